This is an optimization exercise on Yosys and OpenROAD, whose aim is small area, a short achievable clock period and few clock cycles per item, not a production implementation. In this exercise RTL edits were held to simulation tests only and were not proved equivalent to the original. Order is by start time. A run may have started before the one above it ended, and the first run may already hold edits. Not every run is shown, and edits may drop behaviour that the tests do not exercise.

File: flow/run.sh
#!/bin/bash
# synth_recipe.tcl (not shown) runs the flow's synth.tcl, then flattens the netlist and writes it again
# the make line also repeats each setting of config.mk as NAME=value (left out here)
make -C /OpenROAD-flow-scripts/flow DESIGN_CONFIG=/design/flow/config.mk WORK_HOME=/design/flow/orfs CLKGATE_MAP_FILE= SYNTH_SCRIPT=/design/flow/synth_recipe.tcl finish
File: flow/design.v
module fa (input logic a, input logic b, input logic c, output logic s, output logic co);
   assign s  = a ^ b ^ c;
   assign co = (a & b) | (a & c) | (b & c);
endmodule
module psel (input logic one_n, input logic pa_n, input logic two_n, input logic pb_n, output logic m);
   assign m = ~((one_n | pa_n) & (two_n | pb_n));
endmodule
module pnor (input logic a_n, input logic b_n, output logic m);
   assign m = ~(a_n | b_n);
endmodule
module xr (input logic a, input logic b, output logic y);
   assign y = a ^ b;
endmodule
module conv_s1 (
   input  logic [199:0] win_n,  
   input  logic [99:0]  one_n,  
   input  logic [99:0]  two_n,  
   input  logic [99:0]  neg,    
   output logic [41:0]  mid     
);
wire [7:0] pn0 = win_n[0 +: 8];
wire [7:0] pn1 = win_n[8 +: 8];
wire [7:0] pn2 = win_n[16 +: 8];
wire [7:0] pn3 = win_n[24 +: 8];
wire [7:0] pn4 = win_n[32 +: 8];
wire [7:0] pn5 = win_n[40 +: 8];
wire [7:0] pn6 = win_n[48 +: 8];
wire [7:0] pn7 = win_n[56 +: 8];
wire [7:0] pn8 = win_n[64 +: 8];
wire [7:0] pn9 = win_n[72 +: 8];
wire [7:0] pn10 = win_n[80 +: 8];
wire [7:0] pn11 = win_n[88 +: 8];
wire [7:0] pn12 = win_n[96 +: 8];
wire [7:0] pn13 = win_n[104 +: 8];
wire [7:0] pn14 = win_n[112 +: 8];
wire [7:0] pn15 = win_n[120 +: 8];
wire [7:0] pn16 = win_n[128 +: 8];
wire [7:0] pn17 = win_n[136 +: 8];
wire [7:0] pn18 = win_n[144 +: 8];
wire [7:0] pn19 = win_n[152 +: 8];
wire [7:0] pn20 = win_n[160 +: 8];
wire [7:0] pn21 = win_n[168 +: 8];
wire [7:0] pn22 = win_n[176 +: 8];
wire [7:0] pn23 = win_n[184 +: 8];
wire [7:0] pn24 = win_n[192 +: 8];
wire m0_0_0, x0_0_0, m0_0_1, x0_0_1, m0_0_2, x0_0_2, m0_0_3, x0_0_3, m0_0_4, x0_0_4, m0_0_5, x0_0_5, m0_0_6, x0_0_6, m0_0_7, x0_0_7;
wire m0_0_8, x0_0_8, m0_1_0, x0_1_0, m0_1_1, x0_1_1, m0_1_2, x0_1_2, m0_1_3, x0_1_3, m0_1_4, x0_1_4, m0_1_5, x0_1_5, m0_1_6, x0_1_6;
wire m0_1_7, x0_1_7, m0_1_8, x0_1_8, m0_2_0, x0_2_0, m0_2_1, x0_2_1, m0_2_2, x0_2_2, m0_2_3, x0_2_3, m0_2_4, x0_2_4, m0_2_5, x0_2_5;
wire m0_2_6, x0_2_6, m0_2_7, x0_2_7, m0_2_8, x0_2_8, m0_3_0, x0_3_0, m0_3_1, x0_3_1, m0_3_2, x0_3_2, m0_3_3, x0_3_3, m0_3_4, x0_3_4;
wire m0_3_5, x0_3_5, m0_3_6, x0_3_6, m0_3_7, x0_3_7, m0_3_8, x0_3_8, m1_0_0, x1_0_0, m1_0_1, x1_0_1, m1_0_2, x1_0_2, m1_0_3, x1_0_3;
wire m1_0_4, x1_0_4, m1_0_5, x1_0_5, m1_0_6, x1_0_6, m1_0_7, x1_0_7, m1_0_8, x1_0_8, m1_1_0, x1_1_0, m1_1_1, x1_1_1, m1_1_2, x1_1_2;
wire m1_1_3, x1_1_3, m1_1_4, x1_1_4, m1_1_5, x1_1_5, m1_1_6, x1_1_6, m1_1_7, x1_1_7, m1_1_8, x1_1_8, m1_2_0, x1_2_0, m1_2_1, x1_2_1;
wire m1_2_2, x1_2_2, m1_2_3, x1_2_3, m1_2_4, x1_2_4, m1_2_5, x1_2_5, m1_2_6, x1_2_6, m1_2_7, x1_2_7, m1_2_8, x1_2_8, m1_3_0, x1_3_0;
wire m1_3_1, x1_3_1, m1_3_2, x1_3_2, m1_3_3, x1_3_3, m1_3_4, x1_3_4, m1_3_5, x1_3_5, m1_3_6, x1_3_6, m1_3_7, x1_3_7, m1_3_8, x1_3_8;
wire m2_0_0, x2_0_0, m2_0_1, x2_0_1, m2_0_2, x2_0_2, m2_0_3, x2_0_3, m2_0_4, x2_0_4, m2_0_5, x2_0_5, m2_0_6, x2_0_6, m2_0_7, x2_0_7;
wire m2_0_8, x2_0_8, m2_1_0, x2_1_0, m2_1_1, x2_1_1, m2_1_2, x2_1_2, m2_1_3, x2_1_3, m2_1_4, x2_1_4, m2_1_5, x2_1_5, m2_1_6, x2_1_6;
wire m2_1_7, x2_1_7, m2_1_8, x2_1_8, m2_2_0, x2_2_0, m2_2_1, x2_2_1, m2_2_2, x2_2_2, m2_2_3, x2_2_3, m2_2_4, x2_2_4, m2_2_5, x2_2_5;
wire m2_2_6, x2_2_6, m2_2_7, x2_2_7, m2_2_8, x2_2_8, m2_3_0, x2_3_0, m2_3_1, x2_3_1, m2_3_2, x2_3_2, m2_3_3, x2_3_3, m2_3_4, x2_3_4;
wire m2_3_5, x2_3_5, m2_3_6, x2_3_6, m2_3_7, x2_3_7, m2_3_8, x2_3_8, m3_0_0, x3_0_0, m3_0_1, x3_0_1, m3_0_2, x3_0_2, m3_0_3, x3_0_3;
wire m3_0_4, x3_0_4, m3_0_5, x3_0_5, m3_0_6, x3_0_6, m3_0_7, x3_0_7, m3_0_8, x3_0_8, m3_1_0, x3_1_0, m3_1_1, x3_1_1, m3_1_2, x3_1_2;
wire m3_1_3, x3_1_3, m3_1_4, x3_1_4, m3_1_5, x3_1_5, m3_1_6, x3_1_6, m3_1_7, x3_1_7, m3_1_8, x3_1_8, m3_2_0, x3_2_0, m3_2_1, x3_2_1;
wire m3_2_2, x3_2_2, m3_2_3, x3_2_3, m3_2_4, x3_2_4, m3_2_5, x3_2_5, m3_2_6, x3_2_6, m3_2_7, x3_2_7, m3_2_8, x3_2_8, m3_3_0, x3_3_0;
wire m3_3_1, x3_3_1, m3_3_2, x3_3_2, m3_3_3, x3_3_3, m3_3_4, x3_3_4, m3_3_5, x3_3_5, m3_3_6, x3_3_6, m3_3_7, x3_3_7, m3_3_8, x3_3_8;
wire m4_0_0, x4_0_0, m4_0_1, x4_0_1, m4_0_2, x4_0_2, m4_0_3, x4_0_3, m4_0_4, x4_0_4, m4_0_5, x4_0_5, m4_0_6, x4_0_6, m4_0_7, x4_0_7;
wire m4_0_8, x4_0_8, m4_1_0, x4_1_0, m4_1_1, x4_1_1, m4_1_2, x4_1_2, m4_1_3, x4_1_3, m4_1_4, x4_1_4, m4_1_5, x4_1_5, m4_1_6, x4_1_6;
wire m4_1_7, x4_1_7, m4_1_8, x4_1_8, m4_2_0, x4_2_0, m4_2_1, x4_2_1, m4_2_2, x4_2_2, m4_2_3, x4_2_3, m4_2_4, x4_2_4, m4_2_5, x4_2_5;
wire m4_2_6, x4_2_6, m4_2_7, x4_2_7, m4_2_8, x4_2_8, m4_3_0, x4_3_0, m4_3_1, x4_3_1, m4_3_2, x4_3_2, m4_3_3, x4_3_3, m4_3_4, x4_3_4;
wire m4_3_5, x4_3_5, m4_3_6, x4_3_6, m4_3_7, x4_3_7, m4_3_8, x4_3_8, m5_0_0, x5_0_0, m5_0_1, x5_0_1, m5_0_2, x5_0_2, m5_0_3, x5_0_3;
wire m5_0_4, x5_0_4, m5_0_5, x5_0_5, m5_0_6, x5_0_6, m5_0_7, x5_0_7, m5_0_8, x5_0_8, m5_1_0, x5_1_0, m5_1_1, x5_1_1, m5_1_2, x5_1_2;
wire m5_1_3, x5_1_3, m5_1_4, x5_1_4, m5_1_5, x5_1_5, m5_1_6, x5_1_6, m5_1_7, x5_1_7, m5_1_8, x5_1_8, m5_2_0, x5_2_0, m5_2_1, x5_2_1;
wire m5_2_2, x5_2_2, m5_2_3, x5_2_3, m5_2_4, x5_2_4, m5_2_5, x5_2_5, m5_2_6, x5_2_6, m5_2_7, x5_2_7, m5_2_8, x5_2_8, m5_3_0, x5_3_0;
wire m5_3_1, x5_3_1, m5_3_2, x5_3_2, m5_3_3, x5_3_3, m5_3_4, x5_3_4, m5_3_5, x5_3_5, m5_3_6, x5_3_6, m5_3_7, x5_3_7, m5_3_8, x5_3_8;
wire m6_0_0, x6_0_0, m6_0_1, x6_0_1, m6_0_2, x6_0_2, m6_0_3, x6_0_3, m6_0_4, x6_0_4, m6_0_5, x6_0_5, m6_0_6, x6_0_6, m6_0_7, x6_0_7;
wire m6_0_8, x6_0_8, m6_1_0, x6_1_0, m6_1_1, x6_1_1, m6_1_2, x6_1_2, m6_1_3, x6_1_3, m6_1_4, x6_1_4, m6_1_5, x6_1_5, m6_1_6, x6_1_6;
wire m6_1_7, x6_1_7, m6_1_8, x6_1_8, m6_2_0, x6_2_0, m6_2_1, x6_2_1, m6_2_2, x6_2_2, m6_2_3, x6_2_3, m6_2_4, x6_2_4, m6_2_5, x6_2_5;
wire m6_2_6, x6_2_6, m6_2_7, x6_2_7, m6_2_8, x6_2_8, m6_3_0, x6_3_0, m6_3_1, x6_3_1, m6_3_2, x6_3_2, m6_3_3, x6_3_3, m6_3_4, x6_3_4;
wire m6_3_5, x6_3_5, m6_3_6, x6_3_6, m6_3_7, x6_3_7, m6_3_8, x6_3_8, m7_0_0, x7_0_0, m7_0_1, x7_0_1, m7_0_2, x7_0_2, m7_0_3, x7_0_3;
wire m7_0_4, x7_0_4, m7_0_5, x7_0_5, m7_0_6, x7_0_6, m7_0_7, x7_0_7, m7_0_8, x7_0_8, m7_1_0, x7_1_0, m7_1_1, x7_1_1, m7_1_2, x7_1_2;
wire m7_1_3, x7_1_3, m7_1_4, x7_1_4, m7_1_5, x7_1_5, m7_1_6, x7_1_6, m7_1_7, x7_1_7, m7_1_8, x7_1_8, m7_2_0, x7_2_0, m7_2_1, x7_2_1;
wire m7_2_2, x7_2_2, m7_2_3, x7_2_3, m7_2_4, x7_2_4, m7_2_5, x7_2_5, m7_2_6, x7_2_6, m7_2_7, x7_2_7, m7_2_8, x7_2_8, m7_3_0, x7_3_0;
wire m7_3_1, x7_3_1, m7_3_2, x7_3_2, m7_3_3, x7_3_3, m7_3_4, x7_3_4, m7_3_5, x7_3_5, m7_3_6, x7_3_6, m7_3_7, x7_3_7, m7_3_8, x7_3_8;
wire m8_0_0, x8_0_0, m8_0_1, x8_0_1, m8_0_2, x8_0_2, m8_0_3, x8_0_3, m8_0_4, x8_0_4, m8_0_5, x8_0_5, m8_0_6, x8_0_6, m8_0_7, x8_0_7;
wire m8_0_8, x8_0_8, m8_1_0, x8_1_0, m8_1_1, x8_1_1, m8_1_2, x8_1_2, m8_1_3, x8_1_3, m8_1_4, x8_1_4, m8_1_5, x8_1_5, m8_1_6, x8_1_6;
wire m8_1_7, x8_1_7, m8_1_8, x8_1_8, m8_2_0, x8_2_0, m8_2_1, x8_2_1, m8_2_2, x8_2_2, m8_2_3, x8_2_3, m8_2_4, x8_2_4, m8_2_5, x8_2_5;
wire m8_2_6, x8_2_6, m8_2_7, x8_2_7, m8_2_8, x8_2_8, m8_3_0, x8_3_0, m8_3_1, x8_3_1, m8_3_2, x8_3_2, m8_3_3, x8_3_3, m8_3_4, x8_3_4;
wire m8_3_5, x8_3_5, m8_3_6, x8_3_6, m8_3_7, x8_3_7, m8_3_8, x8_3_8, m9_0_0, x9_0_0, m9_0_1, x9_0_1, m9_0_2, x9_0_2, m9_0_3, x9_0_3;
wire m9_0_4, x9_0_4, m9_0_5, x9_0_5, m9_0_6, x9_0_6, m9_0_7, x9_0_7, m9_0_8, x9_0_8, m9_1_0, x9_1_0, m9_1_1, x9_1_1, m9_1_2, x9_1_2;
wire m9_1_3, x9_1_3, m9_1_4, x9_1_4, m9_1_5, x9_1_5, m9_1_6, x9_1_6, m9_1_7, x9_1_7, m9_1_8, x9_1_8, m9_2_0, x9_2_0, m9_2_1, x9_2_1;
wire m9_2_2, x9_2_2, m9_2_3, x9_2_3, m9_2_4, x9_2_4, m9_2_5, x9_2_5, m9_2_6, x9_2_6, m9_2_7, x9_2_7, m9_2_8, x9_2_8, m9_3_0, x9_3_0;
wire m9_3_1, x9_3_1, m9_3_2, x9_3_2, m9_3_3, x9_3_3, m9_3_4, x9_3_4, m9_3_5, x9_3_5, m9_3_6, x9_3_6, m9_3_7, x9_3_7, m9_3_8, x9_3_8;
wire m10_0_0, x10_0_0, m10_0_1, x10_0_1, m10_0_2, x10_0_2, m10_0_3, x10_0_3, m10_0_4, x10_0_4, m10_0_5, x10_0_5, m10_0_6, x10_0_6, m10_0_7, x10_0_7;
wire m10_0_8, x10_0_8, m10_1_0, x10_1_0, m10_1_1, x10_1_1, m10_1_2, x10_1_2, m10_1_3, x10_1_3, m10_1_4, x10_1_4, m10_1_5, x10_1_5, m10_1_6, x10_1_6;
wire m10_1_7, x10_1_7, m10_1_8, x10_1_8, m10_2_0, x10_2_0, m10_2_1, x10_2_1, m10_2_2, x10_2_2, m10_2_3, x10_2_3, m10_2_4, x10_2_4, m10_2_5, x10_2_5;
wire m10_2_6, x10_2_6, m10_2_7, x10_2_7, m10_2_8, x10_2_8, m10_3_0, x10_3_0, m10_3_1, x10_3_1, m10_3_2, x10_3_2, m10_3_3, x10_3_3, m10_3_4, x10_3_4;
wire m10_3_5, x10_3_5, m10_3_6, x10_3_6, m10_3_7, x10_3_7, m10_3_8, x10_3_8, m11_0_0, x11_0_0, m11_0_1, x11_0_1, m11_0_2, x11_0_2, m11_0_3, x11_0_3;
wire m11_0_4, x11_0_4, m11_0_5, x11_0_5, m11_0_6, x11_0_6, m11_0_7, x11_0_7, m11_0_8, x11_0_8, m11_1_0, x11_1_0, m11_1_1, x11_1_1, m11_1_2, x11_1_2;
wire m11_1_3, x11_1_3, m11_1_4, x11_1_4, m11_1_5, x11_1_5, m11_1_6, x11_1_6, m11_1_7, x11_1_7, m11_1_8, x11_1_8, m11_2_0, x11_2_0, m11_2_1, x11_2_1;
wire m11_2_2, x11_2_2, m11_2_3, x11_2_3, m11_2_4, x11_2_4, m11_2_5, x11_2_5, m11_2_6, x11_2_6, m11_2_7, x11_2_7, m11_2_8, x11_2_8, m11_3_0, x11_3_0;
wire m11_3_1, x11_3_1, m11_3_2, x11_3_2, m11_3_3, x11_3_3, m11_3_4, x11_3_4, m11_3_5, x11_3_5, m11_3_6, x11_3_6, m11_3_7, x11_3_7, m11_3_8, x11_3_8;
wire m12_0_0, x12_0_0, m12_0_1, x12_0_1, m12_0_2, x12_0_2, m12_0_3, x12_0_3, m12_0_4, x12_0_4, m12_0_5, x12_0_5, m12_0_6, x12_0_6, m12_0_7, x12_0_7;
wire m12_0_8, x12_0_8, m12_1_0, x12_1_0, m12_1_1, x12_1_1, m12_1_2, x12_1_2, m12_1_3, x12_1_3, m12_1_4, x12_1_4, m12_1_5, x12_1_5, m12_1_6, x12_1_6;
wire m12_1_7, x12_1_7, m12_1_8, x12_1_8, m12_2_0, x12_2_0, m12_2_1, x12_2_1, m12_2_2, x12_2_2, m12_2_3, x12_2_3, m12_2_4, x12_2_4, m12_2_5, x12_2_5;
wire m12_2_6, x12_2_6, m12_2_7, x12_2_7, m12_2_8, x12_2_8, m12_3_0, x12_3_0, m12_3_1, x12_3_1, m12_3_2, x12_3_2, m12_3_3, x12_3_3, m12_3_4, x12_3_4;
wire m12_3_5, x12_3_5, m12_3_6, x12_3_6, m12_3_7, x12_3_7, m12_3_8, x12_3_8, m13_0_0, x13_0_0, m13_0_1, x13_0_1, m13_0_2, x13_0_2, m13_0_3, x13_0_3;
wire m13_0_4, x13_0_4, m13_0_5, x13_0_5, m13_0_6, x13_0_6, m13_0_7, x13_0_7, m13_0_8, x13_0_8, m13_1_0, x13_1_0, m13_1_1, x13_1_1, m13_1_2, x13_1_2;
wire m13_1_3, x13_1_3, m13_1_4, x13_1_4, m13_1_5, x13_1_5, m13_1_6, x13_1_6, m13_1_7, x13_1_7, m13_1_8, x13_1_8, m13_2_0, x13_2_0, m13_2_1, x13_2_1;
wire m13_2_2, x13_2_2, m13_2_3, x13_2_3, m13_2_4, x13_2_4, m13_2_5, x13_2_5, m13_2_6, x13_2_6, m13_2_7, x13_2_7, m13_2_8, x13_2_8, m13_3_0, x13_3_0;
wire m13_3_1, x13_3_1, m13_3_2, x13_3_2, m13_3_3, x13_3_3, m13_3_4, x13_3_4, m13_3_5, x13_3_5, m13_3_6, x13_3_6, m13_3_7, x13_3_7, m13_3_8, x13_3_8;
wire m14_0_0, x14_0_0, m14_0_1, x14_0_1, m14_0_2, x14_0_2, m14_0_3, x14_0_3, m14_0_4, x14_0_4, m14_0_5, x14_0_5, m14_0_6, x14_0_6, m14_0_7, x14_0_7;
wire m14_0_8, x14_0_8, m14_1_0, x14_1_0, m14_1_1, x14_1_1, m14_1_2, x14_1_2, m14_1_3, x14_1_3, m14_1_4, x14_1_4, m14_1_5, x14_1_5, m14_1_6, x14_1_6;
wire m14_1_7, x14_1_7, m14_1_8, x14_1_8, m14_2_0, x14_2_0, m14_2_1, x14_2_1, m14_2_2, x14_2_2, m14_2_3, x14_2_3, m14_2_4, x14_2_4, m14_2_5, x14_2_5;
wire m14_2_6, x14_2_6, m14_2_7, x14_2_7, m14_2_8, x14_2_8, m14_3_0, x14_3_0, m14_3_1, x14_3_1, m14_3_2, x14_3_2, m14_3_3, x14_3_3, m14_3_4, x14_3_4;
wire m14_3_5, x14_3_5, m14_3_6, x14_3_6, m14_3_7, x14_3_7, m14_3_8, x14_3_8, m15_0_0, x15_0_0, m15_0_1, x15_0_1, m15_0_2, x15_0_2, m15_0_3, x15_0_3;
wire m15_0_4, x15_0_4, m15_0_5, x15_0_5, m15_0_6, x15_0_6, m15_0_7, x15_0_7, m15_0_8, x15_0_8, m15_1_0, x15_1_0, m15_1_1, x15_1_1, m15_1_2, x15_1_2;
wire m15_1_3, x15_1_3, m15_1_4, x15_1_4, m15_1_5, x15_1_5, m15_1_6, x15_1_6, m15_1_7, x15_1_7, m15_1_8, x15_1_8, m15_2_0, x15_2_0, m15_2_1, x15_2_1;
wire m15_2_2, x15_2_2, m15_2_3, x15_2_3, m15_2_4, x15_2_4, m15_2_5, x15_2_5, m15_2_6, x15_2_6, m15_2_7, x15_2_7, m15_2_8, x15_2_8, m15_3_0, x15_3_0;
wire m15_3_1, x15_3_1, m15_3_2, x15_3_2, m15_3_3, x15_3_3, m15_3_4, x15_3_4, m15_3_5, x15_3_5, m15_3_6, x15_3_6, m15_3_7, x15_3_7, m15_3_8, x15_3_8;
wire m16_0_0, x16_0_0, m16_0_1, x16_0_1, m16_0_2, x16_0_2, m16_0_3, x16_0_3, m16_0_4, x16_0_4, m16_0_5, x16_0_5, m16_0_6, x16_0_6, m16_0_7, x16_0_7;
wire m16_0_8, x16_0_8, m16_1_0, x16_1_0, m16_1_1, x16_1_1, m16_1_2, x16_1_2, m16_1_3, x16_1_3, m16_1_4, x16_1_4, m16_1_5, x16_1_5, m16_1_6, x16_1_6;
wire m16_1_7, x16_1_7, m16_1_8, x16_1_8, m16_2_0, x16_2_0, m16_2_1, x16_2_1, m16_2_2, x16_2_2, m16_2_3, x16_2_3, m16_2_4, x16_2_4, m16_2_5, x16_2_5;
wire m16_2_6, x16_2_6, m16_2_7, x16_2_7, m16_2_8, x16_2_8, m16_3_0, x16_3_0, m16_3_1, x16_3_1, m16_3_2, x16_3_2, m16_3_3, x16_3_3, m16_3_4, x16_3_4;
wire m16_3_5, x16_3_5, m16_3_6, x16_3_6, m16_3_7, x16_3_7, m16_3_8, x16_3_8, m17_0_0, x17_0_0, m17_0_1, x17_0_1, m17_0_2, x17_0_2, m17_0_3, x17_0_3;
wire m17_0_4, x17_0_4, m17_0_5, x17_0_5, m17_0_6, x17_0_6, m17_0_7, x17_0_7, m17_0_8, x17_0_8, m17_1_0, x17_1_0, m17_1_1, x17_1_1, m17_1_2, x17_1_2;
wire m17_1_3, x17_1_3, m17_1_4, x17_1_4, m17_1_5, x17_1_5, m17_1_6, x17_1_6, m17_1_7, x17_1_7, m17_1_8, x17_1_8, m17_2_0, x17_2_0, m17_2_1, x17_2_1;
wire m17_2_2, x17_2_2, m17_2_3, x17_2_3, m17_2_4, x17_2_4, m17_2_5, x17_2_5, m17_2_6, x17_2_6, m17_2_7, x17_2_7, m17_2_8, x17_2_8, m17_3_0, x17_3_0;
wire m17_3_1, x17_3_1, m17_3_2, x17_3_2, m17_3_3, x17_3_3, m17_3_4, x17_3_4, m17_3_5, x17_3_5, m17_3_6, x17_3_6, m17_3_7, x17_3_7, m17_3_8, x17_3_8;
wire m18_0_0, x18_0_0, m18_0_1, x18_0_1, m18_0_2, x18_0_2, m18_0_3, x18_0_3, m18_0_4, x18_0_4, m18_0_5, x18_0_5, m18_0_6, x18_0_6, m18_0_7, x18_0_7;
wire m18_0_8, x18_0_8, m18_1_0, x18_1_0, m18_1_1, x18_1_1, m18_1_2, x18_1_2, m18_1_3, x18_1_3, m18_1_4, x18_1_4, m18_1_5, x18_1_5, m18_1_6, x18_1_6;
wire m18_1_7, x18_1_7, m18_1_8, x18_1_8, m18_2_0, x18_2_0, m18_2_1, x18_2_1, m18_2_2, x18_2_2, m18_2_3, x18_2_3, m18_2_4, x18_2_4, m18_2_5, x18_2_5;
wire m18_2_6, x18_2_6, m18_2_7, x18_2_7, m18_2_8, x18_2_8, m18_3_0, x18_3_0, m18_3_1, x18_3_1, m18_3_2, x18_3_2, m18_3_3, x18_3_3, m18_3_4, x18_3_4;
wire m18_3_5, x18_3_5, m18_3_6, x18_3_6, m18_3_7, x18_3_7, m18_3_8, x18_3_8, m19_0_0, x19_0_0, m19_0_1, x19_0_1, m19_0_2, x19_0_2, m19_0_3, x19_0_3;
wire m19_0_4, x19_0_4, m19_0_5, x19_0_5, m19_0_6, x19_0_6, m19_0_7, x19_0_7, m19_0_8, x19_0_8, m19_1_0, x19_1_0, m19_1_1, x19_1_1, m19_1_2, x19_1_2;
wire m19_1_3, x19_1_3, m19_1_4, x19_1_4, m19_1_5, x19_1_5, m19_1_6, x19_1_6, m19_1_7, x19_1_7, m19_1_8, x19_1_8, m19_2_0, x19_2_0, m19_2_1, x19_2_1;
wire m19_2_2, x19_2_2, m19_2_3, x19_2_3, m19_2_4, x19_2_4, m19_2_5, x19_2_5, m19_2_6, x19_2_6, m19_2_7, x19_2_7, m19_2_8, x19_2_8, m19_3_0, x19_3_0;
wire m19_3_1, x19_3_1, m19_3_2, x19_3_2, m19_3_3, x19_3_3, m19_3_4, x19_3_4, m19_3_5, x19_3_5, m19_3_6, x19_3_6, m19_3_7, x19_3_7, m19_3_8, x19_3_8;
wire m20_0_0, x20_0_0, m20_0_1, x20_0_1, m20_0_2, x20_0_2, m20_0_3, x20_0_3, m20_0_4, x20_0_4, m20_0_5, x20_0_5, m20_0_6, x20_0_6, m20_0_7, x20_0_7;
wire m20_0_8, x20_0_8, m20_1_0, x20_1_0, m20_1_1, x20_1_1, m20_1_2, x20_1_2, m20_1_3, x20_1_3, m20_1_4, x20_1_4, m20_1_5, x20_1_5, m20_1_6, x20_1_6;
wire m20_1_7, x20_1_7, m20_1_8, x20_1_8, m20_2_0, x20_2_0, m20_2_1, x20_2_1, m20_2_2, x20_2_2, m20_2_3, x20_2_3, m20_2_4, x20_2_4, m20_2_5, x20_2_5;
wire m20_2_6, x20_2_6, m20_2_7, x20_2_7, m20_2_8, x20_2_8, m20_3_0, x20_3_0, m20_3_1, x20_3_1, m20_3_2, x20_3_2, m20_3_3, x20_3_3, m20_3_4, x20_3_4;
wire m20_3_5, x20_3_5, m20_3_6, x20_3_6, m20_3_7, x20_3_7, m20_3_8, x20_3_8, m21_0_0, x21_0_0, m21_0_1, x21_0_1, m21_0_2, x21_0_2, m21_0_3, x21_0_3;
wire m21_0_4, x21_0_4, m21_0_5, x21_0_5, m21_0_6, x21_0_6, m21_0_7, x21_0_7, m21_0_8, x21_0_8, m21_1_0, x21_1_0, m21_1_1, x21_1_1, m21_1_2, x21_1_2;
wire m21_1_3, x21_1_3, m21_1_4, x21_1_4, m21_1_5, x21_1_5, m21_1_6, x21_1_6, m21_1_7, x21_1_7, m21_1_8, x21_1_8, m21_2_0, x21_2_0, m21_2_1, x21_2_1;
wire m21_2_2, x21_2_2, m21_2_3, x21_2_3, m21_2_4, x21_2_4, m21_2_5, x21_2_5, m21_2_6, x21_2_6, m21_2_7, x21_2_7, m21_2_8, x21_2_8, m21_3_0, x21_3_0;
wire m21_3_1, x21_3_1, m21_3_2, x21_3_2, m21_3_3, x21_3_3, m21_3_4, x21_3_4, m21_3_5, x21_3_5, m21_3_6, x21_3_6, m21_3_7, x21_3_7, m21_3_8, x21_3_8;
wire m22_0_0, x22_0_0, m22_0_1, x22_0_1, m22_0_2, x22_0_2, m22_0_3, x22_0_3, m22_0_4, x22_0_4, m22_0_5, x22_0_5, m22_0_6, x22_0_6, m22_0_7, x22_0_7;
wire m22_0_8, x22_0_8, m22_1_0, x22_1_0, m22_1_1, x22_1_1, m22_1_2, x22_1_2, m22_1_3, x22_1_3, m22_1_4, x22_1_4, m22_1_5, x22_1_5, m22_1_6, x22_1_6;
wire m22_1_7, x22_1_7, m22_1_8, x22_1_8, m22_2_0, x22_2_0, m22_2_1, x22_2_1, m22_2_2, x22_2_2, m22_2_3, x22_2_3, m22_2_4, x22_2_4, m22_2_5, x22_2_5;
wire m22_2_6, x22_2_6, m22_2_7, x22_2_7, m22_2_8, x22_2_8, m22_3_0, x22_3_0, m22_3_1, x22_3_1, m22_3_2, x22_3_2, m22_3_3, x22_3_3, m22_3_4, x22_3_4;
wire m22_3_5, x22_3_5, m22_3_6, x22_3_6, m22_3_7, x22_3_7, m22_3_8, x22_3_8, m23_0_0, x23_0_0, m23_0_1, x23_0_1, m23_0_2, x23_0_2, m23_0_3, x23_0_3;
wire m23_0_4, x23_0_4, m23_0_5, x23_0_5, m23_0_6, x23_0_6, m23_0_7, x23_0_7, m23_0_8, x23_0_8, m23_1_0, x23_1_0, m23_1_1, x23_1_1, m23_1_2, x23_1_2;
wire m23_1_3, x23_1_3, m23_1_4, x23_1_4, m23_1_5, x23_1_5, m23_1_6, x23_1_6, m23_1_7, x23_1_7, m23_1_8, x23_1_8, m23_2_0, x23_2_0, m23_2_1, x23_2_1;
wire m23_2_2, x23_2_2, m23_2_3, x23_2_3, m23_2_4, x23_2_4, m23_2_5, x23_2_5, m23_2_6, x23_2_6, m23_2_7, x23_2_7, m23_2_8, x23_2_8, m23_3_0, x23_3_0;
wire m23_3_1, x23_3_1, m23_3_2, x23_3_2, m23_3_3, x23_3_3, m23_3_4, x23_3_4, m23_3_5, x23_3_5, m23_3_6, x23_3_6, m23_3_7, x23_3_7, m23_3_8, x23_3_8;
wire m24_0_0, x24_0_0, m24_0_1, x24_0_1, m24_0_2, x24_0_2, m24_0_3, x24_0_3, m24_0_4, x24_0_4, m24_0_5, x24_0_5, m24_0_6, x24_0_6, m24_0_7, x24_0_7;
wire m24_0_8, x24_0_8, m24_1_0, x24_1_0, m24_1_1, x24_1_1, m24_1_2, x24_1_2, m24_1_3, x24_1_3, m24_1_4, x24_1_4, m24_1_5, x24_1_5, m24_1_6, x24_1_6;
wire m24_1_7, x24_1_7, m24_1_8, x24_1_8, m24_2_0, x24_2_0, m24_2_1, x24_2_1, m24_2_2, x24_2_2, m24_2_3, x24_2_3, m24_2_4, x24_2_4, m24_2_5, x24_2_5;
wire m24_2_6, x24_2_6, m24_2_7, x24_2_7, m24_2_8, x24_2_8, m24_3_0, x24_3_0, m24_3_1, x24_3_1, m24_3_2, x24_3_2, m24_3_3, x24_3_3, m24_3_4, x24_3_4;
wire m24_3_5, x24_3_5, m24_3_6, x24_3_6, m24_3_7, x24_3_7, m24_3_8, x24_3_8;
wire as0, ac0, as1, ac1, as2, ac2, as3, ac3, as4, ac4, as5, ac5, as6, ac6, as7, ac7;
wire as8, ac8, as9, ac9, as10, ac10, as11, ac11, as12, ac12, as13, ac13, as14, ac14, as15, ac15;
wire as16, ac16, as17, ac17, as18, ac18, as19, ac19, as20, ac20, as21, ac21, as22, ac22, as23, ac23;
wire as24, ac24, as25, ac25, as26, ac26, as27, ac27, as28, ac28, as29, ac29, as30, ac30, as31, ac31;
wire as32, ac32, as33, ac33, as34, ac34, as35, ac35, as36, ac36, as37, ac37, as38, ac38, as39, ac39;
wire as40, ac40, as41, ac41, as42, ac42, as43, ac43, as44, ac44, as45, ac45, as46, ac46, as47, ac47;
wire as48, ac48, as49, ac49, as50, ac50, as51, ac51, as52, ac52, as53, ac53, as54, ac54, as55, ac55;
wire as56, ac56, as57, ac57, as58, ac58, as59, ac59, as60, ac60, as61, ac61, as62, ac62, as63, ac63;
wire as64, ac64, as65, ac65, as66, ac66, as67, ac67, as68, ac68, as69, ac69, as70, ac70, as71, ac71;
wire as72, ac72, as73, ac73, as74, ac74, as75, ac75, as76, ac76, as77, ac77, as78, ac78, as79, ac79;
wire as80, ac80, as81, ac81, as82, ac82, as83, ac83, as84, ac84, as85, ac85, as86, ac86, as87, ac87;
wire as88, ac88, as89, ac89, as90, ac90, as91, ac91, as92, ac92, as93, ac93, as94, ac94, as95, ac95;
wire as96, ac96, as97, ac97, as98, ac98, as99, ac99, as100, ac100, as101, ac101, as102, ac102, as103, ac103;
wire as104, ac104, as105, ac105, as106, ac106, as107, ac107, as108, ac108, as109, ac109, as110, ac110, as111, ac111;
wire as112, ac112, as113, ac113, as114, ac114, as115, ac115, as116, ac116, as117, ac117, as118, ac118, as119, ac119;
wire as120, ac120, as121, ac121, as122, ac122, as123, ac123, as124, ac124, as125, ac125, as126, ac126, as127, ac127;
wire as128, ac128, as129, ac129, as130, ac130, as131, ac131, as132, ac132, as133, ac133, as134, ac134, as135, ac135;
wire as136, ac136, as137, ac137, as138, ac138, as139, ac139, as140, ac140, as141, ac141, as142, ac142, as143, ac143;
wire as144, ac144, as145, ac145, as146, ac146, as147, ac147, as148, ac148, as149, ac149, as150, ac150, as151, ac151;
wire as152, ac152, as153, ac153, as154, ac154, as155, ac155, as156, ac156, as157, ac157, as158, ac158, as159, ac159;
wire as160, ac160, as161, ac161, as162, ac162, as163, ac163, as164, ac164, as165, ac165, as166, ac166, as167, ac167;
wire as168, ac168, as169, ac169, as170, ac170, as171, ac171, as172, ac172, as173, ac173, as174, ac174, as175, ac175;
wire as176, ac176, as177, ac177, as178, ac178, as179, ac179, as180, ac180, as181, ac181, as182, ac182, as183, ac183;
wire as184, ac184, as185, ac185, as186, ac186, as187, ac187, as188, ac188, as189, ac189, as190, ac190, as191, ac191;
wire as192, ac192, as193, ac193, as194, ac194, as195, ac195, as196, ac196, as197, ac197, as198, ac198, as199, ac199;
wire as200, ac200, as201, ac201, as202, ac202, as203, ac203, as204, ac204, as205, ac205, as206, ac206, as207, ac207;
wire as208, ac208, as209, ac209, as210, ac210, as211, ac211, as212, ac212, as213, ac213, as214, ac214, as215, ac215;
wire as216, ac216, as217, ac217, as218, ac218, as219, ac219, as220, ac220, as221, ac221, as222, ac222, as223, ac223;
wire as224, ac224, as225, ac225, as226, ac226, as227, ac227, as228, ac228, as229, ac229, as230, ac230, as231, ac231;
wire as232, ac232, as233, ac233, as234, ac234, as235, ac235, as236, ac236, as237, ac237, as238, ac238, as239, ac239;
wire as240, ac240, as241, ac241, as242, ac242, as243, ac243, as244, ac244, as245, ac245, as246, ac246, as247, ac247;
wire as248, ac248, as249, ac249, as250, ac250, as251, ac251, as252, ac252, as253, ac253, as254, ac254, as255, ac255;
wire as256, ac256, as257, ac257, as258, ac258, as259, ac259, as260, ac260, as261, ac261, as262, ac262, as263, ac263;
wire as264, ac264, as265, ac265, as266, ac266, as267, ac267, as268, ac268, as269, ac269, as270, ac270, as271, ac271;
wire as272, ac272, as273, ac273, as274, ac274, as275, ac275, as276, ac276, as277, ac277, as278, ac278, as279, ac279;
wire as280, ac280, as281, ac281, as282, ac282, as283, ac283, as284, ac284, as285, ac285, as286, ac286, as287, ac287;
wire as288, ac288, as289, ac289, as290, ac290, as291, ac291, as292, ac292, as293, ac293, as294, ac294, as295, ac295;
wire as296, ac296, as297, ac297, as298, ac298, as299, ac299, as300, ac300, as301, ac301, as302, ac302, as303, ac303;
wire as304, ac304, as305, ac305, as306, ac306, as307, ac307, as308, ac308, as309, ac309, as310, ac310, as311, ac311;
wire as312, ac312, as313, ac313, as314, ac314, as315, ac315, as316, ac316, as317, ac317, as318, ac318, as319, ac319;
wire as320, ac320, as321, ac321, as322, ac322, as323, ac323, as324, ac324, as325, ac325, as326, ac326, as327, ac327;
wire as328, ac328, as329, ac329, as330, ac330, as331, ac331, as332, ac332, as333, ac333, as334, ac334, as335, ac335;
wire as336, ac336, as337, ac337, as338, ac338, as339, ac339, as340, ac340, as341, ac341, as342, ac342, as343, ac343;
wire as344, ac344, as345, ac345, as346, ac346, as347, ac347, as348, ac348, as349, ac349, as350, ac350, as351, ac351;
wire as352, ac352, as353, ac353, as354, ac354, as355, ac355, as356, ac356, as357, ac357, as358, ac358, as359, ac359;
wire as360, ac360, as361, ac361, as362, ac362, as363, ac363, as364, ac364, as365, ac365, as366, ac366, as367, ac367;
wire as368, ac368, as369, ac369, as370, ac370, as371, ac371, as372, ac372, as373, ac373, as374, ac374, as375, ac375;
wire as376, ac376, as377, ac377, as378, ac378, as379, ac379, as380, ac380, as381, ac381, as382, ac382, as383, ac383;
wire as384, ac384, as385, ac385, as386, ac386, as387, ac387, as388, ac388, as389, ac389, as390, ac390, as391, ac391;
wire as392, ac392, as393, ac393, as394, ac394, as395, ac395, as396, ac396, as397, ac397, as398, ac398, as399, ac399;
wire as400, ac400, as401, ac401, as402, ac402, as403, ac403, as404, ac404, as405, ac405, as406, ac406, as407, ac407;
wire as408, ac408, as409, ac409, as410, ac410, as411, ac411, as412, ac412, as413, ac413, as414, ac414, as415, ac415;
wire as416, ac416, as417, ac417, as418, ac418, as419, ac419, as420, ac420, as421, ac421, as422, ac422, as423, ac423;
wire as424, ac424, as425, ac425, as426, ac426, as427, ac427, as428, ac428, as429, ac429, as430, ac430, as431, ac431;
wire as432, ac432, as433, ac433, as434, ac434, as435, ac435, as436, ac436, as437, ac437, as438, ac438, as439, ac439;
wire as440, ac440, as441, ac441, as442, ac442, as443, ac443, as444, ac444, as445, ac445, as446, ac446, as447, ac447;
wire as448, ac448, as449, ac449, as450, ac450, as451, ac451, as452, ac452, as453, ac453, as454, ac454, as455, ac455;
wire as456, ac456, as457, ac457, as458, ac458, as459, ac459, as460, ac460, as461, ac461, as462, ac462, as463, ac463;
wire as464, ac464, as465, ac465, as466, ac466, as467, ac467, as468, ac468, as469, ac469, as470, ac470, as471, ac471;
wire as472, ac472, as473, ac473, as474, ac474, as475, ac475, as476, ac476, as477, ac477, as478, ac478, as479, ac479;
wire as480, ac480, as481, ac481, as482, ac482, as483, ac483, as484, ac484, as485, ac485, as486, ac486, as487, ac487;
wire as488, ac488, as489, ac489, as490, ac490, as491, ac491, as492, ac492, as493, ac493, as494, ac494, as495, ac495;
wire as496, ac496, as497, ac497, as498, ac498, as499, ac499, as500, ac500, as501, ac501, as502, ac502, as503, ac503;
wire as504, ac504, as505, ac505, as506, ac506, as507, ac507, as508, ac508, as509, ac509, as510, ac510, as511, ac511;
wire as512, ac512, as513, ac513, as514, ac514, as515, ac515, as516, ac516, as517, ac517, as518, ac518, as519, ac519;
wire as520, ac520, as521, ac521, as522, ac522, as523, ac523, as524, ac524, as525, ac525, as526, ac526, as527, ac527;
wire as528, ac528, as529, ac529, as530, ac530, as531, ac531, as532, ac532, as533, ac533, as534, ac534, as535, ac535;
wire as536, ac536, as537, ac537, as538, ac538, as539, ac539, as540, ac540, as541, ac541, as542, ac542, as543, ac543;
wire as544, ac544, as545, ac545, as546, ac546, as547, ac547, as548, ac548, as549, ac549, as550, ac550, as551, ac551;
wire as552, ac552, as553, ac553, as554, ac554, as555, ac555, as556, ac556, as557, ac557, as558, ac558, as559, ac559;
wire as560, ac560, as561, ac561, as562, ac562, as563, ac563, as564, ac564, as565, ac565, as566, ac566, as567, ac567;
wire as568, ac568, as569, ac569, as570, ac570, as571, ac571, as572, ac572, as573, ac573, as574, ac574, as575, ac575;
wire as576, ac576, as577, ac577, as578, ac578, as579, ac579, as580, ac580, as581, ac581, as582, ac582, as583, ac583;
wire as584, ac584, as585, ac585, as586, ac586, as587, ac587, as588, ac588, as589, ac589, as590, ac590, as591, ac591;
wire as592, ac592, as593, ac593, as594, ac594, as595, ac595, as596, ac596, as597, ac597, as598, ac598, as599, ac599;
wire as600, ac600, as601, ac601, as602, ac602, as603, ac603, as604, ac604, as605, ac605, as606, ac606, as607, ac607;
wire as608, ac608, as609, ac609, as610, ac610, as611, ac611, as612, ac612, as613, ac613, as614, ac614, as615, ac615;
wire as616, ac616, as617, ac617, as618, ac618, as619, ac619, as620, ac620, as621, ac621, as622, ac622, as623, ac623;
wire as624, ac624, as625, ac625, as626, ac626, as627, ac627, as628, ac628, as629, ac629, as630, ac630, as631, ac631;
wire as632, ac632, as633, ac633, as634, ac634, as635, ac635, as636, ac636, as637, ac637, as638, ac638, as639, ac639;
wire as640, ac640, as641, ac641, as642, ac642, as643, ac643, as644, ac644, as645, ac645, as646, ac646, as647, ac647;
wire as648, ac648, as649, ac649, as650, ac650, as651, ac651, as652, ac652, as653, ac653, as654, ac654, as655, ac655;
wire as656, ac656, as657, ac657, as658, ac658, as659, ac659, as660, ac660, as661, ac661, as662, ac662, as663, ac663;
wire as664, ac664, as665, ac665, as666, ac666, as667, ac667, as668, ac668, as669, ac669, as670, ac670, as671, ac671;
wire as672, ac672, as673, ac673, as674, ac674, as675, ac675, as676, ac676, as677, ac677, as678, ac678, as679, ac679;
wire as680, ac680, as681, ac681, as682, ac682, as683, ac683, as684, ac684, as685, ac685, as686, ac686, as687, ac687;
wire as688, ac688, as689, ac689, as690, ac690, as691, ac691, as692, ac692, as693, ac693, as694, ac694, as695, ac695;
wire as696, ac696, as697, ac697, as698, ac698, as699, ac699, as700, ac700, as701, ac701, as702, ac702, as703, ac703;
wire as704, ac704, as705, ac705, as706, ac706, as707, ac707, as708, ac708, as709, ac709, as710, ac710, as711, ac711;
wire as712, ac712, as713, ac713, as714, ac714, as715, ac715, as716, ac716, as717, ac717, as718, ac718, as719, ac719;
wire as720, ac720, as721, ac721, as722, ac722, as723, ac723, as724, ac724, as725, ac725, as726, ac726, as727, ac727;
wire as728, ac728, as729, ac729, as730, ac730, as731, ac731, as732, ac732, as733, ac733, as734, ac734, as735, ac735;
wire as736, ac736, as737, ac737, as738, ac738, as739, ac739, as740, ac740, as741, ac741, as742, ac742, as743, ac743;
wire as744, ac744, as745, ac745, as746, ac746, as747, ac747, as748, ac748, as749, ac749, as750, ac750, as751, ac751;
wire as752, ac752, as753, ac753, as754, ac754, as755, ac755, as756, ac756, as757, ac757, as758, ac758, as759, ac759;
wire as760, ac760, as761, ac761, as762, ac762, as763, ac763, as764, ac764, as765, ac765, as766, ac766, as767, ac767;
wire as768, ac768, as769, ac769, as770, ac770, as771, ac771, as772, ac772, as773, ac773, as774, ac774, as775, ac775;
wire as776, ac776, as777, ac777, as778, ac778, as779, ac779, as780, ac780, as781, ac781, as782, ac782, as783, ac783;
wire as784, ac784, as785, ac785, as786, ac786, as787, ac787, as788, ac788, as789, ac789, as790, ac790, as791, ac791;
wire as792, ac792, as793, ac793, as794, ac794, as795, ac795, as796, ac796, as797, ac797, as798, ac798, as799, ac799;
wire as800, ac800, as801, ac801, as802, ac802, as803, ac803, as804, ac804, as805, ac805, as806, ac806, as807, ac807;
wire as808, ac808, as809, ac809, as810, ac810, as811, ac811, as812, ac812, as813, ac813, as814, ac814, as815, ac815;
wire as816, ac816, as817, ac817, as818, ac818, as819, ac819, as820, ac820, as821, ac821, as822, ac822, as823, ac823;
wire as824, ac824, as825, ac825, as826, ac826, as827, ac827, as828, ac828, as829, ac829, as830, ac830, as831, ac831;
wire as832, ac832, as833, ac833, as834, ac834, as835, ac835, as836, ac836, as837, ac837, as838, ac838, as839, ac839;
wire as840, ac840, as841, ac841, as842, ac842, as843, ac843, as844, ac844, as845, ac845, as846, ac846, as847, ac847;
wire as848, ac848, as849, ac849, as850, ac850, as851, ac851, as852, ac852, as853, ac853, as854, ac854, as855, ac855;
wire as856, ac856, as857, ac857;
pnor u_m0_0_0 (.a_n(one_n[0]), .b_n(pn0[0]), .m(m0_0_0));
xr u_x0_0_0 (.a(m0_0_0), .b(neg[0]), .y(x0_0_0));
psel u_m0_0_1 (.one_n(one_n[0]), .pa_n(pn0[1]), .two_n(two_n[0]), .pb_n(pn0[0]), .m(m0_0_1));
xr u_x0_0_1 (.a(m0_0_1), .b(neg[0]), .y(x0_0_1));
psel u_m0_0_2 (.one_n(one_n[0]), .pa_n(pn0[2]), .two_n(two_n[0]), .pb_n(pn0[1]), .m(m0_0_2));
xr u_x0_0_2 (.a(m0_0_2), .b(neg[0]), .y(x0_0_2));
psel u_m0_0_3 (.one_n(one_n[0]), .pa_n(pn0[3]), .two_n(two_n[0]), .pb_n(pn0[2]), .m(m0_0_3));
xr u_x0_0_3 (.a(m0_0_3), .b(neg[0]), .y(x0_0_3));
psel u_m0_0_4 (.one_n(one_n[0]), .pa_n(pn0[4]), .two_n(two_n[0]), .pb_n(pn0[3]), .m(m0_0_4));
xr u_x0_0_4 (.a(m0_0_4), .b(neg[0]), .y(x0_0_4));
psel u_m0_0_5 (.one_n(one_n[0]), .pa_n(pn0[5]), .two_n(two_n[0]), .pb_n(pn0[4]), .m(m0_0_5));
xr u_x0_0_5 (.a(m0_0_5), .b(neg[0]), .y(x0_0_5));
psel u_m0_0_6 (.one_n(one_n[0]), .pa_n(pn0[6]), .two_n(two_n[0]), .pb_n(pn0[5]), .m(m0_0_6));
xr u_x0_0_6 (.a(m0_0_6), .b(neg[0]), .y(x0_0_6));
psel u_m0_0_7 (.one_n(one_n[0]), .pa_n(pn0[7]), .two_n(two_n[0]), .pb_n(pn0[6]), .m(m0_0_7));
xr u_x0_0_7 (.a(m0_0_7), .b(neg[0]), .y(x0_0_7));
pnor u_m0_0_8 (.a_n(two_n[0]), .b_n(pn0[7]), .m(m0_0_8));
xr u_x0_0_8 (.a(m0_0_8), .b(neg[0]), .y(x0_0_8));
pnor u_m0_1_0 (.a_n(one_n[1]), .b_n(pn0[0]), .m(m0_1_0));
xr u_x0_1_0 (.a(m0_1_0), .b(neg[1]), .y(x0_1_0));
psel u_m0_1_1 (.one_n(one_n[1]), .pa_n(pn0[1]), .two_n(two_n[1]), .pb_n(pn0[0]), .m(m0_1_1));
xr u_x0_1_1 (.a(m0_1_1), .b(neg[1]), .y(x0_1_1));
psel u_m0_1_2 (.one_n(one_n[1]), .pa_n(pn0[2]), .two_n(two_n[1]), .pb_n(pn0[1]), .m(m0_1_2));
xr u_x0_1_2 (.a(m0_1_2), .b(neg[1]), .y(x0_1_2));
psel u_m0_1_3 (.one_n(one_n[1]), .pa_n(pn0[3]), .two_n(two_n[1]), .pb_n(pn0[2]), .m(m0_1_3));
xr u_x0_1_3 (.a(m0_1_3), .b(neg[1]), .y(x0_1_3));
psel u_m0_1_4 (.one_n(one_n[1]), .pa_n(pn0[4]), .two_n(two_n[1]), .pb_n(pn0[3]), .m(m0_1_4));
xr u_x0_1_4 (.a(m0_1_4), .b(neg[1]), .y(x0_1_4));
psel u_m0_1_5 (.one_n(one_n[1]), .pa_n(pn0[5]), .two_n(two_n[1]), .pb_n(pn0[4]), .m(m0_1_5));
xr u_x0_1_5 (.a(m0_1_5), .b(neg[1]), .y(x0_1_5));
psel u_m0_1_6 (.one_n(one_n[1]), .pa_n(pn0[6]), .two_n(two_n[1]), .pb_n(pn0[5]), .m(m0_1_6));
xr u_x0_1_6 (.a(m0_1_6), .b(neg[1]), .y(x0_1_6));
psel u_m0_1_7 (.one_n(one_n[1]), .pa_n(pn0[7]), .two_n(two_n[1]), .pb_n(pn0[6]), .m(m0_1_7));
xr u_x0_1_7 (.a(m0_1_7), .b(neg[1]), .y(x0_1_7));
pnor u_m0_1_8 (.a_n(two_n[1]), .b_n(pn0[7]), .m(m0_1_8));
xr u_x0_1_8 (.a(m0_1_8), .b(neg[1]), .y(x0_1_8));
pnor u_m0_2_0 (.a_n(one_n[2]), .b_n(pn0[0]), .m(m0_2_0));
xr u_x0_2_0 (.a(m0_2_0), .b(neg[2]), .y(x0_2_0));
psel u_m0_2_1 (.one_n(one_n[2]), .pa_n(pn0[1]), .two_n(two_n[2]), .pb_n(pn0[0]), .m(m0_2_1));
xr u_x0_2_1 (.a(m0_2_1), .b(neg[2]), .y(x0_2_1));
psel u_m0_2_2 (.one_n(one_n[2]), .pa_n(pn0[2]), .two_n(two_n[2]), .pb_n(pn0[1]), .m(m0_2_2));
xr u_x0_2_2 (.a(m0_2_2), .b(neg[2]), .y(x0_2_2));
psel u_m0_2_3 (.one_n(one_n[2]), .pa_n(pn0[3]), .two_n(two_n[2]), .pb_n(pn0[2]), .m(m0_2_3));
xr u_x0_2_3 (.a(m0_2_3), .b(neg[2]), .y(x0_2_3));
psel u_m0_2_4 (.one_n(one_n[2]), .pa_n(pn0[4]), .two_n(two_n[2]), .pb_n(pn0[3]), .m(m0_2_4));
xr u_x0_2_4 (.a(m0_2_4), .b(neg[2]), .y(x0_2_4));
psel u_m0_2_5 (.one_n(one_n[2]), .pa_n(pn0[5]), .two_n(two_n[2]), .pb_n(pn0[4]), .m(m0_2_5));
xr u_x0_2_5 (.a(m0_2_5), .b(neg[2]), .y(x0_2_5));
psel u_m0_2_6 (.one_n(one_n[2]), .pa_n(pn0[6]), .two_n(two_n[2]), .pb_n(pn0[5]), .m(m0_2_6));
xr u_x0_2_6 (.a(m0_2_6), .b(neg[2]), .y(x0_2_6));
psel u_m0_2_7 (.one_n(one_n[2]), .pa_n(pn0[7]), .two_n(two_n[2]), .pb_n(pn0[6]), .m(m0_2_7));
xr u_x0_2_7 (.a(m0_2_7), .b(neg[2]), .y(x0_2_7));
pnor u_m0_2_8 (.a_n(two_n[2]), .b_n(pn0[7]), .m(m0_2_8));
xr u_x0_2_8 (.a(m0_2_8), .b(neg[2]), .y(x0_2_8));
pnor u_m0_3_0 (.a_n(one_n[3]), .b_n(pn0[0]), .m(m0_3_0));
xr u_x0_3_0 (.a(m0_3_0), .b(neg[3]), .y(x0_3_0));
psel u_m0_3_1 (.one_n(one_n[3]), .pa_n(pn0[1]), .two_n(two_n[3]), .pb_n(pn0[0]), .m(m0_3_1));
xr u_x0_3_1 (.a(m0_3_1), .b(neg[3]), .y(x0_3_1));
psel u_m0_3_2 (.one_n(one_n[3]), .pa_n(pn0[2]), .two_n(two_n[3]), .pb_n(pn0[1]), .m(m0_3_2));
xr u_x0_3_2 (.a(m0_3_2), .b(neg[3]), .y(x0_3_2));
psel u_m0_3_3 (.one_n(one_n[3]), .pa_n(pn0[3]), .two_n(two_n[3]), .pb_n(pn0[2]), .m(m0_3_3));
xr u_x0_3_3 (.a(m0_3_3), .b(neg[3]), .y(x0_3_3));
psel u_m0_3_4 (.one_n(one_n[3]), .pa_n(pn0[4]), .two_n(two_n[3]), .pb_n(pn0[3]), .m(m0_3_4));
xr u_x0_3_4 (.a(m0_3_4), .b(neg[3]), .y(x0_3_4));
psel u_m0_3_5 (.one_n(one_n[3]), .pa_n(pn0[5]), .two_n(two_n[3]), .pb_n(pn0[4]), .m(m0_3_5));
xr u_x0_3_5 (.a(m0_3_5), .b(neg[3]), .y(x0_3_5));
psel u_m0_3_6 (.one_n(one_n[3]), .pa_n(pn0[6]), .two_n(two_n[3]), .pb_n(pn0[5]), .m(m0_3_6));
xr u_x0_3_6 (.a(m0_3_6), .b(neg[3]), .y(x0_3_6));
psel u_m0_3_7 (.one_n(one_n[3]), .pa_n(pn0[7]), .two_n(two_n[3]), .pb_n(pn0[6]), .m(m0_3_7));
xr u_x0_3_7 (.a(m0_3_7), .b(neg[3]), .y(x0_3_7));
pnor u_m0_3_8 (.a_n(two_n[3]), .b_n(pn0[7]), .m(m0_3_8));
xr u_x0_3_8 (.a(m0_3_8), .b(neg[3]), .y(x0_3_8));
pnor u_m1_0_0 (.a_n(one_n[4]), .b_n(pn1[0]), .m(m1_0_0));
xr u_x1_0_0 (.a(m1_0_0), .b(neg[4]), .y(x1_0_0));
psel u_m1_0_1 (.one_n(one_n[4]), .pa_n(pn1[1]), .two_n(two_n[4]), .pb_n(pn1[0]), .m(m1_0_1));
xr u_x1_0_1 (.a(m1_0_1), .b(neg[4]), .y(x1_0_1));
psel u_m1_0_2 (.one_n(one_n[4]), .pa_n(pn1[2]), .two_n(two_n[4]), .pb_n(pn1[1]), .m(m1_0_2));
xr u_x1_0_2 (.a(m1_0_2), .b(neg[4]), .y(x1_0_2));
psel u_m1_0_3 (.one_n(one_n[4]), .pa_n(pn1[3]), .two_n(two_n[4]), .pb_n(pn1[2]), .m(m1_0_3));
xr u_x1_0_3 (.a(m1_0_3), .b(neg[4]), .y(x1_0_3));
psel u_m1_0_4 (.one_n(one_n[4]), .pa_n(pn1[4]), .two_n(two_n[4]), .pb_n(pn1[3]), .m(m1_0_4));
xr u_x1_0_4 (.a(m1_0_4), .b(neg[4]), .y(x1_0_4));
psel u_m1_0_5 (.one_n(one_n[4]), .pa_n(pn1[5]), .two_n(two_n[4]), .pb_n(pn1[4]), .m(m1_0_5));
xr u_x1_0_5 (.a(m1_0_5), .b(neg[4]), .y(x1_0_5));
psel u_m1_0_6 (.one_n(one_n[4]), .pa_n(pn1[6]), .two_n(two_n[4]), .pb_n(pn1[5]), .m(m1_0_6));
xr u_x1_0_6 (.a(m1_0_6), .b(neg[4]), .y(x1_0_6));
psel u_m1_0_7 (.one_n(one_n[4]), .pa_n(pn1[7]), .two_n(two_n[4]), .pb_n(pn1[6]), .m(m1_0_7));
xr u_x1_0_7 (.a(m1_0_7), .b(neg[4]), .y(x1_0_7));
pnor u_m1_0_8 (.a_n(two_n[4]), .b_n(pn1[7]), .m(m1_0_8));
xr u_x1_0_8 (.a(m1_0_8), .b(neg[4]), .y(x1_0_8));
pnor u_m1_1_0 (.a_n(one_n[5]), .b_n(pn1[0]), .m(m1_1_0));
xr u_x1_1_0 (.a(m1_1_0), .b(neg[5]), .y(x1_1_0));
psel u_m1_1_1 (.one_n(one_n[5]), .pa_n(pn1[1]), .two_n(two_n[5]), .pb_n(pn1[0]), .m(m1_1_1));
xr u_x1_1_1 (.a(m1_1_1), .b(neg[5]), .y(x1_1_1));
psel u_m1_1_2 (.one_n(one_n[5]), .pa_n(pn1[2]), .two_n(two_n[5]), .pb_n(pn1[1]), .m(m1_1_2));
xr u_x1_1_2 (.a(m1_1_2), .b(neg[5]), .y(x1_1_2));
psel u_m1_1_3 (.one_n(one_n[5]), .pa_n(pn1[3]), .two_n(two_n[5]), .pb_n(pn1[2]), .m(m1_1_3));
xr u_x1_1_3 (.a(m1_1_3), .b(neg[5]), .y(x1_1_3));
psel u_m1_1_4 (.one_n(one_n[5]), .pa_n(pn1[4]), .two_n(two_n[5]), .pb_n(pn1[3]), .m(m1_1_4));
xr u_x1_1_4 (.a(m1_1_4), .b(neg[5]), .y(x1_1_4));
psel u_m1_1_5 (.one_n(one_n[5]), .pa_n(pn1[5]), .two_n(two_n[5]), .pb_n(pn1[4]), .m(m1_1_5));
xr u_x1_1_5 (.a(m1_1_5), .b(neg[5]), .y(x1_1_5));
psel u_m1_1_6 (.one_n(one_n[5]), .pa_n(pn1[6]), .two_n(two_n[5]), .pb_n(pn1[5]), .m(m1_1_6));
xr u_x1_1_6 (.a(m1_1_6), .b(neg[5]), .y(x1_1_6));
psel u_m1_1_7 (.one_n(one_n[5]), .pa_n(pn1[7]), .two_n(two_n[5]), .pb_n(pn1[6]), .m(m1_1_7));
xr u_x1_1_7 (.a(m1_1_7), .b(neg[5]), .y(x1_1_7));
pnor u_m1_1_8 (.a_n(two_n[5]), .b_n(pn1[7]), .m(m1_1_8));
xr u_x1_1_8 (.a(m1_1_8), .b(neg[5]), .y(x1_1_8));
pnor u_m1_2_0 (.a_n(one_n[6]), .b_n(pn1[0]), .m(m1_2_0));
xr u_x1_2_0 (.a(m1_2_0), .b(neg[6]), .y(x1_2_0));
psel u_m1_2_1 (.one_n(one_n[6]), .pa_n(pn1[1]), .two_n(two_n[6]), .pb_n(pn1[0]), .m(m1_2_1));
xr u_x1_2_1 (.a(m1_2_1), .b(neg[6]), .y(x1_2_1));
psel u_m1_2_2 (.one_n(one_n[6]), .pa_n(pn1[2]), .two_n(two_n[6]), .pb_n(pn1[1]), .m(m1_2_2));
xr u_x1_2_2 (.a(m1_2_2), .b(neg[6]), .y(x1_2_2));
psel u_m1_2_3 (.one_n(one_n[6]), .pa_n(pn1[3]), .two_n(two_n[6]), .pb_n(pn1[2]), .m(m1_2_3));
xr u_x1_2_3 (.a(m1_2_3), .b(neg[6]), .y(x1_2_3));
psel u_m1_2_4 (.one_n(one_n[6]), .pa_n(pn1[4]), .two_n(two_n[6]), .pb_n(pn1[3]), .m(m1_2_4));
xr u_x1_2_4 (.a(m1_2_4), .b(neg[6]), .y(x1_2_4));
psel u_m1_2_5 (.one_n(one_n[6]), .pa_n(pn1[5]), .two_n(two_n[6]), .pb_n(pn1[4]), .m(m1_2_5));
xr u_x1_2_5 (.a(m1_2_5), .b(neg[6]), .y(x1_2_5));
psel u_m1_2_6 (.one_n(one_n[6]), .pa_n(pn1[6]), .two_n(two_n[6]), .pb_n(pn1[5]), .m(m1_2_6));
xr u_x1_2_6 (.a(m1_2_6), .b(neg[6]), .y(x1_2_6));
psel u_m1_2_7 (.one_n(one_n[6]), .pa_n(pn1[7]), .two_n(two_n[6]), .pb_n(pn1[6]), .m(m1_2_7));
xr u_x1_2_7 (.a(m1_2_7), .b(neg[6]), .y(x1_2_7));
pnor u_m1_2_8 (.a_n(two_n[6]), .b_n(pn1[7]), .m(m1_2_8));
xr u_x1_2_8 (.a(m1_2_8), .b(neg[6]), .y(x1_2_8));
pnor u_m1_3_0 (.a_n(one_n[7]), .b_n(pn1[0]), .m(m1_3_0));
xr u_x1_3_0 (.a(m1_3_0), .b(neg[7]), .y(x1_3_0));
psel u_m1_3_1 (.one_n(one_n[7]), .pa_n(pn1[1]), .two_n(two_n[7]), .pb_n(pn1[0]), .m(m1_3_1));
xr u_x1_3_1 (.a(m1_3_1), .b(neg[7]), .y(x1_3_1));
psel u_m1_3_2 (.one_n(one_n[7]), .pa_n(pn1[2]), .two_n(two_n[7]), .pb_n(pn1[1]), .m(m1_3_2));
xr u_x1_3_2 (.a(m1_3_2), .b(neg[7]), .y(x1_3_2));
psel u_m1_3_3 (.one_n(one_n[7]), .pa_n(pn1[3]), .two_n(two_n[7]), .pb_n(pn1[2]), .m(m1_3_3));
xr u_x1_3_3 (.a(m1_3_3), .b(neg[7]), .y(x1_3_3));
psel u_m1_3_4 (.one_n(one_n[7]), .pa_n(pn1[4]), .two_n(two_n[7]), .pb_n(pn1[3]), .m(m1_3_4));
xr u_x1_3_4 (.a(m1_3_4), .b(neg[7]), .y(x1_3_4));
psel u_m1_3_5 (.one_n(one_n[7]), .pa_n(pn1[5]), .two_n(two_n[7]), .pb_n(pn1[4]), .m(m1_3_5));
xr u_x1_3_5 (.a(m1_3_5), .b(neg[7]), .y(x1_3_5));
psel u_m1_3_6 (.one_n(one_n[7]), .pa_n(pn1[6]), .two_n(two_n[7]), .pb_n(pn1[5]), .m(m1_3_6));
xr u_x1_3_6 (.a(m1_3_6), .b(neg[7]), .y(x1_3_6));
psel u_m1_3_7 (.one_n(one_n[7]), .pa_n(pn1[7]), .two_n(two_n[7]), .pb_n(pn1[6]), .m(m1_3_7));
xr u_x1_3_7 (.a(m1_3_7), .b(neg[7]), .y(x1_3_7));
pnor u_m1_3_8 (.a_n(two_n[7]), .b_n(pn1[7]), .m(m1_3_8));
xr u_x1_3_8 (.a(m1_3_8), .b(neg[7]), .y(x1_3_8));
pnor u_m2_0_0 (.a_n(one_n[8]), .b_n(pn2[0]), .m(m2_0_0));
xr u_x2_0_0 (.a(m2_0_0), .b(neg[8]), .y(x2_0_0));
psel u_m2_0_1 (.one_n(one_n[8]), .pa_n(pn2[1]), .two_n(two_n[8]), .pb_n(pn2[0]), .m(m2_0_1));
xr u_x2_0_1 (.a(m2_0_1), .b(neg[8]), .y(x2_0_1));
psel u_m2_0_2 (.one_n(one_n[8]), .pa_n(pn2[2]), .two_n(two_n[8]), .pb_n(pn2[1]), .m(m2_0_2));
xr u_x2_0_2 (.a(m2_0_2), .b(neg[8]), .y(x2_0_2));
psel u_m2_0_3 (.one_n(one_n[8]), .pa_n(pn2[3]), .two_n(two_n[8]), .pb_n(pn2[2]), .m(m2_0_3));
xr u_x2_0_3 (.a(m2_0_3), .b(neg[8]), .y(x2_0_3));
psel u_m2_0_4 (.one_n(one_n[8]), .pa_n(pn2[4]), .two_n(two_n[8]), .pb_n(pn2[3]), .m(m2_0_4));
xr u_x2_0_4 (.a(m2_0_4), .b(neg[8]), .y(x2_0_4));
psel u_m2_0_5 (.one_n(one_n[8]), .pa_n(pn2[5]), .two_n(two_n[8]), .pb_n(pn2[4]), .m(m2_0_5));
xr u_x2_0_5 (.a(m2_0_5), .b(neg[8]), .y(x2_0_5));
psel u_m2_0_6 (.one_n(one_n[8]), .pa_n(pn2[6]), .two_n(two_n[8]), .pb_n(pn2[5]), .m(m2_0_6));
xr u_x2_0_6 (.a(m2_0_6), .b(neg[8]), .y(x2_0_6));
psel u_m2_0_7 (.one_n(one_n[8]), .pa_n(pn2[7]), .two_n(two_n[8]), .pb_n(pn2[6]), .m(m2_0_7));
xr u_x2_0_7 (.a(m2_0_7), .b(neg[8]), .y(x2_0_7));
pnor u_m2_0_8 (.a_n(two_n[8]), .b_n(pn2[7]), .m(m2_0_8));
xr u_x2_0_8 (.a(m2_0_8), .b(neg[8]), .y(x2_0_8));
pnor u_m2_1_0 (.a_n(one_n[9]), .b_n(pn2[0]), .m(m2_1_0));
xr u_x2_1_0 (.a(m2_1_0), .b(neg[9]), .y(x2_1_0));
psel u_m2_1_1 (.one_n(one_n[9]), .pa_n(pn2[1]), .two_n(two_n[9]), .pb_n(pn2[0]), .m(m2_1_1));
xr u_x2_1_1 (.a(m2_1_1), .b(neg[9]), .y(x2_1_1));
psel u_m2_1_2 (.one_n(one_n[9]), .pa_n(pn2[2]), .two_n(two_n[9]), .pb_n(pn2[1]), .m(m2_1_2));
xr u_x2_1_2 (.a(m2_1_2), .b(neg[9]), .y(x2_1_2));
psel u_m2_1_3 (.one_n(one_n[9]), .pa_n(pn2[3]), .two_n(two_n[9]), .pb_n(pn2[2]), .m(m2_1_3));
xr u_x2_1_3 (.a(m2_1_3), .b(neg[9]), .y(x2_1_3));
psel u_m2_1_4 (.one_n(one_n[9]), .pa_n(pn2[4]), .two_n(two_n[9]), .pb_n(pn2[3]), .m(m2_1_4));
xr u_x2_1_4 (.a(m2_1_4), .b(neg[9]), .y(x2_1_4));
psel u_m2_1_5 (.one_n(one_n[9]), .pa_n(pn2[5]), .two_n(two_n[9]), .pb_n(pn2[4]), .m(m2_1_5));
xr u_x2_1_5 (.a(m2_1_5), .b(neg[9]), .y(x2_1_5));
psel u_m2_1_6 (.one_n(one_n[9]), .pa_n(pn2[6]), .two_n(two_n[9]), .pb_n(pn2[5]), .m(m2_1_6));
xr u_x2_1_6 (.a(m2_1_6), .b(neg[9]), .y(x2_1_6));
psel u_m2_1_7 (.one_n(one_n[9]), .pa_n(pn2[7]), .two_n(two_n[9]), .pb_n(pn2[6]), .m(m2_1_7));
xr u_x2_1_7 (.a(m2_1_7), .b(neg[9]), .y(x2_1_7));
pnor u_m2_1_8 (.a_n(two_n[9]), .b_n(pn2[7]), .m(m2_1_8));
xr u_x2_1_8 (.a(m2_1_8), .b(neg[9]), .y(x2_1_8));
pnor u_m2_2_0 (.a_n(one_n[10]), .b_n(pn2[0]), .m(m2_2_0));
xr u_x2_2_0 (.a(m2_2_0), .b(neg[10]), .y(x2_2_0));
psel u_m2_2_1 (.one_n(one_n[10]), .pa_n(pn2[1]), .two_n(two_n[10]), .pb_n(pn2[0]), .m(m2_2_1));
xr u_x2_2_1 (.a(m2_2_1), .b(neg[10]), .y(x2_2_1));
psel u_m2_2_2 (.one_n(one_n[10]), .pa_n(pn2[2]), .two_n(two_n[10]), .pb_n(pn2[1]), .m(m2_2_2));
xr u_x2_2_2 (.a(m2_2_2), .b(neg[10]), .y(x2_2_2));
psel u_m2_2_3 (.one_n(one_n[10]), .pa_n(pn2[3]), .two_n(two_n[10]), .pb_n(pn2[2]), .m(m2_2_3));
xr u_x2_2_3 (.a(m2_2_3), .b(neg[10]), .y(x2_2_3));
psel u_m2_2_4 (.one_n(one_n[10]), .pa_n(pn2[4]), .two_n(two_n[10]), .pb_n(pn2[3]), .m(m2_2_4));
xr u_x2_2_4 (.a(m2_2_4), .b(neg[10]), .y(x2_2_4));
psel u_m2_2_5 (.one_n(one_n[10]), .pa_n(pn2[5]), .two_n(two_n[10]), .pb_n(pn2[4]), .m(m2_2_5));
xr u_x2_2_5 (.a(m2_2_5), .b(neg[10]), .y(x2_2_5));
psel u_m2_2_6 (.one_n(one_n[10]), .pa_n(pn2[6]), .two_n(two_n[10]), .pb_n(pn2[5]), .m(m2_2_6));
xr u_x2_2_6 (.a(m2_2_6), .b(neg[10]), .y(x2_2_6));
psel u_m2_2_7 (.one_n(one_n[10]), .pa_n(pn2[7]), .two_n(two_n[10]), .pb_n(pn2[6]), .m(m2_2_7));
xr u_x2_2_7 (.a(m2_2_7), .b(neg[10]), .y(x2_2_7));
pnor u_m2_2_8 (.a_n(two_n[10]), .b_n(pn2[7]), .m(m2_2_8));
xr u_x2_2_8 (.a(m2_2_8), .b(neg[10]), .y(x2_2_8));
pnor u_m2_3_0 (.a_n(one_n[11]), .b_n(pn2[0]), .m(m2_3_0));
xr u_x2_3_0 (.a(m2_3_0), .b(neg[11]), .y(x2_3_0));
psel u_m2_3_1 (.one_n(one_n[11]), .pa_n(pn2[1]), .two_n(two_n[11]), .pb_n(pn2[0]), .m(m2_3_1));
xr u_x2_3_1 (.a(m2_3_1), .b(neg[11]), .y(x2_3_1));
psel u_m2_3_2 (.one_n(one_n[11]), .pa_n(pn2[2]), .two_n(two_n[11]), .pb_n(pn2[1]), .m(m2_3_2));
xr u_x2_3_2 (.a(m2_3_2), .b(neg[11]), .y(x2_3_2));
psel u_m2_3_3 (.one_n(one_n[11]), .pa_n(pn2[3]), .two_n(two_n[11]), .pb_n(pn2[2]), .m(m2_3_3));
xr u_x2_3_3 (.a(m2_3_3), .b(neg[11]), .y(x2_3_3));
psel u_m2_3_4 (.one_n(one_n[11]), .pa_n(pn2[4]), .two_n(two_n[11]), .pb_n(pn2[3]), .m(m2_3_4));
xr u_x2_3_4 (.a(m2_3_4), .b(neg[11]), .y(x2_3_4));
psel u_m2_3_5 (.one_n(one_n[11]), .pa_n(pn2[5]), .two_n(two_n[11]), .pb_n(pn2[4]), .m(m2_3_5));
xr u_x2_3_5 (.a(m2_3_5), .b(neg[11]), .y(x2_3_5));
psel u_m2_3_6 (.one_n(one_n[11]), .pa_n(pn2[6]), .two_n(two_n[11]), .pb_n(pn2[5]), .m(m2_3_6));
xr u_x2_3_6 (.a(m2_3_6), .b(neg[11]), .y(x2_3_6));
psel u_m2_3_7 (.one_n(one_n[11]), .pa_n(pn2[7]), .two_n(two_n[11]), .pb_n(pn2[6]), .m(m2_3_7));
xr u_x2_3_7 (.a(m2_3_7), .b(neg[11]), .y(x2_3_7));
pnor u_m2_3_8 (.a_n(two_n[11]), .b_n(pn2[7]), .m(m2_3_8));
xr u_x2_3_8 (.a(m2_3_8), .b(neg[11]), .y(x2_3_8));
pnor u_m3_0_0 (.a_n(one_n[12]), .b_n(pn3[0]), .m(m3_0_0));
xr u_x3_0_0 (.a(m3_0_0), .b(neg[12]), .y(x3_0_0));
psel u_m3_0_1 (.one_n(one_n[12]), .pa_n(pn3[1]), .two_n(two_n[12]), .pb_n(pn3[0]), .m(m3_0_1));
xr u_x3_0_1 (.a(m3_0_1), .b(neg[12]), .y(x3_0_1));
psel u_m3_0_2 (.one_n(one_n[12]), .pa_n(pn3[2]), .two_n(two_n[12]), .pb_n(pn3[1]), .m(m3_0_2));
xr u_x3_0_2 (.a(m3_0_2), .b(neg[12]), .y(x3_0_2));
psel u_m3_0_3 (.one_n(one_n[12]), .pa_n(pn3[3]), .two_n(two_n[12]), .pb_n(pn3[2]), .m(m3_0_3));
xr u_x3_0_3 (.a(m3_0_3), .b(neg[12]), .y(x3_0_3));
psel u_m3_0_4 (.one_n(one_n[12]), .pa_n(pn3[4]), .two_n(two_n[12]), .pb_n(pn3[3]), .m(m3_0_4));
xr u_x3_0_4 (.a(m3_0_4), .b(neg[12]), .y(x3_0_4));
psel u_m3_0_5 (.one_n(one_n[12]), .pa_n(pn3[5]), .two_n(two_n[12]), .pb_n(pn3[4]), .m(m3_0_5));
xr u_x3_0_5 (.a(m3_0_5), .b(neg[12]), .y(x3_0_5));
psel u_m3_0_6 (.one_n(one_n[12]), .pa_n(pn3[6]), .two_n(two_n[12]), .pb_n(pn3[5]), .m(m3_0_6));
xr u_x3_0_6 (.a(m3_0_6), .b(neg[12]), .y(x3_0_6));
psel u_m3_0_7 (.one_n(one_n[12]), .pa_n(pn3[7]), .two_n(two_n[12]), .pb_n(pn3[6]), .m(m3_0_7));
xr u_x3_0_7 (.a(m3_0_7), .b(neg[12]), .y(x3_0_7));
pnor u_m3_0_8 (.a_n(two_n[12]), .b_n(pn3[7]), .m(m3_0_8));
xr u_x3_0_8 (.a(m3_0_8), .b(neg[12]), .y(x3_0_8));
pnor u_m3_1_0 (.a_n(one_n[13]), .b_n(pn3[0]), .m(m3_1_0));
xr u_x3_1_0 (.a(m3_1_0), .b(neg[13]), .y(x3_1_0));
psel u_m3_1_1 (.one_n(one_n[13]), .pa_n(pn3[1]), .two_n(two_n[13]), .pb_n(pn3[0]), .m(m3_1_1));
xr u_x3_1_1 (.a(m3_1_1), .b(neg[13]), .y(x3_1_1));
psel u_m3_1_2 (.one_n(one_n[13]), .pa_n(pn3[2]), .two_n(two_n[13]), .pb_n(pn3[1]), .m(m3_1_2));
xr u_x3_1_2 (.a(m3_1_2), .b(neg[13]), .y(x3_1_2));
psel u_m3_1_3 (.one_n(one_n[13]), .pa_n(pn3[3]), .two_n(two_n[13]), .pb_n(pn3[2]), .m(m3_1_3));
xr u_x3_1_3 (.a(m3_1_3), .b(neg[13]), .y(x3_1_3));
psel u_m3_1_4 (.one_n(one_n[13]), .pa_n(pn3[4]), .two_n(two_n[13]), .pb_n(pn3[3]), .m(m3_1_4));
xr u_x3_1_4 (.a(m3_1_4), .b(neg[13]), .y(x3_1_4));
psel u_m3_1_5 (.one_n(one_n[13]), .pa_n(pn3[5]), .two_n(two_n[13]), .pb_n(pn3[4]), .m(m3_1_5));
xr u_x3_1_5 (.a(m3_1_5), .b(neg[13]), .y(x3_1_5));
psel u_m3_1_6 (.one_n(one_n[13]), .pa_n(pn3[6]), .two_n(two_n[13]), .pb_n(pn3[5]), .m(m3_1_6));
xr u_x3_1_6 (.a(m3_1_6), .b(neg[13]), .y(x3_1_6));
psel u_m3_1_7 (.one_n(one_n[13]), .pa_n(pn3[7]), .two_n(two_n[13]), .pb_n(pn3[6]), .m(m3_1_7));
xr u_x3_1_7 (.a(m3_1_7), .b(neg[13]), .y(x3_1_7));
pnor u_m3_1_8 (.a_n(two_n[13]), .b_n(pn3[7]), .m(m3_1_8));
xr u_x3_1_8 (.a(m3_1_8), .b(neg[13]), .y(x3_1_8));
pnor u_m3_2_0 (.a_n(one_n[14]), .b_n(pn3[0]), .m(m3_2_0));
xr u_x3_2_0 (.a(m3_2_0), .b(neg[14]), .y(x3_2_0));
psel u_m3_2_1 (.one_n(one_n[14]), .pa_n(pn3[1]), .two_n(two_n[14]), .pb_n(pn3[0]), .m(m3_2_1));
xr u_x3_2_1 (.a(m3_2_1), .b(neg[14]), .y(x3_2_1));
psel u_m3_2_2 (.one_n(one_n[14]), .pa_n(pn3[2]), .two_n(two_n[14]), .pb_n(pn3[1]), .m(m3_2_2));
xr u_x3_2_2 (.a(m3_2_2), .b(neg[14]), .y(x3_2_2));
psel u_m3_2_3 (.one_n(one_n[14]), .pa_n(pn3[3]), .two_n(two_n[14]), .pb_n(pn3[2]), .m(m3_2_3));
xr u_x3_2_3 (.a(m3_2_3), .b(neg[14]), .y(x3_2_3));
psel u_m3_2_4 (.one_n(one_n[14]), .pa_n(pn3[4]), .two_n(two_n[14]), .pb_n(pn3[3]), .m(m3_2_4));
xr u_x3_2_4 (.a(m3_2_4), .b(neg[14]), .y(x3_2_4));
psel u_m3_2_5 (.one_n(one_n[14]), .pa_n(pn3[5]), .two_n(two_n[14]), .pb_n(pn3[4]), .m(m3_2_5));
xr u_x3_2_5 (.a(m3_2_5), .b(neg[14]), .y(x3_2_5));
psel u_m3_2_6 (.one_n(one_n[14]), .pa_n(pn3[6]), .two_n(two_n[14]), .pb_n(pn3[5]), .m(m3_2_6));
xr u_x3_2_6 (.a(m3_2_6), .b(neg[14]), .y(x3_2_6));
psel u_m3_2_7 (.one_n(one_n[14]), .pa_n(pn3[7]), .two_n(two_n[14]), .pb_n(pn3[6]), .m(m3_2_7));
xr u_x3_2_7 (.a(m3_2_7), .b(neg[14]), .y(x3_2_7));
pnor u_m3_2_8 (.a_n(two_n[14]), .b_n(pn3[7]), .m(m3_2_8));
xr u_x3_2_8 (.a(m3_2_8), .b(neg[14]), .y(x3_2_8));
pnor u_m3_3_0 (.a_n(one_n[15]), .b_n(pn3[0]), .m(m3_3_0));
xr u_x3_3_0 (.a(m3_3_0), .b(neg[15]), .y(x3_3_0));
psel u_m3_3_1 (.one_n(one_n[15]), .pa_n(pn3[1]), .two_n(two_n[15]), .pb_n(pn3[0]), .m(m3_3_1));
xr u_x3_3_1 (.a(m3_3_1), .b(neg[15]), .y(x3_3_1));
psel u_m3_3_2 (.one_n(one_n[15]), .pa_n(pn3[2]), .two_n(two_n[15]), .pb_n(pn3[1]), .m(m3_3_2));
xr u_x3_3_2 (.a(m3_3_2), .b(neg[15]), .y(x3_3_2));
psel u_m3_3_3 (.one_n(one_n[15]), .pa_n(pn3[3]), .two_n(two_n[15]), .pb_n(pn3[2]), .m(m3_3_3));
xr u_x3_3_3 (.a(m3_3_3), .b(neg[15]), .y(x3_3_3));
psel u_m3_3_4 (.one_n(one_n[15]), .pa_n(pn3[4]), .two_n(two_n[15]), .pb_n(pn3[3]), .m(m3_3_4));
xr u_x3_3_4 (.a(m3_3_4), .b(neg[15]), .y(x3_3_4));
psel u_m3_3_5 (.one_n(one_n[15]), .pa_n(pn3[5]), .two_n(two_n[15]), .pb_n(pn3[4]), .m(m3_3_5));
xr u_x3_3_5 (.a(m3_3_5), .b(neg[15]), .y(x3_3_5));
psel u_m3_3_6 (.one_n(one_n[15]), .pa_n(pn3[6]), .two_n(two_n[15]), .pb_n(pn3[5]), .m(m3_3_6));
xr u_x3_3_6 (.a(m3_3_6), .b(neg[15]), .y(x3_3_6));
psel u_m3_3_7 (.one_n(one_n[15]), .pa_n(pn3[7]), .two_n(two_n[15]), .pb_n(pn3[6]), .m(m3_3_7));
xr u_x3_3_7 (.a(m3_3_7), .b(neg[15]), .y(x3_3_7));
pnor u_m3_3_8 (.a_n(two_n[15]), .b_n(pn3[7]), .m(m3_3_8));
xr u_x3_3_8 (.a(m3_3_8), .b(neg[15]), .y(x3_3_8));
pnor u_m4_0_0 (.a_n(one_n[16]), .b_n(pn4[0]), .m(m4_0_0));
xr u_x4_0_0 (.a(m4_0_0), .b(neg[16]), .y(x4_0_0));
psel u_m4_0_1 (.one_n(one_n[16]), .pa_n(pn4[1]), .two_n(two_n[16]), .pb_n(pn4[0]), .m(m4_0_1));
xr u_x4_0_1 (.a(m4_0_1), .b(neg[16]), .y(x4_0_1));
psel u_m4_0_2 (.one_n(one_n[16]), .pa_n(pn4[2]), .two_n(two_n[16]), .pb_n(pn4[1]), .m(m4_0_2));
xr u_x4_0_2 (.a(m4_0_2), .b(neg[16]), .y(x4_0_2));
psel u_m4_0_3 (.one_n(one_n[16]), .pa_n(pn4[3]), .two_n(two_n[16]), .pb_n(pn4[2]), .m(m4_0_3));
xr u_x4_0_3 (.a(m4_0_3), .b(neg[16]), .y(x4_0_3));
psel u_m4_0_4 (.one_n(one_n[16]), .pa_n(pn4[4]), .two_n(two_n[16]), .pb_n(pn4[3]), .m(m4_0_4));
xr u_x4_0_4 (.a(m4_0_4), .b(neg[16]), .y(x4_0_4));
psel u_m4_0_5 (.one_n(one_n[16]), .pa_n(pn4[5]), .two_n(two_n[16]), .pb_n(pn4[4]), .m(m4_0_5));
xr u_x4_0_5 (.a(m4_0_5), .b(neg[16]), .y(x4_0_5));
psel u_m4_0_6 (.one_n(one_n[16]), .pa_n(pn4[6]), .two_n(two_n[16]), .pb_n(pn4[5]), .m(m4_0_6));
xr u_x4_0_6 (.a(m4_0_6), .b(neg[16]), .y(x4_0_6));
psel u_m4_0_7 (.one_n(one_n[16]), .pa_n(pn4[7]), .two_n(two_n[16]), .pb_n(pn4[6]), .m(m4_0_7));
xr u_x4_0_7 (.a(m4_0_7), .b(neg[16]), .y(x4_0_7));
pnor u_m4_0_8 (.a_n(two_n[16]), .b_n(pn4[7]), .m(m4_0_8));
xr u_x4_0_8 (.a(m4_0_8), .b(neg[16]), .y(x4_0_8));
pnor u_m4_1_0 (.a_n(one_n[17]), .b_n(pn4[0]), .m(m4_1_0));
xr u_x4_1_0 (.a(m4_1_0), .b(neg[17]), .y(x4_1_0));
psel u_m4_1_1 (.one_n(one_n[17]), .pa_n(pn4[1]), .two_n(two_n[17]), .pb_n(pn4[0]), .m(m4_1_1));
xr u_x4_1_1 (.a(m4_1_1), .b(neg[17]), .y(x4_1_1));
psel u_m4_1_2 (.one_n(one_n[17]), .pa_n(pn4[2]), .two_n(two_n[17]), .pb_n(pn4[1]), .m(m4_1_2));
xr u_x4_1_2 (.a(m4_1_2), .b(neg[17]), .y(x4_1_2));
psel u_m4_1_3 (.one_n(one_n[17]), .pa_n(pn4[3]), .two_n(two_n[17]), .pb_n(pn4[2]), .m(m4_1_3));
xr u_x4_1_3 (.a(m4_1_3), .b(neg[17]), .y(x4_1_3));
psel u_m4_1_4 (.one_n(one_n[17]), .pa_n(pn4[4]), .two_n(two_n[17]), .pb_n(pn4[3]), .m(m4_1_4));
xr u_x4_1_4 (.a(m4_1_4), .b(neg[17]), .y(x4_1_4));
psel u_m4_1_5 (.one_n(one_n[17]), .pa_n(pn4[5]), .two_n(two_n[17]), .pb_n(pn4[4]), .m(m4_1_5));
xr u_x4_1_5 (.a(m4_1_5), .b(neg[17]), .y(x4_1_5));
psel u_m4_1_6 (.one_n(one_n[17]), .pa_n(pn4[6]), .two_n(two_n[17]), .pb_n(pn4[5]), .m(m4_1_6));
xr u_x4_1_6 (.a(m4_1_6), .b(neg[17]), .y(x4_1_6));
psel u_m4_1_7 (.one_n(one_n[17]), .pa_n(pn4[7]), .two_n(two_n[17]), .pb_n(pn4[6]), .m(m4_1_7));
xr u_x4_1_7 (.a(m4_1_7), .b(neg[17]), .y(x4_1_7));
pnor u_m4_1_8 (.a_n(two_n[17]), .b_n(pn4[7]), .m(m4_1_8));
xr u_x4_1_8 (.a(m4_1_8), .b(neg[17]), .y(x4_1_8));
pnor u_m4_2_0 (.a_n(one_n[18]), .b_n(pn4[0]), .m(m4_2_0));
xr u_x4_2_0 (.a(m4_2_0), .b(neg[18]), .y(x4_2_0));
psel u_m4_2_1 (.one_n(one_n[18]), .pa_n(pn4[1]), .two_n(two_n[18]), .pb_n(pn4[0]), .m(m4_2_1));
xr u_x4_2_1 (.a(m4_2_1), .b(neg[18]), .y(x4_2_1));
psel u_m4_2_2 (.one_n(one_n[18]), .pa_n(pn4[2]), .two_n(two_n[18]), .pb_n(pn4[1]), .m(m4_2_2));
xr u_x4_2_2 (.a(m4_2_2), .b(neg[18]), .y(x4_2_2));
psel u_m4_2_3 (.one_n(one_n[18]), .pa_n(pn4[3]), .two_n(two_n[18]), .pb_n(pn4[2]), .m(m4_2_3));
xr u_x4_2_3 (.a(m4_2_3), .b(neg[18]), .y(x4_2_3));
psel u_m4_2_4 (.one_n(one_n[18]), .pa_n(pn4[4]), .two_n(two_n[18]), .pb_n(pn4[3]), .m(m4_2_4));
xr u_x4_2_4 (.a(m4_2_4), .b(neg[18]), .y(x4_2_4));
psel u_m4_2_5 (.one_n(one_n[18]), .pa_n(pn4[5]), .two_n(two_n[18]), .pb_n(pn4[4]), .m(m4_2_5));
xr u_x4_2_5 (.a(m4_2_5), .b(neg[18]), .y(x4_2_5));
psel u_m4_2_6 (.one_n(one_n[18]), .pa_n(pn4[6]), .two_n(two_n[18]), .pb_n(pn4[5]), .m(m4_2_6));
xr u_x4_2_6 (.a(m4_2_6), .b(neg[18]), .y(x4_2_6));
psel u_m4_2_7 (.one_n(one_n[18]), .pa_n(pn4[7]), .two_n(two_n[18]), .pb_n(pn4[6]), .m(m4_2_7));
xr u_x4_2_7 (.a(m4_2_7), .b(neg[18]), .y(x4_2_7));
pnor u_m4_2_8 (.a_n(two_n[18]), .b_n(pn4[7]), .m(m4_2_8));
xr u_x4_2_8 (.a(m4_2_8), .b(neg[18]), .y(x4_2_8));
pnor u_m4_3_0 (.a_n(one_n[19]), .b_n(pn4[0]), .m(m4_3_0));
xr u_x4_3_0 (.a(m4_3_0), .b(neg[19]), .y(x4_3_0));
psel u_m4_3_1 (.one_n(one_n[19]), .pa_n(pn4[1]), .two_n(two_n[19]), .pb_n(pn4[0]), .m(m4_3_1));
xr u_x4_3_1 (.a(m4_3_1), .b(neg[19]), .y(x4_3_1));
psel u_m4_3_2 (.one_n(one_n[19]), .pa_n(pn4[2]), .two_n(two_n[19]), .pb_n(pn4[1]), .m(m4_3_2));
xr u_x4_3_2 (.a(m4_3_2), .b(neg[19]), .y(x4_3_2));
psel u_m4_3_3 (.one_n(one_n[19]), .pa_n(pn4[3]), .two_n(two_n[19]), .pb_n(pn4[2]), .m(m4_3_3));
xr u_x4_3_3 (.a(m4_3_3), .b(neg[19]), .y(x4_3_3));
psel u_m4_3_4 (.one_n(one_n[19]), .pa_n(pn4[4]), .two_n(two_n[19]), .pb_n(pn4[3]), .m(m4_3_4));
xr u_x4_3_4 (.a(m4_3_4), .b(neg[19]), .y(x4_3_4));
psel u_m4_3_5 (.one_n(one_n[19]), .pa_n(pn4[5]), .two_n(two_n[19]), .pb_n(pn4[4]), .m(m4_3_5));
xr u_x4_3_5 (.a(m4_3_5), .b(neg[19]), .y(x4_3_5));
psel u_m4_3_6 (.one_n(one_n[19]), .pa_n(pn4[6]), .two_n(two_n[19]), .pb_n(pn4[5]), .m(m4_3_6));
xr u_x4_3_6 (.a(m4_3_6), .b(neg[19]), .y(x4_3_6));
psel u_m4_3_7 (.one_n(one_n[19]), .pa_n(pn4[7]), .two_n(two_n[19]), .pb_n(pn4[6]), .m(m4_3_7));
xr u_x4_3_7 (.a(m4_3_7), .b(neg[19]), .y(x4_3_7));
pnor u_m4_3_8 (.a_n(two_n[19]), .b_n(pn4[7]), .m(m4_3_8));
xr u_x4_3_8 (.a(m4_3_8), .b(neg[19]), .y(x4_3_8));
pnor u_m5_0_0 (.a_n(one_n[20]), .b_n(pn5[0]), .m(m5_0_0));
xr u_x5_0_0 (.a(m5_0_0), .b(neg[20]), .y(x5_0_0));
psel u_m5_0_1 (.one_n(one_n[20]), .pa_n(pn5[1]), .two_n(two_n[20]), .pb_n(pn5[0]), .m(m5_0_1));
xr u_x5_0_1 (.a(m5_0_1), .b(neg[20]), .y(x5_0_1));
psel u_m5_0_2 (.one_n(one_n[20]), .pa_n(pn5[2]), .two_n(two_n[20]), .pb_n(pn5[1]), .m(m5_0_2));
xr u_x5_0_2 (.a(m5_0_2), .b(neg[20]), .y(x5_0_2));
psel u_m5_0_3 (.one_n(one_n[20]), .pa_n(pn5[3]), .two_n(two_n[20]), .pb_n(pn5[2]), .m(m5_0_3));
xr u_x5_0_3 (.a(m5_0_3), .b(neg[20]), .y(x5_0_3));
psel u_m5_0_4 (.one_n(one_n[20]), .pa_n(pn5[4]), .two_n(two_n[20]), .pb_n(pn5[3]), .m(m5_0_4));
xr u_x5_0_4 (.a(m5_0_4), .b(neg[20]), .y(x5_0_4));
psel u_m5_0_5 (.one_n(one_n[20]), .pa_n(pn5[5]), .two_n(two_n[20]), .pb_n(pn5[4]), .m(m5_0_5));
xr u_x5_0_5 (.a(m5_0_5), .b(neg[20]), .y(x5_0_5));
psel u_m5_0_6 (.one_n(one_n[20]), .pa_n(pn5[6]), .two_n(two_n[20]), .pb_n(pn5[5]), .m(m5_0_6));
xr u_x5_0_6 (.a(m5_0_6), .b(neg[20]), .y(x5_0_6));
psel u_m5_0_7 (.one_n(one_n[20]), .pa_n(pn5[7]), .two_n(two_n[20]), .pb_n(pn5[6]), .m(m5_0_7));
xr u_x5_0_7 (.a(m5_0_7), .b(neg[20]), .y(x5_0_7));
pnor u_m5_0_8 (.a_n(two_n[20]), .b_n(pn5[7]), .m(m5_0_8));
xr u_x5_0_8 (.a(m5_0_8), .b(neg[20]), .y(x5_0_8));
pnor u_m5_1_0 (.a_n(one_n[21]), .b_n(pn5[0]), .m(m5_1_0));
xr u_x5_1_0 (.a(m5_1_0), .b(neg[21]), .y(x5_1_0));
psel u_m5_1_1 (.one_n(one_n[21]), .pa_n(pn5[1]), .two_n(two_n[21]), .pb_n(pn5[0]), .m(m5_1_1));
xr u_x5_1_1 (.a(m5_1_1), .b(neg[21]), .y(x5_1_1));
psel u_m5_1_2 (.one_n(one_n[21]), .pa_n(pn5[2]), .two_n(two_n[21]), .pb_n(pn5[1]), .m(m5_1_2));
xr u_x5_1_2 (.a(m5_1_2), .b(neg[21]), .y(x5_1_2));
psel u_m5_1_3 (.one_n(one_n[21]), .pa_n(pn5[3]), .two_n(two_n[21]), .pb_n(pn5[2]), .m(m5_1_3));
xr u_x5_1_3 (.a(m5_1_3), .b(neg[21]), .y(x5_1_3));
psel u_m5_1_4 (.one_n(one_n[21]), .pa_n(pn5[4]), .two_n(two_n[21]), .pb_n(pn5[3]), .m(m5_1_4));
xr u_x5_1_4 (.a(m5_1_4), .b(neg[21]), .y(x5_1_4));
psel u_m5_1_5 (.one_n(one_n[21]), .pa_n(pn5[5]), .two_n(two_n[21]), .pb_n(pn5[4]), .m(m5_1_5));
xr u_x5_1_5 (.a(m5_1_5), .b(neg[21]), .y(x5_1_5));
psel u_m5_1_6 (.one_n(one_n[21]), .pa_n(pn5[6]), .two_n(two_n[21]), .pb_n(pn5[5]), .m(m5_1_6));
xr u_x5_1_6 (.a(m5_1_6), .b(neg[21]), .y(x5_1_6));
psel u_m5_1_7 (.one_n(one_n[21]), .pa_n(pn5[7]), .two_n(two_n[21]), .pb_n(pn5[6]), .m(m5_1_7));
xr u_x5_1_7 (.a(m5_1_7), .b(neg[21]), .y(x5_1_7));
pnor u_m5_1_8 (.a_n(two_n[21]), .b_n(pn5[7]), .m(m5_1_8));
xr u_x5_1_8 (.a(m5_1_8), .b(neg[21]), .y(x5_1_8));
pnor u_m5_2_0 (.a_n(one_n[22]), .b_n(pn5[0]), .m(m5_2_0));
xr u_x5_2_0 (.a(m5_2_0), .b(neg[22]), .y(x5_2_0));
psel u_m5_2_1 (.one_n(one_n[22]), .pa_n(pn5[1]), .two_n(two_n[22]), .pb_n(pn5[0]), .m(m5_2_1));
xr u_x5_2_1 (.a(m5_2_1), .b(neg[22]), .y(x5_2_1));
psel u_m5_2_2 (.one_n(one_n[22]), .pa_n(pn5[2]), .two_n(two_n[22]), .pb_n(pn5[1]), .m(m5_2_2));
xr u_x5_2_2 (.a(m5_2_2), .b(neg[22]), .y(x5_2_2));
psel u_m5_2_3 (.one_n(one_n[22]), .pa_n(pn5[3]), .two_n(two_n[22]), .pb_n(pn5[2]), .m(m5_2_3));
xr u_x5_2_3 (.a(m5_2_3), .b(neg[22]), .y(x5_2_3));
psel u_m5_2_4 (.one_n(one_n[22]), .pa_n(pn5[4]), .two_n(two_n[22]), .pb_n(pn5[3]), .m(m5_2_4));
xr u_x5_2_4 (.a(m5_2_4), .b(neg[22]), .y(x5_2_4));
psel u_m5_2_5 (.one_n(one_n[22]), .pa_n(pn5[5]), .two_n(two_n[22]), .pb_n(pn5[4]), .m(m5_2_5));
xr u_x5_2_5 (.a(m5_2_5), .b(neg[22]), .y(x5_2_5));
psel u_m5_2_6 (.one_n(one_n[22]), .pa_n(pn5[6]), .two_n(two_n[22]), .pb_n(pn5[5]), .m(m5_2_6));
xr u_x5_2_6 (.a(m5_2_6), .b(neg[22]), .y(x5_2_6));
psel u_m5_2_7 (.one_n(one_n[22]), .pa_n(pn5[7]), .two_n(two_n[22]), .pb_n(pn5[6]), .m(m5_2_7));
xr u_x5_2_7 (.a(m5_2_7), .b(neg[22]), .y(x5_2_7));
pnor u_m5_2_8 (.a_n(two_n[22]), .b_n(pn5[7]), .m(m5_2_8));
xr u_x5_2_8 (.a(m5_2_8), .b(neg[22]), .y(x5_2_8));
pnor u_m5_3_0 (.a_n(one_n[23]), .b_n(pn5[0]), .m(m5_3_0));
xr u_x5_3_0 (.a(m5_3_0), .b(neg[23]), .y(x5_3_0));
psel u_m5_3_1 (.one_n(one_n[23]), .pa_n(pn5[1]), .two_n(two_n[23]), .pb_n(pn5[0]), .m(m5_3_1));
xr u_x5_3_1 (.a(m5_3_1), .b(neg[23]), .y(x5_3_1));
psel u_m5_3_2 (.one_n(one_n[23]), .pa_n(pn5[2]), .two_n(two_n[23]), .pb_n(pn5[1]), .m(m5_3_2));
xr u_x5_3_2 (.a(m5_3_2), .b(neg[23]), .y(x5_3_2));
psel u_m5_3_3 (.one_n(one_n[23]), .pa_n(pn5[3]), .two_n(two_n[23]), .pb_n(pn5[2]), .m(m5_3_3));
xr u_x5_3_3 (.a(m5_3_3), .b(neg[23]), .y(x5_3_3));
psel u_m5_3_4 (.one_n(one_n[23]), .pa_n(pn5[4]), .two_n(two_n[23]), .pb_n(pn5[3]), .m(m5_3_4));
xr u_x5_3_4 (.a(m5_3_4), .b(neg[23]), .y(x5_3_4));
psel u_m5_3_5 (.one_n(one_n[23]), .pa_n(pn5[5]), .two_n(two_n[23]), .pb_n(pn5[4]), .m(m5_3_5));
xr u_x5_3_5 (.a(m5_3_5), .b(neg[23]), .y(x5_3_5));
psel u_m5_3_6 (.one_n(one_n[23]), .pa_n(pn5[6]), .two_n(two_n[23]), .pb_n(pn5[5]), .m(m5_3_6));
xr u_x5_3_6 (.a(m5_3_6), .b(neg[23]), .y(x5_3_6));
psel u_m5_3_7 (.one_n(one_n[23]), .pa_n(pn5[7]), .two_n(two_n[23]), .pb_n(pn5[6]), .m(m5_3_7));
xr u_x5_3_7 (.a(m5_3_7), .b(neg[23]), .y(x5_3_7));
pnor u_m5_3_8 (.a_n(two_n[23]), .b_n(pn5[7]), .m(m5_3_8));
xr u_x5_3_8 (.a(m5_3_8), .b(neg[23]), .y(x5_3_8));
pnor u_m6_0_0 (.a_n(one_n[24]), .b_n(pn6[0]), .m(m6_0_0));
xr u_x6_0_0 (.a(m6_0_0), .b(neg[24]), .y(x6_0_0));
psel u_m6_0_1 (.one_n(one_n[24]), .pa_n(pn6[1]), .two_n(two_n[24]), .pb_n(pn6[0]), .m(m6_0_1));
xr u_x6_0_1 (.a(m6_0_1), .b(neg[24]), .y(x6_0_1));
psel u_m6_0_2 (.one_n(one_n[24]), .pa_n(pn6[2]), .two_n(two_n[24]), .pb_n(pn6[1]), .m(m6_0_2));
xr u_x6_0_2 (.a(m6_0_2), .b(neg[24]), .y(x6_0_2));
psel u_m6_0_3 (.one_n(one_n[24]), .pa_n(pn6[3]), .two_n(two_n[24]), .pb_n(pn6[2]), .m(m6_0_3));
xr u_x6_0_3 (.a(m6_0_3), .b(neg[24]), .y(x6_0_3));
psel u_m6_0_4 (.one_n(one_n[24]), .pa_n(pn6[4]), .two_n(two_n[24]), .pb_n(pn6[3]), .m(m6_0_4));
xr u_x6_0_4 (.a(m6_0_4), .b(neg[24]), .y(x6_0_4));
psel u_m6_0_5 (.one_n(one_n[24]), .pa_n(pn6[5]), .two_n(two_n[24]), .pb_n(pn6[4]), .m(m6_0_5));
xr u_x6_0_5 (.a(m6_0_5), .b(neg[24]), .y(x6_0_5));
psel u_m6_0_6 (.one_n(one_n[24]), .pa_n(pn6[6]), .two_n(two_n[24]), .pb_n(pn6[5]), .m(m6_0_6));
xr u_x6_0_6 (.a(m6_0_6), .b(neg[24]), .y(x6_0_6));
psel u_m6_0_7 (.one_n(one_n[24]), .pa_n(pn6[7]), .two_n(two_n[24]), .pb_n(pn6[6]), .m(m6_0_7));
xr u_x6_0_7 (.a(m6_0_7), .b(neg[24]), .y(x6_0_7));
pnor u_m6_0_8 (.a_n(two_n[24]), .b_n(pn6[7]), .m(m6_0_8));
xr u_x6_0_8 (.a(m6_0_8), .b(neg[24]), .y(x6_0_8));
pnor u_m6_1_0 (.a_n(one_n[25]), .b_n(pn6[0]), .m(m6_1_0));
xr u_x6_1_0 (.a(m6_1_0), .b(neg[25]), .y(x6_1_0));
psel u_m6_1_1 (.one_n(one_n[25]), .pa_n(pn6[1]), .two_n(two_n[25]), .pb_n(pn6[0]), .m(m6_1_1));
xr u_x6_1_1 (.a(m6_1_1), .b(neg[25]), .y(x6_1_1));
psel u_m6_1_2 (.one_n(one_n[25]), .pa_n(pn6[2]), .two_n(two_n[25]), .pb_n(pn6[1]), .m(m6_1_2));
xr u_x6_1_2 (.a(m6_1_2), .b(neg[25]), .y(x6_1_2));
psel u_m6_1_3 (.one_n(one_n[25]), .pa_n(pn6[3]), .two_n(two_n[25]), .pb_n(pn6[2]), .m(m6_1_3));
xr u_x6_1_3 (.a(m6_1_3), .b(neg[25]), .y(x6_1_3));
psel u_m6_1_4 (.one_n(one_n[25]), .pa_n(pn6[4]), .two_n(two_n[25]), .pb_n(pn6[3]), .m(m6_1_4));
xr u_x6_1_4 (.a(m6_1_4), .b(neg[25]), .y(x6_1_4));
psel u_m6_1_5 (.one_n(one_n[25]), .pa_n(pn6[5]), .two_n(two_n[25]), .pb_n(pn6[4]), .m(m6_1_5));
xr u_x6_1_5 (.a(m6_1_5), .b(neg[25]), .y(x6_1_5));
psel u_m6_1_6 (.one_n(one_n[25]), .pa_n(pn6[6]), .two_n(two_n[25]), .pb_n(pn6[5]), .m(m6_1_6));
xr u_x6_1_6 (.a(m6_1_6), .b(neg[25]), .y(x6_1_6));
psel u_m6_1_7 (.one_n(one_n[25]), .pa_n(pn6[7]), .two_n(two_n[25]), .pb_n(pn6[6]), .m(m6_1_7));
xr u_x6_1_7 (.a(m6_1_7), .b(neg[25]), .y(x6_1_7));
pnor u_m6_1_8 (.a_n(two_n[25]), .b_n(pn6[7]), .m(m6_1_8));
xr u_x6_1_8 (.a(m6_1_8), .b(neg[25]), .y(x6_1_8));
pnor u_m6_2_0 (.a_n(one_n[26]), .b_n(pn6[0]), .m(m6_2_0));
xr u_x6_2_0 (.a(m6_2_0), .b(neg[26]), .y(x6_2_0));
psel u_m6_2_1 (.one_n(one_n[26]), .pa_n(pn6[1]), .two_n(two_n[26]), .pb_n(pn6[0]), .m(m6_2_1));
xr u_x6_2_1 (.a(m6_2_1), .b(neg[26]), .y(x6_2_1));
psel u_m6_2_2 (.one_n(one_n[26]), .pa_n(pn6[2]), .two_n(two_n[26]), .pb_n(pn6[1]), .m(m6_2_2));
xr u_x6_2_2 (.a(m6_2_2), .b(neg[26]), .y(x6_2_2));
psel u_m6_2_3 (.one_n(one_n[26]), .pa_n(pn6[3]), .two_n(two_n[26]), .pb_n(pn6[2]), .m(m6_2_3));
xr u_x6_2_3 (.a(m6_2_3), .b(neg[26]), .y(x6_2_3));
psel u_m6_2_4 (.one_n(one_n[26]), .pa_n(pn6[4]), .two_n(two_n[26]), .pb_n(pn6[3]), .m(m6_2_4));
xr u_x6_2_4 (.a(m6_2_4), .b(neg[26]), .y(x6_2_4));
psel u_m6_2_5 (.one_n(one_n[26]), .pa_n(pn6[5]), .two_n(two_n[26]), .pb_n(pn6[4]), .m(m6_2_5));
xr u_x6_2_5 (.a(m6_2_5), .b(neg[26]), .y(x6_2_5));
psel u_m6_2_6 (.one_n(one_n[26]), .pa_n(pn6[6]), .two_n(two_n[26]), .pb_n(pn6[5]), .m(m6_2_6));
xr u_x6_2_6 (.a(m6_2_6), .b(neg[26]), .y(x6_2_6));
psel u_m6_2_7 (.one_n(one_n[26]), .pa_n(pn6[7]), .two_n(two_n[26]), .pb_n(pn6[6]), .m(m6_2_7));
xr u_x6_2_7 (.a(m6_2_7), .b(neg[26]), .y(x6_2_7));
pnor u_m6_2_8 (.a_n(two_n[26]), .b_n(pn6[7]), .m(m6_2_8));
xr u_x6_2_8 (.a(m6_2_8), .b(neg[26]), .y(x6_2_8));
pnor u_m6_3_0 (.a_n(one_n[27]), .b_n(pn6[0]), .m(m6_3_0));
xr u_x6_3_0 (.a(m6_3_0), .b(neg[27]), .y(x6_3_0));
psel u_m6_3_1 (.one_n(one_n[27]), .pa_n(pn6[1]), .two_n(two_n[27]), .pb_n(pn6[0]), .m(m6_3_1));
xr u_x6_3_1 (.a(m6_3_1), .b(neg[27]), .y(x6_3_1));
psel u_m6_3_2 (.one_n(one_n[27]), .pa_n(pn6[2]), .two_n(two_n[27]), .pb_n(pn6[1]), .m(m6_3_2));
xr u_x6_3_2 (.a(m6_3_2), .b(neg[27]), .y(x6_3_2));
psel u_m6_3_3 (.one_n(one_n[27]), .pa_n(pn6[3]), .two_n(two_n[27]), .pb_n(pn6[2]), .m(m6_3_3));
xr u_x6_3_3 (.a(m6_3_3), .b(neg[27]), .y(x6_3_3));
psel u_m6_3_4 (.one_n(one_n[27]), .pa_n(pn6[4]), .two_n(two_n[27]), .pb_n(pn6[3]), .m(m6_3_4));
xr u_x6_3_4 (.a(m6_3_4), .b(neg[27]), .y(x6_3_4));
psel u_m6_3_5 (.one_n(one_n[27]), .pa_n(pn6[5]), .two_n(two_n[27]), .pb_n(pn6[4]), .m(m6_3_5));
xr u_x6_3_5 (.a(m6_3_5), .b(neg[27]), .y(x6_3_5));
psel u_m6_3_6 (.one_n(one_n[27]), .pa_n(pn6[6]), .two_n(two_n[27]), .pb_n(pn6[5]), .m(m6_3_6));
xr u_x6_3_6 (.a(m6_3_6), .b(neg[27]), .y(x6_3_6));
psel u_m6_3_7 (.one_n(one_n[27]), .pa_n(pn6[7]), .two_n(two_n[27]), .pb_n(pn6[6]), .m(m6_3_7));
xr u_x6_3_7 (.a(m6_3_7), .b(neg[27]), .y(x6_3_7));
pnor u_m6_3_8 (.a_n(two_n[27]), .b_n(pn6[7]), .m(m6_3_8));
xr u_x6_3_8 (.a(m6_3_8), .b(neg[27]), .y(x6_3_8));
pnor u_m7_0_0 (.a_n(one_n[28]), .b_n(pn7[0]), .m(m7_0_0));
xr u_x7_0_0 (.a(m7_0_0), .b(neg[28]), .y(x7_0_0));
psel u_m7_0_1 (.one_n(one_n[28]), .pa_n(pn7[1]), .two_n(two_n[28]), .pb_n(pn7[0]), .m(m7_0_1));
xr u_x7_0_1 (.a(m7_0_1), .b(neg[28]), .y(x7_0_1));
psel u_m7_0_2 (.one_n(one_n[28]), .pa_n(pn7[2]), .two_n(two_n[28]), .pb_n(pn7[1]), .m(m7_0_2));
xr u_x7_0_2 (.a(m7_0_2), .b(neg[28]), .y(x7_0_2));
psel u_m7_0_3 (.one_n(one_n[28]), .pa_n(pn7[3]), .two_n(two_n[28]), .pb_n(pn7[2]), .m(m7_0_3));
xr u_x7_0_3 (.a(m7_0_3), .b(neg[28]), .y(x7_0_3));
psel u_m7_0_4 (.one_n(one_n[28]), .pa_n(pn7[4]), .two_n(two_n[28]), .pb_n(pn7[3]), .m(m7_0_4));
xr u_x7_0_4 (.a(m7_0_4), .b(neg[28]), .y(x7_0_4));
psel u_m7_0_5 (.one_n(one_n[28]), .pa_n(pn7[5]), .two_n(two_n[28]), .pb_n(pn7[4]), .m(m7_0_5));
xr u_x7_0_5 (.a(m7_0_5), .b(neg[28]), .y(x7_0_5));
psel u_m7_0_6 (.one_n(one_n[28]), .pa_n(pn7[6]), .two_n(two_n[28]), .pb_n(pn7[5]), .m(m7_0_6));
xr u_x7_0_6 (.a(m7_0_6), .b(neg[28]), .y(x7_0_6));
psel u_m7_0_7 (.one_n(one_n[28]), .pa_n(pn7[7]), .two_n(two_n[28]), .pb_n(pn7[6]), .m(m7_0_7));
xr u_x7_0_7 (.a(m7_0_7), .b(neg[28]), .y(x7_0_7));
pnor u_m7_0_8 (.a_n(two_n[28]), .b_n(pn7[7]), .m(m7_0_8));
xr u_x7_0_8 (.a(m7_0_8), .b(neg[28]), .y(x7_0_8));
pnor u_m7_1_0 (.a_n(one_n[29]), .b_n(pn7[0]), .m(m7_1_0));
xr u_x7_1_0 (.a(m7_1_0), .b(neg[29]), .y(x7_1_0));
psel u_m7_1_1 (.one_n(one_n[29]), .pa_n(pn7[1]), .two_n(two_n[29]), .pb_n(pn7[0]), .m(m7_1_1));
xr u_x7_1_1 (.a(m7_1_1), .b(neg[29]), .y(x7_1_1));
psel u_m7_1_2 (.one_n(one_n[29]), .pa_n(pn7[2]), .two_n(two_n[29]), .pb_n(pn7[1]), .m(m7_1_2));
xr u_x7_1_2 (.a(m7_1_2), .b(neg[29]), .y(x7_1_2));
psel u_m7_1_3 (.one_n(one_n[29]), .pa_n(pn7[3]), .two_n(two_n[29]), .pb_n(pn7[2]), .m(m7_1_3));
xr u_x7_1_3 (.a(m7_1_3), .b(neg[29]), .y(x7_1_3));
psel u_m7_1_4 (.one_n(one_n[29]), .pa_n(pn7[4]), .two_n(two_n[29]), .pb_n(pn7[3]), .m(m7_1_4));
xr u_x7_1_4 (.a(m7_1_4), .b(neg[29]), .y(x7_1_4));
psel u_m7_1_5 (.one_n(one_n[29]), .pa_n(pn7[5]), .two_n(two_n[29]), .pb_n(pn7[4]), .m(m7_1_5));
xr u_x7_1_5 (.a(m7_1_5), .b(neg[29]), .y(x7_1_5));
psel u_m7_1_6 (.one_n(one_n[29]), .pa_n(pn7[6]), .two_n(two_n[29]), .pb_n(pn7[5]), .m(m7_1_6));
xr u_x7_1_6 (.a(m7_1_6), .b(neg[29]), .y(x7_1_6));
psel u_m7_1_7 (.one_n(one_n[29]), .pa_n(pn7[7]), .two_n(two_n[29]), .pb_n(pn7[6]), .m(m7_1_7));
xr u_x7_1_7 (.a(m7_1_7), .b(neg[29]), .y(x7_1_7));
pnor u_m7_1_8 (.a_n(two_n[29]), .b_n(pn7[7]), .m(m7_1_8));
xr u_x7_1_8 (.a(m7_1_8), .b(neg[29]), .y(x7_1_8));
pnor u_m7_2_0 (.a_n(one_n[30]), .b_n(pn7[0]), .m(m7_2_0));
xr u_x7_2_0 (.a(m7_2_0), .b(neg[30]), .y(x7_2_0));
psel u_m7_2_1 (.one_n(one_n[30]), .pa_n(pn7[1]), .two_n(two_n[30]), .pb_n(pn7[0]), .m(m7_2_1));
xr u_x7_2_1 (.a(m7_2_1), .b(neg[30]), .y(x7_2_1));
psel u_m7_2_2 (.one_n(one_n[30]), .pa_n(pn7[2]), .two_n(two_n[30]), .pb_n(pn7[1]), .m(m7_2_2));
xr u_x7_2_2 (.a(m7_2_2), .b(neg[30]), .y(x7_2_2));
psel u_m7_2_3 (.one_n(one_n[30]), .pa_n(pn7[3]), .two_n(two_n[30]), .pb_n(pn7[2]), .m(m7_2_3));
xr u_x7_2_3 (.a(m7_2_3), .b(neg[30]), .y(x7_2_3));
psel u_m7_2_4 (.one_n(one_n[30]), .pa_n(pn7[4]), .two_n(two_n[30]), .pb_n(pn7[3]), .m(m7_2_4));
xr u_x7_2_4 (.a(m7_2_4), .b(neg[30]), .y(x7_2_4));
psel u_m7_2_5 (.one_n(one_n[30]), .pa_n(pn7[5]), .two_n(two_n[30]), .pb_n(pn7[4]), .m(m7_2_5));
xr u_x7_2_5 (.a(m7_2_5), .b(neg[30]), .y(x7_2_5));
psel u_m7_2_6 (.one_n(one_n[30]), .pa_n(pn7[6]), .two_n(two_n[30]), .pb_n(pn7[5]), .m(m7_2_6));
xr u_x7_2_6 (.a(m7_2_6), .b(neg[30]), .y(x7_2_6));
psel u_m7_2_7 (.one_n(one_n[30]), .pa_n(pn7[7]), .two_n(two_n[30]), .pb_n(pn7[6]), .m(m7_2_7));
xr u_x7_2_7 (.a(m7_2_7), .b(neg[30]), .y(x7_2_7));
pnor u_m7_2_8 (.a_n(two_n[30]), .b_n(pn7[7]), .m(m7_2_8));
xr u_x7_2_8 (.a(m7_2_8), .b(neg[30]), .y(x7_2_8));
pnor u_m7_3_0 (.a_n(one_n[31]), .b_n(pn7[0]), .m(m7_3_0));
xr u_x7_3_0 (.a(m7_3_0), .b(neg[31]), .y(x7_3_0));
psel u_m7_3_1 (.one_n(one_n[31]), .pa_n(pn7[1]), .two_n(two_n[31]), .pb_n(pn7[0]), .m(m7_3_1));
xr u_x7_3_1 (.a(m7_3_1), .b(neg[31]), .y(x7_3_1));
psel u_m7_3_2 (.one_n(one_n[31]), .pa_n(pn7[2]), .two_n(two_n[31]), .pb_n(pn7[1]), .m(m7_3_2));
xr u_x7_3_2 (.a(m7_3_2), .b(neg[31]), .y(x7_3_2));
psel u_m7_3_3 (.one_n(one_n[31]), .pa_n(pn7[3]), .two_n(two_n[31]), .pb_n(pn7[2]), .m(m7_3_3));
xr u_x7_3_3 (.a(m7_3_3), .b(neg[31]), .y(x7_3_3));
psel u_m7_3_4 (.one_n(one_n[31]), .pa_n(pn7[4]), .two_n(two_n[31]), .pb_n(pn7[3]), .m(m7_3_4));
xr u_x7_3_4 (.a(m7_3_4), .b(neg[31]), .y(x7_3_4));
psel u_m7_3_5 (.one_n(one_n[31]), .pa_n(pn7[5]), .two_n(two_n[31]), .pb_n(pn7[4]), .m(m7_3_5));
xr u_x7_3_5 (.a(m7_3_5), .b(neg[31]), .y(x7_3_5));
psel u_m7_3_6 (.one_n(one_n[31]), .pa_n(pn7[6]), .two_n(two_n[31]), .pb_n(pn7[5]), .m(m7_3_6));
xr u_x7_3_6 (.a(m7_3_6), .b(neg[31]), .y(x7_3_6));
psel u_m7_3_7 (.one_n(one_n[31]), .pa_n(pn7[7]), .two_n(two_n[31]), .pb_n(pn7[6]), .m(m7_3_7));
xr u_x7_3_7 (.a(m7_3_7), .b(neg[31]), .y(x7_3_7));
pnor u_m7_3_8 (.a_n(two_n[31]), .b_n(pn7[7]), .m(m7_3_8));
xr u_x7_3_8 (.a(m7_3_8), .b(neg[31]), .y(x7_3_8));
pnor u_m8_0_0 (.a_n(one_n[32]), .b_n(pn8[0]), .m(m8_0_0));
xr u_x8_0_0 (.a(m8_0_0), .b(neg[32]), .y(x8_0_0));
psel u_m8_0_1 (.one_n(one_n[32]), .pa_n(pn8[1]), .two_n(two_n[32]), .pb_n(pn8[0]), .m(m8_0_1));
xr u_x8_0_1 (.a(m8_0_1), .b(neg[32]), .y(x8_0_1));
psel u_m8_0_2 (.one_n(one_n[32]), .pa_n(pn8[2]), .two_n(two_n[32]), .pb_n(pn8[1]), .m(m8_0_2));
xr u_x8_0_2 (.a(m8_0_2), .b(neg[32]), .y(x8_0_2));
psel u_m8_0_3 (.one_n(one_n[32]), .pa_n(pn8[3]), .two_n(two_n[32]), .pb_n(pn8[2]), .m(m8_0_3));
xr u_x8_0_3 (.a(m8_0_3), .b(neg[32]), .y(x8_0_3));
psel u_m8_0_4 (.one_n(one_n[32]), .pa_n(pn8[4]), .two_n(two_n[32]), .pb_n(pn8[3]), .m(m8_0_4));
xr u_x8_0_4 (.a(m8_0_4), .b(neg[32]), .y(x8_0_4));
psel u_m8_0_5 (.one_n(one_n[32]), .pa_n(pn8[5]), .two_n(two_n[32]), .pb_n(pn8[4]), .m(m8_0_5));
xr u_x8_0_5 (.a(m8_0_5), .b(neg[32]), .y(x8_0_5));
psel u_m8_0_6 (.one_n(one_n[32]), .pa_n(pn8[6]), .two_n(two_n[32]), .pb_n(pn8[5]), .m(m8_0_6));
xr u_x8_0_6 (.a(m8_0_6), .b(neg[32]), .y(x8_0_6));
psel u_m8_0_7 (.one_n(one_n[32]), .pa_n(pn8[7]), .two_n(two_n[32]), .pb_n(pn8[6]), .m(m8_0_7));
xr u_x8_0_7 (.a(m8_0_7), .b(neg[32]), .y(x8_0_7));
pnor u_m8_0_8 (.a_n(two_n[32]), .b_n(pn8[7]), .m(m8_0_8));
xr u_x8_0_8 (.a(m8_0_8), .b(neg[32]), .y(x8_0_8));
pnor u_m8_1_0 (.a_n(one_n[33]), .b_n(pn8[0]), .m(m8_1_0));
xr u_x8_1_0 (.a(m8_1_0), .b(neg[33]), .y(x8_1_0));
psel u_m8_1_1 (.one_n(one_n[33]), .pa_n(pn8[1]), .two_n(two_n[33]), .pb_n(pn8[0]), .m(m8_1_1));
xr u_x8_1_1 (.a(m8_1_1), .b(neg[33]), .y(x8_1_1));
psel u_m8_1_2 (.one_n(one_n[33]), .pa_n(pn8[2]), .two_n(two_n[33]), .pb_n(pn8[1]), .m(m8_1_2));
xr u_x8_1_2 (.a(m8_1_2), .b(neg[33]), .y(x8_1_2));
psel u_m8_1_3 (.one_n(one_n[33]), .pa_n(pn8[3]), .two_n(two_n[33]), .pb_n(pn8[2]), .m(m8_1_3));
xr u_x8_1_3 (.a(m8_1_3), .b(neg[33]), .y(x8_1_3));
psel u_m8_1_4 (.one_n(one_n[33]), .pa_n(pn8[4]), .two_n(two_n[33]), .pb_n(pn8[3]), .m(m8_1_4));
xr u_x8_1_4 (.a(m8_1_4), .b(neg[33]), .y(x8_1_4));
psel u_m8_1_5 (.one_n(one_n[33]), .pa_n(pn8[5]), .two_n(two_n[33]), .pb_n(pn8[4]), .m(m8_1_5));
xr u_x8_1_5 (.a(m8_1_5), .b(neg[33]), .y(x8_1_5));
psel u_m8_1_6 (.one_n(one_n[33]), .pa_n(pn8[6]), .two_n(two_n[33]), .pb_n(pn8[5]), .m(m8_1_6));
xr u_x8_1_6 (.a(m8_1_6), .b(neg[33]), .y(x8_1_6));
psel u_m8_1_7 (.one_n(one_n[33]), .pa_n(pn8[7]), .two_n(two_n[33]), .pb_n(pn8[6]), .m(m8_1_7));
xr u_x8_1_7 (.a(m8_1_7), .b(neg[33]), .y(x8_1_7));
pnor u_m8_1_8 (.a_n(two_n[33]), .b_n(pn8[7]), .m(m8_1_8));
xr u_x8_1_8 (.a(m8_1_8), .b(neg[33]), .y(x8_1_8));
pnor u_m8_2_0 (.a_n(one_n[34]), .b_n(pn8[0]), .m(m8_2_0));
xr u_x8_2_0 (.a(m8_2_0), .b(neg[34]), .y(x8_2_0));
psel u_m8_2_1 (.one_n(one_n[34]), .pa_n(pn8[1]), .two_n(two_n[34]), .pb_n(pn8[0]), .m(m8_2_1));
xr u_x8_2_1 (.a(m8_2_1), .b(neg[34]), .y(x8_2_1));
psel u_m8_2_2 (.one_n(one_n[34]), .pa_n(pn8[2]), .two_n(two_n[34]), .pb_n(pn8[1]), .m(m8_2_2));
xr u_x8_2_2 (.a(m8_2_2), .b(neg[34]), .y(x8_2_2));
psel u_m8_2_3 (.one_n(one_n[34]), .pa_n(pn8[3]), .two_n(two_n[34]), .pb_n(pn8[2]), .m(m8_2_3));
xr u_x8_2_3 (.a(m8_2_3), .b(neg[34]), .y(x8_2_3));
psel u_m8_2_4 (.one_n(one_n[34]), .pa_n(pn8[4]), .two_n(two_n[34]), .pb_n(pn8[3]), .m(m8_2_4));
xr u_x8_2_4 (.a(m8_2_4), .b(neg[34]), .y(x8_2_4));
psel u_m8_2_5 (.one_n(one_n[34]), .pa_n(pn8[5]), .two_n(two_n[34]), .pb_n(pn8[4]), .m(m8_2_5));
xr u_x8_2_5 (.a(m8_2_5), .b(neg[34]), .y(x8_2_5));
psel u_m8_2_6 (.one_n(one_n[34]), .pa_n(pn8[6]), .two_n(two_n[34]), .pb_n(pn8[5]), .m(m8_2_6));
xr u_x8_2_6 (.a(m8_2_6), .b(neg[34]), .y(x8_2_6));
psel u_m8_2_7 (.one_n(one_n[34]), .pa_n(pn8[7]), .two_n(two_n[34]), .pb_n(pn8[6]), .m(m8_2_7));
xr u_x8_2_7 (.a(m8_2_7), .b(neg[34]), .y(x8_2_7));
pnor u_m8_2_8 (.a_n(two_n[34]), .b_n(pn8[7]), .m(m8_2_8));
xr u_x8_2_8 (.a(m8_2_8), .b(neg[34]), .y(x8_2_8));
pnor u_m8_3_0 (.a_n(one_n[35]), .b_n(pn8[0]), .m(m8_3_0));
xr u_x8_3_0 (.a(m8_3_0), .b(neg[35]), .y(x8_3_0));
psel u_m8_3_1 (.one_n(one_n[35]), .pa_n(pn8[1]), .two_n(two_n[35]), .pb_n(pn8[0]), .m(m8_3_1));
xr u_x8_3_1 (.a(m8_3_1), .b(neg[35]), .y(x8_3_1));
psel u_m8_3_2 (.one_n(one_n[35]), .pa_n(pn8[2]), .two_n(two_n[35]), .pb_n(pn8[1]), .m(m8_3_2));
xr u_x8_3_2 (.a(m8_3_2), .b(neg[35]), .y(x8_3_2));
psel u_m8_3_3 (.one_n(one_n[35]), .pa_n(pn8[3]), .two_n(two_n[35]), .pb_n(pn8[2]), .m(m8_3_3));
xr u_x8_3_3 (.a(m8_3_3), .b(neg[35]), .y(x8_3_3));
psel u_m8_3_4 (.one_n(one_n[35]), .pa_n(pn8[4]), .two_n(two_n[35]), .pb_n(pn8[3]), .m(m8_3_4));
xr u_x8_3_4 (.a(m8_3_4), .b(neg[35]), .y(x8_3_4));
psel u_m8_3_5 (.one_n(one_n[35]), .pa_n(pn8[5]), .two_n(two_n[35]), .pb_n(pn8[4]), .m(m8_3_5));
xr u_x8_3_5 (.a(m8_3_5), .b(neg[35]), .y(x8_3_5));
psel u_m8_3_6 (.one_n(one_n[35]), .pa_n(pn8[6]), .two_n(two_n[35]), .pb_n(pn8[5]), .m(m8_3_6));
xr u_x8_3_6 (.a(m8_3_6), .b(neg[35]), .y(x8_3_6));
psel u_m8_3_7 (.one_n(one_n[35]), .pa_n(pn8[7]), .two_n(two_n[35]), .pb_n(pn8[6]), .m(m8_3_7));
xr u_x8_3_7 (.a(m8_3_7), .b(neg[35]), .y(x8_3_7));
pnor u_m8_3_8 (.a_n(two_n[35]), .b_n(pn8[7]), .m(m8_3_8));
xr u_x8_3_8 (.a(m8_3_8), .b(neg[35]), .y(x8_3_8));
pnor u_m9_0_0 (.a_n(one_n[36]), .b_n(pn9[0]), .m(m9_0_0));
xr u_x9_0_0 (.a(m9_0_0), .b(neg[36]), .y(x9_0_0));
psel u_m9_0_1 (.one_n(one_n[36]), .pa_n(pn9[1]), .two_n(two_n[36]), .pb_n(pn9[0]), .m(m9_0_1));
xr u_x9_0_1 (.a(m9_0_1), .b(neg[36]), .y(x9_0_1));
psel u_m9_0_2 (.one_n(one_n[36]), .pa_n(pn9[2]), .two_n(two_n[36]), .pb_n(pn9[1]), .m(m9_0_2));
xr u_x9_0_2 (.a(m9_0_2), .b(neg[36]), .y(x9_0_2));
psel u_m9_0_3 (.one_n(one_n[36]), .pa_n(pn9[3]), .two_n(two_n[36]), .pb_n(pn9[2]), .m(m9_0_3));
xr u_x9_0_3 (.a(m9_0_3), .b(neg[36]), .y(x9_0_3));
psel u_m9_0_4 (.one_n(one_n[36]), .pa_n(pn9[4]), .two_n(two_n[36]), .pb_n(pn9[3]), .m(m9_0_4));
xr u_x9_0_4 (.a(m9_0_4), .b(neg[36]), .y(x9_0_4));
psel u_m9_0_5 (.one_n(one_n[36]), .pa_n(pn9[5]), .two_n(two_n[36]), .pb_n(pn9[4]), .m(m9_0_5));
xr u_x9_0_5 (.a(m9_0_5), .b(neg[36]), .y(x9_0_5));
psel u_m9_0_6 (.one_n(one_n[36]), .pa_n(pn9[6]), .two_n(two_n[36]), .pb_n(pn9[5]), .m(m9_0_6));
xr u_x9_0_6 (.a(m9_0_6), .b(neg[36]), .y(x9_0_6));
psel u_m9_0_7 (.one_n(one_n[36]), .pa_n(pn9[7]), .two_n(two_n[36]), .pb_n(pn9[6]), .m(m9_0_7));
xr u_x9_0_7 (.a(m9_0_7), .b(neg[36]), .y(x9_0_7));
pnor u_m9_0_8 (.a_n(two_n[36]), .b_n(pn9[7]), .m(m9_0_8));
xr u_x9_0_8 (.a(m9_0_8), .b(neg[36]), .y(x9_0_8));
pnor u_m9_1_0 (.a_n(one_n[37]), .b_n(pn9[0]), .m(m9_1_0));
xr u_x9_1_0 (.a(m9_1_0), .b(neg[37]), .y(x9_1_0));
psel u_m9_1_1 (.one_n(one_n[37]), .pa_n(pn9[1]), .two_n(two_n[37]), .pb_n(pn9[0]), .m(m9_1_1));
xr u_x9_1_1 (.a(m9_1_1), .b(neg[37]), .y(x9_1_1));
psel u_m9_1_2 (.one_n(one_n[37]), .pa_n(pn9[2]), .two_n(two_n[37]), .pb_n(pn9[1]), .m(m9_1_2));
xr u_x9_1_2 (.a(m9_1_2), .b(neg[37]), .y(x9_1_2));
psel u_m9_1_3 (.one_n(one_n[37]), .pa_n(pn9[3]), .two_n(two_n[37]), .pb_n(pn9[2]), .m(m9_1_3));
xr u_x9_1_3 (.a(m9_1_3), .b(neg[37]), .y(x9_1_3));
psel u_m9_1_4 (.one_n(one_n[37]), .pa_n(pn9[4]), .two_n(two_n[37]), .pb_n(pn9[3]), .m(m9_1_4));
xr u_x9_1_4 (.a(m9_1_4), .b(neg[37]), .y(x9_1_4));
psel u_m9_1_5 (.one_n(one_n[37]), .pa_n(pn9[5]), .two_n(two_n[37]), .pb_n(pn9[4]), .m(m9_1_5));
xr u_x9_1_5 (.a(m9_1_5), .b(neg[37]), .y(x9_1_5));
psel u_m9_1_6 (.one_n(one_n[37]), .pa_n(pn9[6]), .two_n(two_n[37]), .pb_n(pn9[5]), .m(m9_1_6));
xr u_x9_1_6 (.a(m9_1_6), .b(neg[37]), .y(x9_1_6));
psel u_m9_1_7 (.one_n(one_n[37]), .pa_n(pn9[7]), .two_n(two_n[37]), .pb_n(pn9[6]), .m(m9_1_7));
xr u_x9_1_7 (.a(m9_1_7), .b(neg[37]), .y(x9_1_7));
pnor u_m9_1_8 (.a_n(two_n[37]), .b_n(pn9[7]), .m(m9_1_8));
xr u_x9_1_8 (.a(m9_1_8), .b(neg[37]), .y(x9_1_8));
pnor u_m9_2_0 (.a_n(one_n[38]), .b_n(pn9[0]), .m(m9_2_0));
xr u_x9_2_0 (.a(m9_2_0), .b(neg[38]), .y(x9_2_0));
psel u_m9_2_1 (.one_n(one_n[38]), .pa_n(pn9[1]), .two_n(two_n[38]), .pb_n(pn9[0]), .m(m9_2_1));
xr u_x9_2_1 (.a(m9_2_1), .b(neg[38]), .y(x9_2_1));
psel u_m9_2_2 (.one_n(one_n[38]), .pa_n(pn9[2]), .two_n(two_n[38]), .pb_n(pn9[1]), .m(m9_2_2));
xr u_x9_2_2 (.a(m9_2_2), .b(neg[38]), .y(x9_2_2));
psel u_m9_2_3 (.one_n(one_n[38]), .pa_n(pn9[3]), .two_n(two_n[38]), .pb_n(pn9[2]), .m(m9_2_3));
xr u_x9_2_3 (.a(m9_2_3), .b(neg[38]), .y(x9_2_3));
psel u_m9_2_4 (.one_n(one_n[38]), .pa_n(pn9[4]), .two_n(two_n[38]), .pb_n(pn9[3]), .m(m9_2_4));
xr u_x9_2_4 (.a(m9_2_4), .b(neg[38]), .y(x9_2_4));
psel u_m9_2_5 (.one_n(one_n[38]), .pa_n(pn9[5]), .two_n(two_n[38]), .pb_n(pn9[4]), .m(m9_2_5));
xr u_x9_2_5 (.a(m9_2_5), .b(neg[38]), .y(x9_2_5));
psel u_m9_2_6 (.one_n(one_n[38]), .pa_n(pn9[6]), .two_n(two_n[38]), .pb_n(pn9[5]), .m(m9_2_6));
xr u_x9_2_6 (.a(m9_2_6), .b(neg[38]), .y(x9_2_6));
psel u_m9_2_7 (.one_n(one_n[38]), .pa_n(pn9[7]), .two_n(two_n[38]), .pb_n(pn9[6]), .m(m9_2_7));
xr u_x9_2_7 (.a(m9_2_7), .b(neg[38]), .y(x9_2_7));
pnor u_m9_2_8 (.a_n(two_n[38]), .b_n(pn9[7]), .m(m9_2_8));
xr u_x9_2_8 (.a(m9_2_8), .b(neg[38]), .y(x9_2_8));
pnor u_m9_3_0 (.a_n(one_n[39]), .b_n(pn9[0]), .m(m9_3_0));
xr u_x9_3_0 (.a(m9_3_0), .b(neg[39]), .y(x9_3_0));
psel u_m9_3_1 (.one_n(one_n[39]), .pa_n(pn9[1]), .two_n(two_n[39]), .pb_n(pn9[0]), .m(m9_3_1));
xr u_x9_3_1 (.a(m9_3_1), .b(neg[39]), .y(x9_3_1));
psel u_m9_3_2 (.one_n(one_n[39]), .pa_n(pn9[2]), .two_n(two_n[39]), .pb_n(pn9[1]), .m(m9_3_2));
xr u_x9_3_2 (.a(m9_3_2), .b(neg[39]), .y(x9_3_2));
psel u_m9_3_3 (.one_n(one_n[39]), .pa_n(pn9[3]), .two_n(two_n[39]), .pb_n(pn9[2]), .m(m9_3_3));
xr u_x9_3_3 (.a(m9_3_3), .b(neg[39]), .y(x9_3_3));
psel u_m9_3_4 (.one_n(one_n[39]), .pa_n(pn9[4]), .two_n(two_n[39]), .pb_n(pn9[3]), .m(m9_3_4));
xr u_x9_3_4 (.a(m9_3_4), .b(neg[39]), .y(x9_3_4));
psel u_m9_3_5 (.one_n(one_n[39]), .pa_n(pn9[5]), .two_n(two_n[39]), .pb_n(pn9[4]), .m(m9_3_5));
xr u_x9_3_5 (.a(m9_3_5), .b(neg[39]), .y(x9_3_5));
psel u_m9_3_6 (.one_n(one_n[39]), .pa_n(pn9[6]), .two_n(two_n[39]), .pb_n(pn9[5]), .m(m9_3_6));
xr u_x9_3_6 (.a(m9_3_6), .b(neg[39]), .y(x9_3_6));
psel u_m9_3_7 (.one_n(one_n[39]), .pa_n(pn9[7]), .two_n(two_n[39]), .pb_n(pn9[6]), .m(m9_3_7));
xr u_x9_3_7 (.a(m9_3_7), .b(neg[39]), .y(x9_3_7));
pnor u_m9_3_8 (.a_n(two_n[39]), .b_n(pn9[7]), .m(m9_3_8));
xr u_x9_3_8 (.a(m9_3_8), .b(neg[39]), .y(x9_3_8));
pnor u_m10_0_0 (.a_n(one_n[40]), .b_n(pn10[0]), .m(m10_0_0));
xr u_x10_0_0 (.a(m10_0_0), .b(neg[40]), .y(x10_0_0));
psel u_m10_0_1 (.one_n(one_n[40]), .pa_n(pn10[1]), .two_n(two_n[40]), .pb_n(pn10[0]), .m(m10_0_1));
xr u_x10_0_1 (.a(m10_0_1), .b(neg[40]), .y(x10_0_1));
psel u_m10_0_2 (.one_n(one_n[40]), .pa_n(pn10[2]), .two_n(two_n[40]), .pb_n(pn10[1]), .m(m10_0_2));
xr u_x10_0_2 (.a(m10_0_2), .b(neg[40]), .y(x10_0_2));
psel u_m10_0_3 (.one_n(one_n[40]), .pa_n(pn10[3]), .two_n(two_n[40]), .pb_n(pn10[2]), .m(m10_0_3));
xr u_x10_0_3 (.a(m10_0_3), .b(neg[40]), .y(x10_0_3));
psel u_m10_0_4 (.one_n(one_n[40]), .pa_n(pn10[4]), .two_n(two_n[40]), .pb_n(pn10[3]), .m(m10_0_4));
xr u_x10_0_4 (.a(m10_0_4), .b(neg[40]), .y(x10_0_4));
psel u_m10_0_5 (.one_n(one_n[40]), .pa_n(pn10[5]), .two_n(two_n[40]), .pb_n(pn10[4]), .m(m10_0_5));
xr u_x10_0_5 (.a(m10_0_5), .b(neg[40]), .y(x10_0_5));
psel u_m10_0_6 (.one_n(one_n[40]), .pa_n(pn10[6]), .two_n(two_n[40]), .pb_n(pn10[5]), .m(m10_0_6));
xr u_x10_0_6 (.a(m10_0_6), .b(neg[40]), .y(x10_0_6));
psel u_m10_0_7 (.one_n(one_n[40]), .pa_n(pn10[7]), .two_n(two_n[40]), .pb_n(pn10[6]), .m(m10_0_7));
xr u_x10_0_7 (.a(m10_0_7), .b(neg[40]), .y(x10_0_7));
pnor u_m10_0_8 (.a_n(two_n[40]), .b_n(pn10[7]), .m(m10_0_8));
xr u_x10_0_8 (.a(m10_0_8), .b(neg[40]), .y(x10_0_8));
pnor u_m10_1_0 (.a_n(one_n[41]), .b_n(pn10[0]), .m(m10_1_0));
xr u_x10_1_0 (.a(m10_1_0), .b(neg[41]), .y(x10_1_0));
psel u_m10_1_1 (.one_n(one_n[41]), .pa_n(pn10[1]), .two_n(two_n[41]), .pb_n(pn10[0]), .m(m10_1_1));
xr u_x10_1_1 (.a(m10_1_1), .b(neg[41]), .y(x10_1_1));
psel u_m10_1_2 (.one_n(one_n[41]), .pa_n(pn10[2]), .two_n(two_n[41]), .pb_n(pn10[1]), .m(m10_1_2));
xr u_x10_1_2 (.a(m10_1_2), .b(neg[41]), .y(x10_1_2));
psel u_m10_1_3 (.one_n(one_n[41]), .pa_n(pn10[3]), .two_n(two_n[41]), .pb_n(pn10[2]), .m(m10_1_3));
xr u_x10_1_3 (.a(m10_1_3), .b(neg[41]), .y(x10_1_3));
psel u_m10_1_4 (.one_n(one_n[41]), .pa_n(pn10[4]), .two_n(two_n[41]), .pb_n(pn10[3]), .m(m10_1_4));
xr u_x10_1_4 (.a(m10_1_4), .b(neg[41]), .y(x10_1_4));
psel u_m10_1_5 (.one_n(one_n[41]), .pa_n(pn10[5]), .two_n(two_n[41]), .pb_n(pn10[4]), .m(m10_1_5));
xr u_x10_1_5 (.a(m10_1_5), .b(neg[41]), .y(x10_1_5));
psel u_m10_1_6 (.one_n(one_n[41]), .pa_n(pn10[6]), .two_n(two_n[41]), .pb_n(pn10[5]), .m(m10_1_6));
xr u_x10_1_6 (.a(m10_1_6), .b(neg[41]), .y(x10_1_6));
psel u_m10_1_7 (.one_n(one_n[41]), .pa_n(pn10[7]), .two_n(two_n[41]), .pb_n(pn10[6]), .m(m10_1_7));
xr u_x10_1_7 (.a(m10_1_7), .b(neg[41]), .y(x10_1_7));
pnor u_m10_1_8 (.a_n(two_n[41]), .b_n(pn10[7]), .m(m10_1_8));
xr u_x10_1_8 (.a(m10_1_8), .b(neg[41]), .y(x10_1_8));
pnor u_m10_2_0 (.a_n(one_n[42]), .b_n(pn10[0]), .m(m10_2_0));
xr u_x10_2_0 (.a(m10_2_0), .b(neg[42]), .y(x10_2_0));
psel u_m10_2_1 (.one_n(one_n[42]), .pa_n(pn10[1]), .two_n(two_n[42]), .pb_n(pn10[0]), .m(m10_2_1));
xr u_x10_2_1 (.a(m10_2_1), .b(neg[42]), .y(x10_2_1));
psel u_m10_2_2 (.one_n(one_n[42]), .pa_n(pn10[2]), .two_n(two_n[42]), .pb_n(pn10[1]), .m(m10_2_2));
xr u_x10_2_2 (.a(m10_2_2), .b(neg[42]), .y(x10_2_2));
psel u_m10_2_3 (.one_n(one_n[42]), .pa_n(pn10[3]), .two_n(two_n[42]), .pb_n(pn10[2]), .m(m10_2_3));
xr u_x10_2_3 (.a(m10_2_3), .b(neg[42]), .y(x10_2_3));
psel u_m10_2_4 (.one_n(one_n[42]), .pa_n(pn10[4]), .two_n(two_n[42]), .pb_n(pn10[3]), .m(m10_2_4));
xr u_x10_2_4 (.a(m10_2_4), .b(neg[42]), .y(x10_2_4));
psel u_m10_2_5 (.one_n(one_n[42]), .pa_n(pn10[5]), .two_n(two_n[42]), .pb_n(pn10[4]), .m(m10_2_5));
xr u_x10_2_5 (.a(m10_2_5), .b(neg[42]), .y(x10_2_5));
psel u_m10_2_6 (.one_n(one_n[42]), .pa_n(pn10[6]), .two_n(two_n[42]), .pb_n(pn10[5]), .m(m10_2_6));
xr u_x10_2_6 (.a(m10_2_6), .b(neg[42]), .y(x10_2_6));
psel u_m10_2_7 (.one_n(one_n[42]), .pa_n(pn10[7]), .two_n(two_n[42]), .pb_n(pn10[6]), .m(m10_2_7));
xr u_x10_2_7 (.a(m10_2_7), .b(neg[42]), .y(x10_2_7));
pnor u_m10_2_8 (.a_n(two_n[42]), .b_n(pn10[7]), .m(m10_2_8));
xr u_x10_2_8 (.a(m10_2_8), .b(neg[42]), .y(x10_2_8));
pnor u_m10_3_0 (.a_n(one_n[43]), .b_n(pn10[0]), .m(m10_3_0));
xr u_x10_3_0 (.a(m10_3_0), .b(neg[43]), .y(x10_3_0));
psel u_m10_3_1 (.one_n(one_n[43]), .pa_n(pn10[1]), .two_n(two_n[43]), .pb_n(pn10[0]), .m(m10_3_1));
xr u_x10_3_1 (.a(m10_3_1), .b(neg[43]), .y(x10_3_1));
psel u_m10_3_2 (.one_n(one_n[43]), .pa_n(pn10[2]), .two_n(two_n[43]), .pb_n(pn10[1]), .m(m10_3_2));
xr u_x10_3_2 (.a(m10_3_2), .b(neg[43]), .y(x10_3_2));
psel u_m10_3_3 (.one_n(one_n[43]), .pa_n(pn10[3]), .two_n(two_n[43]), .pb_n(pn10[2]), .m(m10_3_3));
xr u_x10_3_3 (.a(m10_3_3), .b(neg[43]), .y(x10_3_3));
psel u_m10_3_4 (.one_n(one_n[43]), .pa_n(pn10[4]), .two_n(two_n[43]), .pb_n(pn10[3]), .m(m10_3_4));
xr u_x10_3_4 (.a(m10_3_4), .b(neg[43]), .y(x10_3_4));
psel u_m10_3_5 (.one_n(one_n[43]), .pa_n(pn10[5]), .two_n(two_n[43]), .pb_n(pn10[4]), .m(m10_3_5));
xr u_x10_3_5 (.a(m10_3_5), .b(neg[43]), .y(x10_3_5));
psel u_m10_3_6 (.one_n(one_n[43]), .pa_n(pn10[6]), .two_n(two_n[43]), .pb_n(pn10[5]), .m(m10_3_6));
xr u_x10_3_6 (.a(m10_3_6), .b(neg[43]), .y(x10_3_6));
psel u_m10_3_7 (.one_n(one_n[43]), .pa_n(pn10[7]), .two_n(two_n[43]), .pb_n(pn10[6]), .m(m10_3_7));
xr u_x10_3_7 (.a(m10_3_7), .b(neg[43]), .y(x10_3_7));
pnor u_m10_3_8 (.a_n(two_n[43]), .b_n(pn10[7]), .m(m10_3_8));
xr u_x10_3_8 (.a(m10_3_8), .b(neg[43]), .y(x10_3_8));
pnor u_m11_0_0 (.a_n(one_n[44]), .b_n(pn11[0]), .m(m11_0_0));
xr u_x11_0_0 (.a(m11_0_0), .b(neg[44]), .y(x11_0_0));
psel u_m11_0_1 (.one_n(one_n[44]), .pa_n(pn11[1]), .two_n(two_n[44]), .pb_n(pn11[0]), .m(m11_0_1));
xr u_x11_0_1 (.a(m11_0_1), .b(neg[44]), .y(x11_0_1));
psel u_m11_0_2 (.one_n(one_n[44]), .pa_n(pn11[2]), .two_n(two_n[44]), .pb_n(pn11[1]), .m(m11_0_2));
xr u_x11_0_2 (.a(m11_0_2), .b(neg[44]), .y(x11_0_2));
psel u_m11_0_3 (.one_n(one_n[44]), .pa_n(pn11[3]), .two_n(two_n[44]), .pb_n(pn11[2]), .m(m11_0_3));
xr u_x11_0_3 (.a(m11_0_3), .b(neg[44]), .y(x11_0_3));
psel u_m11_0_4 (.one_n(one_n[44]), .pa_n(pn11[4]), .two_n(two_n[44]), .pb_n(pn11[3]), .m(m11_0_4));
xr u_x11_0_4 (.a(m11_0_4), .b(neg[44]), .y(x11_0_4));
psel u_m11_0_5 (.one_n(one_n[44]), .pa_n(pn11[5]), .two_n(two_n[44]), .pb_n(pn11[4]), .m(m11_0_5));
xr u_x11_0_5 (.a(m11_0_5), .b(neg[44]), .y(x11_0_5));
psel u_m11_0_6 (.one_n(one_n[44]), .pa_n(pn11[6]), .two_n(two_n[44]), .pb_n(pn11[5]), .m(m11_0_6));
xr u_x11_0_6 (.a(m11_0_6), .b(neg[44]), .y(x11_0_6));
psel u_m11_0_7 (.one_n(one_n[44]), .pa_n(pn11[7]), .two_n(two_n[44]), .pb_n(pn11[6]), .m(m11_0_7));
xr u_x11_0_7 (.a(m11_0_7), .b(neg[44]), .y(x11_0_7));
pnor u_m11_0_8 (.a_n(two_n[44]), .b_n(pn11[7]), .m(m11_0_8));
xr u_x11_0_8 (.a(m11_0_8), .b(neg[44]), .y(x11_0_8));
pnor u_m11_1_0 (.a_n(one_n[45]), .b_n(pn11[0]), .m(m11_1_0));
xr u_x11_1_0 (.a(m11_1_0), .b(neg[45]), .y(x11_1_0));
psel u_m11_1_1 (.one_n(one_n[45]), .pa_n(pn11[1]), .two_n(two_n[45]), .pb_n(pn11[0]), .m(m11_1_1));
xr u_x11_1_1 (.a(m11_1_1), .b(neg[45]), .y(x11_1_1));
psel u_m11_1_2 (.one_n(one_n[45]), .pa_n(pn11[2]), .two_n(two_n[45]), .pb_n(pn11[1]), .m(m11_1_2));
xr u_x11_1_2 (.a(m11_1_2), .b(neg[45]), .y(x11_1_2));
psel u_m11_1_3 (.one_n(one_n[45]), .pa_n(pn11[3]), .two_n(two_n[45]), .pb_n(pn11[2]), .m(m11_1_3));
xr u_x11_1_3 (.a(m11_1_3), .b(neg[45]), .y(x11_1_3));
psel u_m11_1_4 (.one_n(one_n[45]), .pa_n(pn11[4]), .two_n(two_n[45]), .pb_n(pn11[3]), .m(m11_1_4));
xr u_x11_1_4 (.a(m11_1_4), .b(neg[45]), .y(x11_1_4));
psel u_m11_1_5 (.one_n(one_n[45]), .pa_n(pn11[5]), .two_n(two_n[45]), .pb_n(pn11[4]), .m(m11_1_5));
xr u_x11_1_5 (.a(m11_1_5), .b(neg[45]), .y(x11_1_5));
psel u_m11_1_6 (.one_n(one_n[45]), .pa_n(pn11[6]), .two_n(two_n[45]), .pb_n(pn11[5]), .m(m11_1_6));
xr u_x11_1_6 (.a(m11_1_6), .b(neg[45]), .y(x11_1_6));
psel u_m11_1_7 (.one_n(one_n[45]), .pa_n(pn11[7]), .two_n(two_n[45]), .pb_n(pn11[6]), .m(m11_1_7));
xr u_x11_1_7 (.a(m11_1_7), .b(neg[45]), .y(x11_1_7));
pnor u_m11_1_8 (.a_n(two_n[45]), .b_n(pn11[7]), .m(m11_1_8));
xr u_x11_1_8 (.a(m11_1_8), .b(neg[45]), .y(x11_1_8));
pnor u_m11_2_0 (.a_n(one_n[46]), .b_n(pn11[0]), .m(m11_2_0));
xr u_x11_2_0 (.a(m11_2_0), .b(neg[46]), .y(x11_2_0));
psel u_m11_2_1 (.one_n(one_n[46]), .pa_n(pn11[1]), .two_n(two_n[46]), .pb_n(pn11[0]), .m(m11_2_1));
xr u_x11_2_1 (.a(m11_2_1), .b(neg[46]), .y(x11_2_1));
psel u_m11_2_2 (.one_n(one_n[46]), .pa_n(pn11[2]), .two_n(two_n[46]), .pb_n(pn11[1]), .m(m11_2_2));
xr u_x11_2_2 (.a(m11_2_2), .b(neg[46]), .y(x11_2_2));
psel u_m11_2_3 (.one_n(one_n[46]), .pa_n(pn11[3]), .two_n(two_n[46]), .pb_n(pn11[2]), .m(m11_2_3));
xr u_x11_2_3 (.a(m11_2_3), .b(neg[46]), .y(x11_2_3));
psel u_m11_2_4 (.one_n(one_n[46]), .pa_n(pn11[4]), .two_n(two_n[46]), .pb_n(pn11[3]), .m(m11_2_4));
xr u_x11_2_4 (.a(m11_2_4), .b(neg[46]), .y(x11_2_4));
psel u_m11_2_5 (.one_n(one_n[46]), .pa_n(pn11[5]), .two_n(two_n[46]), .pb_n(pn11[4]), .m(m11_2_5));
xr u_x11_2_5 (.a(m11_2_5), .b(neg[46]), .y(x11_2_5));
psel u_m11_2_6 (.one_n(one_n[46]), .pa_n(pn11[6]), .two_n(two_n[46]), .pb_n(pn11[5]), .m(m11_2_6));
xr u_x11_2_6 (.a(m11_2_6), .b(neg[46]), .y(x11_2_6));
psel u_m11_2_7 (.one_n(one_n[46]), .pa_n(pn11[7]), .two_n(two_n[46]), .pb_n(pn11[6]), .m(m11_2_7));
xr u_x11_2_7 (.a(m11_2_7), .b(neg[46]), .y(x11_2_7));
pnor u_m11_2_8 (.a_n(two_n[46]), .b_n(pn11[7]), .m(m11_2_8));
xr u_x11_2_8 (.a(m11_2_8), .b(neg[46]), .y(x11_2_8));
pnor u_m11_3_0 (.a_n(one_n[47]), .b_n(pn11[0]), .m(m11_3_0));
xr u_x11_3_0 (.a(m11_3_0), .b(neg[47]), .y(x11_3_0));
psel u_m11_3_1 (.one_n(one_n[47]), .pa_n(pn11[1]), .two_n(two_n[47]), .pb_n(pn11[0]), .m(m11_3_1));
xr u_x11_3_1 (.a(m11_3_1), .b(neg[47]), .y(x11_3_1));
psel u_m11_3_2 (.one_n(one_n[47]), .pa_n(pn11[2]), .two_n(two_n[47]), .pb_n(pn11[1]), .m(m11_3_2));
xr u_x11_3_2 (.a(m11_3_2), .b(neg[47]), .y(x11_3_2));
psel u_m11_3_3 (.one_n(one_n[47]), .pa_n(pn11[3]), .two_n(two_n[47]), .pb_n(pn11[2]), .m(m11_3_3));
xr u_x11_3_3 (.a(m11_3_3), .b(neg[47]), .y(x11_3_3));
psel u_m11_3_4 (.one_n(one_n[47]), .pa_n(pn11[4]), .two_n(two_n[47]), .pb_n(pn11[3]), .m(m11_3_4));
xr u_x11_3_4 (.a(m11_3_4), .b(neg[47]), .y(x11_3_4));
psel u_m11_3_5 (.one_n(one_n[47]), .pa_n(pn11[5]), .two_n(two_n[47]), .pb_n(pn11[4]), .m(m11_3_5));
xr u_x11_3_5 (.a(m11_3_5), .b(neg[47]), .y(x11_3_5));
psel u_m11_3_6 (.one_n(one_n[47]), .pa_n(pn11[6]), .two_n(two_n[47]), .pb_n(pn11[5]), .m(m11_3_6));
xr u_x11_3_6 (.a(m11_3_6), .b(neg[47]), .y(x11_3_6));
psel u_m11_3_7 (.one_n(one_n[47]), .pa_n(pn11[7]), .two_n(two_n[47]), .pb_n(pn11[6]), .m(m11_3_7));
xr u_x11_3_7 (.a(m11_3_7), .b(neg[47]), .y(x11_3_7));
pnor u_m11_3_8 (.a_n(two_n[47]), .b_n(pn11[7]), .m(m11_3_8));
xr u_x11_3_8 (.a(m11_3_8), .b(neg[47]), .y(x11_3_8));
pnor u_m12_0_0 (.a_n(one_n[48]), .b_n(pn12[0]), .m(m12_0_0));
xr u_x12_0_0 (.a(m12_0_0), .b(neg[48]), .y(x12_0_0));
psel u_m12_0_1 (.one_n(one_n[48]), .pa_n(pn12[1]), .two_n(two_n[48]), .pb_n(pn12[0]), .m(m12_0_1));
xr u_x12_0_1 (.a(m12_0_1), .b(neg[48]), .y(x12_0_1));
psel u_m12_0_2 (.one_n(one_n[48]), .pa_n(pn12[2]), .two_n(two_n[48]), .pb_n(pn12[1]), .m(m12_0_2));
xr u_x12_0_2 (.a(m12_0_2), .b(neg[48]), .y(x12_0_2));
psel u_m12_0_3 (.one_n(one_n[48]), .pa_n(pn12[3]), .two_n(two_n[48]), .pb_n(pn12[2]), .m(m12_0_3));
xr u_x12_0_3 (.a(m12_0_3), .b(neg[48]), .y(x12_0_3));
psel u_m12_0_4 (.one_n(one_n[48]), .pa_n(pn12[4]), .two_n(two_n[48]), .pb_n(pn12[3]), .m(m12_0_4));
xr u_x12_0_4 (.a(m12_0_4), .b(neg[48]), .y(x12_0_4));
psel u_m12_0_5 (.one_n(one_n[48]), .pa_n(pn12[5]), .two_n(two_n[48]), .pb_n(pn12[4]), .m(m12_0_5));
xr u_x12_0_5 (.a(m12_0_5), .b(neg[48]), .y(x12_0_5));
psel u_m12_0_6 (.one_n(one_n[48]), .pa_n(pn12[6]), .two_n(two_n[48]), .pb_n(pn12[5]), .m(m12_0_6));
xr u_x12_0_6 (.a(m12_0_6), .b(neg[48]), .y(x12_0_6));
psel u_m12_0_7 (.one_n(one_n[48]), .pa_n(pn12[7]), .two_n(two_n[48]), .pb_n(pn12[6]), .m(m12_0_7));
xr u_x12_0_7 (.a(m12_0_7), .b(neg[48]), .y(x12_0_7));
pnor u_m12_0_8 (.a_n(two_n[48]), .b_n(pn12[7]), .m(m12_0_8));
xr u_x12_0_8 (.a(m12_0_8), .b(neg[48]), .y(x12_0_8));
pnor u_m12_1_0 (.a_n(one_n[49]), .b_n(pn12[0]), .m(m12_1_0));
xr u_x12_1_0 (.a(m12_1_0), .b(neg[49]), .y(x12_1_0));
psel u_m12_1_1 (.one_n(one_n[49]), .pa_n(pn12[1]), .two_n(two_n[49]), .pb_n(pn12[0]), .m(m12_1_1));
xr u_x12_1_1 (.a(m12_1_1), .b(neg[49]), .y(x12_1_1));
psel u_m12_1_2 (.one_n(one_n[49]), .pa_n(pn12[2]), .two_n(two_n[49]), .pb_n(pn12[1]), .m(m12_1_2));
xr u_x12_1_2 (.a(m12_1_2), .b(neg[49]), .y(x12_1_2));
psel u_m12_1_3 (.one_n(one_n[49]), .pa_n(pn12[3]), .two_n(two_n[49]), .pb_n(pn12[2]), .m(m12_1_3));
xr u_x12_1_3 (.a(m12_1_3), .b(neg[49]), .y(x12_1_3));
psel u_m12_1_4 (.one_n(one_n[49]), .pa_n(pn12[4]), .two_n(two_n[49]), .pb_n(pn12[3]), .m(m12_1_4));
xr u_x12_1_4 (.a(m12_1_4), .b(neg[49]), .y(x12_1_4));
psel u_m12_1_5 (.one_n(one_n[49]), .pa_n(pn12[5]), .two_n(two_n[49]), .pb_n(pn12[4]), .m(m12_1_5));
xr u_x12_1_5 (.a(m12_1_5), .b(neg[49]), .y(x12_1_5));
psel u_m12_1_6 (.one_n(one_n[49]), .pa_n(pn12[6]), .two_n(two_n[49]), .pb_n(pn12[5]), .m(m12_1_6));
xr u_x12_1_6 (.a(m12_1_6), .b(neg[49]), .y(x12_1_6));
psel u_m12_1_7 (.one_n(one_n[49]), .pa_n(pn12[7]), .two_n(two_n[49]), .pb_n(pn12[6]), .m(m12_1_7));
xr u_x12_1_7 (.a(m12_1_7), .b(neg[49]), .y(x12_1_7));
pnor u_m12_1_8 (.a_n(two_n[49]), .b_n(pn12[7]), .m(m12_1_8));
xr u_x12_1_8 (.a(m12_1_8), .b(neg[49]), .y(x12_1_8));
pnor u_m12_2_0 (.a_n(one_n[50]), .b_n(pn12[0]), .m(m12_2_0));
xr u_x12_2_0 (.a(m12_2_0), .b(neg[50]), .y(x12_2_0));
psel u_m12_2_1 (.one_n(one_n[50]), .pa_n(pn12[1]), .two_n(two_n[50]), .pb_n(pn12[0]), .m(m12_2_1));
xr u_x12_2_1 (.a(m12_2_1), .b(neg[50]), .y(x12_2_1));
psel u_m12_2_2 (.one_n(one_n[50]), .pa_n(pn12[2]), .two_n(two_n[50]), .pb_n(pn12[1]), .m(m12_2_2));
xr u_x12_2_2 (.a(m12_2_2), .b(neg[50]), .y(x12_2_2));
psel u_m12_2_3 (.one_n(one_n[50]), .pa_n(pn12[3]), .two_n(two_n[50]), .pb_n(pn12[2]), .m(m12_2_3));
xr u_x12_2_3 (.a(m12_2_3), .b(neg[50]), .y(x12_2_3));
psel u_m12_2_4 (.one_n(one_n[50]), .pa_n(pn12[4]), .two_n(two_n[50]), .pb_n(pn12[3]), .m(m12_2_4));
xr u_x12_2_4 (.a(m12_2_4), .b(neg[50]), .y(x12_2_4));
psel u_m12_2_5 (.one_n(one_n[50]), .pa_n(pn12[5]), .two_n(two_n[50]), .pb_n(pn12[4]), .m(m12_2_5));
xr u_x12_2_5 (.a(m12_2_5), .b(neg[50]), .y(x12_2_5));
psel u_m12_2_6 (.one_n(one_n[50]), .pa_n(pn12[6]), .two_n(two_n[50]), .pb_n(pn12[5]), .m(m12_2_6));
xr u_x12_2_6 (.a(m12_2_6), .b(neg[50]), .y(x12_2_6));
psel u_m12_2_7 (.one_n(one_n[50]), .pa_n(pn12[7]), .two_n(two_n[50]), .pb_n(pn12[6]), .m(m12_2_7));
xr u_x12_2_7 (.a(m12_2_7), .b(neg[50]), .y(x12_2_7));
pnor u_m12_2_8 (.a_n(two_n[50]), .b_n(pn12[7]), .m(m12_2_8));
xr u_x12_2_8 (.a(m12_2_8), .b(neg[50]), .y(x12_2_8));
pnor u_m12_3_0 (.a_n(one_n[51]), .b_n(pn12[0]), .m(m12_3_0));
xr u_x12_3_0 (.a(m12_3_0), .b(neg[51]), .y(x12_3_0));
psel u_m12_3_1 (.one_n(one_n[51]), .pa_n(pn12[1]), .two_n(two_n[51]), .pb_n(pn12[0]), .m(m12_3_1));
xr u_x12_3_1 (.a(m12_3_1), .b(neg[51]), .y(x12_3_1));
psel u_m12_3_2 (.one_n(one_n[51]), .pa_n(pn12[2]), .two_n(two_n[51]), .pb_n(pn12[1]), .m(m12_3_2));
xr u_x12_3_2 (.a(m12_3_2), .b(neg[51]), .y(x12_3_2));
psel u_m12_3_3 (.one_n(one_n[51]), .pa_n(pn12[3]), .two_n(two_n[51]), .pb_n(pn12[2]), .m(m12_3_3));
xr u_x12_3_3 (.a(m12_3_3), .b(neg[51]), .y(x12_3_3));
psel u_m12_3_4 (.one_n(one_n[51]), .pa_n(pn12[4]), .two_n(two_n[51]), .pb_n(pn12[3]), .m(m12_3_4));
xr u_x12_3_4 (.a(m12_3_4), .b(neg[51]), .y(x12_3_4));
psel u_m12_3_5 (.one_n(one_n[51]), .pa_n(pn12[5]), .two_n(two_n[51]), .pb_n(pn12[4]), .m(m12_3_5));
xr u_x12_3_5 (.a(m12_3_5), .b(neg[51]), .y(x12_3_5));
psel u_m12_3_6 (.one_n(one_n[51]), .pa_n(pn12[6]), .two_n(two_n[51]), .pb_n(pn12[5]), .m(m12_3_6));
xr u_x12_3_6 (.a(m12_3_6), .b(neg[51]), .y(x12_3_6));
psel u_m12_3_7 (.one_n(one_n[51]), .pa_n(pn12[7]), .two_n(two_n[51]), .pb_n(pn12[6]), .m(m12_3_7));
xr u_x12_3_7 (.a(m12_3_7), .b(neg[51]), .y(x12_3_7));
pnor u_m12_3_8 (.a_n(two_n[51]), .b_n(pn12[7]), .m(m12_3_8));
xr u_x12_3_8 (.a(m12_3_8), .b(neg[51]), .y(x12_3_8));
pnor u_m13_0_0 (.a_n(one_n[52]), .b_n(pn13[0]), .m(m13_0_0));
xr u_x13_0_0 (.a(m13_0_0), .b(neg[52]), .y(x13_0_0));
psel u_m13_0_1 (.one_n(one_n[52]), .pa_n(pn13[1]), .two_n(two_n[52]), .pb_n(pn13[0]), .m(m13_0_1));
xr u_x13_0_1 (.a(m13_0_1), .b(neg[52]), .y(x13_0_1));
psel u_m13_0_2 (.one_n(one_n[52]), .pa_n(pn13[2]), .two_n(two_n[52]), .pb_n(pn13[1]), .m(m13_0_2));
xr u_x13_0_2 (.a(m13_0_2), .b(neg[52]), .y(x13_0_2));
psel u_m13_0_3 (.one_n(one_n[52]), .pa_n(pn13[3]), .two_n(two_n[52]), .pb_n(pn13[2]), .m(m13_0_3));
xr u_x13_0_3 (.a(m13_0_3), .b(neg[52]), .y(x13_0_3));
psel u_m13_0_4 (.one_n(one_n[52]), .pa_n(pn13[4]), .two_n(two_n[52]), .pb_n(pn13[3]), .m(m13_0_4));
xr u_x13_0_4 (.a(m13_0_4), .b(neg[52]), .y(x13_0_4));
psel u_m13_0_5 (.one_n(one_n[52]), .pa_n(pn13[5]), .two_n(two_n[52]), .pb_n(pn13[4]), .m(m13_0_5));
xr u_x13_0_5 (.a(m13_0_5), .b(neg[52]), .y(x13_0_5));
psel u_m13_0_6 (.one_n(one_n[52]), .pa_n(pn13[6]), .two_n(two_n[52]), .pb_n(pn13[5]), .m(m13_0_6));
xr u_x13_0_6 (.a(m13_0_6), .b(neg[52]), .y(x13_0_6));
psel u_m13_0_7 (.one_n(one_n[52]), .pa_n(pn13[7]), .two_n(two_n[52]), .pb_n(pn13[6]), .m(m13_0_7));
xr u_x13_0_7 (.a(m13_0_7), .b(neg[52]), .y(x13_0_7));
pnor u_m13_0_8 (.a_n(two_n[52]), .b_n(pn13[7]), .m(m13_0_8));
xr u_x13_0_8 (.a(m13_0_8), .b(neg[52]), .y(x13_0_8));
pnor u_m13_1_0 (.a_n(one_n[53]), .b_n(pn13[0]), .m(m13_1_0));
xr u_x13_1_0 (.a(m13_1_0), .b(neg[53]), .y(x13_1_0));
psel u_m13_1_1 (.one_n(one_n[53]), .pa_n(pn13[1]), .two_n(two_n[53]), .pb_n(pn13[0]), .m(m13_1_1));
xr u_x13_1_1 (.a(m13_1_1), .b(neg[53]), .y(x13_1_1));
psel u_m13_1_2 (.one_n(one_n[53]), .pa_n(pn13[2]), .two_n(two_n[53]), .pb_n(pn13[1]), .m(m13_1_2));
xr u_x13_1_2 (.a(m13_1_2), .b(neg[53]), .y(x13_1_2));
psel u_m13_1_3 (.one_n(one_n[53]), .pa_n(pn13[3]), .two_n(two_n[53]), .pb_n(pn13[2]), .m(m13_1_3));
xr u_x13_1_3 (.a(m13_1_3), .b(neg[53]), .y(x13_1_3));
psel u_m13_1_4 (.one_n(one_n[53]), .pa_n(pn13[4]), .two_n(two_n[53]), .pb_n(pn13[3]), .m(m13_1_4));
xr u_x13_1_4 (.a(m13_1_4), .b(neg[53]), .y(x13_1_4));
psel u_m13_1_5 (.one_n(one_n[53]), .pa_n(pn13[5]), .two_n(two_n[53]), .pb_n(pn13[4]), .m(m13_1_5));
xr u_x13_1_5 (.a(m13_1_5), .b(neg[53]), .y(x13_1_5));
psel u_m13_1_6 (.one_n(one_n[53]), .pa_n(pn13[6]), .two_n(two_n[53]), .pb_n(pn13[5]), .m(m13_1_6));
xr u_x13_1_6 (.a(m13_1_6), .b(neg[53]), .y(x13_1_6));
psel u_m13_1_7 (.one_n(one_n[53]), .pa_n(pn13[7]), .two_n(two_n[53]), .pb_n(pn13[6]), .m(m13_1_7));
xr u_x13_1_7 (.a(m13_1_7), .b(neg[53]), .y(x13_1_7));
pnor u_m13_1_8 (.a_n(two_n[53]), .b_n(pn13[7]), .m(m13_1_8));
xr u_x13_1_8 (.a(m13_1_8), .b(neg[53]), .y(x13_1_8));
pnor u_m13_2_0 (.a_n(one_n[54]), .b_n(pn13[0]), .m(m13_2_0));
xr u_x13_2_0 (.a(m13_2_0), .b(neg[54]), .y(x13_2_0));
psel u_m13_2_1 (.one_n(one_n[54]), .pa_n(pn13[1]), .two_n(two_n[54]), .pb_n(pn13[0]), .m(m13_2_1));
xr u_x13_2_1 (.a(m13_2_1), .b(neg[54]), .y(x13_2_1));
psel u_m13_2_2 (.one_n(one_n[54]), .pa_n(pn13[2]), .two_n(two_n[54]), .pb_n(pn13[1]), .m(m13_2_2));
xr u_x13_2_2 (.a(m13_2_2), .b(neg[54]), .y(x13_2_2));
psel u_m13_2_3 (.one_n(one_n[54]), .pa_n(pn13[3]), .two_n(two_n[54]), .pb_n(pn13[2]), .m(m13_2_3));
xr u_x13_2_3 (.a(m13_2_3), .b(neg[54]), .y(x13_2_3));
psel u_m13_2_4 (.one_n(one_n[54]), .pa_n(pn13[4]), .two_n(two_n[54]), .pb_n(pn13[3]), .m(m13_2_4));
xr u_x13_2_4 (.a(m13_2_4), .b(neg[54]), .y(x13_2_4));
psel u_m13_2_5 (.one_n(one_n[54]), .pa_n(pn13[5]), .two_n(two_n[54]), .pb_n(pn13[4]), .m(m13_2_5));
xr u_x13_2_5 (.a(m13_2_5), .b(neg[54]), .y(x13_2_5));
psel u_m13_2_6 (.one_n(one_n[54]), .pa_n(pn13[6]), .two_n(two_n[54]), .pb_n(pn13[5]), .m(m13_2_6));
xr u_x13_2_6 (.a(m13_2_6), .b(neg[54]), .y(x13_2_6));
psel u_m13_2_7 (.one_n(one_n[54]), .pa_n(pn13[7]), .two_n(two_n[54]), .pb_n(pn13[6]), .m(m13_2_7));
xr u_x13_2_7 (.a(m13_2_7), .b(neg[54]), .y(x13_2_7));
pnor u_m13_2_8 (.a_n(two_n[54]), .b_n(pn13[7]), .m(m13_2_8));
xr u_x13_2_8 (.a(m13_2_8), .b(neg[54]), .y(x13_2_8));
pnor u_m13_3_0 (.a_n(one_n[55]), .b_n(pn13[0]), .m(m13_3_0));
xr u_x13_3_0 (.a(m13_3_0), .b(neg[55]), .y(x13_3_0));
psel u_m13_3_1 (.one_n(one_n[55]), .pa_n(pn13[1]), .two_n(two_n[55]), .pb_n(pn13[0]), .m(m13_3_1));
xr u_x13_3_1 (.a(m13_3_1), .b(neg[55]), .y(x13_3_1));
psel u_m13_3_2 (.one_n(one_n[55]), .pa_n(pn13[2]), .two_n(two_n[55]), .pb_n(pn13[1]), .m(m13_3_2));
xr u_x13_3_2 (.a(m13_3_2), .b(neg[55]), .y(x13_3_2));
psel u_m13_3_3 (.one_n(one_n[55]), .pa_n(pn13[3]), .two_n(two_n[55]), .pb_n(pn13[2]), .m(m13_3_3));
xr u_x13_3_3 (.a(m13_3_3), .b(neg[55]), .y(x13_3_3));
psel u_m13_3_4 (.one_n(one_n[55]), .pa_n(pn13[4]), .two_n(two_n[55]), .pb_n(pn13[3]), .m(m13_3_4));
xr u_x13_3_4 (.a(m13_3_4), .b(neg[55]), .y(x13_3_4));
psel u_m13_3_5 (.one_n(one_n[55]), .pa_n(pn13[5]), .two_n(two_n[55]), .pb_n(pn13[4]), .m(m13_3_5));
xr u_x13_3_5 (.a(m13_3_5), .b(neg[55]), .y(x13_3_5));
psel u_m13_3_6 (.one_n(one_n[55]), .pa_n(pn13[6]), .two_n(two_n[55]), .pb_n(pn13[5]), .m(m13_3_6));
xr u_x13_3_6 (.a(m13_3_6), .b(neg[55]), .y(x13_3_6));
psel u_m13_3_7 (.one_n(one_n[55]), .pa_n(pn13[7]), .two_n(two_n[55]), .pb_n(pn13[6]), .m(m13_3_7));
xr u_x13_3_7 (.a(m13_3_7), .b(neg[55]), .y(x13_3_7));
pnor u_m13_3_8 (.a_n(two_n[55]), .b_n(pn13[7]), .m(m13_3_8));
xr u_x13_3_8 (.a(m13_3_8), .b(neg[55]), .y(x13_3_8));
pnor u_m14_0_0 (.a_n(one_n[56]), .b_n(pn14[0]), .m(m14_0_0));
xr u_x14_0_0 (.a(m14_0_0), .b(neg[56]), .y(x14_0_0));
psel u_m14_0_1 (.one_n(one_n[56]), .pa_n(pn14[1]), .two_n(two_n[56]), .pb_n(pn14[0]), .m(m14_0_1));
xr u_x14_0_1 (.a(m14_0_1), .b(neg[56]), .y(x14_0_1));
psel u_m14_0_2 (.one_n(one_n[56]), .pa_n(pn14[2]), .two_n(two_n[56]), .pb_n(pn14[1]), .m(m14_0_2));
xr u_x14_0_2 (.a(m14_0_2), .b(neg[56]), .y(x14_0_2));
psel u_m14_0_3 (.one_n(one_n[56]), .pa_n(pn14[3]), .two_n(two_n[56]), .pb_n(pn14[2]), .m(m14_0_3));
xr u_x14_0_3 (.a(m14_0_3), .b(neg[56]), .y(x14_0_3));
psel u_m14_0_4 (.one_n(one_n[56]), .pa_n(pn14[4]), .two_n(two_n[56]), .pb_n(pn14[3]), .m(m14_0_4));
xr u_x14_0_4 (.a(m14_0_4), .b(neg[56]), .y(x14_0_4));
psel u_m14_0_5 (.one_n(one_n[56]), .pa_n(pn14[5]), .two_n(two_n[56]), .pb_n(pn14[4]), .m(m14_0_5));
xr u_x14_0_5 (.a(m14_0_5), .b(neg[56]), .y(x14_0_5));
psel u_m14_0_6 (.one_n(one_n[56]), .pa_n(pn14[6]), .two_n(two_n[56]), .pb_n(pn14[5]), .m(m14_0_6));
xr u_x14_0_6 (.a(m14_0_6), .b(neg[56]), .y(x14_0_6));
psel u_m14_0_7 (.one_n(one_n[56]), .pa_n(pn14[7]), .two_n(two_n[56]), .pb_n(pn14[6]), .m(m14_0_7));
xr u_x14_0_7 (.a(m14_0_7), .b(neg[56]), .y(x14_0_7));
pnor u_m14_0_8 (.a_n(two_n[56]), .b_n(pn14[7]), .m(m14_0_8));
xr u_x14_0_8 (.a(m14_0_8), .b(neg[56]), .y(x14_0_8));
pnor u_m14_1_0 (.a_n(one_n[57]), .b_n(pn14[0]), .m(m14_1_0));
xr u_x14_1_0 (.a(m14_1_0), .b(neg[57]), .y(x14_1_0));
psel u_m14_1_1 (.one_n(one_n[57]), .pa_n(pn14[1]), .two_n(two_n[57]), .pb_n(pn14[0]), .m(m14_1_1));
xr u_x14_1_1 (.a(m14_1_1), .b(neg[57]), .y(x14_1_1));
psel u_m14_1_2 (.one_n(one_n[57]), .pa_n(pn14[2]), .two_n(two_n[57]), .pb_n(pn14[1]), .m(m14_1_2));
xr u_x14_1_2 (.a(m14_1_2), .b(neg[57]), .y(x14_1_2));
psel u_m14_1_3 (.one_n(one_n[57]), .pa_n(pn14[3]), .two_n(two_n[57]), .pb_n(pn14[2]), .m(m14_1_3));
xr u_x14_1_3 (.a(m14_1_3), .b(neg[57]), .y(x14_1_3));
psel u_m14_1_4 (.one_n(one_n[57]), .pa_n(pn14[4]), .two_n(two_n[57]), .pb_n(pn14[3]), .m(m14_1_4));
xr u_x14_1_4 (.a(m14_1_4), .b(neg[57]), .y(x14_1_4));
psel u_m14_1_5 (.one_n(one_n[57]), .pa_n(pn14[5]), .two_n(two_n[57]), .pb_n(pn14[4]), .m(m14_1_5));
xr u_x14_1_5 (.a(m14_1_5), .b(neg[57]), .y(x14_1_5));
psel u_m14_1_6 (.one_n(one_n[57]), .pa_n(pn14[6]), .two_n(two_n[57]), .pb_n(pn14[5]), .m(m14_1_6));
xr u_x14_1_6 (.a(m14_1_6), .b(neg[57]), .y(x14_1_6));
psel u_m14_1_7 (.one_n(one_n[57]), .pa_n(pn14[7]), .two_n(two_n[57]), .pb_n(pn14[6]), .m(m14_1_7));
xr u_x14_1_7 (.a(m14_1_7), .b(neg[57]), .y(x14_1_7));
pnor u_m14_1_8 (.a_n(two_n[57]), .b_n(pn14[7]), .m(m14_1_8));
xr u_x14_1_8 (.a(m14_1_8), .b(neg[57]), .y(x14_1_8));
pnor u_m14_2_0 (.a_n(one_n[58]), .b_n(pn14[0]), .m(m14_2_0));
xr u_x14_2_0 (.a(m14_2_0), .b(neg[58]), .y(x14_2_0));
psel u_m14_2_1 (.one_n(one_n[58]), .pa_n(pn14[1]), .two_n(two_n[58]), .pb_n(pn14[0]), .m(m14_2_1));
xr u_x14_2_1 (.a(m14_2_1), .b(neg[58]), .y(x14_2_1));
psel u_m14_2_2 (.one_n(one_n[58]), .pa_n(pn14[2]), .two_n(two_n[58]), .pb_n(pn14[1]), .m(m14_2_2));
xr u_x14_2_2 (.a(m14_2_2), .b(neg[58]), .y(x14_2_2));
psel u_m14_2_3 (.one_n(one_n[58]), .pa_n(pn14[3]), .two_n(two_n[58]), .pb_n(pn14[2]), .m(m14_2_3));
xr u_x14_2_3 (.a(m14_2_3), .b(neg[58]), .y(x14_2_3));
psel u_m14_2_4 (.one_n(one_n[58]), .pa_n(pn14[4]), .two_n(two_n[58]), .pb_n(pn14[3]), .m(m14_2_4));
xr u_x14_2_4 (.a(m14_2_4), .b(neg[58]), .y(x14_2_4));
psel u_m14_2_5 (.one_n(one_n[58]), .pa_n(pn14[5]), .two_n(two_n[58]), .pb_n(pn14[4]), .m(m14_2_5));
xr u_x14_2_5 (.a(m14_2_5), .b(neg[58]), .y(x14_2_5));
psel u_m14_2_6 (.one_n(one_n[58]), .pa_n(pn14[6]), .two_n(two_n[58]), .pb_n(pn14[5]), .m(m14_2_6));
xr u_x14_2_6 (.a(m14_2_6), .b(neg[58]), .y(x14_2_6));
psel u_m14_2_7 (.one_n(one_n[58]), .pa_n(pn14[7]), .two_n(two_n[58]), .pb_n(pn14[6]), .m(m14_2_7));
xr u_x14_2_7 (.a(m14_2_7), .b(neg[58]), .y(x14_2_7));
pnor u_m14_2_8 (.a_n(two_n[58]), .b_n(pn14[7]), .m(m14_2_8));
xr u_x14_2_8 (.a(m14_2_8), .b(neg[58]), .y(x14_2_8));
pnor u_m14_3_0 (.a_n(one_n[59]), .b_n(pn14[0]), .m(m14_3_0));
xr u_x14_3_0 (.a(m14_3_0), .b(neg[59]), .y(x14_3_0));
psel u_m14_3_1 (.one_n(one_n[59]), .pa_n(pn14[1]), .two_n(two_n[59]), .pb_n(pn14[0]), .m(m14_3_1));
xr u_x14_3_1 (.a(m14_3_1), .b(neg[59]), .y(x14_3_1));
psel u_m14_3_2 (.one_n(one_n[59]), .pa_n(pn14[2]), .two_n(two_n[59]), .pb_n(pn14[1]), .m(m14_3_2));
xr u_x14_3_2 (.a(m14_3_2), .b(neg[59]), .y(x14_3_2));
psel u_m14_3_3 (.one_n(one_n[59]), .pa_n(pn14[3]), .two_n(two_n[59]), .pb_n(pn14[2]), .m(m14_3_3));
xr u_x14_3_3 (.a(m14_3_3), .b(neg[59]), .y(x14_3_3));
psel u_m14_3_4 (.one_n(one_n[59]), .pa_n(pn14[4]), .two_n(two_n[59]), .pb_n(pn14[3]), .m(m14_3_4));
xr u_x14_3_4 (.a(m14_3_4), .b(neg[59]), .y(x14_3_4));
psel u_m14_3_5 (.one_n(one_n[59]), .pa_n(pn14[5]), .two_n(two_n[59]), .pb_n(pn14[4]), .m(m14_3_5));
xr u_x14_3_5 (.a(m14_3_5), .b(neg[59]), .y(x14_3_5));
psel u_m14_3_6 (.one_n(one_n[59]), .pa_n(pn14[6]), .two_n(two_n[59]), .pb_n(pn14[5]), .m(m14_3_6));
xr u_x14_3_6 (.a(m14_3_6), .b(neg[59]), .y(x14_3_6));
psel u_m14_3_7 (.one_n(one_n[59]), .pa_n(pn14[7]), .two_n(two_n[59]), .pb_n(pn14[6]), .m(m14_3_7));
xr u_x14_3_7 (.a(m14_3_7), .b(neg[59]), .y(x14_3_7));
pnor u_m14_3_8 (.a_n(two_n[59]), .b_n(pn14[7]), .m(m14_3_8));
xr u_x14_3_8 (.a(m14_3_8), .b(neg[59]), .y(x14_3_8));
pnor u_m15_0_0 (.a_n(one_n[60]), .b_n(pn15[0]), .m(m15_0_0));
xr u_x15_0_0 (.a(m15_0_0), .b(neg[60]), .y(x15_0_0));
psel u_m15_0_1 (.one_n(one_n[60]), .pa_n(pn15[1]), .two_n(two_n[60]), .pb_n(pn15[0]), .m(m15_0_1));
xr u_x15_0_1 (.a(m15_0_1), .b(neg[60]), .y(x15_0_1));
psel u_m15_0_2 (.one_n(one_n[60]), .pa_n(pn15[2]), .two_n(two_n[60]), .pb_n(pn15[1]), .m(m15_0_2));
xr u_x15_0_2 (.a(m15_0_2), .b(neg[60]), .y(x15_0_2));
psel u_m15_0_3 (.one_n(one_n[60]), .pa_n(pn15[3]), .two_n(two_n[60]), .pb_n(pn15[2]), .m(m15_0_3));
xr u_x15_0_3 (.a(m15_0_3), .b(neg[60]), .y(x15_0_3));
psel u_m15_0_4 (.one_n(one_n[60]), .pa_n(pn15[4]), .two_n(two_n[60]), .pb_n(pn15[3]), .m(m15_0_4));
xr u_x15_0_4 (.a(m15_0_4), .b(neg[60]), .y(x15_0_4));
psel u_m15_0_5 (.one_n(one_n[60]), .pa_n(pn15[5]), .two_n(two_n[60]), .pb_n(pn15[4]), .m(m15_0_5));
xr u_x15_0_5 (.a(m15_0_5), .b(neg[60]), .y(x15_0_5));
psel u_m15_0_6 (.one_n(one_n[60]), .pa_n(pn15[6]), .two_n(two_n[60]), .pb_n(pn15[5]), .m(m15_0_6));
xr u_x15_0_6 (.a(m15_0_6), .b(neg[60]), .y(x15_0_6));
psel u_m15_0_7 (.one_n(one_n[60]), .pa_n(pn15[7]), .two_n(two_n[60]), .pb_n(pn15[6]), .m(m15_0_7));
xr u_x15_0_7 (.a(m15_0_7), .b(neg[60]), .y(x15_0_7));
pnor u_m15_0_8 (.a_n(two_n[60]), .b_n(pn15[7]), .m(m15_0_8));
xr u_x15_0_8 (.a(m15_0_8), .b(neg[60]), .y(x15_0_8));
pnor u_m15_1_0 (.a_n(one_n[61]), .b_n(pn15[0]), .m(m15_1_0));
xr u_x15_1_0 (.a(m15_1_0), .b(neg[61]), .y(x15_1_0));
psel u_m15_1_1 (.one_n(one_n[61]), .pa_n(pn15[1]), .two_n(two_n[61]), .pb_n(pn15[0]), .m(m15_1_1));
xr u_x15_1_1 (.a(m15_1_1), .b(neg[61]), .y(x15_1_1));
psel u_m15_1_2 (.one_n(one_n[61]), .pa_n(pn15[2]), .two_n(two_n[61]), .pb_n(pn15[1]), .m(m15_1_2));
xr u_x15_1_2 (.a(m15_1_2), .b(neg[61]), .y(x15_1_2));
psel u_m15_1_3 (.one_n(one_n[61]), .pa_n(pn15[3]), .two_n(two_n[61]), .pb_n(pn15[2]), .m(m15_1_3));
xr u_x15_1_3 (.a(m15_1_3), .b(neg[61]), .y(x15_1_3));
psel u_m15_1_4 (.one_n(one_n[61]), .pa_n(pn15[4]), .two_n(two_n[61]), .pb_n(pn15[3]), .m(m15_1_4));
xr u_x15_1_4 (.a(m15_1_4), .b(neg[61]), .y(x15_1_4));
psel u_m15_1_5 (.one_n(one_n[61]), .pa_n(pn15[5]), .two_n(two_n[61]), .pb_n(pn15[4]), .m(m15_1_5));
xr u_x15_1_5 (.a(m15_1_5), .b(neg[61]), .y(x15_1_5));
psel u_m15_1_6 (.one_n(one_n[61]), .pa_n(pn15[6]), .two_n(two_n[61]), .pb_n(pn15[5]), .m(m15_1_6));
xr u_x15_1_6 (.a(m15_1_6), .b(neg[61]), .y(x15_1_6));
psel u_m15_1_7 (.one_n(one_n[61]), .pa_n(pn15[7]), .two_n(two_n[61]), .pb_n(pn15[6]), .m(m15_1_7));
xr u_x15_1_7 (.a(m15_1_7), .b(neg[61]), .y(x15_1_7));
pnor u_m15_1_8 (.a_n(two_n[61]), .b_n(pn15[7]), .m(m15_1_8));
xr u_x15_1_8 (.a(m15_1_8), .b(neg[61]), .y(x15_1_8));
pnor u_m15_2_0 (.a_n(one_n[62]), .b_n(pn15[0]), .m(m15_2_0));
xr u_x15_2_0 (.a(m15_2_0), .b(neg[62]), .y(x15_2_0));
psel u_m15_2_1 (.one_n(one_n[62]), .pa_n(pn15[1]), .two_n(two_n[62]), .pb_n(pn15[0]), .m(m15_2_1));
xr u_x15_2_1 (.a(m15_2_1), .b(neg[62]), .y(x15_2_1));
psel u_m15_2_2 (.one_n(one_n[62]), .pa_n(pn15[2]), .two_n(two_n[62]), .pb_n(pn15[1]), .m(m15_2_2));
xr u_x15_2_2 (.a(m15_2_2), .b(neg[62]), .y(x15_2_2));
psel u_m15_2_3 (.one_n(one_n[62]), .pa_n(pn15[3]), .two_n(two_n[62]), .pb_n(pn15[2]), .m(m15_2_3));
xr u_x15_2_3 (.a(m15_2_3), .b(neg[62]), .y(x15_2_3));
psel u_m15_2_4 (.one_n(one_n[62]), .pa_n(pn15[4]), .two_n(two_n[62]), .pb_n(pn15[3]), .m(m15_2_4));
xr u_x15_2_4 (.a(m15_2_4), .b(neg[62]), .y(x15_2_4));
psel u_m15_2_5 (.one_n(one_n[62]), .pa_n(pn15[5]), .two_n(two_n[62]), .pb_n(pn15[4]), .m(m15_2_5));
xr u_x15_2_5 (.a(m15_2_5), .b(neg[62]), .y(x15_2_5));
psel u_m15_2_6 (.one_n(one_n[62]), .pa_n(pn15[6]), .two_n(two_n[62]), .pb_n(pn15[5]), .m(m15_2_6));
xr u_x15_2_6 (.a(m15_2_6), .b(neg[62]), .y(x15_2_6));
psel u_m15_2_7 (.one_n(one_n[62]), .pa_n(pn15[7]), .two_n(two_n[62]), .pb_n(pn15[6]), .m(m15_2_7));
xr u_x15_2_7 (.a(m15_2_7), .b(neg[62]), .y(x15_2_7));
pnor u_m15_2_8 (.a_n(two_n[62]), .b_n(pn15[7]), .m(m15_2_8));
xr u_x15_2_8 (.a(m15_2_8), .b(neg[62]), .y(x15_2_8));
pnor u_m15_3_0 (.a_n(one_n[63]), .b_n(pn15[0]), .m(m15_3_0));
xr u_x15_3_0 (.a(m15_3_0), .b(neg[63]), .y(x15_3_0));
psel u_m15_3_1 (.one_n(one_n[63]), .pa_n(pn15[1]), .two_n(two_n[63]), .pb_n(pn15[0]), .m(m15_3_1));
xr u_x15_3_1 (.a(m15_3_1), .b(neg[63]), .y(x15_3_1));
psel u_m15_3_2 (.one_n(one_n[63]), .pa_n(pn15[2]), .two_n(two_n[63]), .pb_n(pn15[1]), .m(m15_3_2));
xr u_x15_3_2 (.a(m15_3_2), .b(neg[63]), .y(x15_3_2));
psel u_m15_3_3 (.one_n(one_n[63]), .pa_n(pn15[3]), .two_n(two_n[63]), .pb_n(pn15[2]), .m(m15_3_3));
xr u_x15_3_3 (.a(m15_3_3), .b(neg[63]), .y(x15_3_3));
psel u_m15_3_4 (.one_n(one_n[63]), .pa_n(pn15[4]), .two_n(two_n[63]), .pb_n(pn15[3]), .m(m15_3_4));
xr u_x15_3_4 (.a(m15_3_4), .b(neg[63]), .y(x15_3_4));
psel u_m15_3_5 (.one_n(one_n[63]), .pa_n(pn15[5]), .two_n(two_n[63]), .pb_n(pn15[4]), .m(m15_3_5));
xr u_x15_3_5 (.a(m15_3_5), .b(neg[63]), .y(x15_3_5));
psel u_m15_3_6 (.one_n(one_n[63]), .pa_n(pn15[6]), .two_n(two_n[63]), .pb_n(pn15[5]), .m(m15_3_6));
xr u_x15_3_6 (.a(m15_3_6), .b(neg[63]), .y(x15_3_6));
psel u_m15_3_7 (.one_n(one_n[63]), .pa_n(pn15[7]), .two_n(two_n[63]), .pb_n(pn15[6]), .m(m15_3_7));
xr u_x15_3_7 (.a(m15_3_7), .b(neg[63]), .y(x15_3_7));
pnor u_m15_3_8 (.a_n(two_n[63]), .b_n(pn15[7]), .m(m15_3_8));
xr u_x15_3_8 (.a(m15_3_8), .b(neg[63]), .y(x15_3_8));
pnor u_m16_0_0 (.a_n(one_n[64]), .b_n(pn16[0]), .m(m16_0_0));
xr u_x16_0_0 (.a(m16_0_0), .b(neg[64]), .y(x16_0_0));
psel u_m16_0_1 (.one_n(one_n[64]), .pa_n(pn16[1]), .two_n(two_n[64]), .pb_n(pn16[0]), .m(m16_0_1));
xr u_x16_0_1 (.a(m16_0_1), .b(neg[64]), .y(x16_0_1));
psel u_m16_0_2 (.one_n(one_n[64]), .pa_n(pn16[2]), .two_n(two_n[64]), .pb_n(pn16[1]), .m(m16_0_2));
xr u_x16_0_2 (.a(m16_0_2), .b(neg[64]), .y(x16_0_2));
psel u_m16_0_3 (.one_n(one_n[64]), .pa_n(pn16[3]), .two_n(two_n[64]), .pb_n(pn16[2]), .m(m16_0_3));
xr u_x16_0_3 (.a(m16_0_3), .b(neg[64]), .y(x16_0_3));
psel u_m16_0_4 (.one_n(one_n[64]), .pa_n(pn16[4]), .two_n(two_n[64]), .pb_n(pn16[3]), .m(m16_0_4));
xr u_x16_0_4 (.a(m16_0_4), .b(neg[64]), .y(x16_0_4));
psel u_m16_0_5 (.one_n(one_n[64]), .pa_n(pn16[5]), .two_n(two_n[64]), .pb_n(pn16[4]), .m(m16_0_5));
xr u_x16_0_5 (.a(m16_0_5), .b(neg[64]), .y(x16_0_5));
psel u_m16_0_6 (.one_n(one_n[64]), .pa_n(pn16[6]), .two_n(two_n[64]), .pb_n(pn16[5]), .m(m16_0_6));
xr u_x16_0_6 (.a(m16_0_6), .b(neg[64]), .y(x16_0_6));
psel u_m16_0_7 (.one_n(one_n[64]), .pa_n(pn16[7]), .two_n(two_n[64]), .pb_n(pn16[6]), .m(m16_0_7));
xr u_x16_0_7 (.a(m16_0_7), .b(neg[64]), .y(x16_0_7));
pnor u_m16_0_8 (.a_n(two_n[64]), .b_n(pn16[7]), .m(m16_0_8));
xr u_x16_0_8 (.a(m16_0_8), .b(neg[64]), .y(x16_0_8));
pnor u_m16_1_0 (.a_n(one_n[65]), .b_n(pn16[0]), .m(m16_1_0));
xr u_x16_1_0 (.a(m16_1_0), .b(neg[65]), .y(x16_1_0));
psel u_m16_1_1 (.one_n(one_n[65]), .pa_n(pn16[1]), .two_n(two_n[65]), .pb_n(pn16[0]), .m(m16_1_1));
xr u_x16_1_1 (.a(m16_1_1), .b(neg[65]), .y(x16_1_1));
psel u_m16_1_2 (.one_n(one_n[65]), .pa_n(pn16[2]), .two_n(two_n[65]), .pb_n(pn16[1]), .m(m16_1_2));
xr u_x16_1_2 (.a(m16_1_2), .b(neg[65]), .y(x16_1_2));
psel u_m16_1_3 (.one_n(one_n[65]), .pa_n(pn16[3]), .two_n(two_n[65]), .pb_n(pn16[2]), .m(m16_1_3));
xr u_x16_1_3 (.a(m16_1_3), .b(neg[65]), .y(x16_1_3));
psel u_m16_1_4 (.one_n(one_n[65]), .pa_n(pn16[4]), .two_n(two_n[65]), .pb_n(pn16[3]), .m(m16_1_4));
xr u_x16_1_4 (.a(m16_1_4), .b(neg[65]), .y(x16_1_4));
psel u_m16_1_5 (.one_n(one_n[65]), .pa_n(pn16[5]), .two_n(two_n[65]), .pb_n(pn16[4]), .m(m16_1_5));
xr u_x16_1_5 (.a(m16_1_5), .b(neg[65]), .y(x16_1_5));
psel u_m16_1_6 (.one_n(one_n[65]), .pa_n(pn16[6]), .two_n(two_n[65]), .pb_n(pn16[5]), .m(m16_1_6));
xr u_x16_1_6 (.a(m16_1_6), .b(neg[65]), .y(x16_1_6));
psel u_m16_1_7 (.one_n(one_n[65]), .pa_n(pn16[7]), .two_n(two_n[65]), .pb_n(pn16[6]), .m(m16_1_7));
xr u_x16_1_7 (.a(m16_1_7), .b(neg[65]), .y(x16_1_7));
pnor u_m16_1_8 (.a_n(two_n[65]), .b_n(pn16[7]), .m(m16_1_8));
xr u_x16_1_8 (.a(m16_1_8), .b(neg[65]), .y(x16_1_8));
pnor u_m16_2_0 (.a_n(one_n[66]), .b_n(pn16[0]), .m(m16_2_0));
xr u_x16_2_0 (.a(m16_2_0), .b(neg[66]), .y(x16_2_0));
psel u_m16_2_1 (.one_n(one_n[66]), .pa_n(pn16[1]), .two_n(two_n[66]), .pb_n(pn16[0]), .m(m16_2_1));
xr u_x16_2_1 (.a(m16_2_1), .b(neg[66]), .y(x16_2_1));
psel u_m16_2_2 (.one_n(one_n[66]), .pa_n(pn16[2]), .two_n(two_n[66]), .pb_n(pn16[1]), .m(m16_2_2));
xr u_x16_2_2 (.a(m16_2_2), .b(neg[66]), .y(x16_2_2));
psel u_m16_2_3 (.one_n(one_n[66]), .pa_n(pn16[3]), .two_n(two_n[66]), .pb_n(pn16[2]), .m(m16_2_3));
xr u_x16_2_3 (.a(m16_2_3), .b(neg[66]), .y(x16_2_3));
psel u_m16_2_4 (.one_n(one_n[66]), .pa_n(pn16[4]), .two_n(two_n[66]), .pb_n(pn16[3]), .m(m16_2_4));
xr u_x16_2_4 (.a(m16_2_4), .b(neg[66]), .y(x16_2_4));
psel u_m16_2_5 (.one_n(one_n[66]), .pa_n(pn16[5]), .two_n(two_n[66]), .pb_n(pn16[4]), .m(m16_2_5));
xr u_x16_2_5 (.a(m16_2_5), .b(neg[66]), .y(x16_2_5));
psel u_m16_2_6 (.one_n(one_n[66]), .pa_n(pn16[6]), .two_n(two_n[66]), .pb_n(pn16[5]), .m(m16_2_6));
xr u_x16_2_6 (.a(m16_2_6), .b(neg[66]), .y(x16_2_6));
psel u_m16_2_7 (.one_n(one_n[66]), .pa_n(pn16[7]), .two_n(two_n[66]), .pb_n(pn16[6]), .m(m16_2_7));
xr u_x16_2_7 (.a(m16_2_7), .b(neg[66]), .y(x16_2_7));
pnor u_m16_2_8 (.a_n(two_n[66]), .b_n(pn16[7]), .m(m16_2_8));
xr u_x16_2_8 (.a(m16_2_8), .b(neg[66]), .y(x16_2_8));
pnor u_m16_3_0 (.a_n(one_n[67]), .b_n(pn16[0]), .m(m16_3_0));
xr u_x16_3_0 (.a(m16_3_0), .b(neg[67]), .y(x16_3_0));
psel u_m16_3_1 (.one_n(one_n[67]), .pa_n(pn16[1]), .two_n(two_n[67]), .pb_n(pn16[0]), .m(m16_3_1));
xr u_x16_3_1 (.a(m16_3_1), .b(neg[67]), .y(x16_3_1));
psel u_m16_3_2 (.one_n(one_n[67]), .pa_n(pn16[2]), .two_n(two_n[67]), .pb_n(pn16[1]), .m(m16_3_2));
xr u_x16_3_2 (.a(m16_3_2), .b(neg[67]), .y(x16_3_2));
psel u_m16_3_3 (.one_n(one_n[67]), .pa_n(pn16[3]), .two_n(two_n[67]), .pb_n(pn16[2]), .m(m16_3_3));
xr u_x16_3_3 (.a(m16_3_3), .b(neg[67]), .y(x16_3_3));
psel u_m16_3_4 (.one_n(one_n[67]), .pa_n(pn16[4]), .two_n(two_n[67]), .pb_n(pn16[3]), .m(m16_3_4));
xr u_x16_3_4 (.a(m16_3_4), .b(neg[67]), .y(x16_3_4));
psel u_m16_3_5 (.one_n(one_n[67]), .pa_n(pn16[5]), .two_n(two_n[67]), .pb_n(pn16[4]), .m(m16_3_5));
xr u_x16_3_5 (.a(m16_3_5), .b(neg[67]), .y(x16_3_5));
psel u_m16_3_6 (.one_n(one_n[67]), .pa_n(pn16[6]), .two_n(two_n[67]), .pb_n(pn16[5]), .m(m16_3_6));
xr u_x16_3_6 (.a(m16_3_6), .b(neg[67]), .y(x16_3_6));
psel u_m16_3_7 (.one_n(one_n[67]), .pa_n(pn16[7]), .two_n(two_n[67]), .pb_n(pn16[6]), .m(m16_3_7));
xr u_x16_3_7 (.a(m16_3_7), .b(neg[67]), .y(x16_3_7));
pnor u_m16_3_8 (.a_n(two_n[67]), .b_n(pn16[7]), .m(m16_3_8));
xr u_x16_3_8 (.a(m16_3_8), .b(neg[67]), .y(x16_3_8));
pnor u_m17_0_0 (.a_n(one_n[68]), .b_n(pn17[0]), .m(m17_0_0));
xr u_x17_0_0 (.a(m17_0_0), .b(neg[68]), .y(x17_0_0));
psel u_m17_0_1 (.one_n(one_n[68]), .pa_n(pn17[1]), .two_n(two_n[68]), .pb_n(pn17[0]), .m(m17_0_1));
xr u_x17_0_1 (.a(m17_0_1), .b(neg[68]), .y(x17_0_1));
psel u_m17_0_2 (.one_n(one_n[68]), .pa_n(pn17[2]), .two_n(two_n[68]), .pb_n(pn17[1]), .m(m17_0_2));
xr u_x17_0_2 (.a(m17_0_2), .b(neg[68]), .y(x17_0_2));
psel u_m17_0_3 (.one_n(one_n[68]), .pa_n(pn17[3]), .two_n(two_n[68]), .pb_n(pn17[2]), .m(m17_0_3));
xr u_x17_0_3 (.a(m17_0_3), .b(neg[68]), .y(x17_0_3));
psel u_m17_0_4 (.one_n(one_n[68]), .pa_n(pn17[4]), .two_n(two_n[68]), .pb_n(pn17[3]), .m(m17_0_4));
xr u_x17_0_4 (.a(m17_0_4), .b(neg[68]), .y(x17_0_4));
psel u_m17_0_5 (.one_n(one_n[68]), .pa_n(pn17[5]), .two_n(two_n[68]), .pb_n(pn17[4]), .m(m17_0_5));
xr u_x17_0_5 (.a(m17_0_5), .b(neg[68]), .y(x17_0_5));
psel u_m17_0_6 (.one_n(one_n[68]), .pa_n(pn17[6]), .two_n(two_n[68]), .pb_n(pn17[5]), .m(m17_0_6));
xr u_x17_0_6 (.a(m17_0_6), .b(neg[68]), .y(x17_0_6));
psel u_m17_0_7 (.one_n(one_n[68]), .pa_n(pn17[7]), .two_n(two_n[68]), .pb_n(pn17[6]), .m(m17_0_7));
xr u_x17_0_7 (.a(m17_0_7), .b(neg[68]), .y(x17_0_7));
pnor u_m17_0_8 (.a_n(two_n[68]), .b_n(pn17[7]), .m(m17_0_8));
xr u_x17_0_8 (.a(m17_0_8), .b(neg[68]), .y(x17_0_8));
pnor u_m17_1_0 (.a_n(one_n[69]), .b_n(pn17[0]), .m(m17_1_0));
xr u_x17_1_0 (.a(m17_1_0), .b(neg[69]), .y(x17_1_0));
psel u_m17_1_1 (.one_n(one_n[69]), .pa_n(pn17[1]), .two_n(two_n[69]), .pb_n(pn17[0]), .m(m17_1_1));
xr u_x17_1_1 (.a(m17_1_1), .b(neg[69]), .y(x17_1_1));
psel u_m17_1_2 (.one_n(one_n[69]), .pa_n(pn17[2]), .two_n(two_n[69]), .pb_n(pn17[1]), .m(m17_1_2));
xr u_x17_1_2 (.a(m17_1_2), .b(neg[69]), .y(x17_1_2));
psel u_m17_1_3 (.one_n(one_n[69]), .pa_n(pn17[3]), .two_n(two_n[69]), .pb_n(pn17[2]), .m(m17_1_3));
xr u_x17_1_3 (.a(m17_1_3), .b(neg[69]), .y(x17_1_3));
psel u_m17_1_4 (.one_n(one_n[69]), .pa_n(pn17[4]), .two_n(two_n[69]), .pb_n(pn17[3]), .m(m17_1_4));
xr u_x17_1_4 (.a(m17_1_4), .b(neg[69]), .y(x17_1_4));
psel u_m17_1_5 (.one_n(one_n[69]), .pa_n(pn17[5]), .two_n(two_n[69]), .pb_n(pn17[4]), .m(m17_1_5));
xr u_x17_1_5 (.a(m17_1_5), .b(neg[69]), .y(x17_1_5));
psel u_m17_1_6 (.one_n(one_n[69]), .pa_n(pn17[6]), .two_n(two_n[69]), .pb_n(pn17[5]), .m(m17_1_6));
xr u_x17_1_6 (.a(m17_1_6), .b(neg[69]), .y(x17_1_6));
psel u_m17_1_7 (.one_n(one_n[69]), .pa_n(pn17[7]), .two_n(two_n[69]), .pb_n(pn17[6]), .m(m17_1_7));
xr u_x17_1_7 (.a(m17_1_7), .b(neg[69]), .y(x17_1_7));
pnor u_m17_1_8 (.a_n(two_n[69]), .b_n(pn17[7]), .m(m17_1_8));
xr u_x17_1_8 (.a(m17_1_8), .b(neg[69]), .y(x17_1_8));
pnor u_m17_2_0 (.a_n(one_n[70]), .b_n(pn17[0]), .m(m17_2_0));
xr u_x17_2_0 (.a(m17_2_0), .b(neg[70]), .y(x17_2_0));
psel u_m17_2_1 (.one_n(one_n[70]), .pa_n(pn17[1]), .two_n(two_n[70]), .pb_n(pn17[0]), .m(m17_2_1));
xr u_x17_2_1 (.a(m17_2_1), .b(neg[70]), .y(x17_2_1));
psel u_m17_2_2 (.one_n(one_n[70]), .pa_n(pn17[2]), .two_n(two_n[70]), .pb_n(pn17[1]), .m(m17_2_2));
xr u_x17_2_2 (.a(m17_2_2), .b(neg[70]), .y(x17_2_2));
psel u_m17_2_3 (.one_n(one_n[70]), .pa_n(pn17[3]), .two_n(two_n[70]), .pb_n(pn17[2]), .m(m17_2_3));
xr u_x17_2_3 (.a(m17_2_3), .b(neg[70]), .y(x17_2_3));
psel u_m17_2_4 (.one_n(one_n[70]), .pa_n(pn17[4]), .two_n(two_n[70]), .pb_n(pn17[3]), .m(m17_2_4));
xr u_x17_2_4 (.a(m17_2_4), .b(neg[70]), .y(x17_2_4));
psel u_m17_2_5 (.one_n(one_n[70]), .pa_n(pn17[5]), .two_n(two_n[70]), .pb_n(pn17[4]), .m(m17_2_5));
xr u_x17_2_5 (.a(m17_2_5), .b(neg[70]), .y(x17_2_5));
psel u_m17_2_6 (.one_n(one_n[70]), .pa_n(pn17[6]), .two_n(two_n[70]), .pb_n(pn17[5]), .m(m17_2_6));
xr u_x17_2_6 (.a(m17_2_6), .b(neg[70]), .y(x17_2_6));
psel u_m17_2_7 (.one_n(one_n[70]), .pa_n(pn17[7]), .two_n(two_n[70]), .pb_n(pn17[6]), .m(m17_2_7));
xr u_x17_2_7 (.a(m17_2_7), .b(neg[70]), .y(x17_2_7));
pnor u_m17_2_8 (.a_n(two_n[70]), .b_n(pn17[7]), .m(m17_2_8));
xr u_x17_2_8 (.a(m17_2_8), .b(neg[70]), .y(x17_2_8));
pnor u_m17_3_0 (.a_n(one_n[71]), .b_n(pn17[0]), .m(m17_3_0));
xr u_x17_3_0 (.a(m17_3_0), .b(neg[71]), .y(x17_3_0));
psel u_m17_3_1 (.one_n(one_n[71]), .pa_n(pn17[1]), .two_n(two_n[71]), .pb_n(pn17[0]), .m(m17_3_1));
xr u_x17_3_1 (.a(m17_3_1), .b(neg[71]), .y(x17_3_1));
psel u_m17_3_2 (.one_n(one_n[71]), .pa_n(pn17[2]), .two_n(two_n[71]), .pb_n(pn17[1]), .m(m17_3_2));
xr u_x17_3_2 (.a(m17_3_2), .b(neg[71]), .y(x17_3_2));
psel u_m17_3_3 (.one_n(one_n[71]), .pa_n(pn17[3]), .two_n(two_n[71]), .pb_n(pn17[2]), .m(m17_3_3));
xr u_x17_3_3 (.a(m17_3_3), .b(neg[71]), .y(x17_3_3));
psel u_m17_3_4 (.one_n(one_n[71]), .pa_n(pn17[4]), .two_n(two_n[71]), .pb_n(pn17[3]), .m(m17_3_4));
xr u_x17_3_4 (.a(m17_3_4), .b(neg[71]), .y(x17_3_4));
psel u_m17_3_5 (.one_n(one_n[71]), .pa_n(pn17[5]), .two_n(two_n[71]), .pb_n(pn17[4]), .m(m17_3_5));
xr u_x17_3_5 (.a(m17_3_5), .b(neg[71]), .y(x17_3_5));
psel u_m17_3_6 (.one_n(one_n[71]), .pa_n(pn17[6]), .two_n(two_n[71]), .pb_n(pn17[5]), .m(m17_3_6));
xr u_x17_3_6 (.a(m17_3_6), .b(neg[71]), .y(x17_3_6));
psel u_m17_3_7 (.one_n(one_n[71]), .pa_n(pn17[7]), .two_n(two_n[71]), .pb_n(pn17[6]), .m(m17_3_7));
xr u_x17_3_7 (.a(m17_3_7), .b(neg[71]), .y(x17_3_7));
pnor u_m17_3_8 (.a_n(two_n[71]), .b_n(pn17[7]), .m(m17_3_8));
xr u_x17_3_8 (.a(m17_3_8), .b(neg[71]), .y(x17_3_8));
pnor u_m18_0_0 (.a_n(one_n[72]), .b_n(pn18[0]), .m(m18_0_0));
xr u_x18_0_0 (.a(m18_0_0), .b(neg[72]), .y(x18_0_0));
psel u_m18_0_1 (.one_n(one_n[72]), .pa_n(pn18[1]), .two_n(two_n[72]), .pb_n(pn18[0]), .m(m18_0_1));
xr u_x18_0_1 (.a(m18_0_1), .b(neg[72]), .y(x18_0_1));
psel u_m18_0_2 (.one_n(one_n[72]), .pa_n(pn18[2]), .two_n(two_n[72]), .pb_n(pn18[1]), .m(m18_0_2));
xr u_x18_0_2 (.a(m18_0_2), .b(neg[72]), .y(x18_0_2));
psel u_m18_0_3 (.one_n(one_n[72]), .pa_n(pn18[3]), .two_n(two_n[72]), .pb_n(pn18[2]), .m(m18_0_3));
xr u_x18_0_3 (.a(m18_0_3), .b(neg[72]), .y(x18_0_3));
psel u_m18_0_4 (.one_n(one_n[72]), .pa_n(pn18[4]), .two_n(two_n[72]), .pb_n(pn18[3]), .m(m18_0_4));
xr u_x18_0_4 (.a(m18_0_4), .b(neg[72]), .y(x18_0_4));
psel u_m18_0_5 (.one_n(one_n[72]), .pa_n(pn18[5]), .two_n(two_n[72]), .pb_n(pn18[4]), .m(m18_0_5));
xr u_x18_0_5 (.a(m18_0_5), .b(neg[72]), .y(x18_0_5));
psel u_m18_0_6 (.one_n(one_n[72]), .pa_n(pn18[6]), .two_n(two_n[72]), .pb_n(pn18[5]), .m(m18_0_6));
xr u_x18_0_6 (.a(m18_0_6), .b(neg[72]), .y(x18_0_6));
psel u_m18_0_7 (.one_n(one_n[72]), .pa_n(pn18[7]), .two_n(two_n[72]), .pb_n(pn18[6]), .m(m18_0_7));
xr u_x18_0_7 (.a(m18_0_7), .b(neg[72]), .y(x18_0_7));
pnor u_m18_0_8 (.a_n(two_n[72]), .b_n(pn18[7]), .m(m18_0_8));
xr u_x18_0_8 (.a(m18_0_8), .b(neg[72]), .y(x18_0_8));
pnor u_m18_1_0 (.a_n(one_n[73]), .b_n(pn18[0]), .m(m18_1_0));
xr u_x18_1_0 (.a(m18_1_0), .b(neg[73]), .y(x18_1_0));
psel u_m18_1_1 (.one_n(one_n[73]), .pa_n(pn18[1]), .two_n(two_n[73]), .pb_n(pn18[0]), .m(m18_1_1));
xr u_x18_1_1 (.a(m18_1_1), .b(neg[73]), .y(x18_1_1));
psel u_m18_1_2 (.one_n(one_n[73]), .pa_n(pn18[2]), .two_n(two_n[73]), .pb_n(pn18[1]), .m(m18_1_2));
xr u_x18_1_2 (.a(m18_1_2), .b(neg[73]), .y(x18_1_2));
psel u_m18_1_3 (.one_n(one_n[73]), .pa_n(pn18[3]), .two_n(two_n[73]), .pb_n(pn18[2]), .m(m18_1_3));
xr u_x18_1_3 (.a(m18_1_3), .b(neg[73]), .y(x18_1_3));
psel u_m18_1_4 (.one_n(one_n[73]), .pa_n(pn18[4]), .two_n(two_n[73]), .pb_n(pn18[3]), .m(m18_1_4));
xr u_x18_1_4 (.a(m18_1_4), .b(neg[73]), .y(x18_1_4));
psel u_m18_1_5 (.one_n(one_n[73]), .pa_n(pn18[5]), .two_n(two_n[73]), .pb_n(pn18[4]), .m(m18_1_5));
xr u_x18_1_5 (.a(m18_1_5), .b(neg[73]), .y(x18_1_5));
psel u_m18_1_6 (.one_n(one_n[73]), .pa_n(pn18[6]), .two_n(two_n[73]), .pb_n(pn18[5]), .m(m18_1_6));
xr u_x18_1_6 (.a(m18_1_6), .b(neg[73]), .y(x18_1_6));
psel u_m18_1_7 (.one_n(one_n[73]), .pa_n(pn18[7]), .two_n(two_n[73]), .pb_n(pn18[6]), .m(m18_1_7));
xr u_x18_1_7 (.a(m18_1_7), .b(neg[73]), .y(x18_1_7));
pnor u_m18_1_8 (.a_n(two_n[73]), .b_n(pn18[7]), .m(m18_1_8));
xr u_x18_1_8 (.a(m18_1_8), .b(neg[73]), .y(x18_1_8));
pnor u_m18_2_0 (.a_n(one_n[74]), .b_n(pn18[0]), .m(m18_2_0));
xr u_x18_2_0 (.a(m18_2_0), .b(neg[74]), .y(x18_2_0));
psel u_m18_2_1 (.one_n(one_n[74]), .pa_n(pn18[1]), .two_n(two_n[74]), .pb_n(pn18[0]), .m(m18_2_1));
xr u_x18_2_1 (.a(m18_2_1), .b(neg[74]), .y(x18_2_1));
psel u_m18_2_2 (.one_n(one_n[74]), .pa_n(pn18[2]), .two_n(two_n[74]), .pb_n(pn18[1]), .m(m18_2_2));
xr u_x18_2_2 (.a(m18_2_2), .b(neg[74]), .y(x18_2_2));
psel u_m18_2_3 (.one_n(one_n[74]), .pa_n(pn18[3]), .two_n(two_n[74]), .pb_n(pn18[2]), .m(m18_2_3));
xr u_x18_2_3 (.a(m18_2_3), .b(neg[74]), .y(x18_2_3));
psel u_m18_2_4 (.one_n(one_n[74]), .pa_n(pn18[4]), .two_n(two_n[74]), .pb_n(pn18[3]), .m(m18_2_4));
xr u_x18_2_4 (.a(m18_2_4), .b(neg[74]), .y(x18_2_4));
psel u_m18_2_5 (.one_n(one_n[74]), .pa_n(pn18[5]), .two_n(two_n[74]), .pb_n(pn18[4]), .m(m18_2_5));
xr u_x18_2_5 (.a(m18_2_5), .b(neg[74]), .y(x18_2_5));
psel u_m18_2_6 (.one_n(one_n[74]), .pa_n(pn18[6]), .two_n(two_n[74]), .pb_n(pn18[5]), .m(m18_2_6));
xr u_x18_2_6 (.a(m18_2_6), .b(neg[74]), .y(x18_2_6));
psel u_m18_2_7 (.one_n(one_n[74]), .pa_n(pn18[7]), .two_n(two_n[74]), .pb_n(pn18[6]), .m(m18_2_7));
xr u_x18_2_7 (.a(m18_2_7), .b(neg[74]), .y(x18_2_7));
pnor u_m18_2_8 (.a_n(two_n[74]), .b_n(pn18[7]), .m(m18_2_8));
xr u_x18_2_8 (.a(m18_2_8), .b(neg[74]), .y(x18_2_8));
pnor u_m18_3_0 (.a_n(one_n[75]), .b_n(pn18[0]), .m(m18_3_0));
xr u_x18_3_0 (.a(m18_3_0), .b(neg[75]), .y(x18_3_0));
psel u_m18_3_1 (.one_n(one_n[75]), .pa_n(pn18[1]), .two_n(two_n[75]), .pb_n(pn18[0]), .m(m18_3_1));
xr u_x18_3_1 (.a(m18_3_1), .b(neg[75]), .y(x18_3_1));
psel u_m18_3_2 (.one_n(one_n[75]), .pa_n(pn18[2]), .two_n(two_n[75]), .pb_n(pn18[1]), .m(m18_3_2));
xr u_x18_3_2 (.a(m18_3_2), .b(neg[75]), .y(x18_3_2));
psel u_m18_3_3 (.one_n(one_n[75]), .pa_n(pn18[3]), .two_n(two_n[75]), .pb_n(pn18[2]), .m(m18_3_3));
xr u_x18_3_3 (.a(m18_3_3), .b(neg[75]), .y(x18_3_3));
psel u_m18_3_4 (.one_n(one_n[75]), .pa_n(pn18[4]), .two_n(two_n[75]), .pb_n(pn18[3]), .m(m18_3_4));
xr u_x18_3_4 (.a(m18_3_4), .b(neg[75]), .y(x18_3_4));
psel u_m18_3_5 (.one_n(one_n[75]), .pa_n(pn18[5]), .two_n(two_n[75]), .pb_n(pn18[4]), .m(m18_3_5));
xr u_x18_3_5 (.a(m18_3_5), .b(neg[75]), .y(x18_3_5));
psel u_m18_3_6 (.one_n(one_n[75]), .pa_n(pn18[6]), .two_n(two_n[75]), .pb_n(pn18[5]), .m(m18_3_6));
xr u_x18_3_6 (.a(m18_3_6), .b(neg[75]), .y(x18_3_6));
psel u_m18_3_7 (.one_n(one_n[75]), .pa_n(pn18[7]), .two_n(two_n[75]), .pb_n(pn18[6]), .m(m18_3_7));
xr u_x18_3_7 (.a(m18_3_7), .b(neg[75]), .y(x18_3_7));
pnor u_m18_3_8 (.a_n(two_n[75]), .b_n(pn18[7]), .m(m18_3_8));
xr u_x18_3_8 (.a(m18_3_8), .b(neg[75]), .y(x18_3_8));
pnor u_m19_0_0 (.a_n(one_n[76]), .b_n(pn19[0]), .m(m19_0_0));
xr u_x19_0_0 (.a(m19_0_0), .b(neg[76]), .y(x19_0_0));
psel u_m19_0_1 (.one_n(one_n[76]), .pa_n(pn19[1]), .two_n(two_n[76]), .pb_n(pn19[0]), .m(m19_0_1));
xr u_x19_0_1 (.a(m19_0_1), .b(neg[76]), .y(x19_0_1));
psel u_m19_0_2 (.one_n(one_n[76]), .pa_n(pn19[2]), .two_n(two_n[76]), .pb_n(pn19[1]), .m(m19_0_2));
xr u_x19_0_2 (.a(m19_0_2), .b(neg[76]), .y(x19_0_2));
psel u_m19_0_3 (.one_n(one_n[76]), .pa_n(pn19[3]), .two_n(two_n[76]), .pb_n(pn19[2]), .m(m19_0_3));
xr u_x19_0_3 (.a(m19_0_3), .b(neg[76]), .y(x19_0_3));
psel u_m19_0_4 (.one_n(one_n[76]), .pa_n(pn19[4]), .two_n(two_n[76]), .pb_n(pn19[3]), .m(m19_0_4));
xr u_x19_0_4 (.a(m19_0_4), .b(neg[76]), .y(x19_0_4));
psel u_m19_0_5 (.one_n(one_n[76]), .pa_n(pn19[5]), .two_n(two_n[76]), .pb_n(pn19[4]), .m(m19_0_5));
xr u_x19_0_5 (.a(m19_0_5), .b(neg[76]), .y(x19_0_5));
psel u_m19_0_6 (.one_n(one_n[76]), .pa_n(pn19[6]), .two_n(two_n[76]), .pb_n(pn19[5]), .m(m19_0_6));
xr u_x19_0_6 (.a(m19_0_6), .b(neg[76]), .y(x19_0_6));
psel u_m19_0_7 (.one_n(one_n[76]), .pa_n(pn19[7]), .two_n(two_n[76]), .pb_n(pn19[6]), .m(m19_0_7));
xr u_x19_0_7 (.a(m19_0_7), .b(neg[76]), .y(x19_0_7));
pnor u_m19_0_8 (.a_n(two_n[76]), .b_n(pn19[7]), .m(m19_0_8));
xr u_x19_0_8 (.a(m19_0_8), .b(neg[76]), .y(x19_0_8));
pnor u_m19_1_0 (.a_n(one_n[77]), .b_n(pn19[0]), .m(m19_1_0));
xr u_x19_1_0 (.a(m19_1_0), .b(neg[77]), .y(x19_1_0));
psel u_m19_1_1 (.one_n(one_n[77]), .pa_n(pn19[1]), .two_n(two_n[77]), .pb_n(pn19[0]), .m(m19_1_1));
xr u_x19_1_1 (.a(m19_1_1), .b(neg[77]), .y(x19_1_1));
psel u_m19_1_2 (.one_n(one_n[77]), .pa_n(pn19[2]), .two_n(two_n[77]), .pb_n(pn19[1]), .m(m19_1_2));
xr u_x19_1_2 (.a(m19_1_2), .b(neg[77]), .y(x19_1_2));
psel u_m19_1_3 (.one_n(one_n[77]), .pa_n(pn19[3]), .two_n(two_n[77]), .pb_n(pn19[2]), .m(m19_1_3));
xr u_x19_1_3 (.a(m19_1_3), .b(neg[77]), .y(x19_1_3));
psel u_m19_1_4 (.one_n(one_n[77]), .pa_n(pn19[4]), .two_n(two_n[77]), .pb_n(pn19[3]), .m(m19_1_4));
xr u_x19_1_4 (.a(m19_1_4), .b(neg[77]), .y(x19_1_4));
psel u_m19_1_5 (.one_n(one_n[77]), .pa_n(pn19[5]), .two_n(two_n[77]), .pb_n(pn19[4]), .m(m19_1_5));
xr u_x19_1_5 (.a(m19_1_5), .b(neg[77]), .y(x19_1_5));
psel u_m19_1_6 (.one_n(one_n[77]), .pa_n(pn19[6]), .two_n(two_n[77]), .pb_n(pn19[5]), .m(m19_1_6));
xr u_x19_1_6 (.a(m19_1_6), .b(neg[77]), .y(x19_1_6));
psel u_m19_1_7 (.one_n(one_n[77]), .pa_n(pn19[7]), .two_n(two_n[77]), .pb_n(pn19[6]), .m(m19_1_7));
xr u_x19_1_7 (.a(m19_1_7), .b(neg[77]), .y(x19_1_7));
pnor u_m19_1_8 (.a_n(two_n[77]), .b_n(pn19[7]), .m(m19_1_8));
xr u_x19_1_8 (.a(m19_1_8), .b(neg[77]), .y(x19_1_8));
pnor u_m19_2_0 (.a_n(one_n[78]), .b_n(pn19[0]), .m(m19_2_0));
xr u_x19_2_0 (.a(m19_2_0), .b(neg[78]), .y(x19_2_0));
psel u_m19_2_1 (.one_n(one_n[78]), .pa_n(pn19[1]), .two_n(two_n[78]), .pb_n(pn19[0]), .m(m19_2_1));
xr u_x19_2_1 (.a(m19_2_1), .b(neg[78]), .y(x19_2_1));
psel u_m19_2_2 (.one_n(one_n[78]), .pa_n(pn19[2]), .two_n(two_n[78]), .pb_n(pn19[1]), .m(m19_2_2));
xr u_x19_2_2 (.a(m19_2_2), .b(neg[78]), .y(x19_2_2));
psel u_m19_2_3 (.one_n(one_n[78]), .pa_n(pn19[3]), .two_n(two_n[78]), .pb_n(pn19[2]), .m(m19_2_3));
xr u_x19_2_3 (.a(m19_2_3), .b(neg[78]), .y(x19_2_3));
psel u_m19_2_4 (.one_n(one_n[78]), .pa_n(pn19[4]), .two_n(two_n[78]), .pb_n(pn19[3]), .m(m19_2_4));
xr u_x19_2_4 (.a(m19_2_4), .b(neg[78]), .y(x19_2_4));
psel u_m19_2_5 (.one_n(one_n[78]), .pa_n(pn19[5]), .two_n(two_n[78]), .pb_n(pn19[4]), .m(m19_2_5));
xr u_x19_2_5 (.a(m19_2_5), .b(neg[78]), .y(x19_2_5));
psel u_m19_2_6 (.one_n(one_n[78]), .pa_n(pn19[6]), .two_n(two_n[78]), .pb_n(pn19[5]), .m(m19_2_6));
xr u_x19_2_6 (.a(m19_2_6), .b(neg[78]), .y(x19_2_6));
psel u_m19_2_7 (.one_n(one_n[78]), .pa_n(pn19[7]), .two_n(two_n[78]), .pb_n(pn19[6]), .m(m19_2_7));
xr u_x19_2_7 (.a(m19_2_7), .b(neg[78]), .y(x19_2_7));
pnor u_m19_2_8 (.a_n(two_n[78]), .b_n(pn19[7]), .m(m19_2_8));
xr u_x19_2_8 (.a(m19_2_8), .b(neg[78]), .y(x19_2_8));
pnor u_m19_3_0 (.a_n(one_n[79]), .b_n(pn19[0]), .m(m19_3_0));
xr u_x19_3_0 (.a(m19_3_0), .b(neg[79]), .y(x19_3_0));
psel u_m19_3_1 (.one_n(one_n[79]), .pa_n(pn19[1]), .two_n(two_n[79]), .pb_n(pn19[0]), .m(m19_3_1));
xr u_x19_3_1 (.a(m19_3_1), .b(neg[79]), .y(x19_3_1));
psel u_m19_3_2 (.one_n(one_n[79]), .pa_n(pn19[2]), .two_n(two_n[79]), .pb_n(pn19[1]), .m(m19_3_2));
xr u_x19_3_2 (.a(m19_3_2), .b(neg[79]), .y(x19_3_2));
psel u_m19_3_3 (.one_n(one_n[79]), .pa_n(pn19[3]), .two_n(two_n[79]), .pb_n(pn19[2]), .m(m19_3_3));
xr u_x19_3_3 (.a(m19_3_3), .b(neg[79]), .y(x19_3_3));
psel u_m19_3_4 (.one_n(one_n[79]), .pa_n(pn19[4]), .two_n(two_n[79]), .pb_n(pn19[3]), .m(m19_3_4));
xr u_x19_3_4 (.a(m19_3_4), .b(neg[79]), .y(x19_3_4));
psel u_m19_3_5 (.one_n(one_n[79]), .pa_n(pn19[5]), .two_n(two_n[79]), .pb_n(pn19[4]), .m(m19_3_5));
xr u_x19_3_5 (.a(m19_3_5), .b(neg[79]), .y(x19_3_5));
psel u_m19_3_6 (.one_n(one_n[79]), .pa_n(pn19[6]), .two_n(two_n[79]), .pb_n(pn19[5]), .m(m19_3_6));
xr u_x19_3_6 (.a(m19_3_6), .b(neg[79]), .y(x19_3_6));
psel u_m19_3_7 (.one_n(one_n[79]), .pa_n(pn19[7]), .two_n(two_n[79]), .pb_n(pn19[6]), .m(m19_3_7));
xr u_x19_3_7 (.a(m19_3_7), .b(neg[79]), .y(x19_3_7));
pnor u_m19_3_8 (.a_n(two_n[79]), .b_n(pn19[7]), .m(m19_3_8));
xr u_x19_3_8 (.a(m19_3_8), .b(neg[79]), .y(x19_3_8));
pnor u_m20_0_0 (.a_n(one_n[80]), .b_n(pn20[0]), .m(m20_0_0));
xr u_x20_0_0 (.a(m20_0_0), .b(neg[80]), .y(x20_0_0));
psel u_m20_0_1 (.one_n(one_n[80]), .pa_n(pn20[1]), .two_n(two_n[80]), .pb_n(pn20[0]), .m(m20_0_1));
xr u_x20_0_1 (.a(m20_0_1), .b(neg[80]), .y(x20_0_1));
psel u_m20_0_2 (.one_n(one_n[80]), .pa_n(pn20[2]), .two_n(two_n[80]), .pb_n(pn20[1]), .m(m20_0_2));
xr u_x20_0_2 (.a(m20_0_2), .b(neg[80]), .y(x20_0_2));
psel u_m20_0_3 (.one_n(one_n[80]), .pa_n(pn20[3]), .two_n(two_n[80]), .pb_n(pn20[2]), .m(m20_0_3));
xr u_x20_0_3 (.a(m20_0_3), .b(neg[80]), .y(x20_0_3));
psel u_m20_0_4 (.one_n(one_n[80]), .pa_n(pn20[4]), .two_n(two_n[80]), .pb_n(pn20[3]), .m(m20_0_4));
xr u_x20_0_4 (.a(m20_0_4), .b(neg[80]), .y(x20_0_4));
psel u_m20_0_5 (.one_n(one_n[80]), .pa_n(pn20[5]), .two_n(two_n[80]), .pb_n(pn20[4]), .m(m20_0_5));
xr u_x20_0_5 (.a(m20_0_5), .b(neg[80]), .y(x20_0_5));
psel u_m20_0_6 (.one_n(one_n[80]), .pa_n(pn20[6]), .two_n(two_n[80]), .pb_n(pn20[5]), .m(m20_0_6));
xr u_x20_0_6 (.a(m20_0_6), .b(neg[80]), .y(x20_0_6));
psel u_m20_0_7 (.one_n(one_n[80]), .pa_n(pn20[7]), .two_n(two_n[80]), .pb_n(pn20[6]), .m(m20_0_7));
xr u_x20_0_7 (.a(m20_0_7), .b(neg[80]), .y(x20_0_7));
pnor u_m20_0_8 (.a_n(two_n[80]), .b_n(pn20[7]), .m(m20_0_8));
xr u_x20_0_8 (.a(m20_0_8), .b(neg[80]), .y(x20_0_8));
pnor u_m20_1_0 (.a_n(one_n[81]), .b_n(pn20[0]), .m(m20_1_0));
xr u_x20_1_0 (.a(m20_1_0), .b(neg[81]), .y(x20_1_0));
psel u_m20_1_1 (.one_n(one_n[81]), .pa_n(pn20[1]), .two_n(two_n[81]), .pb_n(pn20[0]), .m(m20_1_1));
xr u_x20_1_1 (.a(m20_1_1), .b(neg[81]), .y(x20_1_1));
psel u_m20_1_2 (.one_n(one_n[81]), .pa_n(pn20[2]), .two_n(two_n[81]), .pb_n(pn20[1]), .m(m20_1_2));
xr u_x20_1_2 (.a(m20_1_2), .b(neg[81]), .y(x20_1_2));
psel u_m20_1_3 (.one_n(one_n[81]), .pa_n(pn20[3]), .two_n(two_n[81]), .pb_n(pn20[2]), .m(m20_1_3));
xr u_x20_1_3 (.a(m20_1_3), .b(neg[81]), .y(x20_1_3));
psel u_m20_1_4 (.one_n(one_n[81]), .pa_n(pn20[4]), .two_n(two_n[81]), .pb_n(pn20[3]), .m(m20_1_4));
xr u_x20_1_4 (.a(m20_1_4), .b(neg[81]), .y(x20_1_4));
psel u_m20_1_5 (.one_n(one_n[81]), .pa_n(pn20[5]), .two_n(two_n[81]), .pb_n(pn20[4]), .m(m20_1_5));
xr u_x20_1_5 (.a(m20_1_5), .b(neg[81]), .y(x20_1_5));
psel u_m20_1_6 (.one_n(one_n[81]), .pa_n(pn20[6]), .two_n(two_n[81]), .pb_n(pn20[5]), .m(m20_1_6));
xr u_x20_1_6 (.a(m20_1_6), .b(neg[81]), .y(x20_1_6));
psel u_m20_1_7 (.one_n(one_n[81]), .pa_n(pn20[7]), .two_n(two_n[81]), .pb_n(pn20[6]), .m(m20_1_7));
xr u_x20_1_7 (.a(m20_1_7), .b(neg[81]), .y(x20_1_7));
pnor u_m20_1_8 (.a_n(two_n[81]), .b_n(pn20[7]), .m(m20_1_8));
xr u_x20_1_8 (.a(m20_1_8), .b(neg[81]), .y(x20_1_8));
pnor u_m20_2_0 (.a_n(one_n[82]), .b_n(pn20[0]), .m(m20_2_0));
xr u_x20_2_0 (.a(m20_2_0), .b(neg[82]), .y(x20_2_0));
psel u_m20_2_1 (.one_n(one_n[82]), .pa_n(pn20[1]), .two_n(two_n[82]), .pb_n(pn20[0]), .m(m20_2_1));
xr u_x20_2_1 (.a(m20_2_1), .b(neg[82]), .y(x20_2_1));
psel u_m20_2_2 (.one_n(one_n[82]), .pa_n(pn20[2]), .two_n(two_n[82]), .pb_n(pn20[1]), .m(m20_2_2));
xr u_x20_2_2 (.a(m20_2_2), .b(neg[82]), .y(x20_2_2));
psel u_m20_2_3 (.one_n(one_n[82]), .pa_n(pn20[3]), .two_n(two_n[82]), .pb_n(pn20[2]), .m(m20_2_3));
xr u_x20_2_3 (.a(m20_2_3), .b(neg[82]), .y(x20_2_3));
psel u_m20_2_4 (.one_n(one_n[82]), .pa_n(pn20[4]), .two_n(two_n[82]), .pb_n(pn20[3]), .m(m20_2_4));
xr u_x20_2_4 (.a(m20_2_4), .b(neg[82]), .y(x20_2_4));
psel u_m20_2_5 (.one_n(one_n[82]), .pa_n(pn20[5]), .two_n(two_n[82]), .pb_n(pn20[4]), .m(m20_2_5));
xr u_x20_2_5 (.a(m20_2_5), .b(neg[82]), .y(x20_2_5));
psel u_m20_2_6 (.one_n(one_n[82]), .pa_n(pn20[6]), .two_n(two_n[82]), .pb_n(pn20[5]), .m(m20_2_6));
xr u_x20_2_6 (.a(m20_2_6), .b(neg[82]), .y(x20_2_6));
psel u_m20_2_7 (.one_n(one_n[82]), .pa_n(pn20[7]), .two_n(two_n[82]), .pb_n(pn20[6]), .m(m20_2_7));
xr u_x20_2_7 (.a(m20_2_7), .b(neg[82]), .y(x20_2_7));
pnor u_m20_2_8 (.a_n(two_n[82]), .b_n(pn20[7]), .m(m20_2_8));
xr u_x20_2_8 (.a(m20_2_8), .b(neg[82]), .y(x20_2_8));
pnor u_m20_3_0 (.a_n(one_n[83]), .b_n(pn20[0]), .m(m20_3_0));
xr u_x20_3_0 (.a(m20_3_0), .b(neg[83]), .y(x20_3_0));
psel u_m20_3_1 (.one_n(one_n[83]), .pa_n(pn20[1]), .two_n(two_n[83]), .pb_n(pn20[0]), .m(m20_3_1));
xr u_x20_3_1 (.a(m20_3_1), .b(neg[83]), .y(x20_3_1));
psel u_m20_3_2 (.one_n(one_n[83]), .pa_n(pn20[2]), .two_n(two_n[83]), .pb_n(pn20[1]), .m(m20_3_2));
xr u_x20_3_2 (.a(m20_3_2), .b(neg[83]), .y(x20_3_2));
psel u_m20_3_3 (.one_n(one_n[83]), .pa_n(pn20[3]), .two_n(two_n[83]), .pb_n(pn20[2]), .m(m20_3_3));
xr u_x20_3_3 (.a(m20_3_3), .b(neg[83]), .y(x20_3_3));
psel u_m20_3_4 (.one_n(one_n[83]), .pa_n(pn20[4]), .two_n(two_n[83]), .pb_n(pn20[3]), .m(m20_3_4));
xr u_x20_3_4 (.a(m20_3_4), .b(neg[83]), .y(x20_3_4));
psel u_m20_3_5 (.one_n(one_n[83]), .pa_n(pn20[5]), .two_n(two_n[83]), .pb_n(pn20[4]), .m(m20_3_5));
xr u_x20_3_5 (.a(m20_3_5), .b(neg[83]), .y(x20_3_5));
psel u_m20_3_6 (.one_n(one_n[83]), .pa_n(pn20[6]), .two_n(two_n[83]), .pb_n(pn20[5]), .m(m20_3_6));
xr u_x20_3_6 (.a(m20_3_6), .b(neg[83]), .y(x20_3_6));
psel u_m20_3_7 (.one_n(one_n[83]), .pa_n(pn20[7]), .two_n(two_n[83]), .pb_n(pn20[6]), .m(m20_3_7));
xr u_x20_3_7 (.a(m20_3_7), .b(neg[83]), .y(x20_3_7));
pnor u_m20_3_8 (.a_n(two_n[83]), .b_n(pn20[7]), .m(m20_3_8));
xr u_x20_3_8 (.a(m20_3_8), .b(neg[83]), .y(x20_3_8));
pnor u_m21_0_0 (.a_n(one_n[84]), .b_n(pn21[0]), .m(m21_0_0));
xr u_x21_0_0 (.a(m21_0_0), .b(neg[84]), .y(x21_0_0));
psel u_m21_0_1 (.one_n(one_n[84]), .pa_n(pn21[1]), .two_n(two_n[84]), .pb_n(pn21[0]), .m(m21_0_1));
xr u_x21_0_1 (.a(m21_0_1), .b(neg[84]), .y(x21_0_1));
psel u_m21_0_2 (.one_n(one_n[84]), .pa_n(pn21[2]), .two_n(two_n[84]), .pb_n(pn21[1]), .m(m21_0_2));
xr u_x21_0_2 (.a(m21_0_2), .b(neg[84]), .y(x21_0_2));
psel u_m21_0_3 (.one_n(one_n[84]), .pa_n(pn21[3]), .two_n(two_n[84]), .pb_n(pn21[2]), .m(m21_0_3));
xr u_x21_0_3 (.a(m21_0_3), .b(neg[84]), .y(x21_0_3));
psel u_m21_0_4 (.one_n(one_n[84]), .pa_n(pn21[4]), .two_n(two_n[84]), .pb_n(pn21[3]), .m(m21_0_4));
xr u_x21_0_4 (.a(m21_0_4), .b(neg[84]), .y(x21_0_4));
psel u_m21_0_5 (.one_n(one_n[84]), .pa_n(pn21[5]), .two_n(two_n[84]), .pb_n(pn21[4]), .m(m21_0_5));
xr u_x21_0_5 (.a(m21_0_5), .b(neg[84]), .y(x21_0_5));
psel u_m21_0_6 (.one_n(one_n[84]), .pa_n(pn21[6]), .two_n(two_n[84]), .pb_n(pn21[5]), .m(m21_0_6));
xr u_x21_0_6 (.a(m21_0_6), .b(neg[84]), .y(x21_0_6));
psel u_m21_0_7 (.one_n(one_n[84]), .pa_n(pn21[7]), .two_n(two_n[84]), .pb_n(pn21[6]), .m(m21_0_7));
xr u_x21_0_7 (.a(m21_0_7), .b(neg[84]), .y(x21_0_7));
pnor u_m21_0_8 (.a_n(two_n[84]), .b_n(pn21[7]), .m(m21_0_8));
xr u_x21_0_8 (.a(m21_0_8), .b(neg[84]), .y(x21_0_8));
pnor u_m21_1_0 (.a_n(one_n[85]), .b_n(pn21[0]), .m(m21_1_0));
xr u_x21_1_0 (.a(m21_1_0), .b(neg[85]), .y(x21_1_0));
psel u_m21_1_1 (.one_n(one_n[85]), .pa_n(pn21[1]), .two_n(two_n[85]), .pb_n(pn21[0]), .m(m21_1_1));
xr u_x21_1_1 (.a(m21_1_1), .b(neg[85]), .y(x21_1_1));
psel u_m21_1_2 (.one_n(one_n[85]), .pa_n(pn21[2]), .two_n(two_n[85]), .pb_n(pn21[1]), .m(m21_1_2));
xr u_x21_1_2 (.a(m21_1_2), .b(neg[85]), .y(x21_1_2));
psel u_m21_1_3 (.one_n(one_n[85]), .pa_n(pn21[3]), .two_n(two_n[85]), .pb_n(pn21[2]), .m(m21_1_3));
xr u_x21_1_3 (.a(m21_1_3), .b(neg[85]), .y(x21_1_3));
psel u_m21_1_4 (.one_n(one_n[85]), .pa_n(pn21[4]), .two_n(two_n[85]), .pb_n(pn21[3]), .m(m21_1_4));
xr u_x21_1_4 (.a(m21_1_4), .b(neg[85]), .y(x21_1_4));
psel u_m21_1_5 (.one_n(one_n[85]), .pa_n(pn21[5]), .two_n(two_n[85]), .pb_n(pn21[4]), .m(m21_1_5));
xr u_x21_1_5 (.a(m21_1_5), .b(neg[85]), .y(x21_1_5));
psel u_m21_1_6 (.one_n(one_n[85]), .pa_n(pn21[6]), .two_n(two_n[85]), .pb_n(pn21[5]), .m(m21_1_6));
xr u_x21_1_6 (.a(m21_1_6), .b(neg[85]), .y(x21_1_6));
psel u_m21_1_7 (.one_n(one_n[85]), .pa_n(pn21[7]), .two_n(two_n[85]), .pb_n(pn21[6]), .m(m21_1_7));
xr u_x21_1_7 (.a(m21_1_7), .b(neg[85]), .y(x21_1_7));
pnor u_m21_1_8 (.a_n(two_n[85]), .b_n(pn21[7]), .m(m21_1_8));
xr u_x21_1_8 (.a(m21_1_8), .b(neg[85]), .y(x21_1_8));
pnor u_m21_2_0 (.a_n(one_n[86]), .b_n(pn21[0]), .m(m21_2_0));
xr u_x21_2_0 (.a(m21_2_0), .b(neg[86]), .y(x21_2_0));
psel u_m21_2_1 (.one_n(one_n[86]), .pa_n(pn21[1]), .two_n(two_n[86]), .pb_n(pn21[0]), .m(m21_2_1));
xr u_x21_2_1 (.a(m21_2_1), .b(neg[86]), .y(x21_2_1));
psel u_m21_2_2 (.one_n(one_n[86]), .pa_n(pn21[2]), .two_n(two_n[86]), .pb_n(pn21[1]), .m(m21_2_2));
xr u_x21_2_2 (.a(m21_2_2), .b(neg[86]), .y(x21_2_2));
psel u_m21_2_3 (.one_n(one_n[86]), .pa_n(pn21[3]), .two_n(two_n[86]), .pb_n(pn21[2]), .m(m21_2_3));
xr u_x21_2_3 (.a(m21_2_3), .b(neg[86]), .y(x21_2_3));
psel u_m21_2_4 (.one_n(one_n[86]), .pa_n(pn21[4]), .two_n(two_n[86]), .pb_n(pn21[3]), .m(m21_2_4));
xr u_x21_2_4 (.a(m21_2_4), .b(neg[86]), .y(x21_2_4));
psel u_m21_2_5 (.one_n(one_n[86]), .pa_n(pn21[5]), .two_n(two_n[86]), .pb_n(pn21[4]), .m(m21_2_5));
xr u_x21_2_5 (.a(m21_2_5), .b(neg[86]), .y(x21_2_5));
psel u_m21_2_6 (.one_n(one_n[86]), .pa_n(pn21[6]), .two_n(two_n[86]), .pb_n(pn21[5]), .m(m21_2_6));
xr u_x21_2_6 (.a(m21_2_6), .b(neg[86]), .y(x21_2_6));
psel u_m21_2_7 (.one_n(one_n[86]), .pa_n(pn21[7]), .two_n(two_n[86]), .pb_n(pn21[6]), .m(m21_2_7));
xr u_x21_2_7 (.a(m21_2_7), .b(neg[86]), .y(x21_2_7));
pnor u_m21_2_8 (.a_n(two_n[86]), .b_n(pn21[7]), .m(m21_2_8));
xr u_x21_2_8 (.a(m21_2_8), .b(neg[86]), .y(x21_2_8));
pnor u_m21_3_0 (.a_n(one_n[87]), .b_n(pn21[0]), .m(m21_3_0));
xr u_x21_3_0 (.a(m21_3_0), .b(neg[87]), .y(x21_3_0));
psel u_m21_3_1 (.one_n(one_n[87]), .pa_n(pn21[1]), .two_n(two_n[87]), .pb_n(pn21[0]), .m(m21_3_1));
xr u_x21_3_1 (.a(m21_3_1), .b(neg[87]), .y(x21_3_1));
psel u_m21_3_2 (.one_n(one_n[87]), .pa_n(pn21[2]), .two_n(two_n[87]), .pb_n(pn21[1]), .m(m21_3_2));
xr u_x21_3_2 (.a(m21_3_2), .b(neg[87]), .y(x21_3_2));
psel u_m21_3_3 (.one_n(one_n[87]), .pa_n(pn21[3]), .two_n(two_n[87]), .pb_n(pn21[2]), .m(m21_3_3));
xr u_x21_3_3 (.a(m21_3_3), .b(neg[87]), .y(x21_3_3));
psel u_m21_3_4 (.one_n(one_n[87]), .pa_n(pn21[4]), .two_n(two_n[87]), .pb_n(pn21[3]), .m(m21_3_4));
xr u_x21_3_4 (.a(m21_3_4), .b(neg[87]), .y(x21_3_4));
psel u_m21_3_5 (.one_n(one_n[87]), .pa_n(pn21[5]), .two_n(two_n[87]), .pb_n(pn21[4]), .m(m21_3_5));
xr u_x21_3_5 (.a(m21_3_5), .b(neg[87]), .y(x21_3_5));
psel u_m21_3_6 (.one_n(one_n[87]), .pa_n(pn21[6]), .two_n(two_n[87]), .pb_n(pn21[5]), .m(m21_3_6));
xr u_x21_3_6 (.a(m21_3_6), .b(neg[87]), .y(x21_3_6));
psel u_m21_3_7 (.one_n(one_n[87]), .pa_n(pn21[7]), .two_n(two_n[87]), .pb_n(pn21[6]), .m(m21_3_7));
xr u_x21_3_7 (.a(m21_3_7), .b(neg[87]), .y(x21_3_7));
pnor u_m21_3_8 (.a_n(two_n[87]), .b_n(pn21[7]), .m(m21_3_8));
xr u_x21_3_8 (.a(m21_3_8), .b(neg[87]), .y(x21_3_8));
pnor u_m22_0_0 (.a_n(one_n[88]), .b_n(pn22[0]), .m(m22_0_0));
xr u_x22_0_0 (.a(m22_0_0), .b(neg[88]), .y(x22_0_0));
psel u_m22_0_1 (.one_n(one_n[88]), .pa_n(pn22[1]), .two_n(two_n[88]), .pb_n(pn22[0]), .m(m22_0_1));
xr u_x22_0_1 (.a(m22_0_1), .b(neg[88]), .y(x22_0_1));
psel u_m22_0_2 (.one_n(one_n[88]), .pa_n(pn22[2]), .two_n(two_n[88]), .pb_n(pn22[1]), .m(m22_0_2));
xr u_x22_0_2 (.a(m22_0_2), .b(neg[88]), .y(x22_0_2));
psel u_m22_0_3 (.one_n(one_n[88]), .pa_n(pn22[3]), .two_n(two_n[88]), .pb_n(pn22[2]), .m(m22_0_3));
xr u_x22_0_3 (.a(m22_0_3), .b(neg[88]), .y(x22_0_3));
psel u_m22_0_4 (.one_n(one_n[88]), .pa_n(pn22[4]), .two_n(two_n[88]), .pb_n(pn22[3]), .m(m22_0_4));
xr u_x22_0_4 (.a(m22_0_4), .b(neg[88]), .y(x22_0_4));
psel u_m22_0_5 (.one_n(one_n[88]), .pa_n(pn22[5]), .two_n(two_n[88]), .pb_n(pn22[4]), .m(m22_0_5));
xr u_x22_0_5 (.a(m22_0_5), .b(neg[88]), .y(x22_0_5));
psel u_m22_0_6 (.one_n(one_n[88]), .pa_n(pn22[6]), .two_n(two_n[88]), .pb_n(pn22[5]), .m(m22_0_6));
xr u_x22_0_6 (.a(m22_0_6), .b(neg[88]), .y(x22_0_6));
psel u_m22_0_7 (.one_n(one_n[88]), .pa_n(pn22[7]), .two_n(two_n[88]), .pb_n(pn22[6]), .m(m22_0_7));
xr u_x22_0_7 (.a(m22_0_7), .b(neg[88]), .y(x22_0_7));
pnor u_m22_0_8 (.a_n(two_n[88]), .b_n(pn22[7]), .m(m22_0_8));
xr u_x22_0_8 (.a(m22_0_8), .b(neg[88]), .y(x22_0_8));
pnor u_m22_1_0 (.a_n(one_n[89]), .b_n(pn22[0]), .m(m22_1_0));
xr u_x22_1_0 (.a(m22_1_0), .b(neg[89]), .y(x22_1_0));
psel u_m22_1_1 (.one_n(one_n[89]), .pa_n(pn22[1]), .two_n(two_n[89]), .pb_n(pn22[0]), .m(m22_1_1));
xr u_x22_1_1 (.a(m22_1_1), .b(neg[89]), .y(x22_1_1));
psel u_m22_1_2 (.one_n(one_n[89]), .pa_n(pn22[2]), .two_n(two_n[89]), .pb_n(pn22[1]), .m(m22_1_2));
xr u_x22_1_2 (.a(m22_1_2), .b(neg[89]), .y(x22_1_2));
psel u_m22_1_3 (.one_n(one_n[89]), .pa_n(pn22[3]), .two_n(two_n[89]), .pb_n(pn22[2]), .m(m22_1_3));
xr u_x22_1_3 (.a(m22_1_3), .b(neg[89]), .y(x22_1_3));
psel u_m22_1_4 (.one_n(one_n[89]), .pa_n(pn22[4]), .two_n(two_n[89]), .pb_n(pn22[3]), .m(m22_1_4));
xr u_x22_1_4 (.a(m22_1_4), .b(neg[89]), .y(x22_1_4));
psel u_m22_1_5 (.one_n(one_n[89]), .pa_n(pn22[5]), .two_n(two_n[89]), .pb_n(pn22[4]), .m(m22_1_5));
xr u_x22_1_5 (.a(m22_1_5), .b(neg[89]), .y(x22_1_5));
psel u_m22_1_6 (.one_n(one_n[89]), .pa_n(pn22[6]), .two_n(two_n[89]), .pb_n(pn22[5]), .m(m22_1_6));
xr u_x22_1_6 (.a(m22_1_6), .b(neg[89]), .y(x22_1_6));
psel u_m22_1_7 (.one_n(one_n[89]), .pa_n(pn22[7]), .two_n(two_n[89]), .pb_n(pn22[6]), .m(m22_1_7));
xr u_x22_1_7 (.a(m22_1_7), .b(neg[89]), .y(x22_1_7));
pnor u_m22_1_8 (.a_n(two_n[89]), .b_n(pn22[7]), .m(m22_1_8));
xr u_x22_1_8 (.a(m22_1_8), .b(neg[89]), .y(x22_1_8));
pnor u_m22_2_0 (.a_n(one_n[90]), .b_n(pn22[0]), .m(m22_2_0));
xr u_x22_2_0 (.a(m22_2_0), .b(neg[90]), .y(x22_2_0));
psel u_m22_2_1 (.one_n(one_n[90]), .pa_n(pn22[1]), .two_n(two_n[90]), .pb_n(pn22[0]), .m(m22_2_1));
xr u_x22_2_1 (.a(m22_2_1), .b(neg[90]), .y(x22_2_1));
psel u_m22_2_2 (.one_n(one_n[90]), .pa_n(pn22[2]), .two_n(two_n[90]), .pb_n(pn22[1]), .m(m22_2_2));
xr u_x22_2_2 (.a(m22_2_2), .b(neg[90]), .y(x22_2_2));
psel u_m22_2_3 (.one_n(one_n[90]), .pa_n(pn22[3]), .two_n(two_n[90]), .pb_n(pn22[2]), .m(m22_2_3));
xr u_x22_2_3 (.a(m22_2_3), .b(neg[90]), .y(x22_2_3));
psel u_m22_2_4 (.one_n(one_n[90]), .pa_n(pn22[4]), .two_n(two_n[90]), .pb_n(pn22[3]), .m(m22_2_4));
xr u_x22_2_4 (.a(m22_2_4), .b(neg[90]), .y(x22_2_4));
psel u_m22_2_5 (.one_n(one_n[90]), .pa_n(pn22[5]), .two_n(two_n[90]), .pb_n(pn22[4]), .m(m22_2_5));
xr u_x22_2_5 (.a(m22_2_5), .b(neg[90]), .y(x22_2_5));
psel u_m22_2_6 (.one_n(one_n[90]), .pa_n(pn22[6]), .two_n(two_n[90]), .pb_n(pn22[5]), .m(m22_2_6));
xr u_x22_2_6 (.a(m22_2_6), .b(neg[90]), .y(x22_2_6));
psel u_m22_2_7 (.one_n(one_n[90]), .pa_n(pn22[7]), .two_n(two_n[90]), .pb_n(pn22[6]), .m(m22_2_7));
xr u_x22_2_7 (.a(m22_2_7), .b(neg[90]), .y(x22_2_7));
pnor u_m22_2_8 (.a_n(two_n[90]), .b_n(pn22[7]), .m(m22_2_8));
xr u_x22_2_8 (.a(m22_2_8), .b(neg[90]), .y(x22_2_8));
pnor u_m22_3_0 (.a_n(one_n[91]), .b_n(pn22[0]), .m(m22_3_0));
xr u_x22_3_0 (.a(m22_3_0), .b(neg[91]), .y(x22_3_0));
psel u_m22_3_1 (.one_n(one_n[91]), .pa_n(pn22[1]), .two_n(two_n[91]), .pb_n(pn22[0]), .m(m22_3_1));
xr u_x22_3_1 (.a(m22_3_1), .b(neg[91]), .y(x22_3_1));
psel u_m22_3_2 (.one_n(one_n[91]), .pa_n(pn22[2]), .two_n(two_n[91]), .pb_n(pn22[1]), .m(m22_3_2));
xr u_x22_3_2 (.a(m22_3_2), .b(neg[91]), .y(x22_3_2));
psel u_m22_3_3 (.one_n(one_n[91]), .pa_n(pn22[3]), .two_n(two_n[91]), .pb_n(pn22[2]), .m(m22_3_3));
xr u_x22_3_3 (.a(m22_3_3), .b(neg[91]), .y(x22_3_3));
psel u_m22_3_4 (.one_n(one_n[91]), .pa_n(pn22[4]), .two_n(two_n[91]), .pb_n(pn22[3]), .m(m22_3_4));
xr u_x22_3_4 (.a(m22_3_4), .b(neg[91]), .y(x22_3_4));
psel u_m22_3_5 (.one_n(one_n[91]), .pa_n(pn22[5]), .two_n(two_n[91]), .pb_n(pn22[4]), .m(m22_3_5));
xr u_x22_3_5 (.a(m22_3_5), .b(neg[91]), .y(x22_3_5));
psel u_m22_3_6 (.one_n(one_n[91]), .pa_n(pn22[6]), .two_n(two_n[91]), .pb_n(pn22[5]), .m(m22_3_6));
xr u_x22_3_6 (.a(m22_3_6), .b(neg[91]), .y(x22_3_6));
psel u_m22_3_7 (.one_n(one_n[91]), .pa_n(pn22[7]), .two_n(two_n[91]), .pb_n(pn22[6]), .m(m22_3_7));
xr u_x22_3_7 (.a(m22_3_7), .b(neg[91]), .y(x22_3_7));
pnor u_m22_3_8 (.a_n(two_n[91]), .b_n(pn22[7]), .m(m22_3_8));
xr u_x22_3_8 (.a(m22_3_8), .b(neg[91]), .y(x22_3_8));
pnor u_m23_0_0 (.a_n(one_n[92]), .b_n(pn23[0]), .m(m23_0_0));
xr u_x23_0_0 (.a(m23_0_0), .b(neg[92]), .y(x23_0_0));
psel u_m23_0_1 (.one_n(one_n[92]), .pa_n(pn23[1]), .two_n(two_n[92]), .pb_n(pn23[0]), .m(m23_0_1));
xr u_x23_0_1 (.a(m23_0_1), .b(neg[92]), .y(x23_0_1));
psel u_m23_0_2 (.one_n(one_n[92]), .pa_n(pn23[2]), .two_n(two_n[92]), .pb_n(pn23[1]), .m(m23_0_2));
xr u_x23_0_2 (.a(m23_0_2), .b(neg[92]), .y(x23_0_2));
psel u_m23_0_3 (.one_n(one_n[92]), .pa_n(pn23[3]), .two_n(two_n[92]), .pb_n(pn23[2]), .m(m23_0_3));
xr u_x23_0_3 (.a(m23_0_3), .b(neg[92]), .y(x23_0_3));
psel u_m23_0_4 (.one_n(one_n[92]), .pa_n(pn23[4]), .two_n(two_n[92]), .pb_n(pn23[3]), .m(m23_0_4));
xr u_x23_0_4 (.a(m23_0_4), .b(neg[92]), .y(x23_0_4));
psel u_m23_0_5 (.one_n(one_n[92]), .pa_n(pn23[5]), .two_n(two_n[92]), .pb_n(pn23[4]), .m(m23_0_5));
xr u_x23_0_5 (.a(m23_0_5), .b(neg[92]), .y(x23_0_5));
psel u_m23_0_6 (.one_n(one_n[92]), .pa_n(pn23[6]), .two_n(two_n[92]), .pb_n(pn23[5]), .m(m23_0_6));
xr u_x23_0_6 (.a(m23_0_6), .b(neg[92]), .y(x23_0_6));
psel u_m23_0_7 (.one_n(one_n[92]), .pa_n(pn23[7]), .two_n(two_n[92]), .pb_n(pn23[6]), .m(m23_0_7));
xr u_x23_0_7 (.a(m23_0_7), .b(neg[92]), .y(x23_0_7));
pnor u_m23_0_8 (.a_n(two_n[92]), .b_n(pn23[7]), .m(m23_0_8));
xr u_x23_0_8 (.a(m23_0_8), .b(neg[92]), .y(x23_0_8));
pnor u_m23_1_0 (.a_n(one_n[93]), .b_n(pn23[0]), .m(m23_1_0));
xr u_x23_1_0 (.a(m23_1_0), .b(neg[93]), .y(x23_1_0));
psel u_m23_1_1 (.one_n(one_n[93]), .pa_n(pn23[1]), .two_n(two_n[93]), .pb_n(pn23[0]), .m(m23_1_1));
xr u_x23_1_1 (.a(m23_1_1), .b(neg[93]), .y(x23_1_1));
psel u_m23_1_2 (.one_n(one_n[93]), .pa_n(pn23[2]), .two_n(two_n[93]), .pb_n(pn23[1]), .m(m23_1_2));
xr u_x23_1_2 (.a(m23_1_2), .b(neg[93]), .y(x23_1_2));
psel u_m23_1_3 (.one_n(one_n[93]), .pa_n(pn23[3]), .two_n(two_n[93]), .pb_n(pn23[2]), .m(m23_1_3));
xr u_x23_1_3 (.a(m23_1_3), .b(neg[93]), .y(x23_1_3));
psel u_m23_1_4 (.one_n(one_n[93]), .pa_n(pn23[4]), .two_n(two_n[93]), .pb_n(pn23[3]), .m(m23_1_4));
xr u_x23_1_4 (.a(m23_1_4), .b(neg[93]), .y(x23_1_4));
psel u_m23_1_5 (.one_n(one_n[93]), .pa_n(pn23[5]), .two_n(two_n[93]), .pb_n(pn23[4]), .m(m23_1_5));
xr u_x23_1_5 (.a(m23_1_5), .b(neg[93]), .y(x23_1_5));
psel u_m23_1_6 (.one_n(one_n[93]), .pa_n(pn23[6]), .two_n(two_n[93]), .pb_n(pn23[5]), .m(m23_1_6));
xr u_x23_1_6 (.a(m23_1_6), .b(neg[93]), .y(x23_1_6));
psel u_m23_1_7 (.one_n(one_n[93]), .pa_n(pn23[7]), .two_n(two_n[93]), .pb_n(pn23[6]), .m(m23_1_7));
xr u_x23_1_7 (.a(m23_1_7), .b(neg[93]), .y(x23_1_7));
pnor u_m23_1_8 (.a_n(two_n[93]), .b_n(pn23[7]), .m(m23_1_8));
xr u_x23_1_8 (.a(m23_1_8), .b(neg[93]), .y(x23_1_8));
pnor u_m23_2_0 (.a_n(one_n[94]), .b_n(pn23[0]), .m(m23_2_0));
xr u_x23_2_0 (.a(m23_2_0), .b(neg[94]), .y(x23_2_0));
psel u_m23_2_1 (.one_n(one_n[94]), .pa_n(pn23[1]), .two_n(two_n[94]), .pb_n(pn23[0]), .m(m23_2_1));
xr u_x23_2_1 (.a(m23_2_1), .b(neg[94]), .y(x23_2_1));
psel u_m23_2_2 (.one_n(one_n[94]), .pa_n(pn23[2]), .two_n(two_n[94]), .pb_n(pn23[1]), .m(m23_2_2));
xr u_x23_2_2 (.a(m23_2_2), .b(neg[94]), .y(x23_2_2));
psel u_m23_2_3 (.one_n(one_n[94]), .pa_n(pn23[3]), .two_n(two_n[94]), .pb_n(pn23[2]), .m(m23_2_3));
xr u_x23_2_3 (.a(m23_2_3), .b(neg[94]), .y(x23_2_3));
psel u_m23_2_4 (.one_n(one_n[94]), .pa_n(pn23[4]), .two_n(two_n[94]), .pb_n(pn23[3]), .m(m23_2_4));
xr u_x23_2_4 (.a(m23_2_4), .b(neg[94]), .y(x23_2_4));
psel u_m23_2_5 (.one_n(one_n[94]), .pa_n(pn23[5]), .two_n(two_n[94]), .pb_n(pn23[4]), .m(m23_2_5));
xr u_x23_2_5 (.a(m23_2_5), .b(neg[94]), .y(x23_2_5));
psel u_m23_2_6 (.one_n(one_n[94]), .pa_n(pn23[6]), .two_n(two_n[94]), .pb_n(pn23[5]), .m(m23_2_6));
xr u_x23_2_6 (.a(m23_2_6), .b(neg[94]), .y(x23_2_6));
psel u_m23_2_7 (.one_n(one_n[94]), .pa_n(pn23[7]), .two_n(two_n[94]), .pb_n(pn23[6]), .m(m23_2_7));
xr u_x23_2_7 (.a(m23_2_7), .b(neg[94]), .y(x23_2_7));
pnor u_m23_2_8 (.a_n(two_n[94]), .b_n(pn23[7]), .m(m23_2_8));
xr u_x23_2_8 (.a(m23_2_8), .b(neg[94]), .y(x23_2_8));
pnor u_m23_3_0 (.a_n(one_n[95]), .b_n(pn23[0]), .m(m23_3_0));
xr u_x23_3_0 (.a(m23_3_0), .b(neg[95]), .y(x23_3_0));
psel u_m23_3_1 (.one_n(one_n[95]), .pa_n(pn23[1]), .two_n(two_n[95]), .pb_n(pn23[0]), .m(m23_3_1));
xr u_x23_3_1 (.a(m23_3_1), .b(neg[95]), .y(x23_3_1));
psel u_m23_3_2 (.one_n(one_n[95]), .pa_n(pn23[2]), .two_n(two_n[95]), .pb_n(pn23[1]), .m(m23_3_2));
xr u_x23_3_2 (.a(m23_3_2), .b(neg[95]), .y(x23_3_2));
psel u_m23_3_3 (.one_n(one_n[95]), .pa_n(pn23[3]), .two_n(two_n[95]), .pb_n(pn23[2]), .m(m23_3_3));
xr u_x23_3_3 (.a(m23_3_3), .b(neg[95]), .y(x23_3_3));
psel u_m23_3_4 (.one_n(one_n[95]), .pa_n(pn23[4]), .two_n(two_n[95]), .pb_n(pn23[3]), .m(m23_3_4));
xr u_x23_3_4 (.a(m23_3_4), .b(neg[95]), .y(x23_3_4));
psel u_m23_3_5 (.one_n(one_n[95]), .pa_n(pn23[5]), .two_n(two_n[95]), .pb_n(pn23[4]), .m(m23_3_5));
xr u_x23_3_5 (.a(m23_3_5), .b(neg[95]), .y(x23_3_5));
psel u_m23_3_6 (.one_n(one_n[95]), .pa_n(pn23[6]), .two_n(two_n[95]), .pb_n(pn23[5]), .m(m23_3_6));
xr u_x23_3_6 (.a(m23_3_6), .b(neg[95]), .y(x23_3_6));
psel u_m23_3_7 (.one_n(one_n[95]), .pa_n(pn23[7]), .two_n(two_n[95]), .pb_n(pn23[6]), .m(m23_3_7));
xr u_x23_3_7 (.a(m23_3_7), .b(neg[95]), .y(x23_3_7));
pnor u_m23_3_8 (.a_n(two_n[95]), .b_n(pn23[7]), .m(m23_3_8));
xr u_x23_3_8 (.a(m23_3_8), .b(neg[95]), .y(x23_3_8));
pnor u_m24_0_0 (.a_n(one_n[96]), .b_n(pn24[0]), .m(m24_0_0));
xr u_x24_0_0 (.a(m24_0_0), .b(neg[96]), .y(x24_0_0));
psel u_m24_0_1 (.one_n(one_n[96]), .pa_n(pn24[1]), .two_n(two_n[96]), .pb_n(pn24[0]), .m(m24_0_1));
xr u_x24_0_1 (.a(m24_0_1), .b(neg[96]), .y(x24_0_1));
psel u_m24_0_2 (.one_n(one_n[96]), .pa_n(pn24[2]), .two_n(two_n[96]), .pb_n(pn24[1]), .m(m24_0_2));
xr u_x24_0_2 (.a(m24_0_2), .b(neg[96]), .y(x24_0_2));
psel u_m24_0_3 (.one_n(one_n[96]), .pa_n(pn24[3]), .two_n(two_n[96]), .pb_n(pn24[2]), .m(m24_0_3));
xr u_x24_0_3 (.a(m24_0_3), .b(neg[96]), .y(x24_0_3));
psel u_m24_0_4 (.one_n(one_n[96]), .pa_n(pn24[4]), .two_n(two_n[96]), .pb_n(pn24[3]), .m(m24_0_4));
xr u_x24_0_4 (.a(m24_0_4), .b(neg[96]), .y(x24_0_4));
psel u_m24_0_5 (.one_n(one_n[96]), .pa_n(pn24[5]), .two_n(two_n[96]), .pb_n(pn24[4]), .m(m24_0_5));
xr u_x24_0_5 (.a(m24_0_5), .b(neg[96]), .y(x24_0_5));
psel u_m24_0_6 (.one_n(one_n[96]), .pa_n(pn24[6]), .two_n(two_n[96]), .pb_n(pn24[5]), .m(m24_0_6));
xr u_x24_0_6 (.a(m24_0_6), .b(neg[96]), .y(x24_0_6));
psel u_m24_0_7 (.one_n(one_n[96]), .pa_n(pn24[7]), .two_n(two_n[96]), .pb_n(pn24[6]), .m(m24_0_7));
xr u_x24_0_7 (.a(m24_0_7), .b(neg[96]), .y(x24_0_7));
pnor u_m24_0_8 (.a_n(two_n[96]), .b_n(pn24[7]), .m(m24_0_8));
xr u_x24_0_8 (.a(m24_0_8), .b(neg[96]), .y(x24_0_8));
pnor u_m24_1_0 (.a_n(one_n[97]), .b_n(pn24[0]), .m(m24_1_0));
xr u_x24_1_0 (.a(m24_1_0), .b(neg[97]), .y(x24_1_0));
psel u_m24_1_1 (.one_n(one_n[97]), .pa_n(pn24[1]), .two_n(two_n[97]), .pb_n(pn24[0]), .m(m24_1_1));
xr u_x24_1_1 (.a(m24_1_1), .b(neg[97]), .y(x24_1_1));
psel u_m24_1_2 (.one_n(one_n[97]), .pa_n(pn24[2]), .two_n(two_n[97]), .pb_n(pn24[1]), .m(m24_1_2));
xr u_x24_1_2 (.a(m24_1_2), .b(neg[97]), .y(x24_1_2));
psel u_m24_1_3 (.one_n(one_n[97]), .pa_n(pn24[3]), .two_n(two_n[97]), .pb_n(pn24[2]), .m(m24_1_3));
xr u_x24_1_3 (.a(m24_1_3), .b(neg[97]), .y(x24_1_3));
psel u_m24_1_4 (.one_n(one_n[97]), .pa_n(pn24[4]), .two_n(two_n[97]), .pb_n(pn24[3]), .m(m24_1_4));
xr u_x24_1_4 (.a(m24_1_4), .b(neg[97]), .y(x24_1_4));
psel u_m24_1_5 (.one_n(one_n[97]), .pa_n(pn24[5]), .two_n(two_n[97]), .pb_n(pn24[4]), .m(m24_1_5));
xr u_x24_1_5 (.a(m24_1_5), .b(neg[97]), .y(x24_1_5));
psel u_m24_1_6 (.one_n(one_n[97]), .pa_n(pn24[6]), .two_n(two_n[97]), .pb_n(pn24[5]), .m(m24_1_6));
xr u_x24_1_6 (.a(m24_1_6), .b(neg[97]), .y(x24_1_6));
psel u_m24_1_7 (.one_n(one_n[97]), .pa_n(pn24[7]), .two_n(two_n[97]), .pb_n(pn24[6]), .m(m24_1_7));
xr u_x24_1_7 (.a(m24_1_7), .b(neg[97]), .y(x24_1_7));
pnor u_m24_1_8 (.a_n(two_n[97]), .b_n(pn24[7]), .m(m24_1_8));
xr u_x24_1_8 (.a(m24_1_8), .b(neg[97]), .y(x24_1_8));
pnor u_m24_2_0 (.a_n(one_n[98]), .b_n(pn24[0]), .m(m24_2_0));
xr u_x24_2_0 (.a(m24_2_0), .b(neg[98]), .y(x24_2_0));
psel u_m24_2_1 (.one_n(one_n[98]), .pa_n(pn24[1]), .two_n(two_n[98]), .pb_n(pn24[0]), .m(m24_2_1));
xr u_x24_2_1 (.a(m24_2_1), .b(neg[98]), .y(x24_2_1));
psel u_m24_2_2 (.one_n(one_n[98]), .pa_n(pn24[2]), .two_n(two_n[98]), .pb_n(pn24[1]), .m(m24_2_2));
xr u_x24_2_2 (.a(m24_2_2), .b(neg[98]), .y(x24_2_2));
psel u_m24_2_3 (.one_n(one_n[98]), .pa_n(pn24[3]), .two_n(two_n[98]), .pb_n(pn24[2]), .m(m24_2_3));
xr u_x24_2_3 (.a(m24_2_3), .b(neg[98]), .y(x24_2_3));
psel u_m24_2_4 (.one_n(one_n[98]), .pa_n(pn24[4]), .two_n(two_n[98]), .pb_n(pn24[3]), .m(m24_2_4));
xr u_x24_2_4 (.a(m24_2_4), .b(neg[98]), .y(x24_2_4));
psel u_m24_2_5 (.one_n(one_n[98]), .pa_n(pn24[5]), .two_n(two_n[98]), .pb_n(pn24[4]), .m(m24_2_5));
xr u_x24_2_5 (.a(m24_2_5), .b(neg[98]), .y(x24_2_5));
psel u_m24_2_6 (.one_n(one_n[98]), .pa_n(pn24[6]), .two_n(two_n[98]), .pb_n(pn24[5]), .m(m24_2_6));
xr u_x24_2_6 (.a(m24_2_6), .b(neg[98]), .y(x24_2_6));
psel u_m24_2_7 (.one_n(one_n[98]), .pa_n(pn24[7]), .two_n(two_n[98]), .pb_n(pn24[6]), .m(m24_2_7));
xr u_x24_2_7 (.a(m24_2_7), .b(neg[98]), .y(x24_2_7));
pnor u_m24_2_8 (.a_n(two_n[98]), .b_n(pn24[7]), .m(m24_2_8));
xr u_x24_2_8 (.a(m24_2_8), .b(neg[98]), .y(x24_2_8));
pnor u_m24_3_0 (.a_n(one_n[99]), .b_n(pn24[0]), .m(m24_3_0));
xr u_x24_3_0 (.a(m24_3_0), .b(neg[99]), .y(x24_3_0));
psel u_m24_3_1 (.one_n(one_n[99]), .pa_n(pn24[1]), .two_n(two_n[99]), .pb_n(pn24[0]), .m(m24_3_1));
xr u_x24_3_1 (.a(m24_3_1), .b(neg[99]), .y(x24_3_1));
psel u_m24_3_2 (.one_n(one_n[99]), .pa_n(pn24[2]), .two_n(two_n[99]), .pb_n(pn24[1]), .m(m24_3_2));
xr u_x24_3_2 (.a(m24_3_2), .b(neg[99]), .y(x24_3_2));
psel u_m24_3_3 (.one_n(one_n[99]), .pa_n(pn24[3]), .two_n(two_n[99]), .pb_n(pn24[2]), .m(m24_3_3));
xr u_x24_3_3 (.a(m24_3_3), .b(neg[99]), .y(x24_3_3));
psel u_m24_3_4 (.one_n(one_n[99]), .pa_n(pn24[4]), .two_n(two_n[99]), .pb_n(pn24[3]), .m(m24_3_4));
xr u_x24_3_4 (.a(m24_3_4), .b(neg[99]), .y(x24_3_4));
psel u_m24_3_5 (.one_n(one_n[99]), .pa_n(pn24[5]), .two_n(two_n[99]), .pb_n(pn24[4]), .m(m24_3_5));
xr u_x24_3_5 (.a(m24_3_5), .b(neg[99]), .y(x24_3_5));
psel u_m24_3_6 (.one_n(one_n[99]), .pa_n(pn24[6]), .two_n(two_n[99]), .pb_n(pn24[5]), .m(m24_3_6));
xr u_x24_3_6 (.a(m24_3_6), .b(neg[99]), .y(x24_3_6));
psel u_m24_3_7 (.one_n(one_n[99]), .pa_n(pn24[7]), .two_n(two_n[99]), .pb_n(pn24[6]), .m(m24_3_7));
xr u_x24_3_7 (.a(m24_3_7), .b(neg[99]), .y(x24_3_7));
pnor u_m24_3_8 (.a_n(two_n[99]), .b_n(pn24[7]), .m(m24_3_8));
xr u_x24_3_8 (.a(m24_3_8), .b(neg[99]), .y(x24_3_8));
fa u_as0 (.a(x0_0_0), .b(x1_0_0), .c(x2_0_0), .s(as0), .co(ac0));
fa u_as1 (.a(x3_0_0), .b(x4_0_0), .c(x5_0_0), .s(as1), .co(ac1));
fa u_as2 (.a(x6_0_0), .b(x7_0_0), .c(x8_0_0), .s(as2), .co(ac2));
fa u_as3 (.a(x9_0_0), .b(x10_0_0), .c(x11_0_0), .s(as3), .co(ac3));
fa u_as4 (.a(x12_0_0), .b(x13_0_0), .c(x14_0_0), .s(as4), .co(ac4));
fa u_as5 (.a(x15_0_0), .b(x16_0_0), .c(x17_0_0), .s(as5), .co(ac5));
fa u_as6 (.a(x18_0_0), .b(x19_0_0), .c(x20_0_0), .s(as6), .co(ac6));
fa u_as7 (.a(x21_0_0), .b(x22_0_0), .c(x23_0_0), .s(as7), .co(ac7));
fa u_as8 (.a(x24_0_0), .b(as0), .c(as1), .s(as8), .co(ac8));
fa u_as9 (.a(as2), .b(as3), .c(as4), .s(as9), .co(ac9));
fa u_as10 (.a(as5), .b(as6), .c(as7), .s(as10), .co(ac10));
fa u_as11 (.a(as8), .b(as9), .c(as10), .s(as11), .co(ac11));
fa u_as12 (.a(x0_0_1), .b(x1_0_1), .c(x2_0_1), .s(as12), .co(ac12));
fa u_as13 (.a(x3_0_1), .b(x4_0_1), .c(x5_0_1), .s(as13), .co(ac13));
fa u_as14 (.a(x6_0_1), .b(x7_0_1), .c(x8_0_1), .s(as14), .co(ac14));
fa u_as15 (.a(x9_0_1), .b(x10_0_1), .c(x11_0_1), .s(as15), .co(ac15));
fa u_as16 (.a(x12_0_1), .b(x13_0_1), .c(x14_0_1), .s(as16), .co(ac16));
fa u_as17 (.a(x15_0_1), .b(x16_0_1), .c(x17_0_1), .s(as17), .co(ac17));
fa u_as18 (.a(x18_0_1), .b(x19_0_1), .c(x20_0_1), .s(as18), .co(ac18));
fa u_as19 (.a(x21_0_1), .b(x22_0_1), .c(x23_0_1), .s(as19), .co(ac19));
fa u_as20 (.a(x24_0_1), .b(ac0), .c(ac1), .s(as20), .co(ac20));
fa u_as21 (.a(ac2), .b(ac3), .c(ac4), .s(as21), .co(ac21));
fa u_as22 (.a(ac5), .b(ac6), .c(ac7), .s(as22), .co(ac22));
fa u_as23 (.a(as12), .b(as13), .c(as14), .s(as23), .co(ac23));
fa u_as24 (.a(as15), .b(as16), .c(as17), .s(as24), .co(ac24));
fa u_as25 (.a(as18), .b(as19), .c(ac8), .s(as25), .co(ac25));
fa u_as26 (.a(ac9), .b(ac10), .c(as20), .s(as26), .co(ac26));
fa u_as27 (.a(as21), .b(as22), .c(as23), .s(as27), .co(ac27));
fa u_as28 (.a(as24), .b(ac11), .c(as25), .s(as28), .co(ac28));
fa u_as29 (.a(as26), .b(as27), .c(as28), .s(as29), .co(ac29));
fa u_as30 (.a(x0_0_2), .b(x0_1_0), .c(x1_0_2), .s(as30), .co(ac30));
fa u_as31 (.a(x1_1_0), .b(x2_0_2), .c(x2_1_0), .s(as31), .co(ac31));
fa u_as32 (.a(x3_0_2), .b(x3_1_0), .c(x4_0_2), .s(as32), .co(ac32));
fa u_as33 (.a(x4_1_0), .b(x5_0_2), .c(x5_1_0), .s(as33), .co(ac33));
fa u_as34 (.a(x6_0_2), .b(x6_1_0), .c(x7_0_2), .s(as34), .co(ac34));
fa u_as35 (.a(x7_1_0), .b(x8_0_2), .c(x8_1_0), .s(as35), .co(ac35));
fa u_as36 (.a(x9_0_2), .b(x9_1_0), .c(x10_0_2), .s(as36), .co(ac36));
fa u_as37 (.a(x10_1_0), .b(x11_0_2), .c(x11_1_0), .s(as37), .co(ac37));
fa u_as38 (.a(x12_0_2), .b(x12_1_0), .c(x13_0_2), .s(as38), .co(ac38));
fa u_as39 (.a(x13_1_0), .b(x14_0_2), .c(x14_1_0), .s(as39), .co(ac39));
fa u_as40 (.a(x15_0_2), .b(x15_1_0), .c(x16_0_2), .s(as40), .co(ac40));
fa u_as41 (.a(x16_1_0), .b(x17_0_2), .c(x17_1_0), .s(as41), .co(ac41));
fa u_as42 (.a(x18_0_2), .b(x18_1_0), .c(x19_0_2), .s(as42), .co(ac42));
fa u_as43 (.a(x19_1_0), .b(x20_0_2), .c(x20_1_0), .s(as43), .co(ac43));
fa u_as44 (.a(x21_0_2), .b(x21_1_0), .c(x22_0_2), .s(as44), .co(ac44));
fa u_as45 (.a(x22_1_0), .b(x23_0_2), .c(x23_1_0), .s(as45), .co(ac45));
fa u_as46 (.a(x24_0_2), .b(x24_1_0), .c(ac12), .s(as46), .co(ac46));
fa u_as47 (.a(ac13), .b(ac14), .c(ac15), .s(as47), .co(ac47));
fa u_as48 (.a(ac16), .b(ac17), .c(ac18), .s(as48), .co(ac48));
fa u_as49 (.a(ac19), .b(as30), .c(as31), .s(as49), .co(ac49));
fa u_as50 (.a(as32), .b(as33), .c(as34), .s(as50), .co(ac50));
fa u_as51 (.a(as35), .b(as36), .c(as37), .s(as51), .co(ac51));
fa u_as52 (.a(as38), .b(as39), .c(as40), .s(as52), .co(ac52));
fa u_as53 (.a(as41), .b(as42), .c(as43), .s(as53), .co(ac53));
fa u_as54 (.a(as44), .b(as45), .c(ac20), .s(as54), .co(ac54));
fa u_as55 (.a(ac21), .b(ac22), .c(ac23), .s(as55), .co(ac55));
fa u_as56 (.a(ac24), .b(as46), .c(as47), .s(as56), .co(ac56));
fa u_as57 (.a(as48), .b(as49), .c(as50), .s(as57), .co(ac57));
fa u_as58 (.a(as51), .b(as52), .c(as53), .s(as58), .co(ac58));
fa u_as59 (.a(ac25), .b(ac26), .c(as54), .s(as59), .co(ac59));
fa u_as60 (.a(ac27), .b(as55), .c(as56), .s(as60), .co(ac60));
fa u_as61 (.a(as57), .b(as58), .c(as59), .s(as61), .co(ac61));
fa u_as62 (.a(ac28), .b(as60), .c(as61), .s(as62), .co(ac62));
fa u_as63 (.a(x0_0_3), .b(x0_1_1), .c(x1_0_3), .s(as63), .co(ac63));
fa u_as64 (.a(x1_1_1), .b(x2_0_3), .c(x2_1_1), .s(as64), .co(ac64));
fa u_as65 (.a(x3_0_3), .b(x3_1_1), .c(x4_0_3), .s(as65), .co(ac65));
fa u_as66 (.a(x4_1_1), .b(x5_0_3), .c(x5_1_1), .s(as66), .co(ac66));
fa u_as67 (.a(x6_0_3), .b(x6_1_1), .c(x7_0_3), .s(as67), .co(ac67));
fa u_as68 (.a(x7_1_1), .b(x8_0_3), .c(x8_1_1), .s(as68), .co(ac68));
fa u_as69 (.a(x9_0_3), .b(x9_1_1), .c(x10_0_3), .s(as69), .co(ac69));
fa u_as70 (.a(x10_1_1), .b(x11_0_3), .c(x11_1_1), .s(as70), .co(ac70));
fa u_as71 (.a(x12_0_3), .b(x12_1_1), .c(x13_0_3), .s(as71), .co(ac71));
fa u_as72 (.a(x13_1_1), .b(x14_0_3), .c(x14_1_1), .s(as72), .co(ac72));
fa u_as73 (.a(x15_0_3), .b(x15_1_1), .c(x16_0_3), .s(as73), .co(ac73));
fa u_as74 (.a(x16_1_1), .b(x17_0_3), .c(x17_1_1), .s(as74), .co(ac74));
fa u_as75 (.a(x18_0_3), .b(x18_1_1), .c(x19_0_3), .s(as75), .co(ac75));
fa u_as76 (.a(x19_1_1), .b(x20_0_3), .c(x20_1_1), .s(as76), .co(ac76));
fa u_as77 (.a(x21_0_3), .b(x21_1_1), .c(x22_0_3), .s(as77), .co(ac77));
fa u_as78 (.a(x22_1_1), .b(x23_0_3), .c(x23_1_1), .s(as78), .co(ac78));
fa u_as79 (.a(x24_0_3), .b(x24_1_1), .c(ac30), .s(as79), .co(ac79));
fa u_as80 (.a(ac31), .b(ac32), .c(ac33), .s(as80), .co(ac80));
fa u_as81 (.a(ac34), .b(ac35), .c(ac36), .s(as81), .co(ac81));
fa u_as82 (.a(ac37), .b(ac38), .c(ac39), .s(as82), .co(ac82));
fa u_as83 (.a(ac40), .b(ac41), .c(ac42), .s(as83), .co(ac83));
fa u_as84 (.a(ac43), .b(ac44), .c(ac45), .s(as84), .co(ac84));
fa u_as85 (.a(as63), .b(as64), .c(as65), .s(as85), .co(ac85));
fa u_as86 (.a(as66), .b(as67), .c(as68), .s(as86), .co(ac86));
fa u_as87 (.a(as69), .b(as70), .c(as71), .s(as87), .co(ac87));
fa u_as88 (.a(as72), .b(as73), .c(as74), .s(as88), .co(ac88));
fa u_as89 (.a(as75), .b(as76), .c(as77), .s(as89), .co(ac89));
fa u_as90 (.a(as78), .b(ac46), .c(ac47), .s(as90), .co(ac90));
fa u_as91 (.a(ac48), .b(ac49), .c(ac50), .s(as91), .co(ac91));
fa u_as92 (.a(ac51), .b(ac52), .c(ac53), .s(as92), .co(ac92));
fa u_as93 (.a(as79), .b(as80), .c(as81), .s(as93), .co(ac93));
fa u_as94 (.a(as82), .b(as83), .c(as84), .s(as94), .co(ac94));
fa u_as95 (.a(as85), .b(as86), .c(as87), .s(as95), .co(ac95));
fa u_as96 (.a(as88), .b(as89), .c(ac54), .s(as96), .co(ac96));
fa u_as97 (.a(ac55), .b(ac56), .c(as90), .s(as97), .co(ac97));
fa u_as98 (.a(ac57), .b(ac58), .c(as91), .s(as98), .co(ac98));
fa u_as99 (.a(as92), .b(as93), .c(as94), .s(as99), .co(ac99));
fa u_as100 (.a(as95), .b(ac59), .c(as96), .s(as100), .co(ac100));
fa u_as101 (.a(as97), .b(ac60), .c(as98), .s(as101), .co(ac101));
fa u_as102 (.a(as99), .b(ac61), .c(as100), .s(as102), .co(ac102));
fa u_as103 (.a(as101), .b(ac62), .c(as102), .s(as103), .co(ac103));
fa u_as104 (.a(x0_0_4), .b(x0_1_2), .c(x0_2_0), .s(as104), .co(ac104));
fa u_as105 (.a(x1_0_4), .b(x1_1_2), .c(x1_2_0), .s(as105), .co(ac105));
fa u_as106 (.a(x2_0_4), .b(x2_1_2), .c(x2_2_0), .s(as106), .co(ac106));
fa u_as107 (.a(x3_0_4), .b(x3_1_2), .c(x3_2_0), .s(as107), .co(ac107));
fa u_as108 (.a(x4_0_4), .b(x4_1_2), .c(x4_2_0), .s(as108), .co(ac108));
fa u_as109 (.a(x5_0_4), .b(x5_1_2), .c(x5_2_0), .s(as109), .co(ac109));
fa u_as110 (.a(x6_0_4), .b(x6_1_2), .c(x6_2_0), .s(as110), .co(ac110));
fa u_as111 (.a(x7_0_4), .b(x7_1_2), .c(x7_2_0), .s(as111), .co(ac111));
fa u_as112 (.a(x8_0_4), .b(x8_1_2), .c(x8_2_0), .s(as112), .co(ac112));
fa u_as113 (.a(x9_0_4), .b(x9_1_2), .c(x9_2_0), .s(as113), .co(ac113));
fa u_as114 (.a(x10_0_4), .b(x10_1_2), .c(x10_2_0), .s(as114), .co(ac114));
fa u_as115 (.a(x11_0_4), .b(x11_1_2), .c(x11_2_0), .s(as115), .co(ac115));
fa u_as116 (.a(x12_0_4), .b(x12_1_2), .c(x12_2_0), .s(as116), .co(ac116));
fa u_as117 (.a(x13_0_4), .b(x13_1_2), .c(x13_2_0), .s(as117), .co(ac117));
fa u_as118 (.a(x14_0_4), .b(x14_1_2), .c(x14_2_0), .s(as118), .co(ac118));
fa u_as119 (.a(x15_0_4), .b(x15_1_2), .c(x15_2_0), .s(as119), .co(ac119));
fa u_as120 (.a(x16_0_4), .b(x16_1_2), .c(x16_2_0), .s(as120), .co(ac120));
fa u_as121 (.a(x17_0_4), .b(x17_1_2), .c(x17_2_0), .s(as121), .co(ac121));
fa u_as122 (.a(x18_0_4), .b(x18_1_2), .c(x18_2_0), .s(as122), .co(ac122));
fa u_as123 (.a(x19_0_4), .b(x19_1_2), .c(x19_2_0), .s(as123), .co(ac123));
fa u_as124 (.a(x20_0_4), .b(x20_1_2), .c(x20_2_0), .s(as124), .co(ac124));
fa u_as125 (.a(x21_0_4), .b(x21_1_2), .c(x21_2_0), .s(as125), .co(ac125));
fa u_as126 (.a(x22_0_4), .b(x22_1_2), .c(x22_2_0), .s(as126), .co(ac126));
fa u_as127 (.a(x23_0_4), .b(x23_1_2), .c(x23_2_0), .s(as127), .co(ac127));
fa u_as128 (.a(x24_0_4), .b(x24_1_2), .c(x24_2_0), .s(as128), .co(ac128));
fa u_as129 (.a(ac63), .b(ac64), .c(ac65), .s(as129), .co(ac129));
fa u_as130 (.a(ac66), .b(ac67), .c(ac68), .s(as130), .co(ac130));
fa u_as131 (.a(ac69), .b(ac70), .c(ac71), .s(as131), .co(ac131));
fa u_as132 (.a(ac72), .b(ac73), .c(ac74), .s(as132), .co(ac132));
fa u_as133 (.a(ac75), .b(ac76), .c(ac77), .s(as133), .co(ac133));
fa u_as134 (.a(ac78), .b(as104), .c(as105), .s(as134), .co(ac134));
fa u_as135 (.a(as106), .b(as107), .c(as108), .s(as135), .co(ac135));
fa u_as136 (.a(as109), .b(as110), .c(as111), .s(as136), .co(ac136));
fa u_as137 (.a(as112), .b(as113), .c(as114), .s(as137), .co(ac137));
fa u_as138 (.a(as115), .b(as116), .c(as117), .s(as138), .co(ac138));
fa u_as139 (.a(as118), .b(as119), .c(as120), .s(as139), .co(ac139));
fa u_as140 (.a(as121), .b(as122), .c(as123), .s(as140), .co(ac140));
fa u_as141 (.a(as124), .b(as125), .c(as126), .s(as141), .co(ac141));
fa u_as142 (.a(as127), .b(as128), .c(ac79), .s(as142), .co(ac142));
fa u_as143 (.a(ac80), .b(ac81), .c(ac82), .s(as143), .co(ac143));
fa u_as144 (.a(ac83), .b(ac84), .c(ac85), .s(as144), .co(ac144));
fa u_as145 (.a(ac86), .b(ac87), .c(ac88), .s(as145), .co(ac145));
fa u_as146 (.a(ac89), .b(as129), .c(as130), .s(as146), .co(ac146));
fa u_as147 (.a(as131), .b(as132), .c(as133), .s(as147), .co(ac147));
fa u_as148 (.a(as134), .b(as135), .c(as136), .s(as148), .co(ac148));
fa u_as149 (.a(as137), .b(as138), .c(as139), .s(as149), .co(ac149));
fa u_as150 (.a(as140), .b(as141), .c(ac90), .s(as150), .co(ac150));
fa u_as151 (.a(ac91), .b(ac92), .c(ac93), .s(as151), .co(ac151));
fa u_as152 (.a(ac94), .b(as142), .c(as143), .s(as152), .co(ac152));
fa u_as153 (.a(ac95), .b(as144), .c(as145), .s(as153), .co(ac153));
fa u_as154 (.a(as146), .b(as147), .c(as148), .s(as154), .co(ac154));
fa u_as155 (.a(as149), .b(ac96), .c(ac97), .s(as155), .co(ac155));
fa u_as156 (.a(as150), .b(as151), .c(as152), .s(as156), .co(ac156));
fa u_as157 (.a(ac98), .b(ac99), .c(as153), .s(as157), .co(ac157));
fa u_as158 (.a(as154), .b(ac100), .c(as155), .s(as158), .co(ac158));
fa u_as159 (.a(as156), .b(ac101), .c(as157), .s(as159), .co(ac159));
fa u_as160 (.a(ac102), .b(as158), .c(as159), .s(as160), .co(ac160));
fa u_as161 (.a(x0_0_5), .b(x0_1_3), .c(x0_2_1), .s(as161), .co(ac161));
fa u_as162 (.a(x1_0_5), .b(x1_1_3), .c(x1_2_1), .s(as162), .co(ac162));
fa u_as163 (.a(x2_0_5), .b(x2_1_3), .c(x2_2_1), .s(as163), .co(ac163));
fa u_as164 (.a(x3_0_5), .b(x3_1_3), .c(x3_2_1), .s(as164), .co(ac164));
fa u_as165 (.a(x4_0_5), .b(x4_1_3), .c(x4_2_1), .s(as165), .co(ac165));
fa u_as166 (.a(x5_0_5), .b(x5_1_3), .c(x5_2_1), .s(as166), .co(ac166));
fa u_as167 (.a(x6_0_5), .b(x6_1_3), .c(x6_2_1), .s(as167), .co(ac167));
fa u_as168 (.a(x7_0_5), .b(x7_1_3), .c(x7_2_1), .s(as168), .co(ac168));
fa u_as169 (.a(x8_0_5), .b(x8_1_3), .c(x8_2_1), .s(as169), .co(ac169));
fa u_as170 (.a(x9_0_5), .b(x9_1_3), .c(x9_2_1), .s(as170), .co(ac170));
fa u_as171 (.a(x10_0_5), .b(x10_1_3), .c(x10_2_1), .s(as171), .co(ac171));
fa u_as172 (.a(x11_0_5), .b(x11_1_3), .c(x11_2_1), .s(as172), .co(ac172));
fa u_as173 (.a(x12_0_5), .b(x12_1_3), .c(x12_2_1), .s(as173), .co(ac173));
fa u_as174 (.a(x13_0_5), .b(x13_1_3), .c(x13_2_1), .s(as174), .co(ac174));
fa u_as175 (.a(x14_0_5), .b(x14_1_3), .c(x14_2_1), .s(as175), .co(ac175));
fa u_as176 (.a(x15_0_5), .b(x15_1_3), .c(x15_2_1), .s(as176), .co(ac176));
fa u_as177 (.a(x16_0_5), .b(x16_1_3), .c(x16_2_1), .s(as177), .co(ac177));
fa u_as178 (.a(x17_0_5), .b(x17_1_3), .c(x17_2_1), .s(as178), .co(ac178));
fa u_as179 (.a(x18_0_5), .b(x18_1_3), .c(x18_2_1), .s(as179), .co(ac179));
fa u_as180 (.a(x19_0_5), .b(x19_1_3), .c(x19_2_1), .s(as180), .co(ac180));
fa u_as181 (.a(x20_0_5), .b(x20_1_3), .c(x20_2_1), .s(as181), .co(ac181));
fa u_as182 (.a(x21_0_5), .b(x21_1_3), .c(x21_2_1), .s(as182), .co(ac182));
fa u_as183 (.a(x22_0_5), .b(x22_1_3), .c(x22_2_1), .s(as183), .co(ac183));
fa u_as184 (.a(x23_0_5), .b(x23_1_3), .c(x23_2_1), .s(as184), .co(ac184));
fa u_as185 (.a(x24_0_5), .b(x24_1_3), .c(x24_2_1), .s(as185), .co(ac185));
fa u_as186 (.a(ac104), .b(ac105), .c(ac106), .s(as186), .co(ac186));
fa u_as187 (.a(ac107), .b(ac108), .c(ac109), .s(as187), .co(ac187));
fa u_as188 (.a(ac110), .b(ac111), .c(ac112), .s(as188), .co(ac188));
fa u_as189 (.a(ac113), .b(ac114), .c(ac115), .s(as189), .co(ac189));
fa u_as190 (.a(ac116), .b(ac117), .c(ac118), .s(as190), .co(ac190));
fa u_as191 (.a(ac119), .b(ac120), .c(ac121), .s(as191), .co(ac191));
fa u_as192 (.a(ac122), .b(ac123), .c(ac124), .s(as192), .co(ac192));
fa u_as193 (.a(ac125), .b(ac126), .c(ac127), .s(as193), .co(ac193));
fa u_as194 (.a(ac128), .b(as161), .c(as162), .s(as194), .co(ac194));
fa u_as195 (.a(as163), .b(as164), .c(as165), .s(as195), .co(ac195));
fa u_as196 (.a(as166), .b(as167), .c(as168), .s(as196), .co(ac196));
fa u_as197 (.a(as169), .b(as170), .c(as171), .s(as197), .co(ac197));
fa u_as198 (.a(as172), .b(as173), .c(as174), .s(as198), .co(ac198));
fa u_as199 (.a(as175), .b(as176), .c(as177), .s(as199), .co(ac199));
fa u_as200 (.a(as178), .b(as179), .c(as180), .s(as200), .co(ac200));
fa u_as201 (.a(as181), .b(as182), .c(as183), .s(as201), .co(ac201));
fa u_as202 (.a(as184), .b(as185), .c(ac129), .s(as202), .co(ac202));
fa u_as203 (.a(ac130), .b(ac131), .c(ac132), .s(as203), .co(ac203));
fa u_as204 (.a(ac133), .b(ac134), .c(ac135), .s(as204), .co(ac204));
fa u_as205 (.a(ac136), .b(ac137), .c(ac138), .s(as205), .co(ac205));
fa u_as206 (.a(ac139), .b(ac140), .c(ac141), .s(as206), .co(ac206));
fa u_as207 (.a(as186), .b(as187), .c(as188), .s(as207), .co(ac207));
fa u_as208 (.a(as189), .b(as190), .c(as191), .s(as208), .co(ac208));
fa u_as209 (.a(as192), .b(as193), .c(as194), .s(as209), .co(ac209));
fa u_as210 (.a(as195), .b(as196), .c(as197), .s(as210), .co(ac210));
fa u_as211 (.a(as198), .b(as199), .c(as200), .s(as211), .co(ac211));
fa u_as212 (.a(as201), .b(ac142), .c(ac143), .s(as212), .co(ac212));
fa u_as213 (.a(ac144), .b(ac145), .c(ac146), .s(as213), .co(ac213));
fa u_as214 (.a(ac147), .b(as202), .c(as203), .s(as214), .co(ac214));
fa u_as215 (.a(ac148), .b(ac149), .c(as204), .s(as215), .co(ac215));
fa u_as216 (.a(as205), .b(as206), .c(as207), .s(as216), .co(ac216));
fa u_as217 (.a(as208), .b(as209), .c(as210), .s(as217), .co(ac217));
fa u_as218 (.a(as211), .b(ac150), .c(ac151), .s(as218), .co(ac218));
fa u_as219 (.a(ac152), .b(as212), .c(as213), .s(as219), .co(ac219));
fa u_as220 (.a(as214), .b(ac153), .c(ac154), .s(as220), .co(ac220));
fa u_as221 (.a(as215), .b(as216), .c(as217), .s(as221), .co(ac221));
fa u_as222 (.a(ac155), .b(ac156), .c(as218), .s(as222), .co(ac222));
fa u_as223 (.a(as219), .b(ac157), .c(as220), .s(as223), .co(ac223));
fa u_as224 (.a(as221), .b(ac158), .c(as222), .s(as224), .co(ac224));
fa u_as225 (.a(ac159), .b(as223), .c(as224), .s(as225), .co(ac225));
fa u_as226 (.a(x0_0_6), .b(x0_1_4), .c(x0_2_2), .s(as226), .co(ac226));
fa u_as227 (.a(x0_3_0), .b(x1_0_6), .c(x1_1_4), .s(as227), .co(ac227));
fa u_as228 (.a(x1_2_2), .b(x1_3_0), .c(x2_0_6), .s(as228), .co(ac228));
fa u_as229 (.a(x2_1_4), .b(x2_2_2), .c(x2_3_0), .s(as229), .co(ac229));
fa u_as230 (.a(x3_0_6), .b(x3_1_4), .c(x3_2_2), .s(as230), .co(ac230));
fa u_as231 (.a(x3_3_0), .b(x4_0_6), .c(x4_1_4), .s(as231), .co(ac231));
fa u_as232 (.a(x4_2_2), .b(x4_3_0), .c(x5_0_6), .s(as232), .co(ac232));
fa u_as233 (.a(x5_1_4), .b(x5_2_2), .c(x5_3_0), .s(as233), .co(ac233));
fa u_as234 (.a(x6_0_6), .b(x6_1_4), .c(x6_2_2), .s(as234), .co(ac234));
fa u_as235 (.a(x6_3_0), .b(x7_0_6), .c(x7_1_4), .s(as235), .co(ac235));
fa u_as236 (.a(x7_2_2), .b(x7_3_0), .c(x8_0_6), .s(as236), .co(ac236));
fa u_as237 (.a(x8_1_4), .b(x8_2_2), .c(x8_3_0), .s(as237), .co(ac237));
fa u_as238 (.a(x9_0_6), .b(x9_1_4), .c(x9_2_2), .s(as238), .co(ac238));
fa u_as239 (.a(x9_3_0), .b(x10_0_6), .c(x10_1_4), .s(as239), .co(ac239));
fa u_as240 (.a(x10_2_2), .b(x10_3_0), .c(x11_0_6), .s(as240), .co(ac240));
fa u_as241 (.a(x11_1_4), .b(x11_2_2), .c(x11_3_0), .s(as241), .co(ac241));
fa u_as242 (.a(x12_0_6), .b(x12_1_4), .c(x12_2_2), .s(as242), .co(ac242));
fa u_as243 (.a(x12_3_0), .b(x13_0_6), .c(x13_1_4), .s(as243), .co(ac243));
fa u_as244 (.a(x13_2_2), .b(x13_3_0), .c(x14_0_6), .s(as244), .co(ac244));
fa u_as245 (.a(x14_1_4), .b(x14_2_2), .c(x14_3_0), .s(as245), .co(ac245));
fa u_as246 (.a(x15_0_6), .b(x15_1_4), .c(x15_2_2), .s(as246), .co(ac246));
fa u_as247 (.a(x15_3_0), .b(x16_0_6), .c(x16_1_4), .s(as247), .co(ac247));
fa u_as248 (.a(x16_2_2), .b(x16_3_0), .c(x17_0_6), .s(as248), .co(ac248));
fa u_as249 (.a(x17_1_4), .b(x17_2_2), .c(x17_3_0), .s(as249), .co(ac249));
fa u_as250 (.a(x18_0_6), .b(x18_1_4), .c(x18_2_2), .s(as250), .co(ac250));
fa u_as251 (.a(x18_3_0), .b(x19_0_6), .c(x19_1_4), .s(as251), .co(ac251));
fa u_as252 (.a(x19_2_2), .b(x19_3_0), .c(x20_0_6), .s(as252), .co(ac252));
fa u_as253 (.a(x20_1_4), .b(x20_2_2), .c(x20_3_0), .s(as253), .co(ac253));
fa u_as254 (.a(x21_0_6), .b(x21_1_4), .c(x21_2_2), .s(as254), .co(ac254));
fa u_as255 (.a(x21_3_0), .b(x22_0_6), .c(x22_1_4), .s(as255), .co(ac255));
fa u_as256 (.a(x22_2_2), .b(x22_3_0), .c(x23_0_6), .s(as256), .co(ac256));
fa u_as257 (.a(x23_1_4), .b(x23_2_2), .c(x23_3_0), .s(as257), .co(ac257));
fa u_as258 (.a(x24_0_6), .b(x24_1_4), .c(x24_2_2), .s(as258), .co(ac258));
fa u_as259 (.a(x24_3_0), .b(ac161), .c(ac162), .s(as259), .co(ac259));
fa u_as260 (.a(ac163), .b(ac164), .c(ac165), .s(as260), .co(ac260));
fa u_as261 (.a(ac166), .b(ac167), .c(ac168), .s(as261), .co(ac261));
fa u_as262 (.a(ac169), .b(ac170), .c(ac171), .s(as262), .co(ac262));
fa u_as263 (.a(ac172), .b(ac173), .c(ac174), .s(as263), .co(ac263));
fa u_as264 (.a(ac175), .b(ac176), .c(ac177), .s(as264), .co(ac264));
fa u_as265 (.a(ac178), .b(ac179), .c(ac180), .s(as265), .co(ac265));
fa u_as266 (.a(ac181), .b(ac182), .c(ac183), .s(as266), .co(ac266));
fa u_as267 (.a(ac184), .b(ac185), .c(as226), .s(as267), .co(ac267));
fa u_as268 (.a(as227), .b(as228), .c(as229), .s(as268), .co(ac268));
fa u_as269 (.a(as230), .b(as231), .c(as232), .s(as269), .co(ac269));
fa u_as270 (.a(as233), .b(as234), .c(as235), .s(as270), .co(ac270));
fa u_as271 (.a(as236), .b(as237), .c(as238), .s(as271), .co(ac271));
fa u_as272 (.a(as239), .b(as240), .c(as241), .s(as272), .co(ac272));
fa u_as273 (.a(as242), .b(as243), .c(as244), .s(as273), .co(ac273));
fa u_as274 (.a(as245), .b(as246), .c(as247), .s(as274), .co(ac274));
fa u_as275 (.a(as248), .b(as249), .c(as250), .s(as275), .co(ac275));
fa u_as276 (.a(as251), .b(as252), .c(as253), .s(as276), .co(ac276));
fa u_as277 (.a(as254), .b(as255), .c(as256), .s(as277), .co(ac277));
fa u_as278 (.a(as257), .b(as258), .c(ac186), .s(as278), .co(ac278));
fa u_as279 (.a(ac187), .b(ac188), .c(ac189), .s(as279), .co(ac279));
fa u_as280 (.a(ac190), .b(ac191), .c(ac192), .s(as280), .co(ac280));
fa u_as281 (.a(ac193), .b(ac194), .c(ac195), .s(as281), .co(ac281));
fa u_as282 (.a(ac196), .b(ac197), .c(ac198), .s(as282), .co(ac282));
fa u_as283 (.a(ac199), .b(ac200), .c(ac201), .s(as283), .co(ac283));
fa u_as284 (.a(as259), .b(as260), .c(as261), .s(as284), .co(ac284));
fa u_as285 (.a(as262), .b(as263), .c(as264), .s(as285), .co(ac285));
fa u_as286 (.a(as265), .b(as266), .c(as267), .s(as286), .co(ac286));
fa u_as287 (.a(as268), .b(as269), .c(as270), .s(as287), .co(ac287));
fa u_as288 (.a(as271), .b(as272), .c(as273), .s(as288), .co(ac288));
fa u_as289 (.a(as274), .b(as275), .c(as276), .s(as289), .co(ac289));
fa u_as290 (.a(as277), .b(ac202), .c(ac203), .s(as290), .co(ac290));
fa u_as291 (.a(ac204), .b(ac205), .c(ac206), .s(as291), .co(ac291));
fa u_as292 (.a(ac207), .b(ac208), .c(as278), .s(as292), .co(ac292));
fa u_as293 (.a(as279), .b(as280), .c(ac209), .s(as293), .co(ac293));
fa u_as294 (.a(ac210), .b(ac211), .c(as281), .s(as294), .co(ac294));
fa u_as295 (.a(as282), .b(as283), .c(as284), .s(as295), .co(ac295));
fa u_as296 (.a(as285), .b(as286), .c(as287), .s(as296), .co(ac296));
fa u_as297 (.a(as288), .b(as289), .c(ac212), .s(as297), .co(ac297));
fa u_as298 (.a(ac213), .b(ac214), .c(as290), .s(as298), .co(ac298));
fa u_as299 (.a(as291), .b(as292), .c(ac215), .s(as299), .co(ac299));
fa u_as300 (.a(ac216), .b(ac217), .c(as293), .s(as300), .co(ac300));
fa u_as301 (.a(as294), .b(as295), .c(as296), .s(as301), .co(ac301));
fa u_as302 (.a(ac218), .b(as297), .c(ac219), .s(as302), .co(ac302));
fa u_as303 (.a(as298), .b(ac220), .c(as299), .s(as303), .co(ac303));
fa u_as304 (.a(ac221), .b(as300), .c(as301), .s(as304), .co(ac304));
fa u_as305 (.a(ac222), .b(as302), .c(ac223), .s(as305), .co(ac305));
fa u_as306 (.a(as303), .b(as304), .c(ac224), .s(as306), .co(ac306));
fa u_as307 (.a(as305), .b(ac225), .c(as306), .s(as307), .co(ac307));
fa u_as308 (.a(x0_0_7), .b(x0_1_5), .c(x0_2_3), .s(as308), .co(ac308));
fa u_as309 (.a(x0_3_1), .b(x1_0_7), .c(x1_1_5), .s(as309), .co(ac309));
fa u_as310 (.a(x1_2_3), .b(x1_3_1), .c(x2_0_7), .s(as310), .co(ac310));
fa u_as311 (.a(x2_1_5), .b(x2_2_3), .c(x2_3_1), .s(as311), .co(ac311));
fa u_as312 (.a(x3_0_7), .b(x3_1_5), .c(x3_2_3), .s(as312), .co(ac312));
fa u_as313 (.a(x3_3_1), .b(x4_0_7), .c(x4_1_5), .s(as313), .co(ac313));
fa u_as314 (.a(x4_2_3), .b(x4_3_1), .c(x5_0_7), .s(as314), .co(ac314));
fa u_as315 (.a(x5_1_5), .b(x5_2_3), .c(x5_3_1), .s(as315), .co(ac315));
fa u_as316 (.a(x6_0_7), .b(x6_1_5), .c(x6_2_3), .s(as316), .co(ac316));
fa u_as317 (.a(x6_3_1), .b(x7_0_7), .c(x7_1_5), .s(as317), .co(ac317));
fa u_as318 (.a(x7_2_3), .b(x7_3_1), .c(x8_0_7), .s(as318), .co(ac318));
fa u_as319 (.a(x8_1_5), .b(x8_2_3), .c(x8_3_1), .s(as319), .co(ac319));
fa u_as320 (.a(x9_0_7), .b(x9_1_5), .c(x9_2_3), .s(as320), .co(ac320));
fa u_as321 (.a(x9_3_1), .b(x10_0_7), .c(x10_1_5), .s(as321), .co(ac321));
fa u_as322 (.a(x10_2_3), .b(x10_3_1), .c(x11_0_7), .s(as322), .co(ac322));
fa u_as323 (.a(x11_1_5), .b(x11_2_3), .c(x11_3_1), .s(as323), .co(ac323));
fa u_as324 (.a(x12_0_7), .b(x12_1_5), .c(x12_2_3), .s(as324), .co(ac324));
fa u_as325 (.a(x12_3_1), .b(x13_0_7), .c(x13_1_5), .s(as325), .co(ac325));
fa u_as326 (.a(x13_2_3), .b(x13_3_1), .c(x14_0_7), .s(as326), .co(ac326));
fa u_as327 (.a(x14_1_5), .b(x14_2_3), .c(x14_3_1), .s(as327), .co(ac327));
fa u_as328 (.a(x15_0_7), .b(x15_1_5), .c(x15_2_3), .s(as328), .co(ac328));
fa u_as329 (.a(x15_3_1), .b(x16_0_7), .c(x16_1_5), .s(as329), .co(ac329));
fa u_as330 (.a(x16_2_3), .b(x16_3_1), .c(x17_0_7), .s(as330), .co(ac330));
fa u_as331 (.a(x17_1_5), .b(x17_2_3), .c(x17_3_1), .s(as331), .co(ac331));
fa u_as332 (.a(x18_0_7), .b(x18_1_5), .c(x18_2_3), .s(as332), .co(ac332));
fa u_as333 (.a(x18_3_1), .b(x19_0_7), .c(x19_1_5), .s(as333), .co(ac333));
fa u_as334 (.a(x19_2_3), .b(x19_3_1), .c(x20_0_7), .s(as334), .co(ac334));
fa u_as335 (.a(x20_1_5), .b(x20_2_3), .c(x20_3_1), .s(as335), .co(ac335));
fa u_as336 (.a(x21_0_7), .b(x21_1_5), .c(x21_2_3), .s(as336), .co(ac336));
fa u_as337 (.a(x21_3_1), .b(x22_0_7), .c(x22_1_5), .s(as337), .co(ac337));
fa u_as338 (.a(x22_2_3), .b(x22_3_1), .c(x23_0_7), .s(as338), .co(ac338));
fa u_as339 (.a(x23_1_5), .b(x23_2_3), .c(x23_3_1), .s(as339), .co(ac339));
fa u_as340 (.a(x24_0_7), .b(x24_1_5), .c(x24_2_3), .s(as340), .co(ac340));
fa u_as341 (.a(x24_3_1), .b(ac226), .c(ac227), .s(as341), .co(ac341));
fa u_as342 (.a(ac228), .b(ac229), .c(ac230), .s(as342), .co(ac342));
fa u_as343 (.a(ac231), .b(ac232), .c(ac233), .s(as343), .co(ac343));
fa u_as344 (.a(ac234), .b(ac235), .c(ac236), .s(as344), .co(ac344));
fa u_as345 (.a(ac237), .b(ac238), .c(ac239), .s(as345), .co(ac345));
fa u_as346 (.a(ac240), .b(ac241), .c(ac242), .s(as346), .co(ac346));
fa u_as347 (.a(ac243), .b(ac244), .c(ac245), .s(as347), .co(ac347));
fa u_as348 (.a(ac246), .b(ac247), .c(ac248), .s(as348), .co(ac348));
fa u_as349 (.a(ac249), .b(ac250), .c(ac251), .s(as349), .co(ac349));
fa u_as350 (.a(ac252), .b(ac253), .c(ac254), .s(as350), .co(ac350));
fa u_as351 (.a(ac255), .b(ac256), .c(ac257), .s(as351), .co(ac351));
fa u_as352 (.a(ac258), .b(as308), .c(as309), .s(as352), .co(ac352));
fa u_as353 (.a(as310), .b(as311), .c(as312), .s(as353), .co(ac353));
fa u_as354 (.a(as313), .b(as314), .c(as315), .s(as354), .co(ac354));
fa u_as355 (.a(as316), .b(as317), .c(as318), .s(as355), .co(ac355));
fa u_as356 (.a(as319), .b(as320), .c(as321), .s(as356), .co(ac356));
fa u_as357 (.a(as322), .b(as323), .c(as324), .s(as357), .co(ac357));
fa u_as358 (.a(as325), .b(as326), .c(as327), .s(as358), .co(ac358));
fa u_as359 (.a(as328), .b(as329), .c(as330), .s(as359), .co(ac359));
fa u_as360 (.a(as331), .b(as332), .c(as333), .s(as360), .co(ac360));
fa u_as361 (.a(as334), .b(as335), .c(as336), .s(as361), .co(ac361));
fa u_as362 (.a(as337), .b(as338), .c(as339), .s(as362), .co(ac362));
fa u_as363 (.a(as340), .b(ac259), .c(ac260), .s(as363), .co(ac363));
fa u_as364 (.a(ac261), .b(ac262), .c(ac263), .s(as364), .co(ac364));
fa u_as365 (.a(ac264), .b(ac265), .c(ac266), .s(as365), .co(ac365));
fa u_as366 (.a(ac267), .b(ac268), .c(ac269), .s(as366), .co(ac366));
fa u_as367 (.a(ac270), .b(ac271), .c(ac272), .s(as367), .co(ac367));
fa u_as368 (.a(ac273), .b(ac274), .c(ac275), .s(as368), .co(ac368));
fa u_as369 (.a(ac276), .b(ac277), .c(as341), .s(as369), .co(ac369));
fa u_as370 (.a(as342), .b(as343), .c(as344), .s(as370), .co(ac370));
fa u_as371 (.a(as345), .b(as346), .c(as347), .s(as371), .co(ac371));
fa u_as372 (.a(as348), .b(as349), .c(as350), .s(as372), .co(ac372));
fa u_as373 (.a(as351), .b(as352), .c(as353), .s(as373), .co(ac373));
fa u_as374 (.a(as354), .b(as355), .c(as356), .s(as374), .co(ac374));
fa u_as375 (.a(as357), .b(as358), .c(as359), .s(as375), .co(ac375));
fa u_as376 (.a(as360), .b(as361), .c(as362), .s(as376), .co(ac376));
fa u_as377 (.a(ac278), .b(ac279), .c(ac280), .s(as377), .co(ac377));
fa u_as378 (.a(ac281), .b(ac282), .c(ac283), .s(as378), .co(ac378));
fa u_as379 (.a(ac284), .b(ac285), .c(as363), .s(as379), .co(ac379));
fa u_as380 (.a(as364), .b(as365), .c(ac286), .s(as380), .co(ac380));
fa u_as381 (.a(ac287), .b(ac288), .c(ac289), .s(as381), .co(ac381));
fa u_as382 (.a(as366), .b(as367), .c(as368), .s(as382), .co(ac382));
fa u_as383 (.a(as369), .b(as370), .c(as371), .s(as383), .co(ac383));
fa u_as384 (.a(as372), .b(as373), .c(as374), .s(as384), .co(ac384));
fa u_as385 (.a(as375), .b(as376), .c(ac290), .s(as385), .co(ac385));
fa u_as386 (.a(ac291), .b(ac292), .c(as377), .s(as386), .co(ac386));
fa u_as387 (.a(as378), .b(as379), .c(ac293), .s(as387), .co(ac387));
fa u_as388 (.a(ac294), .b(ac295), .c(ac296), .s(as388), .co(ac388));
fa u_as389 (.a(as380), .b(as381), .c(as382), .s(as389), .co(ac389));
fa u_as390 (.a(as383), .b(as384), .c(ac297), .s(as390), .co(ac390));
fa u_as391 (.a(ac298), .b(as385), .c(as386), .s(as391), .co(ac391));
fa u_as392 (.a(ac299), .b(ac300), .c(as387), .s(as392), .co(ac392));
fa u_as393 (.a(ac301), .b(as388), .c(as389), .s(as393), .co(ac393));
fa u_as394 (.a(as390), .b(ac302), .c(as391), .s(as394), .co(ac394));
fa u_as395 (.a(ac303), .b(as392), .c(ac304), .s(as395), .co(ac395));
fa u_as396 (.a(as393), .b(as394), .c(ac305), .s(as396), .co(ac396));
fa u_as397 (.a(as395), .b(ac306), .c(as396), .s(as397), .co(ac397));
fa u_as398 (.a(x0_0_8), .b(x0_1_6), .c(x0_2_4), .s(as398), .co(ac398));
fa u_as399 (.a(x0_3_2), .b(x1_0_8), .c(x1_1_6), .s(as399), .co(ac399));
fa u_as400 (.a(x1_2_4), .b(x1_3_2), .c(x2_0_8), .s(as400), .co(ac400));
fa u_as401 (.a(x2_1_6), .b(x2_2_4), .c(x2_3_2), .s(as401), .co(ac401));
fa u_as402 (.a(x3_0_8), .b(x3_1_6), .c(x3_2_4), .s(as402), .co(ac402));
fa u_as403 (.a(x3_3_2), .b(x4_0_8), .c(x4_1_6), .s(as403), .co(ac403));
fa u_as404 (.a(x4_2_4), .b(x4_3_2), .c(x5_0_8), .s(as404), .co(ac404));
fa u_as405 (.a(x5_1_6), .b(x5_2_4), .c(x5_3_2), .s(as405), .co(ac405));
fa u_as406 (.a(x6_0_8), .b(x6_1_6), .c(x6_2_4), .s(as406), .co(ac406));
fa u_as407 (.a(x6_3_2), .b(x7_0_8), .c(x7_1_6), .s(as407), .co(ac407));
fa u_as408 (.a(x7_2_4), .b(x7_3_2), .c(x8_0_8), .s(as408), .co(ac408));
fa u_as409 (.a(x8_1_6), .b(x8_2_4), .c(x8_3_2), .s(as409), .co(ac409));
fa u_as410 (.a(x9_0_8), .b(x9_1_6), .c(x9_2_4), .s(as410), .co(ac410));
fa u_as411 (.a(x9_3_2), .b(x10_0_8), .c(x10_1_6), .s(as411), .co(ac411));
fa u_as412 (.a(x10_2_4), .b(x10_3_2), .c(x11_0_8), .s(as412), .co(ac412));
fa u_as413 (.a(x11_1_6), .b(x11_2_4), .c(x11_3_2), .s(as413), .co(ac413));
fa u_as414 (.a(x12_0_8), .b(x12_1_6), .c(x12_2_4), .s(as414), .co(ac414));
fa u_as415 (.a(x12_3_2), .b(x13_0_8), .c(x13_1_6), .s(as415), .co(ac415));
fa u_as416 (.a(x13_2_4), .b(x13_3_2), .c(x14_0_8), .s(as416), .co(ac416));
fa u_as417 (.a(x14_1_6), .b(x14_2_4), .c(x14_3_2), .s(as417), .co(ac417));
fa u_as418 (.a(x15_0_8), .b(x15_1_6), .c(x15_2_4), .s(as418), .co(ac418));
fa u_as419 (.a(x15_3_2), .b(x16_0_8), .c(x16_1_6), .s(as419), .co(ac419));
fa u_as420 (.a(x16_2_4), .b(x16_3_2), .c(x17_0_8), .s(as420), .co(ac420));
fa u_as421 (.a(x17_1_6), .b(x17_2_4), .c(x17_3_2), .s(as421), .co(ac421));
fa u_as422 (.a(x18_0_8), .b(x18_1_6), .c(x18_2_4), .s(as422), .co(ac422));
fa u_as423 (.a(x18_3_2), .b(x19_0_8), .c(x19_1_6), .s(as423), .co(ac423));
fa u_as424 (.a(x19_2_4), .b(x19_3_2), .c(x20_0_8), .s(as424), .co(ac424));
fa u_as425 (.a(x20_1_6), .b(x20_2_4), .c(x20_3_2), .s(as425), .co(ac425));
fa u_as426 (.a(x21_0_8), .b(x21_1_6), .c(x21_2_4), .s(as426), .co(ac426));
fa u_as427 (.a(x21_3_2), .b(x22_0_8), .c(x22_1_6), .s(as427), .co(ac427));
fa u_as428 (.a(x22_2_4), .b(x22_3_2), .c(x23_0_8), .s(as428), .co(ac428));
fa u_as429 (.a(x23_1_6), .b(x23_2_4), .c(x23_3_2), .s(as429), .co(ac429));
fa u_as430 (.a(x24_0_8), .b(x24_1_6), .c(x24_2_4), .s(as430), .co(ac430));
fa u_as431 (.a(x24_3_2), .b(ac308), .c(ac309), .s(as431), .co(ac431));
fa u_as432 (.a(ac310), .b(ac311), .c(ac312), .s(as432), .co(ac432));
fa u_as433 (.a(ac313), .b(ac314), .c(ac315), .s(as433), .co(ac433));
fa u_as434 (.a(ac316), .b(ac317), .c(ac318), .s(as434), .co(ac434));
fa u_as435 (.a(ac319), .b(ac320), .c(ac321), .s(as435), .co(ac435));
fa u_as436 (.a(ac322), .b(ac323), .c(ac324), .s(as436), .co(ac436));
fa u_as437 (.a(ac325), .b(ac326), .c(ac327), .s(as437), .co(ac437));
fa u_as438 (.a(ac328), .b(ac329), .c(ac330), .s(as438), .co(ac438));
fa u_as439 (.a(ac331), .b(ac332), .c(ac333), .s(as439), .co(ac439));
fa u_as440 (.a(ac334), .b(ac335), .c(ac336), .s(as440), .co(ac440));
fa u_as441 (.a(ac337), .b(ac338), .c(ac339), .s(as441), .co(ac441));
fa u_as442 (.a(ac340), .b(as398), .c(as399), .s(as442), .co(ac442));
fa u_as443 (.a(as400), .b(as401), .c(as402), .s(as443), .co(ac443));
fa u_as444 (.a(as403), .b(as404), .c(as405), .s(as444), .co(ac444));
fa u_as445 (.a(as406), .b(as407), .c(as408), .s(as445), .co(ac445));
fa u_as446 (.a(as409), .b(as410), .c(as411), .s(as446), .co(ac446));
fa u_as447 (.a(as412), .b(as413), .c(as414), .s(as447), .co(ac447));
fa u_as448 (.a(as415), .b(as416), .c(as417), .s(as448), .co(ac448));
fa u_as449 (.a(as418), .b(as419), .c(as420), .s(as449), .co(ac449));
fa u_as450 (.a(as421), .b(as422), .c(as423), .s(as450), .co(ac450));
fa u_as451 (.a(as424), .b(as425), .c(as426), .s(as451), .co(ac451));
fa u_as452 (.a(as427), .b(as428), .c(as429), .s(as452), .co(ac452));
fa u_as453 (.a(as430), .b(ac341), .c(ac342), .s(as453), .co(ac453));
fa u_as454 (.a(ac343), .b(ac344), .c(ac345), .s(as454), .co(ac454));
fa u_as455 (.a(ac346), .b(ac347), .c(ac348), .s(as455), .co(ac455));
fa u_as456 (.a(ac349), .b(ac350), .c(ac351), .s(as456), .co(ac456));
fa u_as457 (.a(ac352), .b(ac353), .c(ac354), .s(as457), .co(ac457));
fa u_as458 (.a(ac355), .b(ac356), .c(ac357), .s(as458), .co(ac458));
fa u_as459 (.a(ac358), .b(ac359), .c(ac360), .s(as459), .co(ac459));
fa u_as460 (.a(ac361), .b(ac362), .c(as431), .s(as460), .co(ac460));
fa u_as461 (.a(as432), .b(as433), .c(as434), .s(as461), .co(ac461));
fa u_as462 (.a(as435), .b(as436), .c(as437), .s(as462), .co(ac462));
fa u_as463 (.a(as438), .b(as439), .c(as440), .s(as463), .co(ac463));
fa u_as464 (.a(as441), .b(as442), .c(as443), .s(as464), .co(ac464));
fa u_as465 (.a(as444), .b(as445), .c(as446), .s(as465), .co(ac465));
fa u_as466 (.a(as447), .b(as448), .c(as449), .s(as466), .co(ac466));
fa u_as467 (.a(as450), .b(as451), .c(as452), .s(as467), .co(ac467));
fa u_as468 (.a(ac363), .b(ac364), .c(ac365), .s(as468), .co(ac468));
fa u_as469 (.a(ac366), .b(ac367), .c(ac368), .s(as469), .co(ac469));
fa u_as470 (.a(ac369), .b(ac370), .c(ac371), .s(as470), .co(ac470));
fa u_as471 (.a(ac372), .b(as453), .c(as454), .s(as471), .co(ac471));
fa u_as472 (.a(as455), .b(as456), .c(ac373), .s(as472), .co(ac472));
fa u_as473 (.a(ac374), .b(ac375), .c(ac376), .s(as473), .co(ac473));
fa u_as474 (.a(as457), .b(as458), .c(as459), .s(as474), .co(ac474));
fa u_as475 (.a(as460), .b(as461), .c(as462), .s(as475), .co(ac475));
fa u_as476 (.a(as463), .b(as464), .c(as465), .s(as476), .co(ac476));
fa u_as477 (.a(as466), .b(as467), .c(ac377), .s(as477), .co(ac477));
fa u_as478 (.a(ac378), .b(ac379), .c(as468), .s(as478), .co(ac478));
fa u_as479 (.a(as469), .b(as470), .c(as471), .s(as479), .co(ac479));
fa u_as480 (.a(ac380), .b(ac381), .c(ac382), .s(as480), .co(ac480));
fa u_as481 (.a(ac383), .b(ac384), .c(as472), .s(as481), .co(ac481));
fa u_as482 (.a(as473), .b(as474), .c(as475), .s(as482), .co(ac482));
fa u_as483 (.a(as476), .b(ac385), .c(ac386), .s(as483), .co(ac483));
fa u_as484 (.a(as477), .b(as478), .c(ac387), .s(as484), .co(ac484));
fa u_as485 (.a(as479), .b(ac388), .c(ac389), .s(as485), .co(ac485));
fa u_as486 (.a(as480), .b(as481), .c(as482), .s(as486), .co(ac486));
fa u_as487 (.a(ac390), .b(ac391), .c(as483), .s(as487), .co(ac487));
fa u_as488 (.a(ac392), .b(as484), .c(ac393), .s(as488), .co(ac488));
fa u_as489 (.a(as485), .b(as486), .c(ac394), .s(as489), .co(ac489));
fa u_as490 (.a(as487), .b(ac395), .c(as488), .s(as490), .co(ac490));
fa u_as491 (.a(as489), .b(ac396), .c(as490), .s(as491), .co(ac491));
fa u_as492 (.a(x0_1_7), .b(x0_2_5), .c(x0_3_3), .s(as492), .co(ac492));
fa u_as493 (.a(x1_1_7), .b(x1_2_5), .c(x1_3_3), .s(as493), .co(ac493));
fa u_as494 (.a(x2_1_7), .b(x2_2_5), .c(x2_3_3), .s(as494), .co(ac494));
fa u_as495 (.a(x3_1_7), .b(x3_2_5), .c(x3_3_3), .s(as495), .co(ac495));
fa u_as496 (.a(x4_1_7), .b(x4_2_5), .c(x4_3_3), .s(as496), .co(ac496));
fa u_as497 (.a(x5_1_7), .b(x5_2_5), .c(x5_3_3), .s(as497), .co(ac497));
fa u_as498 (.a(x6_1_7), .b(x6_2_5), .c(x6_3_3), .s(as498), .co(ac498));
fa u_as499 (.a(x7_1_7), .b(x7_2_5), .c(x7_3_3), .s(as499), .co(ac499));
fa u_as500 (.a(x8_1_7), .b(x8_2_5), .c(x8_3_3), .s(as500), .co(ac500));
fa u_as501 (.a(x9_1_7), .b(x9_2_5), .c(x9_3_3), .s(as501), .co(ac501));
fa u_as502 (.a(x10_1_7), .b(x10_2_5), .c(x10_3_3), .s(as502), .co(ac502));
fa u_as503 (.a(x11_1_7), .b(x11_2_5), .c(x11_3_3), .s(as503), .co(ac503));
fa u_as504 (.a(x12_1_7), .b(x12_2_5), .c(x12_3_3), .s(as504), .co(ac504));
fa u_as505 (.a(x13_1_7), .b(x13_2_5), .c(x13_3_3), .s(as505), .co(ac505));
fa u_as506 (.a(x14_1_7), .b(x14_2_5), .c(x14_3_3), .s(as506), .co(ac506));
fa u_as507 (.a(x15_1_7), .b(x15_2_5), .c(x15_3_3), .s(as507), .co(ac507));
fa u_as508 (.a(x16_1_7), .b(x16_2_5), .c(x16_3_3), .s(as508), .co(ac508));
fa u_as509 (.a(x17_1_7), .b(x17_2_5), .c(x17_3_3), .s(as509), .co(ac509));
fa u_as510 (.a(x18_1_7), .b(x18_2_5), .c(x18_3_3), .s(as510), .co(ac510));
fa u_as511 (.a(x19_1_7), .b(x19_2_5), .c(x19_3_3), .s(as511), .co(ac511));
fa u_as512 (.a(x20_1_7), .b(x20_2_5), .c(x20_3_3), .s(as512), .co(ac512));
fa u_as513 (.a(x21_1_7), .b(x21_2_5), .c(x21_3_3), .s(as513), .co(ac513));
fa u_as514 (.a(x22_1_7), .b(x22_2_5), .c(x22_3_3), .s(as514), .co(ac514));
fa u_as515 (.a(x23_1_7), .b(x23_2_5), .c(x23_3_3), .s(as515), .co(ac515));
fa u_as516 (.a(x24_1_7), .b(x24_2_5), .c(x24_3_3), .s(as516), .co(ac516));
fa u_as517 (.a(ac398), .b(ac399), .c(ac400), .s(as517), .co(ac517));
fa u_as518 (.a(ac401), .b(ac402), .c(ac403), .s(as518), .co(ac518));
fa u_as519 (.a(ac404), .b(ac405), .c(ac406), .s(as519), .co(ac519));
fa u_as520 (.a(ac407), .b(ac408), .c(ac409), .s(as520), .co(ac520));
fa u_as521 (.a(ac410), .b(ac411), .c(ac412), .s(as521), .co(ac521));
fa u_as522 (.a(ac413), .b(ac414), .c(ac415), .s(as522), .co(ac522));
fa u_as523 (.a(ac416), .b(ac417), .c(ac418), .s(as523), .co(ac523));
fa u_as524 (.a(ac419), .b(ac420), .c(ac421), .s(as524), .co(ac524));
fa u_as525 (.a(ac422), .b(ac423), .c(ac424), .s(as525), .co(ac525));
fa u_as526 (.a(ac425), .b(ac426), .c(ac427), .s(as526), .co(ac526));
fa u_as527 (.a(ac428), .b(ac429), .c(ac430), .s(as527), .co(ac527));
fa u_as528 (.a(as492), .b(as493), .c(as494), .s(as528), .co(ac528));
fa u_as529 (.a(as495), .b(as496), .c(as497), .s(as529), .co(ac529));
fa u_as530 (.a(as498), .b(as499), .c(as500), .s(as530), .co(ac530));
fa u_as531 (.a(as501), .b(as502), .c(as503), .s(as531), .co(ac531));
fa u_as532 (.a(as504), .b(as505), .c(as506), .s(as532), .co(ac532));
fa u_as533 (.a(as507), .b(as508), .c(as509), .s(as533), .co(ac533));
fa u_as534 (.a(as510), .b(as511), .c(as512), .s(as534), .co(ac534));
fa u_as535 (.a(as513), .b(as514), .c(as515), .s(as535), .co(ac535));
fa u_as536 (.a(as516), .b(ac431), .c(ac432), .s(as536), .co(ac536));
fa u_as537 (.a(ac433), .b(ac434), .c(ac435), .s(as537), .co(ac537));
fa u_as538 (.a(ac436), .b(ac437), .c(ac438), .s(as538), .co(ac538));
fa u_as539 (.a(ac439), .b(ac440), .c(ac441), .s(as539), .co(ac539));
fa u_as540 (.a(ac442), .b(ac443), .c(ac444), .s(as540), .co(ac540));
fa u_as541 (.a(ac445), .b(ac446), .c(ac447), .s(as541), .co(ac541));
fa u_as542 (.a(ac448), .b(ac449), .c(ac450), .s(as542), .co(ac542));
fa u_as543 (.a(ac451), .b(ac452), .c(as517), .s(as543), .co(ac543));
fa u_as544 (.a(as518), .b(as519), .c(as520), .s(as544), .co(ac544));
fa u_as545 (.a(as521), .b(as522), .c(as523), .s(as545), .co(ac545));
fa u_as546 (.a(as524), .b(as525), .c(as526), .s(as546), .co(ac546));
fa u_as547 (.a(as527), .b(as528), .c(as529), .s(as547), .co(ac547));
fa u_as548 (.a(as530), .b(as531), .c(as532), .s(as548), .co(ac548));
fa u_as549 (.a(as533), .b(as534), .c(as535), .s(as549), .co(ac549));
fa u_as550 (.a(ac453), .b(ac454), .c(ac455), .s(as550), .co(ac550));
fa u_as551 (.a(ac456), .b(ac457), .c(ac458), .s(as551), .co(ac551));
fa u_as552 (.a(ac459), .b(ac460), .c(ac461), .s(as552), .co(ac552));
fa u_as553 (.a(ac462), .b(ac463), .c(as536), .s(as553), .co(ac553));
fa u_as554 (.a(as537), .b(as538), .c(as539), .s(as554), .co(ac554));
fa u_as555 (.a(ac464), .b(ac465), .c(ac466), .s(as555), .co(ac555));
fa u_as556 (.a(ac467), .b(as540), .c(as541), .s(as556), .co(ac556));
fa u_as557 (.a(as542), .b(as543), .c(as544), .s(as557), .co(ac557));
fa u_as558 (.a(as545), .b(as546), .c(as547), .s(as558), .co(ac558));
fa u_as559 (.a(as548), .b(as549), .c(ac468), .s(as559), .co(ac559));
fa u_as560 (.a(ac469), .b(ac470), .c(ac471), .s(as560), .co(ac560));
fa u_as561 (.a(as550), .b(as551), .c(as552), .s(as561), .co(ac561));
fa u_as562 (.a(as553), .b(as554), .c(ac472), .s(as562), .co(ac562));
fa u_as563 (.a(ac473), .b(ac474), .c(ac475), .s(as563), .co(ac563));
fa u_as564 (.a(ac476), .b(as555), .c(as556), .s(as564), .co(ac564));
fa u_as565 (.a(as557), .b(as558), .c(ac477), .s(as565), .co(ac565));
fa u_as566 (.a(ac478), .b(as559), .c(ac479), .s(as566), .co(ac566));
fa u_as567 (.a(as560), .b(ac480), .c(as561), .s(as567), .co(ac567));
fa u_as568 (.a(ac481), .b(ac482), .c(as562), .s(as568), .co(ac568));
fa u_as569 (.a(as563), .b(as564), .c(ac483), .s(as569), .co(ac569));
fa u_as570 (.a(as565), .b(ac484), .c(as566), .s(as570), .co(ac570));
fa u_as571 (.a(ac485), .b(as567), .c(ac486), .s(as571), .co(ac571));
fa u_as572 (.a(as568), .b(ac487), .c(as569), .s(as572), .co(ac572));
fa u_as573 (.a(as570), .b(ac488), .c(as571), .s(as573), .co(ac573));
fa u_as574 (.a(ac489), .b(as572), .c(ac490), .s(as574), .co(ac574));
fa u_as575 (.a(x0_1_8), .b(x0_2_6), .c(x0_3_4), .s(as575), .co(ac575));
fa u_as576 (.a(x1_1_8), .b(x1_2_6), .c(x1_3_4), .s(as576), .co(ac576));
fa u_as577 (.a(x2_1_8), .b(x2_2_6), .c(x2_3_4), .s(as577), .co(ac577));
fa u_as578 (.a(x3_1_8), .b(x3_2_6), .c(x3_3_4), .s(as578), .co(ac578));
fa u_as579 (.a(x4_1_8), .b(x4_2_6), .c(x4_3_4), .s(as579), .co(ac579));
fa u_as580 (.a(x5_1_8), .b(x5_2_6), .c(x5_3_4), .s(as580), .co(ac580));
fa u_as581 (.a(x6_1_8), .b(x6_2_6), .c(x6_3_4), .s(as581), .co(ac581));
fa u_as582 (.a(x7_1_8), .b(x7_2_6), .c(x7_3_4), .s(as582), .co(ac582));
fa u_as583 (.a(x8_1_8), .b(x8_2_6), .c(x8_3_4), .s(as583), .co(ac583));
fa u_as584 (.a(x9_1_8), .b(x9_2_6), .c(x9_3_4), .s(as584), .co(ac584));
fa u_as585 (.a(x10_1_8), .b(x10_2_6), .c(x10_3_4), .s(as585), .co(ac585));
fa u_as586 (.a(x11_1_8), .b(x11_2_6), .c(x11_3_4), .s(as586), .co(ac586));
fa u_as587 (.a(x12_1_8), .b(x12_2_6), .c(x12_3_4), .s(as587), .co(ac587));
fa u_as588 (.a(x13_1_8), .b(x13_2_6), .c(x13_3_4), .s(as588), .co(ac588));
fa u_as589 (.a(x14_1_8), .b(x14_2_6), .c(x14_3_4), .s(as589), .co(ac589));
fa u_as590 (.a(x15_1_8), .b(x15_2_6), .c(x15_3_4), .s(as590), .co(ac590));
fa u_as591 (.a(x16_1_8), .b(x16_2_6), .c(x16_3_4), .s(as591), .co(ac591));
fa u_as592 (.a(x17_1_8), .b(x17_2_6), .c(x17_3_4), .s(as592), .co(ac592));
fa u_as593 (.a(x18_1_8), .b(x18_2_6), .c(x18_3_4), .s(as593), .co(ac593));
fa u_as594 (.a(x19_1_8), .b(x19_2_6), .c(x19_3_4), .s(as594), .co(ac594));
fa u_as595 (.a(x20_1_8), .b(x20_2_6), .c(x20_3_4), .s(as595), .co(ac595));
fa u_as596 (.a(x21_1_8), .b(x21_2_6), .c(x21_3_4), .s(as596), .co(ac596));
fa u_as597 (.a(x22_1_8), .b(x22_2_6), .c(x22_3_4), .s(as597), .co(ac597));
fa u_as598 (.a(x23_1_8), .b(x23_2_6), .c(x23_3_4), .s(as598), .co(ac598));
fa u_as599 (.a(x24_1_8), .b(x24_2_6), .c(x24_3_4), .s(as599), .co(ac599));
fa u_as600 (.a(ac492), .b(ac493), .c(ac494), .s(as600), .co(ac600));
fa u_as601 (.a(ac495), .b(ac496), .c(ac497), .s(as601), .co(ac601));
fa u_as602 (.a(ac498), .b(ac499), .c(ac500), .s(as602), .co(ac602));
fa u_as603 (.a(ac501), .b(ac502), .c(ac503), .s(as603), .co(ac603));
fa u_as604 (.a(ac504), .b(ac505), .c(ac506), .s(as604), .co(ac604));
fa u_as605 (.a(ac507), .b(ac508), .c(ac509), .s(as605), .co(ac605));
fa u_as606 (.a(ac510), .b(ac511), .c(ac512), .s(as606), .co(ac606));
fa u_as607 (.a(ac513), .b(ac514), .c(ac515), .s(as607), .co(ac607));
fa u_as608 (.a(ac516), .b(as575), .c(as576), .s(as608), .co(ac608));
fa u_as609 (.a(as577), .b(as578), .c(as579), .s(as609), .co(ac609));
fa u_as610 (.a(as580), .b(as581), .c(as582), .s(as610), .co(ac610));
fa u_as611 (.a(as583), .b(as584), .c(as585), .s(as611), .co(ac611));
fa u_as612 (.a(as586), .b(as587), .c(as588), .s(as612), .co(ac612));
fa u_as613 (.a(as589), .b(as590), .c(as591), .s(as613), .co(ac613));
fa u_as614 (.a(as592), .b(as593), .c(as594), .s(as614), .co(ac614));
fa u_as615 (.a(as595), .b(as596), .c(as597), .s(as615), .co(ac615));
fa u_as616 (.a(as598), .b(as599), .c(ac517), .s(as616), .co(ac616));
fa u_as617 (.a(ac518), .b(ac519), .c(ac520), .s(as617), .co(ac617));
fa u_as618 (.a(ac521), .b(ac522), .c(ac523), .s(as618), .co(ac618));
fa u_as619 (.a(ac524), .b(ac525), .c(ac526), .s(as619), .co(ac619));
fa u_as620 (.a(ac527), .b(ac528), .c(ac529), .s(as620), .co(ac620));
fa u_as621 (.a(ac530), .b(ac531), .c(ac532), .s(as621), .co(ac621));
fa u_as622 (.a(ac533), .b(ac534), .c(ac535), .s(as622), .co(ac622));
fa u_as623 (.a(as600), .b(as601), .c(as602), .s(as623), .co(ac623));
fa u_as624 (.a(as603), .b(as604), .c(as605), .s(as624), .co(ac624));
fa u_as625 (.a(as606), .b(as607), .c(as608), .s(as625), .co(ac625));
fa u_as626 (.a(as609), .b(as610), .c(as611), .s(as626), .co(ac626));
fa u_as627 (.a(as612), .b(as613), .c(as614), .s(as627), .co(ac627));
fa u_as628 (.a(as615), .b(ac536), .c(ac537), .s(as628), .co(ac628));
fa u_as629 (.a(ac538), .b(ac539), .c(ac540), .s(as629), .co(ac629));
fa u_as630 (.a(ac541), .b(ac542), .c(ac543), .s(as630), .co(ac630));
fa u_as631 (.a(ac544), .b(ac545), .c(ac546), .s(as631), .co(ac631));
fa u_as632 (.a(as616), .b(as617), .c(as618), .s(as632), .co(ac632));
fa u_as633 (.a(as619), .b(ac547), .c(ac548), .s(as633), .co(ac633));
fa u_as634 (.a(ac549), .b(as620), .c(as621), .s(as634), .co(ac634));
fa u_as635 (.a(as622), .b(as623), .c(as624), .s(as635), .co(ac635));
fa u_as636 (.a(as625), .b(as626), .c(as627), .s(as636), .co(ac636));
fa u_as637 (.a(ac550), .b(ac551), .c(ac552), .s(as637), .co(ac637));
fa u_as638 (.a(ac553), .b(ac554), .c(as628), .s(as638), .co(ac638));
fa u_as639 (.a(as629), .b(as630), .c(as631), .s(as639), .co(ac639));
fa u_as640 (.a(as632), .b(ac555), .c(ac556), .s(as640), .co(ac640));
fa u_as641 (.a(ac557), .b(ac558), .c(as633), .s(as641), .co(ac641));
fa u_as642 (.a(as634), .b(as635), .c(as636), .s(as642), .co(ac642));
fa u_as643 (.a(ac559), .b(ac560), .c(ac561), .s(as643), .co(ac643));
fa u_as644 (.a(as637), .b(as638), .c(ac562), .s(as644), .co(ac644));
fa u_as645 (.a(ac563), .b(as639), .c(ac564), .s(as645), .co(ac645));
fa u_as646 (.a(as640), .b(as641), .c(as642), .s(as646), .co(ac646));
fa u_as647 (.a(ac565), .b(ac566), .c(ac567), .s(as647), .co(ac647));
fa u_as648 (.a(as643), .b(ac568), .c(as644), .s(as648), .co(ac648));
fa u_as649 (.a(as645), .b(as646), .c(ac569), .s(as649), .co(ac649));
fa u_as650 (.a(ac570), .b(as647), .c(ac571), .s(as650), .co(ac650));
fa u_as651 (.a(as648), .b(ac572), .c(as649), .s(as651), .co(ac651));
fa u_as652 (.a(x0_2_7), .b(x0_3_5), .c(x1_2_7), .s(as652), .co(ac652));
fa u_as653 (.a(x1_3_5), .b(x2_2_7), .c(x2_3_5), .s(as653), .co(ac653));
fa u_as654 (.a(x3_2_7), .b(x3_3_5), .c(x4_2_7), .s(as654), .co(ac654));
fa u_as655 (.a(x4_3_5), .b(x5_2_7), .c(x5_3_5), .s(as655), .co(ac655));
fa u_as656 (.a(x6_2_7), .b(x6_3_5), .c(x7_2_7), .s(as656), .co(ac656));
fa u_as657 (.a(x7_3_5), .b(x8_2_7), .c(x8_3_5), .s(as657), .co(ac657));
fa u_as658 (.a(x9_2_7), .b(x9_3_5), .c(x10_2_7), .s(as658), .co(ac658));
fa u_as659 (.a(x10_3_5), .b(x11_2_7), .c(x11_3_5), .s(as659), .co(ac659));
fa u_as660 (.a(x12_2_7), .b(x12_3_5), .c(x13_2_7), .s(as660), .co(ac660));
fa u_as661 (.a(x13_3_5), .b(x14_2_7), .c(x14_3_5), .s(as661), .co(ac661));
fa u_as662 (.a(x15_2_7), .b(x15_3_5), .c(x16_2_7), .s(as662), .co(ac662));
fa u_as663 (.a(x16_3_5), .b(x17_2_7), .c(x17_3_5), .s(as663), .co(ac663));
fa u_as664 (.a(x18_2_7), .b(x18_3_5), .c(x19_2_7), .s(as664), .co(ac664));
fa u_as665 (.a(x19_3_5), .b(x20_2_7), .c(x20_3_5), .s(as665), .co(ac665));
fa u_as666 (.a(x21_2_7), .b(x21_3_5), .c(x22_2_7), .s(as666), .co(ac666));
fa u_as667 (.a(x22_3_5), .b(x23_2_7), .c(x23_3_5), .s(as667), .co(ac667));
fa u_as668 (.a(x24_2_7), .b(x24_3_5), .c(ac575), .s(as668), .co(ac668));
fa u_as669 (.a(ac576), .b(ac577), .c(ac578), .s(as669), .co(ac669));
fa u_as670 (.a(ac579), .b(ac580), .c(ac581), .s(as670), .co(ac670));
fa u_as671 (.a(ac582), .b(ac583), .c(ac584), .s(as671), .co(ac671));
fa u_as672 (.a(ac585), .b(ac586), .c(ac587), .s(as672), .co(ac672));
fa u_as673 (.a(ac588), .b(ac589), .c(ac590), .s(as673), .co(ac673));
fa u_as674 (.a(ac591), .b(ac592), .c(ac593), .s(as674), .co(ac674));
fa u_as675 (.a(ac594), .b(ac595), .c(ac596), .s(as675), .co(ac675));
fa u_as676 (.a(ac597), .b(ac598), .c(ac599), .s(as676), .co(ac676));
fa u_as677 (.a(as652), .b(as653), .c(as654), .s(as677), .co(ac677));
fa u_as678 (.a(as655), .b(as656), .c(as657), .s(as678), .co(ac678));
fa u_as679 (.a(as658), .b(as659), .c(as660), .s(as679), .co(ac679));
fa u_as680 (.a(as661), .b(as662), .c(as663), .s(as680), .co(ac680));
fa u_as681 (.a(as664), .b(as665), .c(as666), .s(as681), .co(ac681));
fa u_as682 (.a(as667), .b(ac600), .c(ac601), .s(as682), .co(ac682));
fa u_as683 (.a(ac602), .b(ac603), .c(ac604), .s(as683), .co(ac683));
fa u_as684 (.a(ac605), .b(ac606), .c(ac607), .s(as684), .co(ac684));
fa u_as685 (.a(ac608), .b(ac609), .c(ac610), .s(as685), .co(ac685));
fa u_as686 (.a(ac611), .b(ac612), .c(ac613), .s(as686), .co(ac686));
fa u_as687 (.a(ac614), .b(ac615), .c(as668), .s(as687), .co(ac687));
fa u_as688 (.a(as669), .b(as670), .c(as671), .s(as688), .co(ac688));
fa u_as689 (.a(as672), .b(as673), .c(as674), .s(as689), .co(ac689));
fa u_as690 (.a(as675), .b(as676), .c(as677), .s(as690), .co(ac690));
fa u_as691 (.a(as678), .b(as679), .c(as680), .s(as691), .co(ac691));
fa u_as692 (.a(as681), .b(ac616), .c(ac617), .s(as692), .co(ac692));
fa u_as693 (.a(ac618), .b(ac619), .c(ac620), .s(as693), .co(ac693));
fa u_as694 (.a(ac621), .b(ac622), .c(ac623), .s(as694), .co(ac694));
fa u_as695 (.a(ac624), .b(as682), .c(as683), .s(as695), .co(ac695));
fa u_as696 (.a(as684), .b(ac625), .c(ac626), .s(as696), .co(ac696));
fa u_as697 (.a(ac627), .b(as685), .c(as686), .s(as697), .co(ac697));
fa u_as698 (.a(as687), .b(as688), .c(as689), .s(as698), .co(ac698));
fa u_as699 (.a(as690), .b(as691), .c(ac628), .s(as699), .co(ac699));
fa u_as700 (.a(ac629), .b(ac630), .c(ac631), .s(as700), .co(ac700));
fa u_as701 (.a(ac632), .b(as692), .c(as693), .s(as701), .co(ac701));
fa u_as702 (.a(as694), .b(as695), .c(ac633), .s(as702), .co(ac702));
fa u_as703 (.a(ac634), .b(ac635), .c(ac636), .s(as703), .co(ac703));
fa u_as704 (.a(as696), .b(as697), .c(as698), .s(as704), .co(ac704));
fa u_as705 (.a(ac637), .b(ac638), .c(as699), .s(as705), .co(ac705));
fa u_as706 (.a(ac639), .b(as700), .c(ac640), .s(as706), .co(ac706));
fa u_as707 (.a(as701), .b(ac641), .c(as702), .s(as707), .co(ac707));
fa u_as708 (.a(ac642), .b(as703), .c(as704), .s(as708), .co(ac708));
fa u_as709 (.a(ac643), .b(as705), .c(ac644), .s(as709), .co(ac709));
fa u_as710 (.a(ac645), .b(as706), .c(as707), .s(as710), .co(ac710));
fa u_as711 (.a(ac646), .b(as708), .c(ac647), .s(as711), .co(ac711));
fa u_as712 (.a(ac648), .b(as709), .c(as710), .s(as712), .co(ac712));
fa u_as713 (.a(ac649), .b(as711), .c(ac650), .s(as713), .co(ac713));
fa u_as714 (.a(x0_2_8), .b(x0_3_6), .c(x1_2_8), .s(as714), .co(ac714));
fa u_as715 (.a(x1_3_6), .b(x2_2_8), .c(x2_3_6), .s(as715), .co(ac715));
fa u_as716 (.a(x3_2_8), .b(x3_3_6), .c(x4_2_8), .s(as716), .co(ac716));
fa u_as717 (.a(x4_3_6), .b(x5_2_8), .c(x5_3_6), .s(as717), .co(ac717));
fa u_as718 (.a(x6_2_8), .b(x6_3_6), .c(x7_2_8), .s(as718), .co(ac718));
fa u_as719 (.a(x7_3_6), .b(x8_2_8), .c(x8_3_6), .s(as719), .co(ac719));
fa u_as720 (.a(x9_2_8), .b(x9_3_6), .c(x10_2_8), .s(as720), .co(ac720));
fa u_as721 (.a(x10_3_6), .b(x11_2_8), .c(x11_3_6), .s(as721), .co(ac721));
fa u_as722 (.a(x12_2_8), .b(x12_3_6), .c(x13_2_8), .s(as722), .co(ac722));
fa u_as723 (.a(x13_3_6), .b(x14_2_8), .c(x14_3_6), .s(as723), .co(ac723));
fa u_as724 (.a(x15_2_8), .b(x15_3_6), .c(x16_2_8), .s(as724), .co(ac724));
fa u_as725 (.a(x16_3_6), .b(x17_2_8), .c(x17_3_6), .s(as725), .co(ac725));
fa u_as726 (.a(x18_2_8), .b(x18_3_6), .c(x19_2_8), .s(as726), .co(ac726));
fa u_as727 (.a(x19_3_6), .b(x20_2_8), .c(x20_3_6), .s(as727), .co(ac727));
fa u_as728 (.a(x21_2_8), .b(x21_3_6), .c(x22_2_8), .s(as728), .co(ac728));
fa u_as729 (.a(x22_3_6), .b(x23_2_8), .c(x23_3_6), .s(as729), .co(ac729));
fa u_as730 (.a(x24_2_8), .b(x24_3_6), .c(ac652), .s(as730), .co(ac730));
fa u_as731 (.a(ac653), .b(ac654), .c(ac655), .s(as731), .co(ac731));
fa u_as732 (.a(ac656), .b(ac657), .c(ac658), .s(as732), .co(ac732));
fa u_as733 (.a(ac659), .b(ac660), .c(ac661), .s(as733), .co(ac733));
fa u_as734 (.a(ac662), .b(ac663), .c(ac664), .s(as734), .co(ac734));
fa u_as735 (.a(ac665), .b(ac666), .c(ac667), .s(as735), .co(ac735));
fa u_as736 (.a(as714), .b(as715), .c(as716), .s(as736), .co(ac736));
fa u_as737 (.a(as717), .b(as718), .c(as719), .s(as737), .co(ac737));
fa u_as738 (.a(as720), .b(as721), .c(as722), .s(as738), .co(ac738));
fa u_as739 (.a(as723), .b(as724), .c(as725), .s(as739), .co(ac739));
fa u_as740 (.a(as726), .b(as727), .c(as728), .s(as740), .co(ac740));
fa u_as741 (.a(as729), .b(ac668), .c(ac669), .s(as741), .co(ac741));
fa u_as742 (.a(ac670), .b(ac671), .c(ac672), .s(as742), .co(ac742));
fa u_as743 (.a(ac673), .b(ac674), .c(ac675), .s(as743), .co(ac743));
fa u_as744 (.a(ac676), .b(ac677), .c(ac678), .s(as744), .co(ac744));
fa u_as745 (.a(ac679), .b(ac680), .c(ac681), .s(as745), .co(ac745));
fa u_as746 (.a(as730), .b(as731), .c(as732), .s(as746), .co(ac746));
fa u_as747 (.a(as733), .b(as734), .c(as735), .s(as747), .co(ac747));
fa u_as748 (.a(as736), .b(as737), .c(as738), .s(as748), .co(ac748));
fa u_as749 (.a(as739), .b(as740), .c(ac682), .s(as749), .co(ac749));
fa u_as750 (.a(ac683), .b(ac684), .c(ac685), .s(as750), .co(ac750));
fa u_as751 (.a(ac686), .b(ac687), .c(ac688), .s(as751), .co(ac751));
fa u_as752 (.a(ac689), .b(as741), .c(as742), .s(as752), .co(ac752));
fa u_as753 (.a(as743), .b(ac690), .c(ac691), .s(as753), .co(ac753));
fa u_as754 (.a(as744), .b(as745), .c(as746), .s(as754), .co(ac754));
fa u_as755 (.a(as747), .b(as748), .c(ac692), .s(as755), .co(ac755));
fa u_as756 (.a(ac693), .b(ac694), .c(ac695), .s(as756), .co(ac756));
fa u_as757 (.a(as749), .b(as750), .c(as751), .s(as757), .co(ac757));
fa u_as758 (.a(as752), .b(ac696), .c(ac697), .s(as758), .co(ac758));
fa u_as759 (.a(ac698), .b(as753), .c(as754), .s(as759), .co(ac759));
fa u_as760 (.a(ac699), .b(ac700), .c(as755), .s(as760), .co(ac760));
fa u_as761 (.a(ac701), .b(as756), .c(ac702), .s(as761), .co(ac761));
fa u_as762 (.a(as757), .b(ac703), .c(ac704), .s(as762), .co(ac762));
fa u_as763 (.a(as758), .b(as759), .c(ac705), .s(as763), .co(ac763));
fa u_as764 (.a(as760), .b(ac706), .c(ac707), .s(as764), .co(ac764));
fa u_as765 (.a(as761), .b(ac708), .c(as762), .s(as765), .co(ac765));
fa u_as766 (.a(as763), .b(ac709), .c(ac710), .s(as766), .co(ac766));
fa u_as767 (.a(as764), .b(as765), .c(ac711), .s(as767), .co(ac767));
fa u_as768 (.a(x0_3_7), .b(x1_3_7), .c(x2_3_7), .s(as768), .co(ac768));
fa u_as769 (.a(x3_3_7), .b(x4_3_7), .c(x5_3_7), .s(as769), .co(ac769));
fa u_as770 (.a(x6_3_7), .b(x7_3_7), .c(x8_3_7), .s(as770), .co(ac770));
fa u_as771 (.a(x9_3_7), .b(x10_3_7), .c(x11_3_7), .s(as771), .co(ac771));
fa u_as772 (.a(x12_3_7), .b(x13_3_7), .c(x14_3_7), .s(as772), .co(ac772));
fa u_as773 (.a(x15_3_7), .b(x16_3_7), .c(x17_3_7), .s(as773), .co(ac773));
fa u_as774 (.a(x18_3_7), .b(x19_3_7), .c(x20_3_7), .s(as774), .co(ac774));
fa u_as775 (.a(x21_3_7), .b(x22_3_7), .c(x23_3_7), .s(as775), .co(ac775));
fa u_as776 (.a(x24_3_7), .b(ac714), .c(ac715), .s(as776), .co(ac776));
fa u_as777 (.a(ac716), .b(ac717), .c(ac718), .s(as777), .co(ac777));
fa u_as778 (.a(ac719), .b(ac720), .c(ac721), .s(as778), .co(ac778));
fa u_as779 (.a(ac722), .b(ac723), .c(ac724), .s(as779), .co(ac779));
fa u_as780 (.a(ac725), .b(ac726), .c(ac727), .s(as780), .co(ac780));
fa u_as781 (.a(ac728), .b(ac729), .c(as768), .s(as781), .co(ac781));
fa u_as782 (.a(as769), .b(as770), .c(as771), .s(as782), .co(ac782));
fa u_as783 (.a(as772), .b(as773), .c(as774), .s(as783), .co(ac783));
fa u_as784 (.a(as775), .b(ac730), .c(ac731), .s(as784), .co(ac784));
fa u_as785 (.a(ac732), .b(ac733), .c(ac734), .s(as785), .co(ac785));
fa u_as786 (.a(ac735), .b(ac736), .c(ac737), .s(as786), .co(ac786));
fa u_as787 (.a(ac738), .b(ac739), .c(ac740), .s(as787), .co(ac787));
fa u_as788 (.a(as776), .b(as777), .c(as778), .s(as788), .co(ac788));
fa u_as789 (.a(as779), .b(as780), .c(as781), .s(as789), .co(ac789));
fa u_as790 (.a(as782), .b(as783), .c(ac741), .s(as790), .co(ac790));
fa u_as791 (.a(ac742), .b(ac743), .c(ac744), .s(as791), .co(ac791));
fa u_as792 (.a(ac745), .b(ac746), .c(ac747), .s(as792), .co(ac792));
fa u_as793 (.a(as784), .b(as785), .c(ac748), .s(as793), .co(ac793));
fa u_as794 (.a(as786), .b(as787), .c(as788), .s(as794), .co(ac794));
fa u_as795 (.a(as789), .b(ac749), .c(ac750), .s(as795), .co(ac795));
fa u_as796 (.a(ac751), .b(ac752), .c(as790), .s(as796), .co(ac796));
fa u_as797 (.a(as791), .b(as792), .c(ac753), .s(as797), .co(ac797));
fa u_as798 (.a(ac754), .b(as793), .c(as794), .s(as798), .co(ac798));
fa u_as799 (.a(ac755), .b(ac756), .c(ac757), .s(as799), .co(ac799));
fa u_as800 (.a(as795), .b(as796), .c(ac758), .s(as800), .co(ac800));
fa u_as801 (.a(ac759), .b(as797), .c(as798), .s(as801), .co(ac801));
fa u_as802 (.a(ac760), .b(ac761), .c(as799), .s(as802), .co(ac802));
fa u_as803 (.a(ac762), .b(as800), .c(as801), .s(as803), .co(ac803));
fa u_as804 (.a(ac763), .b(ac764), .c(as802), .s(as804), .co(ac804));
fa u_as805 (.a(ac765), .b(as803), .c(ac766), .s(as805), .co(ac805));
fa u_as806 (.a(x0_3_8), .b(x1_3_8), .c(x2_3_8), .s(as806), .co(ac806));
fa u_as807 (.a(x3_3_8), .b(x4_3_8), .c(x5_3_8), .s(as807), .co(ac807));
fa u_as808 (.a(x6_3_8), .b(x7_3_8), .c(x8_3_8), .s(as808), .co(ac808));
fa u_as809 (.a(x9_3_8), .b(x10_3_8), .c(x11_3_8), .s(as809), .co(ac809));
fa u_as810 (.a(x12_3_8), .b(x13_3_8), .c(x14_3_8), .s(as810), .co(ac810));
fa u_as811 (.a(x15_3_8), .b(x16_3_8), .c(x17_3_8), .s(as811), .co(ac811));
fa u_as812 (.a(x18_3_8), .b(x19_3_8), .c(x20_3_8), .s(as812), .co(ac812));
fa u_as813 (.a(x21_3_8), .b(x22_3_8), .c(x23_3_8), .s(as813), .co(ac813));
fa u_as814 (.a(x24_3_8), .b(ac768), .c(ac769), .s(as814), .co(ac814));
fa u_as815 (.a(ac770), .b(ac771), .c(ac772), .s(as815), .co(ac815));
fa u_as816 (.a(ac773), .b(ac774), .c(ac775), .s(as816), .co(ac816));
fa u_as817 (.a(as806), .b(as807), .c(as808), .s(as817), .co(ac817));
fa u_as818 (.a(as809), .b(as810), .c(as811), .s(as818), .co(ac818));
fa u_as819 (.a(as812), .b(as813), .c(ac776), .s(as819), .co(ac819));
fa u_as820 (.a(ac777), .b(ac778), .c(ac779), .s(as820), .co(ac820));
fa u_as821 (.a(ac780), .b(ac781), .c(ac782), .s(as821), .co(ac821));
fa u_as822 (.a(ac783), .b(as814), .c(as815), .s(as822), .co(ac822));
fa u_as823 (.a(as816), .b(as817), .c(as818), .s(as823), .co(ac823));
fa u_as824 (.a(ac784), .b(ac785), .c(ac786), .s(as824), .co(ac824));
fa u_as825 (.a(ac787), .b(ac788), .c(as819), .s(as825), .co(ac825));
fa u_as826 (.a(as820), .b(ac789), .c(as821), .s(as826), .co(ac826));
fa u_as827 (.a(as822), .b(as823), .c(ac790), .s(as827), .co(ac827));
fa u_as828 (.a(ac791), .b(ac792), .c(as824), .s(as828), .co(ac828));
fa u_as829 (.a(as825), .b(ac793), .c(ac794), .s(as829), .co(ac829));
fa u_as830 (.a(as826), .b(ac795), .c(ac796), .s(as830), .co(ac830));
fa u_as831 (.a(as827), .b(ac797), .c(as828), .s(as831), .co(ac831));
fa u_as832 (.a(ac798), .b(as829), .c(ac799), .s(as832), .co(ac832));
fa u_as833 (.a(as830), .b(ac800), .c(as831), .s(as833), .co(ac833));
fa u_as834 (.a(ac801), .b(ac802), .c(as832), .s(as834), .co(ac834));
fa u_as835 (.a(ac803), .b(as833), .c(ac804), .s(as835), .co(ac835));
fa u_as836 (.a(ac806), .b(ac807), .c(ac808), .s(as836), .co(ac836));
fa u_as837 (.a(ac809), .b(ac810), .c(ac811), .s(as837), .co(ac837));
fa u_as838 (.a(ac812), .b(ac813), .c(ac814), .s(as838), .co(ac838));
fa u_as839 (.a(ac815), .b(ac816), .c(ac817), .s(as839), .co(ac839));
fa u_as840 (.a(ac818), .b(as836), .c(as837), .s(as840), .co(ac840));
fa u_as841 (.a(ac819), .b(ac820), .c(ac821), .s(as841), .co(ac841));
fa u_as842 (.a(ac822), .b(as838), .c(ac823), .s(as842), .co(ac842));
fa u_as843 (.a(as839), .b(as840), .c(ac824), .s(as843), .co(ac843));
fa u_as844 (.a(ac825), .b(as841), .c(ac826), .s(as844), .co(ac844));
fa u_as845 (.a(as842), .b(ac827), .c(ac828), .s(as845), .co(ac845));
fa u_as846 (.a(as843), .b(ac829), .c(as844), .s(as846), .co(ac846));
fa u_as847 (.a(ac830), .b(ac831), .c(as845), .s(as847), .co(ac847));
fa u_as848 (.a(as846), .b(ac832), .c(ac833), .s(as848), .co(ac848));
fa u_as849 (.a(as847), .b(ac834), .c(as848), .s(as849), .co(ac849));
fa u_as850 (.a(ac836), .b(ac837), .c(ac838), .s(as850), .co(ac850));
fa u_as851 (.a(ac839), .b(ac840), .c(ac841), .s(as851), .co(ac851));
fa u_as852 (.a(as850), .b(ac842), .c(ac843), .s(as852), .co(ac852));
fa u_as853 (.a(as851), .b(ac844), .c(ac845), .s(as853), .co(ac853));
fa u_as854 (.a(as852), .b(ac846), .c(ac847), .s(as854), .co(ac854));
fa u_as855 (.a(as853), .b(ac848), .c(as854), .s(as855), .co(ac855));
fa u_as856 (.a(ac850), .b(ac851), .c(ac852), .s(as856), .co(ac856));
fa u_as857 (.a(ac853), .b(as856), .c(ac854), .s(as857), .co(ac857));
assign mid[0] = as11;    
assign mid[1] = as29;    
assign mid[2] = ac29;    
assign mid[3] = as62;    
assign mid[4] = as103;    
assign mid[5] = ac103;    
assign mid[6] = as160;    
assign mid[7] = ac160;    
assign mid[8] = as225;    
assign mid[9] = as307;    
assign mid[10] = ac307;    
assign mid[11] = as397;    
assign mid[12] = ac397;    
assign mid[13] = as491;    
assign mid[14] = as573;    
assign mid[15] = ac491;    
assign mid[16] = as574;    
assign mid[17] = ac573;    
assign mid[18] = as650;    
assign mid[19] = as651;    
assign mid[20] = ac574;    
assign mid[21] = as712;    
assign mid[22] = ac651;    
assign mid[23] = as713;    
assign mid[24] = ac712;    
assign mid[25] = as766;    
assign mid[26] = as767;    
assign mid[27] = ac713;    
assign mid[28] = as804;    
assign mid[29] = ac767;    
assign mid[30] = as805;    
assign mid[31] = as834;    
assign mid[32] = ac805;    
assign mid[33] = as835;    
assign mid[34] = ac835;    
assign mid[35] = as849;    
assign mid[36] = ac849;    
assign mid[37] = as855;    
assign mid[38] = ac855;    
assign mid[39] = as857;    
assign mid[40] = ac856;    
assign mid[41] = ac857;    
endmodule
module conv_s2 (
   input  logic [41:0]  mid,
   input  logic [20:0]  kc,     
   output logic [7:0]   feature
);
wire bs0, bc0, bs1, bc1, bs2, bc2, bs3, bc3, bs4, bc4, bs5, bc5, bs6, bc6, bs7, bc7;
wire bs8, bc8, bs9, bc9, bs10, bc10, bs11, bc11, bs12, bc12, bs13, bc13, bs14, bc14, bs15, bc15;
wire bs16, bc16, bs17, bc17, bs18, bc18, bs19, bc19, bs20, bc20, bs21, bc21, bs22, bc22, bs23, bc23;
wire bs24, bc24, bs25, bc25, bs26, bc26, bs27, bc27, bs28, bc28, bs29, bc29, bs30, bc30, bs31, bc31;
wire bs32, bc32;
fa u_bs0 (.a(mid[2]), .b(mid[3]), .c(kc[2]), .s(bs0), .co(bc0));
fa u_bs1 (.a(mid[4]), .b(kc[3]), .c(bc0), .s(bs1), .co(bc1));
fa u_bs2 (.a(mid[5]), .b(mid[6]), .c(kc[4]), .s(bs2), .co(bc2));
fa u_bs3 (.a(mid[7]), .b(mid[8]), .c(kc[5]), .s(bs3), .co(bc3));
fa u_bs4 (.a(mid[9]), .b(kc[6]), .c(bc3), .s(bs4), .co(bc4));
fa u_bs5 (.a(mid[10]), .b(mid[11]), .c(kc[7]), .s(bs5), .co(bc5));
fa u_bs6 (.a(mid[12]), .b(mid[13]), .c(kc[8]), .s(bs6), .co(bc6));
fa u_bs7 (.a(mid[14]), .b(mid[15]), .c(mid[16]), .s(bs7), .co(bc7));
fa u_bs8 (.a(kc[9]), .b(bc6), .c(bs7), .s(bs8), .co(bc8));
fa u_bs9 (.a(mid[17]), .b(mid[18]), .c(mid[19]), .s(bs9), .co(bc9));
fa u_bs10 (.a(mid[20]), .b(kc[10]), .c(bc7), .s(bs10), .co(bc10));
fa u_bs11 (.a(bs9), .b(bc8), .c(bs10), .s(bs11), .co(bc11));
fa u_bs12 (.a(mid[21]), .b(mid[22]), .c(mid[23]), .s(bs12), .co(bc12));
fa u_bs13 (.a(kc[11]), .b(bc9), .c(bs12), .s(bs13), .co(bc13));
fa u_bs14 (.a(bc10), .b(bs13), .c(bc11), .s(bs14), .co(bc14));
fa u_bs15 (.a(mid[24]), .b(mid[25]), .c(mid[26]), .s(bs15), .co(bc15));
fa u_bs16 (.a(mid[27]), .b(kc[12]), .c(bc12), .s(bs16), .co(bc16));
fa u_bs17 (.a(bs15), .b(bc13), .c(bs16), .s(bs17), .co(bc17));
fa u_bs18 (.a(mid[28]), .b(mid[29]), .c(mid[30]), .s(bs18), .co(bc18));
fa u_bs19 (.a(kc[13]), .b(bc15), .c(bs18), .s(bs19), .co(bc19));
fa u_bs20 (.a(bc16), .b(bs19), .c(bc17), .s(bs20), .co(bc20));
fa u_bs21 (.a(mid[31]), .b(mid[32]), .c(mid[33]), .s(bs21), .co(bc21));
fa u_bs22 (.a(kc[14]), .b(bc18), .c(bs21), .s(bs22), .co(bc22));
fa u_bs23 (.a(bc19), .b(bs22), .c(bc20), .s(bs23), .co(bc23));
fa u_bs24 (.a(mid[34]), .b(mid[35]), .c(kc[15]), .s(bs24), .co(bc24));
fa u_bs25 (.a(bc21), .b(bs24), .c(bc22), .s(bs25), .co(bc25));
fa u_bs26 (.a(mid[36]), .b(mid[37]), .c(kc[16]), .s(bs26), .co(bc26));
fa u_bs27 (.a(bc24), .b(bs26), .c(bc25), .s(bs27), .co(bc27));
fa u_bs28 (.a(mid[38]), .b(mid[39]), .c(kc[17]), .s(bs28), .co(bc28));
fa u_bs29 (.a(bc26), .b(bs28), .c(bc27), .s(bs29), .co(bc29));
fa u_bs30 (.a(mid[40]), .b(mid[41]), .c(kc[18]), .s(bs30), .co(bc30));
fa u_bs31 (.a(bc28), .b(bs30), .c(bc29), .s(bs31), .co(bc31));
fa u_bs32 (.a(kc[19]), .b(bc30), .c(bc31), .s(bs32), .co(bc32));
wire [20:0] ra = {kc[20], bs32, bs31, bs29, bs27, bs25, bs23, bs20, bs17, bs14, bs11, bs8, bc5, bs5, bs4, bc2, bs2, bs1, bs0, mid[1], mid[0]};
wire [20:0] rb = {bc32, 1'b0, 1'b0, 1'b0, 1'b0, bc23, 1'b0, 1'b0, bc14, 1'b0, 1'b0, 1'b0, bs6, bc4, 1'b0, bs3, bc1, 1'b0, 1'b0, kc[1], kc[0]};
wire [20:0] sum = ra + rb;
assign feature = sum[20] ? 8'd0 : sum[13:6];
endmodule
module conv_kc (
   input  logic [99:0] neg,
   output logic [20:0] kc
);
wire [99:0] neg_n = ~neg;
wire ks0, kc0, ks1, kc1, ks2, kc2, ks3, kc3, ks4, kc4, ks5, kc5, ks6, kc6, ks7, kc7;
wire ks8, kc8, ks9, kc9, ks10, kc10, ks11, kc11, ks12, kc12, ks13, kc13, ks14, kc14, ks15, kc15;
wire ks16, kc16, ks17, kc17, ks18, kc18, ks19, kc19, ks20, kc20, ks21, kc21, ks22, kc22, ks23, kc23;
wire ks24, kc24, ks25, kc25, ks26, kc26, ks27, kc27, ks28, kc28, ks29, kc29, ks30, kc30, ks31, kc31;
wire ks32, kc32, ks33, kc33, ks34, kc34, ks35, kc35, ks36, kc36, ks37, kc37, ks38, kc38, ks39, kc39;
wire ks40, kc40, ks41, kc41, ks42, kc42, ks43, kc43, ks44, kc44, ks45, kc45, ks46, kc46, ks47, kc47;
wire ks48, kc48, ks49, kc49, ks50, kc50, ks51, kc51, ks52, kc52, ks53, kc53, ks54, kc54, ks55, kc55;
wire ks56, kc56, ks57, kc57, ks58, kc58, ks59, kc59, ks60, kc60, ks61, kc61, ks62, kc62, ks63, kc63;
wire ks64, kc64, ks65, kc65, ks66, kc66, ks67, kc67, ks68, kc68, ks69, kc69, ks70, kc70, ks71, kc71;
wire ks72, kc72, ks73, kc73, ks74, kc74, ks75, kc75, ks76, kc76, ks77, kc77, ks78, kc78, ks79, kc79;
wire ks80, kc80, ks81, kc81, ks82, kc82, ks83, kc83, ks84, kc84, ks85, kc85, ks86, kc86, ks87, kc87;
wire ks88, kc88, ks89, kc89, ks90, kc90, ks91, kc91, ks92, kc92, ks93, kc93, ks94, kc94, ks95, kc95;
wire ks96, kc96, ks97, kc97, ks98, kc98, ks99, kc99, ks100, kc100, ks101, kc101, ks102, kc102, ks103, kc103;
wire ks104, kc104, ks105, kc105, ks106, kc106, ks107, kc107, ks108, kc108, ks109, kc109, ks110, kc110, ks111, kc111;
wire ks112, kc112, ks113, kc113, ks114, kc114, ks115, kc115, ks116, kc116, ks117, kc117, ks118, kc118, ks119, kc119;
wire ks120, kc120, ks121, kc121, ks122, kc122, ks123, kc123, ks124, kc124, ks125, kc125, ks126, kc126, ks127, kc127;
wire ks128, kc128, ks129, kc129, ks130, kc130, ks131, kc131, ks132, kc132, ks133, kc133, ks134, kc134, ks135, kc135;
wire ks136, kc136, ks137, kc137, ks138, kc138, ks139, kc139, ks140, kc140, ks141, kc141, ks142, kc142, ks143, kc143;
wire ks144, kc144, ks145, kc145, ks146, kc146, ks147, kc147, ks148, kc148, ks149, kc149, ks150, kc150, ks151, kc151;
wire ks152, kc152, ks153, kc153, ks154, kc154, ks155, kc155, ks156, kc156, ks157, kc157, ks158, kc158, ks159, kc159;
wire ks160, kc160, ks161, kc161, ks162, kc162, ks163, kc163, ks164, kc164, ks165, kc165, ks166, kc166, ks167, kc167;
wire ks168, kc168, ks169, kc169, ks170, kc170, ks171, kc171, ks172, kc172;
fa u_ks0 (.a(neg[0]), .b(neg[4]), .c(neg[8]), .s(ks0), .co(kc0));
fa u_ks1 (.a(neg[12]), .b(neg[16]), .c(neg[20]), .s(ks1), .co(kc1));
fa u_ks2 (.a(neg[24]), .b(neg[28]), .c(neg[32]), .s(ks2), .co(kc2));
fa u_ks3 (.a(neg[36]), .b(neg[40]), .c(neg[44]), .s(ks3), .co(kc3));
fa u_ks4 (.a(neg[48]), .b(neg[52]), .c(neg[56]), .s(ks4), .co(kc4));
fa u_ks5 (.a(neg[60]), .b(neg[64]), .c(neg[68]), .s(ks5), .co(kc5));
fa u_ks6 (.a(neg[72]), .b(neg[76]), .c(neg[80]), .s(ks6), .co(kc6));
fa u_ks7 (.a(neg[84]), .b(neg[88]), .c(neg[92]), .s(ks7), .co(kc7));
fa u_ks8 (.a(neg[96]), .b(ks0), .c(ks1), .s(ks8), .co(kc8));
fa u_ks9 (.a(ks2), .b(ks3), .c(ks4), .s(ks9), .co(kc9));
fa u_ks10 (.a(ks5), .b(ks6), .c(ks7), .s(ks10), .co(kc10));
fa u_ks11 (.a(ks8), .b(ks9), .c(ks10), .s(ks11), .co(kc11));
fa u_ks12 (.a(kc0), .b(kc1), .c(kc2), .s(ks12), .co(kc12));
fa u_ks13 (.a(kc3), .b(kc4), .c(kc5), .s(ks13), .co(kc13));
fa u_ks14 (.a(kc6), .b(kc7), .c(kc8), .s(ks14), .co(kc14));
fa u_ks15 (.a(kc9), .b(kc10), .c(ks12), .s(ks15), .co(kc15));
fa u_ks16 (.a(ks13), .b(kc11), .c(ks14), .s(ks16), .co(kc16));
fa u_ks17 (.a(neg[1]), .b(neg[5]), .c(neg[9]), .s(ks17), .co(kc17));
fa u_ks18 (.a(neg[13]), .b(neg[17]), .c(neg[21]), .s(ks18), .co(kc18));
fa u_ks19 (.a(neg[25]), .b(neg[29]), .c(neg[33]), .s(ks19), .co(kc19));
fa u_ks20 (.a(neg[37]), .b(neg[41]), .c(neg[45]), .s(ks20), .co(kc20));
fa u_ks21 (.a(neg[49]), .b(neg[53]), .c(neg[57]), .s(ks21), .co(kc21));
fa u_ks22 (.a(neg[61]), .b(neg[65]), .c(neg[69]), .s(ks22), .co(kc22));
fa u_ks23 (.a(neg[73]), .b(neg[77]), .c(neg[81]), .s(ks23), .co(kc23));
fa u_ks24 (.a(neg[85]), .b(neg[89]), .c(neg[93]), .s(ks24), .co(kc24));
fa u_ks25 (.a(neg[97]), .b(ks17), .c(ks18), .s(ks25), .co(kc25));
fa u_ks26 (.a(ks19), .b(ks20), .c(ks21), .s(ks26), .co(kc26));
fa u_ks27 (.a(ks22), .b(ks23), .c(ks24), .s(ks27), .co(kc27));
fa u_ks28 (.a(kc12), .b(kc13), .c(ks25), .s(ks28), .co(kc28));
fa u_ks29 (.a(ks26), .b(ks27), .c(kc14), .s(ks29), .co(kc29));
fa u_ks30 (.a(kc15), .b(ks28), .c(kc16), .s(ks30), .co(kc30));
fa u_ks31 (.a(kc17), .b(kc18), .c(kc19), .s(ks31), .co(kc31));
fa u_ks32 (.a(kc20), .b(kc21), .c(kc22), .s(ks32), .co(kc32));
fa u_ks33 (.a(kc23), .b(kc24), .c(kc25), .s(ks33), .co(kc33));
fa u_ks34 (.a(kc26), .b(kc27), .c(ks31), .s(ks34), .co(kc34));
fa u_ks35 (.a(ks32), .b(kc28), .c(ks33), .s(ks35), .co(kc35));
fa u_ks36 (.a(ks34), .b(kc29), .c(ks35), .s(ks36), .co(kc36));
fa u_ks37 (.a(neg[2]), .b(neg[6]), .c(neg[10]), .s(ks37), .co(kc37));
fa u_ks38 (.a(neg[14]), .b(neg[18]), .c(neg[22]), .s(ks38), .co(kc38));
fa u_ks39 (.a(neg[26]), .b(neg[30]), .c(neg[34]), .s(ks39), .co(kc39));
fa u_ks40 (.a(neg[38]), .b(neg[42]), .c(neg[46]), .s(ks40), .co(kc40));
fa u_ks41 (.a(neg[50]), .b(neg[54]), .c(neg[58]), .s(ks41), .co(kc41));
fa u_ks42 (.a(neg[62]), .b(neg[66]), .c(neg[70]), .s(ks42), .co(kc42));
fa u_ks43 (.a(neg[74]), .b(neg[78]), .c(neg[82]), .s(ks43), .co(kc43));
fa u_ks44 (.a(neg[86]), .b(neg[90]), .c(neg[94]), .s(ks44), .co(kc44));
fa u_ks45 (.a(neg[98]), .b(ks37), .c(ks38), .s(ks45), .co(kc45));
fa u_ks46 (.a(ks39), .b(ks40), .c(ks41), .s(ks46), .co(kc46));
fa u_ks47 (.a(ks42), .b(ks43), .c(ks44), .s(ks47), .co(kc47));
fa u_ks48 (.a(kc31), .b(kc32), .c(ks45), .s(ks48), .co(kc48));
fa u_ks49 (.a(ks46), .b(ks47), .c(kc33), .s(ks49), .co(kc49));
fa u_ks50 (.a(kc34), .b(ks48), .c(kc35), .s(ks50), .co(kc50));
fa u_ks51 (.a(ks49), .b(kc36), .c(ks50), .s(ks51), .co(kc51));
fa u_ks52 (.a(kc37), .b(kc38), .c(kc39), .s(ks52), .co(kc52));
fa u_ks53 (.a(kc40), .b(kc41), .c(kc42), .s(ks53), .co(kc53));
fa u_ks54 (.a(kc43), .b(kc44), .c(kc45), .s(ks54), .co(kc54));
fa u_ks55 (.a(kc46), .b(kc47), .c(ks52), .s(ks55), .co(kc55));
fa u_ks56 (.a(ks53), .b(kc48), .c(ks54), .s(ks56), .co(kc56));
fa u_ks57 (.a(ks55), .b(kc49), .c(ks56), .s(ks57), .co(kc57));
fa u_ks58 (.a(kc50), .b(ks57), .c(kc51), .s(ks58), .co(kc58));
fa u_ks59 (.a(neg[3]), .b(neg[7]), .c(neg[11]), .s(ks59), .co(kc59));
fa u_ks60 (.a(neg[15]), .b(neg[19]), .c(neg[23]), .s(ks60), .co(kc60));
fa u_ks61 (.a(neg[27]), .b(neg[31]), .c(neg[35]), .s(ks61), .co(kc61));
fa u_ks62 (.a(neg[39]), .b(neg[43]), .c(neg[47]), .s(ks62), .co(kc62));
fa u_ks63 (.a(neg[51]), .b(neg[55]), .c(neg[59]), .s(ks63), .co(kc63));
fa u_ks64 (.a(neg[63]), .b(neg[67]), .c(neg[71]), .s(ks64), .co(kc64));
fa u_ks65 (.a(neg[75]), .b(neg[79]), .c(neg[83]), .s(ks65), .co(kc65));
fa u_ks66 (.a(neg[87]), .b(neg[91]), .c(neg[95]), .s(ks66), .co(kc66));
fa u_ks67 (.a(neg[99]), .b(ks59), .c(ks60), .s(ks67), .co(kc67));
fa u_ks68 (.a(ks61), .b(ks62), .c(ks63), .s(ks68), .co(kc68));
fa u_ks69 (.a(ks64), .b(ks65), .c(ks66), .s(ks69), .co(kc69));
fa u_ks70 (.a(kc52), .b(kc53), .c(ks67), .s(ks70), .co(kc70));
fa u_ks71 (.a(ks68), .b(ks69), .c(kc54), .s(ks71), .co(kc71));
fa u_ks72 (.a(kc55), .b(ks70), .c(kc56), .s(ks72), .co(kc72));
fa u_ks73 (.a(ks71), .b(kc57), .c(ks72), .s(ks73), .co(kc73));
fa u_ks74 (.a(kc59), .b(kc60), .c(kc61), .s(ks74), .co(kc74));
fa u_ks75 (.a(kc62), .b(kc63), .c(kc64), .s(ks75), .co(kc75));
fa u_ks76 (.a(kc65), .b(kc66), .c(kc67), .s(ks76), .co(kc76));
fa u_ks77 (.a(kc68), .b(kc69), .c(ks74), .s(ks77), .co(kc77));
fa u_ks78 (.a(ks75), .b(kc70), .c(ks76), .s(ks78), .co(kc78));
fa u_ks79 (.a(ks77), .b(kc71), .c(ks78), .s(ks79), .co(kc79));
fa u_ks80 (.a(kc72), .b(ks79), .c(kc73), .s(ks80), .co(kc80));
fa u_ks81 (.a(kc74), .b(kc75), .c(kc76), .s(ks81), .co(kc81));
fa u_ks82 (.a(kc77), .b(kc78), .c(ks81), .s(ks82), .co(kc82));
fa u_ks83 (.a(kc79), .b(ks82), .c(kc80), .s(ks83), .co(kc83));
fa u_ks84 (.a(neg_n[0]), .b(neg_n[4]), .c(neg_n[8]), .s(ks84), .co(kc84));
fa u_ks85 (.a(neg_n[12]), .b(neg_n[16]), .c(neg_n[20]), .s(ks85), .co(kc85));
fa u_ks86 (.a(neg_n[24]), .b(neg_n[28]), .c(neg_n[32]), .s(ks86), .co(kc86));
fa u_ks87 (.a(neg_n[36]), .b(neg_n[40]), .c(neg_n[44]), .s(ks87), .co(kc87));
fa u_ks88 (.a(neg_n[48]), .b(neg_n[52]), .c(neg_n[56]), .s(ks88), .co(kc88));
fa u_ks89 (.a(neg_n[60]), .b(neg_n[64]), .c(neg_n[68]), .s(ks89), .co(kc89));
fa u_ks90 (.a(neg_n[72]), .b(neg_n[76]), .c(neg_n[80]), .s(ks90), .co(kc90));
fa u_ks91 (.a(neg_n[84]), .b(neg_n[88]), .c(neg_n[92]), .s(ks91), .co(kc91));
fa u_ks92 (.a(neg_n[96]), .b(ks84), .c(ks85), .s(ks92), .co(kc92));
fa u_ks93 (.a(ks86), .b(ks87), .c(ks88), .s(ks93), .co(kc93));
fa u_ks94 (.a(ks89), .b(ks90), .c(ks91), .s(ks94), .co(kc94));
fa u_ks95 (.a(ks92), .b(ks93), .c(ks94), .s(ks95), .co(kc95));
fa u_ks96 (.a(ks95), .b(kc81), .c(kc82), .s(ks96), .co(kc96));
fa u_ks97 (.a(kc84), .b(kc85), .c(kc86), .s(ks97), .co(kc97));
fa u_ks98 (.a(kc87), .b(kc88), .c(kc89), .s(ks98), .co(kc98));
fa u_ks99 (.a(kc90), .b(kc91), .c(kc92), .s(ks99), .co(kc99));
fa u_ks100 (.a(kc93), .b(kc94), .c(ks97), .s(ks100), .co(kc100));
fa u_ks101 (.a(ks98), .b(kc95), .c(ks99), .s(ks101), .co(kc101));
fa u_ks102 (.a(ks100), .b(ks101), .c(kc96), .s(ks102), .co(kc102));
fa u_ks103 (.a(neg_n[1]), .b(neg_n[5]), .c(neg_n[9]), .s(ks103), .co(kc103));
fa u_ks104 (.a(neg_n[13]), .b(neg_n[17]), .c(neg_n[21]), .s(ks104), .co(kc104));
fa u_ks105 (.a(neg_n[25]), .b(neg_n[29]), .c(neg_n[33]), .s(ks105), .co(kc105));
fa u_ks106 (.a(neg_n[37]), .b(neg_n[41]), .c(neg_n[45]), .s(ks106), .co(kc106));
fa u_ks107 (.a(neg_n[49]), .b(neg_n[53]), .c(neg_n[57]), .s(ks107), .co(kc107));
fa u_ks108 (.a(neg_n[61]), .b(neg_n[65]), .c(neg_n[69]), .s(ks108), .co(kc108));
fa u_ks109 (.a(neg_n[73]), .b(neg_n[77]), .c(neg_n[81]), .s(ks109), .co(kc109));
fa u_ks110 (.a(neg_n[85]), .b(neg_n[89]), .c(neg_n[93]), .s(ks110), .co(kc110));
fa u_ks111 (.a(neg_n[97]), .b(ks103), .c(ks104), .s(ks111), .co(kc111));
fa u_ks112 (.a(ks105), .b(ks106), .c(ks107), .s(ks112), .co(kc112));
fa u_ks113 (.a(ks108), .b(ks109), .c(ks110), .s(ks113), .co(kc113));
fa u_ks114 (.a(kc97), .b(kc98), .c(ks111), .s(ks114), .co(kc114));
fa u_ks115 (.a(ks112), .b(ks113), .c(kc99), .s(ks115), .co(kc115));
fa u_ks116 (.a(kc100), .b(ks114), .c(kc101), .s(ks116), .co(kc116));
fa u_ks117 (.a(ks115), .b(ks116), .c(kc102), .s(ks117), .co(kc117));
fa u_ks118 (.a(kc103), .b(kc104), .c(kc105), .s(ks118), .co(kc118));
fa u_ks119 (.a(kc106), .b(kc107), .c(kc108), .s(ks119), .co(kc119));
fa u_ks120 (.a(kc109), .b(kc110), .c(kc111), .s(ks120), .co(kc120));
fa u_ks121 (.a(kc112), .b(kc113), .c(ks118), .s(ks121), .co(kc121));
fa u_ks122 (.a(ks119), .b(kc114), .c(ks120), .s(ks122), .co(kc122));
fa u_ks123 (.a(ks121), .b(kc115), .c(ks122), .s(ks123), .co(kc123));
fa u_ks124 (.a(kc116), .b(ks123), .c(kc117), .s(ks124), .co(kc124));
fa u_ks125 (.a(neg_n[2]), .b(neg_n[6]), .c(neg_n[10]), .s(ks125), .co(kc125));
fa u_ks126 (.a(neg_n[14]), .b(neg_n[18]), .c(neg_n[22]), .s(ks126), .co(kc126));
fa u_ks127 (.a(neg_n[26]), .b(neg_n[30]), .c(neg_n[34]), .s(ks127), .co(kc127));
fa u_ks128 (.a(neg_n[38]), .b(neg_n[42]), .c(neg_n[46]), .s(ks128), .co(kc128));
fa u_ks129 (.a(neg_n[50]), .b(neg_n[54]), .c(neg_n[58]), .s(ks129), .co(kc129));
fa u_ks130 (.a(neg_n[62]), .b(neg_n[66]), .c(neg_n[70]), .s(ks130), .co(kc130));
fa u_ks131 (.a(neg_n[74]), .b(neg_n[78]), .c(neg_n[82]), .s(ks131), .co(kc131));
fa u_ks132 (.a(neg_n[86]), .b(neg_n[90]), .c(neg_n[94]), .s(ks132), .co(kc132));
fa u_ks133 (.a(neg_n[98]), .b(ks125), .c(ks126), .s(ks133), .co(kc133));
fa u_ks134 (.a(ks127), .b(ks128), .c(ks129), .s(ks134), .co(kc134));
fa u_ks135 (.a(ks130), .b(ks131), .c(ks132), .s(ks135), .co(kc135));
fa u_ks136 (.a(kc118), .b(kc119), .c(ks133), .s(ks136), .co(kc136));
fa u_ks137 (.a(ks134), .b(ks135), .c(kc120), .s(ks137), .co(kc137));
fa u_ks138 (.a(kc121), .b(ks136), .c(kc122), .s(ks138), .co(kc138));
fa u_ks139 (.a(ks137), .b(kc123), .c(ks138), .s(ks139), .co(kc139));
fa u_ks140 (.a(kc125), .b(kc126), .c(kc127), .s(ks140), .co(kc140));
fa u_ks141 (.a(kc128), .b(kc129), .c(kc130), .s(ks141), .co(kc141));
fa u_ks142 (.a(kc131), .b(kc132), .c(kc133), .s(ks142), .co(kc142));
fa u_ks143 (.a(kc134), .b(kc135), .c(ks140), .s(ks143), .co(kc143));
fa u_ks144 (.a(ks141), .b(kc136), .c(ks142), .s(ks144), .co(kc144));
fa u_ks145 (.a(ks143), .b(kc137), .c(ks144), .s(ks145), .co(kc145));
fa u_ks146 (.a(kc138), .b(ks145), .c(kc139), .s(ks146), .co(kc146));
fa u_ks147 (.a(neg_n[3]), .b(neg_n[7]), .c(neg_n[11]), .s(ks147), .co(kc147));
fa u_ks148 (.a(neg_n[15]), .b(neg_n[19]), .c(neg_n[23]), .s(ks148), .co(kc148));
fa u_ks149 (.a(neg_n[27]), .b(neg_n[31]), .c(neg_n[35]), .s(ks149), .co(kc149));
fa u_ks150 (.a(neg_n[39]), .b(neg_n[43]), .c(neg_n[47]), .s(ks150), .co(kc150));
fa u_ks151 (.a(neg_n[51]), .b(neg_n[55]), .c(neg_n[59]), .s(ks151), .co(kc151));
fa u_ks152 (.a(neg_n[63]), .b(neg_n[67]), .c(neg_n[71]), .s(ks152), .co(kc152));
fa u_ks153 (.a(neg_n[75]), .b(neg_n[79]), .c(neg_n[83]), .s(ks153), .co(kc153));
fa u_ks154 (.a(neg_n[87]), .b(neg_n[91]), .c(neg_n[95]), .s(ks154), .co(kc154));
fa u_ks155 (.a(neg_n[99]), .b(ks147), .c(ks148), .s(ks155), .co(kc155));
fa u_ks156 (.a(ks149), .b(ks150), .c(ks151), .s(ks156), .co(kc156));
fa u_ks157 (.a(ks152), .b(ks153), .c(ks154), .s(ks157), .co(kc157));
fa u_ks158 (.a(kc140), .b(kc141), .c(ks155), .s(ks158), .co(kc158));
fa u_ks159 (.a(ks156), .b(ks157), .c(kc142), .s(ks159), .co(kc159));
fa u_ks160 (.a(kc143), .b(ks158), .c(kc144), .s(ks160), .co(kc160));
fa u_ks161 (.a(ks159), .b(kc145), .c(ks160), .s(ks161), .co(kc161));
fa u_ks162 (.a(kc147), .b(kc148), .c(kc149), .s(ks162), .co(kc162));
fa u_ks163 (.a(kc150), .b(kc151), .c(kc152), .s(ks163), .co(kc163));
fa u_ks164 (.a(kc153), .b(kc154), .c(kc155), .s(ks164), .co(kc164));
fa u_ks165 (.a(kc156), .b(kc157), .c(ks162), .s(ks165), .co(kc165));
fa u_ks166 (.a(ks163), .b(kc158), .c(ks164), .s(ks166), .co(kc166));
fa u_ks167 (.a(ks165), .b(kc159), .c(ks166), .s(ks167), .co(kc167));
fa u_ks168 (.a(kc160), .b(ks167), .c(kc161), .s(ks168), .co(kc168));
fa u_ks169 (.a(kc162), .b(kc163), .c(kc164), .s(ks169), .co(kc169));
fa u_ks170 (.a(kc165), .b(kc166), .c(ks169), .s(ks170), .co(kc170));
fa u_ks171 (.a(kc167), .b(ks170), .c(kc168), .s(ks171), .co(kc171));
fa u_ks172 (.a(kc169), .b(kc170), .c(kc171), .s(ks172), .co(kc172));
wire [20:0] ra = {1'b0, kc172, ks172, ks171, ks168, ks161, ks146, ks139, ks124, ks117, ks102, ks96, ks83, ks80, ks73, ks58, ks51, kc30, ks29, ks15, ks11};
wire [20:0] rb = {1'b0, 1'b0, 1'b0, 1'b0, 1'b0, kc146, 1'b0, kc124, 1'b0, 1'b0, 1'b0, kc83, 1'b0, 1'b0, kc58, 1'b0, 1'b0, ks36, ks30, ks16, 1'b0};
assign kc = ra + rb + 21'd1009152;
endmodule
module conv_layer # (parameter KERNEL_SIZE = 5,
                     parameter IMGCOL      = 10,
                     parameter IMGROW      = 10,
                     parameter DATA_WIDTH  = 8,
                     parameter KDATA_WIDTH = 8,
                     parameter ACTIVATION  = "RELU")
(
   input  logic                   clk,
   input  logic                   rst,
   input  logic [IMGROW*IMGCOL*DATA_WIDTH-1:0]           image,
   input  logic [KERNEL_SIZE*KERNEL_SIZE*KDATA_WIDTH-1:0] kernel,
   output logic [(IMGROW-KERNEL_SIZE+1)*(IMGCOL-KERNEL_SIZE+1)*DATA_WIDTH-1:0] conv_out,
   output logic                   layer_done_out
);
localparam OR   = IMGROW-KERNEL_SIZE+1;    
localparam OC   = IMGCOL-KERNEL_SIZE+1;    
localparam RW   = IMGCOL*DATA_WIDTH;       
localparam OW   = OC*DATA_WIDTH;           
localparam NT   = KERNEL_SIZE*KERNEL_SIZE;
localparam NB   = 42;      
localparam LAST = OR+1;                    
logic [2:0] cnt;
logic       done;
always_ff @(posedge clk or negedge rst) begin
   if (~rst) begin
      cnt  <= 3'd0;
      done <= 1'b0;
   end else begin
      cnt  <= (cnt == LAST) ? 3'd0 : cnt + 3'd1;
      done <= (cnt == LAST);
   end
end
assign layer_done_out = done;
logic [KERNEL_SIZE-1:0][RW-1:0] win_n;
logic [RW-1:0] next_row;
always_comb begin
   case (cnt)
      3'd1:    next_row = image[5*RW +: RW];
      3'd2:    next_row = image[6*RW +: RW];
      3'd3:    next_row = image[7*RW +: RW];
      3'd4:    next_row = image[8*RW +: RW];
      3'd5:    next_row = image[9*RW +: RW];
      default: next_row = image[4*RW +: RW];
   endcase
end
logic [NT*KDATA_WIDTH-1:0] kreg;
always_ff @(posedge clk) begin
   for (int i = 0; i < KERNEL_SIZE-1; i++)
      win_n[i] <= (cnt == 3'd0) ? ~image[i*RW +: RW] : win_n[i+1];
   win_n[KERNEL_SIZE-1] <= ~next_row;
   kreg <= kernel;
end
logic [4*NT-1:0] one_n, two_n, neg;
always_comb begin
   for (int t = 0; t < NT; t++) begin
      logic [7:0] k;
      logic [8:0] e;
      k = kreg[t*8 +: 8];
      if (k == 8'h80) k = 8'h00;
      e = {k, 1'b0};
      for (int j = 0; j < 4; j++) begin
         one_n[t*4+j] = ~(e[2*j+1] ^ e[2*j]);
         two_n[t*4+j] = ~((e[2*j+2] & ~e[2*j+1] & ~e[2*j]) | (~e[2*j+2] & e[2*j+1] & e[2*j]));
         neg[t*4+j]   = e[2*j+2] & ~(e[2*j+1] & e[2*j]);
      end
   end
end
logic [20:0] kc, kcreg;
conv_kc u_kc (.neg(neg), .kc(kc));
always_ff @(posedge clk) kcreg <= kc;
logic [OW-1:0] row_out;
logic [OC-1:0][NB-1:0] mid, midreg;
genvar c;
generate
   for (c = 0; c < OC; c++) begin : g_col
      logic [NT*DATA_WIDTH-1:0] w;
      for (genvar i = 0; i < KERNEL_SIZE; i++)
         for (genvar j = 0; j < KERNEL_SIZE; j++)
            assign w[(i*KERNEL_SIZE+j)*DATA_WIDTH +: DATA_WIDTH] = win_n[i][(c+j)*DATA_WIDTH +: DATA_WIDTH];
      conv_s1 u_s1 (
         .win_n (w),
         .one_n (one_n),
         .two_n (two_n),
         .neg   (neg),
         .mid  (mid[c])
      );
      conv_s2 u_s2 (
         .mid     (midreg[c]),
         .kc      (kcreg),
         .feature (row_out[c*DATA_WIDTH +: DATA_WIDTH])
      );
   end
endgenerate
always_ff @(posedge clk) midreg <= mid;
logic [OR-1:0][OW-1:0] oreg;
always_ff @(posedge clk) begin
   for (int r = 0; r < OR-1; r++)
      oreg[r] <= oreg[r+1];
   oreg[OR-1] <= row_out;
end
assign conv_out = oreg;
endmodule
File: flow/constraint.sdc
create_clock -name core_clock -period 30.0 [get_ports {clk}]
set_input_delay 6.0000 -clock core_clock [delete_from_list [all_inputs] [get_ports {clk}]]
set_output_delay 6.0000 -clock core_clock [all_outputs]
set_load 0.01 [all_outputs]
File: flow/config.mk
export PLATFORM = sky130hd
export DESIGN_NAME = conv_layer
export DESIGN_NICKNAME = conv_layer
export VERILOG_FILES = /design/flow/design.v
export SDC_FILE = /design/flow/constraint.sdc
export NUM_CORES = 4
export LEC_CHECK = 0
export CAP_MARGIN = 20
export CORE_MARGIN = 2
export CORE_UTILIZATION = 50
export PLACE_DENSITY = 0.65
export SLEW_MARGIN = 20
export SYNTH_HIERARCHICAL = 1
==> flow_metrics.env, run 1 <==
export IMPL_outcome="did not finish"
export IMPL_stop_stage="global routing"
export IMPL_error="[ERROR GRT-0116] Global routing finished with congestion. Check the congestion regions in the DRC Viewer."
export IMPL_synth_cells=20100
export IMPL_synth_top_family_by_area="adder cells"
export IMPL_async_reset_ff_share_pct=0.343
export IMPL_grt_max_degree=267
export IMPL_synth_seq_cells=1165
export IMPL_dp_cells=28100
export IMPL_yosys_area_share_simple_pct=3.83
export IMPL_numCtsBuffers=155
export IMPL_hpwl_um=1390000
export IMPL_synth_adder_area_share_pct=49.1
export IMPL_synth_compound_area_share_pct=14.1
export IMPL_muxShareOfSynthArea_pct=0.0264
export IMPL_cts_sinks=1165
export IMPL_cts_resized=0
export IMPL_start_util_pct=50.3
export IMPL_h_tree_depth=4
export IMPL_ys_flop_type="dfxtp_1"
export IMPL_die_h_um=679
export IMPL_synth_xor_area_share_pct=21.2
export IMPL_io_buffers=1290
export IMPL_syn_area_per_cell_um2=11.3
export IMPL_gp_congestion=1.28
export IMPL_ys_warn_count=7
export IMPL_clock_path_buffers=4
export IMPL_ctsHoldBuffers=0
export IMPL_clk_root_buffer_cell="clkbuf_16"
export IMPL_synth_seq_area_share_pct=10.3
export IMPL_syn_area_mm2=0.228
export IMPL_fp_dieW_um=679
export IMPL_num_io_pins=1291
export IMPL_synth_cell_type_count=67
export IMPL_rows=247
export IMPL_synth_edf_count=0
export IMPL_postCtsSetupBuffers=0
[cell families after synthesis]
| logic type | Yosys count |
|---|---|
| xor gates and xnor gates | 5508 |
| adders and majority gates | 5612 |
| muxes | 6 |
| AOI/OAI and AO/OA | 5076 |
| DFF | 1165 |
| buffers and inverters | 629 |
| and+or+nand+nor | 2063 |
[synthesized netlist by cell type, types with 7 or more instances]
library cell | instances | area share (%)
ha_1 | 92 | 0.51
nand3_1 | 41 | 0.090
a31oi_1 | 7 | 0.019
buf_6 | 12 | 0.059
nand3b_1 | 27 | 0.089
nor2_1 | 1333 | 2.2
or3_1 | 7 | 0.019
nand4_1 | 21 | 0.058
and2_1 | 48 | 0.13
and3b_1 | 67 | 0.26
nand2b_1 | 15 | 0.041
o31a_1 | 25 | 0.096
buf_1 | 22 | 0.036
a211oi_1 | 20 | 0.066
a32oi_1 | 13 | 0.050
clkbuf_1 | 132 | 0.22
and4_1 | 7 | 0.027
xnor2_1 | 91 | 0.35
o41ai_1 | 25 | 0.096
o21ai_0 | 337 | 0.74
nor3_1 | 24 | 0.053
a31o_2 | 7 | 0.027
or4_1 | 31 | 0.10
inv_1 | 188 | 0.31
a22oi_1 | 80 | 0.26
a21oi_1 | 79 | 0.17
o22ai_1 | 4360 | 12
dfxtp_1 | 1161 | 10
a221o_1 | 67 | 0.29
buf_2 | 21 | 0.046
buf_4 | 253 | 0.83
xor2_1 | 5417 | 21
a21o_1 | 7 | 0.023
fa_1 | 5520 | 49
nand2_1 | 417 | 0.69
[per-module statistics from Yosys, one instance, submodules excluded]
module,cells inside,area [um^2]
psel,1,6.26
conv_s1,42,315
conv_kc,211,1250
pnor,1,3.75
conv_layer,2941,33200
xr,1,8.76
fa,1,20.0
conv_s2,56,435
[per-stage QoR]
step / worst slack (ns) / area [um^2] / hold slack [ns]
3_5_place_dp: 21.27 / 257000 / 0.334
2_1_floorplan: 18.44 / 228000 / 0.382
3_3_place_gp: 21.27 / 257000 / 0.332
4_1_cts: 21.25 / 263000 / 0.321
[worst max-delay path by stage]
stage | to | slack (ns)
after floorplan | kcreg[20] | 18.44
after global placement | midreg[107] | 21.27
after detailed placement | midreg[107] | 21.27
after CTS | midreg[233] | 21.25
Testbench counts, summed over its fixed seeds: cycles 768, frames 96.
## Run 2: large edit since run 1, in outline
flow/design.v: 3321 -> 3966 lines; modules unchanged: 4
  conv_krow: new, 3434 lines, shown in part
  conv_m1: new, 133 lines, not shown
  conv_s2: edited, 48 -> 52 lines, not shown
  conv_kc: edited, 204 -> 219 lines, not shown
  conv_layer: edited, 102 -> 115 lines, not shown
  removed: conv_s1
==> module conv_krow as of run 2, first 16 of 3434 lines <==
module conv_krow (
   input  logic [79:0] pn,      
   input  logic [19:0] one_n,   
   input  logic [19:0] two_n,   
   input  logic [19:0] neg,     
   output logic [137:0] ps    
);
wire x0_0_0_0, x0_0_0_1, x0_0_0_2, x0_0_0_3, x0_0_0_4, x0_0_0_5, x0_0_0_6, x0_0_0_7, x0_0_0_8, x0_0_1_0, x0_0_1_1, x0_0_1_2, x0_0_1_3, x0_0_1_4, x0_0_1_5, x0_0_1_6;
wire x0_0_1_7, x0_0_1_8, x0_0_2_0, x0_0_2_1, x0_0_2_2, x0_0_2_3, x0_0_2_4, x0_0_2_5, x0_0_2_6, x0_0_2_7, x0_0_2_8, x0_0_3_0, x0_0_3_1, x0_0_3_2, x0_0_3_3, x0_0_3_4;
wire x0_0_3_5, x0_0_3_6, x0_0_3_7, x0_0_3_8, x0_1_0_0, x0_1_0_1, x0_1_0_2, x0_1_0_3, x0_1_0_4, x0_1_0_5, x0_1_0_6, x0_1_0_7, x0_1_0_8, x0_1_1_0, x0_1_1_1, x0_1_1_2;
wire x0_1_1_3, x0_1_1_4, x0_1_1_5, x0_1_1_6, x0_1_1_7, x0_1_1_8, x0_1_2_0, x0_1_2_1, x0_1_2_2, x0_1_2_3, x0_1_2_4, x0_1_2_5, x0_1_2_6, x0_1_2_7, x0_1_2_8, x0_1_3_0;
wire x0_1_3_1, x0_1_3_2, x0_1_3_3, x0_1_3_4, x0_1_3_5, x0_1_3_6, x0_1_3_7, x0_1_3_8, x0_2_0_0, x0_2_0_1, x0_2_0_2, x0_2_0_3, x0_2_0_4, x0_2_0_5, x0_2_0_6, x0_2_0_7;
wire x0_2_0_8, x0_2_1_0, x0_2_1_1, x0_2_1_2, x0_2_1_3, x0_2_1_4, x0_2_1_5, x0_2_1_6, x0_2_1_7, x0_2_1_8, x0_2_2_0, x0_2_2_1, x0_2_2_2, x0_2_2_3, x0_2_2_4, x0_2_2_5;
wire x0_2_2_6, x0_2_2_7, x0_2_2_8, x0_2_3_0, x0_2_3_1, x0_2_3_2, x0_2_3_3, x0_2_3_4, x0_2_3_5, x0_2_3_6, x0_2_3_7, x0_2_3_8, x0_3_0_0, x0_3_0_1, x0_3_0_2, x0_3_0_3;
wire x0_3_0_4, x0_3_0_5, x0_3_0_6, x0_3_0_7, x0_3_0_8, x0_3_1_0, x0_3_1_1, x0_3_1_2, x0_3_1_3, x0_3_1_4, x0_3_1_5, x0_3_1_6, x0_3_1_7, x0_3_1_8, x0_3_2_0, x0_3_2_1;
wire x0_3_2_2, x0_3_2_3, x0_3_2_4, x0_3_2_5, x0_3_2_6, x0_3_2_7, x0_3_2_8, x0_3_3_0, x0_3_3_1, x0_3_3_2, x0_3_3_3, x0_3_3_4, x0_3_3_5, x0_3_3_6, x0_3_3_7, x0_3_3_8;
--- a/flow/config.mk
+++ b/flow/config.mk
@@ -7,7 +7,7 @@
 export LEC_CHECK = 0
 export CAP_MARGIN = 20
 export CORE_MARGIN = 2
-export CORE_UTILIZATION = 50
-export PLACE_DENSITY = 0.65
+export CORE_UTILIZATION = 45
+export PLACE_DENSITY = 0.6
 export SLEW_MARGIN = 20
 export SYNTH_HIERARCHICAL = 1
==> run 2 against run 1 <==
Effect of this change:
- the run now finishes clean
- area after synthesis rose by 1.6%
- synthesized cell count rose by 1.7%
==> flow_metrics.env, run 2 <==
export IMPL_synth_cells=20400
export IMPL_finalSetupViolations=0
export IMPL_crit_path_end_kind="flop"
export IMPL_gp_congestion=1.10
export IMPL_drt_iter0_markers=32100
export IMPL_path_delay_family="adder cells"
export IMPL_synth_edf_count=0
export IMPL_hold_depth=0
export IMPL_async_reset_ff_share_pct=0.310
export IMPL_vias=202000
export IMPL_cts_sinks=1289
export IMPL_largest_register="win_n"
export IMPL_hold_end="oreg[95]"
export IMPL_hpwl_um=1070000
export IMPL_fmax_mhz=113
export IMPL_mostFrequentLayoutCell="fa_1"
export IMPL_dr_wl_met3_um=240000
export IMPL_yosysMostFrequentCell="fa_1"
export IMPL_num_io_pins=1291
export IMPL_syn_area_per_cell_um2=11.3
export IMPL_grt_first_pass_wirelength_um=1820000
export IMPL_fin_nets=28100
export IMPL_rows=263
export IMPL_synth_top_area_share_pct=47.9
export IMPL_core_mm2=0.512
export IMPL_clock_path_buffers=4
export IMPL_gr_usage_all_layers_pct=52.2
export IMPL_start_util_pct=45.1
export IMPL_rsz0062_at_grt="false"
export IMPL_numCtsBuffers=171
export IMPL_fillers=46800
export IMPL_wl_per_cell_um=48.1
export IMPL_synth_commonest_cells="fa_1 (5530), xor2_1 (4813), o22ai_1 (4361), nor2_1 (1334), dfxtp_1 (1285)"
export IMPL_final_layout_size_suffix_gt1_share_pct=7.13
export IMPL_crit_arrival_ns=9.77
export IMPL_ys_warn_count=7
export IMPL_tightest_slew_ns=1.44
export IMPL_gr_total_overflow=0
export IMPL_top_regs="win_n: 400 flops, oreg: 288 flops, midreg: 276 flops"
export IMPL_path_buf_inv=1
export IMPL_grt_max_degree=100
export IMPL_cp_max_fo=20
export IMPL_die_h_um=721
export IMPL_ys_flop_type="dfxtp_1"
export IMPL_drv_cap=0
export IMPL_synth_seq_cells=1289
export IMPL_io_buffers=1290
export IMPL_final_cell_mix="fa_1 (5530), xor2_1 (4813), o22ai_1 (4361)"
export IMPL_wl_met2_um=518000
export IMPL_grt_pass1_vias=204000
export IMPL_largest_reg_flops=400
export IMPL_vias_per_cell=7.04
export IMPL_hold_slack_ns=0.335
export IMPL_criticalPathCategory="flop to flop"
export IMPL_drtPass1Iterations=12
export IMPL_clk_root_buffer_cell="clkbuf_16"
export IMPL_hold_path_class="flop to flop"
export IMPL_outcome="no timing/DRC/antenna violations"
export IMPL_cts_resized=0
export IMPL_postCtsSetupBuffers=0
export IMPL_start_kind="flop"
export IMPL_synth_seq_area_share_pct=11.2
export IMPL_cts_tree="yes"
export IMPL_required_ns=30.91
export IMPL_drc_errors=0
export IMPL_hold_viol=0
export IMPL_h_tree_depth=4
export IMPL_worstHoldStart="oreg[143]"
export IMPL_syn_area_mm2=0.231
export IMPL_synth_cell_type_count=68
export IMPL_cts_reportedPaths_clkPinSlew_ns=0.06
export IMPL_cpMostUsedCell="fa_1"
export IMPL_final_period_utilization_pct=29.6
export IMPL_synth_area_leader_cell="fa_1"
export IMPL_path_cells="buf_4, nor2b_1, fa_1, fa_1, fa_1, fa_1, fa_1, fa_1, fa_1, fa_1, fa_1, fa_1, and3_1, o21ai_0, xnor2_1, ha_1, nor2b_1, o2111ai_1, a31oi_2, nor4_2, xnor2_1"
export IMPL_r2r_cells=21
export IMPL_r2r_start="neg[1]"
export IMPL_antenna_found_initial=232
export IMPL_fp_dieW_um=721
export IMPL_regToRegEndpoint="kcreg[20]"
export IMPL_reg2reg_slack_ns=21.13
export IMPL_relSlewSlack_pct=4.09
export IMPL_ant_nets=0
export IMPL_clk_latency_ns=1.02
export IMPL_totalWireLength_um=1380000
export IMPL_ys_top_cells_by_area="fa_1 (48%), xor2_1 (18%), o22ai_1 (12%)"
export IMPL_skew_ns=0.0879
export IMPL_fin_tns_setup_ns=0
export IMPL_slowest_stage="dfxtp_2"
export IMPL_highest_layer="met5"
export IMPL_dieArea_mm2=0.519
export IMPL_maxSlewViolCount=0
export IMPL_min_period_ns=8.87
export IMPL_met1Wirelength_um=455000
export IMPL_slowest_delay_ns=0.68
export IMPL_ctsHoldBuffers=0
export IMPL_syn_to_final_growth_pct=11.5
-- run 2: cell types whose count changed after synthesis, sizes merged, moves of 4 or more --
cell / change
fa: +10
nor2b: +201
xnor2: +4
ha: -9
xor2: -603
dfxtp: +124
o21ai: -5
buf: +717
nor3: +4
inv: -108
-- run 2: through the flow --
stage	worst slack, ns	area (um^2)	instances	utilization, %
6_report	21.13	258000	28700	50.3
5_1_grt	20.97	258000	28500	50.3
4_1_cts	21.32	257000	28400	50.2
3_5_place_dp	21.37	251000	28100	49.0
3_3_place_gp	21.29	251000	28100	49.0
2_1_floorplan	21.82	231000	20400	-
-- run 2: cells by family (layout without fill, tap and decap cells) --
logic type	after synthesis	in the layout	share of synthesized area, %
flip-flops	1289	1289	11.2
buffers and inverters	1239	2470	3.64
multiplexers	7	7	0.0303
other	0	272	0
XOR/XNOR	4909	4909	18.6
adder cells (fa/ha/maj)	5613	5613	48.3
AND/OR/NAND/NOR	2265	2265	4.32
AO/OA/AOI/OAI	5077	5077	13.9
-- run 2: worst max-delay path by stage --
stage / end / startpoint / cells past startpoint / slack [ns]
6_report: kcreg[20] / neg[1] / 21 / 21.13
5_1_grt: kcreg[20] / neg[1] / 21 / 20.97
4_1_cts: kcreg[20] / neg[1] / 21 / 21.32
3_5_place_dp: kcreg[20] / neg[1] / 21 / 21.37
3_3_place_gp: kcreg[20] / neg[1] / 21 / 21.29
2_1_floorplan: kcreg[20] / neg[6] / 20 / 21.82
-- run 2: modules after synthesis (local to each module, per instance), a selection --
module	cells inside	flip-flops and latches	copies in the design	cell area [um^2]
conv_layer	3065	1289	1	35700
conv_kc	303	0	1	2050
conv_m1	46	0	6	345
xr	1	0	4800	8.76
psel	1	0	4200	6.26
pnor	1	0	1200	3.75
-- run 2: final cells by class --
class / count / area [um^2] / area share, %
Multi-Input combinational cell: 17900 / 197000 / 76.5
Sequential cell: 1289 / 26600 / 10.3
Timing Repair Buffer: 2079 / 18900 / 7.33
Tap cell: 6757 / 8450 / 3.28
Clock buffer: 226 / 4720 / 1.83
Clock inverter: 84 / 1100 / 0.427
Antenna cell: 272 / 681 / 0.264
Inverter: 81 / 304 / 0.118
-- run 2: routing by layer --
| metal | up-vias | track usage (%) |
|---|---|---|
| li1 | 73500 | - |
| met1 | 103000 | 59.7 |
| met2 | 20000 | 67.7 |
| met3 | 5289 | 30.8 |
| met4 | 162 | 46.7 |
| met5 | - | 1.81 |
Testbench counts for the RTL of run 2, summed over its fixed seeds: cycles 768, frames 96.
Power of run 2 is not shown: default switching activity piles up to over one toggle a cycle in this logic, so the estimate is an artifact.
==> run 3, diff against run 2 <==
--- a/flow/design.v
+++ b/flow/design.v
@@ -3630,11 +3630,11 @@
 wire [20:0] sum = ra + rb;
 assign feature = sum[20] ? 8'd0 : sum[13:6];
 endmodule
-module conv_kc (
+module conv_kc_a (
    input  logic [99:0] neg,
    input  logic [99:0] one_n,
    input  logic [99:0] two_n,
-   output logic [20:0] kc
+   output logic [135:0] kp
 );
 wire [99:0] n1 = neg & ~one_n;
 wire [99:0] n2 = neg & ~two_n;
@@ -3646,21 +3646,6 @@
 wire ks40, kc40, ks41, kc41, ks42, kc42, ks43, kc43, ks44, kc44, ks45, kc45, ks46, kc46, ks47, kc47;
 wire ks48, kc48, ks49, kc49, ks50, kc50, ks51, kc51, ks52, kc52, ks53, kc53, ks54, kc54, ks55, kc55;
 wire ks56, kc56, ks57, kc57, ks58, kc58, ks59, kc59, ks60, kc60, ks61, kc61, ks62, kc62, ks63, kc63;
-wire ks64, kc64, ks65, kc65, ks66, kc66, ks67, kc67, ks68, kc68, ks69, kc69, ks70, kc70, ks71, kc71;
-wire ks72, kc72, ks73, kc73, ks74, kc74, ks75, kc75, ks76, kc76, ks77, kc77, ks78, kc78, ks79, kc79;
-wire ks80, kc80, ks81, kc81, ks82, kc82, ks83, kc83, ks84, kc84, ks85, kc85, ks86, kc86, ks87, kc87;
-wire ks88, kc88, ks89, kc89, ks90, kc90, ks91, kc91, ks92, kc92, ks93, kc93, ks94, kc94, ks95, kc95;
-wire ks96, kc96, ks97, kc97, ks98, kc98, ks99, kc99, ks100, kc100, ks101, kc101, ks102, kc102, ks103, kc103;
-wire ks104, kc104, ks105, kc105, ks106, kc106, ks107, kc107, ks108, kc108, ks109, kc109, ks110, kc110, ks111, kc111;
-wire ks112, kc112, ks113, kc113, ks114, kc114, ks115, kc115, ks116, kc116, ks117, kc117, ks118, kc118, ks119, kc119;
-wire ks120, kc120, ks121, kc121, ks122, kc122, ks123, kc123, ks124, kc124, ks125, kc125, ks126, kc126, ks127, kc127;
-wire ks128, kc128, ks129, kc129, ks130, kc130, ks131, kc131, ks132, kc132, ks133, kc133, ks134, kc134, ks135, kc135;
-wire ks136, kc136, ks137, kc137, ks138, kc138, ks139, kc139, ks140, kc140, ks141, kc141, ks142, kc142, ks143, kc143;
-wire ks144, kc144, ks145, kc145, ks146, kc146, ks147, kc147, ks148, kc148, ks149, kc149, ks150, kc150, ks151, kc151;
-wire ks152, kc152, ks153, kc153, ks154, kc154, ks155, kc155, ks156, kc156, ks157, kc157, ks158, kc158, ks159, kc159;
-wire ks160, kc160, ks161, kc161, ks162, kc162, ks163, kc163, ks164, kc164, ks165, kc165, ks166, kc166, ks167, kc167;
-wire ks168, kc168, ks169, kc169, ks170, kc170, ks171, kc171, ks172, kc172, ks173, kc173, ks174, kc174, ks175, kc175;
-wire ks176, kc176, ks177, kc177, ks178, kc178, ks179, kc179, ks180, kc180, ks181, kc181, ks182, kc182;
 fa u_ks0 (.a(n1[0]), .b(n1[4]), .c(n1[8]), .s(ks0), .co(kc0));
 fa u_ks1 (.a(n1[12]), .b(n1[16]), .c(n1[20]), .s(ks1), .co(kc1));
 fa u_ks2 (.a(n1[24]), .b(n1[28]), .c(n1[32]), .s(ks2), .co(kc2));
@@ -3669,185 +3654,358 @@
 fa u_ks5 (.a(n1[60]), .b(n1[64]), .c(n1[68]), .s(ks5), .co(kc5));
 fa u_ks6 (.a(n1[72]), .b(n1[76]), .c(n1[80]), .s(ks6), .co(kc6));
 fa u_ks7 (.a(n1[84]), .b(n1[88]), .c(n1[92]), .s(ks7), .co(kc7));
-fa u_ks8 (.a(n1[96]), .b(ks0), .c(ks1), .s(ks8), .co(kc8));
-fa u_ks9 (.a(ks2), .b(ks3), .c(ks4), .s(ks9), .co(kc9));
-fa u_ks10 (.a(ks5), .b(ks6), .c(ks7), .s(ks10), .co(kc10));
-fa u_ks11 (.a(ks8), .b(ks9), .c(ks10), .s(ks11), .co(kc11));
-fa u_ks12 (.a(n2[0]), .b(n2[4]), .c(n2[8]), .s(ks12), .co(kc12));
-fa u_ks13 (.a(n2[12]), .b(n2[16]), .c(n2[20]), .s(ks13), .co(kc13));
-fa u_ks14 (.a(n2[24]), .b(n2[28]), .c(n2[32]), .s(ks14), .co(kc14));
-fa u_ks15 (.a(n2[36]), .b(n2[40]), .c(n2[44]), .s(ks15), .co(kc15));
-fa u_ks16 (.a(n2[48]), .b(n2[52]), .c(n2[56]), .s(ks16), .co(kc16));
-fa u_ks17 (.a(n2[60]), .b(n2[64]), .c(n2[68]), .s(ks17), .co(kc17));
-fa u_ks18 (.a(n2[72]), .b(n2[76]), .c(n2[80]), .s(ks18), .co(kc18));
-fa u_ks19 (.a(n2[84]), .b(n2[88]), .c(n2[92]), .s(ks19), .co(kc19));
-fa u_ks20 (.a(n2[96]), .b(kc0), .c(kc1), .s(ks20), .co(kc20));
-fa u_ks21 (.a(kc2), .b(kc3), .c(kc4), .s(ks21), .co(kc21));
-fa u_ks22 (.a(kc5), .b(kc6), .c(kc7), .s(ks22), .co(kc22));
-fa u_ks23 (.a(ks12), .b(ks13), .c(ks14), .s(ks23), .co(kc23));
-fa u_ks24 (.a(ks15), .b(ks16), .c(ks17), .s(ks24), .co(kc24));
-fa u_ks25 (.a(ks18), .b(ks19), .c(kc8), .s(ks25), .co(kc25));
-fa u_ks26 (.a(kc9), .b(kc10), .c(ks20), .s(ks26), .co(kc26));
-fa u_ks27 (.a(ks21), .b(ks22), .c(ks23), .s(ks27), .co(kc27));
-fa u_ks28 (.a(ks24), .b(kc11), .c(ks25), .s(ks28), .co(kc28));
-fa u_ks29 (.a(ks26), .b(ks27), .c(ks28), .s(ks29), .co(kc29));
-fa u_ks30 (.a(n1[1]), .b(n1[5]), .c(n1[9]), .s(ks30), .co(kc30));
-fa u_ks31 (.a(n1[13]), .b(n1[17]), .c(n1[21]), .s(ks31), .co(kc31));
-fa u_ks32 (.a(n1[25]), .b(n1[29]), .c(n1[33]), .s(ks32), .co(kc32));
-fa u_ks33 (.a(n1[37]), .b(n1[41]), .c(n1[45]), .s(ks33), .co(kc33));
-fa u_ks34 (.a(n1[49]), .b(n1[53]), .c(n1[57]), .s(ks34), .co(kc34));
-fa u_ks35 (.a(n1[61]), .b(n1[65]), .c(n1[69]), .s(ks35), .co(kc35));
-fa u_ks36 (.a(n1[73]), .b(n1[77]), .c(n1[81]), .s(ks36), .co(kc36));
-fa u_ks37 (.a(n1[85]), .b(n1[89]), .c(n1[93]), .s(ks37), .co(kc37));
-fa u_ks38 (.a(n1[97]), .b(kc12), .c(kc13), .s(ks38), .co(kc38));
-fa u_ks39 (.a(kc14), .b(kc15), .c(kc16), .s(ks39), .co(kc39));
-fa u_ks40 (.a(kc17), .b(kc18), .c(kc19), .s(ks40), .co(kc40));
-fa u_ks41 (.a(ks30), .b(ks31), .c(ks32), .s(ks41), .co(kc41));
-fa u_ks42 (.a(ks33), .b(ks34), .c(ks35), .s(ks42), .co(kc42));
-fa u_ks43 (.a(ks36), .b(ks37), .c(kc20), .s(ks43), .co(kc43));
-fa u_ks44 (.a(kc21), .b(kc22), .c(kc23), .s(ks44), .co(kc44));
-fa u_ks45 (.a(kc24), .b(ks38), .c(ks39), .s(ks45), .co(kc45));
-fa u_ks46 (.a(ks40), .b(ks41), .c(ks42), .s(ks46), .co(kc46));
-fa u_ks47 (.a(kc25), .b(kc26), .c(ks43), .s(ks47), .co(kc47));
-fa u_ks48 (.a(kc27), .b(ks44), .c(ks45), .s(ks48), .co(kc48));
-fa u_ks49 (.a(ks46), .b(kc28), .c(ks47), .s(ks49), .co(kc49));
-fa u_ks50 (.a(ks48), .b(kc29), .c(ks49), .s(ks50), .co(kc50));
-fa u_ks51 (.a(n2[1]), .b(n2[5]), .c(n2[9]), .s(ks51), .co(kc51));
-fa u_ks52 (.a(n2[13]), .b(n2[17]), .c(n2[21]), .s(ks52), .co(kc52));
-fa u_ks53 (.a(n2[25]), .b(n2[29]), .c(n2[33]), .s(ks53), .co(kc53));
-fa u_ks54 (.a(n2[37]), .b(n2[41]), .c(n2[45]), .s(ks54), .co(kc54));
-fa u_ks55 (.a(n2[49]), .b(n2[53]), .c(n2[57]), .s(ks55), .co(kc55));
-fa u_ks56 (.a(n2[61]), .b(n2[65]), .c(n2[69]), .s(ks56), .co(kc56));
-fa u_ks57 (.a(n2[73]), .b(n2[77]), .c(n2[81]), .s(ks57), .co(kc57));
-fa u_ks58 (.a(n2[85]), .b(n2[89]), .c(n2[93]), .s(ks58), .co(kc58));
-fa u_ks59 (.a(n2[97]), .b(kc30), .c(kc31), .s(ks59), .co(kc59));
-fa u_ks60 (.a(kc32), .b(kc33), .c(kc34), .s(ks60), .co(kc60));
-fa u_ks61 (.a(kc35), .b(kc36), .c(kc37), .s(ks61), .co(kc61));
-fa u_ks62 (.a(ks51), .b(ks52), .c(ks53), .s(ks62), .co(kc62));
-fa u_ks63 (.a(ks54), .b(ks55), .c(ks56), .s(ks63), .co(kc63));
-fa u_ks64 (.a(ks57), .b(ks58), .c(kc38), .s(ks64), .co(kc64));
-fa u_ks65 (.a(kc39), .b(kc40), .c(kc41), .s(ks65), .co(kc65));
-fa u_ks66 (.a(kc42), .b(ks59), .c(ks60), .s(ks66), .co(kc66));
-fa u_ks67 (.a(ks61), .b(ks62), .c(ks63), .s(ks67), .co(kc67));
-fa u_ks68 (.a(kc43), .b(kc44), .c(kc45), .s(ks68), .co(kc68));
-fa u_ks69 (.a(ks64), .b(kc46), .c(ks65), .s(ks69), .co(kc69));
-fa u_ks70 (.a(ks66), .b(ks67), .c(kc47), .s(ks70), .co(kc70));
-fa u_ks71 (.a(kc48), .b(ks68), .c(ks69), .s(ks71), .co(kc71));
-fa u_ks72 (.a(ks70), .b(kc49), .c(ks71), .s(ks72), .co(kc72));
-fa u_ks73 (.a(n1[2]), .b(n1[6]), .c(n1[10]), .s(ks73), .co(kc73));
-fa u_ks74 (.a(n1[14]), .b(n1[18]), .c(n1[22]), .s(ks74), .co(kc74));
-fa u_ks75 (.a(n1[26]), .b(n1[30]), .c(n1[34]), .s(ks75), .co(kc75));
-fa u_ks76 (.a(n1[38]), .b(n1[42]), .c(n1[46]), .s(ks76), .co(kc76));
-fa u_ks77 (.a(n1[50]), .b(n1[54]), .c(n1[58]), .s(ks77), .co(kc77));
-fa u_ks78 (.a(n1[62]), .b(n1[66]), .c(n1[70]), .s(ks78), .co(kc78));
-fa u_ks79 (.a(n1[74]), .b(n1[78]), .c(n1[82]), .s(ks79), .co(kc79));
-fa u_ks80 (.a(n1[86]), .b(n1[90]), .c(n1[94]), .s(ks80), .co(kc80));
-fa u_ks81 (.a(n1[98]), .b(kc51), .c(kc52), .s(ks81), .co(kc81));
-fa u_ks82 (.a(kc53), .b(kc54), .c(kc55), .s(ks82), .co(kc82));
-fa u_ks83 (.a(kc56), .b(kc57), .c(kc58), .s(ks83), .co(kc83));
-fa u_ks84 (.a(ks73), .b(ks74), .c(ks75), .s(ks84), .co(kc84));
-fa u_ks85 (.a(ks76), .b(ks77), .c(ks78), .s(ks85), .co(kc85));
-fa u_ks86 (.a(ks79), .b(ks80), .c(kc59), .s(ks86), .co(kc86));
-fa u_ks87 (.a(kc60), .b(kc61), .c(kc62), .s(ks87), .co(kc87));
-fa u_ks88 (.a(kc63), .b(ks81), .c(ks82), .s(ks88), .co(kc88));
-fa u_ks89 (.a(ks83), .b(ks84), .c(ks85), .s(ks89), .co(kc89));
-fa u_ks90 (.a(kc64), .b(kc65), .c(kc66), .s(ks90), .co(kc90));
-fa u_ks91 (.a(ks86), .b(kc67), .c(ks87), .s(ks91), .co(kc91));
-fa u_ks92 (.a(ks88), .b(ks89), .c(kc68), .s(ks92), .co(kc92));
-fa u_ks93 (.a(kc69), .b(ks90), .c(ks91), .s(ks93), .co(kc93));
-fa u_ks94 (.a(kc70), .b(ks92), .c(kc71), .s(ks94), .co(kc94));
-fa u_ks95 (.a(ks93), .b(ks94), .c(kc72), .s(ks95), .co(kc95));
-fa u_ks96 (.a(n2[2]), .b(n2[6]), .c(n2[10]), .s(ks96), .co(kc96));
-fa u_ks97 (.a(n2[14]), .b(n2[18]), .c(n2[22]), .s(ks97), .co(kc97));
-fa u_ks98 (.a(n2[26]), .b(n2[30]), .c(n2[34]), .s(ks98), .co(kc98));
-fa u_ks99 (.a(n2[38]), .b(n2[42]), .c(n2[46]), .s(ks99), .co(kc99));
-fa u_ks100 (.a(n2[50]), .b(n2[54]), .c(n2[58]), .s(ks100), .co(kc100));
-fa u_ks101 (.a(n2[62]), .b(n2[66]), .c(n2[70]), .s(ks101), .co(kc101));
-fa u_ks102 (.a(n2[74]), .b(n2[78]), .c(n2[82]), .s(ks102), .co(kc102));
-fa u_ks103 (.a(n2[86]), .b(n2[90]), .c(n2[94]), .s(ks103), .co(kc103));
-fa u_ks104 (.a(n2[98]), .b(kc73), .c(kc74), .s(ks104), .co(kc104));
-fa u_ks105 (.a(kc75), .b(kc76), .c(kc77), .s(ks105), .co(kc105));
-fa u_ks106 (.a(kc78), .b(kc79), .c(kc80), .s(ks106), .co(kc106));
-fa u_ks107 (.a(ks96), .b(ks97), .c(ks98), .s(ks107), .co(kc107));
-fa u_ks108 (.a(ks99), .b(ks100), .c(ks101), .s(ks108), .co(kc108));
-fa u_ks109 (.a(ks102), .b(ks103), .c(kc81), .s(ks109), .co(kc109));
-fa u_ks110 (.a(kc82), .b(kc83), .c(kc84), .s(ks110), .co(kc110));
-fa u_ks111 (.a(kc85), .b(ks104), .c(ks105), .s(ks111), .co(kc111));
-fa u_ks112 (.a(ks106), .b(ks107), .c(ks108), .s(ks112), .co(kc112));
-fa u_ks113 (.a(kc86), .b(kc87), .c(kc88), .s(ks113), .co(kc113));
-fa u_ks114 (.a(ks109), .b(kc89), .c(ks110), .s(ks114), .co(kc114));
-fa u_ks115 (.a(ks111), .b(ks112), .c(kc90), .s(ks115), .co(kc115));
-fa u_ks116 (.a(kc91), .b(ks113), .c(ks114), .s(ks116), .co(kc116));
-fa u_ks117 (.a(kc92), .b(ks115), .c(kc93), .s(ks117), .co(kc117));
-fa u_ks118 (.a(ks116), .b(kc94), .c(ks117), .s(ks118), .co(kc118));
-fa u_ks119 (.a(n1[3]), .b(n1[7]), .c(n1[11]), .s(ks119), .co(kc119));
-fa u_ks120 (.a(n1[15]), .b(n1[19]), .c(n1[23]), .s(ks120), .co(kc120));
-fa u_ks121 (.a(n1[27]), .b(n1[31]), .c(n1[35]), .s(ks121), .co(kc121));
-fa u_ks122 (.a(n1[39]), .b(n1[43]), .c(n1[47]), .s(ks122), .co(kc122));
-fa u_ks123 (.a(n1[51]), .b(n1[55]), .c(n1[59]), .s(ks123), .co(kc123));
-fa u_ks124 (.a(n1[63]), .b(n1[67]), .c(n1[71]), .s(ks124), .co(kc124));
-fa u_ks125 (.a(n1[75]), .b(n1[79]), .c(n1[83]), .s(ks125), .co(kc125));
-fa u_ks126 (.a(n1[87]), .b(n1[91]), .c(n1[95]), .s(ks126), .co(kc126));
-fa u_ks127 (.a(n1[99]), .b(kc96), .c(kc97), .s(ks127), .co(kc127));
-fa u_ks128 (.a(kc98), .b(kc99), .c(kc100), .s(ks128), .co(kc128));
-fa u_ks129 (.a(kc101), .b(kc102), .c(kc103), .s(ks129), .co(kc129));
-fa u_ks130 (.a(ks119), .b(ks120), .c(ks121), .s(ks130), .co(kc130));
-fa u_ks131 (.a(ks122), .b(ks123), .c(ks124), .s(ks131), .co(kc131));
-fa u_ks132 (.a(ks125), .b(ks126), .c(kc104), .s(ks132), .co(kc132));
-fa u_ks133 (.a(kc105), .b(kc106), .c(kc107), .s(ks133), .co(kc133));
-fa u_ks134 (.a(kc108), .b(ks127), .c(ks128), .s(ks134), .co(kc134));
-fa u_ks135 (.a(ks129), .b(ks130), .c(ks131), .s(ks135), .co(kc135));
-fa u_ks136 (.a(kc109), .b(kc110), .c(kc111), .s(ks136), .co(kc136));
-fa u_ks137 (.a(ks132), .b(kc112), .c(ks133), .s(ks137), .co(kc137));
-fa u_ks138 (.a(ks134), .b(ks135), .c(kc113), .s(ks138), .co(kc138));
-fa u_ks139 (.a(kc114), .b(ks136), .c(ks137), .s(ks139), .co(kc139));
-fa u_ks140 (.a(kc115), .b(ks138), .c(kc116), .s(ks140), .co(kc140));
-fa u_ks141 (.a(ks139), .b(kc117), .c(ks140), .s(ks141), .co(kc141));
-fa u_ks142 (.a(n2[3]), .b(n2[7]), .c(n2[11]), .s(ks142), .co(kc142));
-fa u_ks143 (.a(n2[15]), .b(n2[19]), .c(n2[23]), .s(ks143), .co(kc143));
-fa u_ks144 (.a(n2[27]), .b(n2[31]), .c(n2[35]), .s(ks144), .co(kc144));
-fa u_ks145 (.a(n2[39]), .b(n2[43]), .c(n2[47]), .s(ks145), .co(kc145));
-fa u_ks146 (.a(n2[51]), .b(n2[55]), .c(n2[59]), .s(ks146), .co(kc146));
-fa u_ks147 (.a(n2[63]), .b(n2[67]), .c(n2[71]), .s(ks147), .co(kc147));
-fa u_ks148 (.a(n2[75]), .b(n2[79]), .c(n2[83]), .s(ks148), .co(kc148));
-fa u_ks149 (.a(n2[87]), .b(n2[91]), .c(n2[95]), .s(ks149), .co(kc149));
-fa u_ks150 (.a(n2[99]), .b(kc119), .c(kc120), .s(ks150), .co(kc150));
-fa u_ks151 (.a(kc121), .b(kc122), .c(kc123), .s(ks151), .co(kc151));
-fa u_ks152 (.a(kc124), .b(kc125), .c(kc126), .s(ks152), .co(kc152));
-fa u_ks153 (.a(ks142), .b(ks143), .c(ks144), .s(ks153), .co(kc153));
-fa u_ks154 (.a(ks145), .b(ks146), .c(ks147), .s(ks154), .co(kc154));
-fa u_ks155 (.a(ks148), .b(ks149), .c(kc127), .s(ks155), .co(kc155));
-fa u_ks156 (.a(kc128), .b(kc129), .c(kc130), .s(ks156), .co(kc156));
-fa u_ks157 (.a(kc131), .b(ks150), .c(ks151), .s(ks157), .co(kc157));
-fa u_ks158 (.a(ks152), .b(ks153), .c(ks154), .s(ks158), .co(kc158));
-fa u_ks159 (.a(kc132), .b(kc133), .c(kc134), .s(ks159), .co(kc159));
-fa u_ks160 (.a(ks155), .b(kc135), .c(ks156), .s(ks160), .co(kc160));
-fa u_ks161 (.a(ks157), .b(ks158), .c(kc136), .s(ks161), .co(kc161));
-fa u_ks162 (.a(kc137), .b(ks159), .c(ks160), .s(ks162), .co(kc162));
-fa u_ks163 (.a(kc138), .b(ks161), .c(kc139), .s(ks163), .co(kc163));
-fa u_ks164 (.a(ks162), .b(kc140), .c(ks163), .s(ks164), .co(kc164));
-fa u_ks165 (.a(kc142), .b(kc143), .c(kc144), .s(ks165), .co(kc165));
-fa u_ks166 (.a(kc145), .b(kc146), .c(kc147), .s(ks166), .co(kc166));
-fa u_ks167 (.a(kc148), .b(kc149), .c(kc150), .s(ks167), .co(kc167));
-fa u_ks168 (.a(kc151), .b(kc152), .c(kc153), .s(ks168), .co(kc168));
-fa u_ks169 (.a(kc154), .b(ks165), .c(ks166), .s(ks169), .co(kc169));
-fa u_ks170 (.a(kc155), .b(kc156), .c(kc157), .s(ks170), .co(kc170));
-fa u_ks171 (.a(ks167), .b(kc158), .c(ks168), .s(ks171), .co(kc171));
-fa u_ks172 (.a(ks169), .b(kc159), .c(kc160), .s(ks172), .co(kc172));
-fa u_ks173 (.a(ks170), .b(ks171), .c(kc161), .s(ks173), .co(kc173));
-fa u_ks174 (.a(kc162), .b(ks172), .c(ks173), .s(ks174), .co(kc174));
-fa u_ks175 (.a(kc163), .b(ks174), .c(kc164), .s(ks175), .co(kc175));
-fa u_ks176 (.a(kc165), .b(kc166), .c(kc167), .s(ks176), .co(kc176));
-fa u_ks177 (.a(kc168), .b(kc169), .c(kc170), .s(ks177), .co(kc177));
-fa u_ks178 (.a(ks176), .b(kc171), .c(ks177), .s(ks178), .co(kc178));
-fa u_ks179 (.a(kc172), .b(kc173), .c(ks178), .s(ks179), .co(kc179));
-fa u_ks180 (.a(kc174), .b(ks179), .c(kc175), .s(ks180), .co(kc180));
-fa u_ks181 (.a(kc176), .b(kc177), .c(kc178), .s(ks181), .co(kc181));
-fa u_ks182 (.a(kc179), .b(ks181), .c(kc180), .s(ks182), .co(kc182));
-wire [20:0] ra = {1'b0, 1'b0, 1'b0, 1'b0, 1'b0, 1'b0, 1'b0, 1'b0, 1'b0, kc181, ks182, ks180, ks175, kc141, kc118, kc95, ks95, kc50, ks50, ks29, ks11};
-wire [20:0] rb = {1'b0, 1'b0, 1'b0, 1'b0, 1'b0, 1'b0, 1'b0, 1'b0, 1'b0, kc182, 1'b0, 1'b0, 1'b0, ks164, ks141, ks118, 1'b0, ks72, 1'b0, 1'b0, 1'b0};
-wire [20:0] m = ra + rb;
-assign kc = m - (m << 8);
+fa u_ks8 (.a(n2[0]), .b(n2[4]), .c(n2[8]), .s(ks8), .co(kc8));
+fa u_ks9 (.a(n2[12]), .b(n2[16]), .c(n2[20]), .s(ks9), .co(kc9));
+fa u_ks10 (.a(n2[24]), .b(n2[28]), .c(n2[32]), .s(ks10), .co(kc10));
+fa u_ks11 (.a(n2[36]), .b(n2[40]), .c(n2[44]), .s(ks11), .co(kc11));
+fa u_ks12 (.a(n2[48]), .b(n2[52]), .c(n2[56]), .s(ks12), .co(kc12));
+fa u_ks13 (.a(n2[60]), .b(n2[64]), .c(n2[68]), .s(ks13), .co(kc13));
+fa u_ks14 (.a(n2[72]), .b(n2[76]), .c(n2[80]), .s(ks14), .co(kc14));
+fa u_ks15 (.a(n2[84]), .b(n2[88]), .c(n2[92]), .s(ks15), .co(kc15));
+fa u_ks16 (.a(n1[1]), .b(n1[5]), .c(n1[9]), .s(ks16), .co(kc16));
+fa u_ks17 (.a(n1[13]), .b(n1[17]), .c(n1[21]), .s(ks17), .co(kc17));
+fa u_ks18 (.a(n1[25]), .b(n1[29]), .c(n1[33]), .s(ks18), .co(kc18));
+fa u_ks19 (.a(n1[37]), .b(n1[41]), .c(n1[45]), .s(ks19), .co(kc19));
+fa u_ks20 (.a(n1[49]), .b(n1[53]), .c(n1[57]), .s(ks20), .co(kc20));
+fa u_ks21 (.a(n1[61]), .b(n1[65]), .c(n1[69]), .s(ks21), .co(kc21));
+fa u_ks22 (.a(n1[73]), .b(n1[77]), .c(n1[81]), .s(ks22), .co(kc22));
+fa u_ks23 (.a(n1[85]), .b(n1[89]), .c(n1[93]), .s(ks23), .co(kc23));
+fa u_ks24 (.a(n2[1]), .b(n2[5]), .c(n2[9]), .s(ks24), .co(kc24));
+fa u_ks25 (.a(n2[13]), .b(n2[17]), .c(n2[21]), .s(ks25), .co(kc25));
+fa u_ks26 (.a(n2[25]), .b(n2[29]), .c(n2[33]), .s(ks26), .co(kc26));
+fa u_ks27 (.a(n2[37]), .b(n2[41]), .c(n2[45]), .s(ks27), .co(kc27));
+fa u_ks28 (.a(n2[49]), .b(n2[53]), .c(n2[57]), .s(ks28), .co(kc28));
+fa u_ks29 (.a(n2[61]), .b(n2[65]), .c(n2[69]), .s(ks29), .co(kc29));
+fa u_ks30 (.a(n2[73]), .b(n2[77]), .c(n2[81]), .s(ks30), .co(kc30));
+fa u_ks31 (.a(n2[85]), .b(n2[89]), .c(n2[93]), .s(ks31), .co(kc31));
+fa u_ks32 (.a(n1[2]), .b(n1[6]), .c(n1[10]), .s(ks32), .co(kc32));
+fa u_ks33 (.a(n1[14]), .b(n1[18]), .c(n1[22]), .s(ks33), .co(kc33));
+fa u_ks34 (.a(n1[26]), .b(n1[30]), .c(n1[34]), .s(ks34), .co(kc34));
+fa u_ks35 (.a(n1[38]), .b(n1[42]), .c(n1[46]), .s(ks35), .co(kc35));
+fa u_ks36 (.a(n1[50]), .b(n1[54]), .c(n1[58]), .s(ks36), .co(kc36));
+fa u_ks37 (.a(n1[62]), .b(n1[66]), .c(n1[70]), .s(ks37), .co(kc37));
+fa u_ks38 (.a(n1[74]), .b(n1[78]), .c(n1[82]), .s(ks38), .co(kc38));
+fa u_ks39 (.a(n1[86]), .b(n1[90]), .c(n1[94]), .s(ks39), .co(kc39));
+fa u_ks40 (.a(n2[2]), .b(n2[6]), .c(n2[10]), .s(ks40), .co(kc40));
+fa u_ks41 (.a(n2[14]), .b(n2[18]), .c(n2[22]), .s(ks41), .co(kc41));
+fa u_ks42 (.a(n2[26]), .b(n2[30]), .c(n2[34]), .s(ks42), .co(kc42));
+fa u_ks43 (.a(n2[38]), .b(n2[42]), .c(n2[46]), .s(ks43), .co(kc43));
+fa u_ks44 (.a(n2[50]), .b(n2[54]), .c(n2[58]), .s(ks44), .co(kc44));
+fa u_ks45 (.a(n2[62]), .b(n2[66]), .c(n2[70]), .s(ks45), .co(kc45));
+fa u_ks46 (.a(n2[74]), .b(n2[78]), .c(n2[82]), .s(ks46), .co(kc46));
+fa u_ks47 (.a(n2[86]), .b(n2[90]), .c(n2[94]), .s(ks47), .co(kc47));
+fa u_ks48 (.a(n1[3]), .b(n1[7]), .c(n1[11]), .s(ks48), .co(kc48));
+fa u_ks49 (.a(n1[15]), .b(n1[19]), .c(n1[23]), .s(ks49), .co(kc49));
+fa u_ks50 (.a(n1[27]), .b(n1[31]), .c(n1[35]), .s(ks50), .co(kc50));
+fa u_ks51 (.a(n1[39]), .b(n1[43]), .c(n1[47]), .s(ks51), .co(kc51));
+fa u_ks52 (.a(n1[51]), .b(n1[55]), .c(n1[59]), .s(ks52), .co(kc52));
+fa u_ks53 (.a(n1[63]), .b(n1[67]), .c(n1[71]), .s(ks53), .co(kc53));
+fa u_ks54 (.a(n1[75]), .b(n1[79]), .c(n1[83]), .s(ks54), .co(kc54));
+fa u_ks55 (.a(n1[87]), .b(n1[91]), .c(n1[95]), .s(ks55), .co(kc55));
+fa u_ks56 (.a(n2[3]), .b(n2[7]), .c(n2[11]), .s(ks56), .co(kc56));
+fa u_ks57 (.a(n2[15]), .b(n2[19]), .c(n2[23]), .s(ks57), .co(kc57));
+fa u_ks58 (.a(n2[27]), .b(n2[31]), .c(n2[35]), .s(ks58), .co(kc58));
+fa u_ks59 (.a(n2[39]), .b(n2[43]), .c(n2[47]), .s(ks59), .co(kc59));
+fa u_ks60 (.a(n2[51]), .b(n2[55]), .c(n2[59]), .s(ks60), .co(kc60));
+fa u_ks61 (.a(n2[63]), .b(n2[67]), .c(n2[71]), .s(ks61), .co(kc61));
+fa u_ks62 (.a(n2[75]), .b(n2[79]), .c(n2[83]), .s(ks62), .co(kc62));
+fa u_ks63 (.a(n2[87]), .b(n2[91]), .c(n2[95]), .s(ks63), .co(kc63));
+assign kp[0] = n1[96];    
+assign kp[1] = ks0;    
+assign kp[2] = ks1;    
+assign kp[3] = ks2;    
+assign kp[4] = ks3;    
+assign kp[5] = ks4;    
+assign kp[6] = ks5;    
+assign kp[7] = ks6;    
+assign kp[8] = ks7;    
+assign kp[9] = n2[96];    
+assign kp[10] = kc0;    
+assign kp[11] = kc1;    
+assign kp[12] = kc2;    
+assign kp[13] = kc3;    
+assign kp[14] = kc4;    
+assign kp[15] = kc5;    
+assign kp[16] = kc6;    
+assign kp[17] = kc7;    
+assign kp[18] = ks8;    
+assign kp[19] = ks9;    
+assign kp[20] = ks10;    
+assign kp[21] = ks11;    
+assign kp[22] = ks12;    
+assign kp[23] = ks13;    
+assign kp[24] = ks14;    
+assign kp[25] = ks15;    
+assign kp[26] = n1[97];    
+assign kp[27] = kc8;    
+assign kp[28] = kc9;    
+assign kp[29] = kc10;    
+assign kp[30] = kc11;    
+assign kp[31] = kc12;    
+assign kp[32] = kc13;    
+assign kp[33] = kc14;    
+assign kp[34] = kc15;    
+assign kp[35] = ks16;    
+assign kp[36] = ks17;    
+assign kp[37] = ks18;    
+assign kp[38] = ks19;    
+assign kp[39] = ks20;    
+assign kp[40] = ks21;    
+assign kp[41] = ks22;    
+assign kp[42] = ks23;    
+assign kp[43] = n2[97];    
+assign kp[44] = kc16;    
+assign kp[45] = kc17;    
+assign kp[46] = kc18;    
+assign kp[47] = kc19;    
+assign kp[48] = kc20;    
+assign kp[49] = kc21;    
+assign kp[50] = kc22;    
+assign kp[51] = kc23;    
+assign kp[52] = ks24;    
+assign kp[53] = ks25;    
+assign kp[54] = ks26;    
+assign kp[55] = ks27;    
+assign kp[56] = ks28;    
+assign kp[57] = ks29;    
+assign kp[58] = ks30;    
+assign kp[59] = ks31;    
+assign kp[60] = n1[98];    
+assign kp[61] = kc24;    
+assign kp[62] = kc25;    
+assign kp[63] = kc26;    
+assign kp[64] = kc27;    
+assign kp[65] = kc28;    
+assign kp[66] = kc29;    
+assign kp[67] = kc30;    
+assign kp[68] = kc31;    
+assign kp[69] = ks32;    
+assign kp[70] = ks33;    
+assign kp[71] = ks34;    
+assign kp[72] = ks35;    
+assign kp[73] = ks36;    
+assign kp[74] = ks37;    
+assign kp[75] = ks38;    
+assign kp[76] = ks39;    
+assign kp[77] = n2[98];    
+assign kp[78] = kc32;    
+assign kp[79] = kc33;    
+assign kp[80] = kc34;    
+assign kp[81] = kc35;    
+assign kp[82] = kc36;    
+assign kp[83] = kc37;    
+assign kp[84] = kc38;    
+assign kp[85] = kc39;    
+assign kp[86] = ks40;    
+assign kp[87] = ks41;    
+assign kp[88] = ks42;    
+assign kp[89] = ks43;    
+assign kp[90] = ks44;    
+assign kp[91] = ks45;    
+assign kp[92] = ks46;    
+assign kp[93] = ks47;    
+assign kp[94] = n1[99];    
+assign kp[95] = kc40;    
+assign kp[96] = kc41;    
+assign kp[97] = kc42;    
+assign kp[98] = kc43;    
+assign kp[99] = kc44;    
+assign kp[100] = kc45;    
+assign kp[101] = kc46;    
+assign kp[102] = kc47;    
+assign kp[103] = ks48;    
+assign kp[104] = ks49;    
+assign kp[105] = ks50;    
+assign kp[106] = ks51;    
+assign kp[107] = ks52;    
+assign kp[108] = ks53;    
+assign kp[109] = ks54;    
+assign kp[110] = ks55;    
+assign kp[111] = n2[99];    
+assign kp[112] = kc48;    
+assign kp[113] = kc49;    
+assign kp[114] = kc50;    
+assign kp[115] = kc51;    
+assign kp[116] = kc52;    
+assign kp[117] = kc53;    
+assign kp[118] = kc54;    
+assign kp[119] = kc55;    
+assign kp[120] = ks56;    
+assign kp[121] = ks57;    
+assign kp[122] = ks58;    
+assign kp[123] = ks59;    
+assign kp[124] = ks60;    
+assign kp[125] = ks61;    
+assign kp[126] = ks62;    
+assign kp[127] = ks63;    
+assign kp[128] = kc56;    
+assign kp[129] = kc57;    
+assign kp[130] = kc58;    
+assign kp[131] = kc59;    
+assign kp[132] = kc60;    
+assign kp[133] = kc61;    
+assign kp[134] = kc62;    
+assign kp[135] = kc63;    
+endmodule
+module conv_kc_b (
+   input  logic [135:0] kp,
+   output logic [20:0] kc
+);
+wire qs0, qc0, qs1, qc1, qs2, qc2, qs3, qc3, qs4, qc4, qs5, qc5, qs6, qc6, qs7, qc7;
+wire qs8, qc8, qs9, qc9, qs10, qc10, qs11, qc11, qs12, qc12, qs13, qc13, qs14, qc14, qs15, qc15;
+wire qs16, qc16, qs17, qc17, qs18, qc18, qs19, qc19, qs20, qc20, qs21, qc21, qs22, qc22, qs23, qc23;
+wire qs24, qc24, qs25, qc25, qs26, qc26, qs27, qc27, qs28, qc28, qs29, qc29, qs30, qc30, qs31, qc31;
+wire qs32, qc32, qs33, qc33, qs34, qc34, qs35, qc35, qs36, qc36, qs37, qc37, qs38, qc38, qs39, qc39;
+wire qs40, qc40, qs41, qc41, qs42, qc42, qs43, qc43, qs44, qc44, qs45, qc45, qs46, qc46, qs47, qc47;
+wire qs48, qc48, qs49, qc49, qs50, qc50, qs51, qc51, qs52, qc52, qs53, qc53, qs54, qc54, qs55, qc55;
+wire qs56, qc56, qs57, qc57, qs58, qc58, qs59, qc59, qs60, qc60, qs61, qc61, qs62, qc62, qs63, qc63;
+wire qs64, qc64, qs65, qc65, qs66, qc66, qs67, qc67, qs68, qc68, qs69, qc69, qs70, qc70, qs71, qc71;
+wire qs72, qc72, qs73, qc73, qs74, qc74, qs75, qc75, qs76, qc76, qs77, qc77, qs78, qc78, qs79, qc79;
+wire qs80, qc80, qs81, qc81, qs82, qc82, qs83, qc83, qs84, qc84, qs85, qc85, qs86, qc86, qs87, qc87;
+wire qs88, qc88, qs89, qc89, qs90, qc90, qs91, qc91, qs92, qc92, qs93, qc93, qs94, qc94, qs95, qc95;
+wire qs96, qc96, qs97, qc97, qs98, qc98, qs99, qc99, qs100, qc100, qs101, qc101, qs102, qc102, qs103, qc103;
+wire qs104, qc104, qs105, qc105, qs106, qc106, qs107, qc107, qs108, qc108, qs109, qc109, qs110, qc110, qs111, qc111;
+wire qs112, qc112, qs113, qc113, qs114, qc114, qs115, qc115, qs116, qc116, qs117, qc117, qs118, qc118;
+fa u_qs0 (.a(kp[0]), .b(kp[1]), .c(kp[2]), .s(qs0), .co(qc0));
+fa u_qs1 (.a(kp[3]), .b(kp[4]), .c(kp[5]), .s(qs1), .co(qc1));
+fa u_qs2 (.a(kp[6]), .b(kp[7]), .c(kp[8]), .s(qs2), .co(qc2));
+fa u_qs3 (.a(qs0), .b(qs1), .c(qs2), .s(qs3), .co(qc3));
+fa u_qs4 (.a(kp[9]), .b(kp[10]), .c(kp[11]), .s(qs4), .co(qc4));
+fa u_qs5 (.a(kp[12]), .b(kp[13]), .c(kp[14]), .s(qs5), .co(qc5));
+fa u_qs6 (.a(kp[15]), .b(kp[16]), .c(kp[17]), .s(qs6), .co(qc6));
+fa u_qs7 (.a(kp[18]), .b(kp[19]), .c(kp[20]), .s(qs7), .co(qc7));
+fa u_qs8 (.a(kp[21]), .b(kp[22]), .c(kp[23]), .s(qs8), .co(qc8));
+fa u_qs9 (.a(kp[24]), .b(kp[25]), .c(qc0), .s(qs9), .co(qc9));
+fa u_qs10 (.a(qc1), .b(qc2), .c(qs4), .s(qs10), .co(qc10));
+fa u_qs11 (.a(qs5), .b(qs6), .c(qs7), .s(qs11), .co(qc11));
+fa u_qs12 (.a(qs8), .b(qc3), .c(qs9), .s(qs12), .co(qc12));
+fa u_qs13 (.a(qs10), .b(qs11), .c(qs12), .s(qs13), .co(qc13));
+fa u_qs14 (.a(kp[26]), .b(kp[27]), .c(kp[28]), .s(qs14), .co(qc14));
+fa u_qs15 (.a(kp[29]), .b(kp[30]), .c(kp[31]), .s(qs15), .co(qc15));
+fa u_qs16 (.a(kp[32]), .b(kp[33]), .c(kp[34]), .s(qs16), .co(qc16));
+fa u_qs17 (.a(kp[35]), .b(kp[36]), .c(kp[37]), .s(qs17), .co(qc17));
+fa u_qs18 (.a(kp[38]), .b(kp[39]), .c(kp[40]), .s(qs18), .co(qc18));
+fa u_qs19 (.a(kp[41]), .b(kp[42]), .c(qc4), .s(qs19), .co(qc19));
+fa u_qs20 (.a(qc5), .b(qc6), .c(qc7), .s(qs20), .co(qc20));
+fa u_qs21 (.a(qc8), .b(qs14), .c(qs15), .s(qs21), .co(qc21));
+fa u_qs22 (.a(qs16), .b(qs17), .c(qs18), .s(qs22), .co(qc22));
+fa u_qs23 (.a(qc9), .b(qc10), .c(qc11), .s(qs23), .co(qc23));
+fa u_qs24 (.a(qs19), .b(qs20), .c(qs21), .s(qs24), .co(qc24));
+fa u_qs25 (.a(qs22), .b(qc12), .c(qs23), .s(qs25), .co(qc25));
+fa u_qs26 (.a(qs24), .b(qc13), .c(qs25), .s(qs26), .co(qc26));
+fa u_qs27 (.a(kp[43]), .b(kp[44]), .c(kp[45]), .s(qs27), .co(qc27));
+fa u_qs28 (.a(kp[46]), .b(kp[47]), .c(kp[48]), .s(qs28), .co(qc28));
+fa u_qs29 (.a(kp[49]), .b(kp[50]), .c(kp[51]), .s(qs29), .co(qc29));
+fa u_qs30 (.a(kp[52]), .b(kp[53]), .c(kp[54]), .s(qs30), .co(qc30));
+fa u_qs31 (.a(kp[55]), .b(kp[56]), .c(kp[57]), .s(qs31), .co(qc31));
+fa u_qs32 (.a(kp[58]), .b(kp[59]), .c(qc14), .s(qs32), .co(qc32));
+fa u_qs33 (.a(qc15), .b(qc16), .c(qc17), .s(qs33), .co(qc33));
+fa u_qs34 (.a(qc18), .b(qs27), .c(qs28), .s(qs34), .co(qc34));
+fa u_qs35 (.a(qs29), .b(qs30), .c(qs31), .s(qs35), .co(qc35));
+fa u_qs36 (.a(qc19), .b(qc20), .c(qc21), .s(qs36), .co(qc36));
+fa u_qs37 (.a(qc22), .b(qs32), .c(qs33), .s(qs37), .co(qc37));
+fa u_qs38 (.a(qs34), .b(qs35), .c(qc23), .s(qs38), .co(qc38));
+fa u_qs39 (.a(qc24), .b(qs36), .c(qs37), .s(qs39), .co(qc39));
+fa u_qs40 (.a(qc25), .b(qs38), .c(qs39), .s(qs40), .co(qc40));
+fa u_qs41 (.a(kp[60]), .b(kp[61]), .c(kp[62]), .s(qs41), .co(qc41));
+fa u_qs42 (.a(kp[63]), .b(kp[64]), .c(kp[65]), .s(qs42), .co(qc42));
+fa u_qs43 (.a(kp[66]), .b(kp[67]), .c(kp[68]), .s(qs43), .co(qc43));
+fa u_qs44 (.a(kp[69]), .b(kp[70]), .c(kp[71]), .s(qs44), .co(qc44));
+fa u_qs45 (.a(kp[72]), .b(kp[73]), .c(kp[74]), .s(qs45), .co(qc45));
+fa u_qs46 (.a(kp[75]), .b(kp[76]), .c(qc27), .s(qs46), .co(qc46));
+fa u_qs47 (.a(qc28), .b(qc29), .c(qc30), .s(qs47), .co(qc47));
+fa u_qs48 (.a(qc31), .b(qs41), .c(qs42), .s(qs48), .co(qc48));
+fa u_qs49 (.a(qs43), .b(qs44), .c(qs45), .s(qs49), .co(qc49));
+fa u_qs50 (.a(qc32), .b(qc33), .c(qc34), .s(qs50), .co(qc50));
+fa u_qs51 (.a(qc35), .b(qs46), .c(qs47), .s(qs51), .co(qc51));
+fa u_qs52 (.a(qs48), .b(qs49), .c(qc36), .s(qs52), .co(qc52));
+fa u_qs53 (.a(qc37), .b(qs50), .c(qs51), .s(qs53), .co(qc53));
+fa u_qs54 (.a(qc38), .b(qc39), .c(qs52), .s(qs54), .co(qc54));
+fa u_qs55 (.a(qs53), .b(qc40), .c(qs54), .s(qs55), .co(qc55));
+fa u_qs56 (.a(kp[77]), .b(kp[78]), .c(kp[79]), .s(qs56), .co(qc56));
+fa u_qs57 (.a(kp[80]), .b(kp[81]), .c(kp[82]), .s(qs57), .co(qc57));
+fa u_qs58 (.a(kp[83]), .b(kp[84]), .c(kp[85]), .s(qs58), .co(qc58));
+fa u_qs59 (.a(kp[86]), .b(kp[87]), .c(kp[88]), .s(qs59), .co(qc59));
+fa u_qs60 (.a(kp[89]), .b(kp[90]), .c(kp[91]), .s(qs60), .co(qc60));
+fa u_qs61 (.a(kp[92]), .b(kp[93]), .c(qc41), .s(qs61), .co(qc61));
+fa u_qs62 (.a(qc42), .b(qc43), .c(qc44), .s(qs62), .co(qc62));
+fa u_qs63 (.a(qc45), .b(qs56), .c(qs57), .s(qs63), .co(qc63));
+fa u_qs64 (.a(qs58), .b(qs59), .c(qs60), .s(qs64), .co(qc64));
+fa u_qs65 (.a(qc46), .b(qc47), .c(qc48), .s(qs65), .co(qc65));
+fa u_qs66 (.a(qc49), .b(qs61), .c(qs62), .s(qs66), .co(qc66));
+fa u_qs67 (.a(qs63), .b(qs64), .c(qc50), .s(qs67), .co(qc67));
+fa u_qs68 (.a(qc51), .b(qs65), .c(qs66), .s(qs68), .co(qc68));
+fa u_qs69 (.a(qc52), .b(qc53), .c(qs67), .s(qs69), .co(qc69));
+fa u_qs70 (.a(qs68), .b(qc54), .c(qs69), .s(qs70), .co(qc70));
+fa u_qs71 (.a(kp[94]), .b(kp[95]), .c(kp[96]), .s(qs71), .co(qc71));
+fa u_qs72 (.a(kp[97]), .b(kp[98]), .c(kp[99]), .s(qs72), .co(qc72));
+fa u_qs73 (.a(kp[100]), .b(kp[101]), .c(kp[102]), .s(qs73), .co(qc73));
+fa u_qs74 (.a(kp[103]), .b(kp[104]), .c(kp[105]), .s(qs74), .co(qc74));
+fa u_qs75 (.a(kp[106]), .b(kp[107]), .c(kp[108]), .s(qs75), .co(qc75));
+fa u_qs76 (.a(kp[109]), .b(kp[110]), .c(qc56), .s(qs76), .co(qc76));
+fa u_qs77 (.a(qc57), .b(qc58), .c(qc59), .s(qs77), .co(qc77));
+fa u_qs78 (.a(qc60), .b(qs71), .c(qs72), .s(qs78), .co(qc78));
+fa u_qs79 (.a(qs73), .b(qs74), .c(qs75), .s(qs79), .co(qc79));
+fa u_qs80 (.a(qc61), .b(qc62), .c(qc63), .s(qs80), .co(qc80));
+fa u_qs81 (.a(qc64), .b(qs76), .c(qs77), .s(qs81), .co(qc81));
+fa u_qs82 (.a(qs78), .b(qs79), .c(qc65), .s(qs82), .co(qc82));
+fa u_qs83 (.a(qc66), .b(qs80), .c(qs81), .s(qs83), .co(qc83));
+fa u_qs84 (.a(qc67), .b(qc68), .c(qs82), .s(qs84), .co(qc84));
+fa u_qs85 (.a(qs83), .b(qc69), .c(qs84), .s(qs85), .co(qc85));
+fa u_qs86 (.a(kp[111]), .b(kp[112]), .c(kp[113]), .s(qs86), .co(qc86));
+fa u_qs87 (.a(kp[114]), .b(kp[115]), .c(kp[116]), .s(qs87), .co(qc87));
+fa u_qs88 (.a(kp[117]), .b(kp[118]), .c(kp[119]), .s(qs88), .co(qc88));
+fa u_qs89 (.a(kp[120]), .b(kp[121]), .c(kp[122]), .s(qs89), .co(qc89));
+fa u_qs90 (.a(kp[123]), .b(kp[124]), .c(kp[125]), .s(qs90), .co(qc90));
+fa u_qs91 (.a(kp[126]), .b(kp[127]), .c(qc71), .s(qs91), .co(qc91));
+fa u_qs92 (.a(qc72), .b(qc73), .c(qc74), .s(qs92), .co(qc92));
+fa u_qs93 (.a(qc75), .b(qs86), .c(qs87), .s(qs93), .co(qc93));
+fa u_qs94 (.a(qs88), .b(qs89), .c(qs90), .s(qs94), .co(qc94));
+fa u_qs95 (.a(qc76), .b(qc77), .c(qc78), .s(qs95), .co(qc95));
+fa u_qs96 (.a(qc79), .b(qs91), .c(qs92), .s(qs96), .co(qc96));
+fa u_qs97 (.a(qs93), .b(qs94), .c(qc80), .s(qs97), .co(qc97));
+fa u_qs98 (.a(qc81), .b(qs95), .c(qs96), .s(qs98), .co(qc98));
+fa u_qs99 (.a(qc82), .b(qc83), .c(qs97), .s(qs99), .co(qc99));
+fa u_qs100 (.a(qs98), .b(qc84), .c(qs99), .s(qs100), .co(qc100));
+fa u_qs101 (.a(kp[128]), .b(kp[129]), .c(kp[130]), .s(qs101), .co(qc101));
+fa u_qs102 (.a(kp[131]), .b(kp[132]), .c(kp[133]), .s(qs102), .co(qc102));
+fa u_qs103 (.a(kp[134]), .b(kp[135]), .c(qc86), .s(qs103), .co(qc103));
+fa u_qs104 (.a(qc87), .b(qc88), .c(qc89), .s(qs104), .co(qc104));
+fa u_qs105 (.a(qc90), .b(qs101), .c(qs102), .s(qs105), .co(qc105));
+fa u_qs106 (.a(qc91), .b(qc92), .c(qc93), .s(qs106), .co(qc106));
+fa u_qs107 (.a(qc94), .b(qs103), .c(qs104), .s(qs107), .co(qc107));
+fa u_qs108 (.a(qs105), .b(qc95), .c(qc96), .s(qs108), .co(qc108));
+fa u_qs109 (.a(qs106), .b(qs107), .c(qc97), .s(qs109), .co(qc109));
+fa u_qs110 (.a(qc98), .b(qs108), .c(qs109), .s(qs110), .co(qc110));
+fa u_qs111 (.a(qc99), .b(qs110), .c(qc100), .s(qs111), .co(qc111));
+fa u_qs112 (.a(qc101), .b(qc102), .c(qc103), .s(qs112), .co(qc112));
+fa u_qs113 (.a(qc104), .b(qc105), .c(qc106), .s(qs113), .co(qc113));
+fa u_qs114 (.a(qc107), .b(qs112), .c(qc108), .s(qs114), .co(qc114));
+fa u_qs115 (.a(qs113), .b(qc109), .c(qs114), .s(qs115), .co(qc115));
+fa u_qs116 (.a(qc110), .b(qs115), .c(qc111), .s(qs116), .co(qc116));
+fa u_qs117 (.a(qc112), .b(qc113), .c(qc114), .s(qs117), .co(qc117));
+fa u_qs118 (.a(qc115), .b(qs117), .c(qc116), .s(qs118), .co(qc118));
+wire ls0, lc0, ls1, lc1, ls2, lc2, ls3, lc3, ls4, lc4, ls5, lc5, ls6, lc6, ls7, lc7;
+wire ls8, lc8, ls9, lc9, ls10, lc10, ls11, lc11, ls12, lc12, ls13, lc13, ls14, lc14, ls15, lc15;
+fa u_ls0 (.a(1'b1), .b(~qs3), .c(qs111), .s(ls0), .co(lc0));
+fa u_ls1 (.a(1'b1), .b(1'b1), .c(~qs13), .s(ls1), .co(lc1));
+fa u_ls2 (.a(ls1), .b(qs116), .c(lc0), .s(ls2), .co(lc2));
+fa u_ls3 (.a(1'b1), .b(lc1), .c(~qs26), .s(ls3), .co(lc3));
+fa u_ls4 (.a(ls3), .b(qs118), .c(lc2), .s(ls4), .co(lc4));
+fa u_ls5 (.a(~qc26), .b(~qs40), .c(qc117), .s(ls5), .co(lc5));
+fa u_ls6 (.a(lc3), .b(ls5), .c(qc118), .s(ls6), .co(lc6));
+fa u_ls7 (.a(1'b1), .b(~qs55), .c(lc5), .s(ls7), .co(lc7));
+fa u_ls8 (.a(~qc55), .b(~qs70), .c(lc7), .s(ls8), .co(lc8));
+fa u_ls9 (.a(~qc70), .b(~qs85), .c(lc8), .s(ls9), .co(lc9));
+fa u_ls10 (.a(~qc85), .b(~qs100), .c(lc9), .s(ls10), .co(lc10));
+fa u_ls11 (.a(1'b1), .b(~qs111), .c(lc10), .s(ls11), .co(lc11));
+fa u_ls12 (.a(1'b1), .b(~qs116), .c(lc11), .s(ls12), .co(lc12));
+fa u_ls13 (.a(1'b1), .b(~qs118), .c(lc12), .s(ls13), .co(lc13));
+fa u_ls14 (.a(~qc117), .b(~qc118), .c(lc13), .s(ls14), .co(lc14));
+fa u_ls15 (.a(1'b1), .b(1'b1), .c(lc14), .s(ls15), .co(lc15));
+wire [20:0] ra = {ls15, ls14, ls13, ls12, ls11, ls10, ls9, ls8, ls7, lc4, ls4, ls2, ls0, qc85, qc70, qc55, qs55, qc26, qs26, qs13, qs3};
+wire [20:0] rb = {1'b0, 1'b0, 1'b0, 1'b0, 1'b0, 1'b0, 1'b0, 1'b0, lc6, ls6, 1'b0, 1'b0, 1'b0, qs100, qs85, qs70, 1'b0, qs40, 1'b0, 1'b0, 1'b0};
+assign kc = ra + rb;
 endmodule
 module conv_layer # (parameter KERNEL_SIZE = 5,
                      parameter IMGCOL      = 10,
@@ -3869,6 +4027,7 @@
 localparam OW   = OC*DATA_WIDTH;           
 localparam NT   = KERNEL_SIZE*KERNEL_SIZE;
 localparam NB1  = 23;                     
+localparam NKP  = 136;                     
 localparam NB   = 46;      
 localparam LAST = OR+1;                    
 logic [2:0] cnt;
@@ -3920,9 +4079,14 @@
    two_n <= two_d;
    neg   <= neg_d;
 end
+logic [NKP-1:0] kp, kpreg;
 logic [20:0] kc, kcreg;
-conv_kc u_kc (.neg(neg), .one_n(one_n), .two_n(two_n), .kc(kc));
-always_ff @(posedge clk) kcreg <= kc;
+conv_kc_a u_kc_a (.neg(neg_d), .one_n(one_d), .two_n(two_d), .kp(kp));
+conv_kc_b u_kc_b (.kp(kpreg), .kc(kc));
+always_ff @(posedge clk) begin
+   kpreg <= kp;
+   kcreg <= kc;
+end
 logic [KERNEL_SIZE-1:0][OC*NB1-1:0] ps;
 genvar i, c;
 generate
@@ -3958,9 +4122,8 @@
 always_ff @(posedge clk) midreg <= mid;
 logic [OR-1:0][OW-1:0] oreg;
 always_ff @(posedge clk) begin
-   for (int r = 0; r < OR-1; r++)
-      oreg[r] <= oreg[r+1];
-   oreg[OR-1] <= row_out;
+   for (int r = 0; r < OR; r++)
+      if (cnt == r+2) oreg[r] <= row_out;
 end
 assign conv_out = oreg;
 endmodule
==> run 3 against run 2 <==
Effect of this change:
- global-route usage decreased by 2.1 points
- count of clock-buffer cells in the layout grew 18
- wire length fell by 0.48%
- critical path type unchanged
- utilization shrank 0.38 points
- register-to-register slack better by 0.89 ns
- maximum frequency rose by 11%
- sequential cell count increased by 136
- area after synthesis is 3.5% higher
==> flow_metrics.env, run 3 <==
export IMPL_reg2reg_slack_ns=22.02
export IMPL_wl_per_cell_um=47.6
export IMPL_tightest_slew_ns=1.29
export IMPL_min_period_ns=7.98
export IMPL_crit_arrival_ns=8.89
export IMPL_largest_reg_flops=400
export IMPL_final_period_utilization_pct=26.6
export IMPL_core_mm2=0.529
export IMPL_postCtsSetupBuffers=0
export IMPL_start_util_pct=45.2
export IMPL_outcome="no timing/DRC/antenna violations"
export IMPL_ys_top_cells_by_area="fa_1 (46%), xor2_1 (18%), o22ai_1 (11%)"
export IMPL_path_buf_inv=0
export IMPL_hpwl_um=1050000
export IMPL_vias=204000
export IMPL_largest_register="win_n"
export IMPL_multi_input_area_mm2=0.199
export IMPL_drv_cap=0
export IMPL_dieArea_mm2=0.538
export IMPL_fp_dieW_um=733
export IMPL_hold_path_class="flop to flop"
export IMPL_cpMostUsedCell="fa_1"
export IMPL_gp_congestion=1.09
export IMPL_syn_to_final_growth_pct=10.4
export IMPL_io_buffers=1290
export IMPL_grt_pass1_vias=206000
export IMPL_clock_path_buffers=4
export IMPL_synth_edf_count=288
export IMPL_top_regs="win_n: 400 flops, oreg: 288 flops, midreg: 276 flops"
export IMPL_ys_warn_count=7
export IMPL_relSlewSlack_pct=13.8
export IMPL_grt_first_pass_wirelength_um=1820000
export IMPL_synth_commonest_cells="fa_1 (5545), xor2_1 (4815), o22ai_1 (4211), nor2_1 (1335), dfxtp_1 (1133)"
export IMPL_cts_reportedPaths_clkPinSlew_ns=0.07
export IMPL_cts_sinks=1425
export IMPL_criticalPathCategory="flop to flop"
export IMPL_fin_nets=28200
export IMPL_maxSlewViolCount=0
export IMPL_start_kind="flop"
export IMPL_ant_nets=0
export IMPL_drt_iter0_markers=34100
export IMPL_crit_path_end_kind="flop"
export IMPL_hold_viol=0
export IMPL_h_tree_depth=4
export IMPL_path_delay_family="adder cells"
export IMPL_rsz0062_at_grt="false"
export IMPL_fillers=48100
export IMPL_crit_start="kpreg[103]"
export IMPL_grt_max_degree=116
export IMPL_slowest_stage="dfxtp_1"
export IMPL_synth_top_area_share_pct=46.4
export IMPL_worstHoldStart="cnt[0]"
export IMPL_skew_ns=0.121
export IMPL_syn_area_mm2=0.239
export IMPL_final_layout_size_suffix_gt1_share_pct=7.50
export IMPL_synth_area_leader_cell="fa_1"
export IMPL_required_ns=30.91
export IMPL_numCtsBuffers=180
export IMPL_syn_area_per_cell_um2=11.5
export IMPL_ys_flop_type="dfxtp_1"
export IMPL_fmax_mhz=125
export IMPL_vias_per_cell=7.08
export IMPL_async_reset_ff_share_pct=0.281
export IMPL_fin_tns_setup_ns=0
export IMPL_gr_total_overflow=0
export IMPL_antenna_found_initial=183
export IMPL_synth_seq_area_share_pct=13.1
export IMPL_num_io_pins=1291
export IMPL_die_h_um=733
export IMPL_cts_tree="yes"
export IMPL_cp_max_fo=2
export IMPL_rows=267
export IMPL_slowest_delay_ns=0.89
export IMPL_ctsHoldBuffers=0
export IMPL_cts_resized=0
export IMPL_gr_usage_all_layers_pct=50.2
export IMPL_drc_errors=0
export IMPL_totalWireLength_um=1370000
export IMPL_clk_latency_ns=1.02
export IMPL_drtPass1Iterations=9
export IMPL_regArea_mm2=0.0322
export IMPL_final_cell_mix="fa_1 (5545), xor2_1 (4815), o22ai_1 (4211)"
export IMPL_synth_cells=20700
export IMPL_clk_root_buffer_cell="clkbuf_16"
export IMPL_synth_seq_cells=1425
export IMPL_yosysMostFrequentCell="fa_1"
export IMPL_finalSetupViolations=0
export IMPL_synth_cell_type_count=62
export IMPL_r2r_start="kpreg[103]"
export IMPL_path_cells="fa_1, fa_1, fa_1, fa_1, fa_1, fa_1, fa_1, fa_1, fa_1, fa_1, fa_1, fa_1, fa_1, fa_1, fa_1, fa_1, xnor2_1"
export IMPL_mostFrequentLayoutCell="fa_1"
run 3: changes by cell type in the layout (fill, tap and decap cells not counted), moves of 113 or more:
cell,previous run,this run
nor2b_1,200,2
buf_4,783,617
o22ai_1,4361,4211
a21oi_1,77,190
diode_2,272,136
nor2b_4,1,201
edfxtp_1,0,288
dfxtp_1,879,714
run 3: worst register-to-register path, stage by stage (launching register included):
cell     delay, ns
dfxtp_1       0.89
fa_1          0.66
fa_1          0.46
fa_1          0.47
fa_1          0.39
fa_1          0.40
fa_1          0.51
fa_1          0.43
fa_1          0.40
fa_1          0.40
fa_1          0.39
fa_1          0.40
fa_1          0.39
fa_1          0.38
fa_1          0.39
fa_1          0.39
fa_1          0.46
xnor2_1       0.13
run 3: Yosys stat by module (local to each module, per instance):
module / area (um^2) / cells
pnor: 3.75 / 1
conv_kc_b: 547 / 83
conv_krow: 1040 / 138
conv_layer: 41300 / 3259
conv_m1: 345 / 46
xr: 8.76 / 1
psel: 6.26 / 1
conv_kc_a: 3770 / 336
fa: 20.0 / 1
conv_s2: 435 / 56
run 3: cell type report:
cell class / instances / area share (%)
multi-input cells: 17900 / 75.2
repair buffers: 1911 / 6.67
well taps: 6994 / 3.31
clock inverters: 90 / 0.418
flip-flops and latches: 1425 / 12.2
diodes: 136 / 0.129
clock buffers: 244 / 1.93
inverters: 90 / 0.128
run 3: final timing paths:
check,end,cells after the start
min in group asynchronous,cnt[2],1
setup / recovery,kcreg[20],17
hold / removal,cnt[0],1
hold reg to reg,cnt[0],1
max in group asynchronous,cnt[2],1
setup reg to reg,kcreg[20],17
run 3: cell families (layout without fill, tap and decap cells):
logic type	after synthesis	count (layout)	synth area share, %
mux	6	6	0.0251
fa+ha+maj	5625	5625	46.8
simple gates	2307	2307	4.74
xor+xnor	4907	4907	18.0
other cells	1	146	0.00157
compound gates	5077	5077	13.4
buf+inv	1377	2335	3.93
flops	1425	1425	13.1
run 3: metrics by stage:
step           setup WS [ns]  hold WS (ns)  instances  instance area (um^2)  util, %
2_1_floorplan          22.22         0.460      20700                239000        -
3_3_place_gp           21.41         0.535      28300                258000     48.7
3_5_place_dp           21.42         0.545      28400                258000     48.7
4_1_cts                22.05         0.554      28700                264000     49.9
5_1_grt                21.89         0.575      28700                264000     49.9
6_report               22.02         0.553      28800                264000     49.9
run 3: per-layer routing:
metal	global-route usage, %	routed length (um)	vias to the layer above
li1	-	-	73800
met1	59.5	461000	104000
met2	65.4	515000	21200
met3	30.4	255000	4974
met4	37.5	139000	123
met5	0.463	1160	-
Testbench counts for the RTL of run 3, summed over its fixed seeds: cycles 768, frames 96.
Power of run 3 is left out for the same reason.
## Run 4: large edit since run 3, in outline
flow/design.v: 4129 -> 4098 lines; modules unchanged: 5
  conv_m1: edited, 133 -> 132 lines, not shown
  conv_s2: edited, 52 -> 62 lines, not shown
  conv_kc_a: edited, 217 -> 222 lines, shown in part
  conv_kc_b: edited, 160 -> 115 lines, not shown
  conv_layer: edited, 120 -> 120 lines
==> module conv_kc_a, changes in run 4, first 29 of 410 lines <==
@@ -2,7 +2,7 @@
    input  logic [99:0] neg,
    input  logic [99:0] one_n,
    input  logic [99:0] two_n,
-   output logic [135:0] kp
+   output logic [95:0] kp
 );
 wire [99:0] n1 = neg & ~one_n;
 wire [99:0] n2 = neg & ~two_n;
@@ -14,6 +14,11 @@
 wire ks40, kc40, ks41, kc41, ks42, kc42, ks43, kc43, ks44, kc44, ks45, kc45, ks46, kc46, ks47, kc47;
 wire ks48, kc48, ks49, kc49, ks50, kc50, ks51, kc51, ks52, kc52, ks53, kc53, ks54, kc54, ks55, kc55;
 wire ks56, kc56, ks57, kc57, ks58, kc58, ks59, kc59, ks60, kc60, ks61, kc61, ks62, kc62, ks63, kc63;
+wire ks64, kc64, ks65, kc65, ks66, kc66, ks67, kc67, ks68, kc68, ks69, kc69, ks70, kc70, ks71, kc71;
+wire ks72, kc72, ks73, kc73, ks74, kc74, ks75, kc75, ks76, kc76, ks77, kc77, ks78, kc78, ks79, kc79;
+wire ks80, kc80, ks81, kc81, ks82, kc82, ks83, kc83, ks84, kc84, ks85, kc85, ks86, kc86, ks87, kc87;
+wire ks88, kc88, ks89, kc89, ks90, kc90, ks91, kc91, ks92, kc92, ks93, kc93, ks94, kc94, ks95, kc95;
+wire ks96, kc96, ks97, kc97, ks98, kc98, ks99, kc99, ks100, kc100, ks101, kc101, ks102, kc102, ks103, kc103;
 fa u_ks0 (.a(n1[0]), .b(n1[4]), .c(n1[8]), .s(ks0), .co(kc0));
 fa u_ks1 (.a(n1[12]), .b(n1[16]), .c(n1[20]), .s(ks1), .co(kc1));
 fa u_ks2 (.a(n1[24]), .b(n1[28]), .c(n1[32]), .s(ks2), .co(kc2));
@@ -22,196 +27,196 @@
 fa u_ks5 (.a(n1[60]), .b(n1[64]), .c(n1[68]), .s(ks5), .co(kc5));
 fa u_ks6 (.a(n1[72]), .b(n1[76]), .c(n1[80]), .s(ks6), .co(kc6));
 fa u_ks7 (.a(n1[84]), .b(n1[88]), .c(n1[92]), .s(ks7), .co(kc7));
-fa u_ks8 (.a(n2[0]), .b(n2[4]), .c(n2[8]), .s(ks8), .co(kc8));
-fa u_ks9 (.a(n2[12]), .b(n2[16]), .c(n2[20]), .s(ks9), .co(kc9));
-fa u_ks10 (.a(n2[24]), .b(n2[28]), .c(n2[32]), .s(ks10), .co(kc10));
-fa u_ks11 (.a(n2[36]), .b(n2[40]), .c(n2[44]), .s(ks11), .co(kc11));
==> module conv_layer, changes in run 4 <==
@@ -18,8 +18,8 @@
 localparam OW   = OC*DATA_WIDTH;           
 localparam NT   = KERNEL_SIZE*KERNEL_SIZE;
 localparam NB1  = 23;                     
-localparam NKP  = 136;                     
-localparam NB   = 46;      
+localparam NKP  = 96;                     
+localparam NB   = 55;      
 localparam LAST = OR+1;                    
 logic [2:0] cnt;
 logic       done;
==> run 4 against run 3 <==
Effect of this change:
- highest routed layer unchanged
- cell count up 0.33%
- setup slack lost 0.81 ns
- cell area rose by 0.19%
- synthesized cell count grew 0.14%
==> flow_metrics.env, run 4 <==
export IMPL_outcome="no timing/DRC/antenna violations"
export IMPL_syn_area_per_cell_um2=11.6
export IMPL_worstHoldStart="win_n[101]"
export IMPL_hold_end="win_n[21]"
export IMPL_synth_seq_cells=1439
export IMPL_finalSetupViolations=0
export IMPL_path_delay_family="adder cells"
export IMPL_dieArea_mm2=0.539
export IMPL_hold_path_class="flop to flop"
export IMPL_core_mm2=0.531
export IMPL_criticalPathCategory="input pin to flop"
export IMPL_drc_errors=0
export IMPL_synth_top_area_share_pct=46.3
export IMPL_vias=206000
export IMPL_reg2reg_slack_ns=22.31
export IMPL_fp_dieW_um=734
export IMPL_clock_path_buffers=4
export IMPL_drv_cap=0
export IMPL_grt_pass1_vias=210000
export IMPL_min_period_ns=8.79
export IMPL_synth_edf_count=288
export IMPL_start_kind="input pin"
export IMPL_ys_flop_type="dfxtp_1"
export IMPL_cts_reportedPaths_clkPinSlew_ns=0.06
export IMPL_grt_first_pass_wirelength_um=1880000
export IMPL_r2r_start="neg[18]"
export IMPL_drt_iter0_markers=32100
export IMPL_synth_cell_type_count=62
export IMPL_cts_sinks=1439
export IMPL_gp_congestion=1.11
export IMPL_fmax_mhz=114
export IMPL_cpMostUsedCell="fa_1"
export IMPL_maxSlewViolCount=0
export IMPL_largest_register="win_n"
export IMPL_io_buffers=1290
export IMPL_fin_nets=28200
export IMPL_syn_area_mm2=0.240
export IMPL_yosysMostFrequentCell="fa_1"
export IMPL_synth_cells=20800
export IMPL_ys_warn_count=7
export IMPL_slowest_stage="fa_1"
export IMPL_ys_top_cells_by_area="fa_1 (46%), xor2_1 (18%), o22ai_1 (11%)"
export IMPL_final_period_utilization_pct=29.3
export IMPL_clk_root_buffer_cell="clkbuf_16"
export IMPL_tightest_slew_ns=1.38
export IMPL_stdcell_area_mm2=0.265
export IMPL_cts_tree="yes"
export IMPL_hold_viol=0
export IMPL_synth_area_leader_cell="fa_1"
export IMPL_rsz0062_at_grt="false"
export IMPL_gr_usage_all_layers_pct=52.0
export IMPL_largest_reg_flops=400
export IMPL_fin_tns_setup_ns=0
export IMPL_wl_per_cell_um=49.3
export IMPL_regToRegEndpoint="midreg[44]"
export IMPL_hold_depth=2
export IMPL_mostFrequentLayoutCell="fa_1"
export IMPL_die_h_um=734
export IMPL_numCtsBuffers=186
export IMPL_synth_seq_area_share_pct=13.2
export IMPL_h_tree_depth=4
export IMPL_slowest_delay_ns=1.31
export IMPL_syn_to_final_growth_pct=10.5
export IMPL_async_reset_ff_share_pct=0.278
export IMPL_gr_total_overflow=0
export IMPL_required_ns=30.92
export IMPL_totalWireLength_um=1420000
export IMPL_vias_per_cell=7.12
export IMPL_synth_commonest_cells="fa_1 (5545), xor2_1 (4815), o22ai_1 (4211), nor2_1 (1335), dfxtp_1 (1147)"
export IMPL_r2r_cells=12
export IMPL_skew_ns=0.151
export IMPL_crit_arrival_ns=9.71
export IMPL_placed_area_mm2=0.258
export IMPL_rows=268
export IMPL_cp_max_fo=7
export IMPL_grt_max_degree=142
export IMPL_hpwl_um=1090000
export IMPL_clk_latency_ns=1.07
export IMPL_relSlewSlack_pct=8.05
export IMPL_cts_resized=0
export IMPL_antenna_found_initial=232
export IMPL_postCtsSetupBuffers=0
export IMPL_path_cells="clkdlybuf4s50_1, or4_1, o41ai_1, nor2_1, nor2b_4, fa_1, fa_1"
export IMPL_path_buf_inv=1
export IMPL_top_regs="win_n: 400 flops, midreg: 330 flops, oreg: 288 flops"
export IMPL_start_util_pct=45.1
export IMPL_ant_nets=0
export IMPL_crit_path_end_kind="flop"
export IMPL_ctsHoldBuffers=0
export IMPL_final_layout_size_suffix_gt1_share_pct=7.42
export IMPL_drtPass1Iterations=10
export IMPL_final_cell_mix="fa_1 (5542), xor2_1 (4815), o22ai_1 (4211)"
export IMPL_num_io_pins=1291
==> run 4: per-module statistics from Yosys, one instance, submodules excluded <==
module      cells  area [um^2]  flip-flops and latches  copies in the design
pnor            1         3.75                       0                  1200
fa              1         20.0                       0                  5545
conv_m1        55          413                       0                     6
psel            1         6.26                       0                  4200
conv_krow     138         1040                       0                     5
conv_s2        56          435                       0                     6
conv_kc_b      83          547                       0                     1
xr              1         8.76                       0                  4800
conv_layer   3273        41600                    1439                     1
conv_kc_a     296         3470                       0                     1
==> run 4: final cells by class <==
type                            count  area, um^2
Antenna cell                      176         440
Clock buffer                      242        5170
Clock inverter                    101        1200
Fill cell                       48600      267000
Inverter                           90         338
Multi-Input combinational cell  17900      199000
Sequential cell                  1439       32500
Tap cell                         7020        8780
Timing Repair Buffer             1916       17700
==> run 4: how the worst max path moves through the flow <==
| stage | cells past startpoint | start | endpoint |
|---|---|---|---|
| floorplan | 7 | kernel[2] | kpreg[83] |
| global placement | 7 | kernel[123] | kpreg[72] |
| detailed placement | 7 | kernel[123] | kpreg[72] |
| CTS | 7 | kernel[123] | kpreg[72] |
| global route | 7 | kernel[131] | kpreg[72] |
| finish | 7 | kernel[131] | kpreg[72] |
==> run 4: metrics by stage <==
step	hold slack (ns)	setup slack (ns)	std cells	util, %
6_report	0.487	21.21	28900	49.8
5_1_grt	0.515	21.25	28800	49.8
4_1_cts	0.480	21.26	28700	49.7
3_5_place_dp	0.455	20.20	28400	48.5
3_3_place_gp	0.450	20.19	28400	48.5
2_1_floorplan	0.460	21.71	20800	-
==> run 4: cell families (layout without fill, tap and decap cells) <==
logic type | count (synthesis) | after routing | share of synthesized area (%)
xor+xnor | 4907 | 4907 | 17.9
flops | 1439 | 1439 | 13.2
other cells | 1 | 186 | 0.00156
simple gates | 2307 | 2307 | 4.73
mux | 6 | 6 | 0.0251
fa+ha+maj | 5625 | 5625 | 46.7
buf+inv | 1391 | 2349 | 3.97
compound gates | 5077 | 5077 | 13.4
==> run 4: worst register-to-register path: stages, from the launching register on <==
cell	delay, ns
dfxtp_2	0.98
buf_4	0.79
xor2_1	0.47
o22ai_1	0.17
fa_1	0.61
fa_1	0.46
fa_1	0.40
fa_1	0.43
fa_1	0.44
fa_1	1.05
fa_1	0.55
fa_1	0.46
fa_1	0.75
==> run 4: metal layers <==
layer	vias up	track usage [%]	wire length (um)
met1	105000	59.2	467000
met3	5795	28.2	235000
met5	-	2.17	1850
met4	116	49.2	177000
met2	20600	68.4	543000
li1	73900	-	-
Testbench counts for the RTL of run 4, summed over its fixed seeds: cycles 768, frames 96.
Power of run 4 is left out for the same reason.
==> run 5, diff against run 4 <==
--- a/flow/design.v
+++ b/flow/design.v
@@ -2,6 +2,10 @@
    assign s  = a ^ b ^ c;
    assign co = (a & b) | (a & c) | (b & c);
 endmodule
+module ha (input logic a, input logic b, output logic s, output logic co);
+   assign s  = a ^ b;
+   assign co = a & b;
+endmodule
 module psel (input logic one_n, input logic pa_n, input logic two_n, input logic pb_n, output logic m);
    assign m = ~((one_n | pa_n) & (two_n | pb_n));
 endmodule
@@ -3582,17 +3586,17 @@
    input  logic [20:0]  kc,     
    output logic [7:0]   feature
 );
-wire bs0, bc0, bs1, bc1, bs2, bc2, bs3, bc3, bs4, bc4, bs5, bc5, bs6, bc6, bs7, bc7;
+wire bs0, bc0, bh1, bg1, bs2, bc2, bs3, bc3, bh4, bg4, bs5, bc5, bs6, bc6, bs7, bc7;
 wire bs8, bc8, bs9, bc9, bs10, bc10, bs11, bc11, bs12, bc12, bs13, bc13, bs14, bc14, bs15, bc15;
-wire bs16, bc16, bs17, bc17, bs18, bc18, bs19, bc19, bs20, bc20, bs21, bc21, bs22, bc22, bs23, bc23;
-wire bs24, bc24, bs25, bc25, bs26, bc26, bs27, bc27, bs28, bc28, bs29, bc29, bs30, bc30, bs31, bc31;
-wire bs32, bc32, bs33, bc33, bs34, bc34, bs35, bc35, bs36, bc36, bs37, bc37, bs38, bc38, bs39, bc39;
-wire bs40, bc40, bs41, bc41, bs42, bc42, bs43, bc43, bs44, bc44, bs45, bc45;
+wire bs16, bc16, bs17, bc17, bs18, bc18, bs19, bc19, bh20, bg20, bs21, bc21, bs22, bc22, bs23, bc23;
+wire bs24, bc24, bs25, bc25, bs26, bc26, bs27, bc27, bs28, bc28, bh29, bg29, bs30, bc30, bs31, bc31;
+wire bs32, bc32, bh33, bg33, bs34, bc34, bs35, bc35, bs36, bc36, bs37, bc37, bs38, bc38, bh39, bg39;
+wire bs40, bc40, bs41, bc41, bh42, bg42, bs43, bc43, bh44, bg44, bh45, bg45;
 fa u_bs0 (.a(mid[2]), .b(mid[3]), .c(kc[2]), .s(bs0), .co(bc0));
-fa u_bs1 (.a(mid[4]), .b(kc[3]), .c(bc0), .s(bs1), .co(bc1));
+ha u_bh1 (.a(mid[4]), .b(kc[3]), .s(bh1), .co(bg1));
 fa u_bs2 (.a(mid[5]), .b(mid[6]), .c(kc[4]), .s(bs2), .co(bc2));
 fa u_bs3 (.a(mid[7]), .b(mid[8]), .c(kc[5]), .s(bs3), .co(bc3));
-fa u_bs4 (.a(mid[9]), .b(kc[6]), .c(bc3), .s(bs4), .co(bc4));
+ha u_bh4 (.a(mid[9]), .b(kc[6]), .s(bh4), .co(bg4));
 fa u_bs5 (.a(mid[10]), .b(mid[11]), .c(kc[7]), .s(bs5), .co(bc5));
 fa u_bs6 (.a(mid[12]), .b(mid[13]), .c(mid[14]), .s(bs6), .co(bc6));
 fa u_bs7 (.a(mid[15]), .b(kc[8]), .c(bc5), .s(bs7), .co(bc7));
@@ -3608,7 +3612,7 @@
 fa u_bs17 (.a(mid[30]), .b(mid[31]), .c(kc[11]), .s(bs17), .co(bc17));
 fa u_bs18 (.a(bc11), .b(bc12), .c(bs16), .s(bs18), .co(bc18));
 fa u_bs19 (.a(bs17), .b(bc13), .c(bs18), .s(bs19), .co(bc19));
-fa u_bs20 (.a(bc14), .b(bs19), .c(bc15), .s(bs20), .co(bc20));
+ha u_bh20 (.a(bc14), .b(bs19), .s(bh20), .co(bg20));
 fa u_bs21 (.a(mid[32]), .b(mid[33]), .c(mid[34]), .s(bs21), .co(bc21));
 fa u_bs22 (.a(mid[35]), .b(mid[36]), .c(mid[37]), .s(bs22), .co(bc22));
 fa u_bs23 (.a(kc[12]), .b(bc16), .c(bc17), .s(bs23), .co(bc23));
@@ -3617,36 +3621,42 @@
 fa u_bs26 (.a(mid[38]), .b(mid[39]), .c(mid[40]), .s(bs26), .co(bc26));
 fa u_bs27 (.a(kc[13]), .b(bc21), .c(bc22), .s(bs27), .co(bc27));
 fa u_bs28 (.a(bs26), .b(bc23), .c(bs27), .s(bs28), .co(bc28));
-fa u_bs29 (.a(bc24), .b(bs28), .c(bc25), .s(bs29), .co(bc29));
+ha u_bh29 (.a(bc24), .b(bs28), .s(bh29), .co(bg29));
 fa u_bs30 (.a(mid[41]), .b(mid[42]), .c(mid[43]), .s(bs30), .co(bc30));
 fa u_bs31 (.a(mid[44]), .b(kc[14]), .c(bc26), .s(bs31), .co(bc31));
 fa u_bs32 (.a(bs30), .b(bc27), .c(bs31), .s(bs32), .co(bc32));
-fa u_bs33 (.a(bc28), .b(bs32), .c(bc29), .s(bs33), .co(bc33));
+ha u_bh33 (.a(bc28), .b(bs32), .s(bh33), .co(bg33));
 fa u_bs34 (.a(mid[45]), .b(mid[46]), .c(mid[47]), .s(bs34), .co(bc34));
 fa u_bs35 (.a(kc[15]), .b(bc30), .c(bs34), .s(bs35), .co(bc35));
 fa u_bs36 (.a(bc31), .b(bs35), .c(bc32), .s(bs36), .co(bc36));
 fa u_bs37 (.a(mid[48]), .b(mid[49]), .c(mid[50]), .s(bs37), .co(bc37));
 fa u_bs38 (.a(kc[16]), .b(bc34), .c(bs37), .s(bs38), .co(bc38));
-fa u_bs39 (.a(bc35), .b(bs38), .c(bc36), .s(bs39), .co(bc39));
+ha u_bh39 (.a(bc35), .b(bs38), .s(bh39), .co(bg39));
 fa u_bs40 (.a(mid[51]), .b(mid[52]), .c(mid[53]), .s(bs40), .co(bc40));
 fa u_bs41 (.a(kc[17]), .b(bc37), .c(bs40), .s(bs41), .co(bc41));
-fa u_bs42 (.a(bc38), .b(bs41), .c(bc39), .s(bs42), .co(bc42));
+ha u_bh42 (.a(bc38), .b(bs41), .s(bh42), .co(bg42));
 fa u_bs43 (.a(mid[54]), .b(kc[18]), .c(bc40), .s(bs43), .co(bc43));
-fa u_bs44 (.a(bc41), .b(bs43), .c(bc42), .s(bs44), .co(bc44));
-fa u_bs45 (.a(kc[19]), .b(bc43), .c(bc44), .s(bs45), .co(bc45));
-wire [20:0] ra = {kc[20], bs45, bs44, bs42, bs39, bs36, bs33, bs29, bs25, bs20, bs15, bs10, bs6, bs5, bs4, bc2, bs2, bs1, bs0, mid[1], mid[0]};
-wire [20:0] rb = {bc45, 1'b0, 1'b0, 1'b0, 1'b0, bc33, 1'b0, 1'b0, bc20, 1'b0, 1'b0, 1'b0, bs7, bc4, 1'b0, bs3, bc1, 1'b0, 1'b0, kc[1], kc[0]};
+ha u_bh44 (.a(bc41), .b(bs43), .s(bh44), .co(bg44));
+ha u_bh45 (.a(kc[19]), .b(bc43), .s(bh45), .co(bg45));
+wire [20:0] ra = {kc[20], bh45, bh44, bg39, bh39, bg33, bg29, bh29, bg20, bc15, bs15, bs10, bs6, bg4, bh4, bc2, bg1, bh1, bs0, mid[1], mid[0]};
+wire [20:0] rb = {bg45, bg44, bg42, bh42, bc36, bs36, bh33, bc25, bs25, bh20, 1'b0, 1'b0, bs7, bs5, bc3, bs3, bs2, bc0, 1'b0, kc[1], kc[0]};
 wire [20:0] sum = ra + rb;
 assign feature = sum[20] ? 8'd0 : sum[13:6];
 endmodule
 module conv_kc_a (
-   input  logic [99:0] neg,
+   input  logic [99:0] neg_n,
    input  logic [99:0] one_n,
    input  logic [99:0] two_n,
-   output logic [95:0] kp
+   output logic [135:0] kp
 );
-wire [99:0] n1 = neg & ~one_n;
-wire [99:0] n2 = neg & ~two_n;
+wire [99:0] n1, n2;
+genvar g;
+generate
+   for (g = 0; g < 100; g++) begin : g_n
+      pnor u_n1 (.a_n(neg_n[g]), .b_n(one_n[g]), .m(n1[g]));
+      pnor u_n2 (.a_n(neg_n[g]), .b_n(two_n[g]), .m(n2[g]));
+   end
+endgenerate
 wire ks0, kc0, ks1, kc1, ks2, kc2, ks3, kc3, ks4, kc4, ks5, kc5, ks6, kc6, ks7, kc7;
 wire ks8, kc8, ks9, kc9, ks10, kc10, ks11, kc11, ks12, kc12, ks13, kc13, ks14, kc14, ks15, kc15;
 wire ks16, kc16, ks17, kc17, ks18, kc18, ks19, kc19, ks20, kc20, ks21, kc21, ks22, kc22, ks23, kc23;
@@ -3655,11 +3665,6 @@
 wire ks40, kc40, ks41, kc41, ks42, kc42, ks43, kc43, ks44, kc44, ks45, kc45, ks46, kc46, ks47, kc47;
 wire ks48, kc48, ks49, kc49, ks50, kc50, ks51, kc51, ks52, kc52, ks53, kc53, ks54, kc54, ks55, kc55;
 wire ks56, kc56, ks57, kc57, ks58, kc58, ks59, kc59, ks60, kc60, ks61, kc61, ks62, kc62, ks63, kc63;
-wire ks64, kc64, ks65, kc65, ks66, kc66, ks67, kc67, ks68, kc68, ks69, kc69, ks70, kc70, ks71, kc71;
-wire ks72, kc72, ks73, kc73, ks74, kc74, ks75, kc75, ks76, kc76, ks77, kc77, ks78, kc78, ks79, kc79;
-wire ks80, kc80, ks81, kc81, ks82, kc82, ks83, kc83, ks84, kc84, ks85, kc85, ks86, kc86, ks87, kc87;
-wire ks88, kc88, ks89, kc89, ks90, kc90, ks91, kc91, ks92, kc92, ks93, kc93, ks94, kc94, ks95, kc95;
-wire ks96, kc96, ks97, kc97, ks98, kc98, ks99, kc99, ks100, kc100, ks101, kc101, ks102, kc102, ks103, kc103;
 fa u_ks0 (.a(n1[0]), .b(n1[4]), .c(n1[8]), .s(ks0), .co(kc0));
 fa u_ks1 (.a(n1[12]), .b(n1[16]), .c(n1[20]), .s(ks1), .co(kc1));
 fa u_ks2 (.a(n1[24]), .b(n1[28]), .c(n1[32]), .s(ks2), .co(kc2));
@@ -3668,312 +3673,357 @@
 fa u_ks5 (.a(n1[60]), .b(n1[64]), .c(n1[68]), .s(ks5), .co(kc5));
 fa u_ks6 (.a(n1[72]), .b(n1[76]), .c(n1[80]), .s(ks6), .co(kc6));
 fa u_ks7 (.a(n1[84]), .b(n1[88]), .c(n1[92]), .s(ks7), .co(kc7));
-fa u_ks8 (.a(n1[96]), .b(ks0), .c(ks1), .s(ks8), .co(kc8));
-fa u_ks9 (.a(ks2), .b(ks3), .c(ks4), .s(ks9), .co(kc9));
-fa u_ks10 (.a(ks5), .b(ks6), .c(ks7), .s(ks10), .co(kc10));
-fa u_ks11 (.a(n2[0]), .b(n2[4]), .c(n2[8]), .s(ks11), .co(kc11));
-fa u_ks12 (.a(n2[12]), .b(n2[16]), .c(n2[20]), .s(ks12), .co(kc12));
-fa u_ks13 (.a(n2[24]), .b(n2[28]), .c(n2[32]), .s(ks13), .co(kc13));
-fa u_ks14 (.a(n2[36]), .b(n2[40]), .c(n2[44]), .s(ks14), .co(kc14));
-fa u_ks15 (.a(n2[48]), .b(n2[52]), .c(n2[56]), .s(ks15), .co(kc15));
-fa u_ks16 (.a(n2[60]), .b(n2[64]), .c(n2[68]), .s(ks16), .co(kc16));
-fa u_ks17 (.a(n2[72]), .b(n2[76]), .c(n2[80]), .s(ks17), .co(kc17));
-fa u_ks18 (.a(n2[84]), .b(n2[88]), .c(n2[92]), .s(ks18), .co(kc18));
-fa u_ks19 (.a(n2[96]), .b(kc0), .c(kc1), .s(ks19), .co(kc19));
-fa u_ks20 (.a(kc2), .b(kc3), .c(kc4), .s(ks20), .co(kc20));
-fa u_ks21 (.a(kc5), .b(kc6), .c(kc7), .s(ks21), .co(kc21));
-fa u_ks22 (.a(ks11), .b(ks12), .c(ks13), .s(ks22), .co(kc22));
-fa u_ks23 (.a(ks14), .b(ks15), .c(ks16), .s(ks23), .co(kc23));
-fa u_ks24 (.a(n1[1]), .b(n1[5]), .c(n1[9]), .s(ks24), .co(kc24));
-fa u_ks25 (.a(n1[13]), .b(n1[17]), .c(n1[21]), .s(ks25), .co(kc25));
-fa u_ks26 (.a(n1[25]), .b(n1[29]), .c(n1[33]), .s(ks26), .co(kc26));
-fa u_ks27 (.a(n1[37]), .b(n1[41]), .c(n1[45]), .s(ks27), .co(kc27));
-fa u_ks28 (.a(n1[49]), .b(n1[53]), .c(n1[57]), .s(ks28), .co(kc28));
-fa u_ks29 (.a(n1[61]), .b(n1[65]), .c(n1[69]), .s(ks29), .co(kc29));
-fa u_ks30 (.a(n1[73]), .b(n1[77]), .c(n1[81]), .s(ks30), .co(kc30));
-fa u_ks31 (.a(n1[85]), .b(n1[89]), .c(n1[93]), .s(ks31), .co(kc31));
-fa u_ks32 (.a(n1[97]), .b(kc11), .c(kc12), .s(ks32), .co(kc32));
-fa u_ks33 (.a(kc13), .b(kc14), .c(kc15), .s(ks33), .co(kc33));
-fa u_ks34 (.a(kc16), .b(kc17), .c(kc18), .s(ks34), .co(kc34));
-fa u_ks35 (.a(ks24), .b(ks25), .c(ks26), .s(ks35), .co(kc35));
-fa u_ks36 (.a(ks27), .b(ks28), .c(ks29), .s(ks36), .co(kc36));
-fa u_ks37 (.a(n2[1]), .b(n2[5]), .c(n2[9]), .s(ks37), .co(kc37));
-fa u_ks38 (.a(n2[13]), .b(n2[17]), .c(n2[21]), .s(ks38), .co(kc38));
-fa u_ks39 (.a(n2[25]), .b(n2[29]), .c(n2[33]), .s(ks39), .co(kc39));
-fa u_ks40 (.a(n2[37]), .b(n2[41]), .c(n2[45]), .s(ks40), .co(kc40));
-fa u_ks41 (.a(n2[49]), .b(n2[53]), .c(n2[57]), .s(ks41), .co(kc41));
-fa u_ks42 (.a(n2[61]), .b(n2[65]), .c(n2[69]), .s(ks42), .co(kc42));
-fa u_ks43 (.a(n2[73]), .b(n2[77]), .c(n2[81]), .s(ks43), .co(kc43));
-fa u_ks44 (.a(n2[85]), .b(n2[89]), .c(n2[93]), .s(ks44), .co(kc44));
-fa u_ks45 (.a(n2[97]), .b(kc24), .c(kc25), .s(ks45), .co(kc45));
-fa u_ks46 (.a(kc26), .b(kc27), .c(kc28), .s(ks46), .co(kc46));
-fa u_ks47 (.a(kc29), .b(kc30), .c(kc31), .s(ks47), .co(kc47));
-fa u_ks48 (.a(ks37), .b(ks38), .c(ks39), .s(ks48), .co(kc48));
-fa u_ks49 (.a(ks40), .b(ks41), .c(ks42), .s(ks49), .co(kc49));
-fa u_ks50 (.a(n1[2]), .b(n1[6]), .c(n1[10]), .s(ks50), .co(kc50));
-fa u_ks51 (.a(n1[14]), .b(n1[18]), .c(n1[22]), .s(ks51), .co(kc51));
-fa u_ks52 (.a(n1[26]), .b(n1[30]), .c(n1[34]), .s(ks52), .co(kc52));
-fa u_ks53 (.a(n1[38]), .b(n1[42]), .c(n1[46]), .s(ks53), .co(kc53));
-fa u_ks54 (.a(n1[50]), .b(n1[54]), .c(n1[58]), .s(ks54), .co(kc54));
-fa u_ks55 (.a(n1[62]), .b(n1[66]), .c(n1[70]), .s(ks55), .co(kc55));
-fa u_ks56 (.a(n1[74]), .b(n1[78]), .c(n1[82]), .s(ks56), .co(kc56));
-fa u_ks57 (.a(n1[86]), .b(n1[90]), .c(n1[94]), .s(ks57), .co(kc57));
-fa u_ks58 (.a(n1[98]), .b(kc37), .c(kc38), .s(ks58), .co(kc58));
-fa u_ks59 (.a(kc39), .b(kc40), .c(kc41), .s(ks59), .co(kc59));
-fa u_ks60 (.a(kc42), .b(kc43), .c(kc44), .s(ks60), .co(kc60));
-fa u_ks61 (.a(ks50), .b(ks51), .c(ks52), .s(ks61), .co(kc61));
-fa u_ks62 (.a(ks53), .b(ks54), .c(ks55), .s(ks62), .co(kc62));
-fa u_ks63 (.a(n2[2]), .b(n2[6]), .c(n2[10]), .s(ks63), .co(kc63));
-fa u_ks64 (.a(n2[14]), .b(n2[18]), .c(n2[22]), .s(ks64), .co(kc64));
-fa u_ks65 (.a(n2[26]), .b(n2[30]), .c(n2[34]), .s(ks65), .co(kc65));
-fa u_ks66 (.a(n2[38]), .b(n2[42]), .c(n2[46]), .s(ks66), .co(kc66));
-fa u_ks67 (.a(n2[50]), .b(n2[54]), .c(n2[58]), .s(ks67), .co(kc67));
-fa u_ks68 (.a(n2[62]), .b(n2[66]), .c(n2[70]), .s(ks68), .co(kc68));
-fa u_ks69 (.a(n2[74]), .b(n2[78]), .c(n2[82]), .s(ks69), .co(kc69));
-fa u_ks70 (.a(n2[86]), .b(n2[90]), .c(n2[94]), .s(ks70), .co(kc70));
-fa u_ks71 (.a(n2[98]), .b(kc50), .c(kc51), .s(ks71), .co(kc71));
-fa u_ks72 (.a(kc52), .b(kc53), .c(kc54), .s(ks72), .co(kc72));
-fa u_ks73 (.a(kc55), .b(kc56), .c(kc57), .s(ks73), .co(kc73));
-fa u_ks74 (.a(ks63), .b(ks64), .c(ks65), .s(ks74), .co(kc74));
-fa u_ks75 (.a(ks66), .b(ks67), .c(ks68), .s(ks75), .co(kc75));
-fa u_ks76 (.a(n1[3]), .b(n1[7]), .c(n1[11]), .s(ks76), .co(kc76));
-fa u_ks77 (.a(n1[15]), .b(n1[19]), .c(n1[23]), .s(ks77), .co(kc77));
-fa u_ks78 (.a(n1[27]), .b(n1[31]), .c(n1[35]), .s(ks78), .co(kc78));
-fa u_ks79 (.a(n1[39]), .b(n1[43]), .c(n1[47]), .s(ks79), .co(kc79));
-fa u_ks80 (.a(n1[51]), .b(n1[55]), .c(n1[59]), .s(ks80), .co(kc80));
-fa u_ks81 (.a(n1[63]), .b(n1[67]), .c(n1[71]), .s(ks81), .co(kc81));
-fa u_ks82 (.a(n1[75]), .b(n1[79]), .c(n1[83]), .s(ks82), .co(kc82));
-fa u_ks83 (.a(n1[87]), .b(n1[91]), .c(n1[95]), .s(ks83), .co(kc83));
-fa u_ks84 (.a(n1[99]), .b(kc63), .c(kc64), .s(ks84), .co(kc84));
-fa u_ks85 (.a(kc65), .b(kc66), .c(kc67), .s(ks85), .co(kc85));
-fa u_ks86 (.a(kc68), .b(kc69), .c(kc70), .s(ks86), .co(kc86));
-fa u_ks87 (.a(ks76), .b(ks77), .c(ks78), .s(ks87), .co(kc87));
-fa u_ks88 (.a(ks79), .b(ks80), .c(ks81), .s(ks88), .co(kc88));
-fa u_ks89 (.a(n2[3]), .b(n2[7]), .c(n2[11]), .s(ks89), .co(kc89));
-fa u_ks90 (.a(n2[15]), .b(n2[19]), .c(n2[23]), .s(ks90), .co(kc90));
-fa u_ks91 (.a(n2[27]), .b(n2[31]), .c(n2[35]), .s(ks91), .co(kc91));
-fa u_ks92 (.a(n2[39]), .b(n2[43]), .c(n2[47]), .s(ks92), .co(kc92));
-fa u_ks93 (.a(n2[51]), .b(n2[55]), .c(n2[59]), .s(ks93), .co(kc93));
-fa u_ks94 (.a(n2[63]), .b(n2[67]), .c(n2[71]), .s(ks94), .co(kc94));
-fa u_ks95 (.a(n2[75]), .b(n2[79]), .c(n2[83]), .s(ks95), .co(kc95));
-fa u_ks96 (.a(n2[87]), .b(n2[91]), .c(n2[95]), .s(ks96), .co(kc96));
-fa u_ks97 (.a(n2[99]), .b(kc76), .c(kc77), .s(ks97), .co(kc97));
-fa u_ks98 (.a(kc78), .b(kc79), .c(kc80), .s(ks98), .co(kc98));
-fa u_ks99 (.a(kc81), .b(kc82), .c(kc83), .s(ks99), .co(kc99));
-fa u_ks100 (.a(ks89), .b(ks90), .c(ks91), .s(ks100), .co(kc100));
-fa u_ks101 (.a(ks92), .b(ks93), .c(ks94), .s(ks101), .co(kc101));
-fa u_ks102 (.a(kc89), .b(kc90), .c(kc91), .s(ks102), .co(kc102));
-fa u_ks103 (.a(kc92), .b(kc93), .c(kc94), .s(ks103), .co(kc103));
-assign kp[0] = ks8;    
-assign kp[1] = ks9;    
-assign kp[2] = ks10;    
-assign kp[3] = ks17;    
-assign kp[4] = ks18;    
-assign kp[5] = kc8;    
-assign kp[6] = kc9;    
-assign kp[7] = kc10;    
-assign kp[8] = ks19;    
-assign kp[9] = ks20;    
-assign kp[10] = ks21;    
-assign kp[11] = ks22;    
-assign kp[12] = ks23;    
-assign kp[13] = ks30;    
-assign kp[14] = ks31;    
-assign kp[15] = kc19;    
-assign kp[16] = kc20;    
-assign kp[17] = kc21;    
-assign kp[18] = kc22;    
-assign kp[19] = kc23;    
-assign kp[20] = ks32;    
-assign kp[21] = ks33;    
-assign kp[22] = ks34;    
-assign kp[23] = ks35;    
-assign kp[24] = ks36;    
-assign kp[25] = ks43;    
-assign kp[26] = ks44;    
-assign kp[27] = kc32;    
-assign kp[28] = kc33;    
-assign kp[29] = kc34;    
-assign kp[30] = kc35;    
-assign kp[31] = kc36;    
-assign kp[32] = ks45;    
-assign kp[33] = ks46;    
-assign kp[34] = ks47;    
-assign kp[35] = ks48;    
-assign kp[36] = ks49;    
-assign kp[37] = ks56;    
-assign kp[38] = ks57;    
-assign kp[39] = kc45;    
-assign kp[40] = kc46;    
-assign kp[41] = kc47;    
-assign kp[42] = kc48;    
-assign kp[43] = kc49;    
-assign kp[44] = ks58;    
-assign kp[45] = ks59;    
-assign kp[46] = ks60;    
-assign kp[47] = ks61;    
-assign kp[48] = ks62;    
-assign kp[49] = ks69;    
-assign kp[50] = ks70;    
-assign kp[51] = kc58;    
-assign kp[52] = kc59;    
-assign kp[53] = kc60;    
-assign kp[54] = kc61;    
-assign kp[55] = kc62;    
-assign kp[56] = ks71;    
-assign kp[57] = ks72;    
-assign kp[58] = ks73;    
-assign kp[59] = ks74;    
-assign kp[60] = ks75;    
-assign kp[61] = ks82;    
-assign kp[62] = ks83;    
-assign kp[63] = kc71;    
-assign kp[64] = kc72;    
-assign kp[65] = kc73;    
-assign kp[66] = kc74;    
-assign kp[67] = kc75;    
-assign kp[68] = ks84;    
-assign kp[69] = ks85;    
-assign kp[70] = ks86;    
-assign kp[71] = ks87;    
-assign kp[72] = ks88;    
-assign kp[73] = ks95;    
-assign kp[74] = ks96;    
-assign kp[75] = kc84;    
-assign kp[76] = kc85;    
-assign kp[77] = kc86;    
-assign kp[78] = kc87;    
-assign kp[79] = kc88;    
-assign kp[80] = ks97;    
-assign kp[81] = ks98;    
-assign kp[82] = ks99;    
-assign kp[83] = ks100;    
-assign kp[84] = ks101;    
-assign kp[85] = kc95;    
-assign kp[86] = kc96;    
-assign kp[87] = kc97;    
-assign kp[88] = kc98;    
-assign kp[89] = kc99;    
-assign kp[90] = kc100;    
-assign kp[91] = kc101;    
-assign kp[92] = ks102;    
-assign kp[93] = ks103;    
-assign kp[94] = kc102;    
-assign kp[95] = kc103;    
+fa u_ks8 (.a(n2[0]), .b(n2[4]), .c(n2[8]), .s(ks8), .co(kc8));
+fa u_ks9 (.a(n2[12]), .b(n2[16]), .c(n2[20]), .s(ks9), .co(kc9));
+fa u_ks10 (.a(n2[24]), .b(n2[28]), .c(n2[32]), .s(ks10), .co(kc10));
+fa u_ks11 (.a(n2[36]), .b(n2[40]), .c(n2[44]), .s(ks11), .co(kc11));
+fa u_ks12 (.a(n2[48]), .b(n2[52]), .c(n2[56]), .s(ks12), .co(kc12));
+fa u_ks13 (.a(n2[60]), .b(n2[64]), .c(n2[68]), .s(ks13), .co(kc13));
+fa u_ks14 (.a(n2[72]), .b(n2[76]), .c(n2[80]), .s(ks14), .co(kc14));
+fa u_ks15 (.a(n2[84]), .b(n2[88]), .c(n2[92]), .s(ks15), .co(kc15));
+fa u_ks16 (.a(n1[1]), .b(n1[5]), .c(n1[9]), .s(ks16), .co(kc16));
+fa u_ks17 (.a(n1[13]), .b(n1[17]), .c(n1[21]), .s(ks17), .co(kc17));
+fa u_ks18 (.a(n1[25]), .b(n1[29]), .c(n1[33]), .s(ks18), .co(kc18));
+fa u_ks19 (.a(n1[37]), .b(n1[41]), .c(n1[45]), .s(ks19), .co(kc19));
+fa u_ks20 (.a(n1[49]), .b(n1[53]), .c(n1[57]), .s(ks20), .co(kc20));
+fa u_ks21 (.a(n1[61]), .b(n1[65]), .c(n1[69]), .s(ks21), .co(kc21));
+fa u_ks22 (.a(n1[73]), .b(n1[77]), .c(n1[81]), .s(ks22), .co(kc22));
+fa u_ks23 (.a(n1[85]), .b(n1[89]), .c(n1[93]), .s(ks23), .co(kc23));
+fa u_ks24 (.a(n2[1]), .b(n2[5]), .c(n2[9]), .s(ks24), .co(kc24));
+fa u_ks25 (.a(n2[13]), .b(n2[17]), .c(n2[21]), .s(ks25), .co(kc25));
+fa u_ks26 (.a(n2[25]), .b(n2[29]), .c(n2[33]), .s(ks26), .co(kc26));
+fa u_ks27 (.a(n2[37]), .b(n2[41]), .c(n2[45]), .s(ks27), .co(kc27));
+fa u_ks28 (.a(n2[49]), .b(n2[53]), .c(n2[57]), .s(ks28), .co(kc28));
+fa u_ks29 (.a(n2[61]), .b(n2[65]), .c(n2[69]), .s(ks29), .co(kc29));
+fa u_ks30 (.a(n2[73]), .b(n2[77]), .c(n2[81]), .s(ks30), .co(kc30));
+fa u_ks31 (.a(n2[85]), .b(n2[89]), .c(n2[93]), .s(ks31), .co(kc31));
+fa u_ks32 (.a(n1[2]), .b(n1[6]), .c(n1[10]), .s(ks32), .co(kc32));
+fa u_ks33 (.a(n1[14]), .b(n1[18]), .c(n1[22]), .s(ks33), .co(kc33));
+fa u_ks34 (.a(n1[26]), .b(n1[30]), .c(n1[34]), .s(ks34), .co(kc34));
+fa u_ks35 (.a(n1[38]), .b(n1[42]), .c(n1[46]), .s(ks35), .co(kc35));
+fa u_ks36 (.a(n1[50]), .b(n1[54]), .c(n1[58]), .s(ks36), .co(kc36));
+fa u_ks37 (.a(n1[62]), .b(n1[66]), .c(n1[70]), .s(ks37), .co(kc37));
+fa u_ks38 (.a(n1[74]), .b(n1[78]), .c(n1[82]), .s(ks38), .co(kc38));
+fa u_ks39 (.a(n1[86]), .b(n1[90]), .c(n1[94]), .s(ks39), .co(kc39));
+fa u_ks40 (.a(n2[2]), .b(n2[6]), .c(n2[10]), .s(ks40), .co(kc40));
+fa u_ks41 (.a(n2[14]), .b(n2[18]), .c(n2[22]), .s(ks41), .co(kc41));
+fa u_ks42 (.a(n2[26]), .b(n2[30]), .c(n2[34]), .s(ks42), .co(kc42));
+fa u_ks43 (.a(n2[38]), .b(n2[42]), .c(n2[46]), .s(ks43), .co(kc43));
+fa u_ks44 (.a(n2[50]), .b(n2[54]), .c(n2[58]), .s(ks44), .co(kc44));
+fa u_ks45 (.a(n2[62]), .b(n2[66]), .c(n2[70]), .s(ks45), .co(kc45));
+fa u_ks46 (.a(n2[74]), .b(n2[78]), .c(n2[82]), .s(ks46), .co(kc46));
+fa u_ks47 (.a(n2[86]), .b(n2[90]), .c(n2[94]), .s(ks47), .co(kc47));
+fa u_ks48 (.a(n1[3]), .b(n1[7]), .c(n1[11]), .s(ks48), .co(kc48));
+fa u_ks49 (.a(n1[15]), .b(n1[19]), .c(n1[23]), .s(ks49), .co(kc49));
+fa u_ks50 (.a(n1[27]), .b(n1[31]), .c(n1[35]), .s(ks50), .co(kc50));
+fa u_ks51 (.a(n1[39]), .b(n1[43]), .c(n1[47]), .s(ks51), .co(kc51));
+fa u_ks52 (.a(n1[51]), .b(n1[55]), .c(n1[59]), .s(ks52), .co(kc52));
+fa u_ks53 (.a(n1[63]), .b(n1[67]), .c(n1[71]), .s(ks53), .co(kc53));
+fa u_ks54 (.a(n1[75]), .b(n1[79]), .c(n1[83]), .s(ks54), .co(kc54));
+fa u_ks55 (.a(n1[87]), .b(n1[91]), .c(n1[95]), .s(ks55), .co(kc55));
+fa u_ks56 (.a(n2[3]), .b(n2[7]), .c(n2[11]), .s(ks56), .co(kc56));
+fa u_ks57 (.a(n2[15]), .b(n2[19]), .c(n2[23]), .s(ks57), .co(kc57));
+fa u_ks58 (.a(n2[27]), .b(n2[31]), .c(n2[35]), .s(ks58), .co(kc58));
+fa u_ks59 (.a(n2[39]), .b(n2[43]), .c(n2[47]), .s(ks59), .co(kc59));
+fa u_ks60 (.a(n2[51]), .b(n2[55]), .c(n2[59]), .s(ks60), .co(kc60));
+fa u_ks61 (.a(n2[63]), .b(n2[67]), .c(n2[71]), .s(ks61), .co(kc61));
+fa u_ks62 (.a(n2[75]), .b(n2[79]), .c(n2[83]), .s(ks62), .co(kc62));
+fa u_ks63 (.a(n2[87]), .b(n2[91]), .c(n2[95]), .s(ks63), .co(kc63));
+assign kp[0] = n1[96];    
+assign kp[1] = ks0;    
+assign kp[2] = ks1;    
+assign kp[3] = ks2;    
+assign kp[4] = ks3;    
+assign kp[5] = ks4;    
+assign kp[6] = ks5;    
+assign kp[7] = ks6;    
+assign kp[8] = ks7;    
+assign kp[9] = n2[96];    
+assign kp[10] = kc0;    
+assign kp[11] = kc1;    
+assign kp[12] = kc2;    
+assign kp[13] = kc3;    
+assign kp[14] = kc4;    
+assign kp[15] = kc5;    
+assign kp[16] = kc6;    
+assign kp[17] = kc7;    
+assign kp[18] = ks8;    
+assign kp[19] = ks9;    
+assign kp[20] = ks10;    
+assign kp[21] = ks11;    
+assign kp[22] = ks12;    
+assign kp[23] = ks13;    
+assign kp[24] = ks14;    
+assign kp[25] = ks15;    
+assign kp[26] = n1[97];    
+assign kp[27] = kc8;    
+assign kp[28] = kc9;    
+assign kp[29] = kc10;    
+assign kp[30] = kc11;    
+assign kp[31] = kc12;    
+assign kp[32] = kc13;    
+assign kp[33] = kc14;    
+assign kp[34] = kc15;    
+assign kp[35] = ks16;    
+assign kp[36] = ks17;    
+assign kp[37] = ks18;    
+assign kp[38] = ks19;    
+assign kp[39] = ks20;    
+assign kp[40] = ks21;    
+assign kp[41] = ks22;    
+assign kp[42] = ks23;    
+assign kp[43] = n2[97];    
+assign kp[44] = kc16;    
+assign kp[45] = kc17;    
+assign kp[46] = kc18;    
+assign kp[47] = kc19;    
+assign kp[48] = kc20;    
+assign kp[49] = kc21;    
+assign kp[50] = kc22;    
+assign kp[51] = kc23;    
+assign kp[52] = ks24;    
+assign kp[53] = ks25;    
+assign kp[54] = ks26;    
+assign kp[55] = ks27;    
+assign kp[56] = ks28;    
+assign kp[57] = ks29;    
+assign kp[58] = ks30;    
+assign kp[59] = ks31;    
+assign kp[60] = n1[98];    
+assign kp[61] = kc24;    
+assign kp[62] = kc25;    
+assign kp[63] = kc26;    
+assign kp[64] = kc27;    
+assign kp[65] = kc28;    
+assign kp[66] = kc29;    
+assign kp[67] = kc30;    
+assign kp[68] = kc31;    
+assign kp[69] = ks32;    
+assign kp[70] = ks33;    
+assign kp[71] = ks34;    
+assign kp[72] = ks35;    
+assign kp[73] = ks36;    
+assign kp[74] = ks37;    
+assign kp[75] = ks38;    
+assign kp[76] = ks39;    
+assign kp[77] = n2[98];    
+assign kp[78] = kc32;    
+assign kp[79] = kc33;    
+assign kp[80] = kc34;    
+assign kp[81] = kc35;    
+assign kp[82] = kc36;    
+assign kp[83] = kc37;    
+assign kp[84] = kc38;    
+assign kp[85] = kc39;    
+assign kp[86] = ks40;    
+assign kp[87] = ks41;    
+assign kp[88] = ks42;    
+assign kp[89] = ks43;    
+assign kp[90] = ks44;    
+assign kp[91] = ks45;    
+assign kp[92] = ks46;    
+assign kp[93] = ks47;    
+assign kp[94] = n1[99];    
+assign kp[95] = kc40;    
+assign kp[96] = kc41;    
+assign kp[97] = kc42;    
+assign kp[98] = kc43;    
+assign kp[99] = kc44;    
+assign kp[100] = kc45;    
+assign kp[101] = kc46;    
+assign kp[102] = kc47;    
+assign kp[103] = ks48;    
+assign kp[104] = ks49;    
+assign kp[105] = ks50;    
+assign kp[106] = ks51;    
+assign kp[107] = ks52;    
+assign kp[108] = ks53;    
+assign kp[109] = ks54;    
+assign kp[110] = ks55;    
+assign kp[111] = n2[99];    
+assign kp[112] = kc48;    
+assign kp[113] = kc49;    
+assign kp[114] = kc50;    
+assign kp[115] = kc51;    
+assign kp[116] = kc52;    
+assign kp[117] = kc53;    
+assign kp[118] = kc54;    
+assign kp[119] = kc55;    
+assign kp[120] = ks56;    
+assign kp[121] = ks57;    
+assign kp[122] = ks58;    
+assign kp[123] = ks59;    
+assign kp[124] = ks60;    
+assign kp[125] = ks61;    
+assign kp[126] = ks62;    
+assign kp[127] = ks63;    
+assign kp[128] = kc56;    
+assign kp[129] = kc57;    
+assign kp[130] = kc58;    
+assign kp[131] = kc59;    
+assign kp[132] = kc60;    
+assign kp[133] = kc61;    
+assign kp[134] = kc62;    
+assign kp[135] = kc63;    
 endmodule
 module conv_kc_b (
-   input  logic [95:0] kp,
+   input  logic [135:0] kp,
    output logic [20:0] kc
 );
 wire qs0, qc0, qs1, qc1, qs2, qc2, qs3, qc3, qs4, qc4, qs5, qc5, qs6, qc6, qs7, qc7;
-wire qs8, qc8, qs9, qc9, qs10, qc10, qs11, qc11, qs12, qc12, qs13, qc13, qs14, qc14, qs15, qc15;
+wire qs8, qc8, qs9, qc9, qs10, qc10, qs11, qc11, qs12, qc12, qh13, qg13, qs14, qc14, qs15, qc15;
 wire qs16, qc16, qs17, qc17, qs18, qc18, qs19, qc19, qs20, qc20, qs21, qc21, qs22, qc22, qs23, qc23;
-wire qs24, qc24, qs25, qc25, qs26, qc26, qs27, qc27, qs28, qc28, qs29, qc29, qs30, qc30, qs31, qc31;
+wire qs24, qc24, qs25, qc25, qh26, qg26, qs27, qc27, qs28, qc28, qs29, qc29, qs30, qc30, qs31, qc31;
 wire qs32, qc32, qs33, qc33, qs34, qc34, qs35, qc35, qs36, qc36, qs37, qc37, qs38, qc38, qs39, qc39;
 wire qs40, qc40, qs41, qc41, qs42, qc42, qs43, qc43, qs44, qc44, qs45, qc45, qs46, qc46, qs47, qc47;
 wire qs48, qc48, qs49, qc49, qs50, qc50, qs51, qc51, qs52, qc52, qs53, qc53, qs54, qc54, qs55, qc55;
 wire qs56, qc56, qs57, qc57, qs58, qc58, qs59, qc59, qs60, qc60, qs61, qc61, qs62, qc62, qs63, qc63;
 wire qs64, qc64, qs65, qc65, qs66, qc66, qs67, qc67, qs68, qc68, qs69, qc69, qs70, qc70, qs71, qc71;
-wire qs72, qc72, qs73, qc73, qs74, qc74, qs75, qc75, qs76, qc76, qs77, qc77, qs78, qc78;
+wire qs72, qc72, qs73, qc73, qs74, qc74, qs75, qc75, qs76, qc76, qs77, qc77, qs78, qc78, qs79, qc79;
+wire qs80, qc80, qs81, qc81, qs82, qc82, qs83, qc83, qs84, qc84, qs85, qc85, qs86, qc86, qs87, qc87;
+wire qs88, qc88, qs89, qc89, qs90, qc90, qs91, qc91, qs92, qc92, qs93, qc93, qs94, qc94, qs95, qc95;
+wire qs96, qc96, qs97, qc97, qs98, qc98, qs99, qc99, qs100, qc100, qs101, qc101, qs102, qc102, qs103, qc103;
+wire qs104, qc104, qs105, qc105, qs106, qc106, qs107, qc107, qs108, qc108, qs109, qc109, qs110, qc110, qs111, qc111;
+wire qs112, qc112, qs113, qc113, qs114, qc114, qs115, qc115, qh116, qg116, qs117, qc117, qh118, qg118;
 fa u_qs0 (.a(kp[0]), .b(kp[1]), .c(kp[2]), .s(qs0), .co(qc0));
 fa u_qs1 (.a(kp[3]), .b(kp[4]), .c(kp[5]), .s(qs1), .co(qc1));
 fa u_qs2 (.a(kp[6]), .b(kp[7]), .c(kp[8]), .s(qs2), .co(qc2));
-fa u_qs3 (.a(kp[9]), .b(kp[10]), .c(kp[11]), .s(qs3), .co(qc3));
-fa u_qs4 (.a(kp[12]), .b(qc0), .c(qs1), .s(qs4), .co(qc4));
-fa u_qs5 (.a(qs2), .b(qs3), .c(qs4), .s(qs5), .co(qc5));
-fa u_qs6 (.a(kp[13]), .b(kp[14]), .c(kp[15]), .s(qs6), .co(qc6));
-fa u_qs7 (.a(kp[16]), .b(kp[17]), .c(kp[18]), .s(qs7), .co(qc7));
-fa u_qs8 (.a(kp[19]), .b(kp[20]), .c(kp[21]), .s(qs8), .co(qc8));
-fa u_qs9 (.a(kp[22]), .b(kp[23]), .c(kp[24]), .s(qs9), .co(qc9));
-fa u_qs10 (.a(qc1), .b(qc2), .c(qc3), .s(qs10), .co(qc10));
-fa u_qs11 (.a(qs6), .b(qs7), .c(qs8), .s(qs11), .co(qc11));
-fa u_qs12 (.a(qs9), .b(qc4), .c(qs10), .s(qs12), .co(qc12));
-fa u_qs13 (.a(qs11), .b(qc5), .c(qs12), .s(qs13), .co(qc13));
-fa u_qs14 (.a(kp[25]), .b(kp[26]), .c(kp[27]), .s(qs14), .co(qc14));
-fa u_qs15 (.a(kp[28]), .b(kp[29]), .c(kp[30]), .s(qs15), .co(qc15));
-fa u_qs16 (.a(kp[31]), .b(kp[32]), .c(kp[33]), .s(qs16), .co(qc16));
-fa u_qs17 (.a(kp[34]), .b(kp[35]), .c(kp[36]), .s(qs17), .co(qc17));
-fa u_qs18 (.a(qc6), .b(qc7), .c(qc8), .s(qs18), .co(qc18));
-fa u_qs19 (.a(qc9), .b(qs14), .c(qs15), .s(qs19), .co(qc19));
-fa u_qs20 (.a(qs16), .b(qs17), .c(qc10), .s(qs20), .co(qc20));
-fa u_qs21 (.a(qc11), .b(qs18), .c(qs19), .s(qs21), .co(qc21));
-fa u_qs22 (.a(qc12), .b(qs20), .c(qs21), .s(qs22), .co(qc22));
-fa u_qs23 (.a(kp[37]), .b(kp[38]), .c(kp[39]), .s(qs23), .co(qc23));
-fa u_qs24 (.a(kp[40]), .b(kp[41]), .c(kp[42]), .s(qs24), .co(qc24));
-fa u_qs25 (.a(kp[43]), .b(kp[44]), .c(kp[45]), .s(qs25), .co(qc25));
-fa u_qs26 (.a(kp[46]), .b(kp[47]), .c(kp[48]), .s(qs26), .co(qc26));
-fa u_qs27 (.a(qc14), .b(qc15), .c(qc16), .s(qs27), .co(qc27));
-fa u_qs28 (.a(qc17), .b(qs23), .c(qs24), .s(qs28), .co(qc28));
-fa u_qs29 (.a(qs25), .b(qs26), .c(qc18), .s(qs29), .co(qc29));
-fa u_qs30 (.a(qc19), .b(qs27), .c(qs28), .s(qs30), .co(qc30));
-fa u_qs31 (.a(qc20), .b(qs29), .c(qc21), .s(qs31), .co(qc31));
-fa u_qs32 (.a(qs30), .b(qc22), .c(qs31), .s(qs32), .co(qc32));
-fa u_qs33 (.a(kp[49]), .b(kp[50]), .c(kp[51]), .s(qs33), .co(qc33));
-fa u_qs34 (.a(kp[52]), .b(kp[53]), .c(kp[54]), .s(qs34), .co(qc34));
-fa u_qs35 (.a(kp[55]), .b(kp[56]), .c(kp[57]), .s(qs35), .co(qc35));
-fa u_qs36 (.a(kp[58]), .b(kp[59]), .c(kp[60]), .s(qs36), .co(qc36));
-fa u_qs37 (.a(qc23), .b(qc24), .c(qc25), .s(qs37), .co(qc37));
-fa u_qs38 (.a(qc26), .b(qs33), .c(qs34), .s(qs38), .co(qc38));
-fa u_qs39 (.a(qs35), .b(qs36), .c(qc27), .s(qs39), .co(qc39));
-fa u_qs40 (.a(qc28), .b(qs37), .c(qs38), .s(qs40), .co(qc40));
-fa u_qs41 (.a(qc29), .b(qs39), .c(qc30), .s(qs41), .co(qc41));
-fa u_qs42 (.a(qs40), .b(qc31), .c(qs41), .s(qs42), .co(qc42));
-fa u_qs43 (.a(kp[61]), .b(kp[62]), .c(kp[63]), .s(qs43), .co(qc43));
-fa u_qs44 (.a(kp[64]), .b(kp[65]), .c(kp[66]), .s(qs44), .co(qc44));
-fa u_qs45 (.a(kp[67]), .b(kp[68]), .c(kp[69]), .s(qs45), .co(qc45));
-fa u_qs46 (.a(kp[70]), .b(kp[71]), .c(kp[72]), .s(qs46), .co(qc46));
-fa u_qs47 (.a(qc33), .b(qc34), .c(qc35), .s(qs47), .co(qc47));
-fa u_qs48 (.a(qc36), .b(qs43), .c(qs44), .s(qs48), .co(qc48));
-fa u_qs49 (.a(qs45), .b(qs46), .c(qc37), .s(qs49), .co(qc49));
-fa u_qs50 (.a(qc38), .b(qs47), .c(qs48), .s(qs50), .co(qc50));
-fa u_qs51 (.a(qc39), .b(qs49), .c(qc40), .s(qs51), .co(qc51));
-fa u_qs52 (.a(qs50), .b(qc41), .c(qs51), .s(qs52), .co(qc52));
-fa u_qs53 (.a(kp[73]), .b(kp[74]), .c(kp[75]), .s(qs53), .co(qc53));
-fa u_qs54 (.a(kp[76]), .b(kp[77]), .c(kp[78]), .s(qs54), .co(qc54));
-fa u_qs55 (.a(kp[79]), .b(kp[80]), .c(kp[81]), .s(qs55), .co(qc55));
-fa u_qs56 (.a(kp[82]), .b(kp[83]), .c(kp[84]), .s(qs56), .co(qc56));
-fa u_qs57 (.a(qc43), .b(qc44), .c(qc45), .s(qs57), .co(qc57));
-fa u_qs58 (.a(qc46), .b(qs53), .c(qs54), .s(qs58), .co(qc58));
-fa u_qs59 (.a(qs55), .b(qs56), .c(qc47), .s(qs59), .co(qc59));
-fa u_qs60 (.a(qc48), .b(qs57), .c(qs58), .s(qs60), .co(qc60));
-fa u_qs61 (.a(qc49), .b(qs59), .c(qc50), .s(qs61), .co(qc61));
-fa u_qs62 (.a(qs60), .b(qc51), .c(qs61), .s(qs62), .co(qc62));
-fa u_qs63 (.a(kp[85]), .b(kp[86]), .c(kp[87]), .s(qs63), .co(qc63));
-fa u_qs64 (.a(kp[88]), .b(kp[89]), .c(kp[90]), .s(qs64), .co(qc64));
-fa u_qs65 (.a(kp[91]), .b(kp[92]), .c(kp[93]), .s(qs65), .co(qc65));
-fa u_qs66 (.a(qc53), .b(qc54), .c(qc55), .s(qs66), .co(qc66));
-fa u_qs67 (.a(qc56), .b(qs63), .c(qs64), .s(qs67), .co(qc67));
-fa u_qs68 (.a(qs65), .b(qc57), .c(qc58), .s(qs68), .co(qc68));
-fa u_qs69 (.a(qs66), .b(qs67), .c(qc59), .s(qs69), .co(qc69));
-fa u_qs70 (.a(qc60), .b(qs68), .c(qs69), .s(qs70), .co(qc70));
-fa u_qs71 (.a(qc61), .b(qs70), .c(qc62), .s(qs71), .co(qc71));
-fa u_qs72 (.a(kp[94]), .b(kp[95]), .c(qc63), .s(qs72), .co(qc72));
-fa u_qs73 (.a(qc64), .b(qc65), .c(qc66), .s(qs73), .co(qc73));
-fa u_qs74 (.a(qc67), .b(qs72), .c(qc68), .s(qs74), .co(qc74));
-fa u_qs75 (.a(qs73), .b(qc69), .c(qs74), .s(qs75), .co(qc75));
-fa u_qs76 (.a(qc70), .b(qs75), .c(qc71), .s(qs76), .co(qc76));
-fa u_qs77 (.a(qc72), .b(qc73), .c(qc74), .s(qs77), .co(qc77));
-fa u_qs78 (.a(qs77), .b(qc75), .c(qc76), .s(qs78), .co(qc78));
-wire ls0, lc0, ls1, lc1, ls2, lc2, ls3, lc3, ls4, lc4, ls5, lc5, ls6, lc6, ls7, lc7;
-wire ls8, lc8, ls9, lc9, ls10, lc10, ls11, lc11, ls12, lc12, ls13, lc13, ls14, lc14, ls15, lc15;
-fa u_ls0 (.a(1'b1), .b(~qs0), .c(qs71), .s(ls0), .co(lc0));
-fa u_ls1 (.a(1'b1), .b(1'b1), .c(~qs5), .s(ls1), .co(lc1));
-fa u_ls2 (.a(ls1), .b(qs76), .c(lc0), .s(ls2), .co(lc2));
-fa u_ls3 (.a(1'b1), .b(~qs13), .c(lc1), .s(ls3), .co(lc3));
-fa u_ls4 (.a(ls3), .b(qs78), .c(lc2), .s(ls4), .co(lc4));
-fa u_ls5 (.a(~qc13), .b(~qs22), .c(qc77), .s(ls5), .co(lc5));
-fa u_ls6 (.a(lc3), .b(ls5), .c(qc78), .s(ls6), .co(lc6));
-fa u_ls7 (.a(1'b1), .b(~qs32), .c(lc5), .s(ls7), .co(lc7));
-fa u_ls8 (.a(~qc32), .b(~qs42), .c(lc7), .s(ls8), .co(lc8));
-fa u_ls9 (.a(~qc42), .b(~qs52), .c(lc8), .s(ls9), .co(lc9));
-fa u_ls10 (.a(~qc52), .b(~qs62), .c(lc9), .s(ls10), .co(lc10));
-fa u_ls11 (.a(1'b1), .b(~qs71), .c(lc10), .s(ls11), .co(lc11));
-fa u_ls12 (.a(1'b1), .b(~qs76), .c(lc11), .s(ls12), .co(lc12));
-fa u_ls13 (.a(1'b1), .b(~qs78), .c(lc12), .s(ls13), .co(lc13));
-fa u_ls14 (.a(~qc77), .b(~qc78), .c(lc13), .s(ls14), .co(lc14));
-fa u_ls15 (.a(1'b1), .b(1'b1), .c(lc14), .s(ls15), .co(lc15));
-wire [20:0] ra = {ls15, ls14, ls13, ls12, ls11, ls10, ls9, ls8, ls7, lc4, ls4, ls2, ls0, qc52, qc42, qc32, qs32, qc13, qs13, qs5, qs0};
-wire [20:0] rb = {1'b0, 1'b0, 1'b0, 1'b0, 1'b0, 1'b0, 1'b0, 1'b0, lc6, ls6, 1'b0, 1'b0, 1'b0, qs62, qs52, qs42, 1'b0, qs22, 1'b0, 1'b0, 1'b0};
+fa u_qs3 (.a(qs0), .b(qs1), .c(qs2), .s(qs3), .co(qc3));
+fa u_qs4 (.a(kp[9]), .b(kp[10]), .c(kp[11]), .s(qs4), .co(qc4));
+fa u_qs5 (.a(kp[12]), .b(kp[13]), .c(kp[14]), .s(qs5), .co(qc5));
+fa u_qs6 (.a(kp[15]), .b(kp[16]), .c(kp[17]), .s(qs6), .co(qc6));
+fa u_qs7 (.a(kp[18]), .b(kp[19]), .c(kp[20]), .s(qs7), .co(qc7));
+fa u_qs8 (.a(kp[21]), .b(kp[22]), .c(kp[23]), .s(qs8), .co(qc8));
+fa u_qs9 (.a(kp[24]), .b(kp[25]), .c(qc0), .s(qs9), .co(qc9));
+fa u_qs10 (.a(qc1), .b(qc2), .c(qs4), .s(qs10), .co(qc10));
+fa u_qs11 (.a(qs5), .b(qs6), .c(qs7), .s(qs11), .co(qc11));
+fa u_qs12 (.a(qs8), .b(qc3), .c(qs9), .s(qs12), .co(qc12));
+ha u_qh13 (.a(qs10), .b(qs11), .s(qh13), .co(qg13));
+fa u_qs14 (.a(kp[26]), .b(kp[27]), .c(kp[28]), .s(qs14), .co(qc14));
+fa u_qs15 (.a(kp[29]), .b(kp[30]), .c(kp[31]), .s(qs15), .co(qc15));
+fa u_qs16 (.a(kp[32]), .b(kp[33]), .c(kp[34]), .s(qs16), .co(qc16));
+fa u_qs17 (.a(kp[35]), .b(kp[36]), .c(kp[37]), .s(qs17), .co(qc17));
+fa u_qs18 (.a(kp[38]), .b(kp[39]), .c(kp[40]), .s(qs18), .co(qc18));
+fa u_qs19 (.a(kp[41]), .b(kp[42]), .c(qc4), .s(qs19), .co(qc19));
+fa u_qs20 (.a(qc5), .b(qc6), .c(qc7), .s(qs20), .co(qc20));
+fa u_qs21 (.a(qc8), .b(qs14), .c(qs15), .s(qs21), .co(qc21));
+fa u_qs22 (.a(qs16), .b(qs17), .c(qs18), .s(qs22), .co(qc22));
+fa u_qs23 (.a(qc9), .b(qc10), .c(qc11), .s(qs23), .co(qc23));
+fa u_qs24 (.a(qs19), .b(qs20), .c(qs21), .s(qs24), .co(qc24));
+fa u_qs25 (.a(qs22), .b(qg13), .c(qc12), .s(qs25), .co(qc25));
+ha u_qh26 (.a(qs23), .b(qs24), .s(qh26), .co(qg26));
+fa u_qs27 (.a(kp[43]), .b(kp[44]), .c(kp[45]), .s(qs27), .co(qc27));
+fa u_qs28 (.a(kp[46]), .b(kp[47]), .c(kp[48]), .s(qs28), .co(qc28));
+fa u_qs29 (.a(kp[49]), .b(kp[50]), .c(kp[51]), .s(qs29), .co(qc29));
+fa u_qs30 (.a(kp[52]), .b(kp[53]), .c(kp[54]), .s(qs30), .co(qc30));
+fa u_qs31 (.a(kp[55]), .b(kp[56]), .c(kp[57]), .s(qs31), .co(qc31));
+fa u_qs32 (.a(kp[58]), .b(kp[59]), .c(qc14), .s(qs32), .co(qc32));
+fa u_qs33 (.a(qc15), .b(qc16), .c(qc17), .s(qs33), .co(qc33));
+fa u_qs34 (.a(qc18), .b(qs27), .c(qs28), .s(qs34), .co(qc34));
+fa u_qs35 (.a(qs29), .b(qs30), .c(qs31), .s(qs35), .co(qc35));
+fa u_qs36 (.a(qc19), .b(qc20), .c(qc21), .s(qs36), .co(qc36));
+fa u_qs37 (.a(qc22), .b(qs32), .c(qs33), .s(qs37), .co(qc37));
+fa u_qs38 (.a(qs34), .b(qs35), .c(qc23), .s(qs38), .co(qc38));
+fa u_qs39 (.a(qc24), .b(qs36), .c(qs37), .s(qs39), .co(qc39));
+fa u_qs40 (.a(qc25), .b(qg26), .c(qs38), .s(qs40), .co(qc40));
+fa u_qs41 (.a(kp[60]), .b(kp[61]), .c(kp[62]), .s(qs41), .co(qc41));
+fa u_qs42 (.a(kp[63]), .b(kp[64]), .c(kp[65]), .s(qs42), .co(qc42));
+fa u_qs43 (.a(kp[66]), .b(kp[67]), .c(kp[68]), .s(qs43), .co(qc43));
+fa u_qs44 (.a(kp[69]), .b(kp[70]), .c(kp[71]), .s(qs44), .co(qc44));
+fa u_qs45 (.a(kp[72]), .b(kp[73]), .c(kp[74]), .s(qs45), .co(qc45));
+fa u_qs46 (.a(kp[75]), .b(kp[76]), .c(qc27), .s(qs46), .co(qc46));
+fa u_qs47 (.a(qc28), .b(qc29), .c(qc30), .s(qs47), .co(qc47));
+fa u_qs48 (.a(qc31), .b(qs41), .c(qs42), .s(qs48), .co(qc48));
+fa u_qs49 (.a(qs43), .b(qs44), .c(qs45), .s(qs49), .co(qc49));
+fa u_qs50 (.a(qc32), .b(qc33), .c(qc34), .s(qs50), .co(qc50));
+fa u_qs51 (.a(qc35), .b(qs46), .c(qs47), .s(qs51), .co(qc51));
+fa u_qs52 (.a(qs48), .b(qs49), .c(qc36), .s(qs52), .co(qc52));
+fa u_qs53 (.a(qc37), .b(qs50), .c(qs51), .s(qs53), .co(qc53));
+fa u_qs54 (.a(qc38), .b(qc39), .c(qs52), .s(qs54), .co(qc54));
+fa u_qs55 (.a(qs53), .b(qc40), .c(qs54), .s(qs55), .co(qc55));
+fa u_qs56 (.a(kp[77]), .b(kp[78]), .c(kp[79]), .s(qs56), .co(qc56));
+fa u_qs57 (.a(kp[80]), .b(kp[81]), .c(kp[82]), .s(qs57), .co(qc57));
+fa u_qs58 (.a(kp[83]), .b(kp[84]), .c(kp[85]), .s(qs58), .co(qc58));
+fa u_qs59 (.a(kp[86]), .b(kp[87]), .c(kp[88]), .s(qs59), .co(qc59));
+fa u_qs60 (.a(kp[89]), .b(kp[90]), .c(kp[91]), .s(qs60), .co(qc60));
+fa u_qs61 (.a(kp[92]), .b(kp[93]), .c(qc41), .s(qs61), .co(qc61));
+fa u_qs62 (.a(qc42), .b(qc43), .c(qc44), .s(qs62), .co(qc62));
+fa u_qs63 (.a(qc45), .b(qs56), .c(qs57), .s(qs63), .co(qc63));
+fa u_qs64 (.a(qs58), .b(qs59), .c(qs60), .s(qs64), .co(qc64));
+fa u_qs65 (.a(qc46), .b(qc47), .c(qc48), .s(qs65), .co(qc65));
+fa u_qs66 (.a(qc49), .b(qs61), .c(qs62), .s(qs66), .co(qc66));
+fa u_qs67 (.a(qs63), .b(qs64), .c(qc50), .s(qs67), .co(qc67));
+fa u_qs68 (.a(qc51), .b(qs65), .c(qs66), .s(qs68), .co(qc68));
+fa u_qs69 (.a(qc52), .b(qc53), .c(qs67), .s(qs69), .co(qc69));
+fa u_qs70 (.a(qs68), .b(qc54), .c(qs69), .s(qs70), .co(qc70));
+fa u_qs71 (.a(kp[94]), .b(kp[95]), .c(kp[96]), .s(qs71), .co(qc71));
+fa u_qs72 (.a(kp[97]), .b(kp[98]), .c(kp[99]), .s(qs72), .co(qc72));
+fa u_qs73 (.a(kp[100]), .b(kp[101]), .c(kp[102]), .s(qs73), .co(qc73));
+fa u_qs74 (.a(kp[103]), .b(kp[104]), .c(kp[105]), .s(qs74), .co(qc74));
+fa u_qs75 (.a(kp[106]), .b(kp[107]), .c(kp[108]), .s(qs75), .co(qc75));
+fa u_qs76 (.a(kp[109]), .b(kp[110]), .c(qc56), .s(qs76), .co(qc76));
+fa u_qs77 (.a(qc57), .b(qc58), .c(qc59), .s(qs77), .co(qc77));
+fa u_qs78 (.a(qc60), .b(qs71), .c(qs72), .s(qs78), .co(qc78));
+fa u_qs79 (.a(qs73), .b(qs74), .c(qs75), .s(qs79), .co(qc79));
+fa u_qs80 (.a(qc61), .b(qc62), .c(qc63), .s(qs80), .co(qc80));
+fa u_qs81 (.a(qc64), .b(qs76), .c(qs77), .s(qs81), .co(qc81));
+fa u_qs82 (.a(qs78), .b(qs79), .c(qc65), .s(qs82), .co(qc82));
+fa u_qs83 (.a(qc66), .b(qs80), .c(qs81), .s(qs83), .co(qc83));
+fa u_qs84 (.a(qc67), .b(qc68), .c(qs82), .s(qs84), .co(qc84));
+fa u_qs85 (.a(qs83), .b(qc69), .c(qs84), .s(qs85), .co(qc85));
+fa u_qs86 (.a(kp[111]), .b(kp[112]), .c(kp[113]), .s(qs86), .co(qc86));
+fa u_qs87 (.a(kp[114]), .b(kp[115]), .c(kp[116]), .s(qs87), .co(qc87));
+fa u_qs88 (.a(kp[117]), .b(kp[118]), .c(kp[119]), .s(qs88), .co(qc88));
+fa u_qs89 (.a(kp[120]), .b(kp[121]), .c(kp[122]), .s(qs89), .co(qc89));
+fa u_qs90 (.a(kp[123]), .b(kp[124]), .c(kp[125]), .s(qs90), .co(qc90));
+fa u_qs91 (.a(kp[126]), .b(kp[127]), .c(qc71), .s(qs91), .co(qc91));
+fa u_qs92 (.a(qc72), .b(qc73), .c(qc74), .s(qs92), .co(qc92));
+fa u_qs93 (.a(qc75), .b(qs86), .c(qs87), .s(qs93), .co(qc93));
+fa u_qs94 (.a(qs88), .b(qs89), .c(qs90), .s(qs94), .co(qc94));
+fa u_qs95 (.a(qc76), .b(qc77), .c(qc78), .s(qs95), .co(qc95));
+fa u_qs96 (.a(qc79), .b(qs91), .c(qs92), .s(qs96), .co(qc96));
+fa u_qs97 (.a(qs93), .b(qs94), .c(qc80), .s(qs97), .co(qc97));
+fa u_qs98 (.a(qc81), .b(qs95), .c(qs96), .s(qs98), .co(qc98));
+fa u_qs99 (.a(qc82), .b(qc83), .c(qs97), .s(qs99), .co(qc99));
+fa u_qs100 (.a(qs98), .b(qc84), .c(qs99), .s(qs100), .co(qc100));
+fa u_qs101 (.a(kp[128]), .b(kp[129]), .c(kp[130]), .s(qs101), .co(qc101));
+fa u_qs102 (.a(kp[131]), .b(kp[132]), .c(kp[133]), .s(qs102), .co(qc102));
+fa u_qs103 (.a(kp[134]), .b(kp[135]), .c(qc86), .s(qs103), .co(qc103));
+fa u_qs104 (.a(qc87), .b(qc88), .c(qc89), .s(qs104), .co(qc104));
+fa u_qs105 (.a(qc90), .b(qs101), .c(qs102), .s(qs105), .co(qc105));
+fa u_qs106 (.a(qc91), .b(qc92), .c(qc93), .s(qs106), .co(qc106));
+fa u_qs107 (.a(qc94), .b(qs103), .c(qs104), .s(qs107), .co(qc107));
+fa u_qs108 (.a(qs105), .b(qc95), .c(qc96), .s(qs108), .co(qc108));
+fa u_qs109 (.a(qs106), .b(qs107), .c(qc97), .s(qs109), .co(qc109));
+fa u_qs110 (.a(qc98), .b(qs108), .c(qs109), .s(qs110), .co(qc110));
+fa u_qs111 (.a(qc99), .b(qs110), .c(qc100), .s(qs111), .co(qc111));
+fa u_qs112 (.a(qc101), .b(qc102), .c(qc103), .s(qs112), .co(qc112));
+fa u_qs113 (.a(qc104), .b(qc105), .c(qc106), .s(qs113), .co(qc113));
+fa u_qs114 (.a(qc107), .b(qs112), .c(qc108), .s(qs114), .co(qc114));
+fa u_qs115 (.a(qs113), .b(qc109), .c(qs114), .s(qs115), .co(qc115));
+ha u_qh116 (.a(qc110), .b(qs115), .s(qh116), .co(qg116));
+fa u_qs117 (.a(qc112), .b(qc113), .c(qc114), .s(qs117), .co(qc117));
+ha u_qh118 (.a(qc115), .b(qs117), .s(qh118), .co(qg118));
+wire lh0, lg0, ls1, lc1, ls2, lc2, ls3, lc3, ls4, lc4, ls5, lc5, ls6, lc6, ls7, lc7;
+wire lh8, lg8, lh9, lg9, lh10, lg10, ls11, lc11, lh12, lg12, lh13, lg13, lh14, lg14, lh15, lg15;
+ha u_lh0 (.a(1'b1), .b(~qs3), .s(lh0), .co(lg0));
+fa u_ls1 (.a(1'b1), .b(~qh13), .c(lg0), .s(ls1), .co(lc1));
+fa u_ls2 (.a(~qs12), .b(ls1), .c(qh116), .s(ls2), .co(lc2));
+fa u_ls3 (.a(lc1), .b(~qh26), .c(~qs25), .s(ls3), .co(lc3));
+fa u_ls4 (.a(ls3), .b(qh118), .c(qg116), .s(ls4), .co(lc4));
+fa u_ls5 (.a(~qs39), .b(lc3), .c(~qs40), .s(ls5), .co(lc5));
+fa u_ls6 (.a(qc117), .b(ls5), .c(qg118), .s(ls6), .co(lc6));
+fa u_ls7 (.a(1'b1), .b(lc5), .c(~qs55), .s(ls7), .co(lc7));
+ha u_lh8 (.a(~qc55), .b(~qs70), .s(lh8), .co(lg8));
+ha u_lh9 (.a(~qc70), .b(~qs85), .s(lh9), .co(lg9));
+ha u_lh10 (.a(~qc85), .b(~qs100), .s(lh10), .co(lg10));
+fa u_ls11 (.a(1'b1), .b(lg10), .c(~qs111), .s(ls11), .co(lc11));
+ha u_lh12 (.a(~qh116), .b(~qc111), .s(lh12), .co(lg12));
+ha u_lh13 (.a(~qh118), .b(~qg116), .s(lh13), .co(lg13));
+ha u_lh14 (.a(~qc117), .b(~qg118), .s(lh14), .co(lg14));
+ha u_lh15 (.a(1'b1), .b(1'b1), .s(lh15), .co(lg15));
+wire [20:0] ra = {lh15, lh14, lh13, lh12, ls11, lg9, lg8, lh8, ls7, lc4, lc2, qc111, lh0, qc85, qc70, qc55, qs55, qs39, qh26, qh13, qs3};
+wire [20:0] rb = {lg14, lg13, lg12, lc11, 1'b0, lh10, lh9, lc7, lc6, ls6, ls4, ls2, qs111, qs100, qs85, qs70, 1'b0, qs40, qs25, qs12, 1'b0};
 assign kc = ra + rb;
 endmodule
 module conv_layer # (parameter KERNEL_SIZE = 5,
@@ -3996,7 +4046,7 @@
 localparam OW   = OC*DATA_WIDTH;           
 localparam NT   = KERNEL_SIZE*KERNEL_SIZE;
 localparam NB1  = 23;                     
-localparam NKP  = 96;                     
+localparam NKP  = 136;                     
 localparam NB   = 55;      
 localparam LAST = OR+1;                    
 logic [2:0] cnt;
@@ -4050,7 +4100,7 @@
 end
 logic [NKP-1:0] kp, kpreg;
 logic [20:0] kc, kcreg;
-conv_kc_a u_kc_a (.neg(neg_d), .one_n(one_d), .two_n(two_d), .kp(kp));
+conv_kc_a u_kc_a (.neg_n(~neg_d), .one_n(one_d), .two_n(two_d), .kp(kp));
 conv_kc_b u_kc_b (.kp(kpreg), .kc(kc));
 always_ff @(posedge clk) begin
    kpreg <= kp;
==> run 5 against run 4 <==
Effect of this change:
- still clean on timing, DRC and antenna
- non-clock buffer count is 10 lower
- first-iteration DRC count grew 9.6%
- critical path depth shrank 1
- global-route usage shrank 1.8 points
- area after synthesis about the same
- count of clock-buffer cells in the layout decreased by 8
- synthesized cell count up 1.7%
==> flow_metrics.env, run 5 <==
export IMPL_outcome="no timing/DRC/antenna violations"
export IMPL_largest_register="win_n"
export IMPL_crit_path_end_kind="flop"
export IMPL_syn_area_per_cell_um2=11.4
export IMPL_hold_end="cnt[0]"
export IMPL_criticalPathCategory="input pin to flop"
export IMPL_antenna_found_initial=188
export IMPL_worstHoldStart="cnt[0]"
export IMPL_ys_warn_count=7
export IMPL_place_ws_ns=21.17
export IMPL_mostFrequentLayoutCell="fa_1"
export IMPL_hold_path_class="flop to flop"
export IMPL_gr_usage_all_layers_pct=50.3
export IMPL_dieArea_mm2=0.539
export IMPL_synth_seq_area_share_pct=13.6
export IMPL_synth_area_leader_cell="fa_1"
export IMPL_regToRegEndpoint="midreg[102]"
export IMPL_totalWireLength_um=1380000
export IMPL_crit_arrival_ns=8.91
export IMPL_synth_top_area_share_pct=45.7
export IMPL_ctsHoldBuffers=0
export IMPL_start_util_pct=45.1
export IMPL_final_cell_mix="fa_1 (5480), xor2_1 (4821), o22ai_1 (4201)"
export IMPL_grt_first_pass_wirelength_um=1830000
export IMPL_cts_sinks=1479
export IMPL_skew_ns=0.0946
export IMPL_gr_total_overflow=0
export IMPL_rows=268
export IMPL_reg2reg_slack_ns=22.25
export IMPL_die_h_um=734
export IMPL_rsz0062_at_grt="false"
export IMPL_numCtsBuffers=187
export IMPL_gp_congestion=1.13
export IMPL_required_ns=30.86
export IMPL_core_mm2=0.532
export IMPL_fin_nets=28600
export IMPL_ant_nets=0
export IMPL_r2r_cells=12
export IMPL_hpwl_um=1060000
export IMPL_synth_commonest_cells="fa_1 (5480), xor2_1 (4821), o22ai_1 (4201), nor2_1 (1549), dfxtp_1 (1187)"
export IMPL_synth_seq_cells=1479
export IMPL_grt_max_degree=100
export IMPL_ys_top_cells_by_area="fa_1 (46%), xor2_1 (18%), o22ai_1 (11%)"
export IMPL_syn_area_mm2=0.240
export IMPL_postCtsSetupBuffers=0
export IMPL_fin_tns_setup_ns=0
export IMPL_final_period_utilization_pct=26.9
export IMPL_num_io_pins=1291
export IMPL_fin_ws_ns=21.94
export IMPL_drv_cap=0
export IMPL_synth_cell_type_count=75
export IMPL_hold_viol=0
export IMPL_maxSlewViolCount=0
export IMPL_clk_latency_ns=1.02
export IMPL_grt_pass1_vias=209000
export IMPL_cts_tree="yes"
export IMPL_ys_flop_type="dfxtp_1"
export IMPL_fmax_mhz=124
export IMPL_start_kind="input pin"
export IMPL_final_util_pct=49.7
export IMPL_fillers=48500
export IMPL_async_reset_ff_share_pct=0.270
export IMPL_h_tree_depth=4
export IMPL_vias_per_cell=7.12
export IMPL_largest_reg_flops=400
export IMPL_clk_root_buffer_cell="clkbuf_16"
export IMPL_tightest_slew_ns=1.39
export IMPL_yosysMostFrequentCell="fa_1"
export IMPL_min_period_ns=8.06
export IMPL_drtPass1Iterations=13
export IMPL_regArea_mm2=0.0332
export IMPL_syn_to_final_growth_pct=10.3
export IMPL_relSlewSlack_pct=7.29
export IMPL_wl_per_cell_um=47.3
export IMPL_io_buffers=1290
export IMPL_drt_iter0_markers=35200
export IMPL_cts_reportedPaths_clkPinSlew_ns=0.06
export IMPL_multi_input_area_mm2=0.197
export IMPL_cp_max_fo=3
export IMPL_synth_cells=21100
export IMPL_top_regs="win_n: 400 flops, midreg: 330 flops, oreg: 288 flops"
export IMPL_cts_resized=0
export IMPL_drc_errors=0
export IMPL_synth_edf_count=288
export IMPL_final_layout_size_suffix_gt1_share_pct=6.36
export IMPL_finalSetupViolations=0
export IMPL_r2r_start="neg[7]"
export IMPL_fp_dieW_um=734
export IMPL_vias=208000
export IMPL_hold_depth=1
export IMPL_clock_path_buffers=4
-- run 5: per-layer routing --
layer	vias up	global-route usage, %	share of wire, %
met2	22100	63.8	36
met3	5684	32.9	19
li1	74900	-	-
met4	138	41.7	11
met1	105000	57.6	33
met5	-	3.55	0.24
-- run 5: how the worst max path moves through the flow --
stage	cells past startpoint	startpoint	endpoint	slack [ns]
after detailed placement	6	kernel[146]	kpreg[126]	21.17
after CTS	1	oreg[241]	conv_out[241]	22.01
final	6	kernel[146]	kpreg[126]	21.94
after global routing	6	kernel[146]	kpreg[109]	21.99
after global placement	6	kernel[146]	kpreg[126]	21.09
after floorplan	7	kernel[2]	kpreg[120]	22.24
-- run 5: per-stage QoR --
stage	hold slack [ns]	std cells	cell area, um^2
floorplan	0.460	21100	240000
global placement	0.543	28700	257000
detailed placement	0.553	28700	257000
CTS	0.560	29000	264000
global route	0.593	29100	264000
finish	0.561	29200	264000
-- run 5: area by class of cell --
| class | count | share of cell area (%) |
|---|---|---|
| clock buffer | 234 | 1.95 |
| tap | 7020 | 3.32 |
| timing repair buffer | 1906 | 6.64 |
| multi-input combinational | 18100 | 74.5 |
| inverter | 230 | 0.326 |
| clock inverter | 110 | 0.543 |
| antenna | 166 | 0.157 |
| sequential | 1479 | 12.6 |
-- run 5: per-module statistics from Yosys, one instance, submodules excluded, excerpt --
module	flip-flops and latches	cell area [um^2]	times used
psel	0	6.26	4200
conv_m1	0	413	6
conv_layer	1479	42300	1
pnor	0	3.75	1400
conv_s2	0	602	6
fa	0	20.0	5479
conv_kc_a	0	1020	1
conv_krow	0	1040	5
-- run 5: critical path, cell delays in order --
cell and delay [ns]:
clkdlybuf4s50_1 0.98, nor2_1 0.38, nand3_1 0.20, o311ai_0 0.64
nor2_1 0.16, fa_1 0.51
-- run 5: logic make-up after synthesis --
kind of cell | share of synthesized area [%]
fa+ha+maj | 46.8
compound gates | 13.6
xor+xnor | 17.9
simple gates | 3.77
buf+inv | 4.33
flops | 13.6
other cells | 0.00156
mux | 0.00417
Testbench counts for the RTL of run 5, summed over its fixed seeds: cycles 768, frames 96.
Power of run 5 is left out for the same reason.

## what the ideal ports hide
The flow's constraints put no driver on any port. The routed layouts listed below were extracted and timed again, unchanged, in two steps. Step 1 (the two cells are an assumption about what drives the block):
set clk [get_ports {clk}]
set_driving_cell -lib_cell sky130_fd_sc_hd__clkbuf_16 $clk
set_driving_cell -lib_cell sky130_fd_sc_hd__buf_2 [delete_from_list [all_inputs] $clk]
Step 2 adds t to the input delays and takes it off the output delays; t is the mean of the earliest and latest rising clock arrival at the registers after step 1. Input paths then give back, and output paths get back, about the clock's delay inside the block. Slacks: ideal ports / drivers / drivers and shift; pairs: ideal ports / drivers.
run	shift t [ns]	setup slack, ns	latest minus earliest clock arrival (ns)
run 2	1.112	21.132 / 21.132 / 21.132	0.092 / 0.092
run 3	1.109	22.022 / 21.937 / 21.117	0.122 / 0.121
run 4	1.137	21.208 / 21.325 / 20.187	0.154 / 0.153
run 5	1.114	21.942 / 21.939 / 20.937	0.104 / 0.104
After both steps setup and hold are still met in every run listed. For run 4, which loses most, drivers alone change the setup slack by +0.117 ns; drivers and shift together by -1.021 ns.
